What follows belongs to an exercise in optimizing a design on an open flow for small area and a short achievable clock period; a production flow would make more cautious choices. RTL that was checked went through simulation tests only; none was proved equivalent to the original. Runs are listed by start time; runs that overlapped did not see each other's results, and the first one shown may already differ from the original design. Not every run is shown, and edits may drop behaviour that the tests do not exercise. Only the layout flow was run in runs 10, 12 to 14, 18, 19, 22, 23, 26 to 29, 34 and 35; the RTL was not checked for function there. No activity file was given, so power comes from the tool's default toggle rates.

File: design/flow/run.sh
#!/bin/bash
# synth_recipe.tcl (not shown) runs the flow's synth.tcl, then flattens the netlist and writes it again
# the make line also repeats each setting of config.mk as NAME=value (left out here)
make -C /OpenROAD-flow-scripts/flow DESIGN_CONFIG=/design/flow/config.mk WORK_HOME=/design/flow/orfs CLKGATE_MAP_FILE= SYNTH_SCRIPT=/design/flow/synth_recipe.tcl finish
File: design/flow/config.mk
export PLATFORM = sky130hd
export DESIGN_NAME = barrel_shifter
export DESIGN_NICKNAME = barrel_shifter
export VERILOG_FILES = /design/flow/design.v
export SDC_FILE = /design/flow/constraint.sdc
export NUM_CORES = 4
export LEC_CHECK = 0
export CAP_MARGIN = 20
export CORE_MARGIN = 2
export CORE_UTILIZATION = 40
export SLEW_MARGIN = 20
File: design/flow/constraint.sdc
create_clock -name core_clock -period 3.5 [get_ports {i_clk}]
set_input_delay 0.7000 -clock core_clock [delete_from_list [all_inputs] [get_ports {i_clk}]]
set_output_delay 0.7000 -clock core_clock [all_outputs]
set_load 0.01 [all_outputs]
File: design/flow/design.v
module barrel_shifter
    (
        input logic i_clk,
        input logic i_signed,
        input logic i_shift_left,
        input logic [4 : 0] i_shift_amt,
        input logic [31 : 0] i_data,
        output logic [31 : 0] o_data
    );
        const logic [15 : 0] c_fill = 0;
    always_ff @(posedge i_clk) begin : proc_shift
        logic [31 : 0] r_tmp;
        if (i_shift_left) begin
            for (int i=0;i<=31;i++) begin
                r_tmp[i] = i_data[31 - i];
            end
        end else if (i_signed) begin
            if (i_data[$high(i_data)])
                r_tmp = ~i_data;
            else
                r_tmp = i_data;
        end else
            r_tmp = i_data;
        case (i_shift_amt[4])
            1'b0 :
                r_tmp = r_tmp;
            default :
                r_tmp = {c_fill, r_tmp[31 : 16]};
        endcase
        case (i_shift_amt[3 : 2])
            2'b00 :
                r_tmp = r_tmp;
            2'b01 :
                r_tmp = {c_fill[3 : 0], r_tmp[31 : 4]};
            2'b10 :
                r_tmp = {c_fill[7 : 0], r_tmp[31 : 8]};
            default :
                r_tmp = {c_fill[11 : 0], r_tmp[31 : 12]};
        endcase
        case (i_shift_amt[1 : 0])
            2'b00 :
                r_tmp = r_tmp;
            2'b01 :
                r_tmp = {c_fill[0], r_tmp[31 : 1]};
            2'b10 :
                r_tmp = {c_fill[1 : 0], r_tmp[31 : 2]};
            default :
                r_tmp = {c_fill[2 : 0], r_tmp[31 : 3]};
        endcase
        if (i_shift_left) begin
            for (int i=0;i<=31;i++) begin
                o_data[i] <= r_tmp[31 - i];
            end
        end else if (i_signed)
            if (i_data[$high(i_data)])
                o_data <= ~r_tmp;
            else
                o_data <= r_tmp;
        else
            o_data <= r_tmp;
    end
endmodule
==> results.json, run 1 <==
{
  "status": "complete, no violations",
  "post_drt_wl_per_cell_um": 23.6,
  "worst_setup_path_end_kind": "flip-flop",
  "fin_util": 0.513,
  "muxShareOfSynthArea": 0.128,
  "ys_top_cells_by_area": "dfxtp_1 14%, mux4_2 6.2%, mux2i_1 4.7%",
  "layout-drive-gt1-share": 0.158,
  "drc": 0,
  "synth_edf_count": 0,
  "crit_slowest_cell": "o311ai_0",
  "path_class": "primary input to flip-flop",
  "path_cells": "clkdlybuf4s50_1 > and3b_1 > o311ai_0 > nand3_1 > o22ai_1 > a211oi_2 > a222oi_1 > o211ai_1",
  "pre_cts_ws_ns": -0.239,
  "core-area_um2": 11500,
  "fill_cells": 1137,
  "maxCapViolCount": 0,
  "largest_reg_flops": 32,
  "synthAdderAreaFrac": 0,
  "finalWeightedCongestion": 0.954,
  "cts_buffers": 5,
  "worstSetupStartpointType": "primary input",
  "yosys.area_share.simple": 0.301,
  "totalWireLength_mm": 19.3,
  "cts_root_buf": "clkbuf_16",
  "hold_viol_final": 0,
  "relSlewSlack": 0.482,
  "yosysUniqueCellTypes": 89,
  "syn_inst": 601,
  "synth-xor-area-share": 0.0167,
  "antenna_cells": 0,
  "dieArea_um2": 12700,
  "arrival_ns": 3.49,
  "final_antenna_net_count": 0,
  "cts_tree": "yes",
  "rsz0062_at_grt": "false",
  "hpwlAfterDp_mm": 15.2,
  "grt_max_degree": 45,
  "ys_top_cells_by_count": "39 x nor2_1, 32 x dfxtp_1, 30 x nand2_1, 30 x nand4_1, 27 x a21oi_1",
  "postCtsSetupBuffers": 0,
  "firstDrtPassIters": 5,
  "numPortBuffers": 71,
  "drt_iter0_drc": 561,
  "reg.largest.list": "o_data: 32 flops",
  "clockBufferDepth": 2,
  "setup_viol": 0,
  "synthArstFlopShare": 0,
  "synth_compound_gate_area_share": 0.335,
  "initial_core_util": 0.413,
  "area_growth_pct": 24.4,
  "worst_pin_slew_ns": 0.768,
  "fp.dieH_um": 113,
  "synth-main-ff-cell": "dfxtp_1",
  "synth_top_family_by_area": "compound AO/OA/AOI/OAI gates",
  "cts_resized": 0,
  "fin_ws_ns": 0.151,
  "min_period_over_period": 0.957,
  "syn_nets": 641,
  "top_register": "o_data",
  "power-per-cell-area_nw_per_um2": 311,
  "rows": 39,
  "hold_path.startpoint": "i_data[31]",
  "cts_hold_buf": 0,
  "cts.sinks": 32,
  "slowest_delay_ns": 0.63,
  "min_to": "o_data[9]",
  "nNetsFinal": 712,
  "grt_pass1_wl_mm": 30.0,
  "synth_top_area_share": 0.135,
  "synth_most_common_cell": "nor2_1",
  "worst_hold_path.num_cells": 5,
  "grt_util_all_layers": 0.302,
  "yosysWarnings": 1,
  "period_needed_ns": 3.35,
  "power.leakage_nw": 2.16,
  "overflow": 0,
  "synth_area_um2": 4730,
  "cp_data_required_time_ns": 3.64,
  "avgSynthCellArea_um2": 7.87,
  "antenna_found_initial": 0,
  "path_max_fanout": 4,
  "fmax_mhz": 299,
  "synth_top_area_cell": "dfxtp_1",
  "seq_area_frac_synth": 0.135,
  "htree_levels": 2,
  "ys_seq_elements": 32,
  "vias": 5539,
  "die_x_um": 113,
  "clkTransAtPathRegs_ns": 0.05,
  "hp-class": "primary input to flip-flop",
  "grt_pass1_vias": 5111,
  "vdd_drop_max_mv": 0.339,
  "io_pins": 72,
  "drv_slew": 0,
  "routed_via_density": 6.79
}
[layer usage]
layer | vias up | GRT usage | wire length (µm)
li1 | 2581 | - | -
met1 | 2697 | 0.418 | 8380
met2 | 230 | 0.478 | 8910
met3 | 31 | 0.0728 | 1550
met4 | 0 | 0.0675 | 435
met5 | - | 0 | 0
[power by group]
part / switching (mW) / internal, mW / leakage [nW] / total (mW)
combinational: 0.500 / 0.412 / 1.81 / 0.913
sequential: 0.0132 / 0.419 / 0.269 / 0.432
clock: 0.153 / 0.334 / 0.0808 / 0.487
total: 0.667 / 1.17 / 2.16 / 1.83
[layout make-up]
type | count | area (µm²) | share of cell area
Multi-Input combinational cell | 497 | 3700 | 0.629
Timing Repair Buffer | 127 | 1170 | 0.198
Sequential cell | 32 | 641 | 0.109
Tap cell | 143 | 179 | 0.0304
Clock buffer | 6 | 129 | 0.0219
Clock inverter | 2 | 35.0 | 0.00595
Inverter | 9 | 33.8 | 0.00574
[per-stage QoR]
stage                     power (mW)  instance area, µm²  hold WS [ns]  TNS [ns]  instances
after CTS                       1.82                5880          1.19         0        816
final                           1.83                5890          1.21         0        816
after global routing            1.93                5890          1.25         0        816
after detailed placement        1.33                5710          1.44    -0.597        808
after global placement          1.33                5710          1.44    -0.955        808
after floorplan                0.972                4730         0.948         0        601
[logic make-up after synthesis]
family                    count (synthesis)
muxes                                    41
xor gates and xnor gates                  9
DFF                                      32
and+or+nand+nor                         243
AOI/OAI and AO/OA                       204
buffers and inverters                    72
[placed cells by master, fill, tap and decap left out, types with 5 or more instances in the layout]
master and count:
nor2_1 38, a221oi_1 9, o21ai_0 21, nand4_1 30
and4b_1 11, o21ai_1 5, nand2b_1 18, a211o_1 20
buf_4 52, mux2i_1 22, a22oi_1 7, a211oi_1 26
o211ai_1 6, and3_1 13, clkbuf_16 5, nand2_1 30
nand3_1 20, nand4b_1 17, nor2b_1 10, a21oi_1 27
a31oi_1 10, mux4_2 13, xnor2_1 9, clkdlybuf4s50_1 68
dfxtp_1 32, nor4_1 7, nor3_1 23, a41oi_1 6
inv_1 5
[critical path: cells and delay by family]
family,cells,cell delay (ns)
compound gates,5,1.73
simple gates,2,0.56
buf+inv,1,0.50
[how the worst max path moves through the flow]
stage | from | to | slack [ns] | cells after the start
after floorplan | i_signed | o_data[1] | 0.64 | 9
after CTS | i_data[19] | o_data[11] | 0.02 | 9
after detailed placement | i_data[19] | o_data[11] | -0.24 | 9
final | i_data[19] | o_data[6] | 0.15 | 8
after global routing | i_shift_amt[4] | o_data[30] | 0.009 | 9
after global placement | i_data[19] | o_data[11] | -0.34 | 9
==> run 2, diff against run 1 <==
==> design/flow/design.v (replaced) <==
module barrel_shifter (
    input  logic        i_clk,
    input  logic        i_signed,
    input  logic        i_shift_left,
    input  logic [4:0]  i_shift_amt,
    input  logic [31:0] i_data,
    output logic [31:0] o_data
);
    logic        left, left_n;
    logic [4:0]  sh, sh_n;
    logic        fill;
    logic [4:0]  g;
    assign left   = i_shift_left;
    assign left_n = ~i_shift_left;
    assign sh     = i_shift_amt;
    assign sh_n   = ~i_shift_amt;
    assign fill   = i_signed & ~i_shift_left & i_data[31];
    logic [31:0] r_n, a16, a8_n, a4, a2_n, a1, res;
    for (genvar j = 0; j < 32; j++) begin : g_rev_in
        bs_mux_n u (.a(i_data[j]), .sa_n(left), .b(i_data[31-j]), .sb_n(left_n), .y(r_n[j]));
    end
    assign g[4] = ~fill | sh_n[4];
    for (genvar j = 0; j < 32; j++) begin : g_s16
        if (j < 16) begin : m
            bs_mux_n u (.a(r_n[j]), .sa_n(sh[4]), .b(r_n[j+16]), .sb_n(sh_n[4]), .y(a16[j]));
        end else begin : f
            bs_fill_n u (.a(r_n[j]), .s(sh[4]), .g(g[4]), .y(a16[j]));
        end
    end
    assign g[3] = fill | sh_n[3];
    for (genvar j = 0; j < 32; j++) begin : g_s8
        if (j < 24) begin : m
            bs_mux_n u (.a(a16[j]), .sa_n(sh[3]), .b(a16[j+8]), .sb_n(sh_n[3]), .y(a8_n[j]));
        end else begin : f
            bs_fill_n u (.a(a16[j]), .s(sh[3]), .g(g[3]), .y(a8_n[j]));
        end
    end
    assign g[2] = ~fill | sh_n[2];
    for (genvar j = 0; j < 32; j++) begin : g_s4
        if (j < 28) begin : m
            bs_mux_n u (.a(a8_n[j]), .sa_n(sh[2]), .b(a8_n[j+4]), .sb_n(sh_n[2]), .y(a4[j]));
        end else begin : f
            bs_fill_n u (.a(a8_n[j]), .s(sh[2]), .g(g[2]), .y(a4[j]));
        end
    end
    assign g[1] = fill | sh_n[1];
    for (genvar j = 0; j < 32; j++) begin : g_s2
        if (j < 30) begin : m
            bs_mux_n u (.a(a4[j]), .sa_n(sh[1]), .b(a4[j+2]), .sb_n(sh_n[1]), .y(a2_n[j]));
        end else begin : f
            bs_fill_n u (.a(a4[j]), .s(sh[1]), .g(g[1]), .y(a2_n[j]));
        end
    end
    assign g[0] = ~fill | sh_n[0];
    for (genvar j = 0; j < 32; j++) begin : g_s1
        if (j < 31) begin : m
            bs_mux_n u (.a(a2_n[j]), .sa_n(sh[0]), .b(a2_n[j+1]), .sb_n(sh_n[0]), .y(a1[j]));
        end else begin : f
            bs_fill_n u (.a(a2_n[j]), .s(sh[0]), .g(g[0]), .y(a1[j]));
        end
    end
    for (genvar j = 0; j < 32; j++) begin : g_rev_out
        bs_mux_p u (.a(a1[j]), .sa(left_n), .b(a1[31-j]), .sb(left), .y(res[j]));
    end
    always_ff @(posedge i_clk) o_data <= res;
endmodule
module bs_mux_n (input logic a, sa_n, b, sb_n, output logic y);
    assign y = ~((a | sa_n) & (b | sb_n));
endmodule
module bs_fill_n (input logic a, s, g, output logic y);
    assign y = ~((a | s) & g);
endmodule
module bs_mux_p (input logic a, sa, b, sb, output logic y);
    assign y = (a & sa) | (b & sb);
endmodule
--- a/design/flow/config.mk
+++ b/design/flow/config.mk
@@ -11 +11,3 @@
 export SLEW_MARGIN = 20
+export SYNTH_HIERARCHICAL = 1
+export SYNTH_MINIMUM_KEEP_SIZE = 0
==> results.json, run 2 <==
{
  "cts_tree": "yes",
  "synth_most_common_cell": "o22ai_1",
  "fin_util": 0.608,
  "reg.largest.list": "o_data: 32 flops",
  "drc": 0,
  "worst_setup_path_end_kind": "flip-flop",
  "routed_via_density": 6.80,
  "postCtsSetupBuffers": 0,
  "setup_tns_ns": 0,
  "die_x_um": 77.2,
  "yosysUniqueCellTypes": 8,
  "maxCapViolCount": 0,
  "cp_top_family": "compound AO/OA/AOI/OAI gates",
  "stdcell_area_um2": 3120,
  "avgSynthCellArea_um2": 7.96,
  "dr_wl_met3_um": 423,
  "core-area_um2": 5140,
  "crit_buf_inv": 1,
  "vdd_drop_max_mv": 0.242,
  "syn_inst": 269,
  "synth_edf_count": 0,
  "grt_util_all_layers": 0.256,
  "finalWeightedCongestion": 0.892,
  "endpoint": "o_data[10]",
  "antenna_found_initial": 0,
  "cts_root_buf": "clkbuf_8",
  "ff_latch_area_um2": 641,
  "final_common_cell": "o22ai_1",
  "hold_viol_final": 0,
  "mostFrequentLayoutCells": "161 x o22ai_1, 70 x clkdlybuf4s50_1, 32 x a22o_1, 32 x dfxtp_1, 31 x o21ai_1",
  "worstSetupStartpointType": "primary input",
  "path_class": "primary input to flip-flop",
  "synthArstFlopShare": 0,
  "syn_nets": 309,
  "synth-main-ff-cell": "dfxtp_1",
  "synth_top_area_share": 0.470,
  "slowest_delay_ns": 0.47,
  "pre_cts_ws_ns": 0.268,
  "seq_area_frac_synth": 0.299,
  "critPathLaunch": "i_data[31]",
  "dieArea_um2": 5950,
  "hp-class": "primary input to flip-flop",
  "cts_buffers": 5,
  "vias": 2918,
  "drt-met1-wl_mm": 3.38,
  "status": "complete, no violations",
  "drt_iter0_drc": 319,
  "crit_slowest_cell": "clkdlybuf4s50_1",
  "top_layer": "met4",
  "dpl.cell_count": 421,
  "cp_data_required_time_ns": 3.68,
  "whs_ns": 1.08,
  "post_drt_wl_per_cell_um": 17.5,
  "clkTransAtPathRegs_ns": 0.06,
  "nNetsFinal": 398,
  "wl_met2_mm": 3.63,
  "initial_core_util": 0.417,
  "totalWireLength_mm": 7.52,
  "fmax_mhz": 335,
  "period_needed_ns": 2.99,
  "largest_reg_flops": 32,
  "setup_viol": 0,
  "final_cells": 429,
  "min_period_over_period": 0.854,
  "relSlewSlack": 0.438,
  "grt_pass1_vias": 2540,
  "ys_top_cells_by_count": "161 x o22ai_1, 32 x a22o_1, 32 x dfxtp_1",
  "worst_pin_slew_ns": 0.842,
  "cts_hold_buf": 0,
  "power.leakage_nw": 1.08,
  "overflow": 0,
  "p_total_mw": 1.30,
  "power-per-cell-area_nw_per_um2": 418,
  "synth_top_area_cell": "o22ai_1",
  "layout-drive-gt1-share": 0.0529,
  "path_cells": "clkdlybuf4s50_1 > and3b_1 > nand2_1 > o21ai_1 > o22ai_1 > o22ai_1 > o22ai_1 > o22ai_1 > a22o_1",
  "grt_pass1_wl_mm": 12.6,
  "io_pins": 72,
  "fill_cells": 496,
  "final_antenna_net_count": 0,
  "fin_ws_ns": 0.512,
  "rsz0062_at_grt": "false",
  "ys_seq_elements": 32,
  "worst-path-stages": 9,
  "htree_levels": 2,
  "numPortBuffers": 71,
  "top_register": "o_data",
  "path_max_fanout": 16,
  "multi_input_area_um2": 1480,
  "cts_resized": 0,
  "firstDrtPassIters": 5,
  "grt_max_degree": 66,
  "arrival_ns": 3.16,
  "area_growth_pct": 45.9,
  "placed_area_um2": 3020,
  "cts.sinks": 32,
  "clockBufferDepth": 2,
  "antenna_cells": 0,
  "synth_area_um2": 2140,
  "drv_slew": 0,
  "fp.dieH_um": 77.2,
  "hpwlAfterDp_mm": 5.64,
  "ys_top_cells_by_area": "o22ai_1 47%, dfxtp_1 30%, a22o_1 13%",
  "rows": 26,
  "cp_common_cell": "o22ai_1",
  "yosysWarnings": 7
}
run 2: cell types whose count changed after synthesis, moves of 21 or more:
| cell | before | now |
|---|---|---|
| mux2i_1 | 22 | 0 |
| nand2_1 | 30 | 5 |
| nand4_1 | 30 | 0 |
| nor2_1 | 39 | 0 |
| clkbuf_1 | 21 | 0 |
| a211oi_1 | 26 | 0 |
| o21ai_1 | 5 | 31 |
| buf_2 | 21 | 0 |
| o22ai_1 | 3 | 161 |
| a21oi_1 | 27 | 0 |
| o21ai_0 | 21 | 0 |
| nor3_1 | 23 | 0 |
| a22o_1 | 1 | 32 |
run 2: per-layer routing:
layer,up-vias,track usage
met2,122,0.437
met1,1377,0.337
met4,0,0.0839
li1,1411,-
met5,-,0
met3,8,0.0271
run 2: cells by family (layout without fill, tap and decap cells):
family                 Yosys count  in the layout  synth area share
AND/OR/NAND/NOR                  7              7            0.0164
AO/OA/AOI/OAI                  224            224             0.674
flip-flops                      32             32             0.299
buffers and inverters            6             96            0.0105
run 2: per-module statistics from Yosys, one instance, submodules excluded:
module	times used	flops+latches
barrel_shifter	1	32
bs_mux_n	161	0
bs_fill_n	31	0
bs_mux_p	32	0
run 2: how the worst min path moves through the flow:
stage                       startpoint          to  cells after the start
final                     i_shift_left  o_data[15]                      4
after global routing      i_shift_left  o_data[17]                      4
after CTS                 i_shift_left  o_data[15]                      4
after detailed placement  i_shift_left  o_data[15]                      4
after global placement    i_shift_left  o_data[17]                      4
after floorplan           i_shift_left  o_data[31]                      1
run 2: final cells by class:
type | count | share of cell area
clock inverter | 2 | 0.0112
clock buffer | 6 | 0.0232
timing repair buffer | 82 | 0.252
inverter | 6 | 0.00721
tap | 70 | 0.0280
multi-input combinational | 231 | 0.473
sequential | 32 | 0.205
run 2: where the power goes:
group	internal (mW)	switching, mW	total [mW]
Combinational	0.261	0.275	0.536
Clock	0.211	0.130	0.340
Sequential	0.416	0.0131	0.429
==> run 3, diff against run 2 <==
--- a/design/flow/config.mk
+++ b/design/flow/config.mk
@@ -10,2 +10,3 @@
 export CORE_UTILIZATION = 40
+export SETUP_SLACK_MARGIN = 1.4
 export SLEW_MARGIN = 20
==> results.json, run 3 <==
{
  "setup_tns_ns": 0,
  "yosysUniqueCellTypes": 8,
  "grt_pass1_wl_mm": 16.1,
  "fin_ws_ns": 1.07,
  "die_x_um": 77.2,
  "ys_top_cells_by_count": "161 x o22ai_1, 32 x a22o_1, 32 x dfxtp_1",
  "hp-class": "primary input to flip-flop",
  "mostFrequentLayoutCells": "118 x o22ai_2, 40 x clkdlybuf4s50_1, 32 x a22o_1, 32 x dfxtp_1, 26 x o22ai_1",
  "drv_slew": 0,
  "fmax_mhz": 411,
  "totalWireLength_mm": 13.4,
  "hold_viol_final": 0,
  "htree_levels": 2,
  "cts_tree": "yes",
  "rsz0062_at_grt": "true",
  "power_frac_clock": 0.215,
  "arrival_ns": 2.61,
  "numPortBuffers": 71,
  "vias": 3749,
  "relSlewSlack": 0.696,
  "grt_pass1_vias": 3178,
  "grt_util_all_layers": 0.331,
  "period_needed_ns": 2.43,
  "min_period_over_period": 0.695,
  "cp_common_cell": "o22ai_2",
  "p_int_mw": 1.02,
  "worst_pin_slew_ns": 0.456,
  "avgSynthCellArea_um2": 7.96,
  "cts_buffers": 5,
  "crit_slowest_cell": "clkdlybuf4s50_1",
  "initial_core_util": 0.417,
  "seq_area_frac_synth": 0.299,
  "largest_reg_flops": 32,
  "grt_max_degree": 35,
  "seqPwrFrac": 0.261,
  "post_drt_wl_per_cell_um": 29.0,
  "path_max_fanout": 2,
  "vdd_drop_max_mv": 0.270,
  "io_pins": 72,
  "final_antenna_net_count": 0,
  "ff_latch_area_um2": 641,
  "pre_cts_ws_ns": 0.364,
  "reg.largest.list": "o_data: 32 flops",
  "path_class": "primary input to flip-flop",
  "dieArea_um2": 5950,
  "synth_top_area_share": 0.470,
  "endpoint": "o_data[10]",
  "worstSetupStartpointType": "primary input",
  "switching_share": 0.385,
  "synthArstFlopShare": 0,
  "power-per-cell-area_nw_per_um2": 353,
  "synth_edf_count": 0,
  "area_growth_pct": 120,
  "slowest_delay_ns": 0.47,
  "synth-main-ff-cell": "dfxtp_1",
  "path_cells": "clkdlybuf4s50_1 > o22ai_2 > o22ai_2 > o22ai_2 > o22ai_2 > o22ai_2 > o22ai_1 > a22o_1",
  "core-area_um2": 5140,
  "top_register": "o_data",
  "power.leakage_nw": 1.76,
  "nNetsFinal": 430,
  "status": "complete, no violations",
  "multi_input_area_um2": 2670,
  "drt_iter0_drc": 736,
  "antenna_cells": 0,
  "hpwlAfterDp_mm": 5.56,
  "critPathLaunch": "i_data[27]",
  "clockBufferDepth": 2,
  "synth_area_um2": 2140,
  "setup_viol": 0,
  "ys_seq_elements": 32,
  "firstDrtPassIters": 5,
  "ys_top_cells_by_area": "o22ai_1 47%, dfxtp_1 30%, a22o_1 13%",
  "synth_top_area_cell": "o22ai_1",
  "worst_setup_path_end_kind": "flip-flop",
  "cts_root_buf": "clkbuf_8",
  "cp_data_required_time_ns": 3.67,
  "finalWeightedCongestion": 0.917,
  "cts.sinks": 32,
  "overflow": 0,
  "fill_cells": 181,
  "fp.dieH_um": 77.2,
  "p_sw_uw": 640,
  "p_total_mw": 1.66,
  "combPwrFrac": 0.525,
  "antenna_found_initial": 0,
  "final_common_cell": "o22ai_2",
  "rows": 26,
  "syn_nets": 309,
  "syn_inst": 269,
  "layout-drive-gt1-share": 0.583,
  "clkTransAtPathRegs_ns": 0.07,
  "maxCapViolCount": 0,
  "cts_hold_buf": 0,
  "synth_most_common_cell": "o22ai_1",
  "yosysWarnings": 7,
  "drc": 0,
  "routed_via_density": 8.13
}
## run 3: worst min path at each step
stage / from / slack, ns / endpoint / depth (start not counted)
6_report: i_shift_left / 0.99 / o_data[18] / 3
4_1_cts: i_shift_left / 0.96 / o_data[19] / 3
5_1_grt: i_shift_left / 0.99 / o_data[22] / 3
3_3_place_gp: i_shift_left / 1.31 / o_data[15] / 3
3_5_place_dp: i_shift_left / 1.32 / o_data[19] / 3
2_1_floorplan: i_shift_left / 0.82 / o_data[31] / 1
## run 3: area by class of cell
type	count	share of cell area
inverter	6	0.00956
multi-input combinational	232	0.566
clock buffer	6	0.0154
clock inverter	2	0.00744
timing repair buffer	106	0.236
sequential	32	0.136
timing repair inverter	7	0.0106
tap	70	0.0186
## run 3: power groups by stage
stage / Sequential [mW] / Combinational, mW / Clock, mW
global route: 0.436 / 0.891 / 0.368
detailed placement: 0.438 / 0.524 / 0
floorplan: 0.463 / 0.249 / 0
global placement: 0.433 / 0.521 / 0
CTS: 0.429 / 0.740 / 0.343
finish: 0.433 / 0.872 / 0.357
## run 3: per-layer routing
layer | global-route usage | vias to the layer above | wire length (µm)
met1 | 0.398 | 1742 | 4830
met5 | 0 | - | 0
met2 | 0.587 | 387 | 6220
met4 | 0.150 | 0 | 1030
li1 | - | 1485 | -
met3 | 0.0365 | 135 | 1270
## run 3: logic make-up (layout without fill, tap and decap cells)
kind of cell	count (synthesis)	count (layout)	share of synthesized area
AO/OA/AOI/OAI	224	224	0.674
AND/OR/NAND/NOR	7	8	0.0164
buffers and inverters	6	127	0.0105
flip-flops	32	32	0.299
## run 3: modules after synthesis (local to each module, per instance)
module	times used	area (µm²)	flops+latches	cells inside
bs_mux_n	161	6.26	0	1
barrel_shifter	1	698	32	45
bs_fill_n	31	5.00	0	1
bs_mux_p	32	8.76	0	1
## run 3: metrics by stage
step	std cells	area, µm²	hold slack, ns	utilization
floorplan	269	2140	0.821	-
global placement	420	3010	1.31	0.586
detailed placement	420	3010	1.32	0.586
CTS	458	4420	0.963	0.861
global route	461	4710	0.994	0.917
finish	461	4710	0.993	0.917
## run 3: worst max-delay path, delay by kind of cell
kind                   cells  cell delay [ns]
AO/OA/AOI/OAI              7             1.43
buffers and inverters      1             0.47
## run 3: what timing repair did
item,CTS,global route
setup buffers,23,2
setup endpoints to repair,32,32
resized for setup,220,54
hold endpoints to repair,0,0
cloned,7,1
pin swaps,82,45
==> run 4, diff against run 3 <==
--- a/design/flow/config.mk
+++ b/design/flow/config.mk
@@ -10,3 +10,3 @@
 export CORE_UTILIZATION = 40
-export SETUP_SLACK_MARGIN = 1.4
+export SETUP_SLACK_MARGIN = 0.8
 export SLEW_MARGIN = 20
==> results.json, run 4 <==
{
  "period_needed_ns": 2.70,
  "vias": 3119,
  "power-per-cell-area_nw_per_um2": 390,
  "seq_area_frac_synth": 0.299,
  "antenna_cells": 0,
  "rsz0062_at_grt": "true",
  "grt_max_degree": 36,
  "fill_cells": 440,
  "min_period_over_period": 0.772,
  "reg.largest.list": "o_data: 32 flops",
  "synthArstFlopShare": 0,
  "hpwlAfterDp_mm": 5.81,
  "yosysWarnings": 7,
  "overflow": 0,
  "vdd_drop_max_mv": 0.235,
  "synth_top_area_share": 0.470,
  "htree_levels": 2,
  "synth_most_common_cell": "o22ai_1",
  "hold_viol_final": 0,
  "clkTransAtPathRegs_ns": 0.07,
  "totalWireLength_mm": 8.76,
  "die_x_um": 77.2,
  "synth_top_area_cell": "o22ai_1",
  "path_cells": "clkdlybuf4s50_1 > and3b_2 > nand2_4 > o21ai_1 > o22ai_2 > o22ai_1 > o22ai_2 > o22ai_1 > a22o_1",
  "maxCapViolCount": 0,
  "dieArea_um2": 5950,
  "drv_slew": 0,
  "firstDrtPassIters": 5,
  "multi_input_area_um2": 1920,
  "clockBufferDepth": 2,
  "drt_iter0_drc": 431,
  "path_max_fanout": 8,
  "avgSynthCellArea_um2": 7.96,
  "ys_seq_elements": 32,
  "syn_inst": 269,
  "cts_root_buf": "clkbuf_8",
  "io_pins": 72,
  "fin_util": 0.706,
  "status": "complete, no violations",
  "power.leakage_nw": 1.30,
  "routed_via_density": 7.17,
  "numPortBuffers": 71,
  "cts_buffers": 5,
  "ys_top_cells_by_area": "o22ai_1 47%, dfxtp_1 30%, a22o_1 13%",
  "arrival_ns": 2.93,
  "p_sw_uw": 482,
  "mostFrequentLayoutCells": "100 x o22ai_1, 68 x clkdlybuf4s50_1, 61 x o22ai_2",
  "area_growth_pct": 69.4,
  "seqPwrFrac": 0.304,
  "largest_reg_flops": 32,
  "combPwrFrac": 0.454,
  "final_common_cell": "o22ai_1",
  "cts_tree": "yes",
  "power_frac_clock": 0.242,
  "drc": 0,
  "rows": 26,
  "fmax_mhz": 370,
  "hp-class": "primary input to flip-flop",
  "nNetsFinal": 404,
  "crit_slowest_cell": "clkdlybuf4s50_1",
  "finalWeightedCongestion": 0.930,
  "ys_top_cells_by_count": "161 x o22ai_1, 32 x a22o_1, 32 x dfxtp_1",
  "switching_share": 0.341,
  "path_class": "primary input to flip-flop",
  "cp_data_required_time_ns": 3.73,
  "antenna_found_initial": 0,
  "grt_pass1_vias": 2644,
  "initial_core_util": 0.417,
  "worstSetupStartpointType": "primary input",
  "top_register": "o_data",
  "synth_edf_count": 0,
  "fp.dieH_um": 77.2,
  "yosysUniqueCellTypes": 8,
  "synth-main-ff-cell": "dfxtp_1",
  "syn_nets": 309,
  "slowest_delay_ns": 0.52,
  "worst_pin_slew_ns": 1.14,
  "ff_latch_area_um2": 641,
  "grt_pass1_wl_mm": 12.8,
  "post_drt_wl_per_cell_um": 20.1,
  "p_int_uw": 931,
  "grt_util_all_layers": 0.259,
  "cts.sinks": 32,
  "worst_setup_path_end_kind": "flip-flop",
  "cts_hold_buf": 0,
  "setup_viol": 0,
  "layout-drive-gt1-share": 0.285,
  "core-area_um2": 5140,
  "synth_area_um2": 2140,
  "final_antenna_net_count": 0,
  "relSlewSlack": 0.237,
  "setup_tns_ns": 0
}
-- run 4: cell types whose count changed in the layout (fill, tap and decap cells not counted), sizes merged --
| cell | previous run | this run |
|---|---|---|
| inv | 0 | 3 |
| clkdlybuf4s15 | 2 | 0 |
| clkbuf | 6 | 7 |
| buf | 38 | 15 |
| dlymetal6s2s | 11 | 1 |
| clkinvlp | 13 | 5 |
| clkdlybuf4s50 | 40 | 68 |
| dlygate4sd2 | 15 | 0 |
-- run 4: what timing repair did --
action | CTS | global route
gates resized for setup | 5 | 83
pin swaps | 1 | 6
gates cloned | 1 | 2
endpoints found under the setup margin | 32 | 32
buffers inserted | 3 | 0
-- run 4: final timing paths --
check	from	to	slack (ns)	cells past startpoint
setup / recovery	i_data[31]	o_data[17]	0.80	9
hold / removal	i_shift_left	o_data[31]	0.84	2
-- run 4: cells by family (layout without fill, tap and decap cells) --
| group | Yosys count | count (layout) | synth area share |
|---|---|---|---|
| AOI/OAI and AO/OA | 224 | 224 | 0.674 |
| buffers and inverters | 6 | 101 | 0.0105 |
| DFF | 32 | 32 | 0.299 |
| and+or+nand+nor | 7 | 8 | 0.0164 |
-- run 4: cell type report --
class                      count  area share
clock buffer                   6      0.0200
clock inverter                 2     0.00966
inverter                       6     0.00931
multi-input combinational    232       0.531
sequential                    32       0.177
tap                           70      0.0241
timing repair buffer          85       0.226
timing repair inverter         2     0.00414
-- run 4: stage by stage --
stage	power, mW	hold slack (ns)	cell area, µm²	worst slack (ns)	cells
2_1_floorplan	0.712	0.821	2140	0.800	269
3_3_place_gp	0.955	1.27	3020	0.0993	421
3_5_place_dp	0.966	1.28	3020	0.00350	421
4_1_cts	1.31	0.898	3170	0.801	433
5_1_grt	1.47	0.846	3630	0.715	435
6_report	1.41	0.840	3630	0.799	435
-- run 4: worst max-delay path, delay by kind of cell --
kind / cells / cell delay, ns
buffers and inverters: 1 / 0.52
AO/OA/AOI/OAI: 6 / 1.29
AND/OR/NAND/NOR: 2 / 0.42
-- run 4: per-module statistics from Yosys, one instance, submodules excluded --
module,flip-flops and latches,area [µm²],cells
barrel_shifter,32,698,45
bs_mux_n,0,6.26,1
bs_fill_n,0,5.00,1
bs_mux_p,0,8.76,1
-- run 4: metal layers --
layer / vias to the layer above / track usage / part of all wire
li1: 1426 / - / -
met1: 1478 / 0.332 / 0.42
met2: 184 / 0.441 / 0.50
met3: 31 / 0.0247 / 0.061
met4: 0 / 0.113 / 0.024
met5: - / 0 / 0
-- run 4: power by group through the flow --
stage / clock network (mW) / logic [mW] / registers, mW
floorplan: 0 / 0.249 / 0.463
global placement: 0 / 0.522 / 0.433
detailed placement: 0 / 0.529 / 0.437
CTS: 0.339 / 0.540 / 0.430
global route: 0.361 / 0.679 / 0.433
finish: 0.342 / 0.642 / 0.429
==> run 5, diff against run 4 <==
==> design/flow/flow/run.sh (new file) <==
#!/bin/bash
set -e
export BUFFER_PORTS_ARGS="-buffer_cell sky130_fd_sc_hd__buf_1"
bash standard.sh > standard.log 2>&1
==> design/flow/standard.sh (new file) <==
#!/bin/bash
# synth_recipe.tcl (not shown) runs the flow's synth.tcl, then flattens the netlist and writes it again
# the make line also repeats each setting of config.mk as NAME=value (left out here)
make -C /OpenROAD-flow-scripts/flow DESIGN_CONFIG=/design/flow/config.mk WORK_HOME=/design/flow/orfs CLKGATE_MAP_FILE= SYNTH_SCRIPT=/design/flow/synth_recipe.tcl "${@:-finish}"
--- a/design/flow/config.mk
+++ b/design/flow/config.mk
@@ -10,3 +10,2 @@
 export CORE_UTILIZATION = 40
-export SETUP_SLACK_MARGIN = 0.8
 export SLEW_MARGIN = 20
removed: design/flow/run.sh
==> results.json, run 5 <==
{
  "final_cells": 427,
  "ys_seq_elements": 32,
  "rows": 26,
  "ys_top_cells_by_area": "o22ai_1 47%, dfxtp_1 30%, a22o_1 13%",
  "maxCapViolCount": 0,
  "cts_resized": 0,
  "synthArstFlopShare": 0,
  "relSlewSlack": 0.439,
  "io_pins": 72,
  "antenna_found_initial": 0,
  "synth_area_um2": 2140,
  "avgSynthCellArea_um2": 7.96,
  "firstDrtPassIters": 5,
  "final_common_cell": "o22ai_1",
  "whs_ns": 1.00,
  "synth-main-ff-cell": "dfxtp_1",
  "dpl.cell_count": 420,
  "fill_cells": 575,
  "clockBufferDepth": 2,
  "setup_viol": 0,
  "ys_top_cells_by_count": "161 x o22ai_1, 32 x a22o_1, 32 x dfxtp_1",
  "reg.largest.list": "o_data: 32 flops",
  "top_register": "o_data",
  "cts_root_buf": "clkbuf_8",
  "cts_buffers": 5,
  "synth_most_common_cell": "o22ai_1",
  "worst_setup_path_end_kind": "flip-flop",
  "cts.sinks": 32,
  "cp_data_required_time_ns": 3.73,
  "cts_hold_buf": 0,
  "mostFrequentLayoutCells": "161 x o22ai_1, 70 x buf_1, 32 x a22o_1, 32 x dfxtp_1, 31 x o21ai_1",
  "dieArea_um2": 5950,
  "layout-drive-gt1-share": 0.0504,
  "hp-class": "primary input to flip-flop",
  "initial_core_util": 0.417,
  "numPortBuffers": 71,
  "status": "complete, no violations",
  "fmax_mhz": 380,
  "path_max_fanout": 16,
  "largest_reg_flops": 32,
  "drv_slew": 0,
  "die_x_um": 77.2,
  "nNetsFinal": 397,
  "worst_pin_slew_ns": 0.840,
  "yosysUniqueCellTypes": 8,
  "finalWeightedCongestion": 0.893,
  "min_period_over_period": 0.752,
  "synth_edf_count": 0,
  "area_growth_pct": 24.6,
  "syn_nets": 309,
  "grt_util_all_layers": 0.231,
  "cts_tree": "yes",
  "worstSetupStartpointType": "primary input",
  "seq_area_frac_synth": 0.299,
  "final_antenna_net_count": 0,
  "hold_viol_final": 0,
  "grt_max_degree": 37,
  "totalWireLength_mm": 6.77,
  "overflow": 0,
  "rsz0062_at_grt": "false",
  "synth_top_area_cell": "o22ai_1",
  "arrival_ns": 2.86,
  "hpwlAfterDp_mm": 5.22,
  "syn_inst": 269,
  "period_needed_ns": 2.63,
  "post_drt_wl_per_cell_um": 15.9,
  "postCtsSetupBuffers": 0,
  "grt_pass1_vias": 2413,
  "yosysWarnings": 7,
  "synth_top_area_share": 0.470,
  "drc": 0,
  "antenna_cells": 0,
  "drt_iter0_drc": 258,
  "setup_tns_ns": 0,
  "core-area_um2": 5140,
  "htree_levels": 2,
  "power.leakage_nw": 0.889,
  "vias": 2775,
  "clkTransAtPathRegs_ns": 0.06,
  "vdd_drop_max_mv": 0.205,
  "grt_pass1_wl_mm": 11.6,
  "fp.dieH_um": 77.2,
  "routed_via_density": 6.50,
  "fin_util": 0.519,
  "path_class": "primary input to flip-flop",
  "power-per-cell-area_nw_per_um2": 434
}
## run 5: where the power goes
group / switching (mW) / internal [mW] / total (mW)
sequential: 0.0105 / 0.415 / 0.426
clock: 0.121 / 0.175 / 0.296
combinational: 0.265 / 0.170 / 0.435
total: 0.397 / 0.760 / 1.16
## run 5: path summary, 6_finish.rpt
| check | startpoint | end | slack [ns] | depth (start not counted) |
|---|---|---|---|---|
| setup / recovery | i_shift_amt[4] | o_data[4] | 0.87 | 8 |
| hold / removal | i_shift_left | o_data[14] | 1.00 | 3 |
## run 5: per-stage QoR
step	cell area (µm²)	total power, mW	setup slack (ns)
after CTS	2670	1.16	0.912
final	2670	1.16	0.867
after floorplan	2140	0.713	0.599
after detailed placement	2570	0.864	0.639
after global routing	2670	1.23	0.621
after global placement	2570	0.866	0.658
## run 5: area by class of cell
class / count / area, µm² / area share
well taps: 70 / 87.6 / 0.0328
multi-input cells: 231 / 1480 / 0.554
clock buffers: 7 / 96.3 / 0.0361
repair buffers: 81 / 343 / 0.129
flip-flops and latches: 32 / 641 / 0.240
inverters: 6 / 22.5 / 0.00844
## run 5: kinds of logic after synthesis
group,Yosys count,share of synthesized area
AOI/OAI and AO/OA,224,0.674
buffers and inverters,6,0.0105
DFF,32,0.299
and+or+nand+nor,7,0.0164
## run 5: worst max-delay path, stage by stage
cell,delay (ns)
buf_1,0.43
inv_1,0.40
o22ai_1,0.28
o22ai_1,0.14
o22ai_1,0.32
o22ai_1,0.16
o22ai_1,0.26
a22o_1,0.17
## run 5: layer usage
metal | up-vias | track usage | share of wire
li1 | 1412 | - | -
met1 | 1249 | 0.326 | 0.49
met2 | 103 | 0.361 | 0.44
met3 | 11 | 0.0294 | 0.047
met4 | 0 | 0.0804 | 0.017
met5 | - | 0 | 0
## run 5: Yosys stat by module (local to each module, per instance)
module          flip-flops and latches  cell area [µm²]  times used
bs_fill_n                            0             5.00          31
bs_mux_n                             0             6.26         161
bs_mux_p                             0             8.76          32
barrel_shifter                      32              698           1
==> run 6, diff against run 5 <==
--- a/design/flow/config.mk
+++ b/design/flow/config.mk
@@ -10,2 +10,3 @@
 export CORE_UTILIZATION = 40
+export SETUP_SLACK_MARGIN = 0.5
 export SLEW_MARGIN = 20
==> results.json, run 6 <==
{
  "status": "complete, no violations",
  "top_layer": "met4",
  "ys_top_cells_by_area": "o22ai_1 47%, dfxtp_1 30%, a22o_1 13%",
  "drv_slew": 0,
  "worstSetupStartpointType": "primary input",
  "worst_setup_path_end_kind": "flip-flop",
  "die_x_um": 77.2,
  "nNetsFinal": 397,
  "reg.largest.list": "o_data: 32 flops",
  "rows": 26,
  "fp.dieH_um": 77.2,
  "setup_viol": 0,
  "power-per-cell-area_nw_per_um2": 434,
  "setup_tns_ns": 0,
  "top_register": "o_data",
  "totalWireLength_mm": 6.77,
  "antenna_found_initial": 0,
  "cp_common_cell": "o22ai_1",
  "maxCapViolCount": 0,
  "cts.sinks": 32,
  "yosysWarnings": 7,
  "cts_hold_buf": 0,
  "drt_iter0_drc": 258,
  "stdcell_area_um2": 2670,
  "crit_buf_inv": 2,
  "cts_root_buf": "clkbuf_8",
  "core-area_um2": 5140,
  "io_pins": 72,
  "grt_pass1_vias": 2413,
  "area_growth_pct": 24.6,
  "htree_levels": 2,
  "cp_top_family": "compound AO/OA/AOI/OAI gates",
  "fill_cells": 575,
  "multi_input_area_um2": 1480,
  "synth_most_common_cell": "o22ai_1",
  "hp-class": "primary input to flip-flop",
  "initial_core_util": 0.417,
  "syn_inst": 269,
  "finalWeightedCongestion": 0.893,
  "power.leakage_nw": 0.889,
  "path_class": "primary input to flip-flop",
  "cts_resized": 0,
  "syn_nets": 309,
  "whs_ns": 1.00,
  "numPortBuffers": 71,
  "relSlewSlack": 0.439,
  "period_needed_ns": 2.63,
  "ys_top_cells_by_count": "161 x o22ai_1, 32 x a22o_1, 32 x dfxtp_1",
  "overflow": 0,
  "cts_buffers": 5,
  "synth-xor-area-share": 0,
  "dieArea_um2": 5950,
  "vias": 2775,
  "hpwlAfterDp_mm": 5.22,
  "largest_reg_flops": 32,
  "crit_slowest_cell": "buf_1",
  "cp_data_required_time_ns": 3.73,
  "mostFrequentLayoutCells": "161 x o22ai_1, 70 x buf_1, 32 x a22o_1, 32 x dfxtp_1, 31 x o21ai_1",
  "synthAdderAreaFrac": 0,
  "post_drt_wl_per_cell_um": 15.9,
  "path_max_fanout": 16,
  "synth_compound_gate_area_share": 0.674,
  "firstDrtPassIters": 5,
  "avgSynthCellArea_um2": 7.96,
  "ys_seq_elements": 32,
  "path_cells": "buf_1 > inv_1 > o22ai_1 > o22ai_1 > o22ai_1 > o22ai_1 > o22ai_1 > a22o_1",
  "drt-met1-wl_mm": 3.34,
  "fin_util": 0.519,
  "synth_top_family_by_area": "compound AO/OA/AOI/OAI gates",
  "p_total_mw": 1.16,
  "hold_viol_final": 0,
  "slowest_delay_ns": 0.43,
  "antenna_cells": 0,
  "grt_util_all_layers": 0.231,
  "fmax_mhz": 380,
  "fin_ws_ns": 0.867,
  "drc": 0,
  "ff_latch_area_um2": 641,
  "postCtsSetupBuffers": 0,
  "clockBufferDepth": 2,
  "dpl.cell_count": 420,
  "seq_area_frac_synth": 0.299,
  "rsz0062_at_grt": "false",
  "grt_max_degree": 37,
  "dr_wl_met3_um": 318,
  "arrival_ns": 2.86,
  "min_period_over_period": 0.752,
  "yosys.area_share.simple": 0.0164,
  "final_common_cell": "o22ai_1",
  "pre_cts_ws_ns": 0.639,
  "worst_pin_slew_ns": 0.840,
  "yosysUniqueCellTypes": 8,
  "cts_tree": "yes",
  "synth_edf_count": 0,
  "vdd_drop_max_mv": 0.205,
  "placed_area_um2": 2570,
  "final_antenna_net_count": 0,
  "wl_met2_mm": 3.00,
  "synthArstFlopShare": 0,
  "synth_top_area_share": 0.470,
  "clkTransAtPathRegs_ns": 0.06,
  "synth-main-ff-cell": "dfxtp_1",
  "synth_top_area_cell": "o22ai_1",
  "synth_area_um2": 2140,
  "grt_pass1_wl_mm": 11.6,
  "layout-drive-gt1-share": 0.0504,
  "muxShareOfSynthArea": 0,
  "routed_via_density": 6.50,
  "final_cells": 427
}
run 6: cell counts after synthesis:
Identical to the previous run, type by type.
run 6: tightest hold or removal path, cell delays in order:
cell	delay (ns)
clkbuf_2	0.11
buf_4	0.22
a22o_1	0.20
run 6: area by class of cell:
cell class / count / area share
Clock buffer: 7 / 0.0361
Inverter: 6 / 0.00844
Sequential cell: 32 / 0.240
Timing Repair Buffer: 81 / 0.129
Multi-Input combinational cell: 231 / 0.554
Tap cell: 70 / 0.0328
run 6: layer usage:
| layer | global-route usage | vias up |
|---|---|---|
| met2 | 0.361 | 103 |
| met5 | 0 | - |
| met3 | 0.0294 | 11 |
| li1 | - | 1412 |
| met4 | 0.0804 | 0 |
| met1 | 0.326 | 1249 |
run 6: final timing paths:
check | startpoint | end | cells after the start
worst min-delay path | i_shift_left | o_data[14] | 3
worst max-delay path | i_shift_amt[4] | o_data[4] | 8
run 6: cells by family after synthesis:
kind of cell,count (synthesis)
buffers and inverters,6
flip-flops,32
AND/OR/NAND/NOR,7
AO/OA/AOI/OAI,224
run 6: report_power, final:
group / switching, mW / internal (mW) / leakage, nW
sequential: 0.0105 / 0.415 / 0.269
combinational: 0.265 / 0.170 / 0.569
clock: 0.121 / 0.175 / 0.0503
total: 0.397 / 0.760 / 0.889
run 6: per-module statistics from Yosys (local to each module, per instance):
module | times used | cell area [µm²] | flip-flops and latches | cells inside
barrel_shifter | 1 | 698 | 32 | 45
bs_fill_n | 31 | 5.00 | 0 | 1
bs_mux_n | 161 | 6.26 | 0 | 1
bs_mux_p | 32 | 8.76 | 0 | 1
==> run 7, diff against run 6 <==
--- a/design/flow/config.mk
+++ b/design/flow/config.mk
@@ -10,3 +10,3 @@
 export CORE_UTILIZATION = 40
-export SETUP_SLACK_MARGIN = 0.5
+export SETUP_SLACK_MARGIN = 1.0
 export SLEW_MARGIN = 20
==> results.json, run 7 <==
{
  "worst-path-stages": 8,
  "hpwlAfterDp_mm": 5.08,
  "grt_util_all_layers": 0.227,
  "min_to": "o_data[30]",
  "cts_hold_buf": 0,
  "cts.sinks": 32,
  "stdcell_area_um2": 3230,
  "area_growth_pct": 51.0,
  "synth-main-ff-cell": "dfxtp_1",
  "io_pins": 72,
  "worstSetupStartpointType": "primary input",
  "seq_area_frac_synth": 0.299,
  "grt_pass1_wl_mm": 11.3,
  "path_max_fanout": 33,
  "drv_slew": 0,
  "layout-drive-gt1-share": 0.274,
  "yosysUniqueCellTypes": 8,
  "fp.dieH_um": 77.2,
  "fmax_mhz": 410,
  "rsz0062_at_grt": "false",
  "largest_reg_flops": 32,
  "overflow": 0,
  "setup_viol": 0,
  "synth_top_area_cell": "o22ai_1",
  "vias": 2901,
  "min_period_over_period": 0.697,
  "status": "complete, no violations",
  "hold_viol_final": 0,
  "clockBufferDepth": 2,
  "die_x_um": 77.2,
  "finalWeightedCongestion": 0.889,
  "final_common_cell": "o22ai_1",
  "antenna_cells": 0,
  "synth_edf_count": 0,
  "path_cells": "buf_1 > buf_6 > nand2_2 > o21ai_1 > o22ai_1 > o22ai_1 > o22ai_1 > a22o_1",
  "setup_tns_ns": 0,
  "nNetsFinal": 407,
  "hold_path.startpoint": "i_shift_left",
  "htree_levels": 2,
  "slowest_delay_ns": 0.35,
  "cp_top_family": "compound AO/OA/AOI/OAI gates",
  "reg.largest.list": "o_data: 32 flops",
  "relSlewSlack": 0.282,
  "period_needed_ns": 2.44,
  "path_class": "primary input to flip-flop",
  "initial_core_util": 0.417,
  "hp-class": "primary input to flip-flop",
  "routed_via_density": 6.62,
  "grt_pass1_vias": 2343,
  "power-per-cell-area_nw_per_um2": 400,
  "synth_most_common_cell": "o22ai_1",
  "fill_cells": 491,
  "crit_slowest_cell": "buf_6",
  "vdd_drop_max_mv": 0.249,
  "core-area_um2": 5140,
  "rows": 26,
  "crit_buf_inv": 2,
  "top_register": "o_data",
  "avgSynthCellArea_um2": 7.96,
  "p_total_mw": 1.29,
  "ys_top_cells_by_count": "161 x o22ai_1, 32 x a22o_1, 32 x dfxtp_1",
  "multi_input_area_um2": 1900,
  "power.leakage_nw": 1.12,
  "mostFrequentLayoutCells": "98 x o22ai_1, 69 x buf_1, 63 x o22ai_2",
  "cts_root_buf": "clkbuf_8",
  "grt_max_degree": 66,
  "clkTransAtPathRegs_ns": 0.07,
  "firstDrtPassIters": 5,
  "dieArea_um2": 5950,
  "syn_nets": 309,
  "ff_latch_area_um2": 641,
  "cts_buffers": 5,
  "drc": 0,
  "drt_iter0_drc": 170,
  "worst_hold_path.num_cells": 3,
  "worst_setup_path_end_kind": "flip-flop",
  "synth_top_area_share": 0.470,
  "antenna_found_initial": 0,
  "totalWireLength_mm": 7.38,
  "syn_inst": 269,
  "placed_area_um2": 2570,
  "cp_common_cell": "o22ai_1",
  "cts_tree": "yes",
  "yosysWarnings": 7,
  "post_drt_wl_per_cell_um": 16.9,
  "ys_seq_elements": 32,
  "synthArstFlopShare": 0,
  "maxCapViolCount": 0,
  "final_antenna_net_count": 0,
  "cp_data_required_time_ns": 3.67,
  "numPortBuffers": 71,
  "arrival_ns": 2.60,
  "worst_pin_slew_ns": 1.08,
  "ys_top_cells_by_area": "o22ai_1 47%, dfxtp_1 30%, a22o_1 13%",
  "synth_area_um2": 2140
}
[run 7: cell counts after synthesis]
No cell type changed its count.
[run 7: worst max path at each step]
stage                    from          to
2_1_floorplan    i_shift_left  o_data[10]
3_3_place_gp     i_shift_left   o_data[3]
3_5_place_dp     i_shift_left  o_data[11]
4_1_cts          i_shift_left  o_data[11]
5_1_grt          i_shift_left  o_data[21]
6_report       i_shift_amt[3]  o_data[23]
[run 7: cell type report]
| class | instances | area share |
|---|---|---|
| clock buffer | 6 | 0.0225 |
| clock inverter | 2 | 0.0108 |
| inverter | 6 | 0.0105 |
| multi-input combinational | 231 | 0.587 |
| sequential | 32 | 0.198 |
| tap | 70 | 0.0271 |
| timing repair buffer | 88 | 0.138 |
| timing repair inverter | 3 | 0.00619 |
[run 7: worst min-delay path: cells and delay by family]
| kind | cells | cell delay, ns |
|---|---|---|
| buffers and inverters | 2 | 0.41 |
| AOI/OAI and AO/OA | 1 | 0.13 |
[run 7: per-layer routing]
metal | vias up | track usage | share of wire
met5 | - | 0 | 0
met1 | 1378 | 0.323 | 0.47
met3 | 4 | 0.0200 | 0.041
li1 | 1425 | - | -
met2 | 94 | 0.363 | 0.48
met4 | 0 | 0.0714 | 0.0076
[run 7: modules after synthesis (local to each module, per instance)]
module	times used	cells inside
bs_mux_n	161	1
barrel_shifter	1	45
bs_fill_n	31	1
bs_mux_p	32	1
[run 7: stage by stage]
| step | util | std cells | setup slack, ns | hold WS (ns) |
|---|---|---|---|---|
| after CTS | 0.532 | 432 | 0.979 | 1.08 |
| after global placement | 0.500 | 419 | 0.456 | 1.09 |
| final | 0.629 | 438 | 1.06 | 1.01 |
| after floorplan | - | 269 | 0.800 | 0.821 |
| after global routing | 0.629 | 438 | 0.946 | 1.01 |
| after detailed placement | 0.500 | 419 | 0.475 | 1.08 |
[run 7: power breakdown]
part,internal [mW],switching (mW),total (mW)
Clock,0.211,0.126,0.337
Combinational,0.219,0.311,0.530
Sequential,0.415,0.0105,0.426
[run 7: timing repair]
action,4_1_cts,5_1_grt
endpoints found under the setup margin,32,32
buffers inserted,4,3
pin swaps,0,20
gates resized for setup,5,77
gates cloned,1,3
hold endpoints to repair,0,0
[run 7: cell families (layout without fill, tap and decap cells)]
kind of cell,after synthesis,count (layout),synth area share
buf+inv,6,105,0.0105
compound gates,224,224,0.674
flops,32,32,0.299
simple gates,7,7,0.0164
==> run 8, diff against run 7 <==
==> design/flow/design.v (replaced) <==
module barrel_shifter (
    input  logic        i_clk,
    input  logic        i_signed,
    input  logic        i_shift_left,
    input  logic [4:0]  i_shift_amt,
    input  logic [31:0] i_data,
    output logic [31:0] o_data
);
    logic        left, fill;
    logic [3:0]  a, a_n;
    logic        sr0, sr1, sl0, sl1;
    logic        fr1, fr;
    assign left = i_shift_left;
    assign fill = i_signed & i_data[31];
    assign a    = i_shift_amt[3:0] ^ {4{left}};
    assign a_n  = ~a;
    assign sr0 = ~left & ~i_shift_amt[4];
    assign sr1 = ~left &  i_shift_amt[4];
    assign sl0 =  left &  i_shift_amt[4];
    assign sl1 =  left & ~i_shift_amt[4];
    assign fr1 = fill & sr1;
    assign fr  = fill & ~left;
    logic [46:0] v16;
    logic [38:0] v8_n;
    logic [34:0] v4;
    logic [32:0] v2_n;
    logic [31:0] res;
    for (genvar i = 0; i < 15; i++) begin : g_s16_lo
        bs_ao22 u (.a(i_data[i]), .sa(sr0), .b(i_data[i+16]), .sb(sr1), .y(v16[i]));
    end
    assign v16[15] = (i_data[15] & sr0) | (i_data[31] & sr1) | (i_data[0] & sl1);
    for (genvar i = 16; i < 31; i++) begin : g_s16_mid
        bs_ao221 u (.a(i_data[i]), .sa(sr0), .b(i_data[i-15]), .sb(sl1), .c(fr1), .y(v16[i]));
    end
    assign v16[31] = (i_data[31] & sr0) | fr1 | (i_data[0] & sl0) | (i_data[16] & sl1);
    for (genvar i = 32; i < 47; i++) begin : g_s16_hi
        bs_ao221 u (.a(i_data[i-31]), .sa(sl0), .b(i_data[i-15]), .sb(sl1), .c(fr), .y(v16[i]));
    end
    for (genvar i = 0; i < 39; i++) begin : g_s8
        bs_mux_n u (.a(v16[i]), .sa_n(a[3]), .b(v16[i+8]), .sb_n(a_n[3]), .y(v8_n[i]));
    end
    for (genvar i = 0; i < 35; i++) begin : g_s4
        bs_mux_n u (.a(v8_n[i]), .sa_n(a[2]), .b(v8_n[i+4]), .sb_n(a_n[2]), .y(v4[i]));
    end
    for (genvar i = 0; i < 33; i++) begin : g_s2
        bs_mux_n u (.a(v4[i]), .sa_n(a[1]), .b(v4[i+2]), .sb_n(a_n[1]), .y(v2_n[i]));
    end
    for (genvar i = 0; i < 32; i++) begin : g_s1
        bs_mux_n u (.a(v2_n[i]), .sa_n(a[0]), .b(v2_n[i+1]), .sb_n(a_n[0]), .y(res[i]));
    end
    always_ff @(posedge i_clk) o_data <= res;
endmodule
module bs_mux_n (input logic a, sa_n, b, sb_n, output logic y);
    assign y = ~((a | sa_n) & (b | sb_n));
endmodule
module bs_ao22 (input logic a, sa, b, sb, output logic y);
    assign y = (a & sa) | (b & sb);
endmodule
module bs_ao221 (input logic a, sa, b, sb, c, output logic y);
    assign y = (a & sa) | (b & sb) | c;
endmodule
--- a/design/flow/config.mk
+++ b/design/flow/config.mk
@@ -10,3 +10,2 @@
 export CORE_UTILIZATION = 40
-export SETUP_SLACK_MARGIN = 1.0
 export SLEW_MARGIN = 20
==> results.json, run 8 <==
{
  "final_antenna_net_count": 0,
  "finalWeightedCongestion": 0.928,
  "path_class": "primary input to flip-flop",
  "top_register": "o_data",
  "dpl.cell_count": 391,
  "ys_top_cells_by_count": "139 x o22ai_1, 32 x dfxtp_1, 30 x a221o_1",
  "min_period_over_period": 0.720,
  "vias": 2767,
  "mostFrequentLayoutCells": "139 x o22ai_1, 71 x buf_1, 32 x dfxtp_1",
  "grt_util_all_layers": 0.256,
  "synthArstFlopShare": 0,
  "grt_max_degree": 40,
  "htree_levels": 2,
  "clkTransAtPathRegs_ns": 0.06,
  "cp_data_required_time_ns": 3.71,
  "initial_core_util": 0.413,
  "hpwlAfterDp_mm": 5.50,
  "hp-class": "primary input to flip-flop",
  "worst_pin_slew_ns": 0.924,
  "drc": 0,
  "cts_root_buf": "clkbuf_8",
  "maxCapViolCount": 0,
  "nNetsFinal": 368,
  "ys_top_cells_by_area": "o22ai_1 41%, dfxtp_1 31%, a221o_1 14%",
  "power.leakage_nw": 0.873,
  "reg.largest.list": "o_data: 32 flops",
  "area_growth_pct": 25.7,
  "drt_iter0_drc": 289,
  "power-per-cell-area_nw_per_um2": 532,
  "antenna_cells": 0,
  "layout-drive-gt1-share": 0.0762,
  "ff_latch_area_um2": 641,
  "ys_seq_elements": 32,
  "crit_slowest_cell": "and2_1",
  "slowest_delay_ns": 0.58,
  "vdd_drop_max_mv": 0.280,
  "relSlewSlack": 0.384,
  "io_pins": 72,
  "fill_cells": 543,
  "cts_resized": 0,
  "overflow": 0,
  "synth_top_area_share": 0.414,
  "hold_viol_final": 0,
  "drv_slew": 0,
  "yosysWarnings": 7,
  "final_common_cell": "o22ai_1",
  "antenna_found_initial": 0,
  "worstSetupStartpointType": "primary input",
  "setup_viol": 0,
  "rsz0062_at_grt": "false",
  "arrival_ns": 2.73,
  "dieArea_um2": 5840,
  "die_x_um": 76.4,
  "grt_pass1_wl_mm": 12.4,
  "period_needed_ns": 2.52,
  "cts_tree": "yes",
  "setup_tns_ns": 0,
  "grt_pass1_vias": 2445,
  "rows": 26,
  "post_drt_wl_per_cell_um": 19.2,
  "fmax_mhz": 397,
  "syn_nets": 280,
  "cts.sinks": 32,
  "firstDrtPassIters": 5,
  "seq_area_frac_synth": 0.305,
  "worst_setup_path_end_kind": "flip-flop",
  "fp.dieH_um": 76.4,
  "synth_edf_count": 0,
  "totalWireLength_mm": 7.64,
  "clockBufferDepth": 2,
  "synth_top_area_cell": "o22ai_1",
  "multi_input_area_um2": 1450,
  "cts_hold_buf": 0,
  "largest_reg_flops": 32,
  "avgSynthCellArea_um2": 8.74,
  "routed_via_density": 6.95,
  "core-area_um2": 5070,
  "synth_area_um2": 2100,
  "postCtsSetupBuffers": 0,
  "path_max_fanout": 15,
  "numPortBuffers": 71,
  "status": "complete, no violations",
  "final_cells": 398,
  "cp_common_cell": "o22ai_1",
  "synth-main-ff-cell": "dfxtp_1",
  "syn_inst": 240,
  "cts_buffers": 5,
  "yosysUniqueCellTypes": 17,
  "path_cells": "buf_1 > and2_1 > a221o_1 > o22ai_1 > o22ai_1 > o22ai_1 > o22ai_1",
  "synth_most_common_cell": "o22ai_1"
}
-- run 8: where the power goes --
group          switching [mW]  internal (mW)  total [mW]
logic                   0.392          0.232       0.624
registers              0.0200          0.455       0.475
clock network           0.130          0.175       0.304
-- run 8: kinds of logic after synthesis --
logic type / after synthesis / share of synthesized area
flops: 32 / 0.305
simple gates: 9 / 0.0191
compound gates: 187 / 0.627
xor+xnor: 4 / 0.0239
buf+inv: 6 / 0.0143
mux: 2 / 0.0101
-- run 8: layout make-up --
cell class / count / share of cell area
Timing Repair Buffer: 82 / 0.132
Sequential cell: 32 / 0.243
Clock buffer: 7 / 0.0365
Inverter: 5 / 0.00712
Multi-Input combinational cell: 202 / 0.548
Tap cell: 70 / 0.0332
-- run 8: critical path: cells and delay by family --
kind            cells  cell delay [ns]
compound gates      5             1.11
simple gates        1             0.58
buf+inv             1             0.33
-- run 8: metal layers --
metal,up-vias,part of all wire,GRT usage
met5,-,0,0
met2,162,0.43,0.373
met1,1292,0.47,0.380
met4,0,0.015,0.0836
li1,1302,-,-
met3,11,0.083,0.0462
-- run 8: final timing paths --
path / cells past startpoint / slack [ns] / from / end
worst min-delay path: 4 / 1.07 / i_shift_amt[0] / o_data[27]
worst max-delay path: 7 / 0.98 / i_shift_left / o_data[30]
-- run 8: through the flow --
stage	instance area (µm²)	total power, mW	worst slack, ns	utilization	hold slack [ns]
2_1_floorplan	2110	0.898	0.00231	-	1.00
5_1_grt	2640	1.49	0.854	0.520	1.13
6_report	2640	1.40	0.979	0.520	1.07
3_5_place_dp	2540	1.10	0.472	0.501	1.09
3_3_place_gp	2540	1.10	0.427	0.501	1.09
4_1_cts	2640	1.40	0.740	0.520	1.07
-- run 8: Yosys stat by module, one instance, submodules excluded --
module	flops+latches	copies in the design	cells
barrel_shifter	32	1	56
bs_ao221	0	30	1
bs_ao22	0	15	1
bs_mux_n	0	139	1
==> run 9, diff against run 8 <==
--- a/design/flow/config.mk
+++ b/design/flow/config.mk
@@ -10,3 +10,3 @@
 export CORE_UTILIZATION = 40
-export SLEW_MARGIN = 20
+export SLEW_MARGIN = 85
 export SYNTH_HIERARCHICAL = 1
==> results.json, run 9 <==
{
  "clkTransAtPathRegs_ns": 0.07,
  "power-per-cell-area_nw_per_um2": 468,
  "io_pins": 72,
  "synth_edf_count": 0,
  "seqPwrFrac": 0.243,
  "ys_top_cells_by_count": "139 x o22ai_1, 32 x dfxtp_1, 30 x a221o_1",
  "path_cells": "buf_2 > buf_2 > xor2_4 > buf_2 > inv_8 > buf_8 > buf_8 > o22ai_4 > buf_2 > o22ai_2 > o22ai_2 > o22ai_1",
  "synthArstFlopShare": 0,
  "cts_tree": "yes",
  "fmax_mhz": 413,
  "cts_root_buf": "clkbuf_8",
  "worst_setup_path_end_kind": "flip-flop",
  "largest_reg_flops": 32,
  "power.leakage_nw": 1.39,
  "crit_slowest_cell": "o22ai_2",
  "die_x_um": 76.4,
  "period_needed_ns": 2.42,
  "cp_data_required_time_ns": 3.71,
  "ys_seq_elements": 32,
  "postCtsSetupBuffers": 0,
  "path_max_fanout": 10,
  "post_drt_wl_per_cell_um": 23.0,
  "vdd_drop_max_mv": 0.263,
  "layout-drive-gt1-share": 0.506,
  "hp-class": "primary input to flip-flop",
  "vias": 3127,
  "path_class": "primary input to flip-flop",
  "drc": 0,
  "crit_buf_inv": 7,
  "fp.dieH_um": 76.4,
  "cts_buffers": 5,
  "p_int_mw": 1.17,
  "grt_pass1_wl_mm": 14.6,
  "syn_nets": 280,
  "whs_ns": 1.07,
  "grt_pass1_vias": 2795,
  "cts_hold_buf": 0,
  "hold_viol_final": 0,
  "initial_core_util": 0.413,
  "numPortBuffers": 71,
  "top_register": "o_data",
  "final_common_cell": "buf_1",
  "reg.largest.list": "o_data: 32 flops",
  "synth_most_common_cell": "o22ai_1",
  "synth_top_area_share": 0.414,
  "grt_max_degree": 33,
  "avgSynthCellArea_um2": 8.74,
  "power_frac_clock": 0.179,
  "finalWeightedCongestion": 0.928,
  "worst_pin_slew_ns": 0.256,
  "firstDrtPassIters": 5,
  "yosysUniqueCellTypes": 17,
  "grt_util_all_layers": 0.309,
  "maxCapViolCount": 0,
  "antenna_cells": 0,
  "synth_top_area_cell": "o22ai_1",
  "totalWireLength_mm": 9.82,
  "status": "complete, no violations",
  "clockBufferDepth": 2,
  "drt_iter0_drc": 274,
  "arrival_ns": 2.63,
  "htree_levels": 2,
  "syn_inst": 240,
  "mostFrequentLayoutCells": "66 x buf_1, 54 x o22ai_2, 47 x o22ai_4",
  "final_antenna_net_count": 0,
  "cp_top_family": "buffers and inverters",
  "core-area_um2": 5070,
  "drv_slew": 0,
  "overflow": 0,
  "synth-main-ff-cell": "dfxtp_1",
  "rows": 26,
  "setup_viol": 0,
  "nNetsFinal": 395,
  "combPwrFrac": 0.578,
  "routed_via_density": 7.34,
  "placed_area_um2": 3960,
  "rsz0062_at_grt": "false",
  "min_period_over_period": 0.692,
  "p_sw_uw": 794,
  "cts.sinks": 32,
  "relSlewSlack": 0.829,
  "stdcell_area_um2": 4180,
  "seq_area_frac_synth": 0.305,
  "setup_tns_ns": 0,
  "ys_top_cells_by_area": "o22ai_1 41%, dfxtp_1 31%, a221o_1 14%",
  "area_growth_pct": 99.3,
  "switching_share": 0.405,
  "dieArea_um2": 5840,
  "synth_area_um2": 2100,
  "hpwlAfterDp_mm": 7.02,
  "slowest_delay_ns": 0.24,
  "worstSetupStartpointType": "primary input",
  "cts_resized": 0,
  "yosysWarnings": 7,
  "antenna_found_initial": 0,
  "cp_common_cell": "buf_2"
}
-- run 9: logic make-up (layout without fill, tap and decap cells) --
kind of cell | Yosys count | count (layout) | share of synthesized area
simple gates | 9 | 9 | 0.0191
mux | 2 | 2 | 0.0101
flops | 32 | 32 | 0.305
buf+inv | 6 | 122 | 0.0143
xor+xnor | 4 | 4 | 0.0239
compound gates | 187 | 187 | 0.627
-- run 9: final timing paths --
path,start,to,slack [ns],cells after the start
hold / removal,i_shift_amt[0],o_data[26],1.07,4
setup / recovery,i_shift_left,o_data[7],1.08,12
-- run 9: layout make-up --
cell class,instances,area (µm²)
tap,70,87.6
multi-input combinational,202,2520
clock buffer,6,72.6
clock inverter,2,35.0
fill,293,892
sequential,32,641
timing repair buffer,109,781
inverter,5,41.3
-- run 9: metal layers --
metal / vias up / wire length [µm] / global-route usage
li1: 1375 / - / -
met3: 41 / 902 / 0.0652
met5: - / 0 / 0
met1: 1507 / 3900 / 0.405
met2: 204 / 4670 / 0.505
met4: 0 / 340 / 0.102
-- run 9: power by group through the flow --
| stage | Combinational, mW | Clock, mW | Sequential (mW) |
|---|---|---|---|
| after CTS | 1.07 | 0.352 | 0.476 |
| after detailed placement | 1.07 | 0 | 0.484 |
| final | 1.13 | 0.352 | 0.476 |
| after global routing | 1.18 | 0.370 | 0.483 |
| after floorplan | 0.363 | 0 | 0.535 |
| after global placement | 0.616 | 0 | 0.481 |
-- run 9: per-stage QoR --
| stage | utilization | setup WS (ns) | std cells | power [mW] |
|---|---|---|---|---|
| floorplan | - | 0.00231 | 240 | 0.898 |
| global placement | 0.501 | 0.427 | 391 | 1.10 |
| detailed placement | 0.781 | 0.898 | 412 | 1.55 |
| CTS | 0.802 | 1.18 | 420 | 1.90 |
| global route | 0.824 | 1.02 | 426 | 2.03 |
| finish | 0.824 | 1.08 | 426 | 1.96 |
-- run 9: Yosys stat by module, one instance, submodules excluded --
module / cells inside / copies in the design / flops+latches / area (µm²)
bs_mux_n: 1 / 139 / 0 / 6.26
bs_ao221: 1 / 30 / 0 / 10.0
barrel_shifter: 56 / 1 / 32 / 797
bs_ao22: 1 / 15 / 0 / 8.76
==> run 10, diff against run 9 <==
==> design/flow/design.v (replaced) <==
module barrel_shifter (
    input  logic        i_clk,
    input  logic        i_signed,
    input  logic        i_shift_left,
    input  logic [4:0]  i_shift_amt,
    input  logic [31:0] i_data,
    output logic [31:0] o_data
);
    logic        left, fill;
    logic [3:0]  a, a_n;
    logic        sr0, sr1, sl0, sl1;
    logic        fr1, fr;
    assign left = i_shift_left;
    assign fill = i_signed & i_data[31];
    assign a    = i_shift_amt[3:0] ^ {4{left}};
    assign a_n  = ~a;
    assign sr0 = ~left & ~i_shift_amt[4];
    assign sr1 = ~left &  i_shift_amt[4];
    assign sl0 =  left &  i_shift_amt[4];
    assign sl1 =  left & ~i_shift_amt[4];
    assign fr1 = fill & sr1;
    assign fr  = fill & ~left;
    logic [46:0] v16_n;
    logic [38:0] v8;
    logic [34:0] v4_n;
    logic [32:0] v2;
    logic [31:0] res_n;
    logic [31:0] q_n;
    for (genvar i = 0; i < 15; i++) begin : g_s16_lo
        bs_aoi22 u (.a(i_data[i]), .sa(sr0), .b(i_data[i+16]), .sb(sr1), .y(v16_n[i]));
    end
    assign v16_n[15] = ~((i_data[15] & sr0) | (i_data[31] & sr1) | (i_data[0] & sl1));
    for (genvar i = 16; i < 31; i++) begin : g_s16_mid
        bs_aoi221 u (.a(i_data[i]), .sa(sr0), .b(i_data[i-15]), .sb(sl1), .c(fr1), .y(v16_n[i]));
    end
    assign v16_n[31] = ~((i_data[31] & sr0) | fr1 | (i_data[0] & sl0) | (i_data[16] & sl1));
    for (genvar i = 32; i < 47; i++) begin : g_s16_hi
        bs_aoi221 u (.a(i_data[i-31]), .sa(sl0), .b(i_data[i-15]), .sb(sl1), .c(fr), .y(v16_n[i]));
    end
    for (genvar i = 0; i < 39; i++) begin : g_s8
        bs_mux_n u (.a(v16_n[i]), .sa_n(a[3]), .b(v16_n[i+8]), .sb_n(a_n[3]), .y(v8[i]));
    end
    for (genvar i = 0; i < 35; i++) begin : g_s4
        bs_mux_n u (.a(v8[i]), .sa_n(a[2]), .b(v8[i+4]), .sb_n(a_n[2]), .y(v4_n[i]));
    end
    for (genvar i = 0; i < 33; i++) begin : g_s2
        bs_mux_n u (.a(v4_n[i]), .sa_n(a[1]), .b(v4_n[i+2]), .sb_n(a_n[1]), .y(v2[i]));
    end
    for (genvar i = 0; i < 32; i++) begin : g_s1
        bs_mux_n u (.a(v2[i]), .sa_n(a[0]), .b(v2[i+1]), .sb_n(a_n[0]), .y(res_n[i]));
    end
    always_ff @(posedge i_clk) q_n <= res_n;
    assign o_data = ~q_n;
endmodule
module bs_mux_n (input logic a, sa_n, b, sb_n, output logic y);
    assign y = ~((a | sa_n) & (b | sb_n));
endmodule
module bs_aoi22 (input logic a, sa, b, sb, output logic y);
    assign y = ~((a & sa) | (b & sb));
endmodule
module bs_aoi221 (input logic a, sa, b, sb, c, output logic y);
    assign y = ~((a & sa) | (b & sb) | c);
endmodule
==> design/flow/flow/run.sh (replaced) <==
#!/bin/bash
set -e
here=$(pwd)
export BUFFER_PORTS_ARGS="-buffer_cell sky130_fd_sc_hd__buf_1"
export POST_FLOORPLAN_TCL="$here/flow/post_floorplan.tcl"
bash standard.sh > standard.log 2>&1
==> design/flow/flow/post_floorplan.tcl (new file) <==
# Synthesis maps the first-stage AOI cells at drive strength 2; they drive
# only two gates each, so use drive strength 1.
foreach inst [[ord::get_db_block] getInsts] {
  set m [[$inst getMaster] getName]
  if { [regexp {^sky130_fd_sc_hd__(a22oi|a221oi|o22ai)_2$} $m -> base] } {
    set small [[ord::get_db] findMaster "sky130_fd_sc_hd__${base}_1"]
    $inst swapMaster $small
  }
}
--- a/design/flow/config.mk
+++ b/design/flow/config.mk
@@ -10,3 +10,3 @@
 export CORE_UTILIZATION = 40
-export SLEW_MARGIN = 85
+export SLEW_MARGIN = 75
 export SYNTH_HIERARCHICAL = 1
==> results.json, run 10 <==
{
  "antenna_cells": 0,
  "yosysUniqueCellTypes": 16,
  "p_total_mw": 1.41,
  "grt_max_degree": 40,
  "period_needed_ns": 2.85,
  "totalWireLength_mm": 7.64,
  "critPathLaunch": "i_shift_left",
  "initial_core_util": 0.410,
  "relSlewSlack": 0.742,
  "rows": 28,
  "io_pins": 72,
  "vdd_drop_max_mv": 0.229,
  "hold_path.startpoint": "i_shift_amt[0]",
  "largest_reg_flops": 32,
  "synth_edf_count": 0,
  "grt_pass1_vias": 2453,
  "mostFrequentLayoutCells": "138 x o22ai_1, 71 x buf_1, 34 x inv_1",
  "rsz0062_at_grt": "false",
  "dpl.cell_count": 433,
  "ys_top_cells_by_area": "o22ai_1 36%, dfxtp_1 27%, a221oi_2 19%",
  "cts_tree": "yes",
  "die_x_um": 81.7,
  "area_growth_pct": 18.9,
  "routed_via_density": 6.55,
  "fp.dieH_um": 81.7,
  "postCtsSetupBuffers": 0,
  "synth_most_common_cell": "o22ai_1",
  "clkTransAtPathRegs_ns": 0.07,
  "numPortBuffers": 71,
  "grt_pass1_wl_mm": 12.4,
  "power-per-cell-area_nw_per_um2": 490,
  "syn_nets": 311,
  "yosysWarnings": 7,
  "antenna_found_initial": 0,
  "ys_seq_elements": 32,
  "post_drt_wl_per_cell_um": 17.3,
  "drt_iter0_drc": 287,
  "overflow": 0,
  "arrival_ns": 3.05,
  "drv_slew": 0,
  "finalWeightedCongestion": 0.899,
  "cts_buffers": 5,
  "cts_hold_buf": 0,
  "path_cells": "buf_1 > buf_4 > nor2_2 > buf_4 > a221oi_1 > clkdlybuf4s50_1 > o22ai_1 > o22ai_1 > o22ai_1 > o22ai_1",
  "synth_top_area_share": 0.360,
  "worstSetupStartpointType": "primary input",
  "power.leakage_nw": 1.03,
  "final_common_cell": "o22ai_1",
  "clockBufferDepth": 2,
  "crit_slowest_cell": "clkdlybuf4s50_1",
  "path_max_fanout": 30,
  "firstDrtPassIters": 5,
  "setup_tns_ns": 0,
  "dieArea_um2": 6670,
  "synth_area_um2": 2410,
  "layout-drive-gt1-share": 0.101,
  "cts.sinks": 32,
  "fmax_mhz": 351,
  "drc": 0,
  "maxCapViolCount": 0,
  "reg.largest.list": "q_n: 32 flops",
  "status": "complete, no violations",
  "syn_inst": 271,
  "hp-class": "primary input to flip-flop",
  "cp_common_cell": "o22ai_1",
  "avgSynthCellArea_um2": 8.91,
  "top_register": "q_n",
  "core-area_um2": 5890,
  "worst_setup_path_end_kind": "flip-flop",
  "worst_pin_slew_ns": 0.387,
  "nNetsFinal": 407,
  "cts_resized": 0,
  "htree_levels": 2,
  "ys_top_cells_by_count": "139 x o22ai_1, 37 x inv_1, 32 x dfxtp_1",
  "grt_util_all_layers": 0.235,
  "fin_util": 0.488,
  "path_class": "primary input to flip-flop",
  "hpwlAfterDp_mm": 5.65,
  "final_antenna_net_count": 0,
  "synth-main-ff-cell": "dfxtp_1",
  "seq_area_frac_synth": 0.265,
  "vias": 2897,
  "final_cells": 442,
  "setup_viol": 0,
  "cts_root_buf": "clkbuf_8",
  "synth_top_area_cell": "o22ai_1",
  "slowest_delay_ns": 0.57,
  "min_period_over_period": 0.814,
  "hold_viol_final": 0,
  "synthArstFlopShare": 0,
  "cp_data_required_time_ns": 3.71
}
run 10: final cells by class:
| class | count | area (µm²) |
|---|---|---|
| clock buffer | 7 | 96.3 |
| fill | 638 | 3010 |
| sequential | 32 | 641 |
| tap | 75 | 93.8 |
| timing repair buffer | 90 | 438 |
| inverter | 37 | 149 |
| multi-input combinational | 201 | 1450 |
run 10: final timing paths:
check | to | slack, ns | depth (start not counted)
worst max-delay path | q_n[9] | 0.65 | 10
worst min-delay path | q_n[31] | 1.03 | 4
run 10: worst max-delay path: cells and delay by family:
| family | cells | cell delay [ns] |
|---|---|---|
| AOI/OAI and AO/OA | 5 | 0.97 |
| buffers and inverters | 4 | 1.32 |
| and+or+nand+nor | 1 | 0.05 |
run 10: routing by layer:
metal  global-route usage  up-vias  part of all wire  routed length, µm
met2                0.362      158              0.45               3450
li1                     -     1388                 -                  -
met5                    0        -                 0                  0
met1                0.329     1332              0.44               3390
met3               0.0319       19             0.079                600
met4                0.100        0             0.026                201
run 10: kinds of logic (layout without fill, tap and decap cells):
logic type / after synthesis / count (layout) / share of synthesized area
buffers and inverters: 38 / 134 / 0.0606
muxes: 3 / 3 / 0.0145
DFF: 32 / 32 / 0.265
AOI/OAI and AO/OA: 186 / 186 / 0.628
xor gates and xnor gates: 4 / 4 / 0.0145
and+or+nand+nor: 8 / 8 / 0.0166
run 10: power by group:
group          internal (mW)  switching (mW)  leakage, nW
sequential             0.451          0.0193        0.270
combinational          0.241           0.392        0.707
clock                  0.175           0.128       0.0503
run 10: per-module statistics from Yosys, one instance, submodules excluded:
module          flip-flops and latches  cells inside  area [µm²]
barrel_shifter                      32            87         907
bs_aoi22                             0             1        12.5
bs_aoi221                            0             1        15.0
bs_mux_n                             0             1        6.26
run 10: per-stage QoR:
step	area (µm²)	hold WS (ns)	setup slack [ns]
final	2870	1.03	0.653
after global routing	2870	1.10	0.446
after floorplan	2430	1.04	0.0277
after global placement	2610	1.12	0.408
after CTS	2830	1.04	0.647
after detailed placement	2740	1.12	0.360
==> run 11, diff against run 10 <==
==> design/flow/design.v (replaced) <==
module barrel_shifter (
    input  logic        i_clk,
    input  logic        i_signed,
    input  logic        i_shift_left,
    input  logic [4:0]  i_shift_amt,
    input  logic [31:0] i_data,
    output logic [31:0] o_data
);
    logic        left, fill;
    logic [3:0]  a, a_n;
    logic        sr0, sr1, sl0, sl1;
    logic        fr1, fr;
    assign left = i_shift_left;
    assign fill = i_signed & i_data[31];
    assign a    = i_shift_amt[3:0] ^ {4{left}};
    assign a_n  = ~a;
    assign sr0 = ~left & ~i_shift_amt[4];
    assign sr1 = ~left &  i_shift_amt[4];
    assign sl0 =  left &  i_shift_amt[4];
    assign sl1 =  left & ~i_shift_amt[4];
    assign fr1 = fill & sr1;
    assign fr  = fill & ~left;
    logic [46:0] v16;
    logic [38:0] v8_n;
    logic [34:0] v4;
    logic [32:0] v2_n;
    logic [31:0] res;
    for (genvar i = 0; i < 15; i++) begin : g_s16_lo
        bs_ao22 u (.a(i_data[i]), .sa(sr0), .b(i_data[i+16]), .sb(sr1), .y(v16[i]));
    end
    assign v16[15] = (i_data[15] & sr0) | (i_data[31] & sr1) | (i_data[0] & sl1);
    for (genvar i = 16; i < 31; i++) begin : g_s16_mid
        bs_ao221 u (.a(i_data[i]), .sa(sr0), .b(i_data[i-15]), .sb(sl1), .c(fr1), .y(v16[i]));
    end
    assign v16[31] = (i_data[31] & sr0) | fr1 | (i_data[0] & sl0) | (i_data[16] & sl1);
    for (genvar i = 32; i < 47; i++) begin : g_s16_hi
        bs_ao221 u (.a(i_data[i-31]), .sa(sl0), .b(i_data[i-15]), .sb(sl1), .c(fr), .y(v16[i]));
    end
    for (genvar i = 0; i < 39; i++) begin : g_s8
        bs_mux_n u (.a(v16[i]), .sa_n(a[3]), .b(v16[i+8]), .sb_n(a_n[3]), .y(v8_n[i]));
    end
    for (genvar i = 0; i < 35; i++) begin : g_s4
        bs_mux_n u (.a(v8_n[i]), .sa_n(a[2]), .b(v8_n[i+4]), .sb_n(a_n[2]), .y(v4[i]));
    end
    for (genvar i = 0; i < 33; i++) begin : g_s2
        bs_mux_n u (.a(v4[i]), .sa_n(a[1]), .b(v4[i+2]), .sb_n(a_n[1]), .y(v2_n[i]));
    end
    for (genvar i = 0; i < 32; i++) begin : g_s1
        bs_mux_n u (.a(v2_n[i]), .sa_n(a[0]), .b(v2_n[i+1]), .sb_n(a_n[0]), .y(res[i]));
    end
    always_ff @(posedge i_clk) o_data <= res;
endmodule
module bs_mux_n (input logic a, sa_n, b, sb_n, output logic y);
    assign y = ~((a | sa_n) & (b | sb_n));
endmodule
module bs_ao22 (input logic a, sa, b, sb, output logic y);
    assign y = (a & sa) | (b & sb);
endmodule
module bs_ao221 (input logic a, sa, b, sb, c, output logic y);
    assign y = (a & sa) | (b & sb) | c;
endmodule
==> design/flow/flow/run.sh (replaced) <==
#!/bin/bash
set -e
export BUFFER_PORTS_ARGS="-buffer_cell sky130_fd_sc_hd__buf_1"
bash standard.sh > standard.log 2>&1
removed: design/flow/flow/post_floorplan.tcl
==> results.json, run 11 <==
{
  "top_register": "o_data",
  "post_drt_wl_per_cell_um": 19.0,
  "hpwlAfterDp_mm": 5.45,
  "dpl.cell_count": 391,
  "grt_pass1_vias": 2446,
  "dieArea_um2": 5840,
  "setup_viol": 0,
  "synth_area_um2": 2100,
  "overflow": 0,
  "worst_setup_path_end_kind": "flip-flop",
  "min_period_over_period": 0.658,
  "worst_pin_slew_ns": 0.339,
  "ys_seq_elements": 32,
  "io_pins": 72,
  "grt_pass1_wl_mm": 12.1,
  "cts_tree": "yes",
  "clockBufferDepth": 2,
  "crit_buf_inv": 2,
  "ys_top_cells_by_count": "139 x o22ai_1, 32 x dfxtp_1, 30 x a221o_1",
  "drt_iter0_drc": 310,
  "cts_hold_buf": 0,
  "initial_core_util": 0.413,
  "antenna_found_initial": 0,
  "p_total_mw": 1.40,
  "synth_top_area_cell": "o22ai_1",
  "firstDrtPassIters": 5,
  "path_class": "primary input to flip-flop",
  "layout-drive-gt1-share": 0.0884,
  "use_met2": 0.370,
  "maxCapViolCount": 0,
  "cts.sinks": 32,
  "relSlewSlack": 0.774,
  "path_max_fanout": 30,
  "hp-class": "primary input to flip-flop",
  "mostFrequentLayoutCells": "138 x o22ai_1, 70 x buf_1, 32 x dfxtp_1",
  "cp_data_required_time_ns": 3.65,
  "setup_tns_ns": 0,
  "die_x_um": 76.4,
  "final_antenna_net_count": 0,
  "ys_top_cells_by_area": "o22ai_1 41%, dfxtp_1 31%, a221o_1 14%",
  "power.leakage_nw": 0.881,
  "hold_viol_final": 0,
  "final_common_cell": "o22ai_1",
  "vias": 2783,
  "synth-main-ff-cell": "dfxtp_1",
  "largest_reg_flops": 32,
  "routed_via_density": 6.99,
  "yosysUniqueCellTypes": 17,
  "slowest_delay_ns": 0.39,
  "met1_usage": 0.363,
  "finalWeightedCongestion": 0.928,
  "core-area_um2": 5070,
  "cts_buffers": 5,
  "top_usage_layer": "met2",
  "fmax_mhz": 434,
  "synth_most_common_cell": "o22ai_1",
  "grt_max_degree": 40,
  "whs_ns": 1.05,
  "cts_resized": 0,
  "crit_slowest_cell": "a221o_1",
  "cp_common_cell": "o22ai_1",
  "syn_inst": 240,
  "numPortBuffers": 71,
  "vdd_drop_max_mv": 0.225,
  "hold_path.startpoint": "i_shift_amt[0]",
  "clkTransAtPathRegs_ns": 0.06,
  "avgSynthCellArea_um2": 8.74,
  "cts_root_buf": "clkbuf_8",
  "fill_cells": 540,
  "syn_nets": 280,
  "final_cells": 398,
  "worstSetupStartpointType": "primary input",
  "synthArstFlopShare": 0,
  "htree_levels": 2,
  "arrival_ns": 2.45,
  "cp_top_family": "compound AO/OA/AOI/OAI gates",
  "path_cells": "buf_1 > nor2_1 > buf_4 > a221o_1 > o22ai_1 > o22ai_1 > o22ai_1 > o22ai_1",
  "nNetsFinal": 368,
  "status": "complete, no violations",
  "critPathLaunch": "i_shift_amt[4]",
  "period_needed_ns": 2.30,
  "reg.largest.list": "o_data: 32 flops",
  "antenna_cells": 0,
  "postCtsSetupBuffers": 0,
  "rows": 26,
  "yosysWarnings": 7,
  "drv_slew": 0,
  "drc": 0,
  "fin_ws_ns": 1.20,
  "rsz0062_at_grt": "false",
  "totalWireLength_mm": 7.56,
  "pre_cts_ws_ns": 0.947,
  "grt_util_all_layers": 0.250,
  "grt_use_met3": 0.0450,
  "seq_area_frac_synth": 0.305,
  "power-per-cell-area_nw_per_um2": 528,
  "area_growth_pct": 26.8,
  "synth_edf_count": 0,
  "synth_top_area_share": 0.414,
  "fp.dieH_um": 76.4
}
## run 11: cell type report
type	count	area, µm²	share of cell area
Tap cell	70	87.6	0.0329
Multi-Input combinational cell	202	1450	0.546
Inverter	5	28.8	0.0108
Sequential cell	32	641	0.241
Clock buffer	7	96.3	0.0362
Timing Repair Buffer	82	354	0.133
## run 11: power breakdown
group	switching (mW)	leakage (nW)	internal, mW
combinational	0.392	0.561	0.235
clock	0.126	0.0503	0.175
sequential	0.0198	0.270	0.455
total	0.538	0.881	0.865
## run 11: Yosys stat by module, one instance, submodules excluded
module / cells inside / area [µm²] / flip-flops and latches
bs_mux_n: 1 / 6.26 / 0
bs_ao221: 1 / 10.0 / 0
barrel_shifter: 56 / 797 / 32
bs_ao22: 1 / 8.76 / 0
## run 11: worst min-delay path: stages
cell	delay, ns
buf_1	0.11
xor2_2	0.10
inv_4	0.23
o22ai_1	0.13
## run 11: final timing paths
check / endpoint / slack, ns / cells after the start
max: o_data[23] / 1.20 / 8
min: o_data[27] / 1.05 / 4
## run 11: cells by family after synthesis
logic type | count (synthesis) | share of synthesized area
compound gates | 187 | 0.627
simple gates | 9 | 0.0191
xor+xnor | 4 | 0.0239
buf+inv | 6 | 0.0143
mux | 2 | 0.0101
flops | 32 | 0.305
## run 11: metrics by stage
| step | util | area, µm² |
|---|---|---|
| finish | 0.524 | 2660 |
| CTS | 0.523 | 2660 |
| global placement | 0.501 | 2540 |
| floorplan | - | 2110 |
| global route | 0.524 | 2660 |
| detailed placement | 0.504 | 2560 |
## run 11: routing by layer
metal | up-vias | part of all wire
li1 | 1300 | -
met3 | 16 | 0.093
met1 | 1287 | 0.46
met5 | - | 0
met4 | 0 | 0.020
met2 | 180 | 0.43
==> run 12, diff against run 11 <==
==> design/flow/design.v: back to that of run 10 <==
==> design/flow/flow/run.sh (replaced) <==
#!/bin/bash
set -e
here=$(pwd)
export BUFFER_PORTS_ARGS="-buffer_cell sky130_fd_sc_hd__buf_1"
export POST_FLOORPLAN_TCL="$here/flow/post_floorplan.tcl"
export PRE_RESIZE_TCL="$here/flow/pre_resize.tcl"
bash standard.sh > standard.log 2>&1
==> design/flow/flow/post_floorplan.tcl (new file) <==
# Synthesis maps the first-stage AOI cells at drive strength 2; they drive
# only two gates each, so use drive strength 1.
foreach inst [[ord::get_db_block] getInsts] {
  set m [[$inst getMaster] getName]
  if { [regexp {^sky130_fd_sc_hd__(a22oi|a221oi|o22ai)_2$} $m -> base] } {
    set small [[ord::get_db] findMaster "sky130_fd_sc_hd__${base}_1"]
    $inst swapMaster $small
  }
}
==> design/flow/flow/pre_resize.tcl (new file) <==
# Split the high-fanout select nets into buffer trees during repair_design,
# using plain buffers rather than delay cells.
set_dont_use [get_lib_cells {sky130_fd_sc_hd__clkdlybuf4s* sky130_fd_sc_hd__dlygate* sky130_fd_sc_hd__dlymetal*}]
set_max_fanout 10 [current_design]
--- a/design/flow/config.mk
+++ b/design/flow/config.mk
@@ -10,3 +10,3 @@
 export CORE_UTILIZATION = 40
-export SLEW_MARGIN = 75
+export SLEW_MARGIN = 20
 export SYNTH_HIERARCHICAL = 1
==> results.json, run 12 <==
{
  "status": "complete, no violations",
  "synth-main-ff-cell": "dfxtp_1",
  "drv_slew": 0,
  "synth_compound_gate_area_share": 0.628,
  "crit_slowest_cell": "a221oi_1",
  "cts_root_buf": "clkbuf_8",
  "vias": 3218,
  "clkTransAtPathRegs_ns": 0.07,
  "cts_buffers": 5,
  "arrival_ns": 3.32,
  "cp_top_family": "compound AO/OA/AOI/OAI gates",
  "fill_cells": 616,
  "synth_top_family_by_area": "compound AO/OA/AOI/OAI gates",
  "layout-drive-gt1-share": 0.0616,
  "cts.sinks": 32,
  "synth_area_um2": 2410,
  "yosys.area_share.simple": 0.0166,
  "final_cells": 481,
  "ff_latch_area_um2": 641,
  "totalWireLength_mm": 8.62,
  "grt_util_all_layers": 0.265,
  "setup_viol": 0,
  "grt_pass1_vias": 2735,
  "period_needed_ns": 3.12,
  "ys_seq_elements": 32,
  "seq_area_frac_synth": 0.265,
  "die_x_um": 81.7,
  "whs_ns": 1.12,
  "min_period_over_period": 0.891,
  "worstSetupStartpointType": "primary input",
  "synth_edf_count": 0,
  "mostFrequentLayoutCells": "139 x o22ai_1, 119 x buf_1, 37 x inv_1",
  "worst_setup_path_end_kind": "flip-flop",
  "relSlewSlack": 0.577,
  "muxShareOfSynthArea": 0.0145,
  "syn_nets": 311,
  "reg.largest.list": "q_n: 32 flops",
  "post_drt_wl_per_cell_um": 17.9,
  "syn_inst": 271,
  "synthAdderAreaFrac": 0,
  "vdd_drop_max_mv": 0.195,
  "slowest_delay_ns": 0.63,
  "rows": 28,
  "dpl.cell_count": 474,
  "synth_most_common_cell": "o22ai_1",
  "final_antenna_net_count": 0,
  "dieArea_um2": 6670,
  "overflow": 0,
  "core-area_um2": 5890,
  "nNetsFinal": 446,
  "fmax_mhz": 321,
  "area_growth_pct": 19.6,
  "ys_top_cells_by_count": "139 x o22ai_1, 37 x inv_1, 32 x dfxtp_1",
  "stdcell_area_um2": 2890,
  "largest_reg_flops": 32,
  "cts_resized": 0,
  "placed_area_um2": 2790,
  "cp_common_cell": "o22ai_1",
  "synth_top_area_cell": "o22ai_1",
  "finalWeightedCongestion": 0.899,
  "firstDrtPassIters": 6,
  "yosysWarnings": 7,
  "fp.dieH_um": 81.7,
  "htree_levels": 2,
  "maxCapViolCount": 0,
  "p_total_mw": 1.43,
  "io_pins": 72,
  "path_cells": "buf_1 > buf_4 > nor2_2 > buf_4 > buf_1 > buf_1 > a221oi_1 > o22ai_1 > o22ai_1 > o22ai_1 > o22ai_1",
  "setup_tns_ns": 0,
  "path_max_fanout": 10,
  "cts_hold_buf": 0,
  "hp-class": "primary input to flip-flop",
  "numPortBuffers": 71,
  "worst_pin_slew_ns": 0.634,
  "ys_top_cells_by_area": "o22ai_1 36%, dfxtp_1 27%, a221oi_2 19%",
  "antenna_cells": 0,
  "avgSynthCellArea_um2": 8.91,
  "multi_input_area_um2": 1400,
  "crit_buf_inv": 5,
  "path_class": "primary input to flip-flop",
  "hold_viol_final": 0,
  "antenna_found_initial": 0,
  "synth-xor-area-share": 0.0145,
  "yosysUniqueCellTypes": 16,
  "final_common_cell": "o22ai_1",
  "clockBufferDepth": 2,
  "synth_top_area_share": 0.360,
  "initial_core_util": 0.410,
  "top_register": "q_n",
  "cts_tree": "yes",
  "drt_iter0_drc": 468,
  "rsz0062_at_grt": "false",
  "hpwlAfterDp_mm": 6.73,
  "routed_via_density": 6.69,
  "grt_max_degree": 11,
  "drc": 0,
  "cp_data_required_time_ns": 3.70,
  "postCtsSetupBuffers": 0,
  "power-per-cell-area_nw_per_um2": 494,
  "grt_pass1_wl_mm": 13.5,
  "power.leakage_nw": 1.03,
  "synthArstFlopShare": 0
}
-- run 12: cell types whose count changed in the layout (fill, tap and decap cells not counted), sizes merged, moves of 2 or more --
cell / delta
buf: +47
inv: +32
a221o: -30
a221oi: +30
a22o: -15
a22oi: +15
nand2: -2
o21ai: -2
-- run 12: cell families after synthesis --
logic type | Yosys count
compound gates | 186
xor+xnor | 4
buf+inv | 38
flops | 32
mux | 3
simple gates | 8
-- run 12: per-module statistics from Yosys, one instance, submodules excluded --
| module | copies in the design | cell area [µm²] |
|---|---|---|
| bs_aoi22 | 15 | 12.5 |
| barrel_shifter | 1 | 907 |
| bs_mux_n | 139 | 6.26 |
| bs_aoi221 | 30 | 15.0 |
-- run 12: final timing paths --
path	from	end	slack [ns]	cells after the start
worst max-delay path	i_shift_left	q_n[14]	0.38	11
worst min-delay path	i_shift_amt[0]	q_n[3]	1.12	5
-- run 12: final cells by class --
class,instances,share of cell area
multi-input combinational,201,0.484
sequential,32,0.222
timing repair buffer,129,0.181
inverter,37,0.0481
clock buffer,7,0.0333
tap,75,0.0325
-- run 12: per-layer routing --
metal  GRT usage  vias to the layer above  share of wire
li1            -                     1462              -
met1       0.338                     1413           0.39
met2       0.393                      279           0.42
met3      0.0538                       64           0.12
met4       0.195                        0          0.071
met5           0                        -              0
-- run 12: per-stage QoR --
| step | utilization | setup slack [ns] |
|---|---|---|
| global placement | 0.444 | 0.408 |
| floorplan | - | 0.0277 |
| finish | 0.491 | 0.382 |
| global route | 0.491 | 0.311 |
| detailed placement | 0.474 | 0.260 |
| CTS | 0.491 | 0.540 |
-- run 12: tightest hold or removal path: stages --
cell	delay, ns
buf_1	0.09
xor2_2	0.13
inv_1	0.10
buf_1	0.20
o22ai_1	0.14
-- run 12: power breakdown --
part           switching, mW  internal (mW)  total, mW
Sequential            0.0192          0.452      0.471
Clock                  0.129          0.175      0.304
Combinational          0.412          0.239      0.651
Total                  0.561          0.865       1.43
==> run 13, diff against run 12 <==
==> design/flow/design.v (replaced) <==
module barrel_shifter (
    input  logic        i_clk,
    input  logic        i_signed,
    input  logic        i_shift_left,
    input  logic [4:0]  i_shift_amt,
    input  logic [31:0] i_data,
    output logic [31:0] o_data
);
    localparam int NC = 4;    
    logic left, s4, fill;
    assign left = i_shift_left;
    assign s4   = i_shift_amt[4];
    assign fill = i_signed & i_data[31];
    logic [1:0] sr0, sr1, sr0_n, sl0_n, cm, ch;
    logic [3:0] sl1_n;
    for (genvar k = 0; k < 2; k++) begin : g_sel16
        bs_nor2  u_sr0   (.a(left), .b(s4), .y(sr0[k]));
        bs_andn  u_sr1   (.a(s4), .b_n(left), .y(sr1[k]));
        bs_or2   u_sr0_n (.a(left), .b(s4), .y(sr0_n[k]));
        bs_nand2 u_sl0_n (.a(left), .b(s4), .y(sl0_n[k]));
        bs_cm    u_cm    (.s4(s4), .left(left), .fill(fill), .y(cm[k]));
        bs_or2   u_ch    (.a(left), .b(fill), .y(ch[k]));
    end
    for (genvar k = 0; k < 4; k++) begin : g_sel16l
        bs_orn   u_sl1_n (.a(s4), .b_n(left), .y(sl1_n[k]));
    end
    logic [3:0] ax, ax_n;
    logic [NC-1:0] a [4];
    logic [NC-1:0] a_n [4];
    for (genvar t = 0; t < 4; t++) begin : g_sel
        bs_xor2  u_x  (.a(i_shift_amt[t]), .b(left), .y(ax[t]));
        bs_xnor2 u_xn (.a(i_shift_amt[t]), .b(left), .y(ax_n[t]));
        for (genvar k = 0; k < NC; k++) begin : g_cp
            bs_inv u_a  (.a(ax_n[t]), .y(a[t][k]));
            bs_inv u_an (.a(ax[t]),   .y(a_n[t][k]));
        end
    end
    logic [46:0] v16_n;
    logic [38:0] v8;
    logic [34:0] v4_n;
    logic [32:0] v2;
    logic [31:0] res_n;
    logic [31:0] q_n;
    for (genvar i = 0; i < 15; i++) begin : g_s16_lo
        bs_aoi22 u (.a(i_data[i]), .sa(sr0[i/8]), .b(i_data[i+16]), .sb(sr1[i/8]), .y(v16_n[i]));
    end
    assign v16_n[15] = ~((i_data[15] & ~left & ~s4) | (i_data[31] & ~left & s4) | (i_data[0] & left & ~s4));
    for (genvar i = 16; i < 31; i++) begin : g_s16_mid
        bs_oai221 u (.a(i_data[i]), .sa_n(sr0_n[(i-16)/8]), .b(i_data[i-15]), .sb_n(sl1_n[(i-16)/8]),
                     .c(cm[(i-16)/8]), .y(v16_n[i]));
    end
    assign v16_n[31] = ~((i_data[31] & ~left & ~s4) | (fill & ~left & s4) | (i_data[0] & left & s4)
                         | (i_data[16] & left & ~s4));
    for (genvar i = 32; i < 47; i++) begin : g_s16_hi
        bs_oai221 u (.a(i_data[i-31]), .sa_n(sl0_n[(i-32)/8]), .b(i_data[i-15]), .sb_n(sl1_n[2+(i-32)/8]),
                     .c(ch[(i-32)/8]), .y(v16_n[i]));
    end
    for (genvar i = 0; i < 39; i++) begin : g_s8
        bs_mux_n u (.a(v16_n[i]), .sa_n(a[3][i%NC]), .b(v16_n[i+8]), .sb_n(a_n[3][i%NC]), .y(v8[i]));
    end
    for (genvar i = 0; i < 35; i++) begin : g_s4
        bs_mux_n u (.a(v8[i]), .sa_n(a[2][i%NC]), .b(v8[i+4]), .sb_n(a_n[2][i%NC]), .y(v4_n[i]));
    end
    for (genvar i = 0; i < 33; i++) begin : g_s2
        bs_mux_n u (.a(v4_n[i]), .sa_n(a[1][i%NC]), .b(v4_n[i+2]), .sb_n(a_n[1][i%NC]), .y(v2[i]));
    end
    for (genvar i = 0; i < 32; i++) begin : g_s1
        bs_mux_n u (.a(v2[i]), .sa_n(a[0][i%NC]), .b(v2[i+1]), .sb_n(a_n[0][i%NC]), .y(res_n[i]));
    end
    always_ff @(posedge i_clk) q_n <= res_n;
    assign o_data = ~q_n;
endmodule
module bs_mux_n (input logic a, sa_n, b, sb_n, output logic y);
    assign y = ~((a | sa_n) & (b | sb_n));
endmodule
module bs_aoi22 (input logic a, sa, b, sb, output logic y);
    assign y = ~((a & sa) | (b & sb));
endmodule
module bs_oai221 (input logic a, sa_n, b, sb_n, c, output logic y);
    assign y = ~((a | sa_n) & (b | sb_n) & c);
endmodule
module bs_inv (input logic a, output logic y);
    assign y = ~a;
endmodule
module bs_nor2 (input logic a, b, output logic y);
    assign y = ~(a | b);
endmodule
module bs_or2 (input logic a, b, output logic y);
    assign y = a | b;
endmodule
module bs_nand2 (input logic a, b, output logic y);
    assign y = ~(a & b);
endmodule
module bs_andn (input logic a, b_n, output logic y);
    assign y = a & ~b_n;
endmodule
module bs_orn (input logic a, b_n, output logic y);
    assign y = a | ~b_n;
endmodule
module bs_xor2 (input logic a, b, output logic y);
    assign y = a ^ b;
endmodule
module bs_xnor2 (input logic a, b, output logic y);
    assign y = ~(a ^ b);
endmodule
module bs_cm (input logic s4, left, fill, output logic y);
    assign y = ~s4 | (~left & fill);
endmodule
==> design/flow/flow/post_floorplan.tcl (replaced) <==
# Synthesis maps some shifter-stage cells at drive strength 2; each drives
# only two gates, so use drive strength 1.
foreach inst [[ord::get_db_block] getInsts] {
  set m [[$inst getMaster] getName]
  if { [regexp {^sky130_fd_sc_hd__(a22oi|a221oi|o221ai|o22ai)_[24]$} $m -> base] } {
    $inst swapMaster [[ord::get_db] findMaster "sky130_fd_sc_hd__${base}_1"]
  }
}
==> design/flow/flow/pre_resize.tcl (replaced) <==
# Size each input port's buffer (buf_1 from buffer_ports) by the number of
# gates it drives.
set db [ord::get_db]
foreach bterm [[ord::get_db_block] getBTerms] {
  if { [$bterm getIoType] != "INPUT" } { continue }
  set net [$bterm getNet]
  if { $net == "NULL" } { continue }
  foreach it [$net getITerms] {
    set inst [$it getInst]
    if { [[$inst getMaster] getName] != "sky130_fd_sc_hd__buf_1" } { continue }
    set fo 0
    foreach oit [$inst getITerms] {
      if { [$oit isOutputSignal] } { set fo [expr { [llength [[$oit getNet] getITerms]] - 1 }] }
    }
    if { $fo >= 10 } {
      set cell sky130_fd_sc_hd__buf_6
    } elseif { $fo >= 6 } {
      set cell sky130_fd_sc_hd__buf_4
    } elseif { $fo >= 3 } {
      set cell sky130_fd_sc_hd__buf_2
    } else {
      continue
    }
    puts "port [$bterm getName]: fanout $fo, buffer $cell"
    $inst swapMaster [$db findMaster $cell]
  }
}
==> results.json, run 13 <==
{
  "rsz0062_at_grt": "false",
  "final_antenna_net_count": 0,
  "clockBufferDepth": 2,
  "avgSynthCellArea_um2": 8.40,
  "drc": 0,
  "maxCapViolCount": 0,
  "overflow": 0,
  "largest_reg_flops": 32,
  "mostFrequentLayoutCells": "139 x o22ai_1, 66 x inv_1, 38 x buf_1",
  "ys_top_cells_by_area": "o22ai_1 33%, dfxtp_1 24%, o221ai_2 17%",
  "status": "complete, no violations",
  "cp_common_cell": "o22ai_1",
  "ys_top_cells_by_count": "139 x o22ai_1, 66 x inv_1, 32 x dfxtp_1",
  "power.leakage_nw": 1.21,
  "htree_levels": 2,
  "totalWireLength_mm": 8.74,
  "worst_setup_path_end_kind": "flip-flop",
  "setup_tns_ns": 0,
  "power-per-cell-area_nw_per_um2": 515,
  "drt_iter0_drc": 342,
  "synth_most_common_cell": "o22ai_1",
  "period_needed_ns": 2.45,
  "reg.largest.list": "q_n: 32 flops",
  "area_growth_pct": 9.97,
  "layout-drive-gt1-share": 0.117,
  "yosysUniqueCellTypes": 18,
  "synth_edf_count": 0,
  "drv_slew": 0,
  "min_period_over_period": 0.701,
  "fin_util": 0.457,
  "finalWeightedCongestion": 1.09,
  "cts_root_buf": "clkbuf_8",
  "cts_resized": 0,
  "postCtsSetupBuffers": 0,
  "hpwlAfterDp_mm": 7.21,
  "final_common_cell": "o22ai_1",
  "antenna_cells": 0,
  "ys_seq_elements": 32,
  "fin_ws_ns": 1.05,
  "cts.sinks": 32,
  "top_register": "q_n",
  "setup_viol": 0,
  "fill_cells": 673,
  "clkTransAtPathRegs_ns": 0.06,
  "nNetsFinal": 433,
  "numPortBuffers": 71,
  "cts_hold_buf": 0,
  "seq_area_frac_synth": 0.243,
  "ff_latch_area_um2": 641,
  "routed_via_density": 6.50,
  "syn_nets": 354,
  "arrival_ns": 2.61,
  "grt_max_degree": 30,
  "worst_pin_slew_ns": 0.489,
  "core-area_um2": 6350,
  "final_cells": 471,
  "vdd_drop_max_mv": 0.319,
  "yosysWarnings": 9,
  "p_total_mw": 1.49,
  "cts_tree": "yes",
  "dieArea_um2": 7260,
  "synth_top_area_cell": "o22ai_1",
  "synth-main-ff-cell": "dfxtp_1",
  "slowest_delay_ns": 0.38,
  "fp.dieH_um": 85.2,
  "pre_cts_ws_ns": 0.822,
  "antenna_found_initial": 0,
  "die_x_um": 85.2,
  "path_max_fanout": 29,
  "firstDrtPassIters": 5,
  "worstSetupStartpointType": "primary input",
  "synth_top_area_share": 0.330,
  "grt_pass1_wl_mm": 13.6,
  "synth_area_um2": 2640,
  "syn_inst": 314,
  "grt_util_all_layers": 0.233,
  "hp-class": "primary input to flip-flop",
  "dpl.cell_count": 463,
  "vias": 3063,
  "cts_buffers": 5,
  "grt_pass1_vias": 2662,
  "io_pins": 72,
  "path_cells": "buf_1 > buf_4 > xor2_1 > inv_1 > o22ai_1 > o22ai_1 > o22ai_1 > o22ai_1",
  "relSlewSlack": 0.673,
  "post_drt_wl_per_cell_um": 18.5,
  "hold_viol_final": 0,
  "crit_slowest_cell": "xor2_1",
  "path_class": "primary input to flip-flop",
  "synthArstFlopShare": 0,
  "rows": 29,
  "cp_data_required_time_ns": 3.66,
  "initial_core_util": 0.415,
  "fmax_mhz": 407,
  "multi_input_area_um2": 1490
}
run 13: modules after synthesis (local to each module, per instance), a selection:
module | area [µm²] | flops+latches
bs_nor2 | 3.75 | 0
bs_nand2 | 3.75 | 0
bs_mux_n | 6.26 | 0
bs_inv | 3.75 | 0
bs_aoi22 | 12.5 | 0
bs_orn | 6.26 | 0
bs_cm | 12.5 | 0
run 13: path summary, 6_finish.rpt:
| check | start | end | slack [ns] | cells after the start |
|---|---|---|---|---|
| min | i_shift_amt[0] | q_n[5] | 1.09 | 4 |
| max | i_shift_left | q_n[4] | 1.05 | 8 |
run 13: area by class of cell:
cell class,instances,share of cell area
Tap cell,77,0.0332
Clock inverter,2,0.0121
Clock buffer,6,0.0250
Sequential cell,32,0.221
Multi-Input combinational cell,216,0.512
Inverter,66,0.0855
Timing Repair Buffer,72,0.111
run 13: kinds of logic after synthesis:
| family | share of synthesized area |
|---|---|
| xor gates and xnor gates | 0.0266 |
| muxes | 0.00759 |
| and+or+nand+nor | 0.0432 |
| DFF | 0.243 |
| AOI/OAI and AO/OA | 0.586 |
| buffers and inverters | 0.0940 |
run 13: routing by layer:
metal | GRT usage | vias up | wire, µm
met5 | 0 | - | 0
met3 | 0.0370 | 24 | 722
met2 | 0.373 | 187 | 3900
li1 | - | 1450 | -
met1 | 0.320 | 1402 | 3840
met4 | 0.0779 | 0 | 270
run 13: worst max-delay path: cells and delay by family:
kind | cells | cell delay (ns)
buf+inv | 3 | 0.65
xor+xnor | 1 | 0.38
compound gates | 4 | 0.88
run 13: report_power, final:
part / total [mW] / internal [mW] / switching [mW]
Clock: 0.341 / 0.211 / 0.130
Combinational: 0.678 / 0.234 / 0.444
Sequential: 0.475 / 0.454 / 0.0208
run 13: through the flow:
stage | hold WS, ns | area, µm²
global route | 1.14 | 2900
global placement | 1.12 | 2740
floorplan | 1.04 | 2640
detailed placement | 1.12 | 2790
finish | 1.09 | 2900
CTS | 1.08 | 2900
==> run 14, diff against run 13 <==
--- a/design/flow/design.v
+++ b/design/flow/design.v
@@ -8,3 +8,2 @@
 );
-    localparam int NC = 4;    
     logic left, s4, fill;
@@ -13,18 +12,11 @@
     assign fill = i_signed & i_data[31];
-    logic [1:0] sr0, sr1, sr0_n, sl0_n, cm, ch;
-    logic [3:0] sl1_n;
-    for (genvar k = 0; k < 2; k++) begin : g_sel16
-        bs_nor2  u_sr0   (.a(left), .b(s4), .y(sr0[k]));
-        bs_andn  u_sr1   (.a(s4), .b_n(left), .y(sr1[k]));
-        bs_or2   u_sr0_n (.a(left), .b(s4), .y(sr0_n[k]));
-        bs_nand2 u_sl0_n (.a(left), .b(s4), .y(sl0_n[k]));
-        bs_cm    u_cm    (.s4(s4), .left(left), .fill(fill), .y(cm[k]));
-        bs_or2   u_ch    (.a(left), .b(fill), .y(ch[k]));
-    end
-    for (genvar k = 0; k < 4; k++) begin : g_sel16l
-        bs_orn   u_sl1_n (.a(s4), .b_n(left), .y(sl1_n[k]));
-    end
-    logic [3:0] ax, ax_n;
-    logic [NC-1:0] a [4];
-    logic [NC-1:0] a_n [4];
+    logic sr0, sr1, sr0_n, sl0_n, sl1_n, cm, ch;
+    bs_nor2  u_sr0   (.a(left), .b(s4), .y(sr0));
+    bs_andn  u_sr1   (.a(s4), .b_n(left), .y(sr1));
+    bs_or2   u_sr0_n (.a(left), .b(s4), .y(sr0_n));
+    bs_nand2 u_sl0_n (.a(left), .b(s4), .y(sl0_n));
+    bs_orn   u_sl1_n (.a(s4), .b_n(left), .y(sl1_n));
+    bs_cm    u_cm    (.s4(s4), .left(left), .fill(fill), .y(cm));
+    bs_or2   u_ch    (.a(left), .b(fill), .y(ch));
+    logic [3:0] ax, ax_n, a, a_n;
     for (genvar t = 0; t < 4; t++) begin : g_sel
@@ -32,6 +24,4 @@
         bs_xnor2 u_xn (.a(i_shift_amt[t]), .b(left), .y(ax_n[t]));
-        for (genvar k = 0; k < NC; k++) begin : g_cp
-            bs_inv u_a  (.a(ax_n[t]), .y(a[t][k]));
-            bs_inv u_an (.a(ax[t]),   .y(a_n[t][k]));
-        end
+        bs_inv   u_a  (.a(ax_n[t]), .y(a[t]));
+        bs_inv   u_an (.a(ax[t]),   .y(a_n[t]));
     end
@@ -44,3 +34,3 @@
     for (genvar i = 0; i < 15; i++) begin : g_s16_lo
-        bs_aoi22 u (.a(i_data[i]), .sa(sr0[i/8]), .b(i_data[i+16]), .sb(sr1[i/8]), .y(v16_n[i]));
+        bs_aoi22 u (.a(i_data[i]), .sa(sr0), .b(i_data[i+16]), .sb(sr1), .y(v16_n[i]));
     end
@@ -48,4 +38,4 @@
     for (genvar i = 16; i < 31; i++) begin : g_s16_mid
-        bs_oai221 u (.a(i_data[i]), .sa_n(sr0_n[(i-16)/8]), .b(i_data[i-15]), .sb_n(sl1_n[(i-16)/8]),
-                     .c(cm[(i-16)/8]), .y(v16_n[i]));
+        bs_oai221 u (.a(i_data[i]), .sa_n(sr0_n), .b(i_data[i-15]), .sb_n(sl1_n),
+                     .c(cm), .y(v16_n[i]));
     end
@@ -54,16 +44,16 @@
     for (genvar i = 32; i < 47; i++) begin : g_s16_hi
-        bs_oai221 u (.a(i_data[i-31]), .sa_n(sl0_n[(i-32)/8]), .b(i_data[i-15]), .sb_n(sl1_n[2+(i-32)/8]),
-                     .c(ch[(i-32)/8]), .y(v16_n[i]));
+        bs_oai221 u (.a(i_data[i-31]), .sa_n(sl0_n), .b(i_data[i-15]), .sb_n(sl1_n),
+                     .c(ch), .y(v16_n[i]));
     end
     for (genvar i = 0; i < 39; i++) begin : g_s8
-        bs_mux_n u (.a(v16_n[i]), .sa_n(a[3][i%NC]), .b(v16_n[i+8]), .sb_n(a_n[3][i%NC]), .y(v8[i]));
+        bs_mux_n u (.a(v16_n[i]), .sa_n(a[3]), .b(v16_n[i+8]), .sb_n(a_n[3]), .y(v8[i]));
     end
     for (genvar i = 0; i < 35; i++) begin : g_s4
-        bs_mux_n u (.a(v8[i]), .sa_n(a[2][i%NC]), .b(v8[i+4]), .sb_n(a_n[2][i%NC]), .y(v4_n[i]));
+        bs_mux_n u (.a(v8[i]), .sa_n(a[2]), .b(v8[i+4]), .sb_n(a_n[2]), .y(v4_n[i]));
     end
     for (genvar i = 0; i < 33; i++) begin : g_s2
-        bs_mux_n u (.a(v4_n[i]), .sa_n(a[1][i%NC]), .b(v4_n[i+2]), .sb_n(a_n[1][i%NC]), .y(v2[i]));
+        bs_mux_n u (.a(v4_n[i]), .sa_n(a[1]), .b(v4_n[i+2]), .sb_n(a_n[1]), .y(v2[i]));
     end
     for (genvar i = 0; i < 32; i++) begin : g_s1
-        bs_mux_n u (.a(v2[i]), .sa_n(a[0][i%NC]), .b(v2[i+1]), .sb_n(a_n[0][i%NC]), .y(res_n[i]));
+        bs_mux_n u (.a(v2[i]), .sa_n(a[0]), .b(v2[i+1]), .sb_n(a_n[0]), .y(res_n[i]));
     end
==> design/flow/flow/pre_resize.tcl (replaced) <==
# Size each combinational driver by the number of pins it drives: the
# shifter's select lines and the input buffers of the control ports drive
# 10 to 40 gates, the data path only 2. Flip-flops are left alone.
set db [ord::get_db]
proc fanout_of { inst } {
  foreach it [$inst getITerms] {
    if { [$it isOutputSignal] } {
      set net [$it getNet]
      if { $net == "NULL" } { return 0 }
      return [expr { [llength [$net getITerms]] - 1 + [llength [$net getBTerms]] }]
    }
  }
  return 0
}
set caps {1 4 2 10 4 20 6 30 8 1000}
foreach inst [[ord::get_db_block] getInsts] {
  set m [[$inst getMaster] getName]
  if { ![regexp {^sky130_fd_sc_hd__([a-z0-9]+)_([0-9]+)$} $m -> base size] } { continue }
  if { [string match "df*" $base] || [string match "tap*" $base] || [string match "clk*" $base] } { continue }
  set fo [fanout_of $inst]
  foreach {s cap} $caps {
    if { $s < $size && $fo > 4 } { continue }
    set cand [$db findMaster "sky130_fd_sc_hd__${base}_$s"]
    if { $cand == "NULL" } { continue }
    set best $cand
    if { $fo <= $cap } { break }
  }
  if { [$best getName] != $m } {
    puts "resize [$inst getName]: $m -> [$best getName] (fanout $fo)"
    $inst swapMaster $best
  }
}
==> results.json, run 14 <==
{
  "drv_slew": 0,
  "path_cells": "buf_1 > and2_1 > inv_1 > o21ai_4 > o221ai_1 > o22ai_1 > o22ai_1 > o22ai_1 > o22ai_1",
  "worstSetupStartpointType": "primary input",
  "fin_util": 0.479,
  "syn_nets": 320,
  "multi_input_area_um2": 1440,
  "final_cells": 445,
  "fill_cells": 651,
  "firstDrtPassIters": 5,
  "hp-class": "primary input to flip-flop",
  "numPortBuffers": 71,
  "pre_cts_ws_ns": 0.920,
  "grt_pass1_wl_mm": 12.6,
  "yosysWarnings": 7,
  "avgSynthCellArea_um2": 8.86,
  "layout-drive-gt1-share": 0.0703,
  "seq_area_frac_synth": 0.258,
  "status": "complete, no violations",
  "ys_seq_elements": 32,
  "worst_pin_slew_ns": 0.441,
  "cp_top_family": "compound AO/OA/AOI/OAI gates",
  "core-area_um2": 5960,
  "drc": 0,
  "path_class": "primary input to flip-flop",
  "mostFrequentLayoutCells": "139 x o22ai_1, 69 x buf_1, 41 x inv_1",
  "relSlewSlack": 0.705,
  "worst_hold_path.num_cells": 5,
  "fmax_mhz": 414,
  "cts_tree": "yes",
  "fin_ws_ns": 1.09,
  "htree_levels": 2,
  "path_max_fanout": 15,
  "min_period_over_period": 0.689,
  "clockBufferDepth": 2,
  "crit_buf_inv": 2,
  "fp.dieH_um": 82.8,
  "synth_edf_count": 0,
  "grt_pass1_vias": 2536,
  "final_antenna_net_count": 0,
  "slowest_delay_ns": 0.37,
  "clkTransAtPathRegs_ns": 0.06,
  "setup_viol": 0,
  "totalWireLength_mm": 7.95,
  "min_to": "q_n[28]",
  "yosysUniqueCellTypes": 18,
  "synth_top_area_cell": "o22ai_1",
  "routed_via_density": 6.69,
  "period_needed_ns": 2.41,
  "cts_buffers": 5,
  "rsz0062_at_grt": "false",
  "post_drt_wl_per_cell_um": 17.9,
  "hold_path.startpoint": "i_shift_amt[0]",
  "ys_top_cells_by_area": "o22ai_1 35%, dfxtp_1 26%, o221ai_2 18%",
  "ys_top_cells_by_count": "139 x o22ai_1, 41 x inv_1, 32 x dfxtp_1",
  "ff_latch_area_um2": 641,
  "synthArstFlopShare": 0,
  "cts_resized": 0,
  "grt_max_degree": 40,
  "reg.largest.list": "q_n: 32 flops",
  "cts_hold_buf": 0,
  "io_pins": 72,
  "crit_slowest_cell": "o21ai_4",
  "rows": 28,
  "syn_inst": 280,
  "antenna_found_initial": 0,
  "area_growth_pct": 15.0,
  "final_common_cell": "o22ai_1",
  "antenna_cells": 0,
  "dpl.cell_count": 438,
  "hpwlAfterDp_mm": 5.82,
  "finalWeightedCongestion": 0.898,
  "postCtsSetupBuffers": 0,
  "synth_most_common_cell": "o22ai_1",
  "die_x_um": 82.8,
  "vias": 2978,
  "synth-main-ff-cell": "dfxtp_1",
  "drt_iter0_drc": 285,
  "power-per-cell-area_nw_per_um2": 503,
  "vdd_drop_max_mv": 0.272,
  "dieArea_um2": 6850,
  "cts_root_buf": "clkbuf_8",
  "power.leakage_nw": 1.04,
  "arrival_ns": 2.57,
  "p_total_mw": 1.44,
  "cts.sinks": 32,
  "hold_viol_final": 0,
  "cp_common_cell": "o22ai_1",
  "overflow": 0,
  "worst_setup_path_end_kind": "flip-flop",
  "maxCapViolCount": 0,
  "synth_top_area_share": 0.350,
  "initial_core_util": 0.417,
  "largest_reg_flops": 32,
  "top_register": "q_n",
  "nNetsFinal": 410,
  "grt_util_all_layers": 0.236,
  "cp_data_required_time_ns": 3.66,
  "setup_tns_ns": 0,
  "synth_area_um2": 2480
}
## run 14: cell count changes in the layout (fill, tap and decap cells not counted), sizes merged, moves of 2 or more
cell    change
inv        -25
buf        +11
nand2b      -3
or2         -2
## run 14: final cells by class
class	instances	share of cell area
Sequential cell	32	0.225
Multi-Input combinational cell	207	0.506
Inverter	41	0.0539
Tap cell	75	0.0329
Timing Repair Buffer	83	0.149
Clock buffer	7	0.0338
## run 14: cells by family after synthesis
family / Yosys count / synth area share
buffers and inverters: 41 / 0.0620
AND/OR/NAND/NOR: 10 / 0.0247
XOR/XNOR: 8 / 0.0282
AO/OA/AOI/OAI: 187 / 0.619
flip-flops: 32 / 0.258
multiplexers: 2 / 0.00807
## run 14: how the worst max path moves through the flow
stage / cells after the start / endpoint / startpoint
2_1_floorplan: 6 / q_n[16] / i_shift_amt[4]
5_1_grt: 9 / q_n[23] / i_data[31]
3_3_place_gp: 7 / q_n[19] / i_shift_left
6_report: 9 / q_n[23] / i_data[31]
3_5_place_dp: 9 / q_n[23] / i_data[31]
4_1_cts: 9 / q_n[23] / i_data[31]
## run 14: where the power goes
group | internal [mW] | total (mW) | switching, mW
registers | 0.454 | 0.474 | 0.0203
logic | 0.252 | 0.662 | 0.410
clock network | 0.175 | 0.300 | 0.125
## run 14: routing by layer
metal  global-route usage  vias to the layer above  routed length (µm)
li1                     -                     1400                   -
met1                0.341                     1383                3570
met2                0.377                      184                3580
met3               0.0228                       11                 694
met4               0.0541                        0                  93
met5                    0                        -                   0
## run 14: tightest hold or removal path: cells and delay by family
| family | cells | cell delay [ns] |
|---|---|---|
| buf+inv | 3 | 0.39 |
| compound gates | 1 | 0.10 |
| xor+xnor | 1 | 0.08 |
## run 14: modules after synthesis, one instance, submodules excluded, a selection
module	cell area [µm²]	times used	cells	flops+latches
barrel_shifter	821	1	72	32
bs_andn	13.8	1	1	0
bs_aoi22	12.5	15	1	0
bs_cm	12.5	1	2	0
bs_xor2	8.76	4	1	0
bs_xnor2	8.76	4	1	0
bs_orn	6.26	1	1	0
bs_or2	6.26	2	1	0
bs_mux_n	6.26	139	1	0
bs_nor2	3.75	1	1	0
bs_inv	3.75	8	1	0
## run 14: through the flow
step                hold slack [ns]  instance area (µm²)
finish                         1.06                 2850
global route                   1.11                 2850
CTS                            1.06                 2850
detailed placement             1.12                 2760
global placement               1.12                 2670
floorplan                      1.04                 2480
==> run 15, diff against run 14 <==
--- a/design/flow/design.v
+++ b/design/flow/design.v
@@ -8,3 +8,3 @@
 );
-    logic left, s4, fill;
+    logic left, s4, fill, fill_n, cm_n;
     assign left = i_shift_left;
@@ -18,4 +18,6 @@
     bs_orn   u_sl1_n (.a(s4), .b_n(left), .y(sl1_n));
-    bs_cm    u_cm    (.s4(s4), .left(left), .fill(fill), .y(cm));
-    bs_or2   u_ch    (.a(left), .b(fill), .y(ch));
+    bs_nand3b u_cm_n (.a_n(left), .b(i_signed), .c(i_data[31]), .y(cm_n));
+    bs_nand2  u_cm   (.a(s4), .b(cm_n), .y(cm));
+    bs_nand2  u_fl_n (.a(i_signed), .b(i_data[31]), .y(fill_n));
+    bs_nand2b u_ch   (.a_n(left), .b(fill_n), .y(ch));
     logic [3:0] ax, ax_n, a, a_n;
@@ -95,4 +97,7 @@
 endmodule
-module bs_cm (input logic s4, left, fill, output logic y);
-    assign y = ~s4 | (~left & fill);
+module bs_nand3b (input logic a_n, b, c, output logic y);
+    assign y = ~(~a_n & b & c);
 endmodule
+module bs_nand2b (input logic a_n, b, output logic y);
+    assign y = ~(~a_n & b);
+endmodule
==> design/flow/flow/pre_resize.tcl (replaced) <==
# Size each combinational driver by the load it drives: the shifter's select
# lines and the input buffers of the control ports drive 10 to 40 gates, the
# data path only 2. Loads count 1 per pin, 3 per pin of a cell of drive 4 or
# more. Gates are sized first, then the input buffers, so that the buffers see
# the final gate sizes. Flip-flops are left alone.
set db [ord::get_db]
proc load_of { inst } {
  foreach it [$inst getITerms] {
    if { [$it isOutputSignal] } {
      set net [$it getNet]
      if { $net == "NULL" } { return 0 }
      set n [llength [$net getBTerms]]
      foreach l [$net getITerms] {
        if { [$l isOutputSignal] } { continue }
        if { [regexp {_([0-9]+)$} [[[$l getInst] getMaster] getName] -> s] && $s >= 4 } {
          incr n 3
        } else {
          incr n
        }
      }
      return $n
    }
  }
  return 0
}
proc size_inst { inst } {
  set caps {1 3 2 6 4 12 6 20 8 1000}
  set m [[$inst getMaster] getName]
  if { ![regexp {^sky130_fd_sc_hd__([a-z0-9]+)_([0-9]+)$} $m -> base size] } { return }
  if { [string match "df*" $base] || [string match "tap*" $base] || [string match "clk*" $base] } { return }
  set fo [load_of $inst]
  set best ""
  foreach {s cap} $caps {
    set cand [[ord::get_db] findMaster "sky130_fd_sc_hd__${base}_$s"]
    if { $cand == "NULL" } { continue }
    set best $cand
    if { $fo <= $cap } { break }
  }
  if { $best != "" && [$best getName] != $m } {
    puts "resize [$inst getName]: $m -> [$best getName] (load $fo)"
    $inst swapMaster $best
  }
}
set bufs {}
foreach inst [[ord::get_db_block] getInsts] {
  if { [string match "input*" [$inst getName]] } {
    lappend bufs $inst
  } else {
    size_inst $inst
  }
}
foreach inst $bufs { size_inst $inst }
--- a/design/flow/config.mk
+++ b/design/flow/config.mk
@@ -10,2 +10,3 @@
 export CORE_UTILIZATION = 40
+export GPL_TIMING_DRIVEN = 0
 export SLEW_MARGIN = 20
==> results.json, run 15 <==
{
  "status": "complete, no violations",
  "post_drt_wl_per_cell_um": 18.0,
  "vdd_drop_max_mv": 0.252,
  "synth_edf_count": 0,
  "worst_setup_path_end_kind": "flip-flop",
  "ys_seq_elements": 32,
  "die_x_um": 82.7,
  "drc": 0,
  "relSlewSlack": 0.701,
  "grt_pass1_vias": 2525,
  "drv_slew": 0,
  "postCtsSetupBuffers": 0,
  "fill_cells": 628,
  "layout-drive-gt1-share": 0.0698,
  "totalWireLength_mm": 7.78,
  "fmax_mhz": 460,
  "antenna_found_initial": 0,
  "largest_reg_flops": 32,
  "drt_iter0_drc": 412,
  "seqPwrFrac": 0.330,
  "cts_buffers": 5,
  "synth_top_area_share": 0.351,
  "ys_top_cells_by_count": "139 x o22ai_1, 40 x inv_1, 32 x dfxtp_1",
  "ff_latch_area_um2": 641,
  "rsz0062_at_grt": "false",
  "hold_viol_final": 0,
  "syn_nets": 320,
  "cts_hold_buf": 0,
  "io_pins": 72,
  "seq_area_frac_synth": 0.258,
  "routed_via_density": 6.74,
  "synth_top_area_cell": "o22ai_1",
  "placed_area_um2": 2730,
  "rows": 28,
  "core-area_um2": 5960,
  "initial_core_util": 0.416,
  "cts_resized": 0,
  "top_layer": "met4",
  "clockBufferDepth": 2,
  "multi_input_area_um2": 1490,
  "p_int_uw": 863,
  "dieArea_um2": 6840,
  "worst_pin_slew_ns": 0.445,
  "fp.dieH_um": 82.7,
  "period_needed_ns": 2.18,
  "wl_met2_mm": 3.46,
  "avgSynthCellArea_um2": 8.85,
  "antenna_cells": 0,
  "min_period_over_period": 0.622,
  "power-per-cell-area_nw_per_um2": 506,
  "power_frac_clock": 0.212,
  "ys_top_cells_by_area": "o22ai_1 35%, dfxtp_1 26%, o221ai_2 18%",
  "syn_inst": 280,
  "synthArstFlopShare": 0,
  "clkTransAtPathRegs_ns": 0.07,
  "setup_viol": 0,
  "synth_most_common_cell": "o22ai_1",
  "htree_levels": 2,
  "overflow": 0,
  "cts_root_buf": "clkbuf_8",
  "combPwrFrac": 0.458,
  "power.leakage_nw": 0.996,
  "path_max_fanout": 20,
  "vias": 2917,
  "dr_wl_met3_um": 750,
  "stdcell_area_um2": 2820,
  "nNetsFinal": 398,
  "final_antenna_net_count": 0,
  "hpwlAfterDp_mm": 5.56,
  "grt_util_all_layers": 0.233,
  "top_register": "q_n",
  "mostFrequentLayoutCells": "139 x o22ai_1, 68 x buf_1, 32 x inv_1, 32 x dfxtp_1, 30 x o221ai_1",
  "cts.sinks": 32,
  "numPortBuffers": 71,
  "hp-class": "primary input to flip-flop",
  "reg.largest.list": "q_n: 32 flops",
  "p_total_mw": 1.43,
  "final_common_cell": "o22ai_1",
  "switching_share": 0.396,
  "cts_tree": "yes",
  "p_sw_uw": 567,
  "grt_max_degree": 40,
  "maxCapViolCount": 0,
  "arrival_ns": 2.34,
  "path_class": "primary input to flip-flop",
  "drt-met1-wl_mm": 3.41,
  "finalWeightedCongestion": 0.918,
  "yosysUniqueCellTypes": 17,
  "area_growth_pct": 13.9,
  "yosysWarnings": 7,
  "synth_area_um2": 2480,
  "synth-main-ff-cell": "dfxtp_1",
  "worstSetupStartpointType": "primary input",
  "grt_pass1_wl_mm": 12.4,
  "cp_data_required_time_ns": 3.66,
  "firstDrtPassIters": 5
}
-- run 15: final timing paths --
path / startpoint / to / slack (ns) / cells past startpoint
setup / recovery: i_shift_left / q_n[19] / 1.32 / 8
hold / removal: i_shift_amt[0] / q_n[28] / 1.02 / 4
-- run 15: cell families (layout without fill, tap and decap cells) --
family / Yosys count / after routing / synth area share
AO/OA/AOI/OAI: 186 / 186 / 0.615
buffers and inverters: 40 / 118 / 0.0606
flip-flops: 32 / 32 / 0.258
AND/OR/NAND/NOR: 12 / 12 / 0.0298
XOR/XNOR: 8 / 8 / 0.0283
multiplexers: 2 / 2 / 0.00808
-- run 15: layout make-up --
class / instances / share of cell area
flip-flops and latches: 32 / 0.227
inverters: 40 / 0.0745
well taps: 75 / 0.0332
repair buffers: 71 / 0.103
multi-input cells: 208 / 0.528
clock buffers: 7 / 0.0341
-- run 15: metal layers --
metal  up-vias  global-route usage
met5         -                   0
li1       1378                   -
met4         0              0.0885
met2       182               0.368
met1      1334               0.315
met3        23              0.0402
-- run 15: modules after synthesis (local to each module, per instance) --
module / times used / flip-flops and latches / area [µm²]
bs_nand3b: 1 / 0 / 7.51
bs_nor2: 1 / 0 / 3.75
bs_orn: 1 / 0 / 6.26
bs_nand2b: 1 / 0 / 6.26
bs_or2: 1 / 0 / 6.26
bs_xnor2: 4 / 0 / 8.76
bs_andn: 1 / 0 / 13.8
bs_mux_n: 139 / 0 / 6.26
bs_aoi22: 15 / 0 / 12.5
bs_xor2: 4 / 0 / 8.76
barrel_shifter: 1 / 32 / 816
bs_inv: 8 / 0 / 3.75
bs_nand2: 3 / 0 / 3.75
bs_oai221: 30 / 0 / 15.0
-- run 15: worst max-delay path: stages --
cell and delay, ns:
buf_8 0.16, nand3b_1 0.27, nand2_8 0.17, o221ai_1 0.15, o22ai_1 0.37, o22ai_1 0.16
o22ai_1 0.24, o22ai_1 0.10
-- run 15: power by group through the flow --
stage,Combinational [mW],Sequential (mW),Clock [mW]
final,0.654,0.472,0.303
after floorplan,0.457,0.478,0
after global placement,0.607,0.481,0
after detailed placement,0.642,0.482,0
after CTS,0.645,0.474,0.308
after global routing,0.723,0.481,0.321
-- run 15: metrics by stage --
| stage | hold WS (ns) | utilization | instances | setup WS [ns] | setup TNS, ns |
|---|---|---|---|---|---|
| floorplan | 1.04 | - | 280 | 0.637 | 0 |
| global placement | 1.12 | 0.433 | 426 | -0.126 | -2.51 |
| detailed placement | 1.12 | 0.458 | 426 | 1.08 | 0 |
| CTS | 1.03 | 0.474 | 433 | 1.37 | 0 |
| global route | 1.06 | 0.474 | 433 | 1.18 | 0 |
| finish | 1.02 | 0.474 | 433 | 1.32 | 0 |
==> run 16, diff against run 15 <==
==> design/flow/flow/post_floorplan.tcl (replaced) <==
# Size every gate by its load (the shifter stages drive two gates and end up
# at drive strength 1; the select lines drive 15 to 39 gates).
source [file join [file dirname [info script]] sizing.tcl]
size_insts [[ord::get_db_block] getInsts]
==> design/flow/flow/pre_resize.tcl (replaced) <==
# Size the input port buffers (buf_1 from buffer_ports) by their loads.
source [file join [file dirname [info script]] sizing.tcl]
set bufs {}
foreach inst [[ord::get_db_block] getInsts] {
  if { [string match "input*" [$inst getName]] } { lappend bufs $inst }
}
size_insts $bufs
==> design/flow/flow/sizing.tcl (new file) <==
# Drive-strength sizing by load, used by post_floorplan.tcl and
# pre_resize.tcl. The load of a driver counts each input pin it drives by
# the drive strength of that pin's cell (a rough stand-in for its input
# capacitance), and each output port as 1.
proc load_of { inst } {
  foreach it [$inst getITerms] {
    if { [$it isOutputSignal] } {
      set net [$it getNet]
      if { $net == "NULL" } { return 0 }
      set n [llength [$net getBTerms]]
      foreach l [$net getITerms] {
        if { [$l isOutputSignal] } { continue }
        if { [regexp {_([0-9]+)$} [[[$l getInst] getMaster] getName] -> s] && $s > 1 } {
          incr n $s
        } else {
          incr n
        }
      }
      return $n
    }
  }
  return 0
}
# Smallest drive strength whose capacity covers the load.
proc size_inst { inst } {
  set caps {1 3 2 6 4 20 6 30 8 1000}
  set m [[$inst getMaster] getName]
  if { ![regexp {^sky130_fd_sc_hd__([a-z0-9]+)_([0-9]+)$} $m -> base size] } { return }
  if { [string match "df*" $base] || [string match "tap*" $base] || [string match "clk*" $base] } { return }
  set fo [load_of $inst]
  set best ""
  foreach {s cap} $caps {
    set cand [[ord::get_db] findMaster "sky130_fd_sc_hd__${base}_$s"]
    if { $cand == "NULL" } { continue }
    set best $cand
    if { $fo <= $cap } { break }
  }
  if { $best != "" && [$best getName] != $m } {
    puts "resize [$inst getName]: $m -> [$best getName] (load $fo)"
    $inst swapMaster $best
  }
}
# Size the given instances, those with the largest loads first so that
# their drivers see their final sizes (two passes).
proc size_insts { insts } {
  for {set pass 0} {$pass < 2} {incr pass} {
    foreach inst $insts { size_inst $inst }
  }
}
--- a/design/flow/config.mk
+++ b/design/flow/config.mk
@@ -9,3 +9,3 @@
 export CORE_MARGIN = 2
-export CORE_UTILIZATION = 40
+export CORE_UTILIZATION = 65
 export GPL_TIMING_DRIVEN = 0
==> results.json, run 16 <==
{
  "seq_area_frac_synth": 0.258,
  "critPathLaunch": "i_shift_left",
  "cp_data_required_time_ns": 3.65,
  "path_cells": "buf_8 > nand3b_2 > nand2_4 > o221ai_1 > o22ai_1 > o22ai_1 > o22ai_1 > o22ai_1",
  "pre_cts_ws_ns": 1.05,
  "overflow": 0,
  "synth_top_area_cell": "o22ai_1",
  "final_antenna_net_count": 0,
  "cts_root_buf": "clkbuf_8",
  "vdd_drop_max_mv": 0.369,
  "io_pins": 72,
  "core-area_um2": 3660,
  "finalWeightedCongestion": 0.986,
  "dr_wl_met3_um": 786,
  "placed_area_um2": 2840,
  "avgSynthCellArea_um2": 8.85,
  "drc": 0,
  "antenna_cells": 0,
  "numPortBuffers": 71,
  "nNetsFinal": 398,
  "cts_tree": "yes",
  "drt_iter0_drc": 404,
  "power-per-cell-area_nw_per_um2": 495,
  "cts_buffers": 5,
  "area_growth_pct": 18.3,
  "initial_core_util": 0.677,
  "post_drt_wl_per_cell_um": 18.9,
  "syn_inst": 280,
  "reg.largest.list": "q_n: 32 flops",
  "ys_seq_elements": 32,
  "fmax_mhz": 446,
  "endpoint": "q_n[11]",
  "fin_util": 0.801,
  "arrival_ns": 2.40,
  "dpl.cell_count": 399,
  "yosysUniqueCellTypes": 17,
  "ys_top_cells_by_count": "139 x o22ai_1, 40 x inv_1, 32 x dfxtp_1",
  "firstDrtPassIters": 7,
  "syn_nets": 320,
  "cp_common_cell": "o22ai_1",
  "relSlewSlack": 0.747,
  "setup_viol": 0,
  "top_layer": "met4",
  "worst_pin_slew_ns": 0.378,
  "layout-drive-gt1-share": 0.111,
  "power.leakage_nw": 1.05,
  "largest_reg_flops": 32,
  "path_class": "primary input to flip-flop",
  "fp.dieH_um": 65.8,
  "rows": 22,
  "p_total_mw": 1.45,
  "status": "complete, no violations",
  "whs_ns": 0.962,
  "htree_levels": 2,
  "synth_edf_count": 0,
  "antenna_found_initial": 0,
  "stdcell_area_um2": 2930,
  "worst-path-stages": 8,
  "rsz0062_at_grt": "false",
  "drt-met1-wl_mm": 2.74,
  "grt_pass1_wl_mm": 12.2,
  "final_cells": 407,
  "worstSetupStartpointType": "primary input",
  "ys_top_cells_by_area": "o22ai_1 35%, dfxtp_1 26%, o221ai_2 18%",
  "synth_most_common_cell": "o22ai_1",
  "synth_top_area_share": 0.351,
  "setup_tns_ns": 0,
  "top_register": "q_n",
  "cts_resized": 0,
  "min_period_over_period": 0.641,
  "die_x_um": 65.8,
  "hpwlAfterDp_mm": 5.46,
  "synthArstFlopShare": 0,
  "dieArea_um2": 4320,
  "mostFrequentLayoutCells": "139 x o22ai_1, 63 x buf_1, 32 x inv_1, 32 x dfxtp_1, 30 x o221ai_1",
  "totalWireLength_mm": 7.67,
  "cts.sinks": 32,
  "routed_via_density": 7.44,
  "crit_buf_inv": 1,
  "worst_setup_path_end_kind": "flip-flop",
  "maxCapViolCount": 0,
  "yosysWarnings": 7,
  "clkTransAtPathRegs_ns": 0.06,
  "slowest_delay_ns": 0.29,
  "hp-class": "primary input to flip-flop",
  "cp_top_family": "compound AO/OA/AOI/OAI gates",
  "cts_hold_buf": 0,
  "wl_met2_mm": 3.77,
  "grt_pass1_vias": 2645,
  "period_needed_ns": 2.24,
  "postCtsSetupBuffers": 0,
  "grt_util_all_layers": 0.361,
  "clockBufferDepth": 2,
  "fin_ws_ns": 1.26,
  "grt_max_degree": 40,
  "vias": 3030,
  "drv_slew": 0,
  "crit_slowest_cell": "o22ai_1",
  "final_common_cell": "o22ai_1",
  "path_max_fanout": 20,
  "synth_area_um2": 2480,
  "synth-main-ff-cell": "dfxtp_1",
  "hold_viol_final": 0
}
## run 16: cell count changes in the layout (fill, tap and decap cells not counted), moves of 2 or more
cell / delta
xnor2_4: +4
buf_1: -5
xor2_1: -4
xor2_4: +4
nand2_4: +2
nand2_8: -2
buf_4: +5
xnor2_1: -4
## run 16: worst min path at each step
stage	cells after the start	slack [ns]	start	to
after CTS	4	0.96	i_shift_amt[0]	q_n[22]
after global routing	4	0.99	i_shift_amt[0]	q_n[12]
after floorplan	1	1.04	q_n[0]	o_data[0]
after global placement	2	1.12	q_n[0]	o_data[0]
after detailed placement	2	1.13	q_n[18]	o_data[18]
final	4	0.96	i_shift_amt[0]	q_n[22]
## run 16: cells by family (layout without fill, tap and decap cells)
| group | count (synthesis) | in the layout | synth area share |
|---|---|---|---|
| DFF | 32 | 32 | 0.258 |
| and+or+nand+nor | 12 | 12 | 0.0298 |
| xor gates and xnor gates | 8 | 8 | 0.0283 |
| buffers and inverters | 40 | 119 | 0.0606 |
| muxes | 2 | 2 | 0.00808 |
| AOI/OAI and AO/OA | 186 | 186 | 0.615 |
## run 16: per-module statistics from Yosys, one instance, submodules excluded, excerpt
module | flops+latches | copies in the design | cell area (µm²)
bs_nor2 | 0 | 1 | 3.75
bs_xnor2 | 0 | 4 | 8.76
bs_xor2 | 0 | 4 | 8.76
barrel_shifter | 32 | 1 | 816
bs_aoi22 | 0 | 15 | 12.5
bs_orn | 0 | 1 | 6.26
bs_or2 | 0 | 1 | 6.26
bs_nand2b | 0 | 1 | 6.26
## run 16: layer usage
layer / vias up / GRT usage
met3: 52 / 0.0788
li1: 1380 / -
met2: 244 / 0.635
met5: - / 0
met1: 1354 / 0.424
met4: 0 / 0.138
## run 16: tightest hold or removal path: cells and delay by family
| kind | cells | cell delay [ns] |
|---|---|---|
| buf+inv | 2 | 0.28 |
| xor+xnor | 1 | 0.09 |
| compound gates | 1 | 0.10 |
## run 16: final cells by class
cell class | count | area, µm²
clock buffer | 7 | 86.3
clock inverter | 1 | 7.51
fill | 288 | 729
inverter | 40 | 210
multi-input combinational | 208 | 1620
sequential | 32 | 641
tap | 48 | 60.1
timing repair buffer | 71 | 305
## run 16: power breakdown
part	switching [mW]	total (mW)	internal, mW
Clock	0.129	0.288	0.160
Sequential	0.0244	0.479	0.454
Combinational	0.436	0.684	0.248
==> run 17, diff against run 16 <==
--- a/design/flow/config.mk
+++ b/design/flow/config.mk
@@ -10,3 +10,2 @@
 export CORE_UTILIZATION = 65
-export GPL_TIMING_DRIVEN = 0
 export SLEW_MARGIN = 20
==> results.json, run 17 <==
{
  "status": "complete, no violations",
  "area_growth_pct": 18.9,
  "top_register": "q_n",
  "worst_pin_slew_ns": 0.586,
  "avgSynthCellArea_um2": 8.85,
  "setup_tns_ns": 0,
  "final_cells": 408,
  "power.leakage_nw": 1.06,
  "antenna_cells": 0,
  "path_cells": "clkbuf_2 > nand2b_4 > o221ai_1 > o22ai_1 > o22ai_1 > o22ai_1 > o22ai_1",
  "stdcell_area_um2": 2950,
  "drv_slew": 0,
  "layout-drive-gt1-share": 0.117,
  "antenna_found_initial": 0,
  "power-per-cell-area_nw_per_um2": 514,
  "dieArea_um2": 4320,
  "syn_inst": 280,
  "path_class": "primary input to flip-flop",
  "pre_cts_ws_ns": 0.748,
  "final_common_cell": "o22ai_1",
  "synth_top_area_cell": "o22ai_1",
  "hold_viol_final": 0,
  "seq_area_frac_synth": 0.258,
  "period_needed_ns": 2.50,
  "firstDrtPassIters": 7,
  "maxCapViolCount": 0,
  "final_antenna_net_count": 0,
  "grt_pass1_vias": 2680,
  "drc": 0,
  "finalWeightedCongestion": 0.967,
  "grt_max_degree": 40,
  "crit_slowest_cell": "clkbuf_2",
  "hp-class": "primary input to flip-flop",
  "syn_nets": 320,
  "synthArstFlopShare": 0,
  "numPortBuffers": 71,
  "synth_most_common_cell": "o22ai_1",
  "ys_top_cells_by_area": "o22ai_1 35%, dfxtp_1 26%, o221ai_2 18%",
  "rsz0062_at_grt": "false",
  "fp.dieH_um": 65.8,
  "cts.sinks": 32,
  "synth_top_area_share": 0.351,
  "relSlewSlack": 0.609,
  "path_max_fanout": 15,
  "worst_setup_path_end_kind": "flip-flop",
  "worstSetupStartpointType": "primary input",
  "htree_levels": 2,
  "nNetsFinal": 399,
  "fin_ws_ns": 0.995,
  "cts_resized": 0,
  "initial_core_util": 0.677,
  "totalWireLength_mm": 7.77,
  "cts_hold_buf": 0,
  "cp_data_required_time_ns": 3.67,
  "vdd_drop_max_mv": 0.378,
  "cp_common_cell": "o22ai_1",
  "clkTransAtPathRegs_ns": 0.07,
  "yosysUniqueCellTypes": 17,
  "yosysWarnings": 7,
  "drt_iter0_drc": 419,
  "min_period_over_period": 0.716,
  "ys_seq_elements": 32,
  "ys_top_cells_by_count": "139 x o22ai_1, 40 x inv_1, 32 x dfxtp_1",
  "setup_viol": 0,
  "largest_reg_flops": 32,
  "die_x_um": 65.8,
  "grt_util_all_layers": 0.365,
  "reg.largest.list": "q_n: 32 flops",
  "slowest_delay_ns": 0.46,
  "synth-main-ff-cell": "dfxtp_1",
  "placed_area_um2": 2840,
  "clockBufferDepth": 2,
  "cts_tree": "yes",
  "synth_edf_count": 0,
  "hold_path.startpoint": "i_shift_amt[0]",
  "dpl.cell_count": 400,
  "min_to": "q_n[29]",
  "cts_buffers": 5,
  "core-area_um2": 3660,
  "arrival_ns": 2.67,
  "cts_root_buf": "clkbuf_8",
  "whs_ns": 0.947,
  "routed_via_density": 7.44,
  "overflow": 0,
  "hpwlAfterDp_mm": 5.47,
  "io_pins": 72,
  "grt_pass1_wl_mm": 12.3,
  "fmax_mhz": 399,
  "mostFrequentLayoutCells": "139 x o22ai_1, 63 x buf_1, 32 x inv_1, 32 x dfxtp_1, 30 x o221ai_1",
  "postCtsSetupBuffers": 0,
  "vias": 3034,
  "post_drt_wl_per_cell_um": 19.0,
  "worst_hold_path.num_cells": 4,
  "synth_area_um2": 2480,
  "rows": 22
}
-- run 17: cell types whose count changed in the layout (fill, tap and decap cells not counted) --
| cell | previous run | this run |
|---|---|---|
| clkinv_2 | 0 | 1 |
| bufinv_16 | 0 | 1 |
| clkbuf_8 | 6 | 5 |
| buf_4 | 5 | 6 |
| buf_8 | 1 | 0 |
| clkbuf_1 | 1 | 0 |
| clkbuf_2 | 0 | 1 |
-- run 17: layer usage --
| layer | share of wire | track usage |
|---|---|---|
| met5 | 0 | 0 |
| met4 | 0.051 | 0.203 |
| met3 | 0.098 | 0.0873 |
| met2 | 0.48 | 0.611 |
| met1 | 0.37 | 0.424 |
-- run 17: cell type report --
cell class / count / area (µm²)
inverter: 40 / 210
clock inverter: 3 / 42.5
multi-input combinational: 208 / 1620
sequential: 32 / 641
clock buffer: 5 / 68.8
timing repair buffer: 72 / 303
fill: 256 / 714
tap: 48 / 60.1
-- run 17: kinds of logic after synthesis --
group	Yosys count	share of synthesized area
xor+xnor	8	0.0283
mux	2	0.00808
buf+inv	40	0.0606
simple gates	12	0.0298
flops	32	0.258
compound gates	186	0.615
-- run 17: worst max path at each step --
stage          cells after the start  endpoint      startpoint  slack [ns]
2_1_floorplan                      6   q_n[16]  i_shift_amt[4]        0.64
3_3_place_gp                       7   q_n[28]  i_shift_amt[4]        0.75
3_5_place_dp                       7   q_n[28]    i_shift_left        0.75
4_1_cts                            7   q_n[28]    i_shift_left        1.06
5_1_grt                            7    q_n[6]    i_shift_left        0.90
6_report                           7   q_n[28]    i_shift_left         1.0
-- run 17: where the power goes --
group	internal [mW]	total, mW	switching [mW]
registers	0.454	0.478	0.0244
clock network	0.210	0.354	0.144
logic	0.247	0.683	0.436
-- run 17: stage by stage --
step | util | total power, mW
2_1_floorplan | - | 0.934
3_3_place_gp | 0.767 | 1.12
3_5_place_dp | 0.774 | 1.15
4_1_cts | 0.805 | 1.50
5_1_grt | 0.805 | 1.60
6_report | 0.805 | 1.52
-- run 17: Yosys stat by module (local to each module, per instance), excerpt --
module,area [µm²],cells inside
barrel_shifter,816,71
bs_oai221,15.0,1
bs_andn,13.8,1
bs_aoi22,12.5,1
bs_xnor2,8.76,1
bs_nand3b,7.51,1
bs_mux_n,6.26,1
bs_orn,6.26,1
bs_nor2,3.75,1
bs_nand2,3.75,1
-- run 17: worst max-delay path, delay by kind of cell --
family / cells / cell delay, ns
AOI/OAI and AO/OA: 5 / 1.17
buffers and inverters: 1 / 0.46
and+or+nand+nor: 1 / 0.35
==> run 18, diff against run 17 <==
--- a/design/flow/design.v
+++ b/design/flow/design.v
@@ -12,3 +12,4 @@
     assign fill = i_signed & i_data[31];
-    logic sr0, sr1, sr0_n, sl0_n, sl1_n, cm, ch;
+    logic sr0, sr1, sr0_n, sl0_n, cm, ch;
+    logic [1:0] sl1_n;    
     bs_nor2  u_sr0   (.a(left), .b(s4), .y(sr0));
@@ -17,3 +18,4 @@
     bs_nand2 u_sl0_n (.a(left), .b(s4), .y(sl0_n));
-    bs_orn   u_sl1_n (.a(s4), .b_n(left), .y(sl1_n));
+    bs_orn   u_sl1_n0 (.a(s4), .b_n(left), .y(sl1_n[0]));
+    bs_orn   u_sl1_n1 (.a(s4), .b_n(left), .y(sl1_n[1]));
     bs_nand3b u_cm_n (.a_n(left), .b(i_signed), .c(i_data[31]), .y(cm_n));
@@ -22,8 +24,6 @@
     bs_nand2b u_ch   (.a_n(left), .b(fill_n), .y(ch));
-    logic [3:0] ax, ax_n, a, a_n;
+    logic [3:0] a, a_n;
     for (genvar t = 0; t < 4; t++) begin : g_sel
-        bs_xor2  u_x  (.a(i_shift_amt[t]), .b(left), .y(ax[t]));
-        bs_xnor2 u_xn (.a(i_shift_amt[t]), .b(left), .y(ax_n[t]));
-        bs_inv   u_a  (.a(ax_n[t]), .y(a[t]));
-        bs_inv   u_an (.a(ax[t]),   .y(a_n[t]));
+        bs_xor2  u_a  (.a(i_shift_amt[t]), .b(left), .y(a[t]));
+        bs_xnor2 u_an (.a(i_shift_amt[t]), .b(left), .y(a_n[t]));
     end
@@ -40,3 +40,3 @@
     for (genvar i = 16; i < 31; i++) begin : g_s16_mid
-        bs_oai221 u (.a(i_data[i]), .sa_n(sr0_n), .b(i_data[i-15]), .sb_n(sl1_n),
+        bs_oai221 u (.a(i_data[i]), .sa_n(sr0_n), .b(i_data[i-15]), .sb_n(sl1_n[0]),
                      .c(cm), .y(v16_n[i]));
@@ -46,3 +46,3 @@
     for (genvar i = 32; i < 47; i++) begin : g_s16_hi
-        bs_oai221 u (.a(i_data[i-31]), .sa_n(sl0_n), .b(i_data[i-15]), .sb_n(sl1_n),
+        bs_oai221 u (.a(i_data[i-31]), .sa_n(sl0_n), .b(i_data[i-15]), .sb_n(sl1_n[1]),
                      .c(ch), .y(v16_n[i]));
--- a/design/flow/flow/sizing.tcl
+++ b/design/flow/flow/sizing.tcl
@@ -2,4 +2,4 @@
 # pre_resize.tcl. The load of a driver counts each input pin it drives by
-# the drive strength of that pin's cell (a rough stand-in for its input
-# capacitance), and each output port as 1.
+# half the drive strength of that pin's cell, rounded up (a rough stand-in
+# for its input capacitance), and each output port as 1.
 proc load_of { inst } {
@@ -13,3 +13,3 @@
         if { [regexp {_([0-9]+)$} [[[$l getInst] getMaster] getName] -> s] && $s > 1 } {
-          incr n $s
+          incr n [expr { ($s + 1) / 2 }]
         } else {
--- a/design/flow/config.mk
+++ b/design/flow/config.mk
@@ -10,2 +10,3 @@
 export CORE_UTILIZATION = 65
+export GPL_TIMING_DRIVEN = 0
 export SLEW_MARGIN = 20
==> results.json, run 18 <==
{
  "status": "complete, no violations",
  "rows": 22,
  "fin_ws_ns": 0.853,
  "worst-path-stages": 6,
  "maxCapViolCount": 0,
  "dpl.cell_count": 392,
  "cts_resized": 0,
  "whs_ns": 1.07,
  "syn_nets": 313,
  "numPortBuffers": 71,
  "path_max_fanout": 39,
  "nNetsFinal": 391,
  "antenna_cells": 0,
  "initial_core_util": 0.676,
  "synth_most_common_cell": "o22ai_1",
  "ys_top_cells_by_count": "139 x o22ai_1, 32 x dfxtp_1, 32 x inv_1",
  "drc": 0,
  "hp-class": "primary input to flip-flop",
  "ys_seq_elements": 32,
  "power.leakage_nw": 1.00,
  "antenna_found_initial": 0,
  "core-area_um2": 3630,
  "syn_inst": 273,
  "placed_area_um2": 2740,
  "yosysUniqueCellTypes": 17,
  "cp_top_family": "compound AO/OA/AOI/OAI gates",
  "cts.sinks": 32,
  "clockBufferDepth": 2,
  "avgSynthCellArea_um2": 8.99,
  "dieArea_um2": 4280,
  "hold_viol_final": 0,
  "clkTransAtPathRegs_ns": 0.07,
  "fin_util": 0.783,
  "synth_top_area_cell": "o22ai_1",
  "final_common_cell": "o22ai_1",
  "reg.largest.list": "q_n: 32 flops",
  "fmax_mhz": 378,
  "worst_hold_path.num_cells": 3,
  "path_class": "primary input to flip-flop",
  "cp_common_cell": "o22ai_1",
  "routed_via_density": 7.61,
  "largest_reg_flops": 32,
  "relSlewSlack": 0.360,
  "synth_top_area_share": 0.354,
  "area_growth_pct": 15.9,
  "arrival_ns": 2.84,
  "synth_edf_count": 0,
  "final_cells": 400,
  "synth_area_um2": 2450,
  "grt_max_degree": 40,
  "setup_viol": 0,
  "vdd_drop_max_mv": 0.309,
  "synthArstFlopShare": 0,
  "cts_buffers": 5,
  "top_register": "q_n",
  "vias": 3044,
  "totalWireLength_mm": 7.89,
  "min_period_over_period": 0.756,
  "cts_root_buf": "clkbuf_8",
  "finalWeightedCongestion": 0.969,
  "power-per-cell-area_nw_per_um2": 526,
  "overflow": 0,
  "worstSetupStartpointType": "primary input",
  "rsz0062_at_grt": "false",
  "post_drt_wl_per_cell_um": 19.7,
  "grt_pass1_wl_mm": 12.2,
  "synth-main-ff-cell": "dfxtp_1",
  "postCtsSetupBuffers": 0,
  "drt_iter0_drc": 444,
  "p_total_mw": 1.50,
  "seq_area_frac_synth": 0.261,
  "worst_setup_path_end_kind": "flip-flop",
  "crit_slowest_cell": "xor2_4",
  "setup_tns_ns": 0,
  "crit_buf_inv": 1,
  "drv_slew": 0,
  "io_pins": 72,
  "path_cells": "buf_8 > xor2_4 > o22ai_1 > o22ai_1 > o22ai_1 > o22ai_1",
  "pre_cts_ws_ns": 0.706,
  "grt_util_all_layers": 0.364,
  "cts_tree": "yes",
  "yosysWarnings": 7,
  "slowest_delay_ns": 0.78,
  "period_needed_ns": 2.65,
  "worst_pin_slew_ns": 0.960,
  "cts_hold_buf": 0,
  "cp_data_required_time_ns": 3.70,
  "mostFrequentLayoutCells": "139 x o22ai_1, 64 x buf_1, 32 x inv_1, 32 x dfxtp_1, 30 x o221ai_1",
  "htree_levels": 2,
  "die_x_um": 65.5,
  "final_antenna_net_count": 0,
  "grt_pass1_vias": 2643,
  "stdcell_area_um2": 2850,
  "fp.dieH_um": 65.5,
  "layout-drive-gt1-share": 0.0852,
  "ys_top_cells_by_area": "o22ai_1 35%, dfxtp_1 26%, o221ai_2 18%",
  "hpwlAfterDp_mm": 5.19,
  "firstDrtPassIters": 5
}
run 18: Yosys stat by module (local to each module, per instance), excerpt:
| module | area (µm²) | flops+latches | copies in the design |
|---|---|---|---|
| bs_xnor2 | 8.76 | 0 | 4 |
| bs_nand2b | 6.26 | 0 | 1 |
| bs_andn | 13.8 | 0 | 1 |
| bs_nand3b | 7.51 | 0 | 1 |
| bs_or2 | 6.26 | 0 | 1 |
| bs_xor2 | 8.76 | 0 | 4 |
run 18: logic make-up after synthesis:
family / after synthesis / synth area share
AOI/OAI and AO/OA: 186 / 0.621
DFF: 32 / 0.261
buffers and inverters: 32 / 0.0489
and+or+nand+nor: 13 / 0.0326
xor gates and xnor gates: 8 / 0.0285
muxes: 2 / 0.00816
run 18: report_power, final:
part	total, mW	internal [mW]	switching (mW)
registers	0.479	0.454	0.0248
logic	0.662	0.238	0.425
clock network	0.355	0.211	0.144
run 18: layout make-up:
| class | instances | area, µm² |
|---|---|---|
| Clock inverter | 2 | 35.0 |
| Clock buffer | 6 | 72.6 |
| Timing Repair Buffer | 71 | 288 |
| Multi-Input combinational cell | 209 | 1630 |
| Sequential cell | 32 | 641 |
| Fill cell | 295 | 788 |
| Inverter | 32 | 120 |
| Tap cell | 48 | 60.1 |
run 18: metal layers:
layer  vias to the layer above  wire [µm]  track usage
li1                       1363          -            -
met1                      1376       3000        0.454
met2                       257       3630        0.605
met3                        48        890       0.0719
met4                         0        367        0.167
met5                         -          0            0
run 18: path summary, 6_finish.rpt:
path / start / to / slack, ns
setup / recovery: i_shift_left / q_n[22] / 0.85
hold / removal: i_shift_amt[0] / q_n[29] / 1.07
run 18: tightest hold or removal path, stage by stage:
cell	delay [ns]
buf_2	0.16
xor2_4	0.27
o22ai_1	0.19
==> run 19, diff against run 18 <==
--- a/design/flow/config.mk
+++ b/design/flow/config.mk
@@ -9,3 +9,3 @@
 export CORE_MARGIN = 2
-export CORE_UTILIZATION = 65
+export CORE_UTILIZATION = 75
 export GPL_TIMING_DRIVEN = 0
==> results.json, run 19 <==
{
  "synth_edf_count": 0,
  "synth-main-ff-cell": "dfxtp_1",
  "io_pins": 72,
  "status": "stopped before the end",
  "syn_inst": 273,
  "avgSynthCellArea_um2": 8.99,
  "die_x_um": 61.2,
  "yosysUniqueCellTypes": 17,
  "synthArstFlopShare": 0,
  "synth_area_um2": 2450,
  "failing_step": "3_3_place_gp",
  "initial_core_util": 0.798,
  "error": "[ERROR GPL-0301] Utilization 101.934 % exceeds 100%.",
  "seq_area_frac_synth": 0.261,
  "syn_nets": 313,
  "synth_top_area_share": 0.354,
  "ys_top_cells_by_area": "o22ai_1 35%, dfxtp_1 26%, o221ai_2 18%",
  "rows": 20,
  "ys_seq_elements": 32,
  "synth_top_area_cell": "o22ai_1",
  "fp.dieH_um": 61.2,
  "ys_top_cells_by_count": "139 x o22ai_1, 32 x dfxtp_1, 32 x inv_1",
  "numPortBuffers": 71,
  "synth_most_common_cell": "o22ai_1",
  "yosysWarnings": 7
}
## run 19: cells by family after synthesis
| group | after synthesis | share of synthesized area |
|---|---|---|
| AO/OA/AOI/OAI | 186 | 0.621 |
| flip-flops | 32 | 0.261 |
| buffers and inverters | 32 | 0.0489 |
| AND/OR/NAND/NOR | 13 | 0.0326 |
| XOR/XNOR | 8 | 0.0285 |
| multiplexers | 2 | 0.00816 |
## run 19: per-module statistics from Yosys, one instance, submodules excluded, excerpt
module	flops+latches	cells	cell area, µm²
bs_xnor2	0	1	8.76
bs_nand2b	0	1	6.26
barrel_shifter	32	71	816
bs_nand3b	0	1	7.51
bs_andn	0	1	13.8
bs_mux_n	0	1	6.26
bs_xor2	0	1	8.76
==> run 20, diff against run 19 <==
--- a/design/flow/design.v
+++ b/design/flow/design.v
@@ -24,6 +24,8 @@
     bs_nand2b u_ch   (.a_n(left), .b(fill_n), .y(ch));
-    logic [3:0] a, a_n;
+    logic [3:0] ax, ax_n, a, a_n;
     for (genvar t = 0; t < 4; t++) begin : g_sel
-        bs_xor2  u_a  (.a(i_shift_amt[t]), .b(left), .y(a[t]));
-        bs_xnor2 u_an (.a(i_shift_amt[t]), .b(left), .y(a_n[t]));
+        bs_xor2  u_x  (.a(i_shift_amt[t]), .b(left), .y(ax[t]));
+        bs_xnor2 u_xn (.a(i_shift_amt[t]), .b(left), .y(ax_n[t]));
+        bs_inv   u_a  (.a(ax_n[t]), .y(a[t]));
+        bs_inv   u_an (.a(ax[t]),   .y(a_n[t]));
     end
--- a/design/flow/config.mk
+++ b/design/flow/config.mk
@@ -9,3 +9,3 @@
 export CORE_MARGIN = 2
-export CORE_UTILIZATION = 75
+export CORE_UTILIZATION = 65
 export GPL_TIMING_DRIVEN = 0
==> results.json, run 20 <==
{
  "ys_top_cells_by_count": "139 x o22ai_1, 40 x inv_1, 32 x dfxtp_1",
  "power.leakage_nw": 1.02,
  "synthArstFlopShare": 0,
  "synth_most_common_cell": "o22ai_1",
  "power-per-cell-area_nw_per_um2": 505,
  "ys_top_cells_by_area": "o22ai_1 35%, dfxtp_1 26%, o221ai_2 18%",
  "stdcell_area_um2": 2820,
  "synth_top_area_share": 0.350,
  "clkTransAtPathRegs_ns": 0.08,
  "cts.sinks": 32,
  "antenna_cells": 0,
  "nNetsFinal": 399,
  "hold_viol_final": 0,
  "seq_area_frac_synth": 0.258,
  "drv_slew": 0,
  "cts_root_buf": "clkbuf_8",
  "pre_cts_ws_ns": 1.11,
  "area_growth_pct": 13.3,
  "setup_tns_ns": 0,
  "synth_top_area_cell": "o22ai_1",
  "p_total_mw": 1.42,
  "min_period_over_period": 0.617,
  "grt_max_degree": 40,
  "drc": 0,
  "final_common_cell": "o22ai_1",
  "grt_util_all_layers": 0.357,
  "grt_pass1_wl_mm": 12.1,
  "top_register": "q_n",
  "period_needed_ns": 2.16,
  "arrival_ns": 2.32,
  "fp.dieH_um": 65.8,
  "vias": 3010,
  "cts_resized": 0,
  "path_max_fanout": 21,
  "worstSetupStartpointType": "primary input",
  "cts_tree": "yes",
  "synth_area_um2": 2480,
  "yosysWarnings": 7,
  "hp-class": "primary input to flip-flop",
  "initial_core_util": 0.679,
  "p_sw_uw": 594,
  "firstDrtPassIters": 9,
  "overflow": 0,
  "setup_viol": 0,
  "layout-drive-gt1-share": 0.0972,
  "power_frac_clock": 0.201,
  "fin_ws_ns": 1.34,
  "relSlewSlack": 0.745,
  "rows": 22,
  "avgSynthCellArea_um2": 8.84,
  "numPortBuffers": 71,
  "antenna_found_initial": 0,
  "hpwlAfterDp_mm": 5.30,
  "path_class": "primary input to flip-flop",
  "synth-main-ff-cell": "dfxtp_1",
  "syn_inst": 281,
  "yosysUniqueCellTypes": 17,
  "largest_reg_flops": 32,
  "vdd_drop_max_mv": 0.454,
  "reg.largest.list": "q_n: 32 flops",
  "post_drt_wl_per_cell_um": 18.5,
  "worst_setup_path_end_kind": "flip-flop",
  "syn_nets": 321,
  "finalWeightedCongestion": 0.942,
  "mostFrequentLayoutCells": "139 x o22ai_1, 68 x buf_1, 32 x inv_1, 32 x dfxtp_1, 30 x o221ai_1",
  "cp_data_required_time_ns": 3.66,
  "die_x_um": 65.8,
  "placed_area_um2": 2730,
  "io_pins": 72,
  "clockBufferDepth": 2,
  "final_antenna_net_count": 0,
  "fin_util": 0.769,
  "ys_seq_elements": 32,
  "combPwrFrac": 0.463,
  "cts_buffers": 5,
  "p_int_uw": 829,
  "routed_via_density": 7.38,
  "grt_pass1_vias": 2587,
  "maxCapViolCount": 0,
  "worst_pin_slew_ns": 0.381,
  "seqPwrFrac": 0.336,
  "htree_levels": 2,
  "postCtsSetupBuffers": 0,
  "rsz0062_at_grt": "false",
  "synth_edf_count": 0,
  "fmax_mhz": 463,
  "switching_share": 0.417,
  "cts_hold_buf": 0,
  "dieArea_um2": 4330,
  "drt_iter0_drc": 447,
  "core-area_um2": 3660,
  "totalWireLength_mm": 7.55,
  "status": "complete, no violations"
}
[run 20: cell count changes after synthesis, sizes merged]
cell and change:
inv +8
[run 20: layout make-up]
type	count	area [µm²]
clock buffers	5	68.8
well taps	48	60.1
flip-flops and latches	32	641
multi-input cells	209	1540
repair buffers	71	279
fillers	308	845
clock inverters	3	18.8
inverters	40	210
[run 20: cell families after synthesis]
| family | synth area share |
|---|---|
| AOI/OAI and AO/OA | 0.613 |
| buffers and inverters | 0.0604 |
| DFF | 0.258 |
| and+or+nand+nor | 0.0322 |
| xor gates and xnor gates | 0.0282 |
| muxes | 0.00806 |
[run 20: final timing paths]
kind	from	end	slack [ns]	cells after the start
setup / recovery	i_shift_left	q_n[19]	1.34	8
hold / removal	i_shift_amt[0]	q_n[0]	1.07	4
[run 20: metal layers]
layer | global-route usage | share of wire | vias up
met3 | 0.0716 | 0.11 | 41
met1 | 0.458 | 0.38 | 1368
met5 | 0 | 0 | -
met2 | 0.600 | 0.48 | 220
met4 | 0.112 | 0.032 | 0
li1 | - | - | 1381
[run 20: per-module statistics from Yosys, one instance, submodules excluded, a selection]
module	copies in the design	cell area, µm²
bs_orn	2	6.26
bs_mux_n	139	6.26
bs_oai221	30	15.0
bs_nand3b	1	7.51
bs_xnor2	4	8.76
bs_nand2	3	3.75
bs_aoi22	15	12.5
bs_andn	1	13.8
[run 20: metrics by stage]
step	hold WS (ns)	cells
floorplan	1.04	281
global placement	1.12	400
detailed placement	1.12	400
CTS	1.08	408
global route	1.11	408
finish	1.07	408
[run 20: critical path, cell delays in order]
cell and delay [ns]:
buf_6 0.18, nand3b_1 0.23, nand2_4 0.18, o221ai_1 0.16, o22ai_1 0.33, o22ai_1 0.15, o22ai_1 0.24, o22ai_1 0.12
[run 20: power groups by stage]
stage	combinational [mW]	sequential (mW)	clock (mW)
2_1_floorplan	0.457	0.478	0
3_3_place_gp	0.626	0.480	0
3_5_place_dp	0.643	0.485	0
4_1_cts	0.646	0.478	0.288
5_1_grt	0.717	0.485	0.306
6_report	0.658	0.477	0.287
==> run 21, diff against run 20 <==
--- a/design/flow/flow/sizing.tcl
+++ b/design/flow/flow/sizing.tcl
@@ -29,2 +29,4 @@
   if { [string match "df*" $base] || [string match "tap*" $base] || [string match "clk*" $base] } { return }
+  # XOR gates only drive the select inverters; keep them small
+  if { [string match "x*or2" $base] } { return }
   set fo [load_of $inst]
--- a/design/flow/config.mk
+++ b/design/flow/config.mk
@@ -10,2 +10,3 @@
 export CORE_UTILIZATION = 65
+export CTS_BUF_LIST = sky130_fd_sc_hd__clkbuf_4 sky130_fd_sc_hd__clkbuf_8
 export GPL_TIMING_DRIVEN = 0
==> results.json, run 21 <==
{
  "cp_data_required_time_ns": 3.67,
  "routed_via_density": 7.21,
  "ys_top_cells_by_count": "139 x o22ai_1, 40 x inv_1, 32 x dfxtp_1",
  "met1_usage": 0.447,
  "hpwlAfterDp_mm": 5.43,
  "largest_reg_flops": 32,
  "placed_area_um2": 2670,
  "synth_most_common_cell": "o22ai_1",
  "setup_viol": 0,
  "min_to": "q_n[1]",
  "rsz0062_at_grt": "false",
  "fill_cells": 323,
  "hp-class": "primary input to flip-flop",
  "core-area_um2": 3660,
  "status": "complete, no violations",
  "mostFrequentLayoutCells": "139 x o22ai_1, 68 x buf_1, 32 x inv_1, 32 x dfxtp_1, 30 x o221ai_1",
  "clockBufferDepth": 2,
  "syn_nets": 321,
  "grt_util_all_layers": 0.366,
  "avgSynthCellArea_um2": 8.84,
  "final_antenna_net_count": 0,
  "worst_hold_path.num_cells": 4,
  "period_needed_ns": 2.20,
  "totalWireLength_mm": 7.87,
  "hold_viol_final": 0,
  "syn_inst": 281,
  "synth-main-ff-cell": "dfxtp_1",
  "p_total_mw": 1.45,
  "numPortBuffers": 71,
  "use_met2": 0.612,
  "seq_area_frac_synth": 0.258,
  "antenna_found_initial": 0,
  "worstSetupStartpointType": "primary input",
  "power-per-cell-area_nw_per_um2": 524,
  "worst_setup_path_end_kind": "flip-flop",
  "fp.dieH_um": 65.8,
  "vdd_drop_max_mv": 0.340,
  "path_max_fanout": 39,
  "power.leakage_nw": 0.990,
  "antenna_cells": 0,
  "grt_use_met3": 0.0852,
  "postCtsSetupBuffers": 0,
  "synth_area_um2": 2480,
  "area_growth_pct": 11.3,
  "reg.largest.list": "q_n: 32 flops",
  "whs_ns": 1.03,
  "cts_buffers": 5,
  "relSlewSlack": 0.690,
  "top_register": "q_n",
  "layout-drive-gt1-share": 0.0750,
  "overflow": 0,
  "fmax_mhz": 455,
  "setup_tns_ns": 0,
  "io_pins": 72,
  "drc": 0,
  "die_x_um": 65.8,
  "min_period_over_period": 0.628,
  "maxCapViolCount": 0,
  "cts_hold_buf": 0,
  "vias": 2941,
  "rows": 22,
  "htree_levels": 2,
  "yosysWarnings": 7,
  "stdcell_area_um2": 2770,
  "ys_seq_elements": 32,
  "synth_top_area_share": 0.350,
  "grt_pass1_wl_mm": 12.1,
  "cts.sinks": 32,
  "synth_top_area_cell": "o22ai_1",
  "path_class": "primary input to flip-flop",
  "drt_iter0_drc": 351,
  "finalWeightedCongestion": 0.976,
  "firstDrtPassIters": 6,
  "clkTransAtPathRegs_ns": 0.08,
  "cts_resized": 0,
  "hold_path.startpoint": "i_shift_amt[0]",
  "ys_top_cells_by_area": "o22ai_1 35%, dfxtp_1 26%, o221ai_2 18%",
  "final_common_cell": "o22ai_1",
  "synthArstFlopShare": 0,
  "post_drt_wl_per_cell_um": 19.3,
  "grt_pass1_vias": 2566,
  "cts_tree": "yes",
  "drv_slew": 0,
  "yosysUniqueCellTypes": 17,
  "top_usage_layer": "met2",
  "initial_core_util": 0.679,
  "cts_root_buf": "clkbuf_8",
  "worst_pin_slew_ns": 0.462,
  "dieArea_um2": 4330,
  "grt_max_degree": 40,
  "arrival_ns": 2.37,
  "nNetsFinal": 399,
  "synth_edf_count": 0
}
==> run 21: cell type report <==
type                    instances  area, µm²  share of cell area
well taps                      48       60.1              0.0217
repair buffers                 71        279               0.101
clock buffers                   7       90.1              0.0326
inverters                      40        210              0.0760
multi-input cells             209       1480               0.535
flip-flops and latches         32        641               0.232
clock inverters                 1       7.51             0.00271
==> run 21: worst max-delay path, cell delays in order <==
cell and delay, ns:
buf_6 0.17, xnor2_1 0.43, inv_8 0.17, o22ai_1 0.35, o22ai_1 0.16, o22ai_1 0.26
o22ai_1 0.12
==> run 21: cell families after synthesis <==
group	count (synthesis)	synth area share
compound gates	186	0.613
xor+xnor	8	0.0282
buf+inv	40	0.0604
flops	32	0.258
mux	2	0.00806
simple gates	13	0.0322
==> run 21: how the worst max path moves through the flow <==
| stage | start | end | slack, ns | cells after the start |
|---|---|---|---|---|
| 3_3_place_gp | i_shift_left | q_n[23] | 0.38 | 7 |
| 3_5_place_dp | i_shift_left | q_n[2] | 1.07 | 7 |
| 6_report | i_shift_left | q_n[2] | 1.30 | 7 |
| 2_1_floorplan | i_shift_amt[4] | q_n[10] | 0.97 | 6 |
| 4_1_cts | i_shift_left | q_n[2] | 1.37 | 7 |
| 5_1_grt | i_shift_left | q_n[17] | 1.26 | 7 |
==> run 21: per-stage QoR <==
| stage | util | std cells | setup slack [ns] |
|---|---|---|---|
| after floorplan | - | 281 | 0.966 |
| after global placement | 0.726 | 400 | 0.377 |
| after detailed placement | 0.729 | 400 | 1.07 |
| after CTS | 0.756 | 408 | 1.37 |
| after global routing | 0.756 | 408 | 1.26 |
| final | 0.756 | 408 | 1.30 |
==> run 21: power by group <==
part / total, mW / leakage (nW) / switching, mW / internal, mW
combinational: 0.656 / 0.672 / 0.424 / 0.232
sequential: 0.479 / 0.270 / 0.0246 / 0.454
clock: 0.315 / 0.0479 / 0.147 / 0.167
==> run 21: routing by layer <==
layer | up-vias | share of wire
li1 | 1386 | -
met1 | 1327 | 0.39
met2 | 200 | 0.48
met3 | 28 | 0.097
met4 | 0 | 0.029
met5 | - | 0
==> run 21: modules after synthesis (local to each module, per instance) <==
module / cell area [µm²] / cells
bs_aoi22: 12.5 / 1
bs_nand3b: 7.51 / 1
bs_oai221: 15.0 / 1
bs_inv: 3.75 / 1
bs_andn: 13.8 / 1
bs_nand2: 3.75 / 1
barrel_shifter: 816 / 71
bs_orn: 6.26 / 1
bs_nand2b: 6.26 / 1
bs_xnor2: 8.76 / 1
bs_or2: 6.26 / 1
bs_xor2: 8.76 / 1
bs_nor2: 3.75 / 1
bs_mux_n: 6.26 / 1
==> run 22, diff against run 21 <==
--- a/design/flow/design.v
+++ b/design/flow/design.v
@@ -12,7 +12,9 @@
     assign fill = i_signed & i_data[31];
-    logic sr0, sr1, sr0_n, sl0_n, cm, ch;
+    logic sr1_n, sl0_n, cm, ch, left_n;
+    logic [1:0] sr0_n;    
     logic [1:0] sl1_n;    
-    bs_nor2  u_sr0   (.a(left), .b(s4), .y(sr0));
-    bs_andn  u_sr1   (.a(s4), .b_n(left), .y(sr1));
-    bs_or2   u_sr0_n (.a(left), .b(s4), .y(sr0_n));
+    bs_or2   u_sr0_n0 (.a(left), .b(s4), .y(sr0_n[0]));
+    bs_or2   u_sr0_n1 (.a(left), .b(s4), .y(sr0_n[1]));
+    bs_orn   u_sr1_n  (.a(left), .b_n(s4), .y(sr1_n));
+    bs_inv   u_left_n (.a(left), .y(left_n));
     bs_nand2 u_sl0_n (.a(left), .b(s4), .y(sl0_n));
@@ -38,3 +40,4 @@
     for (genvar i = 0; i < 15; i++) begin : g_s16_lo
-        bs_aoi22 u (.a(i_data[i]), .sa(sr0), .b(i_data[i+16]), .sb(sr1), .y(v16_n[i]));
+        bs_oai221 u (.a(i_data[i]), .sa_n(sr0_n[0]), .b(i_data[i+16]), .sb_n(sr1_n), .c(left_n),
+                     .y(v16_n[i]));
     end
@@ -42,3 +45,3 @@
     for (genvar i = 16; i < 31; i++) begin : g_s16_mid
-        bs_oai221 u (.a(i_data[i]), .sa_n(sr0_n), .b(i_data[i-15]), .sb_n(sl1_n[0]),
+        bs_oai221 u (.a(i_data[i]), .sa_n(sr0_n[1]), .b(i_data[i-15]), .sb_n(sl1_n[0]),
                      .c(cm), .y(v16_n[i]));
@@ -69,5 +72,2 @@
 endmodule
-module bs_aoi22 (input logic a, sa, b, sb, output logic y);
-    assign y = ~((a & sa) | (b & sb));
-endmodule
 module bs_oai221 (input logic a, sa_n, b, sb_n, c, output logic y);
@@ -78,5 +78,2 @@
 endmodule
-module bs_nor2 (input logic a, b, output logic y);
-    assign y = ~(a | b);
-endmodule
 module bs_or2 (input logic a, b, output logic y);
@@ -86,5 +83,2 @@
     assign y = ~(a & b);
-endmodule
-module bs_andn (input logic a, b_n, output logic y);
-    assign y = a & ~b_n;
 endmodule
--- a/design/flow/flow/sizing.tcl
+++ b/design/flow/flow/sizing.tcl
@@ -29,4 +29,2 @@
   if { [string match "df*" $base] || [string match "tap*" $base] || [string match "clk*" $base] } { return }
-  # XOR gates only drive the select inverters; keep them small
-  if { [string match "x*or2" $base] } { return }
   set fo [load_of $inst]
--- a/design/flow/config.mk
+++ b/design/flow/config.mk
@@ -10,3 +10,2 @@
 export CORE_UTILIZATION = 65
-export CTS_BUF_LIST = sky130_fd_sc_hd__clkbuf_4 sky130_fd_sc_hd__clkbuf_8
 export GPL_TIMING_DRIVEN = 0
==> results.json, run 22 <==
{
  "yosysUniqueCellTypes": 15,
  "slowest_delay_ns": 0.35,
  "cts_hold_buf": 0,
  "numPortBuffers": 71,
  "rows": 22,
  "path_cells": "buf_6 > nand3b_1 > nand2_4 > o221ai_1 > o22ai_1 > o22ai_1 > o22ai_1 > o22ai_1",
  "drc": 0,
  "drt_iter0_drc": 478,
  "setup_viol": 0,
  "avgSynthCellArea_um2": 8.94,
  "period_needed_ns": 2.29,
  "power-per-cell-area_nw_per_um2": 529,
  "synth-main-ff-cell": "dfxtp_1",
  "setup_tns_ns": 0,
  "antenna_found_initial": 0,
  "post_drt_wl_per_cell_um": 19.9,
  "status": "complete, no violations",
  "area_growth_pct": 13.4,
  "synth_top_area_share": 0.345,
  "cts_buffers": 5,
  "drv_slew": 0,
  "routed_via_density": 7.61,
  "power.leakage_nw": 1.02,
  "dieArea_um2": 4390,
  "grt_max_degree": 40,
  "grt_pass1_wl_mm": 12.7,
  "mostFrequentLayoutCells": "139 x o22ai_1, 68 x buf_1, 45 x o221ai_1",
  "nNetsFinal": 400,
  "synth_top_area_cell": "o22ai_1",
  "cts.sinks": 32,
  "overflow": 0,
  "grt_pass1_vias": 2736,
  "rsz0062_at_grt": "false",
  "synth_area_um2": 2520,
  "postCtsSetupBuffers": 0,
  "cp_common_cell": "o22ai_1",
  "grt_util_all_layers": 0.376,
  "antenna_cells": 0,
  "syn_inst": 282,
  "p_total_mw": 1.51,
  "fin_util": 0.775,
  "top_register": "q_n",
  "io_pins": 72,
  "endpoint": "q_n[10]",
  "syn_nets": 322,
  "vias": 3111,
  "cp_data_required_time_ns": 3.66,
  "final_antenna_net_count": 0,
  "htree_levels": 2,
  "worst_setup_path_end_kind": "flip-flop",
  "final_common_cell": "o22ai_1",
  "final_cells": 409,
  "clkTransAtPathRegs_ns": 0.07,
  "synth_edf_count": 0,
  "die_x_um": 66.3,
  "fmax_mhz": 438,
  "cts_root_buf": "clkbuf_8",
  "hold_viol_final": 0,
  "dpl.cell_count": 401,
  "finalWeightedCongestion": 0.996,
  "hp-class": "primary input to flip-flop",
  "worst_pin_slew_ns": 0.393,
  "worstSetupStartpointType": "primary input",
  "critPathLaunch": "i_shift_left",
  "totalWireLength_mm": 8.15,
  "path_max_fanout": 22,
  "min_period_over_period": 0.653,
  "maxCapViolCount": 0,
  "reg.largest.list": "q_n: 32 flops",
  "path_class": "primary input to flip-flop",
  "layout-drive-gt1-share": 0.0970,
  "whs_ns": 1.05,
  "synthArstFlopShare": 0,
  "synth_most_common_cell": "o22ai_1",
  "cts_resized": 0,
  "fp.dieH_um": 66.3,
  "ys_seq_elements": 32,
  "cts_tree": "yes",
  "clockBufferDepth": 2,
  "crit_slowest_cell": "o22ai_1",
  "ys_top_cells_by_area": "o22ai_1 34%, o221ai_2 27%, dfxtp_1 25%",
  "largest_reg_flops": 32,
  "core-area_um2": 3690,
  "yosysWarnings": 7,
  "initial_core_util": 0.684,
  "seq_area_frac_synth": 0.254,
  "firstDrtPassIters": 7,
  "arrival_ns": 2.45,
  "relSlewSlack": 0.738,
  "ys_top_cells_by_count": "139 x o22ai_1, 45 x o221ai_2, 41 x inv_1",
  "hpwlAfterDp_mm": 5.64,
  "vdd_drop_max_mv": 0.368
}
run 22: cell count changes after synthesis, sizes merged:
cell / change
a22oi: -15
nand2b: +1
inv: +1
nor2b: -1
nor2: -1
o221ai: +15
or2: +1
run 22: Yosys stat by module (local to each module, per instance):
module	copies in the design	cells inside	cell area [µm²]
barrel_shifter	1	71	816
bs_inv	9	1	3.75
bs_mux_n	139	1	6.26
bs_nand2	3	1	3.75
bs_nand2b	1	1	6.26
bs_nand3b	1	1	7.51
bs_oai221	45	1	15.0
bs_or2	2	1	6.26
bs_orn	3	1	6.26
bs_xnor2	4	1	8.76
bs_xor2	4	1	8.76
run 22: final cells by class:
| type | count | area (µm²) |
|---|---|---|
| Tap cell | 48 | 60.1 |
| Inverter | 41 | 216 |
| Multi-Input combinational cell | 209 | 1560 |
| Clock buffer | 6 | 72.6 |
| Clock inverter | 2 | 35.0 |
| Fill cell | 289 | 830 |
| Timing Repair Buffer | 71 | 279 |
| Sequential cell | 32 | 641 |
run 22: how the worst min path moves through the flow:
stage                   start        end  slack (ns)  depth (start not counted)
2_1_floorplan          q_n[0]  o_data[0]        1.04                          1
6_report       i_shift_amt[0]     q_n[0]        1.05                          4
5_1_grt        i_shift_amt[0]    q_n[27]        1.10                          4
4_1_cts        i_shift_amt[0]    q_n[12]        1.06                          4
3_3_place_gp           q_n[8]  o_data[8]        1.12                          2
3_5_place_dp           q_n[6]  o_data[6]        1.12                          2
run 22: layer usage:
metal,GRT usage,part of all wire,up-vias
li1,-,-,1398
met3,0.0750,0.11,69
met5,0,0,-
met4,0.227,0.063,0
met2,0.613,0.45,287
met1,0.452,0.37,1357
run 22: power by group:
| part | switching (mW) | internal (mW) |
|---|---|---|
| Clock | 0.137 | 0.211 |
| Combinational | 0.440 | 0.241 |
| Sequential | 0.0270 | 0.455 |
| Total | 0.604 | 0.907 |
run 22: stage by stage:
step                setup slack, ns  instance area (µm²)
floorplan                      1.23                 2520
global placement             0.0145                 2740
detailed placement             1.13                 2750
CTS                            1.38                 2860
global route                   1.20                 2860
finish                         1.21                 2860
run 22: logic make-up (layout without fill, tap and decap cells):
| family | Yosys count | count (layout) | share of synthesized area |
|---|---|---|---|
| simple gates | 13 | 13 | 0.0298 |
| flops | 32 | 32 | 0.254 |
| mux | 2 | 2 | 0.00794 |
| xor+xnor | 8 | 8 | 0.0278 |
| compound gates | 186 | 186 | 0.619 |
| buf+inv | 41 | 120 | 0.0610 |
run 22: worst max-delay path, delay by kind of cell:
kind	cells	cell delay, ns
AO/OA/AOI/OAI	5	1.15
buffers and inverters	1	0.19
AND/OR/NAND/NOR	2	0.41
==> run 23, diff against run 22 <==
--- a/design/flow/flow/sizing.tcl
+++ b/design/flow/flow/sizing.tcl
@@ -29,2 +29,4 @@
   if { [string match "df*" $base] || [string match "tap*" $base] || [string match "clk*" $base] } { return }
+  # XOR gates only drive the select inverters; keep them small
+  if { [string match "x*or2" $base] } { return }
   set fo [load_of $inst]
==> results.json, run 23 <==
{
  "status": "complete, no violations",
  "seq_area_frac_synth": 0.254,
  "cts_resized": 0,
  "maxCapViolCount": 0,
  "grt_pass1_wl_mm": 12.9,
  "final_common_cell": "o22ai_1",
  "grt_pass1_vias": 2738,
  "synth_area_um2": 2520,
  "synth_edf_count": 0,
  "synth_top_area_cell": "o22ai_1",
  "syn_nets": 322,
  "min_period_over_period": 0.633,
  "relSlewSlack": 0.698,
  "setup_viol": 0,
  "path_max_fanout": 39,
  "yosysUniqueCellTypes": 15,
  "yosysWarnings": 7,
  "totalWireLength_mm": 7.90,
  "cts_tree": "yes",
  "power-per-cell-area_nw_per_um2": 535,
  "synthArstFlopShare": 0,
  "hold_viol_final": 0,
  "vias": 3007,
  "post_drt_wl_per_cell_um": 19.3,
  "mostFrequentLayoutCells": "139 x o22ai_1, 68 x buf_1, 45 x o221ai_1",
  "top_register": "q_n",
  "antenna_found_initial": 0,
  "clkTransAtPathRegs_ns": 0.07,
  "dpl.cell_count": 401,
  "final_antenna_net_count": 0,
  "hp-class": "primary input to flip-flop",
  "cts_hold_buf": 0,
  "p_total_mw": 1.50,
  "fp.dieH_um": 66.3,
  "largest_reg_flops": 32,
  "ys_seq_elements": 32,
  "layout-drive-gt1-share": 0.0776,
  "ys_top_cells_by_count": "139 x o22ai_1, 45 x o221ai_2, 41 x inv_1",
  "syn_inst": 282,
  "grt_util_all_layers": 0.376,
  "reg.largest.list": "q_n: 32 flops",
  "cts.sinks": 32,
  "drv_slew": 0,
  "synth_most_common_cell": "o22ai_1",
  "htree_levels": 2,
  "postCtsSetupBuffers": 0,
  "dieArea_um2": 4390,
  "area_growth_pct": 11.2,
  "overflow": 0,
  "synth-main-ff-cell": "dfxtp_1",
  "cp_data_required_time_ns": 3.66,
  "stdcell_area_um2": 2800,
  "grt_max_degree": 40,
  "numPortBuffers": 71,
  "rows": 22,
  "worstSetupStartpointType": "primary input",
  "drt_iter0_drc": 463,
  "worst_setup_path_end_kind": "flip-flop",
  "placed_area_um2": 2690,
  "path_class": "primary input to flip-flop",
  "fin_util": 0.760,
  "drc": 0,
  "fmax_mhz": 451,
  "rsz0062_at_grt": "false",
  "worst_pin_slew_ns": 0.451,
  "nNetsFinal": 400,
  "cts_buffers": 5,
  "period_needed_ns": 2.21,
  "cts_root_buf": "clkbuf_8",
  "avgSynthCellArea_um2": 8.94,
  "synth_top_area_share": 0.345,
  "initial_core_util": 0.684,
  "setup_tns_ns": 0,
  "firstDrtPassIters": 7,
  "clockBufferDepth": 2,
  "die_x_um": 66.3,
  "antenna_cells": 0,
  "arrival_ns": 2.37,
  "ys_top_cells_by_area": "o22ai_1 34%, o221ai_2 27%, dfxtp_1 25%",
  "routed_via_density": 7.35,
  "power.leakage_nw": 0.995,
  "hpwlAfterDp_mm": 5.40,
  "final_cells": 409,
  "core-area_um2": 3690,
  "vdd_drop_max_mv": 0.351,
  "finalWeightedCongestion": 1.00,
  "io_pins": 72
}
==> run 23: cell counts after synthesis <==
No cell type changed its count.
==> run 23: area by class of cell <==
type                    count  area (µm²)
clock inverters             3        42.5
flip-flops and latches     32         641
inverters                  41         216
multi-input cells         209        1500
well taps                  48        60.1
fillers                   292         886
clock buffers               5        68.8
repair buffers             71         279
==> run 23: per-layer routing <==
layer  up-vias  part of all wire  GRT usage
met3        52              0.11     0.0767
met5         -                 0          0
met4         0             0.054      0.168
li1       1404                 -          -
met2       236              0.44      0.595
met1      1315              0.39      0.491
==> run 23: worst max-delay path, cell delays in order <==
cell and delay, ns:
buf_6 0.21, xor2_1 0.42, inv_8 0.17, o22ai_1 0.35
o22ai_1 0.18, o22ai_1 0.23, o22ai_1 0.11
==> run 23: worst paths after layout <==
kind / startpoint / endpoint / slack [ns] / cells past startpoint
min: i_shift_amt[0] / q_n[30] / 1.01 / 4
max: i_shift_left / q_n[12] / 1.29 / 7
==> run 23: cell families (layout without fill, tap and decap cells) <==
kind of cell | Yosys count | count (layout) | synth area share
xor gates and xnor gates | 8 | 8 | 0.0278
and+or+nand+nor | 13 | 13 | 0.0298
AOI/OAI and AO/OA | 186 | 186 | 0.619
buffers and inverters | 41 | 120 | 0.0610
muxes | 2 | 2 | 0.00794
DFF | 32 | 32 | 0.254
==> run 23: per-stage QoR <==
| step | setup WS (ns) | hold WS (ns) |
|---|---|---|
| after floorplan | 1.23 | 1.04 |
| final | 1.29 | 1.01 |
| after global routing | 1.13 | 1.09 |
| after CTS | 1.37 | 1.02 |
| after detailed placement | 1.07 | 1.13 |
| after global placement | 0.384 | 1.12 |
==> run 23: power by group <==
| group | leakage (nW) | total [mW] | internal (mW) | switching (mW) |
|---|---|---|---|---|
| clock | 0.0541 | 0.351 | 0.210 | 0.140 |
| combinational | 0.671 | 0.669 | 0.237 | 0.432 |
| sequential | 0.270 | 0.479 | 0.455 | 0.0245 |
| total | 0.995 | 1.50 | 0.902 | 0.597 |
==> run 23: Yosys stat by module (local to each module, per instance), a selection <==
module	copies in the design	cells inside	flip-flops and latches	cell area, µm²
bs_mux_n	139	1	0	6.26
bs_or2	2	1	0	6.26
bs_nand3b	1	1	0	7.51
bs_oai221	45	1	0	15.0
bs_nand2b	1	1	0	6.26
bs_xnor2	4	1	0	8.76
bs_orn	3	1	0	6.26
bs_nand2	3	1	0	3.75
bs_xor2	4	1	0	8.76
==> run 24, diff against run 23 <==
--- a/design/flow/design.v
+++ b/design/flow/design.v
@@ -12,9 +12,7 @@
     assign fill = i_signed & i_data[31];
-    logic sr1_n, sl0_n, cm, ch, left_n;
-    logic [1:0] sr0_n;    
+    logic sr0, sr1, sr0_n, sl0_n, cm, ch;
     logic [1:0] sl1_n;    
-    bs_or2   u_sr0_n0 (.a(left), .b(s4), .y(sr0_n[0]));
-    bs_or2   u_sr0_n1 (.a(left), .b(s4), .y(sr0_n[1]));
-    bs_orn   u_sr1_n  (.a(left), .b_n(s4), .y(sr1_n));
-    bs_inv   u_left_n (.a(left), .y(left_n));
+    bs_nor2  u_sr0   (.a(left), .b(s4), .y(sr0));
+    bs_andn  u_sr1   (.a(s4), .b_n(left), .y(sr1));
+    bs_or2   u_sr0_n (.a(left), .b(s4), .y(sr0_n));
     bs_nand2 u_sl0_n (.a(left), .b(s4), .y(sl0_n));
@@ -40,4 +38,3 @@
     for (genvar i = 0; i < 15; i++) begin : g_s16_lo
-        bs_oai221 u (.a(i_data[i]), .sa_n(sr0_n[0]), .b(i_data[i+16]), .sb_n(sr1_n), .c(left_n),
-                     .y(v16_n[i]));
+        bs_aoi22 u (.a(i_data[i]), .sa(sr0), .b(i_data[i+16]), .sb(sr1), .y(v16_n[i]));
     end
@@ -45,3 +42,3 @@
     for (genvar i = 16; i < 31; i++) begin : g_s16_mid
-        bs_oai221 u (.a(i_data[i]), .sa_n(sr0_n[1]), .b(i_data[i-15]), .sb_n(sl1_n[0]),
+        bs_oai221 u (.a(i_data[i]), .sa_n(sr0_n), .b(i_data[i-15]), .sb_n(sl1_n[0]),
                      .c(cm), .y(v16_n[i]));
@@ -72,2 +69,5 @@
 endmodule
+module bs_aoi22 (input logic a, sa, b, sb, output logic y);
+    assign y = ~((a & sa) | (b & sb));
+endmodule
 module bs_oai221 (input logic a, sa_n, b, sb_n, c, output logic y);
@@ -78,2 +78,5 @@
 endmodule
+module bs_nor2 (input logic a, b, output logic y);
+    assign y = ~(a | b);
+endmodule
 module bs_or2 (input logic a, b, output logic y);
@@ -83,2 +86,5 @@
     assign y = ~(a & b);
+endmodule
+module bs_andn (input logic a, b_n, output logic y);
+    assign y = a & ~b_n;
 endmodule
--- a/design/flow/flow/sizing.tcl
+++ b/design/flow/flow/sizing.tcl
@@ -29,4 +29,2 @@
   if { [string match "df*" $base] || [string match "tap*" $base] || [string match "clk*" $base] } { return }
-  # XOR gates only drive the select inverters; keep them small
-  if { [string match "x*or2" $base] } { return }
   set fo [load_of $inst]
--- a/design/flow/config.mk
+++ b/design/flow/config.mk
@@ -11,2 +11,3 @@
 export GPL_TIMING_DRIVEN = 0
+export PLACE_DENSITY = 0.85
 export SLEW_MARGIN = 20
==> results.json, run 24 <==
{
  "status": "complete, no violations",
  "placed_area_um2": 2730,
  "overflow": 0,
  "synthArstFlopShare": 0,
  "area_growth_pct": 13.3,
  "rsz0062_at_grt": "false",
  "maxCapViolCount": 0,
  "final_antenna_net_count": 0,
  "antenna_cells": 0,
  "setup_viol": 0,
  "cts_tree": "yes",
  "post_drt_wl_per_cell_um": 18.8,
  "p_int_uw": 829,
  "relSlewSlack": 0.742,
  "htree_levels": 2,
  "ys_top_cells_by_area": "o22ai_1 35%, dfxtp_1 26%, o221ai_2 18%",
  "ys_top_cells_by_count": "139 x o22ai_1, 40 x inv_1, 32 x dfxtp_1",
  "power_frac_clock": 0.200,
  "clockBufferDepth": 2,
  "final_common_cell": "o22ai_1",
  "hold_path.startpoint": "i_shift_amt[0]",
  "power-per-cell-area_nw_per_um2": 506,
  "crit_slowest_cell": "o22ai_1",
  "slowest_delay_ns": 0.32,
  "worst_hold_path.num_cells": 4,
  "p_total_mw": 1.42,
  "totalWireLength_mm": 7.69,
  "vias": 2980,
  "seq_area_frac_synth": 0.258,
  "initial_core_util": 0.679,
  "arrival_ns": 2.33,
  "p_sw_uw": 595,
  "switching_share": 0.418,
  "path_max_fanout": 21,
  "syn_nets": 321,
  "seqPwrFrac": 0.335,
  "period_needed_ns": 2.17,
  "cts.sinks": 32,
  "synth_top_area_share": 0.350,
  "nNetsFinal": 399,
  "worst_pin_slew_ns": 0.386,
  "rows": 22,
  "synth_edf_count": 0,
  "grt_util_all_layers": 0.359,
  "synth_top_area_cell": "o22ai_1",
  "routed_via_density": 7.30,
  "worst_setup_path_end_kind": "flip-flop",
  "synth_most_common_cell": "o22ai_1",
  "drt_iter0_drc": 388,
  "grt_pass1_wl_mm": 12.1,
  "yosysUniqueCellTypes": 17,
  "synth-main-ff-cell": "dfxtp_1",
  "hold_viol_final": 0,
  "die_x_um": 65.8,
  "cts_hold_buf": 0,
  "ys_seq_elements": 32,
  "io_pins": 72,
  "avgSynthCellArea_um2": 8.84,
  "mostFrequentLayoutCells": "139 x o22ai_1, 68 x buf_1, 32 x inv_1, 32 x dfxtp_1, 30 x o221ai_1",
  "finalWeightedCongestion": 0.996,
  "dieArea_um2": 4330,
  "reg.largest.list": "q_n: 32 flops",
  "cts_resized": 0,
  "combPwrFrac": 0.465,
  "path_cells": "buf_6 > nand3b_1 > nand2_4 > o221ai_1 > o22ai_1 > o22ai_1 > o22ai_1 > o22ai_1",
  "largest_reg_flops": 32,
  "min_period_over_period": 0.620,
  "cts_buffers": 5,
  "fmax_mhz": 461,
  "worstSetupStartpointType": "primary input",
  "hpwlAfterDp_mm": 5.34,
  "yosysWarnings": 7,
  "vdd_drop_max_mv": 0.365,
  "postCtsSetupBuffers": 0,
  "grt_pass1_vias": 2594,
  "firstDrtPassIters": 6,
  "synth_area_um2": 2480,
  "top_register": "q_n",
  "cts_root_buf": "clkbuf_8",
  "cp_common_cell": "o22ai_1",
  "min_to": "q_n[0]",
  "hp-class": "primary input to flip-flop",
  "grt_max_degree": 40,
  "layout-drive-gt1-share": 0.0972,
  "numPortBuffers": 71,
  "fp.dieH_um": 65.8,
  "power.leakage_nw": 1.02,
  "core-area_um2": 3660,
  "cp_data_required_time_ns": 3.66,
  "antenna_found_initial": 0,
  "clkTransAtPathRegs_ns": 0.08,
  "drc": 0,
  "path_class": "primary input to flip-flop",
  "drv_slew": 0,
  "whs_ns": 1.06,
  "setup_tns_ns": 0,
  "syn_inst": 281,
  "stdcell_area_um2": 2820
}
-- run 24: cell count changes after synthesis --
cell	before	now
a22oi_2	0	15
o221ai_2	45	30
inv_1	41	40
nand2b_1	4	3
nor2_1	1	2
nor2b_4	0	1
or2_1	2	1
-- run 24: routing by layer --
metal / part of all wire / vias to the layer above / GRT usage
met4: 0.040 / 0 / 0.146
li1: - / 1384 / -
met5: 0 / - / 0
met3: 0.11 / 39 / 0.0681
met2: 0.48 / 248 / 0.614
met1: 0.37 / 1309 / 0.443
-- run 24: power by group through the flow --
| stage | sequential (mW) | combinational, mW | clock (mW) |
|---|---|---|---|
| 2_1_floorplan | 0.478 | 0.457 | 0 |
| 3_3_place_gp | 0.480 | 0.626 | 0 |
| 3_5_place_dp | 0.486 | 0.640 | 0 |
| 4_1_cts | 0.478 | 0.644 | 0.287 |
| 5_1_grt | 0.485 | 0.718 | 0.301 |
| 6_report | 0.477 | 0.662 | 0.285 |
-- run 24: per-stage QoR --
step	utilization	cells	setup WS [ns]
2_1_floorplan	-	281	0.966
3_3_place_gp	0.742	400	0.0158
3_5_place_dp	0.745	400	1.13
4_1_cts	0.769	408	1.42
5_1_grt	0.769	408	1.26
6_report	0.769	408	1.33
-- run 24: cell families (layout without fill, tap and decap cells) --
logic type,Yosys count,in the layout,share of synthesized area
multiplexers,2,2,0.00806
AO/OA/AOI/OAI,186,186,0.613
AND/OR/NAND/NOR,13,13,0.0322
buffers and inverters,40,119,0.0604
flip-flops,32,32,0.258
XOR/XNOR,8,8,0.0282
-- run 24: cell type report --
cell class	instances	area (µm²)
inverters	40	210
clock buffers	5	68.8
flip-flops and latches	32	641
well taps	48	60.1
clock inverters	3	18.8
repair buffers	71	279
multi-input cells	209	1540
fillers	310	845
-- run 24: how the worst max path moves through the flow --
| stage | startpoint | end | slack (ns) |
|---|---|---|---|
| finish | i_shift_left | q_n[15] | 1.33 |
| global route | i_shift_left | q_n[19] | 1.26 |
| CTS | i_shift_left | q_n[21] | 1.42 |
| detailed placement | i_shift_left | q_n[21] | 1.13 |
| global placement | i_shift_left | q_n[29] | 0.02 |
| floorplan | i_shift_amt[4] | q_n[10] | 0.97 |
-- run 24: per-module statistics from Yosys, one instance, submodules excluded, excerpt --
module / cell area [µm²] / cells inside
barrel_shifter: 816 / 71
bs_oai221: 15.0 / 1
bs_andn: 13.8 / 1
bs_xor2: 8.76 / 1
bs_mux_n: 6.26 / 1
bs_nand2b: 6.26 / 1
bs_orn: 6.26 / 1
bs_inv: 3.75 / 1
bs_nor2: 3.75 / 1
bs_nand2: 3.75 / 1
-- run 24: critical path: cells and delay by family --
family	cells	cell delay [ns]
AOI/OAI and AO/OA	5	1.02
and+or+nand+nor	2	0.41
buffers and inverters	1	0.18
==> run 25, diff against run 24 <==
--- a/design/flow/config.mk
+++ b/design/flow/config.mk
@@ -9,5 +9,5 @@
 export CORE_MARGIN = 2
-export CORE_UTILIZATION = 65
+export CORE_UTILIZATION = 50
 export GPL_TIMING_DRIVEN = 0
-export PLACE_DENSITY = 0.85
+export PLACE_DENSITY = 0.8
 export SLEW_MARGIN = 20
==> results.json, run 25 <==
{
  "status": "complete, no violations",
  "final_cells": 427,
  "core-area_um2": 4750,
  "worst_setup_path_end_kind": "flip-flop",
  "path_max_fanout": 39,
  "arrival_ns": 2.31,
  "synth_most_common_cell": "o22ai_1",
  "overflow": 0,
  "hold_viol_final": 0,
  "antenna_found_initial": 0,
  "syn_inst": 281,
  "fill_cells": 493,
  "cts_resized": 0,
  "firstDrtPassIters": 6,
  "maxCapViolCount": 0,
  "routed_via_density": 6.81,
  "yosysUniqueCellTypes": 17,
  "synth_top_area_share": 0.350,
  "syn_nets": 321,
  "clockBufferDepth": 2,
  "worst_hold_path.num_cells": 4,
  "power.leakage_nw": 1.03,
  "synthArstFlopShare": 0,
  "layout-drive-gt1-share": 0.0944,
  "hpwlAfterDp_mm": 5.59,
  "setup_tns_ns": 0,
  "period_needed_ns": 2.15,
  "largest_reg_flops": 32,
  "worstSetupStartpointType": "primary input",
  "avgSynthCellArea_um2": 8.84,
  "drv_slew": 0,
  "final_antenna_net_count": 0,
  "top_register": "q_n",
  "dpl.cell_count": 419,
  "clkTransAtPathRegs_ns": 0.07,
  "synth_edf_count": 0,
  "rows": 25,
  "vdd_drop_max_mv": 0.262,
  "grt_pass1_vias": 2567,
  "min_to": "q_n[6]",
  "relSlewSlack": 0.734,
  "numPortBuffers": 71,
  "initial_core_util": 0.523,
  "cts_buffers": 5,
  "ys_seq_elements": 32,
  "synth_top_area_cell": "o22ai_1",
  "rsz0062_at_grt": "false",
  "drt_iter0_drc": 367,
  "reg.largest.list": "q_n: 32 flops",
  "grt_pass1_wl_mm": 12.7,
  "vias": 2909,
  "fp.dieH_um": 74.5,
  "grt_util_all_layers": 0.289,
  "mostFrequentLayoutCells": "139 x o22ai_1, 68 x buf_1, 32 x inv_1, 32 x dfxtp_1, 30 x o221ai_1",
  "cts_hold_buf": 0,
  "cp_data_required_time_ns": 3.66,
  "io_pins": 72,
  "synth_area_um2": 2480,
  "post_drt_wl_per_cell_um": 18.3,
  "die_x_um": 74.5,
  "dieArea_um2": 5550,
  "grt_max_degree": 40,
  "min_period_over_period": 0.614,
  "postCtsSetupBuffers": 0,
  "totalWireLength_mm": 7.81,
  "finalWeightedCongestion": 0.914,
  "cts_root_buf": "clkbuf_8",
  "final_common_cell": "o22ai_1",
  "setup_viol": 0,
  "fmax_mhz": 465,
  "cts_tree": "yes",
  "nNetsFinal": 399,
  "seq_area_frac_synth": 0.258,
  "synth-main-ff-cell": "dfxtp_1",
  "yosysWarnings": 7,
  "area_growth_pct": 15.1,
  "drc": 0,
  "power-per-cell-area_nw_per_um2": 516,
  "antenna_cells": 0,
  "worst_pin_slew_ns": 0.399,
  "cts.sinks": 32,
  "path_class": "primary input to flip-flop",
  "hp-class": "primary input to flip-flop",
  "htree_levels": 2,
  "ys_top_cells_by_count": "139 x o22ai_1, 40 x inv_1, 32 x dfxtp_1",
  "hold_path.startpoint": "i_shift_amt[0]",
  "ys_top_cells_by_area": "o22ai_1 35%, dfxtp_1 26%, o221ai_2 18%"
}
## run 25: final cells by class
type / instances / area [µm²] / share of cell area
tap: 67 / 83.8 / 0.0293
sequential: 32 / 641 / 0.224
clock inverter: 2 / 35.0 / 0.0122
inverter: 40 / 210 / 0.0735
clock buffer: 6 / 72.6 / 0.0254
multi-input combinational: 209 / 1540 / 0.538
timing repair buffer: 71 / 279 / 0.0976
## run 25: worst max-delay path, cell delays in order
cell and delay [ns]:
buf_6 0.27, xor2_2 0.29, inv_8 0.14, o22ai_1 0.36, o22ai_1 0.18, o22ai_1 0.22, o22ai_1 0.11
## run 25: worst max path at each step
stage,depth (start not counted),from,slack (ns),to
2_1_floorplan,6,i_shift_amt[4],0.97,q_n[10]
3_3_place_gp,7,i_shift_left,-0.0005,q_n[29]
3_5_place_dp,7,i_shift_left,1.11,q_n[29]
4_1_cts,7,i_shift_left,1.41,q_n[29]
5_1_grt,8,i_shift_left,1.23,q_n[14]
6_report,7,i_shift_left,1.35,q_n[4]
## run 25: kinds of logic (layout without fill, tap and decap cells)
family / count (synthesis) / in the layout / synth area share
simple gates: 13 / 13 / 0.0322
compound gates: 186 / 186 / 0.613
flops: 32 / 32 / 0.258
xor+xnor: 8 / 8 / 0.0282
mux: 2 / 2 / 0.00806
buf+inv: 40 / 119 / 0.0604
## run 25: report_power, final
group / internal (mW) / leakage, nW / switching, mW
combinational: 0.237 / 0.700 / 0.419
sequential: 0.454 / 0.270 / 0.0223
clock: 0.211 / 0.0552 / 0.131
total: 0.901 / 1.03 / 0.573
## run 25: Yosys stat by module, one instance, submodules excluded, a selection
| module | area, µm² | flip-flops and latches | copies in the design |
|---|---|---|---|
| bs_oai221 | 15.0 | 0 | 30 |
| bs_aoi22 | 12.5 | 0 | 15 |
| bs_xor2 | 8.76 | 0 | 4 |
| bs_or2 | 6.26 | 0 | 1 |
| bs_nand2b | 6.26 | 0 | 1 |
| bs_nand2 | 3.75 | 0 | 3 |
## run 25: routing by layer
metal	vias to the layer above	track usage	routed length, µm
li1	1379	-	-
met1	1318	0.373	3130
met2	181	0.477	3700
met3	31	0.0542	695
met4	0	0.113	280
met5	-	0	0
## run 25: stage by stage
stage                     total power, mW   util  hold slack, ns  worst slack [ns]  instance area, µm²
after global placement               1.12  0.576            1.12         -0.000524                2740
after detailed placement             1.13  0.579            1.12              1.11                2750
after global routing                 1.58  0.602            1.09              1.23                2860
final                                1.47  0.602            1.06              1.35                2860
after CTS                            1.47  0.602            1.06              1.41                2860
after floorplan                     0.935      -            1.04             0.966                2480
==> run 26, diff against run 25 <==
--- a/design/flow/design.v
+++ b/design/flow/design.v
@@ -8,3 +8,3 @@
 );
-    logic left, s4, fill, fill_n, cm_n;
+    logic left, s4, fill;
     assign left = i_shift_left;
@@ -12,14 +12,17 @@
     assign fill = i_signed & i_data[31];
-    logic sr0, sr1, sr0_n, sl0_n, cm, ch;
+    logic left_n, s4_n, fill_n, lf_n, sr1_n, sl0_n, cm, ch;
+    logic [1:0] sr0_n;    
     logic [1:0] sl1_n;    
-    bs_nor2  u_sr0   (.a(left), .b(s4), .y(sr0));
-    bs_andn  u_sr1   (.a(s4), .b_n(left), .y(sr1));
-    bs_or2   u_sr0_n (.a(left), .b(s4), .y(sr0_n));
-    bs_nand2 u_sl0_n (.a(left), .b(s4), .y(sl0_n));
-    bs_orn   u_sl1_n0 (.a(s4), .b_n(left), .y(sl1_n[0]));
-    bs_orn   u_sl1_n1 (.a(s4), .b_n(left), .y(sl1_n[1]));
-    bs_nand3b u_cm_n (.a_n(left), .b(i_signed), .c(i_data[31]), .y(cm_n));
-    bs_nand2  u_cm   (.a(s4), .b(cm_n), .y(cm));
-    bs_nand2  u_fl_n (.a(i_signed), .b(i_data[31]), .y(fill_n));
-    bs_nand2b u_ch   (.a_n(left), .b(fill_n), .y(ch));
+    bs_inv   u_left_n (.a(left), .y(left_n));
+    bs_inv   u_s4_n   (.a(s4), .y(s4_n));
+    bs_nand2 u_sr0_n0 (.a(left_n), .b(s4_n), .y(sr0_n[0]));
+    bs_nand2 u_sr0_n1 (.a(left_n), .b(s4_n), .y(sr0_n[1]));
+    bs_nand2 u_sr1_n  (.a(left_n), .b(s4), .y(sr1_n));
+    bs_nand2 u_sl0_n  (.a(left), .b(s4), .y(sl0_n));
+    bs_nand2 u_sl1_n0 (.a(left), .b(s4_n), .y(sl1_n[0]));
+    bs_nand2 u_sl1_n1 (.a(left), .b(s4_n), .y(sl1_n[1]));
+    bs_nand2 u_fill_n (.a(i_signed), .b(i_data[31]), .y(fill_n));
+    bs_nand3 u_lf_n   (.a(left_n), .b(i_signed), .c(i_data[31]), .y(lf_n));
+    bs_nand2 u_cm     (.a(s4), .b(lf_n), .y(cm));
+    bs_nand2 u_ch     (.a(left_n), .b(fill_n), .y(ch));
     logic [3:0] ax, ax_n, a, a_n;
@@ -38,3 +41,4 @@
     for (genvar i = 0; i < 15; i++) begin : g_s16_lo
-        bs_aoi22 u (.a(i_data[i]), .sa(sr0), .b(i_data[i+16]), .sb(sr1), .y(v16_n[i]));
+        bs_oai221 u (.a(i_data[i]), .sa_n(sr0_n[0]), .b(i_data[i+16]), .sb_n(sr1_n), .c(left_n),
+                     .y(v16_n[i]));
     end
@@ -42,3 +46,3 @@
     for (genvar i = 16; i < 31; i++) begin : g_s16_mid
-        bs_oai221 u (.a(i_data[i]), .sa_n(sr0_n), .b(i_data[i-15]), .sb_n(sl1_n[0]),
+        bs_oai221 u (.a(i_data[i]), .sa_n(sr0_n[1]), .b(i_data[i-15]), .sb_n(sl1_n[0]),
                      .c(cm), .y(v16_n[i]));
@@ -69,5 +73,2 @@
 endmodule
-module bs_aoi22 (input logic a, sa, b, sb, output logic y);
-    assign y = ~((a & sa) | (b & sb));
-endmodule
 module bs_oai221 (input logic a, sa_n, b, sb_n, c, output logic y);
@@ -78,8 +79,2 @@
 endmodule
-module bs_nor2 (input logic a, b, output logic y);
-    assign y = ~(a | b);
-endmodule
-module bs_or2 (input logic a, b, output logic y);
-    assign y = a | b;
-endmodule
 module bs_nand2 (input logic a, b, output logic y);
@@ -87,7 +82,4 @@
 endmodule
-module bs_andn (input logic a, b_n, output logic y);
-    assign y = a & ~b_n;
-endmodule
-module bs_orn (input logic a, b_n, output logic y);
-    assign y = a | ~b_n;
+module bs_nand3 (input logic a, b, c, output logic y);
+    assign y = ~(a & b & c);
 endmodule
@@ -99,7 +91 @@
 endmodule
-module bs_nand3b (input logic a_n, b, c, output logic y);
-    assign y = ~(~a_n & b & c);
-endmodule
-module bs_nand2b (input logic a_n, b, output logic y);
-    assign y = ~(~a_n & b);
-endmodule
--- a/design/flow/config.mk
+++ b/design/flow/config.mk
@@ -9,5 +9,4 @@
 export CORE_MARGIN = 2
-export CORE_UTILIZATION = 50
+export CORE_UTILIZATION = 65
 export GPL_TIMING_DRIVEN = 0
-export PLACE_DENSITY = 0.8
 export SLEW_MARGIN = 20
==> results.json, run 26 <==
{
  "maxCapViolCount": 0,
  "grt_max_degree": 40,
  "fmax_mhz": 440,
  "drt_iter0_drc": 541,
  "totalWireLength_mm": 7.70,
  "hp-class": "primary input to flip-flop",
  "syn_inst": 283,
  "seq_area_frac_synth": 0.255,
  "pre_cts_ws_ns": 0.992,
  "min_period_over_period": 0.649,
  "final_antenna_net_count": 0,
  "synthArstFlopShare": 0,
  "layout-drive-gt1-share": 0.0994,
  "rows": 22,
  "antenna_found_initial": 0,
  "muxShareOfSynthArea": 0.00798,
  "die_x_um": 66.1,
  "synth_top_area_share": 0.347,
  "drc": 0,
  "period_needed_ns": 2.27,
  "drv_slew": 0,
  "largest_reg_flops": 32,
  "fin_ws_ns": 1.23,
  "vias": 2951,
  "cts_resized": 0,
  "top_register": "q_n",
  "rsz0062_at_grt": "false",
  "worst_pin_slew_ns": 0.371,
  "synth_top_family_by_area": "compound AO/OA/AOI/OAI gates",
  "post_drt_wl_per_cell_um": 18.8,
  "nNetsFinal": 401,
  "arrival_ns": 2.44,
  "fp.dieH_um": 66.1,
  "ys_seq_elements": 32,
  "synth_compound_gate_area_share": 0.623,
  "grt_pass1_vias": 2636,
  "cts_hold_buf": 0,
  "cts_tree": "yes",
  "relSlewSlack": 0.753,
  "worst_setup_path_end_kind": "flip-flop",
  "io_pins": 72,
  "synthAdderAreaFrac": 0,
  "vdd_drop_max_mv": 0.348,
  "synth_area_um2": 2510,
  "firstDrtPassIters": 7,
  "synth_most_common_cell": "o22ai_1",
  "synth_top_area_cell": "o22ai_1",
  "yosysWarnings": 7,
  "yosysUniqueCellTypes": 14,
  "syn_nets": 323,
  "finalWeightedCongestion": 0.952,
  "htree_levels": 2,
  "cts.sinks": 32,
  "cts_buffers": 5,
  "synth_edf_count": 0,
  "fill_cells": 296,
  "cp_data_required_time_ns": 3.67,
  "yosys.area_share.simple": 0.0230,
  "ys_top_cells_by_area": "o22ai_1 35%, o221ai_2 27%, dfxtp_1 26%",
  "power.leakage_nw": 1.02,
  "area_growth_pct": 13.5,
  "placed_area_um2": 2750,
  "overflow": 0,
  "mostFrequentLayoutCells": "139 x o22ai_1, 68 x buf_1, 45 x o221ai_1",
  "postCtsSetupBuffers": 0,
  "ys_top_cells_by_count": "139 x o22ai_1, 45 x o221ai_2, 42 x inv_1",
  "hpwlAfterDp_mm": 5.42,
  "setup_tns_ns": 0,
  "avgSynthCellArea_um2": 8.86,
  "path_class": "primary input to flip-flop",
  "power-per-cell-area_nw_per_um2": 512,
  "final_common_cell": "o22ai_1",
  "setup_viol": 0,
  "hold_viol_final": 0,
  "fin_util": 0.772,
  "cts_root_buf": "clkbuf_8",
  "synth-xor-area-share": 0.0279,
  "reg.largest.list": "q_n: 32 flops",
  "clockBufferDepth": 2,
  "synth-main-ff-cell": "dfxtp_1",
  "clkTransAtPathRegs_ns": 0.07,
  "routed_via_density": 7.20,
  "numPortBuffers": 71,
  "status": "complete, no violations",
  "grt_util_all_layers": 0.372,
  "grt_pass1_wl_mm": 12.7,
  "core-area_um2": 3690,
  "stdcell_area_um2": 2850,
  "antenna_cells": 0,
  "path_max_fanout": 20,
  "dieArea_um2": 4370,
  "worstSetupStartpointType": "primary input",
  "initial_core_util": 0.680
}
[run 26: per-layer routing]
metal  share of wire  routed length (µm)  global-route usage
met1            0.39                3000               0.474
met2            0.46                3570               0.609
met3            0.10                 798              0.0818
met4           0.043                 330               0.148
met5               0                   0                   0
[run 26: critical path, cell delays in order]
cell and delay (ns):
buf_6 0.18, inv_6 0.19, nand3_1 0.15, nand2_4 0.18
o221ai_1 0.17, o22ai_1 0.33, o22ai_1 0.15, o22ai_1 0.26
o22ai_1 0.12
[run 26: layout make-up]
class | count | area (µm²) | share of cell area
Clock buffer | 7 | 86.3 | 0.0303
Clock inverter | 1 | 7.51 | 0.00264
Inverter | 42 | 225 | 0.0791
Multi-Input combinational cell | 209 | 1550 | 0.544
Sequential cell | 32 | 641 | 0.225
Tap cell | 48 | 60.1 | 0.0211
Timing Repair Buffer | 71 | 279 | 0.0980
[run 26: cells by family (layout without fill, tap and decap cells)]
logic type             count (synthesis)  after routing
AO/OA/AOI/OAI                        186            186
buffers and inverters                 42            121
flip-flops                            32             32
AND/OR/NAND/NOR                       13             13
XOR/XNOR                               8              8
multiplexers                           2              2
[run 26: Yosys stat by module, one instance, submodules excluded]
module,area [µm²],flops+latches
barrel_shifter,816,32
bs_oai221,15.0,0
bs_xnor2,8.76,0
bs_xor2,8.76,0
bs_mux_n,6.26,0
bs_nand3,5.00,0
bs_inv,3.75,0
bs_nand2,3.75,0
[run 26: stage by stage]
| step | hold WS (ns) | total power [mW] | std cells |
|---|---|---|---|
| after floorplan | 1.04 | 0.945 | 283 |
| after global placement | 1.12 | 1.12 | 402 |
| after detailed placement | 1.12 | 1.14 | 402 |
| after CTS | 1.06 | 1.45 | 410 |
| after global routing | 1.10 | 1.54 | 410 |
| final | 1.05 | 1.46 | 410 |
[run 26: final timing paths]
check / from / endpoint / slack (ns) / cells after the start
hold / removal: i_shift_amt[0] / q_n[0] / 1.05 / 4
setup / recovery: i_shift_left / q_n[24] / 1.23 / 9
[run 26: power by group]
group,internal [mW],leakage (nW),switching (mW),total (mW)
clock network,0.160,0.0445,0.147,0.306
registers,0.455,0.270,0.0260,0.481
logic,0.238,0.705,0.433,0.671
==> run 27, diff against run 26 <==
--- a/design/flow/config.mk
+++ b/design/flow/config.mk
@@ -9,4 +9,5 @@
 export CORE_MARGIN = 2
-export CORE_UTILIZATION = 65
+export CORE_UTILIZATION = 50
 export GPL_TIMING_DRIVEN = 0
+export PLACE_DENSITY = 0.8
 export SLEW_MARGIN = 20
==> results.json, run 27 <==
{
  "cp_common_cell": "o22ai_1",
  "cp_top_family": "compound AO/OA/AOI/OAI gates",
  "drv_slew": 0,
  "synthArstFlopShare": 0,
  "syn_nets": 323,
  "nNetsFinal": 401,
  "yosysUniqueCellTypes": 14,
  "min_period_over_period": 0.648,
  "cts_hold_buf": 0,
  "overflow": 0,
  "final_common_cell": "o22ai_1",
  "worst_pin_slew_ns": 0.369,
  "synthAdderAreaFrac": 0,
  "vias": 2892,
  "fmax_mhz": 441,
  "cts_root_buf": "clkbuf_8",
  "crit_slowest_cell": "o22ai_1",
  "grt_pass1_vias": 2547,
  "yosys.area_share.simple": 0.0230,
  "setup_viol": 0,
  "maxCapViolCount": 0,
  "cts_buffers": 5,
  "power-per-cell-area_nw_per_um2": 513,
  "dieArea_um2": 5600,
  "antenna_cells": 0,
  "cts.sinks": 32,
  "synth-main-ff-cell": "dfxtp_1",
  "synth_top_family_by_area": "compound AO/OA/AOI/OAI gates",
  "grt_util_all_layers": 0.281,
  "ys_top_cells_by_area": "o22ai_1 35%, o221ai_2 27%, dfxtp_1 26%",
  "grt_pass1_wl_mm": 12.3,
  "relSlewSlack": 0.754,
  "dr_wl_met3_um": 633,
  "ff_latch_area_um2": 641,
  "finalWeightedCongestion": 0.953,
  "io_pins": 72,
  "rows": 25,
  "routed_via_density": 6.74,
  "worst_setup_path_end_kind": "flip-flop",
  "period_needed_ns": 2.27,
  "worst-path-stages": 9,
  "slowest_delay_ns": 0.34,
  "fp.dieH_um": 74.8,
  "numPortBuffers": 71,
  "final_cells": 429,
  "path_cells": "buf_6 > inv_6 > nand3_1 > nand2_4 > o221ai_1 > o22ai_1 > o22ai_1 > o22ai_1 > o22ai_1",
  "final_antenna_net_count": 0,
  "hpwlAfterDp_mm": 5.39,
  "postCtsSetupBuffers": 0,
  "firstDrtPassIters": 5,
  "seq_area_frac_synth": 0.255,
  "reg.largest.list": "q_n: 32 flops",
  "layout-drive-gt1-share": 0.0994,
  "muxShareOfSynthArea": 0.00798,
  "totalWireLength_mm": 7.62,
  "synth_top_area_share": 0.347,
  "vdd_drop_max_mv": 0.271,
  "clockBufferDepth": 2,
  "grt_max_degree": 40,
  "fill_cells": 464,
  "synth_most_common_cell": "o22ai_1",
  "synth_area_um2": 2510,
  "cp_data_required_time_ns": 3.67,
  "crit_buf_inv": 2,
  "path_class": "primary input to flip-flop",
  "avgSynthCellArea_um2": 8.86,
  "post_drt_wl_per_cell_um": 17.8,
  "hold_viol_final": 0,
  "power.leakage_nw": 1.03,
  "multi_input_area_um2": 1550,
  "wl_met2_mm": 3.55,
  "top_layer": "met4",
  "die_x_um": 74.8,
  "p_total_mw": 1.48,
  "drt-met1-wl_mm": 3.24,
  "synth-xor-area-share": 0.0279,
  "setup_tns_ns": 0,
  "syn_inst": 283,
  "synth_top_area_cell": "o22ai_1",
  "rsz0062_at_grt": "false",
  "mostFrequentLayoutCells": "139 x o22ai_1, 68 x buf_1, 45 x o221ai_1",
  "ys_top_cells_by_count": "139 x o22ai_1, 45 x o221ai_2, 42 x inv_1",
  "synth_compound_gate_area_share": 0.623,
  "path_max_fanout": 20,
  "htree_levels": 2,
  "antenna_found_initial": 0,
  "fin_util": 0.603,
  "drc": 0,
  "area_growth_pct": 15.0,
  "endpoint": "q_n[19]",
  "fin_ws_ns": 1.23,
  "synth_edf_count": 0,
  "top_register": "q_n",
  "hp-class": "primary input to flip-flop",
  "cts_tree": "yes",
  "arrival_ns": 2.44,
  "dpl.cell_count": 421,
  "initial_core_util": 0.524,
  "largest_reg_flops": 32,
  "core-area_um2": 4790,
  "pre_cts_ws_ns": 0.978,
  "critPathLaunch": "i_shift_left",
  "drt_iter0_drc": 324,
  "yosysWarnings": 7,
  "cts_resized": 0,
  "clkTransAtPathRegs_ns": 0.06,
  "worstSetupStartpointType": "primary input",
  "ys_seq_elements": 32,
  "status": "complete, no violations"
}
-- run 27: per-module statistics from Yosys, one instance, submodules excluded --
module          cell area (µm²)  flip-flops and latches
bs_nand2                   3.75                       0
bs_xnor2                   8.76                       0
bs_nand3                   5.00                       0
barrel_shifter              816                      32
bs_mux_n                   6.26                       0
bs_inv                     3.75                       0
bs_oai221                  15.0                       0
bs_xor2                    8.76                       0
-- run 27: logic make-up (layout without fill, tap and decap cells) --
kind of cell           count (synthesis)  in the layout
flip-flops                            32             32
multiplexers                           2              2
AND/OR/NAND/NOR                       13             13
XOR/XNOR                               8              8
buffers and inverters                 42            121
AO/OA/AOI/OAI                        186            186
-- run 27: layout make-up --
cell class / instances / share of cell area
multi-input combinational: 209 / 0.537
sequential: 32 / 0.222
timing repair buffer: 71 / 0.0967
inverter: 42 / 0.0781
tap: 67 / 0.0291
clock buffer: 6 / 0.0252
clock inverter: 2 / 0.0121
-- run 27: worst min path at each step --
stage,slack (ns),depth (start not counted),startpoint,end
3_5_place_dp,1.12,2,q_n[26],o_data[26]
4_1_cts,1.05,4,i_shift_amt[0],q_n[0]
5_1_grt,1.08,4,i_shift_amt[0],q_n[18]
3_3_place_gp,1.12,2,q_n[2],o_data[2]
6_report,1.05,4,i_shift_amt[0],q_n[0]
2_1_floorplan,1.04,1,q_n[0],o_data[0]
-- run 27: per-layer routing --
| metal | global-route usage | vias to the layer above |
|---|---|---|
| met2 | 0.453 | 154 |
| met5 | 0 | - |
| met3 | 0.0763 | 23 |
| met4 | 0.0833 | 0 |
| li1 | - | 1395 |
| met1 | 0.370 | 1320 |
-- run 27: tightest hold or removal path, stage by stage --
cell     delay (ns)
buf_1          0.13
xor2_2         0.20
inv_8          0.15
o22ai_1        0.10
-- run 27: report_power, final --
group,internal (mW),switching [mW]
sequential,0.455,0.0218
combinational,0.238,0.423
clock,0.211,0.131
total,0.904,0.576
-- run 27: stage by stage --
stage / instance area, µm² / hold slack (ns)
after floorplan: 2510 / 1.04
after global placement: 2760 / 1.12
after detailed placement: 2780 / 1.12
after CTS: 2880 / 1.05
after global routing: 2880 / 1.08
final: 2880 / 1.05
==> run 28, diff against run 27 <==
--- a/design/flow/design.v
+++ b/design/flow/design.v
@@ -12,3 +12,3 @@
     assign fill = i_signed & i_data[31];
-    logic left_n, s4_n, fill_n, lf_n, sr1_n, sl0_n, cm, ch;
+    logic left_n, left_nc, s4_n, fill_n, lf_n, sr1_n, sl0_n, cm, ch;
     logic [1:0] sr0_n;    
@@ -16,2 +16,3 @@
     bs_inv   u_left_n (.a(left), .y(left_n));
+    bs_inv   u_left_nc (.a(left), .y(left_nc));
     bs_inv   u_s4_n   (.a(s4), .y(s4_n));
@@ -30,3 +31,3 @@
         bs_xor2  u_x  (.a(i_shift_amt[t]), .b(left), .y(ax[t]));
-        bs_xnor2 u_xn (.a(i_shift_amt[t]), .b(left), .y(ax_n[t]));
+        bs_inv   u_xn (.a(ax[t]), .y(ax_n[t]));
         bs_inv   u_a  (.a(ax_n[t]), .y(a[t]));
@@ -41,3 +42,3 @@
     for (genvar i = 0; i < 15; i++) begin : g_s16_lo
-        bs_oai221 u (.a(i_data[i]), .sa_n(sr0_n[0]), .b(i_data[i+16]), .sb_n(sr1_n), .c(left_n),
+        bs_oai221 u (.a(i_data[i]), .sa_n(sr0_n[0]), .b(i_data[i+16]), .sb_n(sr1_n), .c(left_nc),
                      .y(v16_n[i]));
@@ -88,4 +89 @@
 endmodule
-module bs_xnor2 (input logic a, b, output logic y);
-    assign y = ~(a ^ b);
-endmodule
--- a/design/flow/config.mk
+++ b/design/flow/config.mk
@@ -9,5 +9,4 @@
 export CORE_MARGIN = 2
-export CORE_UTILIZATION = 50
+export CORE_UTILIZATION = 65
 export GPL_TIMING_DRIVEN = 0
-export PLACE_DENSITY = 0.8
 export SLEW_MARGIN = 20
==> results.json, run 28 <==
{
  "status": "complete, no violations",
  "hpwlAfterDp_mm": 5.58,
  "drc": 0,
  "routed_via_density": 7.43,
  "drt_iter0_drc": 569,
  "htree_levels": 2,
  "totalWireLength_mm": 8.01,
  "synth_edf_count": 0,
  "numPortBuffers": 71,
  "path_max_fanout": 15,
  "grt_util_all_layers": 0.387,
  "area_growth_pct": 12.3,
  "wl_met2_mm": 3.70,
  "finalWeightedCongestion": 0.953,
  "cts_resized": 0,
  "ys_top_cells_by_area": "o22ai_1 35%, o221ai_2 27%, dfxtp_1 26%",
  "slowest_delay_ns": 0.32,
  "cts_buffers": 5,
  "worstSetupStartpointType": "primary input",
  "syn_nets": 324,
  "layout-drive-gt1-share": 0.102,
  "nNetsFinal": 402,
  "cp_top_family": "compound AO/OA/AOI/OAI gates",
  "clkTransAtPathRegs_ns": 0.08,
  "cts_hold_buf": 0,
  "reg.largest.list": "q_n: 32 flops",
  "cp_common_cell": "o22ai_1",
  "seq_area_frac_synth": 0.257,
  "hold_viol_final": 0,
  "postCtsSetupBuffers": 0,
  "fmax_mhz": 443,
  "grt_pass1_wl_mm": 13.0,
  "stdcell_area_um2": 2800,
  "post_drt_wl_per_cell_um": 19.5,
  "worst_setup_path_end_kind": "flip-flop",
  "cts_tree": "yes",
  "cts.sinks": 32,
  "clockBufferDepth": 2,
  "path_class": "primary input to flip-flop",
  "min_period_over_period": 0.645,
  "drt-met1-wl_mm": 3.08,
  "dr_wl_met3_um": 823,
  "p_total_mw": 1.46,
  "synth_most_common_cell": "o22ai_1",
  "placed_area_um2": 2700,
  "crit_buf_inv": 2,
  "path_cells": "buf_4 > inv_4 > nand3_1 > nand2_4 > o221ai_1 > o22ai_1 > o22ai_1 > o22ai_1 > o22ai_1",
  "synth_top_area_share": 0.349,
  "overflow": 0,
  "drv_slew": 0,
  "rows": 22,
  "die_x_um": 65.9,
  "top_register": "q_n",
  "power-per-cell-area_nw_per_um2": 522,
  "initial_core_util": 0.680,
  "synthArstFlopShare": 0,
  "top_layer": "met4",
  "core-area_um2": 3660,
  "io_pins": 72,
  "final_antenna_net_count": 0,
  "avgSynthCellArea_um2": 8.77,
  "yosysUniqueCellTypes": 13,
  "hp-class": "primary input to flip-flop",
  "worst_pin_slew_ns": 0.373,
  "cp_data_required_time_ns": 3.66,
  "period_needed_ns": 2.26,
  "synth_area_um2": 2490,
  "setup_viol": 0,
  "largest_reg_flops": 32,
  "antenna_cells": 0,
  "dieArea_um2": 4340,
  "grt_max_degree": 40,
  "vias": 3054,
  "mostFrequentLayoutCells": "139 x o22ai_1, 68 x buf_1, 45 x o221ai_1",
  "synth_top_area_cell": "o22ai_1",
  "fp.dieH_um": 65.9,
  "maxCapViolCount": 0,
  "power.leakage_nw": 1.01,
  "cts_root_buf": "clkbuf_8",
  "crit_slowest_cell": "o22ai_1",
  "rsz0062_at_grt": "false",
  "ys_seq_elements": 32,
  "grt_pass1_vias": 2756,
  "firstDrtPassIters": 8,
  "ys_top_cells_by_count": "139 x o22ai_1, 47 x inv_1, 45 x o221ai_2",
  "yosysWarnings": 7,
  "arrival_ns": 2.42,
  "vdd_drop_max_mv": 0.329,
  "synth-main-ff-cell": "dfxtp_1",
  "final_common_cell": "o22ai_1",
  "antenna_found_initial": 0,
  "relSlewSlack": 0.751,
  "setup_tns_ns": 0,
  "syn_inst": 284
}
-- run 28: logic make-up (layout without fill, tap and decap cells) --
kind of cell / count (synthesis) / in the layout / share of synthesized area
xor+xnor: 4 / 4 / 0.0141
simple gates: 13 / 13 / 0.0231
compound gates: 186 / 186 / 0.627
mux: 2 / 2 / 0.00804
flops: 32 / 32 / 0.257
buf+inv: 47 / 126 / 0.0708
-- run 28: power by group --
part	internal, mW	total [mW]	switching (mW)
registers	0.455	0.479	0.0248
logic	0.234	0.672	0.438
clock network	0.160	0.310	0.150
-- run 28: area by class of cell --
cell class                      instances  area [µm²]
Clock buffer                            7        86.3
Clock inverter                          1        7.51
Fill cell                             281         865
Inverter                               47         244
Multi-Input combinational cell        205        1480
Sequential cell                        32         641
Tap cell                               48        60.1
Timing Repair Buffer                   71         275
-- run 28: metal layers --
layer,track usage,vias to the layer above
li1,-,1404
met1,0.457,1360
met2,0.620,233
met3,0.140,57
met4,0.185,0
met5,0,-
-- run 28: through the flow --
| stage | hold slack [ns] | utilization | instances | setup WS (ns) |
|---|---|---|---|---|
| finish | 1.00 | 0.764 | 411 | 1.24 |
| global route | 1.05 | 0.764 | 411 | 1.14 |
| CTS | 1.02 | 0.764 | 411 | 1.31 |
| detailed placement | 1.12 | 0.738 | 403 | 1.01 |
| global placement | 1.12 | 0.736 | 403 | 0.406 |
| floorplan | 1.04 | - | 284 | 1.22 |
-- run 28: path summary, 6_finish.rpt --
check | start | to | cells past startpoint
min | i_shift_amt[0] | q_n[0] | 4
max | i_shift_left | q_n[18] | 9
-- run 28: modules after synthesis, one instance, submodules excluded --
module | area, µm² | times used
bs_xor2 | 8.76 | 4
bs_oai221 | 15.0 | 45
bs_nand3 | 5.00 | 1
bs_inv | 3.75 | 15
bs_nand2 | 3.75 | 9
barrel_shifter | 816 | 1
bs_mux_n | 6.26 | 139
==> run 29, diff against run 28 <==
--- a/design/flow/config.mk
+++ b/design/flow/config.mk
@@ -9,4 +9,5 @@
 export CORE_MARGIN = 2
-export CORE_UTILIZATION = 65
+export CORE_UTILIZATION = 50
 export GPL_TIMING_DRIVEN = 0
+export PLACE_DENSITY = 0.8
 export SLEW_MARGIN = 20
==> results.json, run 29 <==
{
  "min_period_over_period": 0.635,
  "setup_tns_ns": 0,
  "layout-drive-gt1-share": 0.102,
  "final_common_cell": "o22ai_1",
  "reg.largest.list": "q_n: 32 flops",
  "rows": 25,
  "core-area_um2": 4750,
  "numPortBuffers": 71,
  "synthArstFlopShare": 0,
  "ys_seq_elements": 32,
  "use_met2": 0.451,
  "drt_iter0_drc": 388,
  "dieArea_um2": 5560,
  "path_max_fanout": 15,
  "io_pins": 72,
  "synth_top_area_cell": "o22ai_1",
  "grt_pass1_vias": 2613,
  "firstDrtPassIters": 5,
  "seq_area_frac_synth": 0.257,
  "final_antenna_net_count": 0,
  "grt_use_met3": 0.0569,
  "finalWeightedCongestion": 0.932,
  "hold_path.startpoint": "i_shift_amt[0]",
  "htree_levels": 2,
  "cts_tree": "yes",
  "final_cells": 430,
  "cts_resized": 0,
  "area_growth_pct": 13.8,
  "top_usage_layer": "met2",
  "nNetsFinal": 402,
  "synth_area_um2": 2490,
  "fin_util": 0.596,
  "yosysUniqueCellTypes": 13,
  "dpl.cell_count": 422,
  "power.leakage_nw": 1.02,
  "yosysWarnings": 7,
  "synth_most_common_cell": "o22ai_1",
  "postCtsSetupBuffers": 0,
  "whs_ns": 0.984,
  "vias": 2996,
  "setup_viol": 0,
  "ys_top_cells_by_count": "139 x o22ai_1, 47 x inv_1, 45 x o221ai_2",
  "cts.sinks": 32,
  "grt_pass1_wl_mm": 12.6,
  "avgSynthCellArea_um2": 8.77,
  "syn_inst": 284,
  "period_needed_ns": 2.22,
  "top_register": "q_n",
  "routed_via_density": 6.97,
  "power-per-cell-area_nw_per_um2": 523,
  "relSlewSlack": 0.758,
  "die_x_um": 74.6,
  "cts_buffers": 5,
  "fmax_mhz": 450,
  "maxCapViolCount": 0,
  "overflow": 0,
  "grt_util_all_layers": 0.291,
  "antenna_cells": 0,
  "hpwlAfterDp_mm": 5.63,
  "synth-main-ff-cell": "dfxtp_1",
  "met1_usage": 0.386,
  "fill_cells": 493,
  "critPathLaunch": "i_shift_left",
  "cp_data_required_time_ns": 3.66,
  "totalWireLength_mm": 7.98,
  "post_drt_wl_per_cell_um": 18.5,
  "worstSetupStartpointType": "primary input",
  "synth_top_area_share": 0.349,
  "initial_core_util": 0.524,
  "clockBufferDepth": 2,
  "worst_pin_slew_ns": 0.363,
  "worst_setup_path_end_kind": "flip-flop",
  "synth_edf_count": 0,
  "arrival_ns": 2.39,
  "grt_max_degree": 40,
  "mostFrequentLayoutCells": "139 x o22ai_1, 68 x buf_1, 45 x o221ai_1",
  "hp-class": "primary input to flip-flop",
  "rsz0062_at_grt": "false",
  "vdd_drop_max_mv": 0.309,
  "fp.dieH_um": 74.6,
  "hold_viol_final": 0,
  "ys_top_cells_by_area": "o22ai_1 35%, o221ai_2 27%, dfxtp_1 26%",
  "clkTransAtPathRegs_ns": 0.07,
  "syn_nets": 324,
  "drc": 0,
  "path_class": "primary input to flip-flop",
  "drv_slew": 0,
  "antenna_found_initial": 0,
  "largest_reg_flops": 32,
  "status": "complete, no violations",
  "cts_root_buf": "clkbuf_8",
  "cts_hold_buf": 0
}
==> run 29: per-module statistics from Yosys, one instance, submodules excluded <==
| module | flops+latches | copies in the design | cell area, µm² |
|---|---|---|---|
| bs_inv | 0 | 15 | 3.75 |
| bs_oai221 | 0 | 45 | 15.0 |
| barrel_shifter | 32 | 1 | 816 |
| bs_mux_n | 0 | 139 | 6.26 |
| bs_nand3 | 0 | 1 | 5.00 |
| bs_nand2 | 0 | 9 | 3.75 |
| bs_xor2 | 0 | 4 | 8.76 |
==> run 29: worst max-delay path, stage by stage <==
cell and delay, ns:
buf_4 0.21, inv_4 0.15, nand3_1 0.13, nand2_4 0.19, o221ai_1 0.21, o22ai_1 0.27, o22ai_1 0.17, o22ai_1 0.24
o22ai_1 0.11
==> run 29: where the power goes <==
| group | internal (mW) | switching, mW | leakage, nW |
|---|---|---|---|
| clock | 0.211 | 0.130 | 0.0552 |
| sequential | 0.455 | 0.0226 | 0.270 |
| combinational | 0.234 | 0.429 | 0.694 |
| total | 0.899 | 0.582 | 1.02 |
==> run 29: cell families (layout without fill, tap and decap cells) <==
kind of cell / after synthesis / count (layout) / share of synthesized area
compound gates: 186 / 186 / 0.627
buf+inv: 47 / 126 / 0.0708
flops: 32 / 32 / 0.257
simple gates: 13 / 13 / 0.0231
xor+xnor: 4 / 4 / 0.0141
mux: 2 / 2 / 0.00804
==> run 29: area by class of cell <==
cell class              instances  area [µm²]  area share
well taps                      67        83.8      0.0296
clock inverters                 2        35.0      0.0124
flip-flops and latches         32         641       0.226
multi-input cells             205        1480       0.523
repair buffers                 71         275      0.0971
inverters                      47         244      0.0861
clock buffers                   6        72.6      0.0256
==> run 29: layer usage <==
layer  up-vias  share of wire
li1       1395              -
met1      1376           0.42
met4         0          0.041
met5         -              0
met3        32          0.087
met2       193           0.45
==> run 29: stage by stage <==
step	area, µm²	worst slack (ns)	power (mW)
detailed placement	2730	1.03	1.14
global route	2830	1.16	1.58
global placement	2720	0.367	1.13
floorplan	2490	1.22	0.943
finish	2830	1.28	1.48
CTS	2830	1.33	1.48
==> run 29: final timing paths <==
path / end / slack [ns] / depth (start not counted)
max: q_n[5] / 1.28 / 9
min: q_n[11] / 0.98 / 4
==> run 30, diff against run 29 <==
==> design/flow/design.v: back to that of run 15 <==
==> design/flow/flow/post_floorplan.tcl (replaced) <==
# Synthesis maps some shifter-stage cells at drive strength 2; each drives
# only two gates, so use drive strength 1.
foreach inst [[ord::get_db_block] getInsts] {
  set m [[$inst getMaster] getName]
  if { [regexp {^sky130_fd_sc_hd__(a22oi|a221oi|o221ai|o22ai)_[24]$} $m -> base] } {
    $inst swapMaster [[ord::get_db] findMaster "sky130_fd_sc_hd__${base}_1"]
  }
}
==> design/flow/flow/pre_resize.tcl (replaced) <==
# Size each combinational driver by the load it drives: the shifter's select
# lines and the input buffers of the control ports drive 10 to 40 gates, the
# data path only 2. Loads count 1 per pin, 3 per pin of a cell of drive 4 or
# more. Gates are sized first, then the input buffers, so that the buffers see
# the final gate sizes. Flip-flops are left alone.
set db [ord::get_db]
proc load_of { inst } {
  foreach it [$inst getITerms] {
    if { [$it isOutputSignal] } {
      set net [$it getNet]
      if { $net == "NULL" } { return 0 }
      set n [llength [$net getBTerms]]
      foreach l [$net getITerms] {
        if { [$l isOutputSignal] } { continue }
        if { [regexp {_([0-9]+)$} [[[$l getInst] getMaster] getName] -> s] && $s >= 4 } {
          incr n 3
        } else {
          incr n
        }
      }
      return $n
    }
  }
  return 0
}
proc size_inst { inst } {
  set caps {1 3 2 6 4 20 6 30 8 1000}
  set m [[$inst getMaster] getName]
  if { ![regexp {^sky130_fd_sc_hd__([a-z0-9]+)_([0-9]+)$} $m -> base size] } { return }
  if { [string match "df*" $base] || [string match "tap*" $base] || [string match "clk*" $base] } { return }
  set fo [load_of $inst]
  set best ""
  foreach {s cap} $caps {
    set cand [[ord::get_db] findMaster "sky130_fd_sc_hd__${base}_$s"]
    if { $cand == "NULL" } { continue }
    set best $cand
    if { $fo <= $cap } { break }
  }
  if { $best != "" && [$best getName] != $m } {
    puts "resize [$inst getName]: $m -> [$best getName] (load $fo)"
    $inst swapMaster $best
  }
}
set bufs {}
foreach inst [[ord::get_db_block] getInsts] {
  if { [string match "input*" [$inst getName]] } {
    lappend bufs $inst
  } else {
    size_inst $inst
  }
}
foreach inst $bufs { size_inst $inst }
--- a/design/flow/config.mk
+++ b/design/flow/config.mk
@@ -9,5 +9,4 @@
 export CORE_MARGIN = 2
-export CORE_UTILIZATION = 50
+export CORE_UTILIZATION = 65
 export GPL_TIMING_DRIVEN = 0
-export PLACE_DENSITY = 0.8
 export SLEW_MARGIN = 20
removed: design/flow/flow/sizing.tcl
==> results.json, run 30 <==
{
  "clockBufferDepth": 2,
  "cts.sinks": 32,
  "hpwlAfterDp_mm": 5.41,
  "dieArea_um2": 4320,
  "vias": 2984,
  "worst_pin_slew_ns": 0.461,
  "postCtsSetupBuffers": 0,
  "path_class": "primary input to flip-flop",
  "worst_hold_path.num_cells": 4,
  "synth_most_common_cell": "o22ai_1",
  "antenna_cells": 0,
  "cts_buffers": 5,
  "power_frac_clock": 0.241,
  "yosysWarnings": 7,
  "p_int_uw": 897,
  "totalWireLength_mm": 7.85,
  "firstDrtPassIters": 5,
  "layout-drive-gt1-share": 0.0724,
  "final_antenna_net_count": 0,
  "rsz0062_at_grt": "false",
  "grt_pass1_vias": 2661,
  "arrival_ns": 2.33,
  "maxCapViolCount": 0,
  "hp-class": "primary input to flip-flop",
  "path_max_fanout": 39,
  "numPortBuffers": 71,
  "reg.largest.list": "q_n: 32 flops",
  "clkTransAtPathRegs_ns": 0.08,
  "final_common_cell": "o22ai_1",
  "relSlewSlack": 0.690,
  "overflow": 0,
  "top_register": "q_n",
  "p_sw_uw": 599,
  "fmax_mhz": 465,
  "grt_pass1_wl_mm": 12.4,
  "min_period_over_period": 0.615,
  "synthArstFlopShare": 0,
  "drt_iter0_drc": 335,
  "avgSynthCellArea_um2": 8.85,
  "power.leakage_nw": 0.991,
  "hold_viol_final": 0,
  "ys_top_cells_by_count": "139 x o22ai_1, 40 x inv_1, 32 x dfxtp_1",
  "drc": 0,
  "yosysUniqueCellTypes": 17,
  "nNetsFinal": 398,
  "cts_hold_buf": 0,
  "status": "complete, no violations",
  "routed_via_density": 7.33,
  "fin_ws_ns": 1.35,
  "rows": 22,
  "antenna_found_initial": 0,
  "fin_util": 0.758,
  "ys_top_cells_by_area": "o22ai_1 35%, dfxtp_1 26%, o221ai_2 18%",
  "fp.dieH_um": 65.8,
  "worst_setup_path_end_kind": "flip-flop",
  "grt_max_degree": 40,
  "synth_top_area_share": 0.351,
  "synth_area_um2": 2480,
  "period_needed_ns": 2.15,
  "seq_area_frac_synth": 0.258,
  "finalWeightedCongestion": 0.967,
  "largest_reg_flops": 32,
  "post_drt_wl_per_cell_um": 19.3,
  "core-area_um2": 3660,
  "drv_slew": 0,
  "vdd_drop_max_mv": 0.352,
  "htree_levels": 2,
  "synth-main-ff-cell": "dfxtp_1",
  "combPwrFrac": 0.440,
  "die_x_um": 65.8,
  "initial_core_util": 0.677,
  "area_growth_pct": 11.9,
  "cts_tree": "yes",
  "synth_top_area_cell": "o22ai_1",
  "power-per-cell-area_nw_per_um2": 539,
  "cp_data_required_time_ns": 3.68,
  "worstSetupStartpointType": "primary input",
  "seqPwrFrac": 0.318,
  "synth_edf_count": 0,
  "cts_resized": 0,
  "grt_util_all_layers": 0.374,
  "io_pins": 72,
  "cts_root_buf": "clkbuf_8",
  "ys_seq_elements": 32,
  "pre_cts_ws_ns": 1.11,
  "syn_nets": 320,
  "switching_share": 0.401,
  "setup_viol": 0,
  "syn_inst": 280,
  "mostFrequentLayoutCells": "139 x o22ai_1, 68 x buf_1, 32 x inv_1, 32 x dfxtp_1, 30 x o221ai_1"
}
## run 30: metrics by stage
stage / TNS (ns) / area, µm² / instances / hold slack (ns) / total power [mW]
floorplan: 0 / 2480 / 280 / 1.04 / 0.934
global placement: -0.497 / 2540 / 399 / 1.12 / 1.07
detailed placement: 0 / 2660 / 399 / 1.12 / 1.12
CTS: 0 / 2770 / 407 / 1.02 / 1.48
global route: 0 / 2770 / 407 / 1.06 / 1.58
finish: 0 / 2770 / 407 / 1.03 / 1.50
## run 30: Yosys stat by module, one instance, submodules excluded, a selection
| module | area (µm²) | flops+latches | cells inside |
|---|---|---|---|
| bs_nand2 | 3.75 | 0 | 1 |
| bs_andn | 13.8 | 0 | 1 |
| bs_xor2 | 8.76 | 0 | 1 |
| bs_nand2b | 6.26 | 0 | 1 |
| bs_nor2 | 3.75 | 0 | 1 |
| bs_orn | 6.26 | 0 | 1 |
| bs_inv | 3.75 | 0 | 1 |
| bs_mux_n | 6.26 | 0 | 1 |
| bs_oai221 | 15.0 | 0 | 1 |
| barrel_shifter | 816 | 32 | 71 |
## run 30: logic make-up (layout without fill, tap and decap cells)
group | Yosys count | in the layout | share of synthesized area
buffers and inverters | 40 | 119 | 0.0606
DFF | 32 | 32 | 0.258
AOI/OAI and AO/OA | 186 | 186 | 0.615
xor gates and xnor gates | 8 | 8 | 0.0283
and+or+nand+nor | 12 | 12 | 0.0298
muxes | 2 | 2 | 0.00808
## run 30: path summary, 6_finish.rpt
path	from	end	slack, ns
setup / recovery	i_shift_left	q_n[30]	1.35
hold / removal	i_shift_amt[0]	q_n[30]	1.03
## run 30: metal layers
metal,vias up,global-route usage,wire [µm]
met4,0,0.234,399
met2,241,0.605,3660
met1,1318,0.448,3050
met3,45,0.0805,738
met5,-,0,0
li1,1380,-,-
## run 30: power groups by stage
| stage | Combinational [mW] | Clock [mW] | Sequential [mW] |
|---|---|---|---|
| after floorplan | 0.457 | 0 | 0.478 |
| after global placement | 0.593 | 0 | 0.480 |
| after detailed placement | 0.638 | 0 | 0.485 |
| after CTS | 0.642 | 0.363 | 0.477 |
| after global routing | 0.714 | 0.378 | 0.483 |
| final | 0.659 | 0.361 | 0.476 |
## run 30: area by class of cell
class	count	area, µm²
multi-input combinational	208	1470
fill	313	887
sequential	32	641
timing repair buffer	71	287
inverter	40	210
clock buffer	5	68.8
tap	48	60.1
clock inverter	3	42.5
## run 30: critical path, stage by stage
cell,delay [ns]
buf_8,0.15
xnor2_1,0.40
inv_8,0.16
o22ai_1,0.36
o22ai_1,0.17
o22ai_1,0.25
o22ai_1,0.11
==> run 31, diff against run 30 <==
--- a/design/flow/flow/run.sh
+++ b/design/flow/flow/run.sh
@@ -6,2 +6,4 @@
 export PRE_RESIZE_TCL="$here/flow/pre_resize.tcl"
+# CTS without dummy balancing loads (cells with no output, area only)
+export CTS_ARGS="-sink_clustering_enable -repair_clock_nets -dont_use_dummy_load"
 bash standard.sh > standard.log 2>&1
==> results.json, run 31 <==
{
  "layout-drive-gt1-share": 0.0646,
  "numPortBuffers": 71,
  "seq_area_frac_synth": 0.258,
  "fmax_mhz": 466,
  "yosysWarnings": 7,
  "rows": 22,
  "grt_max_degree": 40,
  "yosysUniqueCellTypes": 17,
  "final_antenna_net_count": 0,
  "clockBufferDepth": 2,
  "largest_reg_flops": 32,
  "fill_cells": 318,
  "vias": 3006,
  "cts_resized": 0,
  "path_max_fanout": 39,
  "fp.dieH_um": 65.8,
  "grt_pass1_vias": 2658,
  "synth-main-ff-cell": "dfxtp_1",
  "cp_data_required_time_ns": 3.66,
  "rsz0062_at_grt": "false",
  "syn_nets": 320,
  "worst_hold_path.num_cells": 4,
  "hold_viol_final": 0,
  "cts_buffers": 5,
  "io_pins": 72,
  "dpl.cell_count": 399,
  "worst_setup_path_end_kind": "flip-flop",
  "synthArstFlopShare": 0,
  "reg.largest.list": "q_n: 32 flops",
  "period_needed_ns": 2.14,
  "cts.sinks": 32,
  "antenna_found_initial": 0,
  "min_to": "q_n[30]",
  "final_common_cell": "o22ai_1",
  "cts_tree": "yes",
  "area_growth_pct": 10.2,
  "whs_ns": 1.04,
  "clkTransAtPathRegs_ns": 0.07,
  "grt_pass1_wl_mm": 12.3,
  "htree_levels": 2,
  "mostFrequentLayoutCells": "139 x o22ai_1, 68 x buf_1, 32 x inv_1, 32 x dfxtp_1, 30 x o221ai_1",
  "initial_core_util": 0.677,
  "totalWireLength_mm": 7.82,
  "hp-class": "primary input to flip-flop",
  "power.leakage_nw": 0.973,
  "antenna_cells": 0,
  "relSlewSlack": 0.688,
  "synth_top_area_share": 0.351,
  "firstDrtPassIters": 6,
  "top_register": "q_n",
  "synth_most_common_cell": "o22ai_1",
  "dieArea_um2": 4320,
  "maxCapViolCount": 0,
  "syn_inst": 280,
  "post_drt_wl_per_cell_um": 19.4,
  "finalWeightedCongestion": 0.967,
  "die_x_um": 65.8,
  "final_cells": 404,
  "core-area_um2": 3660,
  "nNetsFinal": 398,
  "vdd_drop_max_mv": 0.352,
  "ys_top_cells_by_area": "o22ai_1 35%, dfxtp_1 26%, o221ai_2 18%",
  "routed_via_density": 7.44,
  "overflow": 0,
  "worst_pin_slew_ns": 0.465,
  "ys_top_cells_by_count": "139 x o22ai_1, 40 x inv_1, 32 x dfxtp_1",
  "synth_area_um2": 2480,
  "avgSynthCellArea_um2": 8.85,
  "setup_viol": 0,
  "cts_hold_buf": 0,
  "drv_slew": 0,
  "power-per-cell-area_nw_per_um2": 509,
  "drc": 0,
  "arrival_ns": 2.31,
  "hpwlAfterDp_mm": 5.41,
  "cts_root_buf": "clkbuf_8",
  "worstSetupStartpointType": "primary input",
  "min_period_over_period": 0.613,
  "ys_seq_elements": 32,
  "synth_edf_count": 0,
  "postCtsSetupBuffers": 0,
  "hold_path.startpoint": "i_shift_amt[0]",
  "synth_top_area_cell": "o22ai_1",
  "drt_iter0_drc": 408,
  "grt_util_all_layers": 0.371,
  "path_class": "primary input to flip-flop",
  "status": "complete, no violations"
}
run 31: cell counts after synthesis:
Identical to the previous run, type by type.
run 31: how the worst max path moves through the flow:
| stage | from | to | slack, ns |
|---|---|---|---|
| after CTS | i_shift_left | q_n[11] | 1.41 |
| after global placement | i_shift_left | q_n[24] | -0.07 |
| after global routing | i_shift_left | q_n[30] | 1.26 |
| final | i_shift_left | q_n[30] | 1.36 |
| after floorplan | i_shift_amt[4] | q_n[16] | 0.64 |
| after detailed placement | i_shift_left | q_n[24] | 1.11 |
run 31: stage by stage:
| step | power [mW] | worst slack, ns | TNS [ns] | util | cell area (µm²) |
|---|---|---|---|---|---|
| finish | 1.39 | 1.36 | 0 | 0.746 | 2730 |
| global route | 1.47 | 1.26 | 0 | 0.746 | 2730 |
| CTS | 1.38 | 1.41 | 0 | 0.746 | 2730 |
| detailed placement | 1.12 | 1.11 | 0 | 0.727 | 2660 |
| global placement | 1.07 | -0.0661 | -0.497 | 0.694 | 2540 |
| floorplan | 0.934 | 0.637 | 0 | - | 2480 |
run 31: kinds of logic (layout without fill, tap and decap cells):
group	count (synthesis)	after routing	synth area share
AOI/OAI and AO/OA	186	186	0.615
buffers and inverters	40	116	0.0606
DFF	32	32	0.258
and+or+nand+nor	12	12	0.0298
xor gates and xnor gates	8	8	0.0283
muxes	2	2	0.00808
run 31: Yosys stat by module, one instance, submodules excluded:
module,times used,flip-flops and latches
bs_orn,1,0
bs_aoi22,15,0
bs_nand2,3,0
bs_andn,1,0
bs_inv,8,0
bs_or2,1,0
bs_nor2,1,0
barrel_shifter,1,32
bs_nand3b,1,0
bs_xnor2,4,0
bs_xor2,4,0
bs_mux_n,139,0
bs_nand2b,1,0
bs_oai221,30,0
run 31: power by group:
part / internal (mW) / switching, mW / total [mW]
combinational: 0.232 / 0.426 / 0.658
clock: 0.128 / 0.128 / 0.256
sequential: 0.454 / 0.0230 / 0.477
total: 0.814 / 0.577 / 1.39
run 31: layer usage:
layer / global-route usage / wire length (µm)
met5: 0 / 0
met4: 0.234 / 425
met3: 0.0668 / 795
met2: 0.598 / 3640
met1: 0.452 / 2960
run 31: layout make-up:
cell class	count	area [µm²]	share of cell area
Multi-Input combinational cell	208	1470	0.536
Clock buffer	5	68.8	0.0252
Tap cell	48	60.1	0.0220
Timing Repair Buffer	71	287	0.105
Inverter	40	210	0.0770
Sequential cell	32	641	0.235
run 31: critical path, stage by stage:
cell	delay [ns]
buf_8	0.15
xnor2_1	0.40
inv_8	0.17
o22ai_1	0.36
o22ai_1	0.16
o22ai_1	0.25
o22ai_1	0.11
==> run 32, diff against run 31 <==
--- a/design/flow/design.v
+++ b/design/flow/design.v
@@ -12,3 +12,4 @@
     assign fill = i_signed & i_data[31];
-    logic sr0, sr1, sr0_n, sl0_n, sl1_n, cm, ch;
+    logic sr0, sr1, sr0_n, sl0_n, cm, ch;
+    logic [1:0] sl1_n;    
     bs_nor2  u_sr0   (.a(left), .b(s4), .y(sr0));
@@ -17,3 +18,4 @@
     bs_nand2 u_sl0_n (.a(left), .b(s4), .y(sl0_n));
-    bs_orn   u_sl1_n (.a(s4), .b_n(left), .y(sl1_n));
+    bs_orn   u_sl1_n0 (.a(s4), .b_n(left), .y(sl1_n[0]));
+    bs_orn   u_sl1_n1 (.a(s4), .b_n(left), .y(sl1_n[1]));
     bs_nand3b u_cm_n (.a_n(left), .b(i_signed), .c(i_data[31]), .y(cm_n));
@@ -40,3 +42,3 @@
     for (genvar i = 16; i < 31; i++) begin : g_s16_mid
-        bs_oai221 u (.a(i_data[i]), .sa_n(sr0_n), .b(i_data[i-15]), .sb_n(sl1_n),
+        bs_oai221 u (.a(i_data[i]), .sa_n(sr0_n), .b(i_data[i-15]), .sb_n(sl1_n[0]),
                      .c(cm), .y(v16_n[i]));
@@ -46,3 +48,3 @@
     for (genvar i = 32; i < 47; i++) begin : g_s16_hi
-        bs_oai221 u (.a(i_data[i-31]), .sa_n(sl0_n), .b(i_data[i-15]), .sb_n(sl1_n),
+        bs_oai221 u (.a(i_data[i-31]), .sa_n(sl0_n), .b(i_data[i-15]), .sb_n(sl1_n[1]),
                      .c(ch), .y(v16_n[i]));
==> design/flow/flow/post_floorplan.tcl (replaced) <==
# Size every gate by its load (the shifter stages drive two gates and end up
# at drive strength 1; the select lines drive 15 to 39 gates).
source [file join [file dirname [info script]] sizing.tcl]
size_insts [[ord::get_db_block] getInsts]
==> design/flow/flow/pre_resize.tcl (replaced) <==
# Size the input port buffers (buf_1 from buffer_ports) by their loads.
source [file join [file dirname [info script]] sizing.tcl]
set bufs {}
foreach inst [[ord::get_db_block] getInsts] {
  if { [string match "input*" [$inst getName]] } { lappend bufs $inst }
}
size_insts $bufs
==> design/flow/flow/sizing.tcl (new file) <==
# Drive-strength sizing by load, used by post_floorplan.tcl and
# pre_resize.tcl. The load of a driver counts each input pin it drives by
# half the drive strength of that pin's cell, rounded up (a rough stand-in
# for its input capacitance), and each output port as 1.
proc load_of { inst } {
  foreach it [$inst getITerms] {
    if { [$it isOutputSignal] } {
      set net [$it getNet]
      if { $net == "NULL" } { return 0 }
      set n [llength [$net getBTerms]]
      foreach l [$net getITerms] {
        if { [$l isOutputSignal] } { continue }
        if { [regexp {_([0-9]+)$} [[[$l getInst] getMaster] getName] -> s] && $s > 1 } {
          incr n [expr { ($s + 1) / 2 }]
        } else {
          incr n
        }
      }
      return $n
    }
  }
  return 0
}
# Smallest drive strength whose capacity covers the load.
proc size_inst { inst } {
  set caps {1 3 2 6 4 20 6 30 8 1000}
  set m [[$inst getMaster] getName]
  if { ![regexp {^sky130_fd_sc_hd__([a-z0-9]+)_([0-9]+)$} $m -> base size] } { return }
  if { [string match "df*" $base] || [string match "tap*" $base] || [string match "clk*" $base] } { return }
  set fo [load_of $inst]
  set best ""
  foreach {s cap} $caps {
    set cand [[ord::get_db] findMaster "sky130_fd_sc_hd__${base}_$s"]
    if { $cand == "NULL" } { continue }
    set best $cand
    if { $fo <= $cap } { break }
  }
  if { $best != "" && [$best getName] != $m } {
    puts "resize [$inst getName]: $m -> [$best getName] (load $fo)"
    $inst swapMaster $best
  }
}
# Size the given instances, those with the largest loads first so that
# their drivers see their final sizes (two passes).
proc size_insts { insts } {
  for {set pass 0} {$pass < 2} {incr pass} {
    foreach inst $insts { size_inst $inst }
  }
}
--- a/design/flow/config.mk
+++ b/design/flow/config.mk
@@ -9,4 +9,5 @@
 export CORE_MARGIN = 2
-export CORE_UTILIZATION = 65
+export CORE_UTILIZATION = 50
 export GPL_TIMING_DRIVEN = 0
+export PLACE_DENSITY = 0.8
 export SLEW_MARGIN = 20
==> results.json, run 32 <==
{
  "grt_pass1_wl_mm": 12.6,
  "cts_hold_buf": 0,
  "postCtsSetupBuffers": 0,
  "arrival_ns": 2.32,
  "syn_inst": 281,
  "cts_root_buf": "clkbuf_8",
  "maxCapViolCount": 0,
  "hp-class": "primary input to flip-flop",
  "slowest_delay_ns": 0.32,
  "min_to": "q_n[6]",
  "vdd_drop_max_mv": 0.270,
  "nNetsFinal": 399,
  "area_growth_pct": 13.5,
  "core-area_um2": 4750,
  "drt_iter0_drc": 379,
  "yosysWarnings": 7,
  "antenna_found_initial": 0,
  "cts.sinks": 32,
  "worstSetupStartpointType": "primary input",
  "fmax_mhz": 461,
  "top_register": "q_n",
  "synth_edf_count": 0,
  "multi_input_area_um2": 1540,
  "synth_top_area_cell": "o22ai_1",
  "yosysUniqueCellTypes": 17,
  "cp_data_required_time_ns": 3.65,
  "vias": 2903,
  "layout-drive-gt1-share": 0.0896,
  "hold_viol_final": 0,
  "path_max_fanout": 21,
  "cts_resized": 0,
  "final_antenna_net_count": 0,
  "placed_area_um2": 2750,
  "stdcell_area_um2": 2820,
  "finalWeightedCongestion": 0.914,
  "io_pins": 72,
  "grt_pass1_vias": 2561,
  "worst_setup_path_end_kind": "flip-flop",
  "ys_top_cells_by_area": "o22ai_1 35%, dfxtp_1 26%, o221ai_2 18%",
  "drc": 0,
  "setup_viol": 0,
  "worst_hold_path.num_cells": 4,
  "clockBufferDepth": 2,
  "seq_area_frac_synth": 0.258,
  "final_common_cell": "o22ai_1",
  "path_cells": "buf_6 > nand2b_4 > o221ai_1 > o22ai_1 > o22ai_1 > o22ai_1 > o22ai_1",
  "crit_buf_inv": 1,
  "numPortBuffers": 71,
  "ys_seq_elements": 32,
  "ff_latch_area_um2": 641,
  "cts_buffers": 5,
  "synth_top_area_share": 0.350,
  "clkTransAtPathRegs_ns": 0.07,
  "largest_reg_flops": 32,
  "status": "complete, no violations",
  "cp_top_family": "compound AO/OA/AOI/OAI gates",
  "avgSynthCellArea_um2": 8.84,
  "worst_pin_slew_ns": 0.392,
  "htree_levels": 2,
  "synth_most_common_cell": "o22ai_1",
  "rows": 25,
  "p_total_mw": 1.38,
  "hold_path.startpoint": "i_shift_amt[0]",
  "initial_core_util": 0.523,
  "ys_top_cells_by_count": "139 x o22ai_1, 40 x inv_1, 32 x dfxtp_1",
  "routed_via_density": 6.85,
  "grt_max_degree": 40,
  "synth-main-ff-cell": "dfxtp_1",
  "overflow": 0,
  "fill_cells": 497,
  "dieArea_um2": 5550,
  "firstDrtPassIters": 5,
  "cp_common_cell": "o22ai_1",
  "die_x_um": 74.5,
  "hpwlAfterDp_mm": 5.59,
  "crit_slowest_cell": "o22ai_1",
  "cts_tree": "yes",
  "path_class": "primary input to flip-flop",
  "synthArstFlopShare": 0,
  "fp.dieH_um": 74.5,
  "drv_slew": 0,
  "rsz0062_at_grt": "false",
  "fin_util": 0.593,
  "mostFrequentLayoutCells": "139 x o22ai_1, 68 x buf_1, 32 x inv_1, 32 x dfxtp_1, 30 x o221ai_1",
  "totalWireLength_mm": 7.77,
  "min_period_over_period": 0.619,
  "reg.largest.list": "q_n: 32 flops",
  "syn_nets": 321,
  "grt_util_all_layers": 0.288,
  "power.leakage_nw": 1.01,
  "synth_area_um2": 2480,
  "post_drt_wl_per_cell_um": 18.3,
  "power-per-cell-area_nw_per_um2": 488,
  "relSlewSlack": 0.739,
  "antenna_cells": 0,
  "period_needed_ns": 2.17,
  "whs_ns": 1.07
}
==> run 32: cell count changes after synthesis <==
cell,previous run,this run
nand2b_1,2,3
==> run 32: logic make-up after synthesis <==
family          synth area share
compound gates             0.613
xor+xnor                  0.0282
buf+inv                   0.0604
flops                      0.258
mux                      0.00806
simple gates              0.0322
==> run 32: stage by stage <==
step           instances  setup TNS [ns]  worst slack, ns
2_1_floorplan        281               0            0.966
3_3_place_gp         419       -0.000524        -0.000524
3_5_place_dp         419               0             1.11
4_1_cts              424               0             1.40
5_1_grt              424               0             1.20
6_report             424               0             1.33
==> run 32: area by class of cell <==
type	instances	area share
Multi-Input combinational cell	209	0.545
Sequential cell	32	0.227
Timing Repair Buffer	71	0.0989
Inverter	40	0.0745
Tap cell	67	0.0297
Clock buffer	5	0.0244
==> run 32: worst max-delay path by stage <==
stage                               from  cells past startpoint       to
after floorplan           i_shift_amt[4]                      6  q_n[10]
after global placement      i_shift_left                      7  q_n[29]
after detailed placement    i_shift_left                      7  q_n[29]
after CTS                   i_shift_left                      7  q_n[29]
after global routing        i_shift_left                      8  q_n[14]
final                       i_shift_left                      7  q_n[29]
==> run 32: layer usage <==
layer,global-route usage,part of all wire,vias up
li1,-,-,1373
met1,0.367,0.41,1343
met2,0.473,0.47,156
met3,0.0650,0.088,31
met4,0.113,0.037,0
met5,0,0,-
==> run 32: per-module statistics from Yosys (local to each module, per instance), excerpt <==
module / copies in the design / cells / flip-flops and latches / area [µm²]
bs_nand3b: 1 / 1 / 0 / 7.51
bs_aoi22: 15 / 1 / 0 / 12.5
bs_oai221: 30 / 1 / 0 / 15.0
barrel_shifter: 1 / 71 / 32 / 816
bs_orn: 2 / 1 / 0 / 6.26
bs_nor2: 1 / 1 / 0 / 3.75
bs_xnor2: 4 / 1 / 0 / 8.76
bs_inv: 8 / 1 / 0 / 3.75
bs_or2: 1 / 1 / 0 / 6.26
bs_nand2: 3 / 1 / 0 / 3.75
bs_nand2b: 1 / 1 / 0 / 6.26
bs_andn: 1 / 1 / 0 / 13.8
==> run 32: where the power goes <==
part	internal (mW)	total, mW	switching, mW	leakage [nW]
Clock	0.128	0.245	0.117	0.0359
Sequential	0.454	0.476	0.0221	0.270
Combinational	0.237	0.656	0.420	0.700
Total	0.818	1.38	0.559	1.01
==> run 33, diff against run 32 <==
--- a/design/flow/design.v
+++ b/design/flow/design.v
@@ -12,4 +12,3 @@
     assign fill = i_signed & i_data[31];
-    logic sr0, sr1, sr0_n, sl0_n, cm, ch;
-    logic [1:0] sl1_n;    
+    logic sr0, sr1, sr0_n, sl0_n, sl1_n, cm, ch;
     bs_nor2  u_sr0   (.a(left), .b(s4), .y(sr0));
@@ -18,4 +17,3 @@
     bs_nand2 u_sl0_n (.a(left), .b(s4), .y(sl0_n));
-    bs_orn   u_sl1_n0 (.a(s4), .b_n(left), .y(sl1_n[0]));
-    bs_orn   u_sl1_n1 (.a(s4), .b_n(left), .y(sl1_n[1]));
+    bs_orn   u_sl1_n (.a(s4), .b_n(left), .y(sl1_n));
     bs_nand3b u_cm_n (.a_n(left), .b(i_signed), .c(i_data[31]), .y(cm_n));
@@ -42,3 +40,3 @@
     for (genvar i = 16; i < 31; i++) begin : g_s16_mid
-        bs_oai221 u (.a(i_data[i]), .sa_n(sr0_n), .b(i_data[i-15]), .sb_n(sl1_n[0]),
+        bs_oai221 u (.a(i_data[i]), .sa_n(sr0_n), .b(i_data[i-15]), .sb_n(sl1_n),
                      .c(cm), .y(v16_n[i]));
@@ -48,3 +46,3 @@
     for (genvar i = 32; i < 47; i++) begin : g_s16_hi
-        bs_oai221 u (.a(i_data[i-31]), .sa_n(sl0_n), .b(i_data[i-15]), .sb_n(sl1_n[1]),
+        bs_oai221 u (.a(i_data[i-31]), .sa_n(sl0_n), .b(i_data[i-15]), .sb_n(sl1_n),
                      .c(ch), .y(v16_n[i]));
--- a/design/flow/flow/run.sh
+++ b/design/flow/flow/run.sh
@@ -6,3 +6,3 @@
 export PRE_RESIZE_TCL="$here/flow/pre_resize.tcl"
-# CTS without dummy balancing loads (cells with no output, area only)
+# the standard CTS arguments, plus -dont_use_dummy_load
 export CTS_ARGS="-sink_clustering_enable -repair_clock_nets -dont_use_dummy_load"
==> design/flow/flow/post_floorplan.tcl (replaced) <==
# Synthesis maps some shifter-stage cells at drive strength 2; each drives
# only two gates, so use drive strength 1.
foreach inst [[ord::get_db_block] getInsts] {
  set m [[$inst getMaster] getName]
  if { [regexp {^sky130_fd_sc_hd__(a22oi|a221oi|o221ai|o22ai)_[24]$} $m -> base] } {
    $inst swapMaster [[ord::get_db] findMaster "sky130_fd_sc_hd__${base}_1"]
  }
}
==> design/flow/flow/pre_resize.tcl (replaced) <==
# Size each combinational driver by the load it drives: the shifter's select
# lines and the input buffers of the control ports drive 10 to 40 gates, the
# data path only 2. Loads count 1 per pin, 3 per pin of a cell of drive 4 or
# more. Gates are sized first, then the input buffers, so that the buffers see
# the final gate sizes. Flip-flops are left alone.
set db [ord::get_db]
proc load_of { inst } {
  foreach it [$inst getITerms] {
    if { [$it isOutputSignal] } {
      set net [$it getNet]
      if { $net == "NULL" } { return 0 }
      set n [llength [$net getBTerms]]
      foreach l [$net getITerms] {
        if { [$l isOutputSignal] } { continue }
        if { [regexp {_([0-9]+)$} [[[$l getInst] getMaster] getName] -> s] && $s >= 4 } {
          incr n 3
        } else {
          incr n
        }
      }
      return $n
    }
  }
  return 0
}
proc size_inst { inst } {
  set caps {1 3 2 6 4 20 6 30 8 1000}
  set m [[$inst getMaster] getName]
  if { ![regexp {^sky130_fd_sc_hd__([a-z0-9]+)_([0-9]+)$} $m -> base size] } { return }
  if { [string match "df*" $base] || [string match "tap*" $base] || [string match "clk*" $base] } { return }
  set fo [load_of $inst]
  set best ""
  foreach {s cap} $caps {
    set cand [[ord::get_db] findMaster "sky130_fd_sc_hd__${base}_$s"]
    if { $cand == "NULL" } { continue }
    set best $cand
    if { $fo <= $cap } { break }
  }
  if { $best != "" && [$best getName] != $m } {
    puts "resize [$inst getName]: $m -> [$best getName] (load $fo)"
    $inst swapMaster $best
  }
}
set bufs {}
foreach inst [[ord::get_db_block] getInsts] {
  if { [string match "input*" [$inst getName]] } {
    lappend bufs $inst
  } else {
    size_inst $inst
  }
}
foreach inst $bufs { size_inst $inst }
--- a/design/flow/config.mk
+++ b/design/flow/config.mk
@@ -9,5 +9,4 @@
 export CORE_MARGIN = 2
-export CORE_UTILIZATION = 50
+export CORE_UTILIZATION = 65
 export GPL_TIMING_DRIVEN = 0
-export PLACE_DENSITY = 0.8
 export SLEW_MARGIN = 20
removed: design/flow/flow/sizing.tcl
==> results.json, run 33 <==
{
  "worst_pin_slew_ns": 0.465,
  "grt_max_degree": 40,
  "synth-main-ff-cell": "dfxtp_1",
  "path_class": "primary input to flip-flop",
  "pre_cts_ws_ns": 1.11,
  "clkTransAtPathRegs_ns": 0.07,
  "synth_top_area_share": 0.351,
  "vdd_drop_max_mv": 0.352,
  "path_cells": "buf_8 > xnor2_1 > inv_8 > o22ai_1 > o22ai_1 > o22ai_1 > o22ai_1",
  "fp.dieH_um": 65.8,
  "totalWireLength_mm": 7.82,
  "avgSynthCellArea_um2": 8.85,
  "drv_slew": 0,
  "top_register": "q_n",
  "finalWeightedCongestion": 0.967,
  "worstSetupStartpointType": "primary input",
  "hp-class": "primary input to flip-flop",
  "final_antenna_net_count": 0,
  "min_period_over_period": 0.613,
  "hold_viol_final": 0,
  "cts.sinks": 32,
  "muxShareOfSynthArea": 0.00808,
  "power-per-cell-area_nw_per_um2": 509,
  "grt_util_all_layers": 0.371,
  "synth_top_family_by_area": "compound AO/OA/AOI/OAI gates",
  "mostFrequentLayoutCells": "139 x o22ai_1, 68 x buf_1, 32 x inv_1, 32 x dfxtp_1, 30 x o221ai_1",
  "cts_tree": "yes",
  "endpoint": "q_n[30]",
  "synth-xor-area-share": 0.0283,
  "antenna_found_initial": 0,
  "ys_top_cells_by_count": "139 x o22ai_1, 40 x inv_1, 32 x dfxtp_1",
  "post_drt_wl_per_cell_um": 19.4,
  "antenna_cells": 0,
  "stdcell_area_um2": 2730,
  "critPathLaunch": "i_shift_left",
  "reg.largest.list": "q_n: 32 flops",
  "cts_buffers": 5,
  "final_common_cell": "o22ai_1",
  "hpwlAfterDp_mm": 5.41,
  "relSlewSlack": 0.688,
  "crit_buf_inv": 2,
  "core-area_um2": 3660,
  "ys_top_cells_by_area": "o22ai_1 35%, dfxtp_1 26%, o221ai_2 18%",
  "die_x_um": 65.8,
  "rsz0062_at_grt": "false",
  "synthArstFlopShare": 0,
  "nNetsFinal": 398,
  "layout-drive-gt1-share": 0.0646,
  "slowest_delay_ns": 0.40,
  "numPortBuffers": 71,
  "area_growth_pct": 10.2,
  "yosysWarnings": 7,
  "synthAdderAreaFrac": 0,
  "synth_edf_count": 0,
  "synth_top_area_cell": "o22ai_1",
  "vias": 3006,
  "cp_top_family": "compound AO/OA/AOI/OAI gates",
  "crit_slowest_cell": "xnor2_1",
  "arrival_ns": 2.31,
  "syn_nets": 320,
  "power.leakage_nw": 0.973,
  "drt_iter0_drc": 408,
  "worst_setup_path_end_kind": "flip-flop",
  "cp_common_cell": "o22ai_1",
  "initial_core_util": 0.677,
  "status": "complete, no violations",
  "rows": 22,
  "fin_util": 0.746,
  "path_max_fanout": 39,
  "grt_pass1_wl_mm": 12.3,
  "drc": 0,
  "postCtsSetupBuffers": 0,
  "cts_resized": 0,
  "cts_root_buf": "clkbuf_8",
  "synth_area_um2": 2480,
  "yosysUniqueCellTypes": 17,
  "clockBufferDepth": 2,
  "maxCapViolCount": 0,
  "overflow": 0,
  "largest_reg_flops": 32,
  "yosys.area_share.simple": 0.0298,
  "fin_ws_ns": 1.36,
  "fmax_mhz": 466,
  "cts_hold_buf": 0,
  "synth_most_common_cell": "o22ai_1",
  "seq_area_frac_synth": 0.258,
  "worst-path-stages": 7,
  "synth_compound_gate_area_share": 0.615,
  "setup_viol": 0,
  "firstDrtPassIters": 6,
  "cp_data_required_time_ns": 3.66,
  "period_needed_ns": 2.14,
  "fill_cells": 318,
  "dieArea_um2": 4320,
  "htree_levels": 2,
  "placed_area_um2": 2660,
  "ys_seq_elements": 32,
  "syn_inst": 280,
  "routed_via_density": 7.44,
  "io_pins": 72,
  "grt_pass1_vias": 2658
}
[run 33: cell count changes after synthesis, sizes merged]
cell,before,now
nand2b,3,2
[run 33: Yosys stat by module (local to each module, per instance), a selection]
module          cells inside  times used  flip-flops and latches  area (µm²)
bs_xnor2                   1           4                       0        8.76
bs_or2                     1           1                       0        6.26
bs_oai221                  1          30                       0        15.0
bs_nand2b                  1           1                       0        6.26
barrel_shifter            71           1                      32         816
bs_inv                     1           8                       0        3.75
bs_aoi22                   1          15                       0        12.5
bs_mux_n                   1         139                       0        6.26
bs_xor2                    1           4                       0        8.76
bs_orn                     1           1                       0        6.26
[run 33: layout make-up]
cell class,count,area (µm²),share of cell area
Multi-Input combinational cell,208,1470,0.536
Sequential cell,32,641,0.235
Timing Repair Buffer,71,287,0.105
Inverter,40,210,0.0770
Clock buffer,5,68.8,0.0252
Tap cell,48,60.1,0.0220
[run 33: worst min-delay path by stage]
stage                           end  cells after the start  slack (ns)            from
after floorplan           o_data[0]                      1        1.04          q_n[0]
after global placement    o_data[1]                      2        1.12          q_n[1]
after CTS                   q_n[29]                      4        1.02  i_shift_amt[0]
after global routing        q_n[22]                      4        1.06  i_shift_amt[0]
after detailed placement  o_data[9]                      2        1.12          q_n[9]
final                       q_n[30]                      4        1.04  i_shift_amt[0]
[run 33: power by group]
part	leakage, nW	switching, mW	internal (mW)
logic	0.667	0.426	0.232
clock network	0.0359	0.128	0.128
registers	0.270	0.0230	0.454
[run 33: metal layers]
metal,global-route usage,share of wire,wire [µm]
met4,0.234,0.054,425
met3,0.0668,0.10,795
met1,0.452,0.38,2960
met2,0.598,0.47,3640
met5,0,0,0
[run 33: through the flow]
step                TNS [ns]  power (mW)  hold slack, ns  cells
finish                     0        1.39            1.04    404
floorplan                  0       0.934            1.04    280
detailed placement         0        1.12            1.12    399
global placement      -0.497        1.07            1.12    399
global route               0        1.47            1.06    404
CTS                        0        1.38            1.02    404
[run 33: kinds of logic after synthesis]
group	count (synthesis)
multiplexers	2
XOR/XNOR	8
buffers and inverters	40
flip-flops	32
AO/OA/AOI/OAI	186
AND/OR/NAND/NOR	12
[run 33: worst min-delay path: cells and delay by family]
kind	cells	cell delay [ns]
AO/OA/AOI/OAI	1	0.11
XOR/XNOR	1	0.15
buffers and inverters	2	0.30
==> run 34, diff against run 33 <==
--- a/design/flow/design.v
+++ b/design/flow/design.v
@@ -8,3 +8,3 @@
 );
-    logic left, s4, fill, fill_n, cm_n;
+    logic left, s4, fill, fill_n, cm_n, left_nf;
     assign left = i_shift_left;
@@ -12,3 +12,5 @@
     assign fill = i_signed & i_data[31];
-    logic sr0, sr1, sr0_n, sl0_n, sl1_n, cm, ch;
+    logic sr0, sr1, sr0_n, sl0_n, ch;
+    logic [1:0] cm;       
+    logic [1:0] sl1_n;    
     bs_nor2  u_sr0   (.a(left), .b(s4), .y(sr0));
@@ -17,7 +19,10 @@
     bs_nand2 u_sl0_n (.a(left), .b(s4), .y(sl0_n));
-    bs_orn   u_sl1_n (.a(s4), .b_n(left), .y(sl1_n));
-    bs_nand3b u_cm_n (.a_n(left), .b(i_signed), .c(i_data[31]), .y(cm_n));
-    bs_nand2  u_cm   (.a(s4), .b(cm_n), .y(cm));
+    bs_orn   u_sl1_n0 (.a(s4), .b_n(left), .y(sl1_n[0]));
+    bs_orn   u_sl1_n1 (.a(s4), .b_n(left), .y(sl1_n[1]));
+    bs_inv    u_left_nf (.a(left), .y(left_nf));
+    bs_nand3  u_cm_n (.a(left_nf), .b(i_signed), .c(i_data[31]), .y(cm_n));
+    bs_nand2  u_cm0  (.a(s4), .b(cm_n), .y(cm[0]));
+    bs_nand2  u_cm1  (.a(s4), .b(cm_n), .y(cm[1]));
     bs_nand2  u_fl_n (.a(i_signed), .b(i_data[31]), .y(fill_n));
-    bs_nand2b u_ch   (.a_n(left), .b(fill_n), .y(ch));
+    bs_nand2  u_ch   (.a(left_nf), .b(fill_n), .y(ch));
     logic [3:0] ax, ax_n, a, a_n;
@@ -40,4 +45,4 @@
     for (genvar i = 16; i < 31; i++) begin : g_s16_mid
-        bs_oai221 u (.a(i_data[i]), .sa_n(sr0_n), .b(i_data[i-15]), .sb_n(sl1_n),
-                     .c(cm), .y(v16_n[i]));
+        bs_oai221 u (.a(i_data[i]), .sa_n(sr0_n), .b(i_data[i-15]), .sb_n(sl1_n[0]),
+                     .c(cm[(i-16)/8]), .y(v16_n[i]));
     end
@@ -46,3 +51,3 @@
     for (genvar i = 32; i < 47; i++) begin : g_s16_hi
-        bs_oai221 u (.a(i_data[i-31]), .sa_n(sl0_n), .b(i_data[i-15]), .sb_n(sl1_n),
+        bs_oai221 u (.a(i_data[i-31]), .sa_n(sl0_n), .b(i_data[i-15]), .sb_n(sl1_n[1]),
                      .c(ch), .y(v16_n[i]));
@@ -97,7 +102,4 @@
 endmodule
-module bs_nand3b (input logic a_n, b, c, output logic y);
-    assign y = ~(~a_n & b & c);
+module bs_nand3 (input logic a, b, c, output logic y);
+    assign y = ~(a & b & c);
 endmodule
-module bs_nand2b (input logic a_n, b, output logic y);
-    assign y = ~(~a_n & b);
-endmodule
==> design/flow/flow/post_floorplan.tcl (replaced) <==
# Size every gate by its load (the shifter stages drive two gates and end up
# at drive strength 1; the select lines drive 15 to 39 gates).
source [file join [file dirname [info script]] sizing.tcl]
size_insts [[ord::get_db_block] getInsts]
==> design/flow/flow/pre_resize.tcl (replaced) <==
# Size the input port buffers (buf_1 from buffer_ports) by their loads.
source [file join [file dirname [info script]] sizing.tcl]
set bufs {}
foreach inst [[ord::get_db_block] getInsts] {
  if { [string match "input*" [$inst getName]] } { lappend bufs $inst }
}
size_insts $bufs
==> design/flow/flow/sizing.tcl (new file) <==
# Drive-strength sizing by load, used by post_floorplan.tcl and
# pre_resize.tcl. The load of a driver counts each input pin it drives by
# half the drive strength of that pin's cell, rounded up (a rough stand-in
# for its input capacitance), and each output port as 1.
proc load_of { inst } {
  foreach it [$inst getITerms] {
    if { [$it isOutputSignal] } {
      set net [$it getNet]
      if { $net == "NULL" } { return 0 }
      set n [llength [$net getBTerms]]
      foreach l [$net getITerms] {
        if { [$l isOutputSignal] } { continue }
        if { [regexp {_([0-9]+)$} [[[$l getInst] getMaster] getName] -> s] && $s > 1 } {
          incr n [expr { ($s + 1) / 2 }]
        } else {
          incr n
        }
      }
      return $n
    }
  }
  return 0
}
# Smallest drive strength whose capacity covers the load.
proc size_inst { inst } {
  set caps {1 3 2 6 4 20 6 30 8 1000}
  set m [[$inst getMaster] getName]
  if { ![regexp {^sky130_fd_sc_hd__([a-z0-9]+)_([0-9]+)$} $m -> base size] } { return }
  if { [string match "df*" $base] || [string match "tap*" $base] || [string match "clk*" $base] } { return }
  set fo [load_of $inst]
  set best ""
  foreach {s cap} $caps {
    set cand [[ord::get_db] findMaster "sky130_fd_sc_hd__${base}_$s"]
    if { $cand == "NULL" } { continue }
    set best $cand
    if { $fo <= $cap } { break }
  }
  if { $best != "" && [$best getName] != $m } {
    puts "resize [$inst getName]: $m -> [$best getName] (load $fo)"
    $inst swapMaster $best
  }
}
# Size the given instances, those with the largest loads first so that
# their drivers see their final sizes (two passes).
proc size_insts { insts } {
  for {set pass 0} {$pass < 2} {incr pass} {
    foreach inst $insts { size_inst $inst }
  }
}
==> results.json, run 34 <==
{
  "worst_pin_slew_ns": 0.374,
  "cp_common_cell": "o22ai_1",
  "cts_hold_buf": 0,
  "cts_buffers": 5,
  "ys_top_cells_by_area": "o22ai_1 35%, dfxtp_1 26%, o221ai_2 18%",
  "status": "complete, no violations",
  "finalWeightedCongestion": 0.984,
  "firstDrtPassIters": 5,
  "period_needed_ns": 2.20,
  "cts.sinks": 32,
  "mostFrequentLayoutCells": "139 x o22ai_1, 68 x buf_1, 33 x inv_1",
  "slowest_delay_ns": 0.41,
  "synth-main-ff-cell": "dfxtp_1",
  "top_register": "q_n",
  "layout-drive-gt1-share": 0.0947,
  "hpwlAfterDp_mm": 5.84,
  "power-per-cell-area_nw_per_um2": 502,
  "worstSetupStartpointType": "primary input",
  "area_growth_pct": 13.1,
  "crit_buf_inv": 1,
  "antenna_cells": 0,
  "synth_top_area_share": 0.350,
  "avgSynthCellArea_um2": 8.79,
  "grt_use_met3": 0.0750,
  "cts_root_buf": "clkbuf_8",
  "hold_viol_final": 0,
  "synthArstFlopShare": 0,
  "yosysUniqueCellTypes": 18,
  "worst_setup_path_end_kind": "flip-flop",
  "die_x_um": 65.9,
  "hp-class": "primary input to flip-flop",
  "nNetsFinal": 401,
  "synth_area_um2": 2490,
  "ys_seq_elements": 32,
  "power.leakage_nw": 1.01,
  "rows": 22,
  "synth_most_common_cell": "o22ai_1",
  "overflow": 0,
  "hold_path.startpoint": "i_shift_amt[0]",
  "rsz0062_at_grt": "false",
  "final_common_cell": "o22ai_1",
  "path_max_fanout": 15,
  "core-area_um2": 3660,
  "dieArea_um2": 4340,
  "initial_core_util": 0.679,
  "grt_pass1_wl_mm": 12.7,
  "grt_util_all_layers": 0.385,
  "use_met2": 0.655,
  "grt_max_degree": 40,
  "fill_cells": 304,
  "drv_slew": 0,
  "pre_cts_ws_ns": 1.09,
  "seq_area_frac_synth": 0.258,
  "dpl.cell_count": 402,
  "cp_data_required_time_ns": 3.65,
  "final_cells": 407,
  "routed_via_density": 7.41,
  "reg.largest.list": "q_n: 32 flops",
  "p_total_mw": 1.41,
  "io_pins": 72,
  "ys_top_cells_by_count": "139 x o22ai_1, 41 x inv_1, 32 x dfxtp_1",
  "fin_ws_ns": 1.30,
  "vdd_drop_max_mv": 0.370,
  "vias": 3016,
  "post_drt_wl_per_cell_um": 20.2,
  "largest_reg_flops": 32,
  "totalWireLength_mm": 8.21,
  "path_class": "primary input to flip-flop",
  "relSlewSlack": 0.750,
  "fmax_mhz": 455,
  "clkTransAtPathRegs_ns": 0.07,
  "fin_util": 0.768,
  "maxCapViolCount": 0,
  "path_cells": "buf_4 > nor2b_4 > a22oi_1 > o22ai_1 > o22ai_1 > o22ai_1 > o22ai_1",
  "htree_levels": 2,
  "arrival_ns": 2.35,
  "clockBufferDepth": 2,
  "min_period_over_period": 0.628,
  "grt_pass1_vias": 2638,
  "numPortBuffers": 71,
  "final_antenna_net_count": 0,
  "met1_usage": 0.457,
  "syn_inst": 283,
  "cts_resized": 0,
  "cts_tree": "yes",
  "postCtsSetupBuffers": 0,
  "whs_ns": 1.06,
  "synth_edf_count": 0,
  "top_usage_layer": "met2",
  "synth_top_area_cell": "o22ai_1",
  "antenna_found_initial": 0,
  "drc": 0,
  "fp.dieH_um": 65.9,
  "crit_slowest_cell": "nor2b_4",
  "syn_nets": 323,
  "setup_viol": 0,
  "critPathLaunch": "i_shift_amt[4]",
  "cp_top_family": "compound AO/OA/AOI/OAI gates",
  "yosysWarnings": 7,
  "drt_iter0_drc": 486
}
==> run 34: cell types whose count changed in the layout (fill, tap and decap cells not counted), sizes merged <==
cell    delta
nand2      +2
inv        +1
nand3      +1
nand3b     -1
==> run 34: kinds of logic after synthesis <==
group                     share of synthesized area
buffers and inverters                        0.0619
DFF                                           0.258
muxes                                       0.00805
AOI/OAI and AO/OA                             0.613
xor gates and xnor gates                     0.0282
and+or+nand+nor                              0.0317
==> run 34: cell type report <==
| type | instances | area [µm²] | area share |
|---|---|---|---|
| timing repair buffer | 71 | 279 | 0.0992 |
| sequential | 32 | 641 | 0.228 |
| clock buffer | 5 | 68.8 | 0.0245 |
| tap | 48 | 60.1 | 0.0214 |
| inverter | 41 | 214 | 0.0761 |
| multi-input combinational | 210 | 1550 | 0.551 |
==> run 34: routing by layer <==
metal / wire length (µm) / part of all wire / vias to the layer above
met5: 0 / 0 / -
met4: 386 / 0.047 / 0
met3: 727 / 0.089 / 52
met2: 3990 / 0.49 / 242
met1: 3110 / 0.38 / 1340
li1: - / - / 1382
==> run 34: report_power, final <==
group          internal [mW]  switching, mW  total, mW
Clock                  0.128          0.127      0.255
Combinational          0.237          0.436      0.673
Sequential             0.455         0.0295      0.484
Total                  0.819          0.593       1.41
==> run 34: modules after synthesis, one instance, submodules excluded <==
module	flip-flops and latches	times used	cells inside	area, µm²
barrel_shifter	32	1	71	816
bs_andn	0	1	1	13.8
bs_aoi22	0	15	1	12.5
bs_inv	0	9	1	3.75
bs_mux_n	0	139	1	6.26
bs_nand2	0	5	1	3.75
bs_nand3	0	1	1	5.00
bs_nor2	0	1	1	3.75
bs_oai221	0	30	1	15.0
bs_or2	0	1	1	6.26
bs_orn	0	2	1	6.26
bs_xnor2	0	4	1	8.76
bs_xor2	0	4	1	8.76
==> run 34: through the flow <==
step	TNS (ns)	cell area (µm²)
2_1_floorplan	0	2490
3_3_place_gp	-0.118	2730
3_5_place_dp	0	2740
4_1_cts	0	2810
5_1_grt	0	2810
6_report	0	2810
==> run 34: worst paths after layout <==
path	cells after the start	slack, ns	endpoint
setup / recovery	7	1.30	q_n[3]
hold / removal	4	1.06	q_n[13]
==> run 35, diff against run 34 <==
==> design/flow/flow/post_floorplan.tcl (replaced) <==
# Synthesis maps some shifter-stage cells at drive strength 2; each drives
# only two gates, so use drive strength 1.
foreach inst [[ord::get_db_block] getInsts] {
  set m [[$inst getMaster] getName]
  if { [regexp {^sky130_fd_sc_hd__(a22oi|a221oi|o221ai|o22ai)_[24]$} $m -> base] } {
    $inst swapMaster [[ord::get_db] findMaster "sky130_fd_sc_hd__${base}_1"]
  }
}
==> design/flow/flow/pre_resize.tcl (replaced) <==
# Size each combinational driver by the load it drives: the shifter's select
# lines and the input buffers of the control ports drive 10 to 40 gates, the
# data path only 2. Loads count 1 per pin, 3 per pin of a cell of drive 4 or
# more. Gates are sized first, then the input buffers, so that the buffers see
# the final gate sizes. Flip-flops are left alone.
set db [ord::get_db]
proc load_of { inst } {
  foreach it [$inst getITerms] {
    if { [$it isOutputSignal] } {
      set net [$it getNet]
      if { $net == "NULL" } { return 0 }
      set n [llength [$net getBTerms]]
      foreach l [$net getITerms] {
        if { [$l isOutputSignal] } { continue }
        if { [regexp {_([0-9]+)$} [[[$l getInst] getMaster] getName] -> s] && $s >= 4 } {
          incr n 3
        } else {
          incr n
        }
      }
      return $n
    }
  }
  return 0
}
proc size_inst { inst } {
  set caps {1 3 2 6 4 20 6 30 8 1000}
  set m [[$inst getMaster] getName]
  if { ![regexp {^sky130_fd_sc_hd__([a-z0-9]+)_([0-9]+)$} $m -> base size] } { return }
  if { [string match "df*" $base] || [string match "tap*" $base] || [string match "clk*" $base] } { return }
  set fo [load_of $inst]
  set best ""
  foreach {s cap} $caps {
    set cand [[ord::get_db] findMaster "sky130_fd_sc_hd__${base}_$s"]
    if { $cand == "NULL" } { continue }
    set best $cand
    if { $fo <= $cap } { break }
  }
  if { $best != "" && [$best getName] != $m } {
    puts "resize [$inst getName]: $m -> [$best getName] (load $fo)"
    $inst swapMaster $best
  }
}
set bufs {}
foreach inst [[ord::get_db_block] getInsts] {
  if { [string match "input*" [$inst getName]] } {
    lappend bufs $inst
  } else {
    size_inst $inst
  }
}
foreach inst $bufs { size_inst $inst }
removed: design/flow/flow/sizing.tcl
==> results.json, run 35 <==
{
  "totalWireLength_mm": 7.94,
  "dieArea_um2": 4340,
  "largest_reg_flops": 32,
  "worst_pin_slew_ns": 0.466,
  "top_register": "q_n",
  "relSlewSlack": 0.687,
  "worst_setup_path_end_kind": "flip-flop",
  "cts_buffers": 5,
  "min_to": "q_n[26]",
  "setup_tns_ns": 0,
  "path_max_fanout": 39,
  "maxCapViolCount": 0,
  "min_period_over_period": 0.636,
  "p_total_mw": 1.40,
  "cts_root_buf": "clkbuf_8",
  "cts_tree": "yes",
  "ys_seq_elements": 32,
  "fp.dieH_um": 65.9,
  "io_pins": 72,
  "numPortBuffers": 71,
  "clkTransAtPathRegs_ns": 0.07,
  "core-area_um2": 3660,
  "arrival_ns": 2.38,
  "area_growth_pct": 11.0,
  "hold_path.startpoint": "i_shift_amt[0]",
  "drt_iter0_drc": 437,
  "ys_top_cells_by_count": "139 x o22ai_1, 41 x inv_1, 32 x dfxtp_1",
  "grt_max_degree": 40,
  "power-per-cell-area_nw_per_um2": 506,
  "synth_top_area_share": 0.350,
  "hp-class": "primary input to flip-flop",
  "initial_core_util": 0.679,
  "nNetsFinal": 401,
  "setup_viol": 0,
  "cts.sinks": 32,
  "yosysUniqueCellTypes": 18,
  "rsz0062_at_grt": "false",
  "clockBufferDepth": 2,
  "vias": 3001,
  "seq_area_frac_synth": 0.258,
  "synth_area_um2": 2490,
  "die_x_um": 65.9,
  "synth_top_area_cell": "o22ai_1",
  "period_needed_ns": 2.23,
  "synth_edf_count": 0,
  "syn_nets": 323,
  "cts_resized": 0,
  "worst_hold_path.num_cells": 4,
  "overflow": 0,
  "reg.largest.list": "q_n: 32 flops",
  "syn_inst": 283,
  "antenna_cells": 0,
  "cts_hold_buf": 0,
  "layout-drive-gt1-share": 0.0752,
  "firstDrtPassIters": 5,
  "avgSynthCellArea_um2": 8.79,
  "worstSetupStartpointType": "primary input",
  "vdd_drop_max_mv": 0.309,
  "postCtsSetupBuffers": 0,
  "hold_viol_final": 0,
  "power.leakage_nw": 0.988,
  "synth-main-ff-cell": "dfxtp_1",
  "ys_top_cells_by_area": "o22ai_1 35%, dfxtp_1 26%, o221ai_2 18%",
  "fmax_mhz": 449,
  "fill_cells": 303,
  "final_common_cell": "o22ai_1",
  "finalWeightedCongestion": 0.928,
  "synthArstFlopShare": 0,
  "drc": 0,
  "rows": 22,
  "antenna_found_initial": 0,
  "grt_pass1_wl_mm": 12.8,
  "path_class": "primary input to flip-flop",
  "drv_slew": 0,
  "status": "complete, no violations",
  "routed_via_density": 7.37,
  "final_antenna_net_count": 0,
  "cp_data_required_time_ns": 3.65,
  "synth_most_common_cell": "o22ai_1",
  "grt_util_all_layers": 0.378,
  "yosysWarnings": 7,
  "grt_pass1_vias": 2705,
  "post_drt_wl_per_cell_um": 19.5,
  "hpwlAfterDp_mm": 5.63,
  "mostFrequentLayoutCells": "139 x o22ai_1, 68 x buf_1, 32 x inv_1, 32 x dfxtp_1, 30 x o221ai_1",
  "htree_levels": 2
}
==> run 35: cells by family (layout without fill, tap and decap cells) <==
family	Yosys count	in the layout	synth area share
mux	2	2	0.00805
xor+xnor	8	8	0.0282
flops	32	32	0.258
buf+inv	41	117	0.0619
simple gates	14	14	0.0317
compound gates	186	186	0.613
==> run 35: area by class of cell <==
| class | count | area [µm²] | area share |
|---|---|---|---|
| Multi-Input combinational cell | 210 | 1490 | 0.540 |
| Sequential cell | 32 | 641 | 0.232 |
| Timing Repair Buffer | 71 | 287 | 0.104 |
| Inverter | 41 | 214 | 0.0775 |
| Clock buffer | 5 | 68.8 | 0.0249 |
| Tap cell | 48 | 60.1 | 0.0218 |
==> run 35: routing by layer <==
layer	routed length [µm]	GRT usage	up-vias
li1	-	-	1385
met1	3100	0.465	1355
met2	3740	0.636	216
met3	743	0.0733	45
met4	362	0.164	0
met5	0	0	-
==> run 35: Yosys stat by module (local to each module, per instance) <==
module,flops+latches,cells,times used
barrel_shifter,32,71,1
bs_andn,0,1,1
bs_aoi22,0,1,15
bs_inv,0,1,9
bs_mux_n,0,1,139
bs_nand2,0,1,5
bs_nand3,0,1,1
bs_nor2,0,1,1
bs_oai221,0,1,30
bs_or2,0,1,1
bs_orn,0,1,2
bs_xnor2,0,1,4
bs_xor2,0,1,4
==> run 35: report_power, final <==
group / total [mW] / switching [mW] / internal [mW]
Combinational: 0.663 / 0.430 / 0.234
Sequential: 0.478 / 0.0239 / 0.454
Clock: 0.254 / 0.126 / 0.128
Total: 1.40 / 0.580 / 0.816
==> run 35: worst max-delay path, cell delays in order <==
cell and delay (ns):
buf_8 0.16, xnor2_1 0.43, inv_8 0.17, o22ai_1 0.37
o22ai_1 0.17, o22ai_1 0.24, o22ai_1 0.12
==> run 35: metrics by stage <==
| step | std cells | worst slack [ns] | utilization | area, µm² | hold WS (ns) |
|---|---|---|---|---|---|
| after floorplan | 283 | 0.966 | - | 2490 | 1.04 |
| after global routing | 407 | 1.27 | 0.754 | 2760 | 1.05 |
| after CTS | 407 | 1.34 | 0.754 | 2760 | 1.03 |
| final | 407 | 1.27 | 0.754 | 2760 | 1.02 |
| after global placement | 402 | 0.101 | 0.697 | 2550 | 1.12 |
| after detailed placement | 402 | 1.04 | 0.735 | 2690 | 1.12 |
==> run 35: worst max-delay path by stage <==
stage / end / startpoint / slack (ns)
2_1_floorplan: q_n[10] / i_shift_amt[4] / 0.97
5_1_grt: q_n[15] / i_shift_left / 1.27
3_5_place_dp: q_n[30] / i_shift_left / 1.04
4_1_cts: q_n[30] / i_shift_left / 1.34
3_3_place_gp: q_n[23] / i_shift_left / 0.10
6_report: q_n[9] / i_shift_left / 1.27

what the ideal ports hide:
Ports are ideal in the flow. The routed layouts listed here were re-timed in OpenROAD. Step 1 sets driving cells, clkbuf_16 on the clock port and buf_2 on the other inputs (assumed; they add their load-dependent delay and slew). Step 2 times the ports against the registers' clock, not the clock port: input delays grow and output delays shrink by t, the midpoint of the rising clock arrivals with the driver on. Slacks: no drivers / after step 1 / after step 2; pairs: no drivers / after step 1.
run	t, ns	setup WS [ns]	worst setup path at the end	worst data-port slew with drivers (ns)	cell pins on the clock port's net
run 1	0.314	0.151 / 0.162 / -0.152	input to register	0.04	1
run 2	0.312	0.512 / 0.519 / 0.207	input to register	0.03	1
run 3	0.316	1.066 / 1.051 / 0.735	input to register	0.06	1
run 4	0.308	0.799 / 0.801 / 0.493	input to register	0.04	1
run 5	0.305	0.867 / 0.865 / 0.559	input to register	0.03	1
run 6	0.305	0.867 / 0.865 / 0.559	input to register	0.03	1
run 7	0.299	1.061 / 1.062 / 0.762	input to register	0.03	1
run 8	0.308	0.979 / 0.984 / 0.676	input to register	0.03	1
run 9	0.314	1.078 / 1.088 / 0.774	input to register	0.04	1
run 10	0.309	0.653 / 0.661 / 0.351	input to register	0.04	1
run 11	0.307	1.197 / 1.205 / 0.897	input to register	0.04	1
run 12	0.311	0.382 / 0.390 / 0.078	input to register	0.04	1
run 13	0.310	1.045 / 1.051 / 0.741	input to register	0.04	1
run 14	0.307	1.087 / 1.091 / 0.784	input to register	0.03	1
run 15	0.308	1.324 / 1.314 / 1.006	input to register	0.05	1
run 16	0.302	1.256 / 1.234 / 0.931	input to register	0.06	1
run 17	0.315	0.995 / 1.004 / 0.689	input to register	0.05	1
run 18	0.311	0.853 / 0.831 / 0.520	input to register	0.05	1
run 20	0.308	1.340 / 1.330 / 1.021	input to register	0.05	1
run 21	0.322	1.302 / 1.300 / 0.978	input to register	0.04	1
run 22	0.317	1.214 / 1.210 / 0.893	input to register	0.04	1
run 23	0.308	1.285 / 1.276 / 0.968	input to register	0.04	1
run 24	0.312	1.331 / 1.329 / 1.017	input to register	0.04	1
run 25	0.305	1.350 / 1.330 / 1.025	input to register	0.05	1
run 26	0.314	1.229 / 1.225 / 0.911	input to register	0.04	1
run 27	0.315	1.231 / 1.230 / 0.915	input to register	0.04	1
run 28	0.315	1.243 / 1.249 / 0.935	input to register	0.04	1
run 29	0.305	1.277 / 1.284 / 0.978	input to register	0.05	1
run 30	0.320	1.348 / 1.341 / 1.022	input to register	0.05	1
run 31	0.310	1.356 / 1.348 / 1.038	input to register	0.05	1
run 32	0.296	1.333 / 1.313 / 1.017	input to register	0.05	1
run 33	0.310	1.356 / 1.348 / 1.038	input to register	0.05	1
run 34	0.314	1.300 / 1.307 / 0.993	input to register	0.04	1
run 35	0.306	1.273 / 1.259 / 0.952	input to register	0.06	1
Met with ideal ports but missed after step 2: setup timing in run 1. The setup slack of run 18, which loses most, moves by -0.022 ns with the drivers and by -0.333 ns with both steps.
